Context: an optimization exercise on an open-source flow, tuned for small area, a short achievable clock period and few clock cycles. The choices shown serve that exercise and are no tape-out recipe. At most, simulation tests tie the RTL to the original design; equivalence was not proved. Runs are listed by start time; runs that overlapped did not see each other's results, and the first one shown may already differ from the original design. Some runs may be left out. An edit can pass the tests and still lose a function that they never use. Only the layout flow was run in runs 4, 8, 10, 16, 19 to 23, 25 to 31, 33, 35, 38 and 40; the RTL was not checked for function there. No activity file was given, so power comes from the tool's default toggle rates.

==> config.mk <==
export PLATFORM = sky130hd
export DESIGN_NAME = finder
export DESIGN_NICKNAME = finder
export VERILOG_FILES = /design/flow/design.v
export SDC_FILE = /design/flow/constraint.sdc
export NUM_CORES = 4
export LEC_CHECK = 0
export CAP_MARGIN = 20
export CORE_MARGIN = 2
export CORE_UTILIZATION = 40
export SLEW_MARGIN = 20
==> constraint.sdc <==
create_clock -name core_clock -period 8.0 [get_ports {clk}]
set_input_delay 1.6000 -clock core_clock [delete_from_list [all_inputs] [get_ports {clk}]]
set_output_delay 1.6000 -clock core_clock [all_outputs]
set_load 0.01 [all_outputs]
==> design.v <==
module finder(clk,rst_n,wr,din,find,dfind,full,is,location);
	input clk;
	input rst_n;
	input wr;
	input [7:0] din;
	input find;
	input [7:0] dfind;
	output reg full;
	output reg is;
	output reg [5:0] location;
	reg [7:0] mem [0:62];
	reg [5:0] pointer;
	always @(posedge clk or negedge rst_n)
		if (!rst_n) begin
			pointer <= 6'd0;
			full <= 1'b0;
		end else if (wr) begin
			if (pointer != 6'd63) begin
				pointer <= pointer + 6'd1;
				full <= 1'b0;
			end else begin
				pointer <= 6'd0;
				full <= 1'b1;
			end
		end
	genvar i;
	generate
		for (i = 0; i < 63; i = i + 1) begin : g_mem
			always @(posedge clk)
				if (wr && pointer == i)
					mem[i] <= din;
		end
	endgenerate
	wire [63:0] m;
	wire [63:0] h;
	generate
		for (i = 0; i < 63; i = i + 1) begin : g_cmp
			assign m[i] = (mem[i] == dfind);
			assign h[i] = m[i] & (location <= i);
		end
	endgenerate
	assign m[63] = 1'b0;
	assign h[63] = 1'b0;
	function [6:0] first64(input [63:0] v);
		reg [5:0] idx;
		integer k;
		begin
			idx = 6'd0;
			for (k = 63; k >= 0; k = k - 1)
				if (v[k]) idx = k;
			first64 = {|v, idx};
		end
	endfunction
	wire [6:0] fh = first64(h);
	wire [6:0] fm = first64(m);
	wire [5:0] loc = fh[6] ? fh[5:0] : fm[5:0];
	always @(posedge clk or negedge rst_n)
		if (!rst_n) begin
			is <= 1'b0;
			location <= 6'd0;
		end else if (find) begin
			is <= fm[6];
			if (fm[6])
				location <= loc;
		end
endmodule
==> run.sh <==
#!/bin/bash
# synth_recipe.tcl (not shown) runs the flow's synth.tcl, then flattens the netlist and writes it again
# the make line also repeats each setting of config.mk as NAME=value (left out here)
make -C /OpenROAD-flow-scripts/flow DESIGN_CONFIG=/design/flow/config.mk WORK_HOME=/design/flow/orfs CLKGATE_MAP_FILE= SYNTH_SCRIPT=/design/flow/synth_recipe.tcl finish
==> flow_summary.yaml, run 1 <==
setup_path:
  crit_fanout: 42
  crit_required_ns: 8.49
  r2r_start: "location[1]$_DFFE_PN0P_"
  endpoint: "location[0]$_DFFE_PN0P_"
  r2r_end: "location[0]$_DFFE_PN0P_"
  crit_path_start: "dfind[5]"
  r2r_setup_slack_ns: 4.07
  criticalPathCategory: "primary input to register"
  r2r_cells: 9
  startpoint_type: "primary input"
  crit_arrival_ns: 5.64
  end_kind: "register"
synthesis:
  yosysWarnings: 2
  syn_area_sq_um: 25300
  synth_compound_area_share_pct: 6.42
  yosysTopAreaCell: "edfxtp_1"
  synth_ff_type: "edfxtp_1"
  synth_top_family_by_area: "XOR/XNOR gates"
  synth.area.mux_share_pct: 0
  synth_common_cells: "504 x edfxtp_1, 258 x xnor2_1, 248 x xor2_1, 144 x nor2_1, 87 x nand2_1"
  synth.distinct_cells: 84
  ys_seq_area_share_pct: 61.2
  synth_top_cell_area_share_pct: 59.8
  synthMostInstantiatedCell: "edfxtp_1"
  synthSimpleGateAreaFrac_pct: 11.1
  synth_area_leaders: "edfxtp_1 60%, xnor2_1 8.9%, xor2_1 8.6%, nor2_1 2.1%, nand4_1 1.9%"
  synthCells: 1879
  synthArstFlopShare_pct: 2.70
  syn_nets: 1903
  synth_edf_count: 504
  synth_xor_area_share_pct: 17.5
  ys_ff_latch: 518
  synth.avg_cell_area_sq_um: 13.5
  synthAdderAreaFrac_pct: 0.198
die:
  fp-row-count: 92
  dieHeight_um: 255
  io_pins: 28
  dieArea_sq_um: 65300
  core_sq_um: 62900
  die_x_um: 255
  start_util_pct: 40.3
timing:
  final-setup-viol-count: 0
  rsz0062_at_grt: "false"
  max_slew.worst_pin.slew_ns: 1.15
  setup-tns-final_ns: 0
  relSlewSlack_pct: 22.7
  slew_viol_final: 0
  period_needed_ns: 5.15
  fmax_mhz: 194
  finalCritPeriodShare_pct: 64.4
  clock-skew-final_ns: 0.0149
  hold_viol: 0
placement:
  place.gp.congestion: 0.981
  dpl.hpwl_mm: 43.7
  port_buffers: 27
  dp_cells: 2693
route:
  wirelength_mm: 70.4
  wire_per_inst_um: 25.2
  drt_iter0_drc: 1345
  antenna_left: 0
  vias: 15452
  wl_met1_mm: 31.0
  drc: 0
  dr.pass1.iters: 6
  wl_met3_mm: 3.93
  met2_length_mm: 33.8
  via_per_inst: 5.54
  route.top_layer_used: "met4"
cells_and_area:
  fin_nets: 1925
  syn_to_final_growth_pct: 9.22
  final-instance-count-excl-fill: 2789
  layout-drive-gt1-share_pct: 8.13
  diodes: 0
clock_tree:
  clkLatencyLatePin_ns: 0.61
  clockBufferDepth: 3
  cts_max_level: 2
  post_cts_resize_count: 0
  root_buffer: "clkbuf_16"
  cts_tree: "yes"
  hold_buffers: 0
  clock-sinks: 518
  cts_buffers: 51
  clkTransAtPathRegs_ns: 0.06
  postCtsSetupBuffers: 0
run_status:
  status: "complete, no violations"
grt:
  grt_use_total_pct: 21.4
  grt_pass1_vias: 15294
  antenna_found_initial: 0
  grt_max_degree: 64
  grt_pass1_wl_mm: 104
  overflow: 0
pwr:
  leakage_nw: 8.84
  power.total_w: 0.00658
  power_density_nw_per_um2: 238
  vdd_drop_max_mv: 0.154
run:
  drv_cap: 0
worst_hold_path:
  hp-class: "register to register"
[registers in the layout, summed over array words and instances, names as in the netlist]
name      count
is            1
pointer       6
full          1
location      6
mem         504
[layout make-up]
cell class                      instances  area [sq um]
Clock buffer                           65          1350
Clock inverter                         30           287
Fill cell                            5690         35200
Multi-Input combinational cell       1258          8920
Timing Repair Buffer                   60           490
Sequential cell                       518         15500
Tap cell                              846          1060
Inverter                               12          45.0
[critical path: stages]
cell and delay [ns]:
buf_4 0.70, buf_4 0.37, xor2_1 0.20, nor4_1 0.13, and2_1 0.19, nor4_1 0.51, nand4_1 0.35, o41ai_4 0.83
a2111oi_0 0.15, and4_1 0.25, a221o_1 0.26
[how the worst min path moves through the flow]
stage,start,end,depth (start not counted)
global placement,full$_DFFE_PN0P_,full$_DFFE_PN0P_,2
floorplan,is$_DFFE_PN0P_,is$_DFFE_PN0P_,2
detailed placement,full$_DFFE_PN0P_,full$_DFFE_PN0P_,2
global route,full$_DFFE_PN0P_,full$_DFFE_PN0P_,2
finish,full$_DFFE_PN0P_,full$_DFFE_PN0P_,2
CTS,full$_DFFE_PN0P_,full$_DFFE_PN0P_,2
[placed cells by master, fill, tap and decap left out, types with 9 or more instances in the layout]
cell,Yosys,layout
xor2_1,248,248
clkdlybuf4s50_1,0,11
buf_4,9,38
dfrtp_1,14,14
clkinv_2,0,9
nor2_1,144,144
clkinv_1,0,11
a21oi_1,31,31
nand4_1,76,76
xnor2_1,258,258
and2_1,29,29
nand2_1,87,87
edfxtp_1,504,504
or2_2,15,15
clkbuf_16,0,51
o21a_1,9,9
clkbuf_1,24,12
a211oi_1,15,15
a31oi_1,10,10
nand3_1,24,24
o21ai_0,38,38
nor3_1,23,23
nor4_1,72,72
inv_1,12,12
o211ai_1,14,14
[stage by stage]
| step | hold slack (ns) | util (%) | cell area, sq um | worst slack [ns] |
|---|---|---|---|---|
| final | 0.547 | 44.0 | 27600 | 2.85 |
| after global routing | 0.582 | 44.0 | 27600 | 2.57 |
| after CTS | 0.551 | 43.9 | 27600 | 2.90 |
| after detailed placement | 0.525 | 41.3 | 26000 | 2.26 |
| after global placement | 0.528 | 41.3 | 26000 | 2.36 |
| after floorplan | 0.549 | - | 25300 | 3.88 |
[cell families (layout without fill, tap and decap cells)]
logic type | after synthesis | count (layout)
simple gates | 531 | 531
flops | 518 | 518
xor+xnor | 506 | 506
compound gates | 217 | 217
buf+inv | 103 | 167
fa+ha+maj | 4 | 4
[metal layers]
layer / vias up / track usage, %
met4: 0 / 5.59
met1: 7863 / 29.7
met2: 494 / 35.4
met5: - / 0
li1: 7010 / -
met3: 85 / 2.90
[report_power, final]
part / leakage [nW] / switching, W / internal [W]
Clock: 0.800 / 0.00102 / 0.00133
Combinational: 3.33 / 0.000756 / 0.000295
Sequential: 4.71 / 0.0000881 / 0.00309
Total: 8.84 / 0.00187 / 0.00471
Testbench counts, summed over its fixed seeds: cycles 2,400.
==> inputs of run 2 (changes only) <==
--- a/config.mk
+++ b/config.mk
@@ -7,5 +7,7 @@
 export LEC_CHECK = 0
+export ABC_CLOCK_PERIOD_IN_PS = 3000
 export CAP_MARGIN = 20
 export CORE_MARGIN = 2
-export CORE_UTILIZATION = 40
+export CORE_UTILIZATION = 60
+export SETUP_SLACK_MARGIN = 4.5
 export SLEW_MARGIN = 20
==> run 2 against run 1 <==
  * Die area fell by 33%
  * Clock power down 2%
  * Critical path depth grew 1
  * Highest routed layer is now met5
  * Routed wire length is 13% higher
  * Sequential share of layout area decreased by 4.3 points
  * Power up 2.8%
  * Area after synthesis is the same
  * Sequential power is essentially flat
  * Synthesized cell count unchanged
  * First-iteration DRC count is 53% higher
  * Clock skew is 0.013 ns higher
  * Register-to-register slack better by 0.35 ns
  * Critical endpoint unchanged
==> flow_summary.yaml, run 2 <==
synthesis:
  synthMostInstantiatedCell: "edfxtp_1"
  synth_ff_type: "edfxtp_1"
  ys_ff_latch: 518
  synth_top_cell_area_share_pct: 59.8
  synth.distinct_cells: 84
  synth_compound_area_share_pct: 6.42
  synthArstFlopShare_pct: 2.70
  synthCells: 1879
  synth_area_leaders: "edfxtp_1 60%, xnor2_1 8.9%, xor2_1 8.6%, nor2_1 2.1%, nand4_1 1.9%"
  syn_nets: 1903
  ys_seq_area_share_pct: 61.2
  synth_common_cells: "504 x edfxtp_1, 258 x xnor2_1, 248 x xor2_1, 144 x nor2_1, 87 x nand2_1"
  synth.avg_cell_area_sq_um: 13.5
  synthSimpleGateAreaFrac_pct: 11.1
  synth_top_family_by_area: "XOR/XNOR gates"
  yosysWarnings: 2
  synth.area.mux_share_pct: 0
  synth_xor_area_share_pct: 17.5
  syn_area_sq_um: 25300
  yosysTopAreaCell: "edfxtp_1"
  synthAdderAreaFrac_pct: 0.198
  synth_edf_count: 504
cells_and_area:
  layout_common_cells: "504 x edfxtp_1, 256 x xnor2_1, 219 x xor2_1"
  diodes: 0
  syn_to_final_growth_pct: 18.3
  reg_top3: "mem: 504 flops, location: 6 flops, pointer: 6 flops"
  layout-drive-gt1-share_pct: 20.0
  finalCoreUtilization_pct: 71.7
  final_common_cell: "edfxtp_1"
  fin_nets: 2014
  fillerInstances: 2782
  largest_register_ffs: 504
  top_register: "mem"
timing:
  rsz0062_at_grt: "true"
  fmax_mhz: 258
  setup-tns-final_ns: 0
  hold_viol: 0
  slew_viol_final: 0
  relSlewSlack_pct: 30.9
  final-setup-viol-count: 0
  clock-skew-final_ns: 0.0284
  max_slew.worst_pin.slew_ns: 1.03
  finalCritPeriodShare_pct: 48.5
  period_needed_ns: 3.88
clock_tree:
  clock-sinks: 518
  cts_buffers: 51
  root_buffer: "clkbuf_16"
  cts_tree: "yes"
  hold_buffers: 0
  cts_max_level: 2
  clkTransAtPathRegs_ns: 0.07
  clockBufferDepth: 3
  clkLatencyLatePin_ns: 0.62
route:
  wire_per_inst_um: 31.0
  drc: 0
  antenna_left: 0
  vias: 16811
  wirelength_mm: 79.8
  via_per_inst: 6.54
  drt_iter0_drc: 2061
  dr.pass1.iters: 6
pwr:
  power_density_nw_per_um2: 226
  switching_share_pct: 29.1
  comb_power_share_pct: 19.1
  internal-power_w: 0.00479
  p_switching_w: 0.00197
  seq_power_share_pct: 46.9
  power.total_w: 0.00676
  clkPwrFrac_pct: 34.0
  vdd_drop_max_mv: 0.277
  leakage_nw: 9.91
grt:
  grt_pass1_vias: 16206
  overflow: 0
  grt_max_degree: 64
  antenna_found_initial: 1
  grt_use_total_pct: 36.8
  grt_pass1_wl_mm: 114
setup_path:
  max_stage_delay_ns: 0.48
  cp_num_buf_inv: 3
  r2r_end: "location[0]$_DFFE_PN0P_"
  crit_required_ns: 8.48
  crit_path_start: "dfind[7]"
  crit_arrival_ns: 4.36
  r2r_start: "location[2]$_DFFE_PN0P_"
  end_kind: "register"
  worst_path_max_delay_cell: "nor4_2"
  r2r_setup_slack_ns: 4.42
  crit_family: "compound AO/OA/AOI/OAI gates"
  crit_fanout: 9
  crit_chain: "buf_16, buf_12, buf_16, xor2_1, nor4_2, nand2_1, a211o_1, a31oi_1, a2111o_1, a211oi_2, a211o_1, a221o_1"
  r2r_cells: 10
  criticalPathCategory: "primary input to register"
  startpoint_type: "primary input"
worst_hold_path:
  min_path_cells: 2
  hp-class: "register to register"
  hp-start: "is$_DFFE_PN0P_"
  min_to: "is$_DFFE_PN0P_"
die:
  start_util_pct: 60.6
  dieArea_sq_um: 43800
  io_pins: 28
  dieHeight_um: 209
  fp-row-count: 75
  die_x_um: 209
  core_sq_um: 41800
run:
  drv_cap: 0
placement:
  port_buffers: 27
  place.gp.congestion: 0.976
  dpl.hpwl_mm: 42.8
run_status:
  status: "complete, no violations"
## run 2: cell counts after synthesis
Identical to the previous run, type by type.
## run 2: worst register-to-register path: stages, from the launching register on
cell,delay [ns]
dfrtp_1,0.34
buf_4,0.33
and2_1,0.56
o21ai_0,0.20
nor3b_2,0.22
or4b_4,0.56
nor4_4,0.19
nand4_1,0.17
or3_4,0.46
and4_1,0.16
a221o_1,0.26
## run 2: per-layer routing
metal  vias to the layer above  track usage, %  share of wire [%]
met3                       189            6.58                 10
met2                       964            58.1                 47
li1                       7179               -                  -
met1                      8477            51.4                 39
met4                         2            14.3                3.9
met5                         -               0              0.023
## run 2: cell type report
type / count / area (sq um) / share of cell area [%]
inverters: 12 / 45.0 / 0.150
repair buffers: 149 / 2110 / 7.05
clock inverters: 29 / 231 / 0.773
flip-flops and latches: 518 / 15500 / 51.7
clock buffers: 64 / 1350 / 4.50
multi-input cells: 1258 / 10000 / 33.5
well taps: 539 / 674 / 2.25
## run 2: power by group through the flow
| stage | Combinational, W | Clock [W] | Sequential [W] |
|---|---|---|---|
| finish | 0.00129 | 0.00230 | 0.00317 |
| global route | 0.00134 | 0.00241 | 0.00318 |
| CTS | 0.00120 | 0.00231 | 0.00317 |
| detailed placement | 0.00102 | 0 | 0.00323 |
| global placement | 0.00102 | 0 | 0.00323 |
| floorplan | 0.000667 | 0 | 0.00319 |
## run 2: worst max path at each step
stage                         endpoint  slack (ns)  cells past startpoint
2_1_floorplan  location[1]$_DFFE_PN0P_        3.91                     11
3_3_place_gp   location[0]$_DFFE_PN0P_        2.21                     11
3_5_place_dp   location[0]$_DFFE_PN0P_        2.18                     11
4_1_cts        location[0]$_DFFE_PN0P_        4.19                     11
5_1_grt        location[0]$_DFFE_PN0P_        4.06                     12
6_report       location[0]$_DFFE_PN0P_        4.12                     12
## run 2: logic make-up (layout without fill, tap and decap cells)
kind of cell             count (synthesis)  in the layout
AND/OR/NAND/NOR                        531            531
flip-flops                             518            518
adder cells (fa/ha/maj)                  4              4
AO/OA/AOI/OAI                          217            217
XOR/XNOR                               506            506
buffers and inverters                  103            254
## run 2: repair_timing
action	4_1_cts	5_1_grt
endpoints found under the setup margin	259	175
resized for setup	201	91
gates cloned	21	1
pin swaps	34	10
buffers inserted	53	20
## run 2: stage by stage
step           hold slack (ns)  area, sq um  instances  setup WS, ns
2_1_floorplan            0.540        25500       1879          3.91
3_5_place_dp             0.571        25600       2381          2.18
5_1_grt                  0.617        29900       2569          4.06
6_report                 0.589        29900       2569          4.12
3_3_place_gp             0.561        25600       2381          2.21
4_1_cts                  0.581        29300       2548          4.19
==> inputs of run 3 (changes only) <==
--- a/config.mk
+++ b/config.mk
@@ -7,6 +7,5 @@
 export LEC_CHECK = 0
-export ABC_CLOCK_PERIOD_IN_PS = 3000
 export CAP_MARGIN = 20
 export CORE_MARGIN = 2
-export CORE_UTILIZATION = 60
+export CORE_UTILIZATION = 40
 export SETUP_SLACK_MARGIN = 4.5
==> run 3 against run 2 <==
  * Still clean
  * Synthesized cell count stayed put
  * Clock skew is 0.011 ns higher
  * Sequential power hardly changed
  * Flip-flop and latch count stayed put
  * Area after synthesis stayed put
  * Critical endpoint unchanged
==> flow_summary.yaml, run 3 <==
timing:
  finalCritPeriodShare_pct: 47.7
  hold_viol: 0
  relSlewSlack_pct: 30.0
  period_needed_ns: 3.81
  setup-tns-final_ns: 0
  fmax_mhz: 262
  rsz0062_at_grt: "true"
  clock-skew-final_ns: 0.0396
  slew_viol_final: 0
  max_slew.worst_pin.slew_ns: 1.05
  final-setup-viol-count: 0
  fin_hold_ws_ns: 0.567
setup_path:
  crit_arrival_ns: 4.33
  crit_fanout: 11
  max_stage_delay_ns: 0.46
  criticalPathCategory: "primary input to register"
  crit_family: "simple AND/OR/NAND/NOR gates"
  startpoint_type: "primary input"
  worst_path_max_delay_cell: "nor4_1"
  end_kind: "register"
  crit_chain: "bufbuf_16, xor2_1, nor4_1, nand2_1, nor3_1, a221oi_1, a211oi_1, a2111oi_0, and4_1, a221o_1"
  r2r_setup_slack_ns: 4.49
  crit_required_ns: 8.52
  cp_num_buf_inv: 1
pwr:
  power.total_w: 0.00701
  vdd_drop_max_mv: 0.137
  power_density_nw_per_um2: 231
  leakage_nw: 9.98
cells_and_area:
  largest_register_ffs: 504
  diodes: 0
  layout-drive-gt1-share_pct: 19.1
  final-instance-count-excl-fill: 2882
  finalCoreUtilization_pct: 48.2
  fillerInstances: 5511
  fin_nets: 2015
  reg_top3: "mem: 504 flops, location: 6 flops, pointer: 6 flops"
  syn_to_final_growth_pct: 19.7
  layout_common_cells: "504 x edfxtp_1, 255 x xnor2_1, 234 x xor2_1"
  final_common_cell: "edfxtp_1"
  top_register: "mem"
synthesis:
  synth_compound_area_share_pct: 6.42
  synthAdderAreaFrac_pct: 0.198
  synth.avg_cell_area_sq_um: 13.5
  synth_top_family_by_area: "XOR/XNOR gates"
  syn_nets: 1903
  synth_common_cells: "504 x edfxtp_1, 258 x xnor2_1, 248 x xor2_1, 144 x nor2_1, 87 x nand2_1"
  yosysWarnings: 2
  synthArstFlopShare_pct: 2.70
  syn_area_sq_um: 25300
  synth_xor_area_share_pct: 17.5
  synth_edf_count: 504
  yosysTopAreaCell: "edfxtp_1"
  synth.area.mux_share_pct: 0
  synth_area_leaders: "edfxtp_1 60%, xnor2_1 8.9%, xor2_1 8.6%, nor2_1 2.1%, nand4_1 1.9%"
  synthSimpleGateAreaFrac_pct: 11.1
  ys_ff_latch: 518
  synth_top_cell_area_share_pct: 59.8
  ys_seq_area_share_pct: 61.2
  synthMostInstantiatedCell: "edfxtp_1"
  synth.distinct_cells: 84
  synthCells: 1879
  synth_ff_type: "edfxtp_1"
placement:
  dp_cells: 2691
  port_buffers: 27
  place.gp.congestion: 0.950
  dpl.hpwl_mm: 45.1
grt:
  grt_pass1_vias: 16237
  grt_use_total_pct: 24.4
  grt_pass1_wl_mm: 115
  grt_max_degree: 64
  antenna_found_initial: 0
  overflow: 0
clock_tree:
  clkTransAtPathRegs_ns: 0.07
  clockBufferDepth: 3
  clkLatencyLatePin_ns: 0.64
  cts_tree: "yes"
  cts_max_level: 2
  clock-sinks: 518
  root_buffer: "clkbuf_16"
  cts_buffers: 53
die:
  die_x_um: 255
  fp-row-count: 92
  io_pins: 28
  start_util_pct: 40.3
  dieArea_sq_um: 65300
  dieHeight_um: 255
  core_sq_um: 62900
run:
  drv_cap: 0
worst_hold_path:
  hp-class: "register to register"
route:
  via_per_inst: 5.68
  wirelength_mm: 80.9
  wire_per_inst_um: 28.1
  vias: 16380
  antenna_left: 0
  drc: 0
  dr.pass1.iters: 6
  drt_iter0_drc: 1947
run_status:
  status: "complete, no violations"
[run 3: layer usage]
metal / up-vias / routed length (um) / global-route usage [%]
met4: 0 / 2260 / 7.02
met3: 126 / 4920 / 3.01
met1: 8375 / 34900 / 33.8
met2: 662 / 38800 / 40.4
li1: 7217 / - / -
met5: - / 0 / 0
[run 3: where the power goes]
| group | total, W | switching [W] | internal [W] | leakage [nW] |
|---|---|---|---|---|
| logic | 0.00129 | 0.000867 | 0.000427 | 4.39 |
| registers | 0.00317 | 0.0000772 | 0.00309 | 4.71 |
| clock network | 0.00255 | 0.00109 | 0.00146 | 0.885 |
| total | 0.00701 | 0.00203 | 0.00497 | 9.98 |
[run 3: per-stage QoR]
step | worst slack (ns) | area, sq um
6_report | 4.19 | 30300
5_1_grt | 4.14 | 30300
4_1_cts | 4.17 | 29800
3_5_place_dp | 2.19 | 26000
3_3_place_gp | 2.24 | 26000
2_1_floorplan | 3.91 | 25500
[run 3: worst paths after layout]
check	from	depth (start not counted)	to
max in group asynchronous	rst_n	1	location[3]$_DFFE_PN0P_
min in group asynchronous	rst_n	1	location[4]$_DFFE_PN0P_
worst min-delay path	full$_DFFE_PN0P_	2	full$_DFFE_PN0P_
worst min register to register	full$_DFFE_PN0P_	2	full$_DFFE_PN0P_
worst max-delay path	dfind[1]	10	location[0]$_DFFE_PN0P_
worst max register to register	location[2]$_DFFE_PN0P_	11	location[3]$_DFFE_PN0P_
[run 3: worst min-delay path: cells and delay by family (launching register included)]
kind            cells  cell delay [ns]
flops               1             0.39
buf+inv             1             0.06
compound gates      1             0.07
[run 3: repair_timing]
action | in CTS | in global routing
resized for setup | 186 | 65
buffers inserted | 53 | 15
hold buffers | 0 | 0
endpoints found under the setup margin | 252 | 177
gates cloned | 21 | 2
pin swaps | 35 | 18
[run 3: logic make-up (layout without fill, tap and decap cells)]
group | count (synthesis) | after routing
AO/OA/AOI/OAI | 217 | 217
XOR/XNOR | 506 | 506
flip-flops | 518 | 518
buffers and inverters | 103 | 260
adder cells (fa/ha/maj) | 4 | 4
AND/OR/NAND/NOR | 531 | 531
[run 3: layout make-up]
type                            count  area [sq um]  area share, %
Sequential cell                   518         15500           51.2
Multi-Input combinational cell   1258          9780           32.3
Timing Repair Buffer              148          2110           6.96
Clock buffer                       58          1350           4.44
Tap cell                          846          1060           3.50
Clock inverter                     42           449           1.48
Inverter                           12          45.0          0.149
==> inputs of run 4 (changes only) <==
--- a/design.v
+++ b/design.v
@@ -62,4 +62,3 @@
 			is <= fm[6];
-			if (fm[6])
-				location <= loc;
+			location <= loc;
 		end
==> run 4 against run 3 <==
  * Still clean
  * First-iteration DRC count down 20%
  * Clock power fell by 7%
  * Sequential power barely moved
==> flow_summary.yaml, run 4 <==
cells_and_area:
  syn_to_final_growth_pct: 17.2
  regArea_sq_um: 15500
  fin_nets: 1981
  top_register: "mem"
  fillerInstances: 5408
  largest_register_ffs: 504
  diodes: 0
  layout_common_cells: "504 x edfxtp_1, 258 x xnor2_1, 238 x xor2_1"
  layout-drive-gt1-share_pct: 15.9
  final-instance-count-excl-fill: 2835
  multi_input_area_sq_um: 9180
  final_common_cell: "edfxtp_1"
  postLayoutCellArea_sq_um: 29200
  reg_top3: "mem: 504 flops, location: 6 flops, pointer: 6 flops"
setup_path:
  end_kind: "register"
  cp_num_buf_inv: 2
  crit_fanout: 8
  max_stage_delay_ns: 0.57
  r2r_setup_slack_ns: 4.47
  startpoint_type: "primary input"
  crit_required_ns: 8.52
  crit_arrival_ns: 4.35
  r2r_start: "location[1]$_DFFE_PN0P_"
  worst_path_max_delay_cell: "or4_4"
  r2r_end: "location[4]$_DFFE_PN0P_"
  cp.depth: 12
  crit_chain: "buf_16, buf_16, xor2_1, nor4_1, nand2_1, o21ai_4, a211o_1, or4_4, nor4_4, nand4_4, or3_1, a31oi_1"
  crit_top_cell: "buf_16"
  criticalPathCategory: "primary input to register"
  crit_family: "simple AND/OR/NAND/NOR gates"
  r2r_cells: 9
placement:
  placed_cell_area_sq_um: 25700
  place.gp.congestion: 0.959
  dp_cells: 2671
  dpl.hpwl_mm: 43.1
  port_buffers: 27
timing:
  finalCritPeriodShare_pct: 47.9
  hold_viol: 0
  final-setup-viol-count: 0
  clock-skew-final_ns: 0.0234
  relSlewSlack_pct: 34.1
  slew_viol_final: 0
  period_needed_ns: 3.83
  rsz0062_at_grt: "true"
  fin_hold_ws_ns: 0.564
  fmax_mhz: 261
  setup-tns-final_ns: 0
  max_slew.worst_pin.slew_ns: 0.989
synthesis:
  ys_seq_area_share_pct: 62.3
  synth_top_family_by_area: "XOR/XNOR gates"
  synth_ff_type: "edfxtp_1"
  synth.distinct_cells: 84
  synth_xor_area_share_pct: 17.8
  synth_edf_count: 504
  synth.area.mux_share_pct: 0
  synth.avg_cell_area_sq_um: 13.4
  synth_area_leaders: "edfxtp_1 61%, xnor2_1 9.1%, xor2_1 8.7%, nor2_1 2.3%, nand4_1 1.8%"
  synthAdderAreaFrac_pct: 0.201
  synthSimpleGateAreaFrac_pct: 10.4
  synth_compound_area_share_pct: 6.16
  syn_area_sq_um: 24900
  yosysTopAreaCell: "edfxtp_1"
  synthArstFlopShare_pct: 2.70
  synth_common_cells: "504 x edfxtp_1, 258 x xnor2_1, 247 x xor2_1, 151 x nor2_1, 103 x nand2_1"
  synthCells: 1860
  ys_ff_latch: 518
  syn_nets: 1884
  synth_top_cell_area_share_pct: 60.8
  yosysWarnings: 2
  synthMostInstantiatedCell: "edfxtp_1"
grt:
  grt_pass1_wl_mm: 110
  grt_use_total_pct: 24.0
  grt_pass1_vias: 15787
  overflow: 0
  antenna_found_initial: 0
  grt_max_degree: 64
clock_tree:
  clock-sinks: 518
  cts_tree: "yes"
  cts_buffers: 53
  clkTransAtPathRegs_ns: 0.06
  root_buffer: "clkbuf_16"
  clkLatencyLatePin_ns: 0.62
  hold_buffers: 0
  cts_max_level: 2
  clockBufferDepth: 3
die:
  io_pins: 28
  dieArea_sq_um: 64200
  die_x_um: 253
  dieHeight_um: 253
  fp-row-count: 91
  start_util_pct: 40.4
  core_sq_um: 61600
pwr:
  power_density_nw_per_um2: 224
  vdd_drop_max_mv: 0.152
  leakage_nw: 9.45
  power.total_w: 0.00652
route:
  antenna_left: 0
  drc: 0
  drt_iter0_drc: 1548
  dr.pass1.iters: 5
  via_per_inst: 5.66
  wirelength_mm: 76.8
  vias: 16058
  wire_per_inst_um: 27.1
worst_hold_path:
  hp-start: "full$_DFFE_PN0P_"
  min_to: "full$_DFFE_PN0P_"
  min_path_cells: 2
  hp-class: "register to register"
run:
  drv_cap: 0
run_status:
  status: "complete, no violations"
-- run 4: cell count changes in the layout (fill, tap and decap cells not counted), moves of 6 or more --
cell / before / now
nor2_1: 102 / 112
clkinv_2: 12 / 6
a21oi_1: 28 / 46
or2_2: 15 / 5
nand2_1: 81 / 98
and2_1: 24 / 12
nor4_4: 18 / 9
buf_4: 75 / 61
clkbuf_1: 5 / 16
nor3_1: 21 / 12
-- run 4: what timing repair did --
item | CTS | global route
pin swaps | 16 | 18
cloned | 14 | 1
setup endpoints to repair | 382 | 195
gates resized for setup | 126 | 73
buffers inserted | 44 | 9
-- run 4: through the flow --
step                setup WS [ns]  util (%)
floorplan                    4.06         -
global placement             2.66      41.8
detailed placement           2.60      41.8
CTS                          4.18      46.7
global route                 4.10      47.3
finish                       4.17      47.3
-- run 4: routing by layer --
| layer | GRT usage, % | wire [um] | up-vias | share of wire, % |
|---|---|---|---|---|
| li1 | - | - | 7028 | - |
| met5 | 0 | 0 | - | 0 |
| met2 | 40.3 | 37500 | 712 | 49 |
| met3 | 3.51 | 5590 | 123 | 7.3 |
| met1 | 31.9 | 31400 | 8195 | 41 |
| met4 | 7.86 | 2380 | 0 | 3.1 |
-- run 4: worst max-delay path by stage --
stage / start / end / slack (ns)
after global placement: dfind[7] / location[0]$_DFFE_PN0P_ / 2.66
after floorplan: dfind[0] / location[0]$_DFFE_PN0P_ / 4.06
final: dfind[4] / location[4]$_DFFE_PN0P_ / 4.17
after global routing: dfind[5] / location[0]$_DFFE_PN0P_ / 4.10
after CTS: dfind[6] / location[4]$_DFFE_PN0P_ / 4.18
after detailed placement: dfind[7] / location[0]$_DFFE_PN0P_ / 2.60
-- run 4: layout make-up --
cell class	count	area share, %
clock inverter	25	0.747
clock buffer	71	4.89
timing repair buffer	124	5.94
multi-input combinational	1245	31.5
sequential	518	53.2
inverter	15	0.206
tap	837	3.59
-- run 4: worst register-to-register path, stage by stage (launching register included) --
cell and delay (ns):
dfrtp_4 0.59, nor2_1 0.25, nor2b_1 0.45, nor2_1 0.19, a221o_1 0.40, or4_4 0.54, nor4_4 0.30, nand4_4 0.19
or3_1 0.35, a31oi_1 0.16
-- run 4: kinds of logic (layout without fill, tap and decap cells) --
logic type | Yosys count | after routing
DFF | 518 | 518
and+or+nand+nor | 508 | 508
xor gates and xnor gates | 506 | 506
AOI/OAI and AO/OA | 227 | 227
buffers and inverters | 97 | 235
adders and majority gates | 4 | 4
-- run 4: report_power, final --
group	internal, W	switching (W)	total [W]
logic	0.000307	0.000644	0.000952
registers	0.00310	0.0000916	0.00319
clock network	0.00135	0.00103	0.00238
==> inputs of run 5 (changes only) <==
--- a/design.v
+++ b/design.v
@@ -9,3 +9,3 @@
 	output reg is;
-	output reg [5:0] location;
+	output [5:0] location;
 	reg [7:0] mem [0:62];
@@ -55,3 +55,4 @@
 	wire [6:0] fm = first64(m);
-	wire [5:0] loc = fh[6] ? fh[5:0] : fm[5:0];
+	reg [5:0] fh_r, fm_r;
+	reg anyh_r;
 	always @(posedge clk or negedge rst_n)
@@ -59,7 +60,12 @@
 			is <= 1'b0;
-			location <= 6'd0;
+			anyh_r <= 1'b0;
+			fh_r <= 6'd0;
+			fm_r <= 6'd0;
 		end else if (find) begin
 			is <= fm[6];
-			location <= loc;
+			anyh_r <= fh[6];
+			fh_r <= fh[5:0];
+			fm_r <= fm[5:0];
 		end
+	assign location = anyh_r ? fh_r : fm_r;
 endmodule
==> run 5 against run 4 <==
  * Cell area increased by 5.1%
  * Flip-flop and latch count up 7
  * Utilization grew 1.5 points
  * Die area rose by 1.3%
  * Critical endpoint is now fh_r[1]$_DFFE_PN0P_
  * Maximum frequency is 8.6% higher
  * Hold slack worse by 0.051 ns
  * Register-to-register slack better by 0.21 ns
  * Power increased by 2.0%
  * Via count rose by 3.6%
==> flow_summary.yaml, run 5 <==
run_status:
  status: "complete, no violations"
setup_path:
  crit_arrival_ns: 4.05
  crit_required_ns: 8.53
  startpoint_type: "primary input"
  r2r_setup_slack_ns: 4.68
  end_kind: "register"
  criticalPathCategory: "primary input to register"
  crit_fanout: 11
  r2r_cells: 12
synthesis:
  ys_seq_area_share_pct: 62.1
  ys_ff_latch: 525
  syn_area_sq_um: 25200
  synth_top_cell_area_share_pct: 60.0
  synthArstFlopShare_pct: 4.00
  yosysWarnings: 2
  synth_common_cells: "504 x edfxtp_1, 304 x xor2_1, 202 x xnor2_1, 144 x nor2_1, 96 x nand2_1"
  synth_area_leaders: "edfxtp_1 60%, xor2_1 11%, xnor2_1 7.0%, nor2_1 2.1%, dfrtp_1 2.1%"
  yosysTopAreaCell: "edfxtp_1"
  synthMostInstantiatedCell: "edfxtp_1"
  synth.distinct_cells: 87
  syn_nets: 1918
  synth.avg_cell_area_sq_um: 13.3
  synth_ff_type: "edfxtp_1"
  synthCells: 1894
  synth_edf_count: 504
placement:
  dp_cells: 2715
  placed_cell_area_sq_um: 26200
  port_buffers: 27
  place.gp.congestion: 0.942
  dpl.hpwl_mm: 45.6
grt:
  grt_pass1_wl_mm: 112
  grt_max_degree: 64
  grt_pass1_vias: 15681
  grt_use_total_pct: 24.0
  overflow: 0
  antenna_found_initial: 2
pwr:
  leakage_nw: 10.3
  vdd_drop_max_mv: 0.207
  power_density_nw_per_um2: 217
cells_and_area:
  layout-drive-gt1-share_pct: 20.6
  regArea_sq_um: 15700
  syn_to_final_growth_pct: 21.6
  fin_nets: 2064
  postLayoutCellArea_sq_um: 30700
  multi_input_area_sq_um: 9770
  final-instance-count-excl-fill: 2934
  fillerInstances: 5406
  final_common_cell: "edfxtp_1"
  top_register: "mem"
  largest_register_ffs: 504
  layout_common_cells: "504 x edfxtp_1, 294 x xor2_1, 200 x xnor2_1"
timing:
  rsz0062_at_grt: "true"
  finalCritPeriodShare_pct: 44.1
  slew_viol_final: 0
  hold_viol: 0
  period_needed_ns: 3.53
  clock-skew-final_ns: 0.0494
  max_slew.worst_pin.slew_ns: 1.02
  relSlewSlack_pct: 31.4
  fin_hold_ws_ns: 0.512
  setup-tns-final_ns: 0
  fmax_mhz: 283
  final-setup-viol-count: 0
route:
  vias: 16630
  via_per_inst: 5.67
  wirelength_mm: 80.1
  wire_per_inst_um: 27.3
  dr.pass1.iters: 6
  antenna_left: 0
  drc: 0
  drt_iter0_drc: 1869
run:
  drv_cap: 0
die:
  die_x_um: 255
  dieArea_sq_um: 65100
  io_pins: 28
  core_sq_um: 62700
  fp-row-count: 92
  dieHeight_um: 255
  start_util_pct: 40.2
clock_tree:
  cts_buffers: 56
  cts_max_level: 2
  clock-sinks: 525
  clkLatencyLatePin_ns: 0.64
  hold_buffers: 0
  clkTransAtPathRegs_ns: 0.06
  clockBufferDepth: 3
  cts_tree: "yes"
  root_buffer: "clkbuf_16"
worst_hold_path:
  hp-class: "register to register"
  min_path_cells: 1
run 5: changes by cell type after synthesis, sizes merged, moves of 7 or more:
cell,before,now
xnor2,258,202
nand4,74,59
nor2,152,144
nor2b,3,11
o2bb2ai,1,8
nand2,105,98
o22ai,5,12
xor2,248,304
nor4,66,83
dfrtp,14,21
a21oi,51,65
run 5: through the flow:
| stage | setup slack (ns) | util [%] | power [W] |
|---|---|---|---|
| after floorplan | 4.37 | - | 0.00368 |
| after global placement | 2.72 | 41.8 | 0.00393 |
| after detailed placement | 2.81 | 41.8 | 0.00394 |
| after CTS | 4.34 | 46.7 | 0.00660 |
| after global routing | 4.36 | 48.8 | 0.00684 |
| final | 4.47 | 48.9 | 0.00665 |
run 5: power by group:
group / total, W / switching, W / internal [W]
Combinational: 0.000887 / 0.000569 / 0.000318
Clock: 0.00258 / 0.00111 / 0.00147
Sequential: 0.00318 / 0.0000702 / 0.00311
run 5: final timing paths:
path	endpoint	from
max	fh_r[1]$_DFFE_PN0P_	dfind[7]
min	full$_DFFE_PN0P_	full$_DFFE_PN0P_
max reg2reg	fh_r[0]$_DFFE_PN0P_	anyh_r$_DFFE_PN0P_
min reg2reg	full$_DFFE_PN0P_	full$_DFFE_PN0P_
max in group asynchronous	anyh_r$_DFFE_PN0P_	rst_n
min in group asynchronous	pointer[4]$_DFFE_PN0P_	rst_n
run 5: cell type report:
type / instances / share of cell area [%]
inverters: 16 / 0.278
multi-input cells: 1267 / 31.9
well taps: 846 / 3.45
repair buffers: 174 / 7.31
diodes: 2 / 0.0163
flip-flops and latches: 525 / 51.1
clock inverters: 32 / 1.02
clock buffers: 72 / 4.94
run 5: what timing repair did:
| item | CTS | global route |
|---|---|---|
| gates cloned | 15 | 4 |
| pin swaps | 9 | 43 |
| endpoints found under the hold margin | 0 | 0 |
| setup buffers | 17 | 76 |
| resized for setup | 150 | 119 |
| setup endpoints to repair | 28 | 64 |
run 5: critical path, cell delays in order:
cell,delay [ns]
buf_16,0.15
buf_16,0.17
buf_8,0.15
xnor2_1,0.17
nand4_1,0.22
a211oi_2,0.34
nand3b_1,0.15
and3b_1,0.19
o311a_1,0.33
nor4b_4,0.28
o31ai_1,0.12
a21oi_1,0.14
run 5: kinds of logic (layout without fill, tap and decap cells):
kind of cell / after synthesis / in the layout / share of synthesized area, %
multiplexers: 4 / 4 / 0.198
buffers and inverters: 102 / 294 / 2.92
AND/OR/NAND/NOR: 493 / 493 / 9.95
AO/OA/AOI/OAI: 260 / 260 / 7.04
XOR/XNOR: 506 / 506 / 17.6
other: 0 / 2 / 0
adder cells (fa/ha/maj): 4 / 4 / 0.198
flip-flops: 525 / 525 / 62.1
run 5: per-layer routing:
layer | global-route usage (%) | share of wire [%] | wire (um)
met4 | 7.90 | 3.0 | 2370
met3 | 3.42 | 7.2 | 5740
met2 | 38.5 | 47 | 37800
met1 | 33.8 | 43 | 34200
met5 | 0 | 0.040 | 32
Testbench counts for the RTL of run 5, summed over its fixed seeds: cycles 2,400.
==> inputs of run 6 (changes only) <==
--- a/config.mk
+++ b/config.mk
@@ -10,3 +10,3 @@
 export CORE_UTILIZATION = 40
-export SETUP_SLACK_MARGIN = 4.5
+export SETUP_SLACK_MARGIN = 5.0
 export SLEW_MARGIN = 20
==> run 6 against run 5 <==
  * Still clean on timing, DRC and antenna
  * Utilization up 2.8 points
  * Sequential power is essentially flat
  * Count of clock-buffer cells in the layout decreased by 8
  * Maximum frequency fell by 3.6%
  * Critical path type unchanged
  * Highest routed layer is now met4
==> flow_summary.yaml, run 6 <==
run_status:
  status: "complete, no violations"
grt:
  antenna_found_initial: 2
  grt_pass1_wl_mm: 119
  grt_max_degree: 64
  grt_pass1_vias: 16602
  grt_use_total_pct: 25.9
  overflow: 0
placement:
  dpl.hpwl_mm: 45.8
  dp_worst_setup_slack_ns: 2.94
  place.gp.congestion: 0.979
  port_buffers: 27
  dp_cells: 2709
synthesis:
  synth.avg_cell_area_sq_um: 13.3
  synth_top_cell_area_share_pct: 60.0
  ys_seq_area_share_pct: 62.1
  syn_nets: 1918
  synthArstFlopShare_pct: 4.00
  syn_area_sq_um: 25200
  yosysTopAreaCell: "edfxtp_1"
  synth.distinct_cells: 87
  synth_ff_type: "edfxtp_1"
  synth_edf_count: 504
  synth_area_leaders: "edfxtp_1 60%, xor2_1 11%, xnor2_1 7.0%, nor2_1 2.1%, dfrtp_1 2.1%"
  synthCells: 1894
  yosysWarnings: 2
  synthMostInstantiatedCell: "edfxtp_1"
  ys_ff_latch: 525
  synth_common_cells: "504 x edfxtp_1, 304 x xor2_1, 202 x xnor2_1, 144 x nor2_1, 96 x nand2_1"
clock_tree:
  clkLatencyLatePin_ns: 0.63
  cts_buffers: 55
  root_buffer: "clkbuf_16"
  cts_max_level: 2
  clock-sinks: 525
  clockBufferDepth: 3
  clkTransAtPathRegs_ns: 0.06
  cts_tree: "yes"
  hold_buffers: 0
die:
  dieArea_sq_um: 65100
  io_pins: 28
  start_util_pct: 40.2
  dieHeight_um: 255
  core_sq_um: 62700
  die_x_um: 255
  fp-row-count: 92
timing:
  setup_ws_ns: 4.34
  setup-tns-final_ns: 0
  rsz0062_at_grt: "true"
  slew_viol_final: 0
  period_needed_ns: 3.66
  fin_hold_ws_ns: 0.607
  final-setup-viol-count: 0
  relSlewSlack_pct: 30.0
  finalCritPeriodShare_pct: 45.8
  max_slew.worst_pin.slew_ns: 1.05
  hold_viol: 0
  clock-skew-final_ns: 0.0355
  fmax_mhz: 273
pwr:
  vdd_drop_max_mv: 0.177
  power.total_w: 0.00667
  power_density_nw_per_um2: 206
  leakage_nw: 11.1
route:
  drc: 0
  vias: 17266
  drt_iter0_drc: 2060
  wire_per_inst_um: 27.9
  dr.pass1.iters: 6
  antenna_left: 0
  via_per_inst: 5.69
  wirelength_mm: 84.8
cells_and_area:
  final_common_cell: "edfxtp_1"
  final-instance-count-excl-fill: 3037
  syn_to_final_growth_pct: 28.5
  layout-drive-gt1-share_pct: 30.0
  top_register: "mem"
  layout_common_cells: "504 x edfxtp_1, 286 x xor2_1, 192 x xnor2_1"
  largest_register_ffs: 504
  fin_nets: 2173
setup_path:
  crit_required_ns: 8.50
  crit_arrival_ns: 4.16
  r2r_cells: 12
  end_kind: "register"
  crit_fanout: 7
  startpoint_type: "primary input"
  criticalPathCategory: "primary input to register"
worst_hold_path:
  min_path_cells: 1
  hp-class: "register to register"
run:
  drv_cap: 0
## run 6: final timing paths
kind	startpoint	to	slack, ns
max reg2reg	anyh_r$_DFFE_PN0P_	fh_r[4]$_DFFE_PN0P_	4.63
max	dfind[5]	fh_r[0]$_DFFE_PN0P_	4.34
min reg2reg	pointer[5]$_DFFE_PN0P_	pointer[5]$_DFFE_PN0P_	0.61
min	pointer[5]$_DFFE_PN0P_	pointer[5]$_DFFE_PN0P_	0.61
min in group asynchronous	rst_n	pointer[5]$_DFFE_PN0P_	0.96
max in group asynchronous	rst_n	fm_r[1]$_DFFE_PN0P_	6.61
## run 6: kinds of logic after synthesis
kind of cell | Yosys count | synth area share, %
adders and majority gates | 4 | 0.198
muxes | 4 | 0.198
AOI/OAI and AO/OA | 260 | 7.04
xor gates and xnor gates | 506 | 17.6
DFF | 525 | 62.1
buffers and inverters | 102 | 2.92
and+or+nand+nor | 493 | 9.95
## run 6: per-stage QoR
stage / utilization (%) / instance area [sq um]
2_1_floorplan: - / 25800
3_3_place_gp: 42.1 / 26400
3_5_place_dp: 42.1 / 26400
4_1_cts: 49.5 / 31000
5_1_grt: 51.7 / 32400
6_report: 51.7 / 32400
## run 6: area by class of cell
class	count	area, sq um
antenna	1	2.50
clock buffer	64	1410
clock inverter	34	270
fill	5222	30300
inverter	16	92.6
multi-input combinational	1267	10600
sequential	525	15700
tap	846	1060
timing repair buffer	283	3340
timing repair inverter	1	11.3
## run 6: what timing repair did
item | in CTS | in global routing
buffers inserted | 121 | 84
pin swaps | 86 | 64
hold endpoints to repair | 0 | 0
cloned | 21 | 3
gates resized for setup | 310 | 113
setup endpoints to repair | 358 | 28
## run 6: power breakdown
part	internal, W	total (W)	switching [W]
clock	0.00135	0.00244	0.00108
combinational	0.000395	0.00105	0.000653
sequential	0.00311	0.00318	0.0000721
total	0.00486	0.00667	0.00181
## run 6: metal layers
metal / global-route usage (%) / up-vias / wire (um)
li1: - / 7491 / -
met3: 3.84 / 167 / 6530
met5: 0 / - / 0
met2: 41.3 / 823 / 39500
met1: 35.9 / 8785 / 35600
met4: 9.54 / 0 / 3170
## run 6: worst max-delay path, stage by stage
cell      delay, ns
buf_16         0.13
buf_12         0.15
buf_16         0.15
xnor2_1        0.16
nand4_1        0.27
nor2_1         0.26
o21a_1         0.33
a2111o_1       0.29
nor3_1         0.10
a211oi_2       0.37
o211ai_2       0.13
a22o_1         0.21
==> inputs of run 7 (changes only) <==
--- a/config.mk
+++ b/config.mk
@@ -10,3 +10,6 @@
 export CORE_UTILIZATION = 40
-export SETUP_SLACK_MARGIN = 5.0
+export CTS_BUF_LIST = sky130_fd_sc_hd__clkbuf_16
+export CTS_CLUSTER_DIAMETER = 100
+export CTS_CLUSTER_SIZE = 30
+export SETUP_SLACK_MARGIN = 4.5
 export SLEW_MARGIN = 20
==> run 7 against run 6 <==
  * Critical endpoint is now fh_r[1]$_DFFE_PN0P_
  * Combinational power down 18%
  * Die area did not move
  * Non-clock buffer count is 164 lower
  * First-iteration DRC count fell by 14%
  * Critical path depth is 1 lower
  * Via count is 7.4% lower
  * Setup slack improved by 0.13 ns
  * Cell count shrank 7.1%
  * Global-route usage shrank 2.2 points
  * Register-to-register slack worse by 0.06 ns
==> flow_summary.yaml, run 7 <==
run_status:
  status: "complete, no violations"
synthesis:
  synthCells: 1894
  yosysWarnings: 2
  synthAdderAreaFrac_pct: 0.198
  syn_nets: 1918
  synth_ff_type: "edfxtp_1"
  synth_compound_area_share_pct: 7.04
  yosysTopAreaCell: "edfxtp_1"
  synth_xor_area_share_pct: 17.6
  synth_edf_count: 504
  synth.avg_cell_area_sq_um: 13.3
  synthArstFlopShare_pct: 4.00
  ys_seq_area_share_pct: 62.1
  synthMostInstantiatedCell: "edfxtp_1"
  synth_common_cells: "504 x edfxtp_1, 304 x xor2_1, 202 x xnor2_1, 144 x nor2_1, 96 x nand2_1"
  ys_ff_latch: 525
  synthSimpleGateAreaFrac_pct: 9.95
  synth_top_cell_area_share_pct: 60.0
  syn_area_sq_um: 25200
  synth.area.mux_share_pct: 0.198
  synth_area_leaders: "edfxtp_1 60%, xor2_1 11%, xnor2_1 7.0%, nor2_1 2.1%, dfrtp_1 2.1%"
  synth.distinct_cells: 87
  synth_top_family_by_area: "XOR/XNOR gates"
setup_path:
  r2r_setup_slack_ns: 4.57
  crit_chain: "buf_16, buf_12, xor2_1, nor4_4, nand2_2, a2bb2o_4, and3b_1, o311a_1, nor4b_2, o31ai_1, a21oi_1"
  criticalPathCategory: "primary input to register"
  max_stage_delay_ns: 0.41
  crit_fanout: 18
  r2r_end: "fh_r[0]$_DFFE_PN0P_"
  crit_required_ns: 8.50
  end_kind: "register"
  r2r_start: "anyh_r$_DFFE_PN0P_"
  worst_path_max_delay_cell: "nor4_4"
  crit_arrival_ns: 4.03
  r2r_cells: 10
  startpoint_type: "primary input"
die:
  io_pins: 28
  dieArea_sq_um: 65100
  core_sq_um: 62700
  die_x_um: 255
  fp-row-count: 92
  dieHeight_um: 255
  start_util_pct: 40.2
worst_hold_path:
  min_path_cells: 1
  min_to: "full$_DFFE_PN0P_"
  hp-class: "register to register"
  hp-start: "full$_DFFE_PN0P_"
cells_and_area:
  finalCoreUtilization_pct: 46.1
  multi_input_area_sq_um: 9560
  fin_nets: 1978
  fillerInstances: 5534
  largest_register_ffs: 504
  layout_common_cells: "504 x edfxtp_1, 302 x xor2_1, 201 x xnor2_1"
  layout-drive-gt1-share_pct: 15.6
  syn_to_final_growth_pct: 14.8
  final_common_cell: "edfxtp_1"
  regArea_sq_um: 15700
  top_register: "mem"
clock_tree:
  cts_max_level: 1
  hold_buffers: 0
  clockBufferDepth: 3
  clkTransAtPathRegs_ns: 0.10
  cts_tree: "yes"
  clock-sinks: 525
  cts_buffers: 25
  clkLatencyLatePin_ns: 0.62
  root_buffer: "clkbuf_16"
placement:
  dp_worst_setup_slack_ns: 2.81
  port_buffers: 27
  dpl.hpwl_mm: 45.6
  place.gp.congestion: 0.942
timing:
  finalCritPeriodShare_pct: 44.1
  clock-skew-final_ns: 0.0562
  slew_viol_final: 0
  setup-tns-final_ns: 0
  hold_viol: 0
  final-setup-viol-count: 0
  relSlewSlack_pct: 30.5
  max_slew.worst_pin.slew_ns: 1.04
  period_needed_ns: 3.53
  rsz0062_at_grt: "true"
  fmax_mhz: 283
  setup_ws_ns: 4.47
route:
  vias: 15981
  wire_per_inst_um: 27.6
  via_per_inst: 5.67
  drt_iter0_drc: 1762
  dr.pass1.iters: 6
  antenna_left: 0
  wirelength_mm: 77.8
  drc: 0
grt:
  grt_pass1_vias: 15232
  grt_use_total_pct: 23.7
  antenna_found_initial: 1
  grt_pass1_wl_mm: 110
  overflow: 0
  grt_max_degree: 64
pwr:
  vdd_drop_max_mv: 0.148
  power_density_nw_per_um2: 193
  leakage_nw: 9.52
  power.total_w: 0.00559
run:
  drv_cap: 0
[run 7: changes by cell type in the layout (fill, tap and decap cells not counted), sizes merged]
| cell | before | now |
|---|---|---|
| buf | 263 | 91 |
| bufinv | 3 | 0 |
| bufbuf | 14 | 16 |
| inv | 17 | 30 |
| clkdlybuf4s50 | 0 | 5 |
| clkbuf | 66 | 28 |
| clkinv | 29 | 5 |
[run 7: cell families (layout without fill, tap and decap cells)]
group | count (synthesis) | count (layout)
AO/OA/AOI/OAI | 260 | 260
AND/OR/NAND/NOR | 493 | 493
buffers and inverters | 102 | 181
XOR/XNOR | 506 | 506
other | 0 | 1
flip-flops | 525 | 525
multiplexers | 4 | 4
adder cells (fa/ha/maj) | 4 | 4
[run 7: worst max path at each step]
stage | endpoint | from | depth (start not counted)
6_report | fh_r[1]$_DFFE_PN0P_ | dfind[2] | 11
5_1_grt | fh_r[1]$_DFFE_PN0P_ | dfind[2] | 11
4_1_cts | location[5] | anyh_r$_DFFE_PN0P_ | 6
3_5_place_dp | fm_r[0]$_DFFE_PN0P_ | dfind[4] | 10
3_3_place_gp | fm_r[0]$_DFFE_PN0P_ | dfind[2] | 10
2_1_floorplan | fh_r[0]$_DFFE_PN0P_ | dfind[4] | 11
[run 7: layout make-up]
cell class / count / area share, %
Antenna cell: 1 / 0.00864
Clock inverter: 21 / 0.705
Sequential cell: 525 / 54.1
Tap cell: 846 / 3.66
Timing Repair Buffer: 119 / 6.05
Inverter: 16 / 0.294
Multi-Input combinational cell: 1267 / 33.0
Clock buffer: 25 / 2.16
[run 7: per-stage QoR]
step,instance area (sq um),cells,hold slack (ns)
final,28900,2820,0.524
after CTS,28500,2804,0.530
after global placement,26200,2715,0.502
after detailed placement,26200,2715,0.500
after global routing,28900,2819,0.546
after floorplan,25500,1894,0.512
[run 7: worst max-delay path: cells and delay by family]
family	cells	cell delay (ns)
simple gates	4	1.05
buf+inv	2	0.36
compound gates	4	0.82
xor+xnor	1	0.17
[run 7: timing repair]
item                                    4_1_cts  5_1_grt
endpoints found under the setup margin       32       65
hold endpoints to repair                      0        0
cloned                                       17        1
pin swaps                                     9       24
setup buffers                                26       14
resized for setup                           155       81
[run 7: power breakdown]
part / leakage (nW) / internal (W) / total (W) / switching, W
combinational: 4.28 / 0.000299 / 0.000857 / 0.000558
clock: 0.438 / 0.000618 / 0.00156 / 0.000938
sequential: 4.81 / 0.00310 / 0.00317 / 0.0000697
[run 7: routing by layer]
metal,track usage [%],routed length [um]
met2,37.9,36200
met3,4.29,5850
met5,0,13
met1,33.1,33200
met4,7.02,2510
==> inputs of run 8 (changes only) <==
--- a/design.v
+++ b/design.v
@@ -43,16 +43,18 @@
 	assign h[63] = 1'b0;
-	function [6:0] first64(input [63:0] v);
-		reg [5:0] idx;
+	function [5:0] first32(input [31:0] v);
+		reg [4:0] idx;
 		integer k;
 		begin
-			idx = 6'd0;
-			for (k = 63; k >= 0; k = k - 1)
+			idx = 5'd0;
+			for (k = 31; k >= 0; k = k - 1)
 				if (v[k]) idx = k;
-			first64 = {|v, idx};
+			first32 = {|v, idx};
 		end
 	endfunction
-	wire [6:0] fh = first64(h);
-	wire [6:0] fm = first64(m);
-	reg [5:0] fh_r, fm_r;
-	reg anyh_r;
+	wire [5:0] c_hl = first32(h[31:0]);
+	wire [5:0] c_hh = first32(h[63:32]);
+	wire [5:0] c_ml = first32(m[31:0]);
+	wire [5:0] c_mh = first32(m[63:32]);
+	reg a_hl, a_hh, a_ml;
+	reg [4:0] i_hl, i_hh, i_ml, i_mh;
 	always @(posedge clk or negedge rst_n)
@@ -60,12 +62,22 @@
 			is <= 1'b0;
-			anyh_r <= 1'b0;
-			fh_r <= 6'd0;
-			fm_r <= 6'd0;
+			a_hl <= 1'b1;
+			a_hh <= 1'b0;
+			a_ml <= 1'b0;
+			i_hl <= 5'd0;
+			i_hh <= 5'd0;
+			i_ml <= 5'd0;
+			i_mh <= 5'd0;
 		end else if (find) begin
-			is <= fm[6];
-			anyh_r <= fh[6];
-			fh_r <= fh[5:0];
-			fm_r <= fm[5:0];
+			is <= c_ml[5] | c_mh[5];
+			a_hl <= c_hl[5];
+			a_hh <= c_hh[5];
+			a_ml <= c_ml[5];
+			i_hl <= c_hl[4:0];
+			i_hh <= c_hh[4:0];
+			i_ml <= c_ml[4:0];
+			i_mh <= c_mh[4:0];
 		end
-	assign location = anyh_r ? fh_r : fm_r;
+	assign location = a_hl ? {1'b0, i_hl} :
+	                  a_hh ? {1'b1, i_hh} :
+	                  a_ml ? {1'b0, i_ml} : {1'b1, i_mh};
 endmodule
--- a/config.mk
+++ b/config.mk
@@ -12,3 +12,3 @@
 export CTS_CLUSTER_DIAMETER = 100
-export CTS_CLUSTER_SIZE = 30
+export CTS_CLUSTER_SIZE = 25
 export SETUP_SLACK_MARGIN = 4.5
==> run 8 against run 7 <==
  * Clock power about the same
  * Flip-flop and latch count up 10
  * Clock skew down 0.030 ns
  * Still clean on timing, DRC and antenna
  * Register-to-register slack better by 0.05 ns
  * Synthesized cell count up 1.8%
  * Critical path type is now register to output port
  * Power up 2.3%
  * Area after synthesis up 2.7%
==> flow_summary.yaml, run 8 <==
run_status:
  status: "complete, no violations"
clock_tree:
  cts_tree: "yes"
  clockBufferDepth: 3
  root_buffer: "clkbuf_16"
  clkLatencyLatePin_ns: 0.62
  hold_buffers: 0
  cts_buffers: 27
  cts_max_level: 1
  clkTransAtPathRegs_ns: 0.09
  clock-sinks: 535
pwr:
  vdd_drop_max_mv: 0.172
  p_switching_w: 0.00161
  clkPwrFrac_pct: 27.3
  seq_power_share_pct: 56.5
  leakage_nw: 9.55
  power_density_nw_per_um2: 197
  comb_power_share_pct: 16.3
  internal-power_w: 0.00411
  switching_share_pct: 28.2
route:
  via_per_inst: 5.68
  dr.pass1.iters: 5
  wirelength_mm: 75.7
  wire_per_inst_um: 26.6
  antenna_left: 0
  vias: 16177
  drt_iter0_drc: 1672
  drc: 0
synthesis:
  synth_area_leaders: "edfxtp_1 58%, xor2_1 11%, xnor2_1 6.4%, dfrtp_1 2.9%, nor4_1 2.1%"
  yosysWarnings: 2
  synth.distinct_cells: 105
  synth.avg_cell_area_sq_um: 13.4
  synthMostInstantiatedCell: "edfxtp_1"
  synth_edf_count: 504
  syn_nets: 1953
  ys_seq_area_share_pct: 61.5
  synth_common_cells: "504 x edfxtp_1, 318 x xor2_1, 188 x xnor2_1, 120 x nor2_1, 100 x nand2_1"
  yosysTopAreaCell: "edfxtp_1"
  synth_ff_type: "edfxtp_1"
  synth_top_cell_area_share_pct: 58.5
  ys_ff_latch: 535
  synthArstFlopShare_pct: 5.79
  synthCells: 1929
  syn_area_sq_um: 25900
grt:
  grt_use_total_pct: 22.1
  grt_max_degree: 64
  grt_pass1_wl_mm: 109
  grt_pass1_vias: 16083
  overflow: 0
  antenna_found_initial: 0
setup_path:
  crit_arrival_ns: 2.25
  crit_fanout: 5
  crit_required_ns: 6.40
  r2r_start: "a_hl$_DFFE_PN1P_"
  r2r_cells: 11
  criticalPathCategory: "register to output port"
  startpoint_type: "register"
  r2r_end: "i_hl[3]$_DFFE_PN0P_"
  end_kind: "output port"
  r2r_setup_slack_ns: 4.62
placement:
  dp_worst_setup_slack_ns: 3.01
  dpl.hpwl_mm: 43.9
  port_buffers: 27
  placed_cell_area_sq_um: 26800
  place.gp.congestion: 0.929
cells_and_area:
  diodes: 0
  fin_nets: 2006
  final_common_cell: "edfxtp_1"
  postLayoutCellArea_sq_um: 29100
  regArea_sq_um: 15900
  layout-drive-gt1-share_pct: 16.0
  multi_input_area_sq_um: 9750
  fillerInstances: 5687
  syn_to_final_growth_pct: 12.2
  largest_register_ffs: 504
  layout_common_cells: "504 x edfxtp_1, 318 x xor2_1, 188 x xnor2_1"
  reg_top3: "mem: 504 flops, pointer: 6 flops"
  top_register: "mem"
die:
  fp-row-count: 93
  core_sq_um: 64200
  dieArea_sq_um: 66800
  io_pins: 28
  die_x_um: 258
  start_util_pct: 40.3
  dieHeight_um: 258
timing:
  rsz0062_at_grt: "true"
  setup-tns-final_ns: 0
  period_needed_ns: 3.85
  clock-skew-final_ns: 0.0266
  setup_ws_ns: 4.15
  max_slew.worst_pin.slew_ns: 1.08
  slew_viol_final: 0
  finalCritPeriodShare_pct: 48.1
  hold_viol: 0
  final-setup-viol-count: 0
  fmax_mhz: 260
  relSlewSlack_pct: 28.0
worst_hold_path:
  hp-start: "i_ml[0]$_DFFE_PN0P_"
  min_to: "i_ml[0]$_DFFE_PN0P_"
  min_path_cells: 1
  hp-class: "register to register"
run:
  drv_cap: 0
[run 8: cell types whose count changed after synthesis, moves of 9 or more]
cell     before  now
a21oi_1      64   38
buf_4        23   35
buf_6        34   20
dfrtp_1      21   30
nor2_1      144  120
o21ai_0      50   36
xnor2_1     202  188
xor2_1      304  318
[run 8: final cells by class]
cell class / instances / share of cell area (%)
Timing Repair Buffer: 111 / 4.75
Multi-Input combinational cell: 1283 / 33.6
Tap cell: 855 / 3.68
Inverter: 24 / 0.487
Sequential cell: 535 / 54.8
Clock inverter: 14 / 0.418
Clock buffer: 27 / 2.33
[run 8: critical path, stage by stage (launching register included)]
cell,delay (ns)
dfstp_4,0.66
buf_6,0.11
and2b_2,0.23
a221oi_4,0.35
buf_12,0.16
inv_12,0.03
buf_6,0.10
[run 8: per-stage QoR]
step | utilization [%] | std cells | hold slack, ns | total power [W]
after floorplan | - | 1929 | 0.451 | 0.00378
after global placement | 41.8 | 2749 | 0.526 | 0.00405
after detailed placement | 41.8 | 2749 | 0.516 | 0.00406
after CTS | 44.5 | 2830 | 0.536 | 0.00569
after global routing | 45.2 | 2849 | 0.561 | 0.00589
final | 45.2 | 2849 | 0.543 | 0.00571
[run 8: kinds of logic after synthesis]
family	share of synthesized area, %
multiplexers	0.329
AND/OR/NAND/NOR	10.5
flip-flops	61.5
buffers and inverters	2.81
XOR/XNOR	17.1
adder cells (fa/ha/maj)	0.232
AO/OA/AOI/OAI	7.51
[run 8: how the worst max path moves through the flow]
stage	endpoint	slack, ns	start	depth (start not counted)
after floorplan	i_ml[0]$_DFFE_PN0P_	4.30	dfind[1]	11
after global placement	i_ml[0]$_DFFE_PN0P_	2.99	dfind[3]	10
after detailed placement	i_ml[0]$_DFFE_PN0P_	3.01	dfind[3]	10
after CTS	location[4]	4.14	a_hl$_DFFE_PN1P_	5
after global routing	location[2]	4.09	a_hl$_DFFE_PN1P_	6
final	location[2]	4.15	a_hl$_DFFE_PN1P_	6
[run 8: power by group through the flow]
| stage | registers, W | logic, W | clock network (W) |
|---|---|---|---|
| after floorplan | 0.00326 | 0.000526 | 0 |
| after global placement | 0.00329 | 0.000764 | 0 |
| after detailed placement | 0.00329 | 0.000768 | 0 |
| after CTS | 0.00322 | 0.000894 | 0.00157 |
| after global routing | 0.00324 | 0.000982 | 0.00167 |
| final | 0.00323 | 0.000930 | 0.00156 |
[run 8: timing repair]
action,4_1_cts,5_1_grt
gates resized for setup,173,70
pin swaps,10,15
setup endpoints to repair,518,235
gates cloned,5,3
setup buffers,35,16
[run 8: per-layer routing]
| metal | track usage [%] | vias to the layer above | wire (um) |
|---|---|---|---|
| met1 | 31.9 | 8281 | 34300 |
| met5 | 0 | - | 0 |
| met3 | 2.05 | 99 | 4200 |
| li1 | - | 7207 | - |
| met2 | 35.9 | 590 | 35400 |
| met4 | 5.60 | 0 | 1760 |
==> inputs of run 9 (changes only) <==
--- a/design.v
+++ b/design.v
@@ -43,18 +43,16 @@
 	assign h[63] = 1'b0;
-	function [5:0] first32(input [31:0] v);
-		reg [4:0] idx;
+	function [6:0] first64(input [63:0] v);
+		reg [5:0] idx;
 		integer k;
 		begin
-			idx = 5'd0;
-			for (k = 31; k >= 0; k = k - 1)
+			idx = 6'd0;
+			for (k = 63; k >= 0; k = k - 1)
 				if (v[k]) idx = k;
-			first32 = {|v, idx};
+			first64 = {|v, idx};
 		end
 	endfunction
-	wire [5:0] c_hl = first32(h[31:0]);
-	wire [5:0] c_hh = first32(h[63:32]);
-	wire [5:0] c_ml = first32(m[31:0]);
-	wire [5:0] c_mh = first32(m[63:32]);
-	reg a_hl, a_hh, a_ml;
-	reg [4:0] i_hl, i_hh, i_ml, i_mh;
+	wire [6:0] fh = first64(h);
+	wire [6:0] fm = first64(m);
+	reg [5:0] fh_r, fm_r;
+	reg anyh_r;
 	always @(posedge clk or negedge rst_n)
@@ -62,22 +60,12 @@
 			is <= 1'b0;
-			a_hl <= 1'b1;
-			a_hh <= 1'b0;
-			a_ml <= 1'b0;
-			i_hl <= 5'd0;
-			i_hh <= 5'd0;
-			i_ml <= 5'd0;
-			i_mh <= 5'd0;
+			anyh_r <= 1'b0;
+			fh_r <= 6'd0;
+			fm_r <= 6'd0;
 		end else if (find) begin
-			is <= c_ml[5] | c_mh[5];
-			a_hl <= c_hl[5];
-			a_hh <= c_hh[5];
-			a_ml <= c_ml[5];
-			i_hl <= c_hl[4:0];
-			i_hh <= c_hh[4:0];
-			i_ml <= c_ml[4:0];
-			i_mh <= c_mh[4:0];
+			is <= fm[6];
+			anyh_r <= fh[6];
+			fh_r <= fh[5:0];
+			fm_r <= fm[5:0];
 		end
-	assign location = a_hl ? {1'b0, i_hl} :
-	                  a_hh ? {1'b1, i_hh} :
-	                  a_ml ? {1'b0, i_ml} : {1'b1, i_mh};
+	assign location = anyh_r ? fh_r : fm_r;
 endmodule
--- a/config.mk
+++ b/config.mk
@@ -10,5 +10,5 @@
 export CORE_UTILIZATION = 40
-export CTS_BUF_LIST = sky130_fd_sc_hd__clkbuf_16
-export CTS_CLUSTER_DIAMETER = 100
-export CTS_CLUSTER_SIZE = 25
+export CTS_BUF_LIST = sky130_fd_sc_hd__clkbuf_8
+export CTS_CLUSTER_DIAMETER = 60
+export CTS_CLUSTER_SIZE = 18
 export SETUP_SLACK_MARGIN = 4.5
==> run 9 against run 8 <==
  * Setup slack better by 0.35 ns
  * Cell count down 0.42%
  * Utilization up 0.71 points
  * First-iteration DRC count up 16%
  * Flip-flop and latch count down 10
  * Clock skew up 0.042 ns
  * Critical path type unchanged
  * Highest routed layer unchanged
==> flow_summary.yaml, run 9 <==
setup_path:
  criticalPathCategory: "register to output port"
  crit_fanout: 18
  crit_path_start: "anyh_r$_DFFE_PN0P_"
  end_kind: "output port"
  r2r_start: "anyh_r$_DFFE_PN0P_"
  startpoint_type: "register"
  crit_arrival_ns: 1.90
  crit_required_ns: 6.40
cells_and_area:
  syn_to_final_growth_pct: 14.3
  fin_nets: 1985
  final_common_cell: "edfxtp_1"
  layout-drive-gt1-share_pct: 15.7
  layout_common_cells: "504 x edfxtp_1, 302 x xor2_1, 201 x xnor2_1"
  top_register: "mem"
  largest_register_ffs: 504
  final-instance-count-excl-fill: 2837
timing:
  rsz0062_at_grt: "true"
  slew_viol_final: 0
  hold_viol: 0
  setup-tns-final_ns: 0
  max_slew.worst_pin.slew_ns: 1.00
  relSlewSlack_pct: 32.7
  clock-skew-final_ns: 0.0688
  fmax_mhz: 286
  period_needed_ns: 3.50
  finalCritPeriodShare_pct: 43.8
  final-setup-viol-count: 0
worst_hold_path:
  hp-start: "full$_DFFE_PN0P_"
  hp-class: "register to register"
placement:
  port_buffers: 27
  place.gp.congestion: 0.942
  dp_cells: 2715
  dpl.hpwl_mm: 45.6
grt:
  grt_pass1_wl_mm: 108
  grt_pass1_vias: 15186
  overflow: 0
  grt_max_degree: 64
  grt_use_total_pct: 23.4
  antenna_found_initial: 0
die:
  dieHeight_um: 255
  die_x_um: 255
  dieArea_sq_um: 65100
  core_sq_um: 62700
  start_util_pct: 40.2
  fp-row-count: 92
  io_pins: 28
clock_tree:
  clock-sinks: 525
  hold_buffers: 0
  root_buffer: "clkbuf_8"
  cts_max_level: 2
  clockBufferDepth: 3
  clkTransAtPathRegs_ns: 0.10
  clkLatencyLatePin_ns: 0.68
  cts_buffers: 43
  cts_tree: "yes"
synthesis:
  ys_ff_latch: 525
  synthArstFlopShare_pct: 4.00
  synth_area_leaders: "edfxtp_1 60%, xor2_1 11%, xnor2_1 7.0%, nor2_1 2.1%, dfrtp_1 2.1%"
  synth_top_cell_area_share_pct: 60.0
  ys_seq_area_share_pct: 62.1
  yosysWarnings: 2
  yosysTopAreaCell: "edfxtp_1"
  syn_nets: 1918
  synth_common_cells: "504 x edfxtp_1, 304 x xor2_1, 202 x xnor2_1, 144 x nor2_1, 96 x nand2_1"
  synth_ff_type: "edfxtp_1"
  syn_area_sq_um: 25200
  synth.distinct_cells: 87
  synthMostInstantiatedCell: "edfxtp_1"
  synthCells: 1894
  synth_edf_count: 504
  synth.avg_cell_area_sq_um: 13.3
run:
  drv_cap: 0
route:
  drt_iter0_drc: 1946
  dr.pass1.iters: 6
  antenna_left: 0
  drc: 0
  wire_per_inst_um: 27.5
  via_per_inst: 5.69
  vias: 16147
  wirelength_mm: 77.9
pwr:
  leakage_nw: 9.47
  vdd_drop_max_mv: 0.149
  power_density_nw_per_um2: 196
  power.total_w: 0.00564
run_status:
  status: "complete, no violations"
run 9: power breakdown:
part | internal [W] | switching, W
registers | 0.00310 | 0.0000712
clock network | 0.000639 | 0.000981
logic | 0.000293 | 0.000554
total | 0.00404 | 0.00161
run 9: metal layers:
layer,up-vias,share of wire [%],GRT usage [%]
li1,7099,-,-
met1,8203,43,33.2
met2,721,46,37.0
met3,124,7.4,3.50
met4,0,3.0,7.82
met5,-,0,0
run 9: per-stage QoR:
step / util (%) / setup slack [ns] / instance area (sq um) / hold WS (ns)
after detailed placement: 41.8 / 2.81 / 26200 / 0.500
after global routing: 45.9 / 4.45 / 28800 / 0.545
after CTS: 44.9 / 4.26 / 28100 / 0.529
after global placement: 41.8 / 2.72 / 26200 / 0.502
final: 46.0 / 4.50 / 28800 / 0.521
after floorplan: - / 4.37 / 25500 / 0.512
run 9: area by class of cell:
| class | count | area (sq um) |
|---|---|---|
| Inverter | 16 | 87.6 |
| Clock inverter | 27 | 274 |
| Multi-Input combinational cell | 1267 | 9500 |
| Antenna cell | 2 | 5.00 |
| Timing Repair Buffer | 108 | 1610 |
| Fill cell | 5563 | 33900 |
| Clock buffer | 46 | 633 |
| Sequential cell | 525 | 15700 |
| Tap cell | 846 | 1060 |
run 9: kinds of logic after synthesis:
group	Yosys count	share of synthesized area (%)
compound gates	260	7.04
xor+xnor	506	17.6
fa+ha+maj	4	0.198
flops	525	62.1
buf+inv	102	2.92
mux	4	0.198
simple gates	493	9.95
run 9: final timing paths:
path / end / slack, ns / depth (start not counted)
worst min-delay path: full$_DFFE_PN0P_ / 0.52 / 1
worst max-delay path: location[5] / 4.50 / 5
worst min register to register: full$_DFFE_PN0P_ / 0.52 / 1
max in group asynchronous: anyh_r$_DFFE_PN0P_ / 6.36 / 2
worst max register to register: fh_r[0]$_DFFE_PN0P_ / 4.64 / 12
min in group asynchronous: pointer[0]$_DFFE_PN0P_ / 1.28 / 2
run 9: timing repair:
item | 4_1_cts | 5_1_grt
setup endpoints to repair | 22 | 55
gates resized for setup | 133 | 82
pin swaps | 6 | 14
cloned | 12 | 6
setup buffers | 13 | 16
run 9: worst max-delay path: stages (launching register included):
cell      delay (ns)
dfrtp_2         0.43
buf_12          0.15
o21a_2          0.24
buf_12          0.15
clkinv_8        0.10
clkbuf_2        0.15
Testbench counts for the RTL of run 9, summed over its fixed seeds: cycles 2,400.
==> inputs of run 10 (changes only) <==
--- a/design.v
+++ b/design.v
@@ -43,16 +43,18 @@
 	assign h[63] = 1'b0;
-	function [6:0] first64(input [63:0] v);
-		reg [5:0] idx;
+	function [5:0] first32(input [31:0] v);
+		reg [4:0] idx;
 		integer k;
 		begin
-			idx = 6'd0;
-			for (k = 63; k >= 0; k = k - 1)
+			idx = 5'd0;
+			for (k = 31; k >= 0; k = k - 1)
 				if (v[k]) idx = k;
-			first64 = {|v, idx};
+			first32 = {|v, idx};
 		end
 	endfunction
-	wire [6:0] fh = first64(h);
-	wire [6:0] fm = first64(m);
-	reg [5:0] fh_r, fm_r;
-	reg anyh_r;
+	wire [5:0] c_hl = first32(h[31:0]);
+	wire [5:0] c_hh = first32(h[63:32]);
+	wire [5:0] c_ml = first32(m[31:0]);
+	wire [5:0] c_mh = first32(m[63:32]);
+	reg s_hh, s_ml, s_mh;
+	reg [4:0] i_hl, i_hh, i_ml, i_mh;
 	always @(posedge clk or negedge rst_n)
@@ -60,12 +62,23 @@
 			is <= 1'b0;
-			anyh_r <= 1'b0;
-			fh_r <= 6'd0;
-			fm_r <= 6'd0;
+			s_hh <= 1'b0;
+			s_ml <= 1'b0;
+			s_mh <= 1'b0;
+			i_hl <= 5'd0;
+			i_hh <= 5'd0;
+			i_ml <= 5'd0;
+			i_mh <= 5'd0;
 		end else if (find) begin
-			is <= fm[6];
-			anyh_r <= fh[6];
-			fh_r <= fh[5:0];
-			fm_r <= fm[5:0];
+			is <= c_ml[5] | c_mh[5];
+			s_hh <= ~c_hl[5] & c_hh[5];
+			s_ml <= ~c_hl[5] & ~c_hh[5] & c_ml[5];
+			s_mh <= ~c_hl[5] & ~c_hh[5] & ~c_ml[5];
+			i_hl <= c_hl[4:0];
+			i_hh <= c_hh[4:0];
+			i_ml <= c_ml[4:0];
+			i_mh <= c_mh[4:0];
 		end
-	assign location = anyh_r ? fh_r : fm_r;
+	wire s_hl = ~(s_hh | s_ml | s_mh);
+	assign location = {s_hh | s_mh,
+	                   ({5{s_hl}} & i_hl) | ({5{s_hh}} & i_hh) |
+	                   ({5{s_ml}} & i_ml) | ({5{s_mh}} & i_mh)};
 endmodule
==> run 10 against run 9 <==
  * Largest power group unchanged
  * Count of clock-buffer cells in the layout shrank 3
  * Still clean on timing, DRC and antenna
  * Area after synthesis is 0.21% higher
  * Hold slack worse by 0.0052 ns
  * Die area grew 0.21%
  * Combinational power about the same
  * Sequential power rose by 1%
==> flow_summary.yaml, run 10 <==
run_status:
  status: "complete, no violations"
setup_path:
  startpoint_type: "register"
  r2r_setup_slack_ns: 4.61
  crit_family: "buffers and inverters"
  max_stage_delay_ns: 0.49
  criticalPathCategory: "register to output port"
  crit_fanout: 7
  r2r_cells: 10
  crit_chain: "buf_6, a222oi_1, buf_4, o31a_4, clkinvlp_4, buf_6"
  crit_required_ns: 6.40
  r2r_start: "s_hh$_DFFE_PN0P_"
  end_kind: "output port"
  crit_arrival_ns: 2.22
  r2r_end: "s_mh$_DFFE_PN0P_"
  crit_top_cell: "buf_6"
  worst_path_max_delay_cell: "dfrtp_2"
  cp_num_buf_inv: 4
die:
  die_x_um: 255
  core_sq_um: 62700
  start_util_pct: 40.3
  fp-row-count: 92
  io_pins: 28
  dieArea_sq_um: 65200
  dieHeight_um: 255
clock_tree:
  cts_tree: "yes"
  clock-sinks: 535
  clkLatencyLatePin_ns: 0.67
  root_buffer: "clkbuf_8"
  clkTransAtPathRegs_ns: 0.09
  clockBufferDepth: 3
  cts_buffers: 43
  cts_max_level: 2
synthesis:
  synthAdderAreaFrac_pct: 0.198
  synthMostInstantiatedCell: "edfxtp_1"
  synthArstFlopShare_pct: 5.79
  syn_nets: 1943
  synth_area_leaders: "edfxtp_1 60%, xor2_1 11%, xnor2_1 7.0%, dfrtp_1 3.1%, nor2_1 2.1%"
  yosysWarnings: 2
  synthSimpleGateAreaFrac_pct: 10.4
  synthCells: 1919
  synth.area.mux_share_pct: 0.0396
  synth_top_family_by_area: "XOR/XNOR gates"
  yosysTopAreaCell: "edfxtp_1"
  synth.distinct_cells: 86
  synth_ff_type: "edfxtp_1"
  synth_common_cells: "504 x edfxtp_1, 305 x xor2_1, 202 x xnor2_1, 144 x nor2_1, 95 x nand2_1"
  ys_ff_latch: 535
  synth_xor_area_share_pct: 17.6
  synth.avg_cell_area_sq_um: 13.2
  synth_edf_count: 504
  ys_seq_area_share_pct: 63.0
  synth_top_cell_area_share_pct: 59.9
  synth_compound_area_share_pct: 6.62
  syn_area_sq_um: 25300
route:
  drc: 0
  wirelength_mm: 74.3
  wire_per_inst_um: 26.0
  dr.pass1.iters: 7
  antenna_left: 0
  via_per_inst: 5.61
  drt_iter0_drc: 1574
  vias: 16037
cells_and_area:
  syn_to_final_growth_pct: 13.9
  largest_register_ffs: 504
  top_register: "mem"
  layout_common_cells: "504 x edfxtp_1, 304 x xor2_1, 202 x xnor2_1"
  fin_nets: 2008
  layout-drive-gt1-share_pct: 16.3
  final_common_cell: "edfxtp_1"
  reg_top3: "mem: 504 flops, pointer: 6 flops"
worst_hold_path:
  hp-class: "register to register"
  hp-start: "i_ml[3]$_DFFE_PN0P_"
  min_path_cells: 1
  min_to: "i_ml[3]$_DFFE_PN0P_"
timing:
  period_needed_ns: 3.82
  hold_viol: 0
  rsz0062_at_grt: "true"
  max_slew.worst_pin.slew_ns: 0.998
  fin_hold_ws_ns: 0.516
  setup-tns-final_ns: 0
  clock-skew-final_ns: 0.0563
  final-setup-viol-count: 0
  slew_viol_final: 0
  relSlewSlack_pct: 33.5
  finalCritPeriodShare_pct: 47.8
  fmax_mhz: 262
grt:
  overflow: 0
  grt_pass1_vias: 15858
  grt_use_total_pct: 21.9
  grt_pass1_wl_mm: 106
  antenna_found_initial: 1
  grt_max_degree: 64
placement:
  port_buffers: 27
  place.gp.congestion: 0.914
  dpl.hpwl_mm: 42.7
pwr:
  vdd_drop_max_mv: 0.142
  leakage_nw: 9.40
  power_density_nw_per_um2: 196
run:
  drv_cap: 0
[run 10: cell types whose count changed after synthesis, moves of 7 or more]
cell	before	now
buf_6	34	5
buf_4	23	3
o21ai_0	50	57
buf_2	9	57
o2bb2ai_1	8	1
dfrtp_1	21	31
and3_1	3	12
and2_1	10	18
a31oi_1	3	12
[run 10: how the worst max path moves through the flow]
stage	startpoint	to	slack, ns	depth (start not counted)
5_1_grt	s_hh$_DFFE_PN0P_	location[4]	4.11	6
3_5_place_dp	dfind[7]	i_hl[1]$_DFFE_PN0P_	3.10	11
4_1_cts	s_hh$_DFFE_PN0P_	location[4]	4.17	6
3_3_place_gp	s_hh$_DFFE_PN0P_	location[4]	3.08	6
6_report	s_hh$_DFFE_PN0P_	location[4]	4.18	6
2_1_floorplan	dfind[2]	s_hh$_DFFE_PN0P_	4.40	12
[run 10: what timing repair did]
item	4_1_cts	5_1_grt
gates resized for setup	152	84
pin swaps	17	16
gates cloned	7	5
endpoints found under the setup margin	334	184
hold buffers	0	0
setup buffers	36	10
[run 10: per-stage QoR]
| step | instance area, sq um | utilization, % | power, W | std cells | setup slack [ns] |
|---|---|---|---|---|---|
| 2_1_floorplan | 25700 | - | 0.00374 | 1919 | 4.40 |
| 3_3_place_gp | 26400 | 42.1 | 0.00397 | 2727 | 3.08 |
| 3_5_place_dp | 26400 | 42.1 | 0.00398 | 2727 | 3.10 |
| 4_1_cts | 28200 | 44.9 | 0.00562 | 2842 | 4.17 |
| 5_1_grt | 28800 | 45.9 | 0.00583 | 2858 | 4.11 |
| 6_report | 28800 | 45.9 | 0.00563 | 2858 | 4.18 |
[run 10: where the power goes]
group	leakage (nW)	switching, W	internal [W]
Sequential	4.94	0.0000607	0.00316
Combinational	4.01	0.000562	0.000283
Clock	0.446	0.000986	0.000576
Total	9.40	0.00161	0.00402
[run 10: routing by layer]
layer / track usage, % / wire length, um / vias to the layer above
met5: 0 / 0 / -
met4: 6.50 / 1960 / 0
met3: 2.92 / 4870 / 115
met2: 35.3 / 34700 / 586
met1: 31.1 / 32700 / 8209
li1: - / - / 7127
[run 10: kinds of logic after synthesis]
group                      Yosys count
muxes                                1
DFF                                535
AOI/OAI and AO/OA                  250
and+or+nand+nor                    509
buffers and inverters              113
adders and majority gates            4
xor gates and xnor gates           507
[run 10: cell type report]
cell class,count,area [sq um]
Inverter,24,130
Multi-Input combinational cell,1271,9410
Timing Repair Buffer,108,1400
Timing Repair inverter,1,5.00
Clock buffer,43,592
Fill cell,5595,34000
Tap cell,846,1060
Sequential cell,535,15900
Clock inverter,29,262
Antenna cell,1,2.50
[run 10: worst register-to-register path, stage by stage, from the launching register on]
cell and delay [ns]:
dfrtp_2 0.49, buf_6 0.16, or4b_4 0.54, a22oi_2 0.58
o21ai_1 0.26, a21o_1 0.30, a21oi_1 0.17, nor4b_4 0.25
and2_1 0.21, nand2b_4 0.08, o32ai_2 0.26
==> inputs of run 11 (changes only) <==
==> design.v (replaced) <==
module finder(clk,rst_n,wr,din,find,dfind,full,is,location);
	input clk;
	input rst_n;
	input wr;
	input [7:0] din;
	input find;
	input [7:0] dfind;
	output reg full;
	output reg is;
	output [5:0] location;
	reg [7:0] mem [0:62];
	reg [5:0] pointer;
	always @(posedge clk or negedge rst_n)
		if (!rst_n) begin
			pointer <= 6'd0;
			full <= 1'b0;
		end else if (wr) begin
			if (pointer != 6'd63) begin
				pointer <= pointer + 6'd1;
				full <= 1'b0;
			end else begin
				pointer <= 6'd0;
				full <= 1'b1;
			end
		end
	genvar i;
	generate
		for (i = 0; i < 63; i = i + 1) begin : g_mem
			always @(posedge clk)
				if (wr && pointer == i)
					mem[i] <= din;
		end
	endgenerate
	wire [63:0] m;
	wire [63:0] h;
	generate
		for (i = 0; i < 63; i = i + 1) begin : g_cmp
			assign m[i] = (mem[i] == dfind);
			assign h[i] = m[i] & (location <= i);
		end
	endgenerate
	assign m[63] = 1'b0;
	assign h[63] = 1'b0;
	function [6:0] first64(input [63:0] v);
		reg [5:0] idx;
		integer k;
		begin
			idx = 6'd0;
			for (k = 63; k >= 0; k = k - 1)
				if (v[k]) idx = k;
			first64 = {|v, idx};
		end
	endfunction
	wire [6:0] fh = first64(h);
	wire [6:0] fm = first64(m);
	reg [5:0] fh_r, fm_r;
	reg anyh_r;
	always @(posedge clk or negedge rst_n)
		if (!rst_n) begin
			is <= 1'b0;
			anyh_r <= 1'b0;
			fh_r <= 6'd0;
			fm_r <= 6'd0;
		end else if (find) begin
			is <= fm[6];
			anyh_r <= fh[6];
			fh_r <= fh[5:0];
			fm_r <= fm[5:0];
		end
	assign location = anyh_r ? fh_r : fm_r;
endmodule
--- a/config.mk
+++ b/config.mk
@@ -9,3 +9,3 @@
 export CORE_MARGIN = 2
-export CORE_UTILIZATION = 40
+export CORE_UTILIZATION = 65
 export CTS_BUF_LIST = sky130_fd_sc_hd__clkbuf_8
==> run 11 against run 10 <==
  * Still clean
  * Maximum frequency increased by 6.4%
  * Flip-flop and latch count decreased by 10
  * Cell count shrank 12%
  * Hold slack better by 0.016 ns
  * Via count rose by 3.5%
==> flow_summary.yaml, run 11 <==
setup_path:
  crit_fanout: 15
  crit_path_start: "dfind[5]"
  crit_required_ns: 8.55
  max_stage_delay_ns: 0.57
  worst_path_max_delay_cell: "a311oi_2"
  crit_chain: "buf_16, buf_6, xnor2_1, nand4_1, a311oi_2, o22ai_1, a22oi_1, o21ai_0, a211oi_2, o211ai_2, a22o_1"
  startpoint_type: "primary input"
  end_kind: "register"
  crit_arrival_ns: 4.14
  r2r_start: "anyh_r$_DFFE_PN0P_"
  criticalPathCategory: "primary input to register"
grt:
  overflow: 0
  grt_pass1_vias: 16159
  grt_pass1_wl_mm: 106
  antenna_found_initial: 0
  grt_use_total_pct: 36.3
  grt_max_degree: 64
route:
  dr.pass1.iters: 9
  wire_per_inst_um: 29.8
  drt_iter0_drc: 2044
  drc: 0
  vias: 16595
  wirelength_mm: 75.1
  via_per_inst: 6.58
  antenna_left: 0
run:
  drv_cap: 0
cells_and_area:
  syn_to_final_growth_pct: 12.3
  final_common_cell: "edfxtp_1"
  final-instance-count-excl-fill: 2522
  largest_register_ffs: 504
  layout_common_cells: "504 x edfxtp_1, 301 x xor2_1, 201 x xnor2_1"
  top_register: "mem"
  diodes: 0
  fin_nets: 2005
  fillerInstances: 2513
  layout-drive-gt1-share_pct: 16.7
clock_tree:
  clkLatencyLatePin_ns: 0.67
  clkTransAtPathRegs_ns: 0.11
  cts_tree: "yes"
  cts_buffers: 39
  clockBufferDepth: 3
  cts_max_level: 2
  clock-sinks: 525
  root_buffer: "clkbuf_8"
synthesis:
  synth.avg_cell_area_sq_um: 13.3
  yosysWarnings: 2
  synthArstFlopShare_pct: 4.00
  syn_area_sq_um: 25200
  ys_ff_latch: 525
  synthMostInstantiatedCell: "edfxtp_1"
  syn_nets: 1918
  synth.distinct_cells: 87
  synth_ff_type: "edfxtp_1"
  synth_edf_count: 504
  ys_seq_area_share_pct: 62.1
  synth_common_cells: "504 x edfxtp_1, 304 x xor2_1, 202 x xnor2_1, 144 x nor2_1, 96 x nand2_1"
  synth_top_cell_area_share_pct: 60.0
  synth_area_leaders: "edfxtp_1 60%, xor2_1 11%, xnor2_1 7.0%, nor2_1 2.1%, dfrtp_1 2.1%"
  yosysTopAreaCell: "edfxtp_1"
  synthCells: 1894
timing:
  max_slew.worst_pin.slew_ns: 1.11
  slew_viol_final: 0
  setup-tns-final_ns: 0
  relSlewSlack_pct: 25.1
  clock-skew-final_ns: 0.0443
  hold_viol: 0
  fmax_mhz: 279
  rsz0062_at_grt: "true"
  period_needed_ns: 3.59
  fin_hold_ws_ns: 0.533
  final-setup-viol-count: 0
  finalCritPeriodShare_pct: 44.9
placement:
  port_buffers: 27
  place.gp.congestion: 1.00
  dp_cells: 2386
  dpl.hpwl_mm: 43.9
die:
  io_pins: 28
  start_util_pct: 65.5
  dieArea_sq_um: 40400
  core_sq_um: 38500
  dieHeight_um: 201
  fp-row-count: 72
  die_x_um: 201
pwr:
  power_density_nw_per_um2: 193
  vdd_drop_max_mv: 0.195
  leakage_nw: 9.46
worst_hold_path:
  hp-start: "full$_DFFE_PN0P_"
  hp-class: "register to register"
run_status:
  status: "complete, no violations"
-- run 11: cell types whose count changed in the layout (fill, tap and decap cells not counted), moves of 10 or more --
cell	before	now
a31oi_1	12	2
and3_1	12	2
buf_4	52	75
dfrtp_1	28	18
o21ai_0	52	40
-- run 11: cell families after synthesis --
family,synth area share (%)
AND/OR/NAND/NOR,9.95
buffers and inverters,2.92
adder cells (fa/ha/maj),0.198
multiplexers,0.198
XOR/XNOR,17.6
flip-flops,62.1
AO/OA/AOI/OAI,7.04
-- run 11: layout make-up --
| cell class | count | area [sq um] | area share [%] |
|---|---|---|---|
| Tap cell | 518 | 648 | 2.29 |
| Inverter | 16 | 71.3 | 0.252 |
| Clock inverter | 22 | 161 | 0.570 |
| Timing Repair Buffer | 132 | 1610 | 5.70 |
| Multi-Input combinational cell | 1267 | 9570 | 33.8 |
| Sequential cell | 525 | 15700 | 55.3 |
| Clock buffer | 42 | 578 | 2.04 |
-- run 11: power breakdown --
group          leakage, nW  switching (W)  internal, W  total (W)
clock network        0.406       0.000904     0.000511    0.00141
registers             4.81      0.0000743      0.00310    0.00318
logic                 4.25       0.000582     0.000289   0.000872
total                 9.46        0.00156      0.00390    0.00547
-- run 11: worst paths after layout --
| kind | endpoint | slack (ns) | cells past startpoint |
|---|---|---|---|
| min in group asynchronous | fm_r[2]$_DFFE_PN0P_ | 1.35 | 2 |
| min reg2reg | full$_DFFE_PN0P_ | 0.53 | 1 |
| min | full$_DFFE_PN0P_ | 0.53 | 1 |
| max | fh_r[0]$_DFFE_PN0P_ | 4.41 | 11 |
| max in group asynchronous | anyh_r$_DFFE_PN0P_ | 6.30 | 2 |
| max reg2reg | fh_r[0]$_DFFE_PN0P_ | 4.56 | 11 |
-- run 11: what timing repair did --
action,CTS,global route
resized for setup,142,73
buffers inserted,17,43
pin swaps,11,19
gates cloned,7,5
hold buffers,0,0
endpoints found under the setup margin,284,97
-- run 11: layer usage --
layer	share of wire (%)	vias to the layer above	global-route usage (%)
li1	-	7108	-
met1	38	8260	48.9
met2	47	1009	58.3
met3	10	218	6.98
met4	5.1	0	15.6
met5	0	-	0
-- run 11: stage by stage --
step           setup slack, ns  area (sq um)  util (%)  total power, W
2_1_floorplan             4.37         25500         -         0.00368
3_3_place_gp              3.04         25800      67.1         0.00394
3_5_place_dp              2.97         25800      67.1         0.00395
4_1_cts                   4.34         27500      71.5         0.00540
5_1_grt                   4.38         28300      73.6         0.00561
6_report                  4.41         28300      73.6         0.00547
-- run 11: critical path: cells and delay by family --
kind                   cells  cell delay, ns
XOR/XNOR                   1            0.13
AND/OR/NAND/NOR            1            0.21
AO/OA/AOI/OAI              7            1.77
buffers and inverters      2            0.39
Testbench counts for the RTL of run 11, summed over its fixed seeds: cycles 2,400.
==> inputs of run 12 (changes only) <==
--- a/config.mk
+++ b/config.mk
@@ -7,5 +7,6 @@
 export LEC_CHECK = 0
+export ABC_CLOCK_PERIOD_IN_PS = 1500
 export CAP_MARGIN = 20
 export CORE_MARGIN = 2
-export CORE_UTILIZATION = 65
+export CORE_UTILIZATION = 40
 export CTS_BUF_LIST = sky130_fd_sc_hd__clkbuf_8
==> run 12 against run 11 <==
  * Via count down 2.7%
  * First-iteration DRC count down 4.8%
  * Hold slack worse by 0.011 ns
  * Area after synthesis unchanged
  * Critical path depth down 6
  * Largest power group unchanged
==> flow_summary.yaml, run 12 <==
pwr:
  internal-power_w: 0.00404
  clkPwrFrac_pct: 28.7
  seq_power_share_pct: 56.3
  power_density_nw_per_um2: 196
  vdd_drop_max_mv: 0.149
  switching_share_pct: 28.5
  leakage_nw: 9.47
  comb_power_share_pct: 15.0
  p_switching_w: 0.00161
clock_tree:
  clkLatencyLatePin_ns: 0.68
  clock-sinks: 525
  clockBufferDepth: 3
  cts_buffers: 43
  cts_tree: "yes"
  root_buffer: "clkbuf_8"
  cts_max_level: 2
  clkTransAtPathRegs_ns: 0.10
grt:
  grt_pass1_vias: 15186
  met3_usage_pct: 3.50
  antenna_found_initial: 0
  overflow: 0
  grt_pass1_wl_mm: 108
  grt_use_total_pct: 23.4
  use_met1_pct: 33.2
  top_usage_layer: "met2"
  met2_usage_pct: 37.0
  grt_max_degree: 64
setup_path:
  crit_fanout: 18
  startpoint_type: "register"
  crit_arrival_ns: 1.90
  criticalPathCategory: "register to output port"
  end_kind: "output port"
  crit_required_ns: 6.40
cells_and_area:
  regArea_sq_um: 15700
  top_register: "mem"
  final_common_cell: "edfxtp_1"
  fillerInstances: 5563
  largest_register_ffs: 504
  finalCoreUtilization_pct: 46.0
  layout-drive-gt1-share_pct: 15.7
  multi_input_area_sq_um: 9500
  syn_to_final_growth_pct: 14.3
  fin_nets: 1985
  layout_common_cells: "504 x edfxtp_1, 302 x xor2_1, 201 x xnor2_1"
synthesis:
  synth.area.mux_share_pct: 0.198
  synth_common_cells: "504 x edfxtp_1, 304 x xor2_1, 202 x xnor2_1, 144 x nor2_1, 96 x nand2_1"
  syn_nets: 1918
  synthAdderAreaFrac_pct: 0.198
  synth_xor_area_share_pct: 17.6
  synthMostInstantiatedCell: "edfxtp_1"
  synth.avg_cell_area_sq_um: 13.3
  synth_area_leaders: "edfxtp_1 60%, xor2_1 11%, xnor2_1 7.0%, nor2_1 2.1%, dfrtp_1 2.1%"
  synthArstFlopShare_pct: 4.00
  synth.distinct_cells: 87
  synth_ff_type: "edfxtp_1"
  ys_seq_area_share_pct: 62.1
  yosysWarnings: 2
  yosysTopAreaCell: "edfxtp_1"
  synthSimpleGateAreaFrac_pct: 9.95
  synth_top_family_by_area: "XOR/XNOR gates"
  syn_area_sq_um: 25200
  synthCells: 1894
  ys_ff_latch: 525
  synth_edf_count: 504
  synth_compound_area_share_pct: 7.04
  synth_top_cell_area_share_pct: 60.0
timing:
  setup-tns-final_ns: 0
  period_needed_ns: 3.50
  max_slew.worst_pin.slew_ns: 1.00
  fmax_mhz: 286
  hold_viol: 0
  finalCritPeriodShare_pct: 43.8
  relSlewSlack_pct: 32.7
  slew_viol_final: 0
  final-setup-viol-count: 0
  rsz0062_at_grt: "true"
  clock-skew-final_ns: 0.0688
route:
  dr.pass1.iters: 6
  drc: 0
  wirelength_mm: 77.9
  via_per_inst: 5.69
  antenna_left: 0
  drt_iter0_drc: 1946
  vias: 16147
  wire_per_inst_um: 27.5
worst_hold_path:
  hp-class: "register to register"
die:
  start_util_pct: 40.2
  core_sq_um: 62700
  io_pins: 28
  fp-row-count: 92
  dieArea_sq_um: 65100
  die_x_um: 255
  dieHeight_um: 255
placement:
  place.gp.congestion: 0.942
  dpl.hpwl_mm: 45.6
  port_buffers: 27
run:
  drv_cap: 0
run_status:
  status: "complete, no violations"
==> run 12: layout make-up <==
cell class	count	area share (%)
sequential	525	54.3
multi-input combinational	1267	32.9
timing repair buffer	108	5.58
tap	846	3.67
clock buffer	46	2.20
clock inverter	27	0.951
inverter	16	0.304
antenna	2	0.0174
==> run 12: per-layer routing <==
metal	wire, um	vias up
met5	0	-
met1	33900	8203
met4	2380	0
li1	-	7099
met3	5790	124
met2	35900	721
==> run 12: critical path, stage by stage, from the launching register on <==
cell      delay [ns]
dfrtp_2         0.43
buf_12          0.15
o21a_2          0.24
buf_12          0.15
clkinv_8        0.10
clkbuf_2        0.15
==> run 12: kinds of logic (layout without fill, tap and decap cells) <==
kind of cell | after synthesis | after routing
and+or+nand+nor | 493 | 493
DFF | 525 | 525
AOI/OAI and AO/OA | 260 | 260
muxes | 4 | 4
other | 0 | 2
buffers and inverters | 102 | 197
adders and majority gates | 4 | 4
xor gates and xnor gates | 506 | 506
==> run 12: timing repair <==
item | in CTS | in global routing
hold buffers | 0 | 0
pin swaps | 6 | 14
setup buffers | 13 | 16
setup endpoints to repair | 22 | 55
endpoints found under the hold margin | 0 | 0
gates resized for setup | 133 | 82
cloned | 12 | 6
==> run 12: path summary, 6_finish.rpt <==
check | start | end | slack [ns] | cells after the start
max | anyh_r$_DFFE_PN0P_ | location[5] | 4.50 | 5
min | full$_DFFE_PN0P_ | full$_DFFE_PN0P_ | 0.52 | 1
max reg2reg | anyh_r$_DFFE_PN0P_ | fh_r[0]$_DFFE_PN0P_ | 4.64 | 12
min reg2reg | full$_DFFE_PN0P_ | full$_DFFE_PN0P_ | 0.52 | 1
max in group asynchronous | rst_n | anyh_r$_DFFE_PN0P_ | 6.36 | 2
min in group asynchronous | rst_n | pointer[0]$_DFFE_PN0P_ | 1.28 | 2
==> run 12: stage by stage <==
step	cell area, sq um	cells	setup slack, ns	hold slack (ns)	power, W
5_1_grt	28800	2835	4.45	0.545	0.00581
4_1_cts	28100	2813	4.26	0.529	0.00561
3_5_place_dp	26200	2715	2.81	0.500	0.00394
3_3_place_gp	26200	2715	2.72	0.502	0.00393
6_report	28800	2837	4.50	0.521	0.00564
2_1_floorplan	25500	1894	4.37	0.512	0.00368
==> run 12: power by group through the flow <==
stage | registers, W | logic [W] | clock network (W)
6_report | 0.00318 | 0.000847 | 0.00162
3_5_place_dp | 0.00323 | 0.000705 | 0
2_1_floorplan | 0.00320 | 0.000487 | 0
3_3_place_gp | 0.00323 | 0.000699 | 0
4_1_cts | 0.00317 | 0.000799 | 0.00164
5_1_grt | 0.00319 | 0.000894 | 0.00173
==> inputs of run 13 (changes only) <==
==> flow/run.sh (new file) <==
#!/bin/bash
# Standard layout (standard synthesis and every standard step), with ORFS's
# power recovery enabled after global-route repair: it downsizes cells on
# paths that have slack to spare.
set -euo pipefail
bash standard.sh RECOVER_POWER=100 finish > flow_make.log 2>&1
==> standard.sh (new file) <==
#!/bin/bash
# synth_recipe.tcl (not shown) runs the flow's synth.tcl, then flattens the netlist and writes it again
# the make line also repeats each setting of config.mk as NAME=value (left out here)
make -C /OpenROAD-flow-scripts/flow DESIGN_CONFIG=/design/flow/config.mk WORK_HOME=/design/flow/orfs CLKGATE_MAP_FILE= SYNTH_SCRIPT=/design/flow/synth_recipe.tcl "${@:-finish}"
--- a/config.mk
+++ b/config.mk
@@ -7,3 +7,2 @@
 export LEC_CHECK = 0
-export ABC_CLOCK_PERIOD_IN_PS = 1500
 export CAP_MARGIN = 20
removed: run.sh
==> run 13 against run 12 <==
  * The layout now fails its checks (capacitance limit, slew limit)
  * Power down 0.36%
  * Critical endpoint is now fm_r[3]$_DFFE_PN0P_
  * Clock power about the same
  * Non-clock buffer count did not move
  * First-iteration DRC count is 1.2% higher
==> flow_summary.yaml, run 13 <==
synthesis:
  yosysTopAreaCell: "edfxtp_1"
  synth_area_leaders: "edfxtp_1 60%, xor2_1 11%, xnor2_1 7.0%, nor2_1 2.1%, dfrtp_1 2.1%"
  synth_top_cell_area_share_pct: 60.0
  syn_area_sq_um: 25200
  synth_ff_type: "edfxtp_1"
  synth.avg_cell_area_sq_um: 13.3
  synth_edf_count: 504
  synthMostInstantiatedCell: "edfxtp_1"
  synth_common_cells: "504 x edfxtp_1, 304 x xor2_1, 202 x xnor2_1, 144 x nor2_1, 96 x nand2_1"
  ys_seq_area_share_pct: 62.1
  synthCells: 1894
  synth.distinct_cells: 87
  synthArstFlopShare_pct: 4.00
  ys_ff_latch: 525
  syn_nets: 1918
  yosysWarnings: 2
setup_path:
  crit_chain: "buf_16, clkbuf_1, xor2_1, nor4_1, nand2_1, o21ai_0, nor4b_1, a21oi_2, o2111ai_1, a2111oi_0, o2bb2ai_1"
  r2r_setup_slack_ns: 4.23
  max_stage_delay_ns: 1.16
  startpoint_type: "primary input"
  crit_fanout: 18
  worst_path_max_delay_cell: "clkbuf_1"
  end_kind: "register"
  r2r_start: "anyh_r$_DFFE_PN0P_"
  criticalPathCategory: "primary input to register"
  crit_path_start: "dfind[5]"
  crit_arrival_ns: 5.66
  r2r_end: "fh_r[0]$_DFFE_PN0P_"
  r2r_cells: 11
  crit_required_ns: 8.55
run_status:
  so_faults: "capacitance limit, slew limit"
  status: "finished with violations"
clock_tree:
  hold_buffers: 0
  clockBufferDepth: 3
  clkTransAtPathRegs_ns: 0.10
  cts_max_level: 2
  clock-sinks: 525
  clkLatencyLatePin_ns: 0.68
  cts_buffers: 43
  cts_tree: "yes"
  root_buffer: "clkbuf_8"
worst_hold_path:
  min_to: "full$_DFFE_PN0P_"
  min_path_cells: 1
  hp-start: "full$_DFFE_PN0P_"
  hp-class: "register to register"
timing:
  rsz0062_at_grt: "true"
  fin_hold_ws_ns: 0.516
  setup-tns-final_ns: 0
  period_needed_ns: 5.11
  hold_viol: 0
  setup_ws_ns: 2.89
  fmax_mhz: 196
  finalCritPeriodShare_pct: 63.9
  relSlewSlack_pct: -172
  final-setup-viol-count: 0
  slew_viol_final: 550
  max_slew.worst_pin.slew_ns: 4.08
  clock-skew-final_ns: 0.0644
route:
  wire_per_inst_um: 27.5
  dr.pass1.iters: 5
  vias: 16146
  drc: 0
  wirelength_mm: 78.1
  antenna_left: 0
  drt_iter0_drc: 1969
  via_per_inst: 5.69
die:
  dieHeight_um: 255
  core_sq_um: 62700
  die_x_um: 255
  dieArea_sq_um: 65100
  start_util_pct: 40.2
  io_pins: 28
  fp-row-count: 92
cells_and_area:
  layout-drive-gt1-share_pct: 14.0
  fin_nets: 1985
  final_common_cell: "edfxtp_1"
  largest_register_ffs: 504
  top_register: "mem"
  layout_common_cells: "504 x edfxtp_1, 302 x xor2_1, 201 x xnor2_1"
  syn_to_final_growth_pct: 13.5
run:
  drv_cap: 10
placement:
  dp_worst_setup_slack_ns: 2.81
  port_buffers: 27
  place.gp.congestion: 0.942
  dpl.hpwl_mm: 45.6
grt:
  antenna_found_initial: 0
  grt_pass1_vias: 15186
  grt_use_total_pct: 23.4
  grt_max_degree: 64
  overflow: 0
  grt_pass1_wl_mm: 108
pwr:
  leakage_nw: 9.38
  vdd_drop_max_mv: 0.147
  power_density_nw_per_um2: 196
-- run 13: cell count changes in the layout (fill, tap and decap cells not counted), sizes merged --
cell	previous run	this run
clkinvlp	3	4
dlygate4sd3	0	4
clkbuf	53	68
clkinv	10	9
clkdlybuf4s50	5	1
diode	2	1
buf	80	65
-- run 13: through the flow --
stage	util, %	total power [W]	area (sq um)	cells
6_report	45.6	0.00562	28600	2836
5_1_grt	45.6	0.00580	28600	2835
4_1_cts	44.9	0.00561	28100	2813
3_5_place_dp	41.8	0.00394	26200	2715
3_3_place_gp	41.8	0.00393	26200	2715
2_1_floorplan	-	0.00368	25500	1894
-- run 13: cell type report --
type                       instances  area, sq um
antenna                            1         2.50
clock buffer                      46          633
clock inverter                    27          274
fill                            5590        34100
inverter                          16         76.3
multi-input combinational       1267         9390
sequential                       525        15700
tap                              846         1060
timing repair buffer             108         1520
-- run 13: routing by layer --
layer | up-vias | routed length (um) | GRT usage, %
met1 | 8197 | 33600 | 33.2
met4 | 0 | 2280 | 7.82
met3 | 119 | 6180 | 3.50
met2 | 733 | 36000 | 37.0
met5 | - | 0 | 0
li1 | 7097 | - | -
-- run 13: kinds of logic after synthesis --
logic type	after synthesis	synth area share (%)
flops	525	62.1
xor+xnor	506	17.6
simple gates	493	9.95
compound gates	260	7.04
buf+inv	102	2.92
mux	4	0.198
fa+ha+maj	4	0.198
-- run 13: timing repair --
item,in CTS,in global routing
pin swaps,6,14
buffers inserted,13,16
resized for setup,133,82
endpoints found under the setup margin,22,55
gates cloned,12,6
-- run 13: power breakdown --
part | internal [W] | switching [W] | total (W)
clock network | 0.000639 | 0.000978 | 0.00162
registers | 0.00311 | 0.0000689 | 0.00318
logic | 0.000279 | 0.000546 | 0.000824
total | 0.00403 | 0.00159 | 0.00562
-- run 13: how the worst max path moves through the flow --
stage                                endpoint  cells after the start
final                     fm_r[3]$_DFFE_PN0P_                     11
after global routing      fm_r[3]$_DFFE_PN0P_                     11
after CTS                         location[5]                      6
after detailed placement  fm_r[0]$_DFFE_PN0P_                     10
after global placement    fm_r[0]$_DFFE_PN0P_                     10
after floorplan           fh_r[0]$_DFFE_PN0P_                     11
-- run 13: critical path: cells and delay by family --
family / cells / cell delay, ns
buf+inv: 2 / 1.33
xor+xnor: 1 / 0.19
simple gates: 3 / 1.37
compound gates: 5 / 1.13
==> inputs of run 14 (changes only) <==
==> run.sh (new file) <==
#!/bin/bash
# synth_recipe.tcl (not shown) runs the flow's synth.tcl, then flattens the netlist and writes it again
# the make line also repeats each setting of config.mk as NAME=value (left out here)
make -C /OpenROAD-flow-scripts/flow DESIGN_CONFIG=/design/flow/config.mk WORK_HOME=/design/flow/orfs CLKGATE_MAP_FILE= SYNTH_SCRIPT=/design/flow/synth_recipe.tcl finish
--- a/config.mk
+++ b/config.mk
@@ -7,2 +7,3 @@
 export LEC_CHECK = 0
+export ABC_CLOCK_PERIOD_IN_PS = 2500
 export CAP_MARGIN = 20
removed: flow/run.sh
removed: standard.sh
==> run 14 against run 13 <==
  * Now clean on timing, DRC and antenna
  * Sequential share of layout area fell by 0.40 points
  * Count of clock-buffer cells in the layout did not move
  * Routed wire length shrank 0.27%
  * Global-route usage unchanged
  * Clock power about the same
  * Hold slack improved by 0.0059 ns
  * Utilization increased by 0.34 points
  * Setup slack gained 1.6 ns
  * Cell area rose by 0.73%
  * Power is 0.36% higher
  * Critical path type is now register to output port
  * Largest power group unchanged
==> flow_summary.yaml, run 14 <==
setup_path:
  crit_chain: "buf_12, o21a_2, buf_12, clkinv_8, clkbuf_2"
  crit_fanout: 18
  worst_path_max_delay_cell: "dfrtp_2"
  startpoint_type: "register"
  crit_top_cell: "buf_12"
  max_stage_delay_ns: 0.43
  crit_arrival_ns: 1.90
  criticalPathCategory: "register to output port"
  crit_required_ns: 6.40
  cp_num_buf_inv: 4
  end_kind: "output port"
  r2r_setup_slack_ns: 4.64
  crit_family: "buffers and inverters"
cells_and_area:
  fin_nets: 1985
  top_register: "mem"
  syn_to_final_growth_pct: 14.3
  layout-drive-gt1-share_pct: 15.7
  largest_register_ffs: 504
  layout_common_cells: "504 x edfxtp_1, 302 x xor2_1, 201 x xnor2_1"
  final_common_cell: "edfxtp_1"
route:
  via_per_inst: 5.69
  wirelength_mm: 77.9
  drt_iter0_drc: 1946
  wire_per_inst_um: 27.5
  antenna_left: 0
  dr.pass1.iters: 6
  vias: 16147
  drc: 0
timing:
  period_needed_ns: 3.50
  relSlewSlack_pct: 32.7
  rsz0062_at_grt: "true"
  final-setup-viol-count: 0
  finalCritPeriodShare_pct: 43.8
  slew_viol_final: 0
  setup-tns-final_ns: 0
  fmax_mhz: 286
  clock-skew-final_ns: 0.0688
  max_slew.worst_pin.slew_ns: 1.00
  hold_viol: 0
placement:
  port_buffers: 27
  dpl.hpwl_mm: 45.6
  place.gp.congestion: 0.942
grt:
  overflow: 0
  grt_pass1_vias: 15186
  antenna_found_initial: 0
  grt_pass1_wl_mm: 108
  grt_max_degree: 64
  grt_use_total_pct: 23.4
worst_hold_path:
  hp-class: "register to register"
synthesis:
  yosysWarnings: 2
  synthCells: 1894
  synth.avg_cell_area_sq_um: 13.3
  ys_ff_latch: 525
  synth_top_cell_area_share_pct: 60.0
  synth.distinct_cells: 87
  yosysTopAreaCell: "edfxtp_1"
  synth_area_leaders: "edfxtp_1 60%, xor2_1 11%, xnor2_1 7.0%, nor2_1 2.1%, dfrtp_1 2.1%"
  synthMostInstantiatedCell: "edfxtp_1"
  syn_area_sq_um: 25200
  synth_edf_count: 504
  synth_common_cells: "504 x edfxtp_1, 304 x xor2_1, 202 x xnor2_1, 144 x nor2_1, 96 x nand2_1"
  synth_ff_type: "edfxtp_1"
  synthArstFlopShare_pct: 4.00
  syn_nets: 1918
  ys_seq_area_share_pct: 62.1
pwr:
  power.total_w: 0.00564
  power_density_nw_per_um2: 196
  vdd_drop_max_mv: 0.149
  leakage_nw: 9.47
run:
  drv_cap: 0
die:
  die_x_um: 255
  dieHeight_um: 255
  io_pins: 28
  start_util_pct: 40.2
  dieArea_sq_um: 65100
  core_sq_um: 62700
  fp-row-count: 92
clock_tree:
  clock-sinks: 525
  cts_max_level: 2
  cts_buffers: 43
  clkLatencyLatePin_ns: 0.68
  cts_tree: "yes"
  hold_buffers: 0
  root_buffer: "clkbuf_8"
  clockBufferDepth: 3
  clkTransAtPathRegs_ns: 0.10
run_status:
  status: "complete, no violations"
## run 14: changes by cell type in the layout (fill, tap and decap cells not counted), sizes merged, moves of 4 or more
cell           change
clkbuf            -15
dlygate4sd3        -4
clkdlybuf4s50      +4
buf               +15
## run 14: cell type report
class                      instances  area (sq um)
fill                            5563         33900
sequential                       525         15700
multi-input combinational       1267          9500
timing repair buffer             108          1610
tap                              846          1060
clock buffer                      46           633
clock inverter                    27           274
inverter                          16          87.6
antenna                            2          5.00
## run 14: stage by stage
step	area, sq um	setup WS [ns]	hold slack, ns	instances	utilization (%)
3_3_place_gp	26200	2.72	0.502	2715	41.8
5_1_grt	28800	4.45	0.545	2835	45.9
3_5_place_dp	26200	2.81	0.500	2715	41.8
2_1_floorplan	25500	4.37	0.512	1894	-
4_1_cts	28100	4.26	0.529	2813	44.9
6_report	28800	4.50	0.521	2837	46.0
## run 14: final timing paths
path,startpoint,to,depth (start not counted)
max,anyh_r$_DFFE_PN0P_,location[5],5
min reg2reg,full$_DFFE_PN0P_,full$_DFFE_PN0P_,1
max in group asynchronous,rst_n,anyh_r$_DFFE_PN0P_,2
min,full$_DFFE_PN0P_,full$_DFFE_PN0P_,1
min in group asynchronous,rst_n,pointer[0]$_DFFE_PN0P_,2
max reg2reg,anyh_r$_DFFE_PN0P_,fh_r[0]$_DFFE_PN0P_,12
## run 14: cell families after synthesis
family	count (synthesis)	share of synthesized area, %
flip-flops	525	62.1
XOR/XNOR	506	17.6
AND/OR/NAND/NOR	493	9.95
AO/OA/AOI/OAI	260	7.04
buffers and inverters	102	2.92
multiplexers	4	0.198
adder cells (fa/ha/maj)	4	0.198
## run 14: layer usage
metal  vias to the layer above  routed length, um  track usage [%]
met2                       721              35900             37.0
met5                         -                  0                0
met1                      8203              33900             33.2
li1                       7099                  -                -
met3                       124               5790             3.50
met4                         0               2380             7.82
## run 14: where the power goes
group,leakage [nW],total (W),internal [W],switching [W]
clock,0.483,0.00162,0.000639,0.000981
sequential,4.81,0.00318,0.00310,0.0000712
combinational,4.18,0.000847,0.000293,0.000554
## run 14: timing repair
action,CTS,global route
resized for setup,133,82
endpoints found under the setup margin,22,55
cloned,12,6
pin swaps,6,14
setup buffers,13,16
==> inputs of run 15 (changes only) <==
--- a/config.mk
+++ b/config.mk
@@ -7,3 +7,3 @@
 export LEC_CHECK = 0
-export ABC_CLOCK_PERIOD_IN_PS = 2500
+export ABC_AREA = 1
 export CAP_MARGIN = 20
==> run 15 against run 14 <==
  * Non-clock buffer count increased by 41
  * Global-route usage increased by 0.40 points
  * Routed wire length increased by 2.5%
  * Clock skew decreased by 0.0041 ns
  * Maximum frequency decreased by 34%
  * Area after synthesis increased by 3.8%
  * Sequential share of layout area decreased by 2.6 points
  * Critical path depth increased by 44
  * Die area increased by 3.8%
  * Count of clock-buffer cells in the layout decreased by 3
  * Critical endpoint is now fm_r[1]$_DFFE_PN0P_
  * Largest power group unchanged
==> flow_summary.yaml, run 15 <==
timing:
  period_needed_ns: 5.32
  clock-skew-final_ns: 0.0648
  slew_viol_final: 0
  relSlewSlack_pct: 32.4
  hold_viol: 0
  rsz0062_at_grt: "true"
  max_slew.worst_pin.slew_ns: 1.01
  fin_hold_ws_ns: 0.493
  fmax_mhz: 188
  setup-tns-final_ns: 0
  finalCritPeriodShare_pct: 66.6
  final-setup-viol-count: 0
die:
  die_x_um: 260
  dieHeight_um: 260
  start_util_pct: 40.5
  core_sq_um: 64600
  io_pins: 28
  fp-row-count: 93
  dieArea_sq_um: 67500
synthesis:
  yosysWarnings: 2
  syn_nets: 2598
  synth_edf_count: 504
  synth_area_leaders: "edfxtp_1 58%, nand2_1 9.2%, or2_2 6.1%, nor2_1 4.1%, xnor2_1 3.0%"
  syn_area_sq_um: 26200
  synthArstFlopShare_pct: 4.00
  synthMostInstantiatedCell: "nand2_1"
  synth_top_cell_area_share_pct: 57.8
  synth.distinct_cells: 48
  yosysTopAreaCell: "edfxtp_1"
  synth_common_cells: "641 x nand2_1, 504 x edfxtp_1, 288 x nor2_1, 257 x or2_2, 166 x inv_1"
  synthCells: 2574
  synth_ff_type: "edfxtp_1"
  synth.avg_cell_area_sq_um: 10.2
  ys_ff_latch: 525
  ys_seq_area_share_pct: 59.8
setup_path:
  crit_arrival_ns: 5.83
  end_kind: "register"
  r2r_start: "anyh_r$_DFFE_PN0P_"
  r2r_cells: 59
  crit_top_cell: "nand2_1"
  max_stage_delay_ns: 0.17
  worst_path_max_delay_cell: "nor2_4"
  startpoint_type: "primary input"
  criticalPathCategory: "primary input to register"
  r2r_end: "fh_r[0]$_DFFE_PN0P_"
  r2r_setup_slack_ns: 3.21
  crit_fanout: 7
  crit_required_ns: 8.50
route:
  via_per_inst: 5.32
  vias: 18960
  wire_per_inst_um: 22.4
  antenna_left: 0
  wirelength_mm: 79.9
  drc: 0
  drt_iter0_drc: 1652
  dr.pass1.iters: 6
clock_tree:
  clockBufferDepth: 3
  clkLatencyLatePin_ns: 0.70
  cts_tree: "yes"
  clkTransAtPathRegs_ns: 0.09
  cts_buffers: 43
  cts_max_level: 2
  root_buffer: "clkbuf_8"
  clock-sinks: 525
cells_and_area:
  top_register: "mem"
  finalCoreUtilization_pct: 46.8
  fillerInstances: 5874
  regArea_sq_um: 15700
  final-instance-count-excl-fill: 3561
  syn_to_final_growth_pct: 15.5
  layout-drive-gt1-share_pct: 23.3
  fin_nets: 2699
  final_common_cell: "nand2_1"
  layout_common_cells: "627 x nand2_1, 504 x edfxtp_1, 266 x nor2_1"
  multi_input_area_sq_um: 10100
  largest_register_ffs: 504
grt:
  grt_max_degree: 64
  grt_use_total_pct: 23.8
  grt_pass1_vias: 18220
  overflow: 0
  grt_pass1_wl_mm: 118
  antenna_found_initial: 3
pwr:
  vdd_drop_max_mv: 0.0979
  leakage_nw: 11.2
  power_density_nw_per_um2: 195
  power.total_w: 0.00589
placement:
  dp_cells: 3397
  place.gp.congestion: 0.996
  dpl.hpwl_mm: 46.6
  port_buffers: 27
worst_hold_path:
  min_to: "fh_r[0]$_DFFE_PN0P_"
  hp-class: "register to register"
  min_path_cells: 2
  hp-start: "fh_r[0]$_DFFE_PN0P_"
run_status:
  status: "complete, no violations"
run:
  drv_cap: 0
-- run 15: changes by cell type after synthesis, sizes merged, moves of 58 or more --
cell	previous run	this run
or2	5	259
xnor2	202	90
nand2	98	653
inv	15	175
nor4	83	25
nor2	144	291
xor2	304	72
-- run 15: layer usage --
metal | up-vias | wire, um | track usage [%]
met5 | - | 0 | 0
met4 | 0 | 2280 | 6.10
met2 | 583 | 36000 | 37.8
met1 | 9399 | 35900 | 34.0
li1 | 8868 | - | -
met3 | 110 | 5760 | 3.93
-- run 15: cells by family after synthesis --
group,Yosys count,synth area share [%]
and+or+nand+nor,1486,27.1
xor gates and xnor gates,162,5.42
adders and majority gates,4,0.191
AOI/OAI and AO/OA,123,3.10
buffers and inverters,274,4.40
DFF,525,59.8
-- run 15: how the worst max path moves through the flow --
stage	start	end	slack (ns)	cells past startpoint
after global routing	dfind[2]	fh_r[0]$_DFFE_PN0P_	2.04	69
final	dfind[0]	fm_r[1]$_DFFE_PN0P_	2.68	49
after detailed placement	dfind[3]	fh_r[0]$_DFFE_PN0P_	1.26	62
after CTS	dfind[0]	fm_r[0]$_DFFE_PN0P_	2.92	68
after global placement	dfind[3]	fh_r[0]$_DFFE_PN0P_	1.15	62
after floorplan	dfind[4]	fh_r[0]$_DFFE_PN0P_	2.97	64
-- run 15: cell type report --
cell class	instances	area share, %
Multi-Input combinational cell	1775	33.3
Sequential cell	525	51.8
Tap cell	855	3.54
Clock buffer	43	1.96
Clock inverter	32	1.11
Timing Repair inverter	5	0.141
Timing Repair Buffer	149	5.63
Antenna cell	1	0.00827
Inverter	176	2.56
-- run 15: where the power goes --
part | internal (W) | leakage, nW | switching [W]
Combinational | 0.000322 | 5.98 | 0.000729
Sequential | 0.00312 | 4.80 | 0.0000521
Clock | 0.000672 | 0.460 | 0.000995
Total | 0.00412 | 11.2 | 0.00178
-- run 15: timing repair --
item	4_1_cts	5_1_grt
resized for setup	244	67
hold buffers	0	0
setup buffers	66	11
pin swaps	59	51
setup endpoints to repair	154	52
cloned	11	0
-- run 15: stage by stage --
step / setup slack, ns / instance area, sq um
after floorplan: 2.97 / 26700
after global placement: 1.15 / 27400
after detailed placement: 1.26 / 27400
after CTS: 2.92 / 29900
after global routing: 2.04 / 30200
final: 2.68 / 30200
-- run 15: worst max-delay path: cells and delay by family --
family | cells | cell delay, ns
AO/OA/AOI/OAI | 3 | 0.36
XOR/XNOR | 1 | 0.11
buffers and inverters | 13 | 1.64
AND/OR/NAND/NOR | 32 | 2.09
==> inputs of run 16 (changes only) <==
--- a/design.v
+++ b/design.v
@@ -37,3 +37,3 @@
 		for (i = 0; i < 63; i = i + 1) begin : g_cmp
-			assign m[i] = (mem[i] == dfind);
+			eq8 u_eq (.a(mem[i]), .b(dfind), .y(m[i]));
 			assign h[i] = m[i] & (location <= i);
@@ -71 +71,7 @@
 endmodule
+module eq8(a, b, y);
+	input [7:0] a;
+	input [7:0] b;
+	output y;
+	assign y = (a == b);
+endmodule
--- a/config.mk
+++ b/config.mk
@@ -7,3 +7,2 @@
 export LEC_CHECK = 0
-export ABC_AREA = 1
 export CAP_MARGIN = 20
@@ -16 +15,2 @@
 export SLEW_MARGIN = 20
+export SYNTH_HIERARCHICAL = 1
==> run 16 against run 15 <==
  * Combinational power decreased by about 20%
  * Non-clock buffer count shrank 12
  * Largest power group unchanged
  * Clock power grew 4%
  * Sequential power hardly changed
  * Area after synthesis shrank 5.5%
  * Via count shrank 14%
  * Routed wire length shrank 5.4%
  * Clock skew is 0.032 ns lower
  * Highest routed layer unchanged
  * First-iteration DRC count up 4.2%
  * Setup slack gained 1.8 ns
  * Global-route usage is 0.79 points lower
  * Die area down 5.4%
==> flow_summary.yaml, run 16 <==
synthesis:
  yosysWarnings: 9
  ys_seq_area_share_pct: 63.3
  synthCells: 1855
  synth_ff_type: "edfxtp_1"
  synth_edf_count: 504
  synthArstFlopShare_pct: 4.00
  synth.distinct_cells: 79
  yosysTopAreaCell: "edfxtp_1"
  synth_common_cells: "506 x xnor2_1, 504 x edfxtp_1, 194 x nor2_1, 130 x nand4_1, 54 x o21ai_0"
  ys_ff_latch: 525
  synth_top_cell_area_share_pct: 61.2
  syn_nets: 1879
  syn_area_sq_um: 24700
  synth.avg_cell_area_sq_um: 13.3
  synthMostInstantiatedCell: "xnor2_1"
  synth_area_leaders: "edfxtp_1 61%, xnor2_1 18%, nand4_1 3.3%, nor2_1 2.9%, dfrtp_1 2.1%"
timing:
  final-setup-viol-count: 0
  clock-skew-final_ns: 0.0323
  hold_viol: 0
  fmax_mhz: 282
  setup-tns-final_ns: 0
  rsz0062_at_grt: "true"
  max_slew.worst_pin.slew_ns: 0.978
  finalCritPeriodShare_pct: 44.4
  setup_ws_ns: 4.45
  relSlewSlack_pct: 34.8
  slew_viol_final: 0
  period_needed_ns: 3.55
grt:
  grt_pass1_wl_mm: 107
  overflow: 0
  antenna_found_initial: 2
  grt_max_degree: 64
  grt_pass1_vias: 15553
  grt_use_total_pct: 23.0
placement:
  port_buffers: 27
  dp_worst_setup_slack_ns: 2.90
  dpl.hpwl_mm: 46.4
  place.gp.congestion: 1.01
setup_path:
  crit_fanout: 16
  crit_arrival_ns: 3.86
  crit_required_ns: 8.31
  startpoint_type: "primary input"
  r2r_cells: 12
  criticalPathCategory: "primary input to register"
  end_kind: "register"
pwr:
  leakage_nw: 8.65
  power_density_nw_per_um2: 201
  vdd_drop_max_mv: 0.140
cells_and_area:
  layout_common_cells: "506 x xnor2_1, 504 x edfxtp_1, 130 x nand4_1"
  top_register: "mem"
  diodes: 0
  largest_register_ffs: 504
  fillerInstances: 5407
  final_common_cell: "xnor2_1"
  syn_to_final_growth_pct: 15.7
  fin_nets: 2028
  finalCoreUtilization_pct: 46.7
  layout-drive-gt1-share_pct: 15.9
route:
  wire_per_inst_um: 26.7
  dr.pass1.iters: 6
  vias: 16280
  wirelength_mm: 75.5
  drt_iter0_drc: 1722
  via_per_inst: 5.76
  drc: 0
  antenna_left: 0
clock_tree:
  cts_buffers: 43
  clock-sinks: 525
  clkTransAtPathRegs_ns: 0.10
  clockBufferDepth: 3
  cts_tree: "yes"
  clkLatencyLatePin_ns: 0.67
  cts_max_level: 2
  root_buffer: "clkbuf_8"
worst_hold_path:
  hp-class: "register to register"
  min_path_cells: 2
die:
  start_util_pct: 40.3
  fp-row-count: 91
  dieHeight_um: 253
  core_sq_um: 61400
  die_x_um: 253
  dieArea_sq_um: 63900
  io_pins: 28
run:
  drv_cap: 0
run_status:
  status: "complete, no violations"
run 16: cell families after synthesis:
family | Yosys count | synth area share (%)
buffers and inverters | 61 | 1.12
muxes | 10 | 0.425
xor gates and xnor gates | 506 | 17.9
and+or+nand+nor | 522 | 10.9
DFF | 525 | 63.3
AOI/OAI and AO/OA | 227 | 6.19
adders and majority gates | 4 | 0.202
run 16: metal layers:
layer	track usage [%]	up-vias	wire length, um
met5	0	-	0
met4	8.62	0	2940
li1	-	7183	-
met2	37.0	651	34700
met1	31.8	8296	33100
met3	3.30	150	4860
run 16: worst paths after layout:
check	slack [ns]	endpoint	from
setup reg to reg	4.81	fh_r[0]$_DFFE_PN0P_	anyh_r$_DFFE_PN0P_
hold reg to reg	0.57	is$_DFFE_PN0P_	is$_DFFE_PN0P_
hold / removal	0.57	is$_DFFE_PN0P_	is$_DFFE_PN0P_
min in group asynchronous	1.32	is$_DFFE_PN0P_	rst_n
setup / recovery	4.45	mem[4][4]$_DFFE_PP_	wr
max in group asynchronous	6.34	fm_r[3]$_DFFE_PN0P_	rst_n
run 16: per-module statistics from Yosys (local to each module, per instance):
module | flip-flops and latches | cells
finder | 525 | 1162
eq8 | 0 | 11
run 16: layout make-up:
type	count	area (sq um)	share of cell area [%]
Clock buffer	45	619	2.16
Multi-Input combinational cell	1269	9240	32.3
Clock inverter	31	377	1.32
Sequential cell	525	15700	54.7
Tap cell	790	988	3.45
Timing Repair Buffer	137	1610	5.62
Inverter	28	125	0.437
run 16: what timing repair did:
item / in CTS / in global routing
gates cloned: 4 / 4
pin swaps: 3 / 13
gates resized for setup: 169 / 81
buffers inserted: 12 / 51
endpoints found under the setup margin: 284 / 107
hold buffers: 0 / 0
run 16: power breakdown:
group          switching (W)  internal [W]
logic               0.000527      0.000313
clock network       0.000976      0.000754
registers          0.0000821       0.00311
run 16: through the flow:
stage / power [W] / cells / hold WS [ns] / area (sq um)
2_1_floorplan: 0.00362 / 1855 / 0.551 / 24700
3_3_place_gp: 0.00395 / 2677 / 0.510 / 26100
3_5_place_dp: 0.00395 / 2678 / 0.552 / 26100
4_1_cts: 0.00573 / 2770 / 0.578 / 27800
5_1_grt: 0.00596 / 2825 / 0.618 / 28600
6_report: 0.00576 / 2825 / 0.571 / 28600
run 16: worst max-delay path, cell delays in order:
cell and delay (ns):
clkdlybuf4s50_1 0.79, or3b_2 0.80, nor2_2 0.65
==> inputs of run 17 (changes only) <==
--- a/design.v
+++ b/design.v
@@ -37,3 +37,3 @@
 		for (i = 0; i < 63; i = i + 1) begin : g_cmp
-			eq8 u_eq (.a(mem[i]), .b(dfind), .y(m[i]));
+			assign m[i] = (mem[i] == dfind);
 			assign h[i] = m[i] & (location <= i);
@@ -71,7 +71 @@
 endmodule
-module eq8(a, b, y);
-	input [7:0] a;
-	input [7:0] b;
-	output y;
-	assign y = (a == b);
-endmodule
--- a/config.mk
+++ b/config.mk
@@ -13,4 +13,3 @@
 export CTS_CLUSTER_SIZE = 18
-export SETUP_SLACK_MARGIN = 4.5
+export SETUP_SLACK_MARGIN = 4.7
 export SLEW_MARGIN = 20
-export SYNTH_HIERARCHICAL = 1
==> run 17 against run 16 <==
  * Register-to-register slack worse by 0.19 ns
  * Combinational power grew 12%
  * Area after synthesis up 1.9%
  * Critical path depth up 3
  * Maximum frequency grew 1.4%
  * Sequential power about the same
  * Synthesized cell count increased by 2.1%
  * Utilization up 1.8 points
  * Cell area up 6.1%
  * Via count up 2.0%
  * Hold slack worse by 0.029 ns
  * First-iteration DRC count is 21% higher
  * Largest power group unchanged
  * Highest routed layer unchanged
==> flow_summary.yaml, run 17 <==
run_status:
  status: "complete, no violations"
timing:
  slew_viol_final: 0
  rsz0062_at_grt: "true"
  clock-skew-final_ns: 0.0515
  max_slew.worst_pin.slew_ns: 0.990
  hold_viol: 0
  fmax_mhz: 286
  fin_hold_ws_ns: 0.542
  setup_ws_ns: 4.50
  relSlewSlack_pct: 34.0
  setup-tns-final_ns: 0
  final-setup-viol-count: 0
  finalCritPeriodShare_pct: 43.7
  period_needed_ns: 3.50
pwr:
  power.total_w: 0.00574
  leakage_nw: 10.1
  clkPwrFrac_pct: 28.2
  power_density_nw_per_um2: 189
  switching_share_pct: 29.0
  internal-power_w: 0.00407
  vdd_drop_max_mv: 0.131
  seq_power_share_pct: 55.3
  p_switching_w: 0.00167
  comb_power_share_pct: 16.5
clock_tree:
  root_buffer: "clkbuf_8"
  clock-sinks: 525
  clockBufferDepth: 3
  clkTransAtPathRegs_ns: 0.09
  clkLatencyLatePin_ns: 0.68
  cts_buffers: 43
  cts_max_level: 2
  cts_tree: "yes"
run:
  drv_cap: 0
setup_path:
  crit_top_cell: "buf_12"
  startpoint_type: "register"
  crit_chain: "buf_12, nand2_1, o21a_4, buf_12, inv_16, buf_4"
  worst_path_max_delay_cell: "dfrtp_2"
  endpoint: "location[5]"
  r2r_cells: 10
  criticalPathCategory: "register to output port"
  end_kind: "output port"
  max_stage_delay_ns: 0.43
  r2r_start: "anyh_r$_DFFE_PN0P_"
  crit_required_ns: 6.40
  crit_arrival_ns: 1.90
  r2r_end: "fh_r[1]$_DFFE_PN0P_"
  r2r_setup_slack_ns: 4.62
  crit_fanout: 18
  crit_path_start: "anyh_r$_DFFE_PN0P_"
synthesis:
  synthArstFlopShare_pct: 4.00
  synth_compound_area_share_pct: 7.04
  ys_seq_area_share_pct: 62.1
  synthAdderAreaFrac_pct: 0.198
  synthCells: 1894
  synthMostInstantiatedCell: "edfxtp_1"
  yosysTopAreaCell: "edfxtp_1"
  yosysWarnings: 2
  synth_top_family_by_area: "XOR/XNOR gates"
  synth.avg_cell_area_sq_um: 13.3
  ys_ff_latch: 525
  syn_area_sq_um: 25200
  synth_xor_area_share_pct: 17.6
  synth_common_cells: "504 x edfxtp_1, 304 x xor2_1, 202 x xnor2_1, 144 x nor2_1, 96 x nand2_1"
  synth_edf_count: 504
  synth.distinct_cells: 87
  syn_nets: 1918
  synth_top_cell_area_share_pct: 60.0
  synth_ff_type: "edfxtp_1"
  synth_area_leaders: "edfxtp_1 60%, xor2_1 11%, xnor2_1 7.0%, nor2_1 2.1%, dfrtp_1 2.1%"
  synthSimpleGateAreaFrac_pct: 9.95
  synth.area.mux_share_pct: 0.198
route:
  dr.pass1.iters: 8
  via_per_inst: 5.69
  antenna_left: 0
  drc: 0
  wire_per_inst_um: 27.4
  drt_iter0_drc: 2083
  vias: 16602
  wirelength_mm: 80.1
die:
  dieArea_sq_um: 65100
  fp-row-count: 92
  die_x_um: 255
  start_util_pct: 40.2
  core_sq_um: 62700
  dieHeight_um: 255
  io_pins: 28
grt:
  grt_pass1_vias: 16093
  grt_max_degree: 64
  grt_use_total_pct: 24.8
  overflow: 0
  antenna_found_initial: 1
  grt_pass1_wl_mm: 115
cells_and_area:
  layout-drive-gt1-share_pct: 24.0
  largest_register_ffs: 504
  fin_nets: 2064
  final_common_cell: "edfxtp_1"
  final-instance-count-excl-fill: 2917
  top_register: "mem"
  layout_common_cells: "504 x edfxtp_1, 292 x xor2_1, 199 x xnor2_1"
  syn_to_final_growth_pct: 20.5
placement:
  dp_cells: 2710
  dp_worst_setup_slack_ns: 2.83
  dpl.hpwl_mm: 46.3
  place.gp.congestion: 0.978
  port_buffers: 27
worst_hold_path:
  hp-class: "register to register"
## run 17: cell types whose count changed after synthesis, sizes merged, moves of 12 or more
cell	before	now
xnor2	506	202
nor2	195	144
nor3	30	18
a31oi	16	3
buf	16	66
nand2	50	98
nor4	24	83
a21oi	40	65
nand4	130	59
inv	27	15
xor2	0	304
## run 17: timing repair
item / in CTS / in global routing
cloned: 20 / 1
hold buffers: 0 / 0
buffers inserted: 91 / 19
resized for setup: 305 / 90
endpoints found under the setup margin: 504 / 269
pin swaps: 60 / 38
endpoints found under the hold margin: 0 / 0
## run 17: worst min-delay path by stage
stage	from	to	slack, ns	cells after the start
floorplan	fh_r[5]$_DFFE_PN0P_	fh_r[5]$_DFFE_PN0P_	0.51	1
global route	is$_DFFE_PN0P_	is$_DFFE_PN0P_	0.58	2
finish	is$_DFFE_PN0P_	is$_DFFE_PN0P_	0.54	2
global placement	is$_DFFE_PN0P_	is$_DFFE_PN0P_	0.52	2
detailed placement	is$_DFFE_PN0P_	is$_DFFE_PN0P_	0.53	2
CTS	is$_DFFE_PN0P_	is$_DFFE_PN0P_	0.55	2
## run 17: critical path, delay by kind of cell, from the launching register on
family	cells	cell delay, ns
buffers and inverters	4	0.56
flip-flops	1	0.43
AO/OA/AOI/OAI	1	0.18
AND/OR/NAND/NOR	1	0.07
## run 17: cell families (layout without fill, tap and decap cells)
kind of cell / after synthesis / after routing
compound gates: 260 / 260
fa+ha+maj: 4 / 4
buf+inv: 102 / 278
other cells: 0 / 1
flops: 525 / 525
mux: 4 / 4
xor+xnor: 506 / 506
simple gates: 493 / 493
## run 17: power by group through the flow
| stage | Clock [W] | Sequential (W) | Combinational (W) |
|---|---|---|---|
| 6_report | 0.00162 | 0.00317 | 0.000945 |
| 5_1_grt | 0.00174 | 0.00319 | 0.000993 |
| 3_3_place_gp | 0 | 0.00323 | 0.000706 |
| 4_1_cts | 0.00165 | 0.00317 | 0.000902 |
| 3_5_place_dp | 0 | 0.00323 | 0.000715 |
| 2_1_floorplan | 0 | 0.00320 | 0.000491 |
## run 17: routing by layer
layer / track usage (%) / vias to the layer above / part of all wire [%]
li1: - / 7245 / -
met3: 3.74 / 129 / 7.2
met4: 7.45 / 0 / 2.9
met2: 39.0 / 710 / 46
met5: 0 / - / 0
met1: 35.5 / 8518 / 44
## run 17: through the flow
step | utilization, % | area (sq um)
global route | 48.4 | 30400
detailed placement | 41.8 | 26200
CTS | 47.4 | 29700
finish | 48.4 | 30400
global placement | 41.7 | 26200
floorplan | - | 25600
## run 17: final cells by class
| type | count | area (sq um) |
|---|---|---|
| clock buffers | 44 | 606 |
| well taps | 846 | 1060 |
| clock inverters | 31 | 298 |
| repair buffers | 187 | 2520 |
| multi-input cells | 1267 | 10100 |
| inverters | 16 | 82.6 |
| diodes | 1 | 2.50 |
| fillers | 5415 | 32400 |
| flip-flops and latches | 525 | 15700 |
Testbench counts for the RTL of run 17, summed over its fixed seeds: cycles 2,400.
==> inputs of run 18 (changes only) <==
--- a/config.mk
+++ b/config.mk
@@ -13,3 +13,4 @@
 export CTS_CLUSTER_SIZE = 18
-export SETUP_SLACK_MARGIN = 4.7
+export PLACE_DENSITY = 0.75
+export SETUP_SLACK_MARGIN = 4.5
 export SLEW_MARGIN = 20
==> run 18 against run 17 <==
  * Non-clock buffer count shrank 44
  * Clock skew increased by 0.0032 ns
  * Die area did not move
  * Global-route usage shrank 2.0 points
  * Area after synthesis is the same
==> flow_summary.yaml, run 18 <==
run_status:
  status: "complete, no violations"
route:
  drt_iter0_drc: 2245
  via_per_inst: 5.87
  wirelength_mm: 77.0
  drc: 0
  antenna_left: 0
  wire_per_inst_um: 27.0
  vias: 16746
  dr.pass1.iters: 8
pwr:
  power_density_nw_per_um2: 187
  switching_share_pct: 28.5
  vdd_drop_max_mv: 0.150
  clkPwrFrac_pct: 25.6
  p_switching_w: 0.00155
  internal-power_w: 0.00389
  leakage_nw: 9.58
  comb_power_share_pct: 16.1
  seq_power_share_pct: 58.3
worst_hold_path:
  min_to: "is$_DFFE_PN0P_"
  hp-class: "register to register"
  min_path_cells: 2
  hp-start: "is$_DFFE_PN0P_"
synthesis:
  syn_nets: 1918
  yosysTopAreaCell: "edfxtp_1"
  synth_edf_count: 504
  synth_top_family_by_area: "XOR/XNOR gates"
  synth.distinct_cells: 87
  synth_common_cells: "504 x edfxtp_1, 304 x xor2_1, 202 x xnor2_1, 144 x nor2_1, 96 x nand2_1"
  synth.avg_cell_area_sq_um: 13.3
  synth.area.mux_share_pct: 0.198
  synth_top_cell_area_share_pct: 60.0
  syn_area_sq_um: 25200
  synthMostInstantiatedCell: "edfxtp_1"
  synth_xor_area_share_pct: 17.6
  yosysWarnings: 2
  synthAdderAreaFrac_pct: 0.198
  synth_area_leaders: "edfxtp_1 60%, xor2_1 11%, xnor2_1 7.0%, nor2_1 2.1%, dfrtp_1 2.1%"
  ys_ff_latch: 525
  synthCells: 1894
  synthSimpleGateAreaFrac_pct: 9.95
  synthArstFlopShare_pct: 4.00
  synth_ff_type: "edfxtp_1"
  ys_seq_area_share_pct: 62.1
  synth_compound_area_share_pct: 7.04
cells_and_area:
  fin_nets: 2016
  fillerInstances: 5371
  diodes: 0
  final_common_cell: "edfxtp_1"
  syn_to_final_growth_pct: 15.3
  layout_common_cells: "504 x edfxtp_1, 302 x xor2_1, 201 x xnor2_1"
  top_register: "mem"
  layout-drive-gt1-share_pct: 18.1
  largest_register_ffs: 504
  postLayoutCellArea_sq_um: 29100
grt:
  grt_pass1_wl_mm: 108
  grt_max_degree: 64
  grt_pass1_vias: 15985
  antenna_found_initial: 0
  overflow: 0
  grt_use_total_pct: 22.8
setup_path:
  crit_arrival_ns: 3.86
  end_kind: "register"
  crit_required_ns: 8.28
  r2r_cells: 11
  criticalPathCategory: "primary input to register"
  startpoint_type: "primary input"
  r2r_end: "fh_r[1]$_DFFE_PN0P_"
  r2r_start: "anyh_r$_DFFE_PN0P_"
  r2r_setup_slack_ns: 4.73
  crit_fanout: 15
timing:
  final-setup-viol-count: 0
  period_needed_ns: 3.57
  rsz0062_at_grt: "true"
  fmax_mhz: 280
  hold_viol: 0
  slew_viol_final: 0
  setup-tns-final_ns: 0
  finalCritPeriodShare_pct: 44.7
  clock-skew-final_ns: 0.0547
  relSlewSlack_pct: 28.0
  max_slew.worst_pin.slew_ns: 1.07
clock_tree:
  clock-sinks: 525
  clkTransAtPathRegs_ns: 0.10
  cts_max_level: 2
  clkLatencyLatePin_ns: 0.67
  clockBufferDepth: 3
  cts_tree: "yes"
  root_buffer: "clkbuf_8"
  cts_buffers: 39
run:
  drv_cap: 0
die:
  dieHeight_um: 255
  fp-row-count: 92
  dieArea_sq_um: 65100
  core_sq_um: 62700
  die_x_um: 255
  io_pins: 28
  start_util_pct: 40.2
placement:
  place.gp.congestion: 0.980
  port_buffers: 27
  placed_cell_area_sq_um: 26200
  dpl.hpwl_mm: 44.7
-- run 18: cell count changes in the layout (fill, tap and decap cells not counted), sizes merged, moves of 2 or more --
cell,previous run,this run
buf,166,119
bufbuf,15,12
bufinv,2,0
clkbuf,45,43
clkdlybuf4s50,3,5
clkinv,11,5
inv,30,23
-- run 18: how the worst max path moves through the flow --
stage,start,to,slack [ns]
after global routing,dfind[2],fh_r[2]$_DFFE_PN0P_,4.36
after detailed placement,dfind[1],fh_r[1]$_DFFE_PN0P_,2.63
final,wr,mem[55][4]$_DFFE_PP_,4.43
after CTS,anyh_r$_DFFE_PN0P_,location[5],4.25
after floorplan,dfind[4],fh_r[0]$_DFFE_PN0P_,4.37
after global placement,dfind[1],fh_r[1]$_DFFE_PN0P_,2.66
-- run 18: power by group through the flow --
stage	Sequential, W	Combinational (W)	Clock [W]
CTS	0.00317	0.000815	0.00139
detailed placement	0.00324	0.000691	0
global route	0.00319	0.000914	0.00149
global placement	0.00323	0.000682	0
floorplan	0.00320	0.000487	0
finish	0.00318	0.000876	0.00139
-- run 18: layout make-up --
type	instances	area (sq um)	area share, %
flip-flops and latches	525	15700	53.9
multi-input cells	1267	9660	33.2
repair buffers	143	1920	6.61
well taps	846	1060	3.64
clock buffers	39	537	1.85
clock inverters	15	141	0.486
inverters	16	92.6	0.318
-- run 18: per-stage QoR --
| stage | total power, W | setup slack, ns | hold slack (ns) | std cells | utilization [%] |
|---|---|---|---|---|---|
| 4_1_cts | 0.00538 | 4.25 | 0.554 | 2823 | 45.3 |
| 5_1_grt | 0.00559 | 4.36 | 0.591 | 2851 | 46.3 |
| 2_1_floorplan | 0.00368 | 4.37 | 0.512 | 1894 | - |
| 3_3_place_gp | 0.00391 | 2.66 | 0.520 | 2709 | 41.8 |
| 3_5_place_dp | 0.00393 | 2.63 | 0.535 | 2709 | 41.8 |
| 6_report | 0.00544 | 4.43 | 0.544 | 2851 | 46.3 |
-- run 18: cell families after synthesis --
logic type,count (synthesis)
AOI/OAI and AO/OA,260
and+or+nand+nor,493
DFF,525
adders and majority gates,4
muxes,4
xor gates and xnor gates,506
buffers and inverters,102
-- run 18: timing repair --
action / CTS / global route
pin swaps: 24 / 28
buffers inserted: 45 / 24
endpoints found under the setup margin: 148 / 178
resized for setup: 169 / 91
hold endpoints to repair: 0 / 0
gates cloned: 15 / 4
hold buffers: 0 / 0
-- run 18: routing by layer --
metal / track usage, % / part of all wire [%]
met3: 4.25 / 11
met2: 35.5 / 46
met5: 0 / 0
met4: 8.97 / 4.0
met1: 31.5 / 39
-- run 18: critical path, cell delays in order --
cell and delay [ns]:
clkdlybuf4s50_1 0.80, nand3_2 0.65, nor2_1 0.80
==> inputs of run 19 (changes only) <==
--- a/design.v
+++ b/design.v
@@ -33,2 +33,3 @@
 	endgenerate
+	wire [5:0] p;
 	wire [63:0] m;
@@ -37,4 +38,4 @@
 		for (i = 0; i < 63; i = i + 1) begin : g_cmp
-			assign m[i] = (mem[i] == dfind);
-			assign h[i] = m[i] & (location <= i);
+			eq8 u_eq (.a(mem[i]), .b(dfind), .y(m[i]));
+			assign h[i] = m[i] & (p <= i);
 		end
@@ -69,3 +70,17 @@
 		end
-	assign location = anyh_r ? fh_r : fm_r;
+	sel6 u_loc (.s(anyh_r), .a(fh_r), .b(fm_r), .y(location));
+	sel6 u_p (.s(anyh_r), .a(fh_r), .b(fm_r), .y(p));
 endmodule
+module eq8(a, b, y);
+	input [7:0] a;
+	input [7:0] b;
+	output y;
+	assign y = (a == b);
+endmodule
+module sel6(s, a, b, y);
+	input s;
+	input [5:0] a;
+	input [5:0] b;
+	output [5:0] y;
+	assign y = s ? a : b;
+endmodule
--- a/config.mk
+++ b/config.mk
@@ -13,4 +13,4 @@
 export CTS_CLUSTER_SIZE = 18
-export PLACE_DENSITY = 0.75
 export SETUP_SLACK_MARGIN = 4.5
 export SLEW_MARGIN = 20
+export SYNTH_HIERARCHICAL = 1
==> run 19 against run 18 <==
  * Clock power up 11%
  * Still clean on timing, DRC and antenna
  * Register-to-register slack got worse by 0.14 ns
  * Highest routed layer unchanged
  * Via count is 4.8% lower
  * Flip-flop and latch count did not move
  * Largest cell class unchanged
  * Power grew 2.0%
  * Sequential power hardly changed
  * Area after synthesis decreased by 1.2%
  * Critical endpoint is now mem[11][4]$_DFFE_PP_
  * Routed wire length fell by 3.1%
  * Setup slack worse by 0.035 ns
  * Global-route usage increased by 0.19 points
==> flow_summary.yaml, run 19 <==
setup_path:
  criticalPathCategory: "primary input to register"
  r2r_setup_slack_ns: 4.59
  r2r_cells: 10
  r2r_start: "anyh_r$_DFFE_PN0P_"
  startpoint_type: "primary input"
  crit_fanout: 16
  crit_family: "simple AND/OR/NAND/NOR gates"
  cp_num_buf_inv: 1
  worst_path_max_delay_cell: "or3b_2"
  crit_arrival_ns: 3.90
  cp.depth: 3
  crit_path_start: "wr"
  end_kind: "register"
  crit_chain: "clkdlybuf4s50_1, or3b_2, nor2_1"
  max_stage_delay_ns: 0.82
  crit_required_ns: 8.30
  r2r_end: "fh_r[1]$_DFFE_PN0P_"
  endpoint: "mem[11][4]$_DFFE_PP_"
synthesis:
  synth.area.mux_share_pct: 0.808
  synth.avg_cell_area_sq_um: 13.3
  ys_ff_latch: 525
  synth_common_cells: "506 x xnor2_1, 504 x edfxtp_1, 186 x nor2_1, 136 x nand4_1, 63 x a21oi_1"
  ys_seq_area_share_pct: 62.8
  synth_ff_type: "edfxtp_1"
  yosysTopAreaCell: "edfxtp_1"
  synth_xor_area_share_pct: 17.8
  synth_top_cell_area_share_pct: 60.7
  yosysWarnings: 9
  synthMostInstantiatedCell: "xnor2_1"
  synth_compound_area_share_pct: 6.68
  synthAdderAreaFrac_pct: 0.241
  synth_area_leaders: "edfxtp_1 61%, xnor2_1 18%, nand4_1 3.4%, nor2_1 2.8%, dfrtp_1 2.1%"
  syn_area_sq_um: 24900
  synth_edf_count: 504
  synth.distinct_cells: 80
  synth_top_family_by_area: "XOR/XNOR gates"
  synthSimpleGateAreaFrac_pct: 10.2
  syn_nets: 1894
  synthCells: 1870
  synthArstFlopShare_pct: 4.00
grt:
  grt_pass1_vias: 15468
  overflow: 0
  antenna_found_initial: 0
  grt_use_total_pct: 23.0
  grt_pass1_wl_mm: 107
  grt_max_degree: 64
route:
  drt_iter0_drc: 1594
  vias: 15940
  dr.pass1.iters: 6
  wire_per_inst_um: 26.3
  drc: 0
  via_per_inst: 5.63
  antenna_left: 0
  wirelength_mm: 74.6
timing:
  relSlewSlack_pct: 34.3
  hold_viol: 0
  setup-tns-final_ns: 0
  period_needed_ns: 3.61
  rsz0062_at_grt: "true"
  setup_ws_ns: 4.39
  clock-skew-final_ns: 0.0399
  slew_viol_final: 0
  final-setup-viol-count: 0
  fmax_mhz: 277
  finalCritPeriodShare_pct: 45.1
  max_slew.worst_pin.slew_ns: 0.986
pwr:
  power_density_nw_per_um2: 196
  leakage_nw: 8.45
  vdd_drop_max_mv: 0.0922
  power.total_w: 0.00555
worst_hold_path:
  hp-class: "register to register"
cells_and_area:
  syn_to_final_growth_pct: 13.4
  diodes: 0
  final_common_cell: "xnor2_1"
  top_register: "mem"
  largest_register_ffs: 504
  layout-drive-gt1-share_pct: 13.4
  layout_common_cells: "505 x xnor2_1, 504 x edfxtp_1, 136 x nand4_1"
  fin_nets: 1997
die:
  dieArea_sq_um: 64300
  core_sq_um: 61600
  dieHeight_um: 254
  fp-row-count: 91
  die_x_um: 254
  io_pins: 28
  start_util_pct: 40.5
clock_tree:
  cts_max_level: 2
  clock-sinks: 525
  cts_tree: "yes"
  clockBufferDepth: 3
  cts_buffers: 41
  hold_buffers: 0
  root_buffer: "clkbuf_8"
  clkTransAtPathRegs_ns: 0.11
  clkLatencyLatePin_ns: 0.65
run_status:
  status: "complete, no violations"
placement:
  port_buffers: 27
  dp_worst_setup_slack_ns: 2.70
  dpl.hpwl_mm: 43.2
  place.gp.congestion: 1.01
run:
  drv_cap: 0
==> run 19: cell types whose count changed after synthesis, moves of 42 or more <==
cell	change
xnor2_1	+304
nand2_1	-44
nor2_1	+42
nor4_1	-69
xor2_1	-304
nand4_1	+77
==> run 19: per-module statistics from Yosys, one instance, submodules excluded <==
module  area, sq um  times used  flops+latches
sel6            101           2              0
eq8            86.3          63              0
finder        19300           1            525
==> run 19: layer usage <==
metal | GRT usage (%) | share of wire, % | up-vias
li1 | - | - | 7090
met1 | 31.1 | 43 | 8074
met2 | 37.4 | 47 | 630
met3 | 3.56 | 6.3 | 146
met4 | 8.55 | 4.1 | 0
met5 | 0 | 0 | -
==> run 19: how the worst min path moves through the flow <==
stage,start,slack [ns],depth (start not counted),to
after detailed placement,fh_r[4]$_DFFE_PN0P_,0.51,1,fh_r[4]$_DFFE_PN0P_
after CTS,fm_r[3]$_DFFE_PN0P_,0.53,1,fm_r[3]$_DFFE_PN0P_
after global routing,fh_r[4]$_DFFE_PN0P_,0.57,1,fh_r[4]$_DFFE_PN0P_
after global placement,fm_r[4]$_DFFE_PN0P_,0.50,1,fm_r[4]$_DFFE_PN0P_
final,fm_r[4]$_DFFE_PN0P_,0.54,1,fm_r[4]$_DFFE_PN0P_
after floorplan,fm_r[3]$_DFFE_PN0P_,0.48,1,fm_r[3]$_DFFE_PN0P_
==> run 19: through the flow <==
stage	hold slack [ns]	area, sq um	cells	utilization, %
2_1_floorplan	0.477	24900	1870	-
3_3_place_gp	0.502	26200	2722	42.5
3_5_place_dp	0.505	26200	2722	42.5
4_1_cts	0.531	27700	2801	45.0
5_1_grt	0.566	28300	2833	45.9
6_report	0.544	28300	2833	45.9
==> run 19: layout make-up <==
cell class / count / area (sq um)
clock buffers: 42 / 578
clock inverters: 24 / 260
fillers: 5452 / 33300
inverters: 34 / 128
multi-input cells: 1273 / 9250
flip-flops and latches: 525 / 15700
well taps: 837 / 1050
repair buffers: 98 / 1340
==> run 19: kinds of logic after synthesis <==
| family | count (synthesis) |
|---|---|
| flops | 525 |
| fa+ha+maj | 5 |
| xor+xnor | 506 |
| simple gates | 496 |
| compound gates | 252 |
| mux | 14 |
| buf+inv | 72 |
==> run 19: power by group <==
group | switching [W] | internal (W) | leakage (nW)
registers | 0.0000671 | 0.00311 | 4.81
clock network | 0.000921 | 0.000614 | 0.426
logic | 0.000553 | 0.000289 | 3.22
==> run 19: timing repair <==
action,CTS,global route
cloned,8,3
pin swaps,0,13
endpoints found under the setup margin,139,101
resized for setup,122,54
endpoints found under the hold margin,0,0
buffers inserted,5,29
==> inputs of run 20 (changes only) <==
--- a/design.v
+++ b/design.v
@@ -44,16 +44,18 @@
 	assign h[63] = 1'b0;
-	function [6:0] first64(input [63:0] v);
-		reg [5:0] idx;
+	function [5:0] first32(input [31:0] v);
+		reg [4:0] idx;
 		integer k;
 		begin
-			idx = 6'd0;
-			for (k = 63; k >= 0; k = k - 1)
+			idx = 5'd0;
+			for (k = 31; k >= 0; k = k - 1)
 				if (v[k]) idx = k;
-			first64 = {|v, idx};
+			first32 = {|v, idx};
 		end
 	endfunction
-	wire [6:0] fh = first64(h);
-	wire [6:0] fm = first64(m);
-	reg [5:0] fh_r, fm_r;
-	reg anyh_r;
+	wire [5:0] c_hl = first32(h[31:0]);
+	wire [5:0] c_hh = first32(h[63:32]);
+	wire [5:0] c_ml = first32(m[31:0]);
+	wire [5:0] c_mh = first32(m[63:32]);
+	reg s_hh, s_ml, s_mh;
+	reg [4:0] i_hl, i_hh, i_ml, i_mh;
 	always @(posedge clk or negedge rst_n)
@@ -61,13 +63,21 @@
 			is <= 1'b0;
-			anyh_r <= 1'b0;
-			fh_r <= 6'd0;
-			fm_r <= 6'd0;
+			s_hh <= 1'b0;
+			s_ml <= 1'b0;
+			s_mh <= 1'b0;
+			i_hl <= 5'd0;
+			i_hh <= 5'd0;
+			i_ml <= 5'd0;
+			i_mh <= 5'd0;
 		end else if (find) begin
-			is <= fm[6];
-			anyh_r <= fh[6];
-			fh_r <= fh[5:0];
-			fm_r <= fm[5:0];
+			is <= c_ml[5] | c_mh[5];
+			s_hh <= ~c_hl[5] & c_hh[5];
+			s_ml <= ~c_hl[5] & ~c_hh[5] & c_ml[5];
+			s_mh <= ~c_hl[5] & ~c_hh[5] & ~c_ml[5];
+			i_hl <= c_hl[4:0];
+			i_hh <= c_hh[4:0];
+			i_ml <= c_ml[4:0];
+			i_mh <= c_mh[4:0];
 		end
-	sel6 u_loc (.s(anyh_r), .a(fh_r), .b(fm_r), .y(location));
-	sel6 u_p (.s(anyh_r), .a(fh_r), .b(fm_r), .y(p));
+	sel4 u_loc (.s({s_mh, s_ml, s_hh}), .a(i_hl), .b(i_hh), .c(i_ml), .d(i_mh), .y(location));
+	sel4 u_p (.s({s_mh, s_ml, s_hh}), .a(i_hl), .b(i_hh), .c(i_ml), .d(i_mh), .y(p));
 endmodule
@@ -79,8 +89,9 @@
 endmodule
-module sel6(s, a, b, y);
-	input s;
-	input [5:0] a;
-	input [5:0] b;
+module sel4(s, a, b, c, d, y);
+	input [2:0] s;
+	input [4:0] a, b, c, d;
 	output [5:0] y;
-	assign y = s ? a : b;
+	wire sa = ~(s[0] | s[1] | s[2]);
+	assign y = {s[0] | s[2],
+	            ({5{sa}} & a) | ({5{s[0]}} & b) | ({5{s[1]}} & c) | ({5{s[2]}} & d)};
 endmodule
==> run 20 against run 19 <==
  * Still clean
  * Setup slack better by 0.00051 ns
  * Via count is 0.97% higher
  * Hold slack worse by 0.013 ns
  * Die area is 1.2% higher
  * Clock power is 16% higher
  * Sequential power is 2% higher
  * Register-to-register slack worse by 0.03 ns
  * Highest routed layer is now met5
==> flow_summary.yaml, run 20 <==
synthesis:
  ys_seq_area_share_pct: 63.1
  synth_common_cells: "506 x xnor2_1, 504 x edfxtp_1, 175 x nor2_1, 137 x nand4_1, 48 x nand2_1"
  synthSimpleGateAreaFrac_pct: 10.6
  synth_compound_area_share_pct: 7.00
  synthCells: 1866
  synth_edf_count: 504
  synthMostInstantiatedCell: "xnor2_1"
  synth_area_leaders: "edfxtp_1 60%, xnor2_1 18%, nand4_1 3.4%, dfrtp_1 3.1%, nor2_1 2.6%"
  synth.avg_cell_area_sq_um: 13.5
  synth_top_family_by_area: "XOR/XNOR gates"
  synth_top_cell_area_share_pct: 60.0
  synth_ff_type: "edfxtp_1"
  syn_nets: 1890
  synth.distinct_cells: 92
  synthArstFlopShare_pct: 5.79
  syn_area_sq_um: 25200
  yosysWarnings: 9
  synthAdderAreaFrac_pct: 0.243
  ys_ff_latch: 535
  synth.area.mux_share_pct: 0.164
  synth_xor_area_share_pct: 17.6
  yosysTopAreaCell: "edfxtp_1"
die:
  dieArea_sq_um: 65100
  fp-row-count: 92
  io_pins: 28
  die_x_um: 255
  core_sq_um: 62700
  dieHeight_um: 255
  start_util_pct: 40.2
cells_and_area:
  regArea_sq_um: 15900
  layout-drive-gt1-share_pct: 13.8
  layout_common_cells: "506 x xnor2_1, 504 x edfxtp_1, 137 x nand4_1"
  top_register: "mem"
  fin_nets: 1993
  reg_top3: "mem: 504 flops, pointer: 6 flops"
  fillerInstances: 5568
  largest_register_ffs: 504
  syn_to_final_growth_pct: 13.8
  postLayoutCellArea_sq_um: 28700
  multi_input_area_sq_um: 9300
  final_common_cell: "xnor2_1"
  finalCoreUtilization_pct: 45.8
worst_hold_path:
  hp-start: "i_mh[3]$_DFFE_PN0P_"
  hp-class: "register to register"
timing:
  fin_hold_ws_ns: 0.531
  clock-skew-final_ns: 0.0351
  relSlewSlack_pct: 32.5
  fmax_mhz: 277
  final-setup-viol-count: 0
  finalCritPeriodShare_pct: 45.1
  period_needed_ns: 3.61
  max_slew.worst_pin.slew_ns: 1.01
  rsz0062_at_grt: "true"
  slew_viol_final: 0
  setup-tns-final_ns: 0
  hold_viol: 0
setup_path:
  crit_path_start: "wr"
  startpoint_type: "primary input"
  r2r_start: "s_hh$_DFFE_PN0P_"
  crit_arrival_ns: 3.91
  criticalPathCategory: "primary input to register"
  crit_fanout: 16
  end_kind: "register"
  crit_required_ns: 8.30
route:
  via_per_inst: 5.65
  dr.pass1.iters: 6
  wirelength_mm: 75.1
  antenna_left: 0
  wl_met1_mm: 33.4
  wire_per_inst_um: 26.4
  met2_length_mm: 35.1
  route.top_layer_used: "met5"
  drc: 0
  wl_met3_mm: 4.62
  drt_iter0_drc: 1683
  vias: 16094
clock_tree:
  cts_buffers: 45
  root_buffer: "clkbuf_8"
  clkTransAtPathRegs_ns: 0.10
  hold_buffers: 0
  clkLatencyLatePin_ns: 0.68
  clock-sinks: 535
  clockBufferDepth: 3
  cts_tree: "yes"
  cts_max_level: 2
grt:
  overflow: 0
  antenna_found_initial: 1
  grt_pass1_wl_mm: 105
  grt_use_total_pct: 22.3
  grt_max_degree: 64
  grt_pass1_vias: 15835
placement:
  place.gp.congestion: 0.927
  dpl.hpwl_mm: 43.3
  port_buffers: 27
  placed_cell_area_sq_um: 26500
pwr:
  comb_power_share_pct: 14.6
  power_density_nw_per_um2: 205
  p_switching_w: 0.00162
  vdd_drop_max_mv: 0.101
  seq_power_share_pct: 54.9
  leakage_nw: 8.65
  switching_share_pct: 27.7
  internal-power_w: 0.00425
  clkPwrFrac_pct: 30.5
  power.total_w: 0.00587
run:
  drv_cap: 0
run_status:
  status: "complete, no violations"
-- run 20: path summary, 6_finish.rpt --
kind / end / slack [ns] / cells after the start
min in group asynchronous: pointer[5]$_DFFE_PN0P_ / 1.10 / 1
worst min-delay path: i_mh[3]$_DFFE_PN0P_ / 0.53 / 1
max in group asynchronous: s_hh$_DFFE_PN0P_ / 6.21 / 1
worst max-delay path: mem[10][5]$_DFFE_PP_ / 4.39 / 3
worst max register to register: i_hl[2]$_DFFE_PN0P_ / 4.56 / 11
worst min register to register: i_mh[3]$_DFFE_PN0P_ / 0.53 / 1
-- run 20: modules after synthesis, one instance, submodules excluded --
module | cell area [sq um] | cells | copies in the design
eq8 | 86.3 | 11 | 63
finder | 19600 | 1149 | 1
sel4 | 116 | 12 | 2
-- run 20: critical path, cell delays in order --
cell	delay, ns
clkdlybuf4s50_1	0.84
or3b_2	0.84
nor2_1	0.62
-- run 20: power groups by stage --
stage / logic (W) / clock network, W / registers [W]
finish: 0.000857 / 0.00179 / 0.00322
global route: 0.000911 / 0.00192 / 0.00323
CTS: 0.000805 / 0.00183 / 0.00322
detailed placement: 0.000745 / 0 / 0.00329
global placement: 0.000742 / 0 / 0.00329
floorplan: 0.000442 / 0 / 0.00326
-- run 20: routing by layer --
layer,track usage (%),vias to the layer above
li1,-,7145
met1,30.9,8257
met2,36.8,590
met3,2.67,100
met4,6.57,2
met5,0,-
-- run 20: cell families (layout without fill, tap and decap cells) --
family | count (synthesis) | count (layout)
multiplexers | 4 | 4
other | 0 | 1
adder cells (fa/ha/maj) | 5 | 5
AO/OA/AOI/OAI | 242 | 242
flip-flops | 535 | 535
XOR/XNOR | 507 | 507
buffers and inverters | 70 | 206
AND/OR/NAND/NOR | 503 | 503
-- run 20: per-stage QoR --
stage	instances	setup WS (ns)
global placement	2730	2.94
global route	2848	4.38
floorplan	1866	4.65
finish	2849	4.39
detailed placement	2730	2.91
CTS	2823	4.13
-- run 20: layout make-up --
cell class                 instances  share of cell area [%]
clock buffer                      45                    2.16
clock inverter                    35                    1.52
timing repair buffer              93                    4.34
inverter                          33                   0.445
multi-input combinational       1261                    32.4
antenna                            1                 0.00872
tap                              846                    3.69
sequential                       535                    55.4
-- run 20: what timing repair did --
item                       CTS  global route
gates resized for setup    114            67
buffers inserted            10            17
pin swaps                    3             7
setup endpoints to repair  227           119
cloned                       3             8
==> inputs of run 21 (changes only) <==
--- a/config.mk
+++ b/config.mk
@@ -13,3 +13,3 @@
 export CTS_CLUSTER_SIZE = 18
-export SETUP_SLACK_MARGIN = 4.5
+export SETUP_SLACK_MARGIN = 4.8
 export SLEW_MARGIN = 20
==> run 21 against run 20 <==
  * Register-to-register slack improved by 0.26 ns
  * Setup slack got worse by 0.032 ns
  * Critical path type is now register to output port
  * Highest routed layer is now met4
  * Non-clock buffer count increased by 74
  * Cell count increased by 2.4%
  * Power increased by 1.1%
  * Sequential power about the same
  * Cell area increased by 5.0%
  * Critical endpoint is now location[3]
  * Count of clock-buffer cells in the layout decreased by 2
  * Maximum frequency decreased by 0.87%
  * Sequential share of layout area decreased by 2.6 points
==> flow_summary.yaml, run 21 <==
setup_path:
  r2r_setup_slack_ns: 4.82
  crit_top_cell: "buf_6"
  crit_chain: "buf_6, buf_6, a22o_1, a221o_1, buf_6"
  end_kind: "output port"
  cp_num_buf_inv: 3
  startpoint_type: "register"
  worst_path_max_delay_cell: "dfrtp_2"
  max_stage_delay_ns: 0.45
  crit_family: "compound AO/OA/AOI/OAI gates"
  crit_arrival_ns: 2.04
  crit_required_ns: 6.40
  criticalPathCategory: "register to output port"
  crit_fanout: 4
placement:
  dp_cells: 2730
  port_buffers: 27
  place.gp.congestion: 0.903
  placed_cell_area_sq_um: 26500
  dpl.hpwl_mm: 41.7
timing:
  final-setup-viol-count: 0
  finalCritPeriodShare_pct: 45.5
  clock-skew-final_ns: 0.0653
  max_slew.worst_pin.slew_ns: 1.03
  setup-tns-final_ns: 0
  rsz0062_at_grt: "true"
  relSlewSlack_pct: 31.0
  fin_hold_ws_ns: 0.528
  hold_viol: 0
  fmax_mhz: 275
  period_needed_ns: 3.64
  slew_viol_final: 0
die:
  dieArea_sq_um: 65100
  fp-row-count: 92
  core_sq_um: 62700
  die_x_um: 255
  io_pins: 28
  start_util_pct: 40.2
  dieHeight_um: 255
cells_and_area:
  fin_nets: 2066
  final_common_cell: "edfxtp_1"
  top_register: "mem"
  final-instance-count-excl-fill: 2916
  layout-drive-gt1-share_pct: 20.2
  syn_to_final_growth_pct: 19.5
  diodes: 0
  largest_register_ffs: 504
  reg_top3: "mem: 504 flops, pointer: 6 flops"
  postLayoutCellArea_sq_um: 30100
  layout_common_cells: "504 x edfxtp_1, 501 x xnor2_1, 137 x nand4_1"
grt:
  antenna_found_initial: 0
  grt_pass1_wl_mm: 108
  overflow: 0
  grt_pass1_vias: 15466
  grt_max_degree: 64
  grt_use_total_pct: 23.2
route:
  vias: 16772
  antenna_left: 0
  drc: 0
  wire_per_inst_um: 26.8
  via_per_inst: 5.75
  wirelength_mm: 78.3
  drt_iter0_drc: 2058
  dr.pass1.iters: 6
clock_tree:
  hold_buffers: 0
  clockBufferDepth: 3
  root_buffer: "clkbuf_8"
  cts_buffers: 43
  clkTransAtPathRegs_ns: 0.10
  cts_max_level: 2
  clock-sinks: 535
  clkLatencyLatePin_ns: 0.69
  cts_tree: "yes"
synthesis:
  ys_seq_area_share_pct: 63.1
  synthArstFlopShare_pct: 5.79
  synth_edf_count: 504
  synth_top_cell_area_share_pct: 60.0
  synthCells: 1866
  synth_ff_type: "edfxtp_1"
  syn_area_sq_um: 25200
  yosysTopAreaCell: "edfxtp_1"
  syn_nets: 1890
  ys_ff_latch: 535
  synth.avg_cell_area_sq_um: 13.5
  synth_common_cells: "506 x xnor2_1, 504 x edfxtp_1, 175 x nor2_1, 137 x nand4_1, 48 x nand2_1"
  synth_area_leaders: "edfxtp_1 60%, xnor2_1 18%, nand4_1 3.4%, dfrtp_1 3.1%, nor2_1 2.6%"
  synthMostInstantiatedCell: "xnor2_1"
  synth.distinct_cells: 92
  yosysWarnings: 9
pwr:
  vdd_drop_max_mv: 0.123
  power_density_nw_per_um2: 197
  leakage_nw: 9.30
worst_hold_path:
  hp-class: "register to register"
run_status:
  status: "complete, no violations"
run:
  drv_cap: 0
[run 21: cells by family after synthesis]
family	synth area share (%)
buf+inv	1.29
xor+xnor	17.6
fa+ha+maj	0.243
flops	63.1
mux	0.164
compound gates	7.00
simple gates	10.6
[run 21: cell type report]
| type | count | area [sq um] |
|---|---|---|
| repair buffers | 167 | 2210 |
| fillers | 5462 | 32600 |
| flip-flops and latches | 535 | 15900 |
| clock buffers | 43 | 592 |
| multi-input cells | 1261 | 9850 |
| well taps | 846 | 1060 |
| repair inverters | 1 | 5.00 |
| clock inverters | 30 | 382 |
| inverters | 33 | 129 |
[run 21: report_power, final]
group          switching [W]  total, W  internal, W
Clock                0.00101   0.00174     0.000737
Sequential         0.0000656   0.00323      0.00316
Combinational       0.000610  0.000965     0.000355
Total                0.00168   0.00594      0.00425
[run 21: per-stage QoR]
step | worst slack (ns) | total power [W] | utilization (%)
2_1_floorplan | 4.75 | 0.00371 | -
3_3_place_gp | 2.99 | 0.00402 | 42.3
3_5_place_dp | 3.00 | 0.00403 | 42.3
4_1_cts | 4.22 | 0.00588 | 46.3
5_1_grt | 4.30 | 0.00611 | 48.0
6_report | 4.36 | 0.00594 | 48.0
[run 21: path summary, 6_finish.rpt]
kind,from,to,cells after the start
min in group asynchronous,rst_n,i_ml[0]$_DFFE_PN0P_,1
max in group asynchronous,rst_n,s_ml$_DFFE_PN0P_,1
hold reg to reg,i_mh[3]$_DFFE_PN0P_,i_mh[3]$_DFFE_PN0P_,1
hold / removal,i_mh[3]$_DFFE_PN0P_,i_mh[3]$_DFFE_PN0P_,1
setup / recovery,s_hh$_DFFE_PN0P_,location[3],5
setup reg to reg,s_ml$_DFFE_PN0P_,i_hh[1]$_DFFE_PN0P_,11
[run 21: modules after synthesis, one instance, submodules excluded]
module  cell area, sq um  cells  times used
finder             19600   1149           1
sel4                 116     12           2
eq8                 86.3     11          63
[run 21: metal layers]
metal / routed length (um) / global-route usage [%] / vias up
met5: 0 / 0 / -
met4: 2670 / 7.44 / 0
met3: 6150 / 3.00 / 150
met2: 35800 / 37.1 / 749
met1: 33600 / 32.9 / 8575
li1: - / - / 7298
[run 21: timing repair]
action                                  in CTS  in global routing
gates resized for setup                    241                111
endpoints found under the hold margin        0                  0
pin swaps                                   23                 47
endpoints found under the setup margin     424                180
cloned                                      16                  9
buffers inserted                            35                 53
==> inputs of run 22 (changes only) <==
==> design.v (replaced) <==
module finder(clk,rst_n,wr,din,find,dfind,full,is,location);
	input clk;
	input rst_n;
	input wr;
	input [7:0] din;
	input find;
	input [7:0] dfind;
	output reg full;
	output reg is;
	output [5:0] location;
	reg [7:0] mem [0:62];
	reg [5:0] pointer;
	always @(posedge clk or negedge rst_n)
		if (!rst_n) begin
			pointer <= 6'd0;
			full <= 1'b0;
		end else if (wr) begin
			if (pointer != 6'd63) begin
				pointer <= pointer + 6'd1;
				full <= 1'b0;
			end else begin
				pointer <= 6'd0;
				full <= 1'b1;
			end
		end
	genvar i;
	generate
		for (i = 0; i < 63; i = i + 1) begin : g_mem
			always @(posedge clk)
				if (wr && pointer == i)
					mem[i] <= din;
		end
	endgenerate
	wire [5:0] p;
	wire [63:0] m;
	wire [63:0] h;
	generate
		for (i = 0; i < 63; i = i + 1) begin : g_cmp
			eq8 u_eq (.a(mem[i]), .b(dfind), .y(m[i]));
			assign h[i] = m[i] & (p <= i);
		end
	endgenerate
	assign m[63] = 1'b0;
	assign h[63] = 1'b0;
	function [6:0] first64(input [63:0] v);
		reg [5:0] idx;
		integer k;
		begin
			idx = 6'd0;
			for (k = 63; k >= 0; k = k - 1)
				if (v[k]) idx = k;
			first64 = {|v, idx};
		end
	endfunction
	wire [6:0] fh = first64(h);
	wire [6:0] fm = first64(m);
	reg [5:0] fh_r, fm_r;
	reg anyh_r;
	always @(posedge clk or negedge rst_n)
		if (!rst_n) begin
			is <= 1'b0;
			anyh_r <= 1'b0;
			fh_r <= 6'd0;
			fm_r <= 6'd0;
		end else if (find) begin
			is <= fm[6];
			anyh_r <= fh[6];
			fh_r <= fh[5:0];
			fm_r <= fm[5:0];
		end
	sel6 u_loc (.s(anyh_r), .a(fh_r), .b(fm_r), .y(location));
	sel6 u_p (.s(anyh_r), .a(fh_r), .b(fm_r), .y(p));
endmodule
module eq8(a, b, y);
	input [7:0] a;
	input [7:0] b;
	output y;
	assign y = (a == b);
endmodule
module sel6(s, a, b, y);
	input s;
	input [5:0] a;
	input [5:0] b;
	output [5:0] y;
	assign y = s ? a : b;
endmodule
==> run 22 against run 21 <==
  * First-iteration DRC count down 18%
  * Utilization up 1.7 points
  * Still clean on timing, DRC and antenna
  * Largest power group unchanged
  * Critical path depth down 1
  * Highest routed layer unchanged
  * Combinational power up 3.0%
  * Clock power down 11%
  * Synthesized cell count up 0.21%
  * Critical endpoint is now location[4]
  * Cell count up 0.65%
  * Cell area up 1.7%
  * Area after synthesis down 1.2%
==> flow_summary.yaml, run 22 <==
worst_hold_path:
  min_to: "fm_r[4]$_DFFE_PN0P_"
  hp-start: "fm_r[4]$_DFFE_PN0P_"
  min_path_cells: 1
  hp-class: "register to register"
synthesis:
  synth_edf_count: 504
  yosysTopAreaCell: "edfxtp_1"
  synth_common_cells: "506 x xnor2_1, 504 x edfxtp_1, 186 x nor2_1, 136 x nand4_1, 63 x a21oi_1"
  synth_top_cell_area_share_pct: 60.7
  synth_area_leaders: "edfxtp_1 61%, xnor2_1 18%, nand4_1 3.4%, nor2_1 2.8%, dfrtp_1 2.1%"
  ys_seq_area_share_pct: 62.8
  synthCells: 1870
  syn_area_sq_um: 24900
  ys_ff_latch: 525
  synth.avg_cell_area_sq_um: 13.3
  synthMostInstantiatedCell: "xnor2_1"
  yosysWarnings: 9
  syn_nets: 1894
  synthArstFlopShare_pct: 4.00
  synth_ff_type: "edfxtp_1"
  synth.distinct_cells: 80
cells_and_area:
  layout-drive-gt1-share_pct: 24.5
  syn_to_final_growth_pct: 22.9
  finalCoreUtilization_pct: 49.7
  diodes: 0
  final_common_cell: "edfxtp_1"
  fillerInstances: 5206
  top_register: "mem"
  fin_nets: 2096
  largest_register_ffs: 504
  layout_common_cells: "504 x edfxtp_1, 474 x xnor2_1, 136 x nand4_1"
setup_path:
  crit_arrival_ns: 1.85
  startpoint_type: "register"
  r2r_start: "anyh_r$_DFFE_PN0P_"
  crit_chain: "buf_6, buf_6, mux2_4, buf_6"
  worst_path_max_delay_cell: "dfrtp_4"
  crit_top_cell: "buf_6"
  max_stage_delay_ns: 0.51
  crit_required_ns: 6.40
  end_kind: "output port"
  r2r_cells: 12
  r2r_setup_slack_ns: 4.65
  criticalPathCategory: "register to output port"
  r2r_end: "fh_r[5]$_DFFE_PN0P_"
  crit_fanout: 4
die:
  start_util_pct: 40.5
  fp-row-count: 91
  io_pins: 28
  dieArea_sq_um: 64300
  core_sq_um: 61600
  dieHeight_um: 254
  die_x_um: 254
timing:
  hold_viol: 0
  final-setup-viol-count: 0
  finalCritPeriodShare_pct: 43.1
  clock-skew-final_ns: 0.0290
  rsz0062_at_grt: "true"
  relSlewSlack_pct: 32.8
  fmax_mhz: 290
  period_needed_ns: 3.45
  fin_hold_ws_ns: 0.533
  setup-tns-final_ns: 0
  max_slew.worst_pin.slew_ns: 1.01
  slew_viol_final: 0
route:
  via_per_inst: 5.71
  wirelength_mm: 80.4
  drc: 0
  vias: 16761
  antenna_left: 0
  wire_per_inst_um: 27.4
  dr.pass1.iters: 6
  drt_iter0_drc: 1685
clock_tree:
  root_buffer: "clkbuf_8"
  clockBufferDepth: 3
  clkTransAtPathRegs_ns: 0.09
  cts_buffers: 41
  cts_tree: "yes"
  clkLatencyLatePin_ns: 0.67
  clock-sinks: 525
  cts_max_level: 2
pwr:
  vdd_drop_max_mv: 0.0955
  power.total_w: 0.00572
  power_density_nw_per_um2: 187
  leakage_nw: 9.54
placement:
  port_buffers: 27
  place.gp.congestion: 0.934
  dpl.hpwl_mm: 43.5
grt:
  grt_use_total_pct: 24.6
  antenna_found_initial: 0
  overflow: 0
  grt_max_degree: 64
  grt_pass1_vias: 15876
  grt_pass1_wl_mm: 113
run:
  drv_cap: 0
run_status:
  status: "complete, no violations"
## run 22: cell types whose count changed after synthesis, sizes merged, moves of 8 or more
| cell | before | now |
|---|---|---|
| a22o | 12 | 2 |
| nor2 | 176 | 190 |
| o21ai | 45 | 56 |
| o21a | 4 | 12 |
| dfrtp | 31 | 21 |
| mux2 | 1 | 13 |
| a22oi | 1 | 9 |
| a221o | 13 | 2 |
| a21oi | 46 | 64 |
## run 22: final cells by class
cell class,count,area [sq um],area share [%]
Tap cell,837,1050,3.42
Clock buffer,41,564,1.84
Clock inverter,28,272,0.886
Multi-Input combinational cell,1276,10300,33.6
Inverter,34,128,0.417
Sequential cell,525,15700,51.1
Timing Repair Buffer,194,2660,8.67
## run 22: how the worst max path moves through the flow
stage | start | end | slack, ns | cells after the start
after floorplan | dfind[6] | fh_r[0]$_DFFE_PN0P_ | 4.74 | 10
after global placement | dfind[7] | fh_r[0]$_DFFE_PN0P_ | 2.58 | 12
after detailed placement | dfind[0] | fh_r[0]$_DFFE_PN0P_ | 2.67 | 12
after CTS | anyh_r$_DFFE_PN0P_ | location[4] | 4.45 | 4
after global routing | anyh_r$_DFFE_PN0P_ | fh_r[5]$_DFFE_PN0P_ | 4.50 | 12
final | anyh_r$_DFFE_PN0P_ | location[4] | 4.55 | 4
## run 22: cells by family after synthesis
| group | Yosys count | synth area share [%] |
|---|---|---|
| flip-flops | 525 | 62.8 |
| buffers and inverters | 72 | 1.48 |
| AO/OA/AOI/OAI | 252 | 6.68 |
| multiplexers | 14 | 0.808 |
| AND/OR/NAND/NOR | 496 | 10.2 |
| adder cells (fa/ha/maj) | 5 | 0.241 |
| XOR/XNOR | 506 | 17.8 |
## run 22: report_power, final
part | switching (W) | internal (W) | leakage, nW
registers | 0.0000676 | 0.00311 | 4.81
logic | 0.000613 | 0.000381 | 4.29
clock network | 0.000945 | 0.000608 | 0.446
## run 22: what timing repair did
item                       CTS  global route
setup endpoints to repair  493           284
pin swaps                   44            59
cloned                      25             7
resized for setup          279           151
buffers inserted            67            48
hold buffers                 0             0
## run 22: per-stage QoR
stage          cells  worst slack, ns  instance area, sq um
2_1_floorplan   1870             4.74                 25000
3_3_place_gp    2718             2.58                 26200
3_5_place_dp    2719             2.67                 26200
4_1_cts         2880             4.45                 29400
5_1_grt         2935             4.50                 30600
6_report        2935             4.55                 30600
## run 22: critical path: cells and delay by family (launching register included)
family / cells / cell delay (ns)
DFF: 1 / 0.51
buffers and inverters: 3 / 0.39
muxes: 1 / 0.30
## run 22: layer usage
| layer | vias to the layer above | track usage [%] | part of all wire, % |
|---|---|---|---|
| met5 | - | 0 | 0 |
| met2 | 732 | 41.0 | 47 |
| met3 | 155 | 3.25 | 7.0 |
| met4 | 0 | 6.93 | 3.7 |
| li1 | 7320 | - | - |
| met1 | 8554 | 33.7 | 42 |
## run 22: modules after synthesis (local to each module, per instance)
module / cell area (sq um) / copies in the design / cells inside / flip-flops and latches
finder: 19300 / 1 / 1163 / 525
eq8: 86.3 / 63 / 11 / 0
sel6: 101 / 2 / 7 / 0
==> inputs of run 23 (changes only) <==
--- a/design.v
+++ b/design.v
@@ -28,4 +28,6 @@
 		for (i = 0; i < 63; i = i + 1) begin : g_mem
+			wire we;
+			and2 u_we (.a(wr), .b(pointer == i), .y(we));
 			always @(posedge clk)
-				if (wr && pointer == i)
+				if (we)
 					mem[i] <= din;
@@ -86 +88,7 @@
 endmodule
+module and2(a, b, y);
+	input a;
+	input b;
+	output y;
+	assign y = a & b;
+endmodule
--- a/config.mk
+++ b/config.mk
@@ -13,3 +13,3 @@
 export CTS_CLUSTER_SIZE = 18
-export SETUP_SLACK_MARGIN = 4.8
+export SETUP_SLACK_MARGIN = 4.5
 export SLEW_MARGIN = 20
==> run 23 against run 22 <==
  * Still clean on timing, DRC and antenna
  * Clock power is essentially flat
  * Non-clock buffer count shrank 93
  * Setup slack lost 0.0039 ns
  * Maximum frequency down 0.11%
  * Power is 2.1% lower
  * Sequential power is essentially flat
  * Critical endpoint is now anyh_r$_DFFE_PN0P_
  * Highest routed layer unchanged
==> flow_summary.yaml, run 23 <==
run_status:
  status: "complete, no violations"
cells_and_area:
  layout-drive-gt1-share_pct: 13.2
  syn_to_final_growth_pct: 14.4
  multi_input_area_sq_um: 9600
  layout_common_cells: "506 x xnor2_1, 504 x edfxtp_1, 142 x nor2_1"
  top_register: "mem"
  fillerInstances: 5568
  final-instance-count-excl-fill: 2899
  final_common_cell: "xnor2_1"
  fin_nets: 2057
  largest_register_ffs: 504
  regArea_sq_um: 15700
setup_path:
  criticalPathCategory: "primary input to register"
  crit_fanout: 19
  startpoint_type: "primary input"
  crit_required_ns: 8.56
  crit_arrival_ns: 4.01
  crit_path_start: "dfind[5]"
  end_kind: "register"
  r2r_start: "anyh_r$_DFFE_PN0P_"
synthesis:
  synth_top_cell_area_share_pct: 60.2
  ys_ff_latch: 525
  synth_edf_count: 504
  synth_area_leaders: "edfxtp_1 60%, xnor2_1 18%, nand4_1 3.3%, nor2_1 3.0%, dfrtp_1 2.1%"
  syn_nets: 1953
  yosysTopAreaCell: "edfxtp_1"
  synthArstFlopShare_pct: 4.00
  yosysWarnings: 9
  synth.avg_cell_area_sq_um: 13.0
  synth.distinct_cells: 74
  ys_seq_area_share_pct: 62.3
  synth_common_cells: "506 x xnor2_1, 504 x edfxtp_1, 201 x nor2_1, 134 x nand4_1, 65 x and2_1"
  syn_area_sq_um: 25100
  synthMostInstantiatedCell: "xnor2_1"
  synth_ff_type: "edfxtp_1"
  synthCells: 1929
placement:
  dpl.hpwl_mm: 43.4
  port_buffers: 27
  place.gp.congestion: 0.963
  dp_worst_setup_slack_ns: 2.82
  dp_cells: 2780
die:
  io_pins: 28
  dieArea_sq_um: 64900
  start_util_pct: 40.6
  core_sq_um: 61900
  fp-row-count: 91
  dieHeight_um: 255
  die_x_um: 255
clock_tree:
  cts_buffers: 41
  cts_tree: "yes"
  cts_max_level: 2
  hold_buffers: 0
  clock-sinks: 525
  clkLatencyLatePin_ns: 0.66
  clkTransAtPathRegs_ns: 0.09
  root_buffer: "clkbuf_8"
  clockBufferDepth: 3
pwr:
  switching_share_pct: 28.6
  internal-power_w: 0.00400
  leakage_nw: 8.69
  p_switching_w: 0.00160
  clkPwrFrac_pct: 27.6
  seq_power_share_pct: 56.2
  power_density_nw_per_um2: 195
  comb_power_share_pct: 16.2
  vdd_drop_max_mv: 0.128
run:
  drv_cap: 0
grt:
  grt_pass1_wl_mm: 110
  overflow: 0
  grt_max_degree: 73
  grt_pass1_vias: 15904
  grt_use_total_pct: 23.3
  antenna_found_initial: 1
route:
  wirelength_mm: 76.4
  vias: 16298
  dr.pass1.iters: 6
  via_per_inst: 5.62
  drt_iter0_drc: 1669
  antenna_left: 0
  wire_per_inst_um: 26.3
  drc: 0
timing:
  finalCritPeriodShare_pct: 43.2
  max_slew.worst_pin.slew_ns: 1.08
  rsz0062_at_grt: "false"
  slew_viol_final: 0
  fmax_mhz: 290
  hold_viol: 0
  period_needed_ns: 3.45
  setup-tns-final_ns: 0
  final-setup-viol-count: 0
  clock-skew-final_ns: 0.0279
  fin_hold_ws_ns: 0.534
  setup_ws_ns: 4.55
  relSlewSlack_pct: 28.1
worst_hold_path:
  hp-class: "register to register"
  hp-start: "fm_r[3]$_DFFE_PN0P_"
## run 23: cell families (layout without fill, tap and decap cells)
group / after synthesis / in the layout / synth area share [%]
compound gates: 250 / 250 / 6.45
xor+xnor: 506 / 506 / 17.6
fa+ha+maj: 5 / 5 / 0.239
buf+inv: 69 / 201 / 1.21
flops: 525 / 525 / 62.3
mux: 14 / 14 / 0.801
other cells: 0 / 1 / 0
simple gates: 560 / 560 / 11.4
## run 23: metrics by stage
| step | util [%] | power, W | cell area, sq um |
|---|---|---|---|
| CTS | 45.4 | 0.00559 | 28100 |
| global placement | 42.7 | 0.00401 | 26400 |
| finish | 46.4 | 0.00560 | 28800 |
| detailed placement | 42.7 | 0.00401 | 26400 |
| global route | 46.4 | 0.00579 | 28800 |
| floorplan | - | 0.00366 | 25100 |
## run 23: repair_timing
action / CTS / global route
setup buffers: 4 / 28
endpoints found under the setup margin: 20 / 15
pin swaps: 4 / 20
gates cloned: 10 / 5
resized for setup: 157 / 63
## run 23: layout make-up
type	count	area share [%]
Antenna cell	1	0.00870
Clock buffer	44	2.11
Clock inverter	27	0.835
Inverter	29	0.405
Multi-Input combinational cell	1335	33.4
Sequential cell	525	54.5
Tap cell	837	3.64
Timing Repair Buffer	101	5.15
## run 23: final timing paths
path / end / slack [ns] / cells after the start
min reg2reg: fm_r[3]$_DFFE_PN0P_ / 0.53 / 1
min in group asynchronous: full$_DFFE_PN0P_ / 1.33 / 2
max: anyh_r$_DFFE_PN0P_ / 4.55 / 12
min: fm_r[3]$_DFFE_PN0P_ / 0.53 / 1
max reg2reg: anyh_r$_DFFE_PN0P_ / 4.63 / 10
max in group asynchronous: anyh_r$_DFFE_PN0P_ / 6.33 / 2
## run 23: worst max-delay path, stage by stage
cell and delay (ns):
buf_16 0.15, buf_16 0.23, xnor2_1 0.14, nand4_1 0.16, nor2_4 0.07, nor2b_1 0.14
a2111oi_2 0.38, o32ai_2 0.14, and3b_1 0.25, nor3b_4 0.20, nand4_1 0.14, o32a_1 0.32
## run 23: per-layer routing
layer / vias to the layer above / global-route usage, % / wire (um)
met5: - / 0 / 0
met4: 0 / 5.83 / 1860
met3: 93 / 2.95 / 4630
met2: 611 / 37.1 / 34900
met1: 8327 / 33.9 / 34900
li1: 7267 / - / -
## run 23: power groups by stage
stage	Sequential, W	Combinational [W]	Clock [W]
floorplan	0.00319	0.000472	0
global placement	0.00321	0.000796	0
detailed placement	0.00322	0.000798	0
CTS	0.00315	0.000866	0.00158
global route	0.00316	0.000956	0.00168
finish	0.00315	0.000905	0.00155
## run 23: modules after synthesis (local to each module, per instance)
module	area, sq um	copies in the design	cells inside	flops+latches
sel6	101	2	7	0
eq8	86.3	63	11	0
and2	6.26	63	1	0
finder	19100	1	1159	525
==> inputs of run 24 (changes only) <==
--- a/design.v
+++ b/design.v
@@ -28,6 +28,4 @@
 		for (i = 0; i < 63; i = i + 1) begin : g_mem
-			wire we;
-			and2 u_we (.a(wr), .b(pointer == i), .y(we));
 			always @(posedge clk)
-				if (we)
+				if (wr && pointer == i)
 					mem[i] <= din;
@@ -35,3 +33,2 @@
 	endgenerate
-	wire [5:0] p;
 	wire [63:0] m;
@@ -40,4 +37,4 @@
 		for (i = 0; i < 63; i = i + 1) begin : g_cmp
-			eq8 u_eq (.a(mem[i]), .b(dfind), .y(m[i]));
-			assign h[i] = m[i] & (p <= i);
+			assign m[i] = (mem[i] == dfind);
+			assign h[i] = m[i] & (location <= i);
 		end
@@ -72,23 +69,3 @@
 		end
-	sel6 u_loc (.s(anyh_r), .a(fh_r), .b(fm_r), .y(location));
-	sel6 u_p (.s(anyh_r), .a(fh_r), .b(fm_r), .y(p));
+	assign location = anyh_r ? fh_r : fm_r;
 endmodule
-module eq8(a, b, y);
-	input [7:0] a;
-	input [7:0] b;
-	output y;
-	assign y = (a == b);
-endmodule
-module sel6(s, a, b, y);
-	input s;
-	input [5:0] a;
-	input [5:0] b;
-	output [5:0] y;
-	assign y = s ? a : b;
-endmodule
-module and2(a, b, y);
-	input a;
-	input b;
-	output y;
-	assign y = a & b;
-endmodule
--- a/config.mk
+++ b/config.mk
@@ -15,2 +15,2 @@
 export SLEW_MARGIN = 20
-export SYNTH_HIERARCHICAL = 1
+export TNS_END_PERCENT = 10
==> run 24 against run 23 <==
  * Still clean on timing, DRC and antenna
  * Via count is essentially flat
  * Non-clock buffer count fell by 8
  * Utilization down 1.1 points
  * Routed wire length increased by 4.3%
  * Combinational power fell by 7.4%
  * Critical path type unchanged
==> flow_summary.yaml, run 24 <==
setup_path:
  r2r_cells: 11
  crit_arrival_ns: 4.22
  startpoint_type: "primary input"
  criticalPathCategory: "primary input to register"
  crit_required_ns: 8.54
  end_kind: "register"
  crit_fanout: 18
synthesis:
  synth.distinct_cells: 87
  ys_seq_area_share_pct: 62.1
  synth_common_cells: "504 x edfxtp_1, 304 x xor2_1, 202 x xnor2_1, 144 x nor2_1, 96 x nand2_1"
  syn_area_sq_um: 25200
  yosysTopAreaCell: "edfxtp_1"
  synth_edf_count: 504
  synth_ff_type: "edfxtp_1"
  yosysWarnings: 2
  synthArstFlopShare_pct: 4.00
  synth_area_leaders: "edfxtp_1 60%, xor2_1 11%, xnor2_1 7.0%, nor2_1 2.1%, dfrtp_1 2.1%"
  syn_nets: 1918
  synth.avg_cell_area_sq_um: 13.3
  synth_top_cell_area_share_pct: 60.0
  ys_ff_latch: 525
  synthCells: 1894
  synthMostInstantiatedCell: "edfxtp_1"
placement:
  dp_cells: 2707
  dp_worst_setup_slack_ns: 2.64
  place.gp.congestion: 0.980
  port_buffers: 27
  dpl.hpwl_mm: 45.7
die:
  io_pins: 28
  dieHeight_um: 255
  core_sq_um: 62700
  dieArea_sq_um: 65100
  start_util_pct: 40.2
  fp-row-count: 92
  die_x_um: 255
route:
  wire_per_inst_um: 28.2
  dr.pass1.iters: 6
  drt_iter0_drc: 1932
  wirelength_mm: 79.7
  antenna_left: 0
  vias: 16309
  drc: 0
  via_per_inst: 5.78
clock_tree:
  cts_buffers: 45
  root_buffer: "clkbuf_8"
  clockBufferDepth: 3
  clkTransAtPathRegs_ns: 0.10
  clock-sinks: 525
  cts_max_level: 2
  cts_tree: "yes"
  clkLatencyLatePin_ns: 0.67
timing:
  hold_viol: 0
  final-setup-viol-count: 0
  rsz0062_at_grt: "true"
  fmax_mhz: 272
  setup-tns-final_ns: 0
  fin_hold_ws_ns: 0.559
  clock-skew-final_ns: 0.0340
  period_needed_ns: 3.68
  relSlewSlack_pct: 30.6
  finalCritPeriodShare_pct: 46.0
  slew_viol_final: 0
  setup_ws_ns: 4.32
  max_slew.worst_pin.slew_ns: 1.04
cells_and_area:
  syn_to_final_growth_pct: 12.9
  layout-drive-gt1-share_pct: 12.9
  finalCoreUtilization_pct: 45.4
  layout_common_cells: "504 x edfxtp_1, 304 x xor2_1, 202 x xnor2_1"
  largest_register_ffs: 504
  final-instance-count-excl-fill: 2823
  top_register: "mem"
  final_common_cell: "edfxtp_1"
  fin_nets: 1972
grt:
  grt_max_degree: 64
  antenna_found_initial: 1
  overflow: 0
  grt_pass1_vias: 15745
  grt_pass1_wl_mm: 114
  grt_use_total_pct: 24.6
worst_hold_path:
  hp-class: "register to register"
  min_path_cells: 1
pwr:
  internal-power_w: 0.00408
  comb_power_share_pct: 14.7
  clkPwrFrac_pct: 29.8
  p_switching_w: 0.00164
  power_density_nw_per_um2: 201
  leakage_nw: 9.36
  switching_share_pct: 28.7
  seq_power_share_pct: 55.5
  vdd_drop_max_mv: 0.143
run:
  drv_cap: 0
run_status:
  status: "complete, no violations"
[run 24: cells by family (layout without fill, tap and decap cells)]
family	count (synthesis)	in the layout	share of synthesized area, %
flops	525	525	62.1
other cells	0	1	0
buf+inv	102	184	2.92
fa+ha+maj	4	4	0.198
mux	4	4	0.198
compound gates	260	260	7.04
simple gates	493	493	9.95
xor+xnor	506	506	17.6
[run 24: repair_timing]
action,4_1_cts,5_1_grt
hold buffers,0,0
setup buffers,21,1
pin swaps,8,1
cloned,17,1
gates resized for setup,139,7
endpoints found under the hold margin,0,0
endpoints found under the setup margin,156,114
[run 24: metal layers]
metal / wire, um / up-vias / track usage (%)
met4: 2070 / 0 / 7.13
met3: 5450 / 108 / 3.31
met5: 0 / - / 0
met2: 37400 / 697 / 39.9
li1: - / 7073 / -
met1: 34700 / 8431 / 34.6
[run 24: path summary, 6_finish.rpt]
path	end	start	slack [ns]
setup / recovery	fm_r[5]$_DFFE_PN0P_	dfind[1]	4.32
hold / removal	full$_DFFE_PN0P_	full$_DFFE_PN0P_	0.56
setup reg to reg	fh_r[1]$_DFFE_PN0P_	anyh_r$_DFFE_PN0P_	4.55
hold reg to reg	full$_DFFE_PN0P_	full$_DFFE_PN0P_	0.56
max in group asynchronous	anyh_r$_DFFE_PN0P_	rst_n	6.36
min in group asynchronous	fm_r[3]$_DFFE_PN0P_	rst_n	1.33
[run 24: critical path: stages]
cell and delay, ns:
buf_16 0.17, bufbuf_16 0.38, xor2_1 0.16, nor4_1 0.07, nand2_1 0.24, nor3b_2 0.30, nand2_1 0.15, or4_1 0.69
o32ai_1 0.42
[run 24: metrics by stage]
step	cell area [sq um]	total power [W]
2_1_floorplan	25300	0.00367
3_3_place_gp	26100	0.00394
3_5_place_dp	26100	0.00395
4_1_cts	28400	0.00573
5_1_grt	28500	0.00589
6_report	28500	0.00572
[run 24: cell type report]
cell class                 count  area [sq um]
antenna                        1          2.50
multi-input combinational   1267          9200
timing repair buffer          93          1480
inverter                      16          78.8
sequential                   525         15700
clock buffer                  46           633
fill                        5609         34300
tap                          846          1060
clock inverter                29           340
[run 24: power groups by stage]
stage               combinational (W)  clock [W]  sequential [W]
finish                       0.000838    0.00170         0.00318
global route                 0.000880    0.00183         0.00319
CTS                          0.000829    0.00172         0.00317
detailed placement           0.000711          0         0.00323
global placement             0.000708          0         0.00323
floorplan                    0.000474          0         0.00320
Testbench counts for the RTL of run 24, summed over its fixed seeds: cycles 2,400.
==> inputs of run 25 (changes only) <==
--- a/design.v
+++ b/design.v
@@ -28,4 +28,6 @@
 		for (i = 0; i < 63; i = i + 1) begin : g_mem
+			wire we;
+			and2 u_we (.a(wr), .b(pointer == i), .y(we));
 			always @(posedge clk)
-				if (wr && pointer == i)
+				if (we)
 					mem[i] <= din;
@@ -33,2 +35,3 @@
 	endgenerate
+	wire [5:0] p;
 	wire [63:0] m;
@@ -37,4 +40,4 @@
 		for (i = 0; i < 63; i = i + 1) begin : g_cmp
-			assign m[i] = (mem[i] == dfind);
-			assign h[i] = m[i] & (location <= i);
+			eq8 u_eq (.a(mem[i]), .b(dfind), .y(m[i]));
+			assign h[i] = m[i] & (p <= i);
 		end
@@ -69,3 +72,23 @@
 		end
-	assign location = anyh_r ? fh_r : fm_r;
+	sel6 u_loc (.s(anyh_r), .a(fh_r), .b(fm_r), .y(location));
+	sel6 u_p (.s(anyh_r), .a(fh_r), .b(fm_r), .y(p));
 endmodule
+module eq8(a, b, y);
+	input [7:0] a;
+	input [7:0] b;
+	output y;
+	assign y = (a == b);
+endmodule
+module sel6(s, a, b, y);
+	input s;
+	input [5:0] a;
+	input [5:0] b;
+	output [5:0] y;
+	assign y = s ? a : b;
+endmodule
+module and2(a, b, y);
+	input a;
+	input b;
+	output y;
+	assign y = a & b;
+endmodule
--- a/config.mk
+++ b/config.mk
@@ -13,4 +13,4 @@
 export CTS_CLUSTER_SIZE = 18
-export SETUP_SLACK_MARGIN = 4.5
+export SETUP_SLACK_MARGIN = 4.6
 export SLEW_MARGIN = 20
-export TNS_END_PERCENT = 10
+export SYNTH_HIERARCHICAL = 1
==> run 25 against run 24 <==
  * Flip-flop and latch count unchanged
  * Critical endpoint is now anyh_r$_DFFE_PN0P_
  * Sequential share of layout area decreased by 3.0 points
  * Largest power group unchanged
  * Still clean
  * Register-to-register slack improved by 0.09 ns
  * First-iteration DRC count decreased by 5.6%
  * Routed wire length decreased by 0.63%
==> flow_summary.yaml, run 25 <==
pwr:
  power_density_nw_per_um2: 190
  p_switching_w: 0.00164
  vdd_drop_max_mv: 0.105
  leakage_nw: 9.33
  seq_power_share_pct: 55.1
  comb_power_share_pct: 17.0
  switching_share_pct: 28.7
  internal-power_w: 0.00408
  clkPwrFrac_pct: 27.8
  power.total_w: 0.00572
synthesis:
  yosysTopAreaCell: "edfxtp_1"
  synthMostInstantiatedCell: "xnor2_1"
  ys_ff_latch: 525
  synthArstFlopShare_pct: 4.00
  ys_seq_area_share_pct: 62.3
  synth.avg_cell_area_sq_um: 13.0
  syn_area_sq_um: 25100
  synth_top_cell_area_share_pct: 60.2
  syn_nets: 1953
  synth_ff_type: "edfxtp_1"
  synth_common_cells: "506 x xnor2_1, 504 x edfxtp_1, 201 x nor2_1, 134 x nand4_1, 65 x and2_1"
  yosysWarnings: 9
  synth_edf_count: 504
  synth_area_leaders: "edfxtp_1 60%, xnor2_1 18%, nand4_1 3.3%, nor2_1 3.0%, dfrtp_1 2.1%"
  synth.distinct_cells: 74
  synthCells: 1929
timing:
  slew_viol_final: 0
  rsz0062_at_grt: "true"
  finalCritPeriodShare_pct: 42.7
  final-setup-viol-count: 0
  max_slew.worst_pin.slew_ns: 1.01
  relSlewSlack_pct: 32.4
  clock-skew-final_ns: 0.0347
  setup-tns-final_ns: 0
  hold_viol: 0
  fmax_mhz: 293
  period_needed_ns: 3.42
placement:
  place.gp.congestion: 0.974
  dpl.hpwl_mm: 43.4
  port_buffers: 27
setup_path:
  crit_family: "simple AND/OR/NAND/NOR gates"
  crit_chain: "buf_16, buf_16, buf_6, xnor2_1, nand4_1, nor2_4, o21a_1, nor2_1, a21oi_2, or2_0, or3_1, o32a_1"
  crit_top_cell: "buf_16"
  worst_path_max_delay_cell: "or3_1"
  crit_arrival_ns: 3.97
  r2r_setup_slack_ns: 4.64
  end_kind: "register"
  criticalPathCategory: "primary input to register"
  startpoint_type: "primary input"
  crit_fanout: 16
  cp_num_buf_inv: 3
  crit_required_ns: 8.56
  max_stage_delay_ns: 0.37
cells_and_area:
  diodes: 0
  fillerInstances: 5456
  final_common_cell: "edfxtp_1"
  largest_register_ffs: 504
  fin_nets: 2127
  syn_to_final_growth_pct: 19.6
  layout-drive-gt1-share_pct: 18.8
  layout_common_cells: "504 x edfxtp_1, 486 x xnor2_1, 141 x nor2_1"
  top_register: "mem"
die:
  core_sq_um: 61900
  die_x_um: 255
  dieArea_sq_um: 64900
  dieHeight_um: 255
  start_util_pct: 40.6
  io_pins: 28
  fp-row-count: 91
grt:
  grt_max_degree: 73
  grt_use_total_pct: 23.4
  grt_pass1_vias: 15898
  overflow: 0
  grt_pass1_wl_mm: 110
  antenna_found_initial: 0
route:
  drt_iter0_drc: 1824
  wire_per_inst_um: 26.7
  antenna_left: 0
  drc: 0
  vias: 16777
  via_per_inst: 5.66
  wirelength_mm: 79.2
  dr.pass1.iters: 5
clock_tree:
  root_buffer: "clkbuf_8"
  clkLatencyLatePin_ns: 0.67
  cts_buffers: 42
  clockBufferDepth: 3
  clock-sinks: 525
  clkTransAtPathRegs_ns: 0.10
  hold_buffers: 0
  cts_max_level: 2
  cts_tree: "yes"
worst_hold_path:
  hp-class: "register to register"
run:
  drv_cap: 0
run_status:
  status: "complete, no violations"
[run 25: worst paths after layout]
| path | from | endpoint | cells after the start |
|---|---|---|---|
| min reg2reg | fm_r[1]$_DFFE_PN0P_ | fm_r[1]$_DFFE_PN0P_ | 2 |
| max | dfind[5] | anyh_r$_DFFE_PN0P_ | 12 |
| max in group asynchronous | rst_n | pointer[3]$_DFFE_PN0P_ | 2 |
| min | fm_r[1]$_DFFE_PN0P_ | fm_r[1]$_DFFE_PN0P_ | 2 |
| min in group asynchronous | rst_n | anyh_r$_DFFE_PN0P_ | 2 |
| max reg2reg | anyh_r$_DFFE_PN0P_ | fh_r[5]$_DFFE_PN0P_ | 11 |
[run 25: logic make-up (layout without fill, tap and decap cells)]
logic type	Yosys count	after routing	share of synthesized area, %
AO/OA/AOI/OAI	250	250	6.45
adder cells (fa/ha/maj)	5	5	0.239
AND/OR/NAND/NOR	560	560	11.4
buffers and inverters	69	268	1.21
XOR/XNOR	506	506	17.6
multiplexers	14	14	0.801
flip-flops	525	525	62.3
[run 25: metrics by stage]
stage | cell area [sq um] | instances | setup WS, ns | hold WS, ns | util (%)
after floorplan | 25100 | 1929 | 4.58 | 0.477 | -
after global placement | 26400 | 2779 | 2.77 | 0.502 | 42.6
after detailed placement | 26400 | 2779 | 2.74 | 0.516 | 42.6
after CTS | 28700 | 2902 | 4.58 | 0.536 | 46.4
after global routing | 30100 | 2965 | 4.50 | 0.557 | 48.6
final | 30100 | 2965 | 4.58 | 0.530 | 48.6
[run 25: layout make-up]
type	count	area, sq um	area share, %
clock buffer	43	592	1.97
clock inverter	26	275	0.915
multi-input combinational	1335	10100	33.4
inverter	29	116	0.387
timing repair buffer	170	2330	7.74
sequential	525	15700	52.1
tap	837	1050	3.48
[run 25: Yosys stat by module, one instance, submodules excluded]
module  cells  times used  flip-flops and latches  area, sq um
finder   1159           1                     525        19100
eq8        11          63                       0         86.3
sel6        7           2                       0          101
and2        1          63                       0         6.26
[run 25: power by group through the flow]
stage	registers, W	logic, W	clock network (W)
2_1_floorplan	0.00319	0.000472	0
3_3_place_gp	0.00321	0.000778	0
3_5_place_dp	0.00322	0.000780	0
4_1_cts	0.00315	0.000892	0.00162
5_1_grt	0.00316	0.00103	0.00172
6_report	0.00315	0.000976	0.00159
[run 25: per-layer routing]
metal	routed length [um]	up-vias	part of all wire (%)	track usage, %
li1	-	7426	-	-
met5	0	-	0	0
met1	34600	8535	44	33.3
met2	37000	695	47	37.9
met4	1850	0	2.3	5.91
met3	5700	121	7.2	3.20
[run 25: worst reg2reg max path, cell delays in order, from the launching register on]
cell       delay (ns)
dfrtp_4          0.55
buf_6            0.15
buf_4            0.13
mux2_4           0.47
nand4_1          0.40
a2111oi_4        0.47
o32ai_2          0.16
and3b_1          0.25
nor3b_2          0.19
nand4_1          0.15
buf_4            0.18
a22o_1           0.16
[run 25: repair_timing]
action | CTS | global route
resized for setup | 188 | 136
buffers inserted | 36 | 53
endpoints found under the setup margin | 20 | 19
cloned | 18 | 10
pin swaps | 15 | 88
==> inputs of run 26 (changes only) <==
--- a/config.mk
+++ b/config.mk
@@ -13,3 +13,3 @@
 export CTS_CLUSTER_SIZE = 18
-export SETUP_SLACK_MARGIN = 4.6
+export SETUP_SLACK_MARGIN = 4.7
 export SLEW_MARGIN = 20
==> run 26 against run 25 <==
  * Flip-flop and latch count stayed put
  * Synthesized cell count unchanged
  * Sequential power is essentially flat
  * Sequential share of layout area decreased by 1.4 points
  * Setup slack better by 0.0091 ns
  * Power rose by 1.7%
  * Highest routed layer unchanged
==> flow_summary.yaml, run 26 <==
placement:
  dpl.hpwl_mm: 43.4
  placed_cell_area_sq_um: 26500
  place.gp.congestion: 0.967
  port_buffers: 27
setup_path:
  startpoint_type: "primary input"
  r2r_end: "fh_r[5]$_DFFE_PN0P_"
  criticalPathCategory: "primary input to register"
  crit_required_ns: 8.57
  crit_fanout: 16
  r2r_cells: 10
  crit_arrival_ns: 3.98
  end_kind: "register"
  r2r_start: "anyh_r$_DFFE_PN0P_"
  r2r_setup_slack_ns: 4.64
route:
  wirelength_mm: 79.9
  dr.pass1.iters: 5
  met2_length_mm: 37.6
  wire_per_inst_um: 26.5
  via_per_inst: 5.64
  drt_iter0_drc: 1726
  route.top_layer_used: "met4"
  wl_met3_mm: 5.57
  vias: 17003
  wl_met1_mm: 34.2
  drc: 0
  antenna_left: 0
grt:
  grt_pass1_wl_mm: 114
  grt_use_total_pct: 24.4
  overflow: 0
  grt_pass1_vias: 16127
  grt_max_degree: 73
  antenna_found_initial: 1
synthesis:
  yosysWarnings: 9
  synthArstFlopShare_pct: 4.00
  synth_ff_type: "edfxtp_1"
  synthMostInstantiatedCell: "xnor2_1"
  synth_common_cells: "506 x xnor2_1, 504 x edfxtp_1, 201 x nor2_1, 134 x nand4_1, 65 x and2_1"
  synth_edf_count: 504
  ys_ff_latch: 525
  synthCells: 1929
  syn_area_sq_um: 25100
  syn_nets: 1953
  synth_top_cell_area_share_pct: 60.2
  yosysTopAreaCell: "edfxtp_1"
  synth.avg_cell_area_sq_um: 13.0
  synth_area_leaders: "edfxtp_1 60%, xnor2_1 18%, nand4_1 3.3%, nor2_1 3.0%, dfrtp_1 2.1%"
  ys_seq_area_share_pct: 62.3
  synth.distinct_cells: 74
pwr:
  p_switching_w: 0.00168
  comb_power_share_pct: 17.3
  vdd_drop_max_mv: 0.0981
  switching_share_pct: 28.8
  leakage_nw: 9.80
  seq_power_share_pct: 54.2
  power.total_w: 0.00582
  power_density_nw_per_um2: 188
  clkPwrFrac_pct: 28.5
  internal-power_w: 0.00414
cells_and_area:
  fillerInstances: 5388
  postLayoutCellArea_sq_um: 30900
  top_register: "mem"
  diodes: 0
  fin_nets: 2174
  finalCoreUtilization_pct: 49.9
  layout-drive-gt1-share_pct: 21.2
  final_common_cell: "edfxtp_1"
  syn_to_final_growth_pct: 22.9
  largest_register_ffs: 504
  layout_common_cells: "504 x edfxtp_1, 484 x xnor2_1, 142 x nor2_1"
die:
  io_pins: 28
  die_x_um: 255
  core_sq_um: 61900
  dieHeight_um: 255
  dieArea_sq_um: 64900
  fp-row-count: 91
  start_util_pct: 40.6
timing:
  fmax_mhz: 293
  finalCritPeriodShare_pct: 42.6
  slew_viol_final: 0
  hold_viol: 0
  max_slew.worst_pin.slew_ns: 0.967
  fin_hold_ws_ns: 0.545
  setup-tns-final_ns: 0
  period_needed_ns: 3.41
  clock-skew-final_ns: 0.0585
  final-setup-viol-count: 0
  relSlewSlack_pct: 35.5
  rsz0062_at_grt: "true"
clock_tree:
  clkLatencyLatePin_ns: 0.68
  cts_buffers: 44
  clock-sinks: 525
  root_buffer: "clkbuf_8"
  clkTransAtPathRegs_ns: 0.09
  cts_tree: "yes"
  cts_max_level: 2
  clockBufferDepth: 3
worst_hold_path:
  hp-class: "register to register"
  min_to: "fm_r[3]$_DFFE_PN0P_"
  min_path_cells: 1
  hp-start: "fm_r[3]$_DFFE_PN0P_"
run:
  drv_cap: 0
run_status:
  status: "complete, no violations"
[run 26: cell types whose count changed in the layout (fill, tap and decap cells not counted), moves of 5 or more]
cell | before | now
xnor2_2 | 17 | 22
bufbuf_16 | 9 | 17
nor4_1 | 8 | 3
buf_4 | 90 | 116
nor2_4 | 42 | 47
nor2_2 | 19 | 13
buf_12 | 7 | 13
clkbuf_16 | 10 | 5
buf_6 | 14 | 21
[run 26: Yosys stat by module (local to each module, per instance)]
module | times used | flops+latches | cells
eq8 | 63 | 0 | 11
and2 | 63 | 0 | 1
sel6 | 2 | 0 | 7
finder | 1 | 525 | 1159
[run 26: cell families after synthesis]
| logic type | share of synthesized area, % |
|---|---|
| xor gates and xnor gates | 17.6 |
| adders and majority gates | 0.239 |
| muxes | 0.801 |
| DFF | 62.3 |
| buffers and inverters | 1.21 |
| AOI/OAI and AO/OA | 6.45 |
| and+or+nand+nor | 11.4 |
[run 26: area by class of cell]
cell class | count | area (sq um) | share of cell area [%]
Clock buffer | 45 | 619 | 2.00
Clock inverter | 30 | 319 | 1.03
Inverter | 29 | 116 | 0.377
Multi-Input combinational cell | 1336 | 10200 | 33.0
Sequential cell | 525 | 15700 | 50.7
Tap cell | 837 | 1050 | 3.39
Timing Repair Buffer | 214 | 2930 | 9.48
[run 26: metal layers]
metal	vias up	global-route usage, %
met5	-	0
li1	7542	-
met3	117	3.19
met4	0	7.40
met2	703	39.6
met1	8641	34.3
[run 26: worst max-delay path, cell delays in order]
cell	delay, ns
bufbuf_16	0.31
xnor2_1	0.17
nand4_1	0.26
nor2_4	0.38
o21bai_1	0.16
a311o_1	0.40
nand2_1	0.07
a211oi_1	0.04
o21ai_1	0.16
nand4_1	0.15
a211oi_2	0.23
[run 26: power by group through the flow]
stage	Clock [W]	Sequential [W]	Combinational [W]
after floorplan	0	0.00319	0.000475
after global placement	0	0.00321	0.000790
after detailed placement	0	0.00322	0.000791
after CTS	0.00169	0.00315	0.000950
after global routing	0.00178	0.00317	0.00106
final	0.00166	0.00316	0.00101
[run 26: metrics by stage]
step | worst slack (ns) | instances
2_1_floorplan | 4.58 | 1929
3_3_place_gp | 2.76 | 2783
3_5_place_dp | 2.78 | 2783
4_1_cts | 4.60 | 2959
5_1_grt | 4.48 | 3016
6_report | 4.59 | 3016
[run 26: what timing repair did]
action                     in CTS  in global routing
cloned                         25                  6
setup endpoints to repair      21                 19
hold buffers                    0                  0
pin swaps                      50                 66
gates resized for setup       249                104
setup buffers                  76                 51
[run 26: worst max-delay path by stage]
stage,to,start,depth (start not counted),slack [ns]
after floorplan,fh_r[0]$_DFFE_PN0P_,dfind[6],11,4.58
after global placement,fm_r[4]$_DFFE_PN0P_,dfind[2],10,2.76
after detailed placement,fh_r[1]$_DFFE_PN0P_,dfind[3],12,2.78
after CTS,location[2],anyh_r$_DFFE_PN0P_,3,4.60
after global routing,fh_r[1]$_DFFE_PN0P_,dfind[4],13,4.48
final,fh_r[1]$_DFFE_PN0P_,dfind[6],11,4.59
==> inputs of run 27 (changes only) <==
--- a/design.v
+++ b/design.v
@@ -46,16 +46,18 @@
 	assign h[63] = 1'b0;
-	function [6:0] first64(input [63:0] v);
-		reg [5:0] idx;
+	function [5:0] first32(input [31:0] v);
+		reg [4:0] idx;
 		integer k;
 		begin
-			idx = 6'd0;
-			for (k = 63; k >= 0; k = k - 1)
+			idx = 5'd0;
+			for (k = 31; k >= 0; k = k - 1)
 				if (v[k]) idx = k;
-			first64 = {|v, idx};
+			first32 = {|v, idx};
 		end
 	endfunction
-	wire [6:0] fh = first64(h);
-	wire [6:0] fm = first64(m);
-	reg [5:0] fh_r, fm_r;
-	reg anyh_r;
+	wire [5:0] c_hl = first32(h[31:0]);
+	wire [5:0] c_hh = first32(h[63:32]);
+	wire [5:0] c_ml = first32(m[31:0]);
+	wire [5:0] c_mh = first32(m[63:32]);
+	reg s_hh, s_ml, s_mh;
+	reg [4:0] i_hl, i_hh, i_ml, i_mh;
 	always @(posedge clk or negedge rst_n)
@@ -63,13 +65,21 @@
 			is <= 1'b0;
-			anyh_r <= 1'b0;
-			fh_r <= 6'd0;
-			fm_r <= 6'd0;
+			s_hh <= 1'b0;
+			s_ml <= 1'b0;
+			s_mh <= 1'b0;
+			i_hl <= 5'd0;
+			i_hh <= 5'd0;
+			i_ml <= 5'd0;
+			i_mh <= 5'd0;
 		end else if (find) begin
-			is <= fm[6];
-			anyh_r <= fh[6];
-			fh_r <= fh[5:0];
-			fm_r <= fm[5:0];
+			is <= c_ml[5] | c_mh[5];
+			s_hh <= ~c_hl[5] & c_hh[5];
+			s_ml <= ~c_hl[5] & ~c_hh[5] & c_ml[5];
+			s_mh <= ~c_hl[5] & ~c_hh[5] & ~c_ml[5];
+			i_hl <= c_hl[4:0];
+			i_hh <= c_hh[4:0];
+			i_ml <= c_ml[4:0];
+			i_mh <= c_mh[4:0];
 		end
-	sel6 u_loc (.s(anyh_r), .a(fh_r), .b(fm_r), .y(location));
-	sel6 u_p (.s(anyh_r), .a(fh_r), .b(fm_r), .y(p));
+	sel4 u_loc (.s({s_mh, s_ml, s_hh}), .a(i_hl), .b(i_hh), .c(i_ml), .d(i_mh), .y(location));
+	sel4 u_p (.s({s_mh, s_ml, s_hh}), .a(i_hl), .b(i_hh), .c(i_ml), .d(i_mh), .y(p));
 endmodule
@@ -81,8 +91,9 @@
 endmodule
-module sel6(s, a, b, y);
-	input s;
-	input [5:0] a;
-	input [5:0] b;
+module sel4(s, a, b, c, d, y);
+	input [2:0] s;
+	input [4:0] a, b, c, d;
 	output [5:0] y;
-	assign y = s ? a : b;
+	wire sa = ~(s[0] | s[1] | s[2]);
+	assign y = {s[0] | s[2],
+	            ({5{sa}} & a) | ({5{s[0]}} & b) | ({5{s[1]}} & c) | ({5{s[2]}} & d)};
 endmodule
--- a/config.mk
+++ b/config.mk
@@ -13,3 +13,3 @@
 export CTS_CLUSTER_SIZE = 18
-export SETUP_SLACK_MARGIN = 4.7
+export SETUP_SLACK_MARGIN = 4.8
 export SLEW_MARGIN = 20
==> run 27 against run 26 <==
  * Combinational power rose by 25%
  * Clock power barely moved
  * Critical path depth fell by 6
  * Cell count rose by 0.53%
  * Flip-flop and latch count rose by 10
  * Synthesized cell count rose by 1.3%
  * Area after synthesis rose by 1.6%
  * Routed wire length rose by 4.7%
==> flow_summary.yaml, run 27 <==
run_status:
  status: "complete, no violations"
setup_path:
  r2r_setup_slack_ns: 4.67
  end_kind: "output port"
  max_stage_delay_ns: 0.43
  crit_chain: "buf_6, nor3_4, buf_4, a221o_1, buf_2"
  r2r_cells: 12
  crit_arrival_ns: 1.94
  criticalPathCategory: "register to output port"
  crit_required_ns: 6.40
  startpoint_type: "register"
  worst_path_max_delay_cell: "dfrtp_2"
  r2r_end: "s_ml$_DFFE_PN0P_"
  crit_fanout: 4
  r2r_start: "s_mh$_DFFE_PN0P_"
timing:
  finalCritPeriodShare_pct: 44.3
  slew_viol_final: 0
  max_slew.worst_pin.slew_ns: 0.979
  relSlewSlack_pct: 34.7
  setup_ws_ns: 4.46
  period_needed_ns: 3.54
  clock-skew-final_ns: 0.0349
  final-setup-viol-count: 0
  setup-tns-final_ns: 0
  rsz0062_at_grt: "true"
  hold_viol: 0
  fmax_mhz: 282
clock_tree:
  clock-sinks: 535
  clockBufferDepth: 3
  cts_buffers: 42
  root_buffer: "clkbuf_8"
  clkTransAtPathRegs_ns: 0.10
  cts_tree: "yes"
  clkLatencyLatePin_ns: 0.67
  cts_max_level: 2
  hold_buffers: 0
die:
  die_x_um: 257
  start_util_pct: 40.5
  fp-row-count: 92
  dieHeight_um: 257
  dieArea_sq_um: 65900
  io_pins: 28
  core_sq_um: 63100
cells_and_area:
  postLayoutCellArea_sq_um: 30900
  fin_nets: 2178
  syn_to_final_growth_pct: 20.9
  reg_top3: "mem: 504 flops, pointer: 6 flops"
  largest_register_ffs: 504
  layout-drive-gt1-share_pct: 19.7
  layout_common_cells: "504 x edfxtp_1, 496 x xnor2_1, 136 x nand4_1"
  top_register: "mem"
  final_common_cell: "edfxtp_1"
worst_hold_path:
  min_to: "i_mh[2]$_DFFE_PN0P_"
  hp-start: "i_mh[2]$_DFFE_PN0P_"
  hp-class: "register to register"
  min_path_cells: 1
synthesis:
  ys_ff_latch: 535
  synth.avg_cell_area_sq_um: 13.1
  synth_common_cells: "507 x xnor2_1, 504 x edfxtp_1, 193 x nor2_1, 136 x nand4_1, 66 x and2_1"
  synthCells: 1955
  ys_seq_area_share_pct: 62.3
  synth_top_cell_area_share_pct: 59.2
  synth_ff_type: "edfxtp_1"
  synthArstFlopShare_pct: 5.79
  synth.distinct_cells: 73
  syn_nets: 1979
  syn_area_sq_um: 25500
  yosysTopAreaCell: "edfxtp_1"
  synthMostInstantiatedCell: "xnor2_1"
  synth_area_leaders: "edfxtp_1 59%, xnor2_1 17%, nand4_1 3.3%, dfrtp_1 3.0%, nor2_1 2.8%"
  synth_edf_count: 504
  yosysWarnings: 9
pwr:
  power_density_nw_per_um2: 200
  comb_power_share_pct: 20.5
  clkPwrFrac_pct: 26.8
  seq_power_share_pct: 52.7
  internal-power_w: 0.00435
  power.total_w: 0.00617
  p_switching_w: 0.00182
  switching_share_pct: 29.5
  leakage_nw: 9.72
  vdd_drop_max_mv: 0.0900
route:
  via_per_inst: 5.73
  antenna_left: 0
  wirelength_mm: 83.7
  vias: 17372
  wire_per_inst_um: 27.6
  drt_iter0_drc: 1882
  drc: 0
  dr.pass1.iters: 7
placement:
  dpl.hpwl_mm: 43.3
  place.gp.congestion: 0.948
  port_buffers: 27
  placed_cell_area_sq_um: 26900
  dp_worst_setup_slack_ns: 2.81
grt:
  antenna_found_initial: 3
  grt_max_degree: 71
  overflow: 0
  grt_pass1_vias: 16727
  grt_use_total_pct: 24.2
  grt_pass1_wl_mm: 116
run:
  drv_cap: 0
-- run 27: cells by family after synthesis --
kind of cell,after synthesis,share of synthesized area [%]
flip-flops,535,62.3
buffers and inverters,72,1.22
XOR/XNOR,508,17.4
AND/OR/NAND/NOR,580,11.9
adder cells (fa/ha/maj),4,0.196
AO/OA/AOI/OAI,256,7.03
-- run 27: modules after synthesis, one instance, submodules excluded --
| module | times used | flip-flops and latches | area (sq um) | cells inside |
|---|---|---|---|---|
| finder | 1 | 535 | 19500 | 1175 |
| sel4 | 2 | 0 | 116 | 12 |
| eq8 | 63 | 0 | 86.3 | 11 |
| and2 | 63 | 0 | 6.26 | 1 |
-- run 27: worst max-delay path: cells and delay by family, from the launching register on --
kind / cells / cell delay (ns)
AO/OA/AOI/OAI: 1 / 0.19
flip-flops: 1 / 0.43
AND/OR/NAND/NOR: 1 / 0.21
buffers and inverters: 3 / 0.45
-- run 27: power by group through the flow --
stage          registers, W  logic (W)  clock network, W
2_1_floorplan       0.00330   0.000523                 0
3_3_place_gp        0.00332   0.000904                 0
3_5_place_dp        0.00333   0.000912                 0
4_1_cts             0.00325    0.00113           0.00169
5_1_grt             0.00327    0.00132           0.00178
6_report            0.00325    0.00126           0.00165
-- run 27: layer usage --
| metal | wire length [um] | up-vias | global-route usage (%) |
|---|---|---|---|
| li1 | - | 7620 | - |
| met1 | 34800 | 8819 | 33.0 |
| met2 | 39200 | 745 | 39.3 |
| met3 | 5630 | 188 | 3.19 |
| met4 | 4140 | 0 | 9.71 |
| met5 | 0 | - | 0 |
-- run 27: worst max-delay path by stage --
stage                      from                   to  slack (ns)  cells past startpoint
6_report       s_hh$_DFFE_PN0P_          location[0]        4.46                      5
3_3_place_gp           dfind[2]  i_mh[0]$_DFFE_PN0P_        2.79                     11
2_1_floorplan          dfind[6]     s_mh$_DFFE_PN0P_        4.76                      8
5_1_grt        s_hh$_DFFE_PN0P_          location[0]        4.42                      5
4_1_cts        s_mh$_DFFE_PN0P_          location[0]        4.47                      4
3_5_place_dp           dfind[4]  i_mh[0]$_DFFE_PN0P_        2.81                     11
-- run 27: repair_timing --
item	CTS	global route
endpoints found under the setup margin	32	26
gates resized for setup	213	145
cloned	22	9
setup buffers	47	62
pin swaps	26	68
-- run 27: layout make-up --
cell class,count,area (sq um)
antenna,1,2.50
clock buffer,46,633
clock inverter,29,302
fill,5474,32200
inverter,32,135
multi-input combinational,1348,10300
sequential,535,15900
tap,846,1060
timing repair buffer,194,2580
timing repair inverter,1,5.00
-- run 27: through the flow --
step	hold WS (ns)	util, %	instances
floorplan	0.478	-	1955
global placement	0.510	42.6	2816
detailed placement	0.518	42.6	2816
CTS	0.542	46.9	2960
global route	0.574	49.0	3032
finish	0.554	49.0	3032
==> inputs of run 28 (changes only) <==
--- a/config.mk
+++ b/config.mk
@@ -13,3 +13,3 @@
 export CTS_CLUSTER_SIZE = 18
-export SETUP_SLACK_MARGIN = 4.8
+export SETUP_SLACK_MARGIN = 4.5
 export SLEW_MARGIN = 20
==> run 28 against run 27 <==
  * Still clean on timing, DRC and antenna
  * Maximum frequency decreased by 0.71%
  * Cell area decreased by 7.4%
  * Combinational power decreased by 23%
  * Clock power about the same
  * Sequential share of layout area increased by 4.1 points
  * Hold slack got worse by 0.013 ns
  * Non-clock buffer count decreased by 111
  * Cell count decreased by 3.7%
  * Power decreased by 5.1%
  * Largest cell class unchanged
==> flow_summary.yaml, run 28 <==
run_status:
  status: "complete, no violations"
timing:
  slew_viol_final: 0
  hold_viol: 0
  setup-tns-final_ns: 0
  rsz0062_at_grt: "true"
  finalCritPeriodShare_pct: 44.6
  fmax_mhz: 280
  max_slew.worst_pin.slew_ns: 0.985
  clock-skew-final_ns: 0.0455
  final-setup-viol-count: 0
  relSlewSlack_pct: 34.3
  period_needed_ns: 3.57
grt:
  grt_pass1_vias: 16039
  grt_pass1_wl_mm: 104
  antenna_found_initial: 1
  overflow: 0
  grt_use_total_pct: 21.0
  grt_max_degree: 71
setup_path:
  startpoint_type: "register"
  r2r_setup_slack_ns: 4.59
  r2r_cells: 10
  crit_arrival_ns: 1.97
  crit_required_ns: 6.40
  criticalPathCategory: "register to output port"
  crit_fanout: 7
  end_kind: "output port"
  r2r_start: "s_hh$_DFFE_PN0P_"
  crit_path_start: "s_hh$_DFFE_PN0P_"
route:
  drt_iter0_drc: 1657
  vias: 16347
  dr.pass1.iters: 7
  antenna_left: 0
  drc: 0
  wirelength_mm: 72.0
  via_per_inst: 5.60
  wire_per_inst_um: 24.7
pwr:
  vdd_drop_max_mv: 0.131
  internal-power_w: 0.00416
  switching_share_pct: 29.0
  power.total_w: 0.00586
  leakage_nw: 8.62
  seq_power_share_pct: 55.5
  comb_power_share_pct: 16.5
  power_density_nw_per_um2: 205
  clkPwrFrac_pct: 28.0
  p_switching_w: 0.00170
die:
  core_sq_um: 63100
  die_x_um: 257
  fp-row-count: 92
  dieHeight_um: 257
  io_pins: 28
  start_util_pct: 40.5
  dieArea_sq_um: 65900
cells_and_area:
  layout_common_cells: "507 x xnor2_1, 504 x edfxtp_1, 158 x nor2_1"
  diodes: 0
  largest_register_ffs: 504
  syn_to_final_growth_pct: 12.0
  finalCoreUtilization_pct: 45.3
  reg_top3: "mem: 504 flops, pointer: 6 flops"
  fillerInstances: 5844
  final-instance-count-excl-fill: 2920
  layout-drive-gt1-share_pct: 10.7
  postLayoutCellArea_sq_um: 28600
  fin_nets: 2068
  top_register: "mem"
  final_common_cell: "xnor2_1"
placement:
  placed_cell_area_sq_um: 26800
  dpl.hpwl_mm: 43.0
  dp_cells: 2819
  place.gp.congestion: 0.959
  port_buffers: 27
run:
  drv_cap: 0
clock_tree:
  cts_tree: "yes"
  cts_max_level: 2
  cts_buffers: 43
  clock-sinks: 535
  clkTransAtPathRegs_ns: 0.11
  clockBufferDepth: 3
  clkLatencyLatePin_ns: 0.68
  root_buffer: "clkbuf_8"
worst_hold_path:
  min_path_cells: 1
  hp-start: "i_mh[2]$_DFFE_PN0P_"
  hp-class: "register to register"
synthesis:
  synthMostInstantiatedCell: "xnor2_1"
  synth.distinct_cells: 73
  synth_area_leaders: "edfxtp_1 59%, xnor2_1 17%, nand4_1 3.3%, dfrtp_1 3.0%, nor2_1 2.8%"
  yosysWarnings: 9
  ys_seq_area_share_pct: 62.3
  syn_area_sq_um: 25500
  synth.avg_cell_area_sq_um: 13.1
  synth_top_cell_area_share_pct: 59.2
  synth_common_cells: "507 x xnor2_1, 504 x edfxtp_1, 193 x nor2_1, 136 x nand4_1, 66 x and2_1"
  syn_nets: 1979
  synthCells: 1955
  synthArstFlopShare_pct: 5.79
  ys_ff_latch: 535
  synth_edf_count: 504
  yosysTopAreaCell: "edfxtp_1"
  synth_ff_type: "edfxtp_1"
-- run 28: logic make-up after synthesis --
family                     count (synthesis)  share of synthesized area, %
AOI/OAI and AO/OA                        256                          7.03
buffers and inverters                     72                          1.22
xor gates and xnor gates                 508                          17.4
adders and majority gates                  4                         0.196
DFF                                      535                          62.3
and+or+nand+nor                          580                          11.9
-- run 28: Yosys stat by module (local to each module, per instance) --
module / cells inside / area [sq um] / copies in the design
finder: 1175 / 19500 / 1
sel4: 12 / 116 / 2
eq8: 11 / 86.3 / 63
and2: 1 / 6.26 / 63
-- run 28: layout make-up --
cell class / count / area [sq um] / share of cell area (%)
Sequential cell: 535 / 15900 / 55.6
Inverter: 32 / 128 / 0.446
Multi-Input combinational cell: 1348 / 9530 / 33.3
Tap cell: 846 / 1060 / 3.70
Clock inverter: 31 / 320 / 1.12
Timing Repair inverter: 1 / 5.00 / 0.0175
Timing Repair Buffer: 83 / 1040 / 3.64
Clock buffer: 44 / 606 / 2.12
-- run 28: worst max-delay path, stage by stage (launching register included) --
cell and delay (ns):
dfrtp_2 0.51, buf_6 0.15, a22o_1 0.19, a221o_1 0.30, buf_2 0.15
-- run 28: per-stage QoR --
step / hold WS [ns] / setup WS (ns)
final: 0.541 / 4.43
after global placement: 0.509 / 2.88
after global routing: 0.560 / 4.38
after floorplan: 0.478 / 4.53
after CTS: 0.537 / 4.39
after detailed placement: 0.515 / 2.94
-- run 28: routing by layer --
metal | routed length, um | share of wire (%) | GRT usage, %
met5 | 0 | 0 | 0
met4 | 1600 | 2.2 | 5.36
met3 | 4470 | 6.2 | 2.81
met2 | 35100 | 49 | 35.5
met1 | 30900 | 43 | 28.6
-- run 28: worst paths after layout --
path,endpoint
min reg2reg,i_mh[2]$_DFFE_PN0P_
min,i_mh[2]$_DFFE_PN0P_
max in group asynchronous,s_hh$_DFFE_PN0P_
min in group asynchronous,pointer[0]$_DFFE_PN0P_
max,location[2]
max reg2reg,s_ml$_DFFE_PN0P_
-- run 28: what timing repair did --
action | CTS | global route
hold buffers | 0 | 0
cloned | 2 | 5
setup endpoints to repair | 30 | 20
pin swaps | 3 | 9
resized for setup | 114 | 50
buffers inserted | 12 | 7
-- run 28: power by group through the flow --
stage	logic, W	clock network [W]	registers, W
after floorplan	0.000520	0	0.00330
after global placement	0.000856	0	0.00332
after detailed placement	0.000864	0	0.00332
after CTS	0.000922	0.00168	0.00325
after global routing	0.00103	0.00177	0.00326
final	0.000966	0.00164	0.00325
==> inputs of run 29 (changes only) <==
--- a/design.v
+++ b/design.v
@@ -60,4 +60,9 @@
 	wire [5:0] c_mh = first32(m[63:32]);
-	reg s_hh, s_ml, s_mh;
+	reg n_hl, s_hh, s_ml, s_mh;
+	reg q_hl, q_hh, q_ml, q_mh;
 	reg [4:0] i_hl, i_hh, i_ml, i_mh;
+	wire e_hl = c_hl[5];
+	wire e_hh = ~c_hl[5] & c_hh[5];
+	wire e_ml = ~c_hl[5] & ~c_hh[5] & c_ml[5];
+	wire e_mh = ~c_hl[5] & ~c_hh[5] & ~c_ml[5];
 	always @(posedge clk or negedge rst_n)
@@ -65,2 +70,3 @@
 			is <= 1'b0;
+			n_hl <= 1'b0;
 			s_hh <= 1'b0;
@@ -68,2 +74,6 @@
 			s_mh <= 1'b0;
+			q_hl <= 1'b1;
+			q_hh <= 1'b1;
+			q_ml <= 1'b1;
+			q_mh <= 1'b1;
 			i_hl <= 5'd0;
@@ -74,5 +84,10 @@
 			is <= c_ml[5] | c_mh[5];
-			s_hh <= ~c_hl[5] & c_hh[5];
-			s_ml <= ~c_hl[5] & ~c_hh[5] & c_ml[5];
-			s_mh <= ~c_hl[5] & ~c_hh[5] & ~c_ml[5];
+			n_hl <= ~e_hl;
+			s_hh <= e_hh;
+			s_ml <= e_ml;
+			s_mh <= e_mh;
+			q_hl <= e_hl;
+			q_hh <= ~e_hh;
+			q_ml <= ~e_ml;
+			q_mh <= ~e_mh;
 			i_hl <= c_hl[4:0];
@@ -82,4 +97,4 @@
 		end
-	sel4 u_loc (.s({s_mh, s_ml, s_hh}), .a(i_hl), .b(i_hh), .c(i_ml), .d(i_mh), .y(location));
-	sel4 u_p (.s({s_mh, s_ml, s_hh}), .a(i_hl), .b(i_hh), .c(i_ml), .d(i_mh), .y(p));
+	sel4 u_loc (.s({s_mh, s_ml, s_hh, n_hl}), .a(i_hl), .b(i_hh), .c(i_ml), .d(i_mh), .y(location));
+	sel4 u_p (.s({~q_mh, ~q_ml, ~q_hh, ~q_hl}), .a(i_hl), .b(i_hh), .c(i_ml), .d(i_mh), .y(p));
 endmodule
@@ -92,8 +107,7 @@
 module sel4(s, a, b, c, d, y);
-	input [2:0] s;
+	input [3:0] s;
 	input [4:0] a, b, c, d;
 	output [5:0] y;
-	wire sa = ~(s[0] | s[1] | s[2]);
-	assign y = {s[0] | s[2],
-	            ({5{sa}} & a) | ({5{s[0]}} & b) | ({5{s[1]}} & c) | ({5{s[2]}} & d)};
+	assign y = {s[1] | s[3],
+	            ({5{~s[0]}} & a) | ({5{s[1]}} & b) | ({5{s[2]}} & c) | ({5{s[3]}} & d)};
 endmodule
==> run 29 against run 28 <==
  * Still clean
  * Sequential power barely moved
  * Non-clock buffer count rose by 55
  * Register-to-register slack improved by 0.07 ns
  * Flip-flop and latch count rose by 5
  * Area after synthesis fell by 0.17%
  * Setup slack improved by 0.081 ns
  * Die area fell by 0.16%
  * Clock skew rose by 0.0078 ns
  * Critical path depth rose by 8
  * Combinational power fell by 11%
  * Cell area rose by 3.4%
  * Sequential share of layout area fell by 1.4 points
==> flow_summary.yaml, run 29 <==
synthesis:
  synth_ff_type: "edfxtp_1"
  ys_ff_latch: 540
  synthArstFlopShare_pct: 6.67
  yosysWarnings: 9
  synthCells: 1950
  synth.avg_cell_area_sq_um: 13.1
  synthMostInstantiatedCell: "xnor2_1"
  synth_common_cells: "506 x xnor2_1, 504 x edfxtp_1, 173 x nor2_1, 143 x nand4_1"
  ys_seq_area_share_pct: 62.9
  synth_area_leaders: "edfxtp_1 59%, xnor2_1 17%, nand4_1 3.5%, dfrtp_1 3.1%, nor2_1 2.5%"
  synth_top_cell_area_share_pct: 59.3
  syn_area_sq_um: 25500
  yosysTopAreaCell: "edfxtp_1"
  syn_nets: 1974
  synth.distinct_cells: 69
  synth_edf_count: 504
route:
  antenna_left: 0
  wirelength_mm: 76.2
  via_per_inst: 5.63
  drt_iter0_drc: 1890
  vias: 16767
  dr.pass1.iters: 6
  drc: 0
  wire_per_inst_um: 25.6
grt:
  grt_pass1_vias: 16018
  grt_pass1_wl_mm: 108
  grt_use_total_pct: 22.1
  antenna_found_initial: 2
  grt_max_degree: 74
  overflow: 0
setup_path:
  crit_fanout: 28
  crit_arrival_ns: 4.08
  criticalPathCategory: "primary input to register"
  crit_required_ns: 8.59
  startpoint_type: "primary input"
  end_kind: "register"
placement:
  placed_cell_area_sq_um: 26800
  port_buffers: 27
  dpl.hpwl_mm: 43.3
  place.gp.congestion: 0.917
clock_tree:
  clock-sinks: 540
  clkTransAtPathRegs_ns: 0.09
  cts_max_level: 2
  cts_tree: "yes"
  cts_buffers: 44
  clkLatencyLatePin_ns: 0.70
  clockBufferDepth: 3
  root_buffer: "clkbuf_8"
timing:
  clock-skew-final_ns: 0.0532
  period_needed_ns: 3.49
  setup-tns-final_ns: 0
  hold_viol: 0
  final-setup-viol-count: 0
  rsz0062_at_grt: "true"
  relSlewSlack_pct: 30.2
  finalCritPeriodShare_pct: 43.6
  slew_viol_final: 0
  fin_hold_ws_ns: 0.548
  fmax_mhz: 287
  max_slew.worst_pin.slew_ns: 1.05
cells_and_area:
  diodes: 0
  largest_register_ffs: 504
  syn_to_final_growth_pct: 16.0
  fillerInstances: 5656
  top_register: "mem"
  layout_common_cells: "504 x edfxtp_1, 503 x xnor2_1, 143 x nand4_1"
  postLayoutCellArea_sq_um: 29600
  layout-drive-gt1-share_pct: 14.4
  finalCoreUtilization_pct: 46.9
  reg_top3: "mem: 504 flops, pointer: 6 flops"
  fin_nets: 2124
  final_common_cell: "edfxtp_1"
die:
  start_util_pct: 40.4
  io_pins: 28
  fp-row-count: 92
  dieArea_sq_um: 65800
  die_x_um: 257
  core_sq_um: 63100
  dieHeight_um: 257
pwr:
  vdd_drop_max_mv: 0.105
  leakage_nw: 9.13
  power_density_nw_per_um2: 197
run_status:
  status: "complete, no violations"
worst_hold_path:
  hp-class: "register to register"
run:
  drv_cap: 0
==> run 29: cell count changes in the layout (fill, tap and decap cells not counted), sizes merged, moves of 10 or more <==
cell	previous run	this run
nand2	57	69
o21ai	53	72
buf	74	116
nor2	193	174
a221o	11	0
inv	43	54
a22o	13	3
==> run 29: final timing paths <==
check                      slack [ns]                  end        startpoint  depth (start not counted)
min in group asynchronous        0.92     full$_DFFE_PN0P_             rst_n                          1
hold reg to reg                  0.55     q_ml$_DFFE_PN1P_  q_ml$_DFFE_PN1P_                          2
setup reg to reg                 4.66  i_hl[2]$_DFFE_PN0P_  q_ml$_DFFE_PN1P_                         10
hold / removal                   0.55     q_ml$_DFFE_PN1P_  q_ml$_DFFE_PN1P_                          2
setup / recovery                 4.51     s_hh$_DFFE_PN0P_          dfind[3]                         12
max in group asynchronous        6.64     s_hh$_DFFE_PN0P_             rst_n                          1
==> run 29: cells by family after synthesis <==
| family | Yosys count | share of synthesized area (%) |
|---|---|---|
| adders and majority gates | 7 | 0.314 |
| DFF | 540 | 62.9 |
| xor gates and xnor gates | 506 | 17.4 |
| and+or+nand+nor | 579 | 11.8 |
| AOI/OAI and AO/OA | 246 | 6.30 |
| buffers and inverters | 71 | 1.25 |
| muxes | 1 | 0.0442 |
==> run 29: final cells by class <==
| type | count | area, sq um | share of cell area [%] |
|---|---|---|---|
| Clock inverter | 32 | 362 | 1.22 |
| Clock buffer | 44 | 606 | 2.05 |
| Tap cell | 846 | 1060 | 3.58 |
| Sequential cell | 540 | 16000 | 54.2 |
| Timing Repair Buffer | 138 | 1760 | 5.95 |
| Multi-Input combinational cell | 1339 | 9610 | 32.5 |
| Inverter | 37 | 143 | 0.482 |
==> run 29: metrics by stage <==
| step | std cells | power, W | setup WS [ns] |
|---|---|---|---|
| final | 2976 | 0.00583 | 4.51 |
| after global routing | 2976 | 0.00604 | 4.44 |
| after CTS | 2906 | 0.00580 | 4.46 |
| after detailed placement | 2820 | 0.00408 | 2.79 |
| after global placement | 2820 | 0.00407 | 2.85 |
| after floorplan | 1950 | 0.00373 | 4.57 |
==> run 29: metal layers <==
| layer | global-route usage (%) | up-vias | share of wire, % |
|---|---|---|---|
| li1 | - | 7446 | - |
| met1 | 31.7 | 8533 | 44 |
| met2 | 35.6 | 677 | 47 |
| met3 | 2.63 | 111 | 6.2 |
| met4 | 5.78 | 0 | 2.5 |
| met5 | 0 | - | 0 |
==> run 29: modules after synthesis, one instance, submodules excluded <==
module,copies in the design,area (sq um),cells inside
finder,1,19400,1152
and2,63,6.26,1
sel4,2,119,21
eq8,63,86.3,11
==> run 29: worst max-delay path, cell delays in order <==
cell	delay, ns
buf_16	0.15
buf_16	0.23
xnor2_1	0.14
nand4_1	0.16
nor2_4	0.08
nor2b_2	0.17
o21ai_0	0.26
o2111ai_2	0.27
a2111oi_4	0.40
nand3_2	0.21
nor2_1	0.18
a21o_1	0.12
==> run 29: timing repair <==
item                                    4_1_cts  5_1_grt
hold buffers                                  0        0
endpoints found under the setup margin       35       23
cloned                                        5        9
resized for setup                           108       97
setup buffers                                 5       61
pin swaps                                     8       30
==> run 29: power breakdown <==
group | internal, W | total [W] | switching [W] | leakage (nW)
combinational | 0.000295 | 0.000863 | 0.000568 | 3.63
clock | 0.000694 | 0.00171 | 0.00102 | 0.504
sequential | 0.00319 | 0.00326 | 0.0000639 | 4.99
==> inputs of run 30 (changes only) <==
--- a/config.mk
+++ b/config.mk
@@ -13,3 +13,3 @@
 export CTS_CLUSTER_SIZE = 18
-export SETUP_SLACK_MARGIN = 4.5
+export SETUP_SLACK_MARGIN = 4.7
 export SLEW_MARGIN = 20
==> run 30 against run 29 <==
  * Still clean on timing, DRC and antenna
  * Utilization is 1.8 points higher
  * Power is 2.2% higher
  * Via count hardly changed
  * Cell count is 1.2% higher
  * Combinational power is 6.3% higher
  * Critical endpoint unchanged
==> flow_summary.yaml, run 30 <==
cells_and_area:
  reg_top3: "mem: 504 flops, pointer: 6 flops"
  fin_nets: 2162
  multi_input_area_sq_um: 10100
  regArea_sq_um: 16000
  syn_to_final_growth_pct: 20.5
  final_common_cell: "edfxtp_1"
  top_register: "mem"
  postLayoutCellArea_sq_um: 30700
  finalCoreUtilization_pct: 48.7
  largest_register_ffs: 504
  fillerInstances: 5567
  layout-drive-gt1-share_pct: 18.9
  layout_common_cells: "504 x edfxtp_1, 480 x xnor2_1, 143 x nand4_1"
  diodes: 0
clock_tree:
  clockBufferDepth: 3
  clkTransAtPathRegs_ns: 0.10
  cts_max_level: 2
  root_buffer: "clkbuf_8"
  cts_tree: "yes"
  clock-sinks: 540
  hold_buffers: 0
  clkLatencyLatePin_ns: 0.66
  cts_buffers: 44
setup_path:
  cp_num_buf_inv: 5
  startpoint_type: "primary input"
  criticalPathCategory: "primary input to register"
  crit_chain: "buf_16, buf_16, buf_12, buf_6, xnor2_2, nand4_1, nor2_4, maj3_2, o21ai_4, a32oi_4, nor4b_4, buf_4, nor2_2, a21o_1"
  crit_family: "buffers and inverters"
  end_kind: "register"
  worst_path_max_delay_cell: "nor4b_4"
  max_stage_delay_ns: 0.35
  crit_arrival_ns: 3.91
  r2r_end: "s_hh$_DFFE_PN0P_"
  crit_fanout: 8
  crit_top_cell: "buf_16"
  crit_required_ns: 8.54
  r2r_setup_slack_ns: 4.79
  r2r_start: "q_hl$_DFFE_PN1P_"
  r2r_cells: 14
synthesis:
  synthCells: 1950
  synth.avg_cell_area_sq_um: 13.1
  yosysWarnings: 9
  synth_edf_count: 504
  syn_nets: 1974
  synth_top_cell_area_share_pct: 59.3
  ys_seq_area_share_pct: 62.9
  synth_common_cells: "506 x xnor2_1, 504 x edfxtp_1, 173 x nor2_1, 143 x nand4_1"
  syn_area_sq_um: 25500
  synth_area_leaders: "edfxtp_1 59%, xnor2_1 17%, nand4_1 3.5%, dfrtp_1 3.1%, nor2_1 2.5%"
  yosysTopAreaCell: "edfxtp_1"
  synthMostInstantiatedCell: "xnor2_1"
  synth.distinct_cells: 69
  ys_ff_latch: 540
  synth_ff_type: "edfxtp_1"
  synthArstFlopShare_pct: 6.67
die:
  core_sq_um: 63100
  dieArea_sq_um: 65800
  die_x_um: 257
  dieHeight_um: 257
  start_util_pct: 40.4
  fp-row-count: 92
  io_pins: 28
placement:
  place.gp.congestion: 0.905
  dpl.hpwl_mm: 40.6
  placed_cell_area_sq_um: 26900
  port_buffers: 27
pwr:
  power_density_nw_per_um2: 194
  vdd_drop_max_mv: 0.0914
  leakage_nw: 9.66
grt:
  grt_max_degree: 74
  grt_pass1_wl_mm: 109
  overflow: 0
  grt_use_total_pct: 22.4
  antenna_found_initial: 0
  grt_pass1_vias: 16077
timing:
  setup-tns-final_ns: 0
  max_slew.worst_pin.slew_ns: 0.994
  final-setup-viol-count: 0
  fmax_mhz: 297
  period_needed_ns: 3.37
  clock-skew-final_ns: 0.0371
  rsz0062_at_grt: "true"
  slew_viol_final: 0
  relSlewSlack_pct: 33.7
  finalCritPeriodShare_pct: 42.1
  hold_viol: 0
route:
  antenna_left: 0
  wirelength_mm: 75.9
  wire_per_inst_um: 25.2
  drt_iter0_drc: 1561
  vias: 16764
  via_per_inst: 5.56
  drc: 0
  dr.pass1.iters: 5
run:
  drv_cap: 0
worst_hold_path:
  min_path_cells: 1
  hp-class: "register to register"
  min_to: "i_hl[4]$_DFFE_PN0P_"
  hp-start: "i_hl[4]$_DFFE_PN0P_"
run_status:
  status: "complete, no violations"
run 30: changes by cell type in the layout (fill, tap and decap cells not counted), sizes merged:
cell / previous run / this run
buf: 116 / 152
bufbuf: 4 / 13
inv: 54 / 45
dlygate4sd2: 5 / 1
bufinv: 4 / 7
clkinv: 7 / 10
clkdlybuf4s15: 0 / 2
clkbuf: 53 / 52
clkdlybuf4s50: 3 / 2
dlymetal6s2s: 1 / 0
run 30: layout make-up:
cell class	instances	share of cell area (%)
sequential	540	52.2
clock buffer	46	2.06
tap	846	3.44
inverter	37	0.476
multi-input combinational	1339	32.9
clock inverter	29	1.30
timing repair buffer	176	7.59
run 30: routing by layer:
layer  part of all wire (%)  vias to the layer above  track usage [%]
met4                    2.5                        0             5.85
met1                     43                     8486             31.1
met5                      0                        -                0
met2                     47                      624             37.3
met3                    6.9                      118             2.63
li1                       -                     7536                -
run 30: worst max path at each step:
stage | startpoint | endpoint | slack, ns | depth (start not counted)
floorplan | dfind[3] | is$_DFFE_PN0P_ | 4.61 | 9
global placement | dfind[4] | is$_DFFE_PN0P_ | 2.82 | 10
detailed placement | dfind[7] | is$_DFFE_PN0P_ | 2.79 | 10
CTS | dfind[5] | is$_DFFE_PN0P_ | 4.56 | 10
global route | dfind[1] | s_hh$_DFFE_PN0P_ | 4.59 | 14
finish | dfind[1] | s_hh$_DFFE_PN0P_ | 4.63 | 14
run 30: what timing repair did:
action / 4_1_cts / 5_1_grt
setup endpoints to repair: 37 / 26
setup buffers: 25 / 72
gates cloned: 21 / 5
resized for setup: 167 / 150
pin swaps: 23 / 62
run 30: kinds of logic after synthesis:
| kind of cell | share of synthesized area, % |
|---|---|
| xor+xnor | 17.4 |
| fa+ha+maj | 0.314 |
| mux | 0.0442 |
| buf+inv | 1.25 |
| simple gates | 11.8 |
| compound gates | 6.30 |
| flops | 62.9 |
run 30: stage by stage:
stage | total power (W) | instances | hold slack [ns] | setup WS, ns
2_1_floorplan | 0.00374 | 1950 | 0.466 | 4.61
3_3_place_gp | 0.00406 | 2815 | 0.513 | 2.82
3_5_place_dp | 0.00407 | 2815 | 0.509 | 2.79
4_1_cts | 0.00593 | 2936 | 0.535 | 4.56
5_1_grt | 0.00616 | 3013 | 0.577 | 4.59
6_report | 0.00596 | 3013 | 0.545 | 4.63
run 30: power breakdown:
group          switching, W  leakage (nW)  internal, W
Sequential        0.0000620          4.99      0.00319
Combinational      0.000588          4.14     0.000329
Clock              0.000990         0.533     0.000795
Total               0.00164          9.66      0.00432
run 30: modules after synthesis, one instance, submodules excluded:
module  copies in the design  cells inside
eq8                       63            11
sel4                       2            21
and2                      63             1
finder                     1          1152
==> inputs of run 31 (changes only) <==
==> design.v (replaced) <==
module finder(clk,rst_n,wr,din,find,dfind,full,is,location);
	input clk;
	input rst_n;
	input wr;
	input [7:0] din;
	input find;
	input [7:0] dfind;
	output reg full;
	output reg is;
	output [5:0] location;
	reg [7:0] mem [0:62];
	reg [5:0] pointer;
	always @(posedge clk or negedge rst_n)
		if (!rst_n) begin
			pointer <= 6'd0;
			full <= 1'b0;
		end else if (wr) begin
			if (pointer != 6'd63) begin
				pointer <= pointer + 6'd1;
				full <= 1'b0;
			end else begin
				pointer <= 6'd0;
				full <= 1'b1;
			end
		end
	genvar i;
	generate
		for (i = 0; i < 63; i = i + 1) begin : g_mem
			wire we;
			and2 u_we (.a(wr), .b(pointer == i), .y(we));
			always @(posedge clk)
				if (we)
					mem[i] <= din;
		end
	endgenerate
	wire [5:0] p;	 
	wire [63:0] m;
	generate
		for (i = 0; i < 63; i = i + 1) begin : g_cmp
			eq8 u_eq (.a(mem[i]), .b(dfind), .y(m[i]));
		end
	endgenerate
	assign m[63] = 1'b0;
	wire [31:0] hs;
	generate
		for (i = 0; i < 32; i = i + 1) begin : g_h
			assign hs[i] = (m[i] & ~p[5] & (p[4:0] <= i)) |
			               (m[32 + i] & p[5] & (p[4:0] <= i));
		end
	endgenerate
	function [5:0] first32(input [31:0] v);
		reg [4:0] idx;
		integer k;
		begin
			idx = 5'd0;
			for (k = 31; k >= 0; k = k - 1)
				if (v[k]) idx = k;
			first32 = {|v, idx};
		end
	endfunction
	wire [5:0] c_h = first32(hs);
	wire [5:0] c_l = first32(m[31:0]);
	wire [5:0] c_u = first32(m[63:32]);
	reg n_h, s_l, s_u, loc5;
	reg [4:0] i_h, i_l, i_u;
	always @(posedge clk or negedge rst_n)
		if (!rst_n) begin
			is <= 1'b0;
			n_h <= 1'b0;
			s_l <= 1'b0;
			s_u <= 1'b0;
			loc5 <= 1'b0;
			i_h <= 5'd0;
			i_l <= 5'd0;
			i_u <= 5'd0;
		end else if (find) begin
			is <= c_l[5] | c_u[5];
			n_h <= ~c_h[5];
			s_l <= ~c_h[5] & (p[5] ? c_l[5] : ~c_u[5]);
			s_u <= ~c_h[5] & (p[5] ? ~c_l[5] : c_u[5]);
			loc5 <= c_h[5] ? p[5] : (p[5] ? ~c_l[5] : c_u[5]);
			i_h <= c_h[4:0];
			i_l <= c_l[4:0];
			i_u <= c_u[4:0];
		end
	sel3 u_loc (.n_h(n_h), .s_l(s_l), .s_u(s_u), .t(loc5), .a(i_h), .b(i_l), .c(i_u), .y(location));
	sel3 u_p (.n_h(n_h), .s_l(s_l), .s_u(s_u), .t(loc5), .a(i_h), .b(i_l), .c(i_u), .y(p));
endmodule
module eq8(a, b, y);
	input [7:0] a;
	input [7:0] b;
	output y;
	assign y = (a == b);
endmodule
module and2(a, b, y);
	input a;
	input b;
	output y;
	assign y = a & b;
endmodule
module sel3(n_h, s_l, s_u, t, a, b, c, y);
	input n_h, s_l, s_u, t;
	input [4:0] a, b, c;
	output [5:0] y;
	assign y = {t, ({5{~n_h}} & a) | ({5{s_l}} & b) | ({5{s_u}} & c)};
endmodule
--- a/config.mk
+++ b/config.mk
@@ -13,3 +13,3 @@
 export CTS_CLUSTER_SIZE = 18
-export SETUP_SLACK_MARGIN = 4.7
+export SETUP_SLACK_MARGIN = 4.5
 export SLEW_MARGIN = 20
==> run 31 against run 30 <==
  * Routed wire length down 7.2%
  * Cell area down 8.5%
  * Critical path type unchanged
  * Utilization down 2.9 points
  * Die area down 3.2%
  * Sequential share of layout area up 4.0 points
  * Register-to-register slack better by 0.15 ns
  * Cell count down 8.6%
  * First-iteration DRC count down 7.0%
  * Still clean on timing, DRC and antenna
  * Global-route usage down 0.32 points
  * Critical path depth down 2
  * Non-clock buffer count down 72
  * Via count down 8.9%
==> flow_summary.yaml, run 31 <==
pwr:
  leakage_nw: 8.64
  power.total_w: 0.00606
  vdd_drop_max_mv: 0.147
  power_density_nw_per_um2: 215
grt:
  antenna_found_initial: 1
  grt_pass1_wl_mm: 103
  grt_pass1_vias: 14748
  grt_max_degree: 74
  overflow: 0
  grt_use_total_pct: 22.0
clock_tree:
  cts_buffers: 42
  root_buffer: "clkbuf_8"
  clkTransAtPathRegs_ns: 0.10
  clkLatencyLatePin_ns: 0.67
  cts_max_level: 2
  hold_buffers: 0
  cts_tree: "yes"
  clock-sinks: 531
  clockBufferDepth: 3
synthesis:
  ys_seq_area_share_pct: 64.1
  syn_nets: 1841
  yosysWarnings: 9
  synth_area_leaders: "edfxtp_1 61%, xnor2_1 18%, nand4_1 3.3%, dfrtp_1 2.7%, nor2_1 2.6%"
  synth.avg_cell_area_sq_um: 13.6
  synth_top_cell_area_share_pct: 61.4
  synth_common_cells: "506 x xnor2_1, 504 x edfxtp_1, 173 x nor2_1, 132 x nand4_1, 64 x and2_1"
  synthCells: 1817
  ys_ff_latch: 531
  yosysTopAreaCell: "edfxtp_1"
  synth.distinct_cells: 69
  synth_edf_count: 504
  syn_area_sq_um: 24700
  synth_ff_type: "edfxtp_1"
  synthArstFlopShare_pct: 5.08
  synthMostInstantiatedCell: "xnor2_1"
cells_and_area:
  reg_top3: "mem: 504 flops, pointer: 6 flops"
  layout-drive-gt1-share_pct: 11.6
  finalCoreUtilization_pct: 45.9
  layout_common_cells: "506 x xnor2_1, 504 x edfxtp_1, 139 x nor2_1"
  fin_nets: 1956
  top_register: "mem"
  postLayoutCellArea_sq_um: 28100
  final_common_cell: "xnor2_1"
  syn_to_final_growth_pct: 14.1
  diodes: 0
  largest_register_ffs: 504
timing:
  fin_hold_ws_ns: 0.571
  rsz0062_at_grt: "true"
  clock-skew-final_ns: 0.0312
  finalCritPeriodShare_pct: 44.3
  slew_viol_final: 0
  setup-tns-final_ns: 0
  max_slew.worst_pin.slew_ns: 1.07
  period_needed_ns: 3.54
  relSlewSlack_pct: 28.5
  final-setup-viol-count: 0
  fmax_mhz: 282
  hold_viol: 0
run_status:
  status: "complete, no violations"
placement:
  dpl.hpwl_mm: 38.6
  port_buffers: 27
  placed_cell_area_sq_um: 25900
  place.gp.congestion: 0.969
setup_path:
  criticalPathCategory: "primary input to register"
  startpoint_type: "primary input"
  r2r_cells: 12
  crit_arrival_ns: 4.10
  crit_fanout: 19
  crit_required_ns: 8.56
  end_kind: "register"
die:
  io_pins: 28
  fp-row-count: 91
  dieArea_sq_um: 63700
  start_util_pct: 40.2
  die_x_um: 252
  core_sq_um: 61400
  dieHeight_um: 252
route:
  antenna_left: 0
  dr.pass1.iters: 5
  drt_iter0_drc: 1451
  drc: 0
  via_per_inst: 5.55
  wirelength_mm: 70.4
  vias: 15278
  wire_per_inst_um: 25.6
run:
  drv_cap: 0
worst_hold_path:
  min_path_cells: 1
  hp-class: "register to register"
run 31: cell types whose count changed after synthesis, moves of 15 or more:
cell and change:
mux2i_1 +27, nand2_1 -18, nand2b_1 -15, nand3_1 -17, o21ai_0 -42
run 31: modules after synthesis, one instance, submodules excluded:
module	area, sq um	copies in the design
and2	6.26	63
sel3	88.8	2
finder	18700	1
eq8	86.3	63
run 31: metrics by stage:
step / instances / setup slack [ns]
5_1_grt: 2754 / 4.43
6_report: 2754 / 4.46
3_5_place_dp: 2628 / 2.81
4_1_cts: 2736 / 4.51
2_1_floorplan: 1817 / 4.58
3_3_place_gp: 2628 / 2.86
run 31: cells by family (layout without fill, tap and decap cells):
kind of cell | after synthesis | after routing | share of synthesized area (%)
DFF | 531 | 531 | 64.1
xor gates and xnor gates | 506 | 506 | 18.0
and+or+nand+nor | 503 | 503 | 10.5
AOI/OAI and AO/OA | 164 | 164 | 4.42
buffers and inverters | 76 | 223 | 1.46
muxes | 33 | 33 | 1.37
adders and majority gates | 4 | 4 | 0.203
run 31: what timing repair did:
action / 4_1_cts / 5_1_grt
pin swaps: 1 / 7
hold endpoints to repair: 0 / 0
setup buffers: 16 / 15
cloned: 16 / 3
gates resized for setup: 92 / 51
endpoints found under the setup margin: 26 / 16
run 31: critical path: stages:
cell and delay [ns]:
buf_16 0.15, buf_16 0.21, xnor2_1 0.13, nand4_1 0.11
nor2_2 0.09, mux2i_1 0.23, a21oi_2 0.09, or4_4 0.56
nand3b_1 0.29, nor4_4 0.33, nand3_1 0.14, o221ai_1 0.11
run 31: worst paths after layout:
| check | startpoint | endpoint | slack (ns) |
|---|---|---|---|
| max in group asynchronous | rst_n | s_l$_DFFE_PN0P_ | 6.29 |
| max reg2reg | s_l$_DFFE_PN0P_ | loc5$_DFFE_PN0P_ | 4.94 |
| max | dfind[4] | loc5$_DFFE_PN0P_ | 4.46 |
| min reg2reg | pointer[4]$_DFFE_PN0P_ | pointer[4]$_DFFE_PN0P_ | 0.57 |
| min | pointer[4]$_DFFE_PN0P_ | pointer[4]$_DFFE_PN0P_ | 0.57 |
| min in group asynchronous | rst_n | pointer[0]$_DFFE_PN0P_ | 1.36 |
run 31: final cells by class:
| cell class | instances | area, sq um |
|---|---|---|
| inverters | 43 | 161 |
| repair buffers | 104 | 1620 |
| clock inverters | 33 | 277 |
| clock buffers | 43 | 592 |
| multi-input cells | 1210 | 8690 |
| well taps | 790 | 988 |
| fillers | 5422 | 33200 |
| flip-flops and latches | 531 | 15800 |
run 31: per-layer routing:
layer	vias up	routed length, um	global-route usage, %
li1	6852	-	-
met1	7807	31600	31.7
met2	507	32400	34.9
met3	112	4440	3.15
met4	0	2040	6.04
met5	-	0	0
run 31: power by group:
group	internal, W	switching (W)
clock network	0.000606	0.000966
logic	0.000480	0.000766
registers	0.00316	0.0000846
==> inputs of run 32 (changes only) <==
--- a/design.v
+++ b/design.v
@@ -28,6 +28,4 @@
 		for (i = 0; i < 63; i = i + 1) begin : g_mem
-			wire we;
-			and2 u_we (.a(wr), .b(pointer == i), .y(we));
 			always @(posedge clk)
-				if (we)
+				if (wr && pointer == i)
 					mem[i] <= din;
@@ -35,3 +33,3 @@
 	endgenerate
-	wire [5:0] p;	 
+	wire [5:0] p = location;	 
 	wire [63:0] m;
@@ -39,3 +37,3 @@
 		for (i = 0; i < 63; i = i + 1) begin : g_cmp
-			eq8 u_eq (.a(mem[i]), .b(dfind), .y(m[i]));
+			assign m[i] = (mem[i] == dfind);
 		end
@@ -85,22 +83,3 @@
 		end
-	sel3 u_loc (.n_h(n_h), .s_l(s_l), .s_u(s_u), .t(loc5), .a(i_h), .b(i_l), .c(i_u), .y(location));
-	sel3 u_p (.n_h(n_h), .s_l(s_l), .s_u(s_u), .t(loc5), .a(i_h), .b(i_l), .c(i_u), .y(p));
+	assign location = {loc5, ({5{~n_h}} & i_h) | ({5{s_l}} & i_l) | ({5{s_u}} & i_u)};
 endmodule
-module eq8(a, b, y);
-	input [7:0] a;
-	input [7:0] b;
-	output y;
-	assign y = (a == b);
-endmodule
-module and2(a, b, y);
-	input a;
-	input b;
-	output y;
-	assign y = a & b;
-endmodule
-module sel3(n_h, s_l, s_u, t, a, b, c, y);
-	input n_h, s_l, s_u, t;
-	input [4:0] a, b, c;
-	output [5:0] y;
-	assign y = {t, ({5{~n_h}} & a) | ({5{s_l}} & b) | ({5{s_u}} & c)};
-endmodule
--- a/config.mk
+++ b/config.mk
@@ -15,2 +15 @@
 export SLEW_MARGIN = 20
-export SYNTH_HIERARCHICAL = 1
==> run 32 against run 31 <==
  * First-iteration DRC count grew 16%
  * Clock power grew 3%
  * Register-to-register slack got worse by 0.06 ns
  * Via count fell by 2.7%
  * Die area is 1.2% higher
  * Power hardly changed
  * Non-clock buffer count decreased by 22
  * Cell count is 2.4% lower
  * Critical path type unchanged
  * Critical endpoint unchanged
  * Largest cell class unchanged
  * Highest routed layer is now met5
==> flow_summary.yaml, run 32 <==
run_status:
  status: "complete, no violations"
pwr:
  comb_power_share_pct: 20.0
  clkPwrFrac_pct: 26.7
  seq_power_share_pct: 53.3
  power_density_nw_per_um2: 219
  vdd_drop_max_mv: 0.134
  leakage_nw: 8.74
  switching_share_pct: 29.9
  p_switching_w: 0.00181
  internal-power_w: 0.00425
die:
  dieArea_sq_um: 64400
  start_util_pct: 40.5
  die_x_um: 254
  core_sq_um: 61700
  dieHeight_um: 254
  io_pins: 28
  fp-row-count: 91
synthesis:
  synth_ff_type: "edfxtp_1"
  synth_area_leaders: "edfxtp_1 61%, xor2_1 9.3%, xnor2_1 8.5%, dfrtp_1 2.7%, nor2_1 1.9%"
  synth.avg_cell_area_sq_um: 14.0
  synth.distinct_cells: 91
  synth_top_family_by_area: "XOR/XNOR gates"
  ys_ff_latch: 531
  synthArstFlopShare_pct: 5.08
  syn_nets: 1803
  yosysTopAreaCell: "edfxtp_1"
  synthAdderAreaFrac_pct: 0.200
  synth_top_cell_area_share_pct: 60.6
  synth_compound_area_share_pct: 4.76
  synthMostInstantiatedCell: "edfxtp_1"
  syn_area_sq_um: 25000
  ys_seq_area_share_pct: 63.3
  synthSimpleGateAreaFrac_pct: 9.94
  synth_xor_area_share_pct: 17.8
  synth_common_cells: "504 x edfxtp_1, 264 x xor2_1, 242 x xnor2_1, 129 x nor2_1, 72 x nand2_1"
  synth_edf_count: 504
  synth.area.mux_share_pct: 0.456
  synthCells: 1779
  yosysWarnings: 2
cells_and_area:
  multi_input_area_sq_um: 8670
  finalCoreUtilization_pct: 44.7
  regArea_sq_um: 15800
  syn_to_final_growth_pct: 10.6
  diodes: 0
  fillerInstances: 5586
  final_common_cell: "edfxtp_1"
  largest_register_ffs: 504
  fin_nets: 1850
  layout-drive-gt1-share_pct: 14.0
  top_register: "mem"
  reg_top3: "mem: 504 flops, pointer: 6 flops"
  layout_common_cells: "504 x edfxtp_1, 264 x xor2_1, 242 x xnor2_1"
  final-instance-count-excl-fill: 2688
timing:
  max_slew.worst_pin.slew_ns: 1.06
  clock-skew-final_ns: 0.0317
  slew_viol_final: 0
  setup_ws_ns: 4.51
  fmax_mhz: 286
  period_needed_ns: 3.49
  final-setup-viol-count: 0
  rsz0062_at_grt: "true"
  fin_hold_ws_ns: 0.507
  relSlewSlack_pct: 28.9
  setup-tns-final_ns: 0
  finalCritPeriodShare_pct: 43.6
  hold_viol: 0
grt:
  grt_pass1_wl_mm: 101
  grt_use_total_pct: 21.5
  grt_max_degree: 64
  grt_pass1_vias: 14658
  overflow: 0
  antenna_found_initial: 1
setup_path:
  max_stage_delay_ns: 0.60
  crit_arrival_ns: 4.04
  criticalPathCategory: "primary input to register"
  crit_family: "simple AND/OR/NAND/NOR gates"
  crit_path_start: "dfind[3]"
  r2r_start: "loc5$_DFFE_PN0P_"
  crit_top_cell: "buf_16"
  crit_fanout: 32
  r2r_setup_slack_ns: 4.88
  startpoint_type: "primary input"
  worst_path_max_delay_cell: "nor4_1"
  crit_required_ns: 8.55
  end_kind: "register"
  cp_num_buf_inv: 2
  crit_chain: "buf_16, buf_16, xor2_1, nor4_1, nand3_1, o21ai_1, a2bb2oi_1, and4_1, nand4_4, mux2i_1"
worst_hold_path:
  hp-start: "i_u[3]$_DFFE_PN0P_"
  hp-class: "register to register"
placement:
  dp_worst_setup_slack_ns: 3.00
  port_buffers: 27
  dp_cells: 2588
  place.gp.congestion: 0.938
  dpl.hpwl_mm: 40.2
route:
  drt_iter0_drc: 1684
  drc: 0
  dr.pass1.iters: 8
  antenna_left: 0
  wire_per_inst_um: 25.9
  vias: 14873
  wirelength_mm: 69.7
  via_per_inst: 5.53
clock_tree:
  cts_tree: "yes"
  hold_buffers: 0
  cts_max_level: 2
  clockBufferDepth: 3
  clkTransAtPathRegs_ns: 0.11
  cts_buffers: 42
  clkLatencyLatePin_ns: 0.67
  root_buffer: "clkbuf_8"
  clock-sinks: 531
run:
  drv_cap: 0
-- run 32: changes by cell type after synthesis, sizes merged, moves of 23 or more --
cell	delta
xor2	+264
xnor2	-264
inv	-29
nand4	-59
buf	+43
nor2	-42
and2	-58
mux2i	-25
nor4	+55
nand2	+23
-- run 32: cell families (layout without fill, tap and decap cells) --
kind of cell               Yosys count  count (layout)
xor gates and xnor gates           506             506
AOI/OAI and AO/OA                  168             168
DFF                                531             531
buffers and inverters               95             167
muxes                               10              10
and+or+nand+nor                    465             465
adders and majority gates            4               4
-- run 32: metrics by stage --
step,total power (W),instance area [sq um]
floorplan,0.00396,25000
global placement,0.00430,25600
detailed placement,0.00431,25600
CTS,0.00603,27300
global route,0.00626,27600
finish,0.00606,27600
-- run 32: timing repair --
action,4_1_cts,5_1_grt
resized for setup,119,53
hold endpoints to repair,0,0
endpoints found under the setup margin,34,44
cloned,5,3
setup buffers,16,7
pin swaps,10,6
-- run 32: final timing paths --
| check | end | cells past startpoint |
|---|---|---|
| max in group asynchronous | s_l$_DFFE_PN0P_ | 2 |
| setup reg to reg | loc5$_DFFE_PN0P_ | 7 |
| setup / recovery | loc5$_DFFE_PN0P_ | 10 |
| hold / removal | i_u[3]$_DFFE_PN0P_ | 2 |
| min in group asynchronous | i_l[2]$_DFFE_PN0P_ | 2 |
| hold reg to reg | i_u[3]$_DFFE_PN0P_ | 2 |
-- run 32: final cells by class --
class,count,area share (%)
well taps,837,3.79
inverters,16,0.317
repair buffers,82,3.97
flip-flops and latches,531,57.3
multi-input cells,1153,31.4
clock buffers,43,2.14
clock inverters,26,1.08
-- run 32: power by group through the flow --
stage,Combinational (W),Sequential [W],Clock [W]
after global routing,0.00128,0.00324,0.00174
after floorplan,0.000711,0.00325,0
after detailed placement,0.00103,0.00329,0
after CTS,0.00116,0.00323,0.00164
after global placement,0.00102,0.00328,0
final,0.00121,0.00323,0.00162
-- run 32: per-layer routing --
metal	wire [um]	global-route usage, %
met5	12	0
met1	30300	29.8
met3	4130	3.31
met4	1720	5.45
met2	33500	35.6
-- run 32: tightest hold or removal path, delay by kind of cell (launching register included) --
kind	cells	cell delay, ns
compound gates	1	0.06
flops	1	0.37
simple gates	1	0.05
Testbench counts for the RTL of run 32, summed over its fixed seeds: cycles 2,400.
==> inputs of run 33 (changes only) <==
--- a/design.v
+++ b/design.v
@@ -28,4 +28,6 @@
 		for (i = 0; i < 63; i = i + 1) begin : g_mem
+			wire we;
+			and2 u_we (.a(wr), .b(pointer == i), .y(we));
 			always @(posedge clk)
-				if (wr && pointer == i)
+				if (we)
 					mem[i] <= din;
@@ -85 +87,7 @@
 endmodule
+module and2(a, b, y);
+	input a;
+	input b;
+	output y;
+	assign y = a & b;
+endmodule
--- a/config.mk
+++ b/config.mk
@@ -15 +15,2 @@
 export SLEW_MARGIN = 20
+export SYNTH_HIERARCHICAL = 1
==> run 33 against run 32 <==
  * Area after synthesis decreased by 0.24%
  * Die area fell by 0.24%
  * Utilization is 2.3 points higher
  * Global-route usage is 1.7 points higher
  * Cell count is 5.2% higher
  * Combinational power up 26%
  * Cell area up 4.9%
  * Largest power group unchanged
  * Clock skew up 0.0069 ns
  * Critical endpoint is now location[5]
  * Hold slack better by 0.027 ns
==> flow_summary.yaml, run 33 <==
pwr:
  seq_power_share_pct: 49.8
  vdd_drop_max_mv: 0.121
  clkPwrFrac_pct: 26.7
  power_density_nw_per_um2: 224
  internal-power_w: 0.00445
  p_switching_w: 0.00203
  comb_power_share_pct: 23.5
  switching_share_pct: 31.3
  leakage_nw: 9.75
synthesis:
  synth_edf_count: 504
  synth_top_cell_area_share_pct: 60.8
  synth_common_cells: "504 x edfxtp_1, 320 x xor2_1, 186 x xnor2_1, 127 x nor2_1, 101 x nand2_1"
  synthCells: 1845
  synth_area_leaders: "edfxtp_1 61%, xor2_1 11%, xnor2_1 6.5%, dfrtp_1 2.7%, nor4_1 2.1%"
  synth.area.mux_share_pct: 0.196
  synth_top_family_by_area: "XOR/XNOR gates"
  synthSimpleGateAreaFrac_pct: 11.0
  synth.avg_cell_area_sq_um: 13.5
  synth_xor_area_share_pct: 17.8
  synthAdderAreaFrac_pct: 0.201
  yosysTopAreaCell: "edfxtp_1"
  synthMostInstantiatedCell: "edfxtp_1"
  syn_area_sq_um: 24900
  ys_ff_latch: 531
  synth_compound_area_share_pct: 4.62
  syn_nets: 1869
  yosysWarnings: 8
  synthArstFlopShare_pct: 5.08
  synth.distinct_cells: 85
  synth_ff_type: "edfxtp_1"
  ys_seq_area_share_pct: 63.5
route:
  wirelength_mm: 74.3
  dr.pass1.iters: 6
  drt_iter0_drc: 1593
  drc: 0
  vias: 15552
  wire_per_inst_um: 26.3
  antenna_left: 0
  via_per_inst: 5.50
grt:
  grt_pass1_wl_mm: 107
  grt_pass1_vias: 15107
  overflow: 0
  grt_max_degree: 74
  antenna_found_initial: 2
  grt_use_total_pct: 23.2
timing:
  finalCritPeriodShare_pct: 43.6
  slew_viol_final: 0
  period_needed_ns: 3.49
  relSlewSlack_pct: 28.9
  rsz0062_at_grt: "true"
  final-setup-viol-count: 0
  setup-tns-final_ns: 0
  fin_hold_ws_ns: 0.534
  fmax_mhz: 287
  hold_viol: 0
  setup_ws_ns: 4.51
  max_slew.worst_pin.slew_ns: 1.06
  clock-skew-final_ns: 0.0386
die:
  dieArea_sq_um: 64300
  core_sq_um: 61600
  start_util_pct: 40.4
  dieHeight_um: 254
  die_x_um: 254
  io_pins: 28
  fp-row-count: 91
cells_and_area:
  layout-drive-gt1-share_pct: 17.2
  reg_top3: "mem: 504 flops, pointer: 6 flops"
  final_common_cell: "edfxtp_1"
  layout_common_cells: "504 x edfxtp_1, 313 x xor2_1, 186 x xnor2_1"
  top_register: "mem"
  largest_register_ffs: 504
  syn_to_final_growth_pct: 16.2
  finalCoreUtilization_pct: 47.0
  fin_nets: 1982
setup_path:
  r2r_setup_slack_ns: 4.99
  crit_arrival_ns: 1.89
  end_kind: "output port"
  r2r_start: "s_u$_DFFE_PN0P_"
  max_stage_delay_ns: 0.58
  endpoint: "location[5]"
  crit_chain: "buf_12, clkdlybuf4s50_1"
  crit_path_start: "loc5$_DFFE_PN0P_"
  crit_required_ns: 6.40
  r2r_cells: 9
  r2r_end: "i_h[2]$_DFFE_PN0P_"
  crit_fanout: 24
  criticalPathCategory: "register to output port"
  startpoint_type: "register"
  worst_path_max_delay_cell: "clkdlybuf4s50_1"
worst_hold_path:
  hp-class: "register to register"
  hp-start: "i_u[0]$_DFFE_PN0P_"
placement:
  place.gp.congestion: 0.928
  dp_worst_setup_slack_ns: 2.89
  port_buffers: 27
  dpl.hpwl_mm: 39.5
clock_tree:
  root_buffer: "clkbuf_8"
  cts_max_level: 2
  clockBufferDepth: 3
  clkLatencyLatePin_ns: 0.68
  cts_buffers: 43
  cts_tree: "yes"
  clkTransAtPathRegs_ns: 0.11
  hold_buffers: 0
  clock-sinks: 531
run:
  drv_cap: 0
run_status:
  status: "complete, no violations"
[run 33: how the worst min path moves through the flow]
| stage | to | slack, ns | depth (start not counted) |
|---|---|---|---|
| 2_1_floorplan | i_u[0]$_DFFE_PN0P_ | 0.47 | 2 |
| 3_3_place_gp | i_u[0]$_DFFE_PN0P_ | 0.50 | 2 |
| 3_5_place_dp | i_u[0]$_DFFE_PN0P_ | 0.50 | 2 |
| 4_1_cts | i_u[0]$_DFFE_PN0P_ | 0.53 | 2 |
| 5_1_grt | full$_DFFE_PN0P_ | 0.57 | 1 |
| 6_report | i_u[0]$_DFFE_PN0P_ | 0.53 | 2 |
[run 33: per-layer routing]
layer	wire length, um	global-route usage, %
met5	0	0
met4	2060	6.81
met3	5400	3.52
met2	35600	38.5
met1	31200	31.5
[run 33: what timing repair did]
item	CTS	global route
gates cloned	13	1
pin swaps	15	36
buffers inserted	58	23
gates resized for setup	125	85
endpoints found under the setup margin	26	18
[run 33: area by class of cell]
type,count,area (sq um)
sequential,531,15800
inverter,27,120
timing repair buffer,149,1940
clock buffer,44,606
fill,5333,32700
multi-input combinational,1206,9030
clock inverter,33,387
antenna,1,2.50
tap,837,1050
[run 33: logic make-up after synthesis]
logic type	count (synthesis)
AND/OR/NAND/NOR	523
flip-flops	531
buffers and inverters	108
XOR/XNOR	506
multiplexers	4
AO/OA/AOI/OAI	169
adder cells (fa/ha/maj)	4
[run 33: Yosys stat by module (local to each module, per instance)]
module	cell area [sq um]	times used	cells	flip-flops and latches
and2	6.26	63	1	0
finder	24500	1	1782	531
[run 33: worst max-delay path: cells and delay by family (launching register included)]
family / cells / cell delay (ns)
flops: 1 / 0.43
buf+inv: 2 / 0.79
[run 33: power groups by stage]
stage	Sequential [W]	Combinational [W]	Clock, W
finish	0.00323	0.00152	0.00173
global route	0.00324	0.00160	0.00186
CTS	0.00322	0.00144	0.00175
detailed placement	0.00328	0.00126	0
global placement	0.00328	0.00126	0
floorplan	0.00326	0.000867	0
[run 33: stage by stage]
step / std cells / cell area (sq um) / power [W]
after detailed placement: 2655 / 25900 / 0.00454
after CTS: 2803 / 28400 / 0.00642
after global placement: 2655 / 25900 / 0.00453
after global routing: 2828 / 28900 / 0.00669
final: 2828 / 28900 / 0.00648
after floorplan: 1845 / 25200 / 0.00412
==> inputs of run 34 (changes only) <==
--- a/design.v
+++ b/design.v
@@ -28,6 +28,4 @@
 		for (i = 0; i < 63; i = i + 1) begin : g_mem
-			wire we;
-			and2 u_we (.a(wr), .b(pointer == i), .y(we));
 			always @(posedge clk)
-				if (we)
+				if (wr && pointer == i)
 					mem[i] <= din;
@@ -87,7 +85 @@
 endmodule
-module and2(a, b, y);
-	input a;
-	input b;
-	output y;
-	assign y = a & b;
-endmodule
--- a/config.mk
+++ b/config.mk
@@ -13,4 +13,3 @@
 export CTS_CLUSTER_SIZE = 18
-export SETUP_SLACK_MARGIN = 4.5
+export SETUP_SLACK_MARGIN = 4.6
 export SLEW_MARGIN = 20
-export SYNTH_HIERARCHICAL = 1
==> run 34 against run 33 <==
  * Sequential share of layout area increased by 1.7 points
  * Die area increased by 0.24%
  * Cell area decreased by 3.0%
  * Critical path type unchanged
  * Critical endpoint is now location[0]
==> flow_summary.yaml, run 34 <==
timing:
  final-setup-viol-count: 0
  slew_viol_final: 0
  fmax_mhz: 287
  relSlewSlack_pct: 34.3
  period_needed_ns: 3.48
  fin_hold_ws_ns: 0.511
  max_slew.worst_pin.slew_ns: 0.985
  setup-tns-final_ns: 0
  rsz0062_at_grt: "true"
  finalCritPeriodShare_pct: 43.5
  clock-skew-final_ns: 0.0333
  hold_viol: 0
pwr:
  vdd_drop_max_mv: 0.138
  leakage_nw: 8.92
  power_density_nw_per_um2: 216
synthesis:
  synthArstFlopShare_pct: 5.08
  synth_top_cell_area_share_pct: 60.6
  syn_area_sq_um: 25000
  ys_ff_latch: 531
  synthMostInstantiatedCell: "edfxtp_1"
  synth.avg_cell_area_sq_um: 14.0
  synth_common_cells: "504 x edfxtp_1, 264 x xor2_1, 242 x xnor2_1, 129 x nor2_1, 72 x nand2_1"
  yosysTopAreaCell: "edfxtp_1"
  ys_seq_area_share_pct: 63.3
  synth_ff_type: "edfxtp_1"
  synth.distinct_cells: 91
  yosysWarnings: 2
  synth_area_leaders: "edfxtp_1 61%, xor2_1 9.3%, xnor2_1 8.5%, dfrtp_1 2.7%, nor2_1 1.9%"
  syn_nets: 1803
  synthCells: 1779
  synth_edf_count: 504
clock_tree:
  cts_max_level: 2
  clock-sinks: 531
  cts_buffers: 40
  clkTransAtPathRegs_ns: 0.12
  clockBufferDepth: 3
  clkLatencyLatePin_ns: 0.65
  root_buffer: "clkbuf_8"
  cts_tree: "yes"
  hold_buffers: 0
die:
  core_sq_um: 61700
  start_util_pct: 40.5
  io_pins: 28
  die_x_um: 254
  dieHeight_um: 254
  fp-row-count: 91
  dieArea_sq_um: 64400
route:
  vias: 14981
  via_per_inst: 5.54
  drt_iter0_drc: 1475
  wire_per_inst_um: 25.9
  drc: 0
  wirelength_mm: 69.9
  antenna_left: 0
  dr.pass1.iters: 5
grt:
  overflow: 0
  grt_pass1_wl_mm: 97.5
  grt_pass1_vias: 14629
  grt_max_degree: 64
  grt_use_total_pct: 20.9
  antenna_found_initial: 1
cells_and_area:
  layout-drive-gt1-share_pct: 16.7
  layout_common_cells: "504 x edfxtp_1, 263 x xor2_1, 242 x xnor2_1"
  largest_register_ffs: 504
  multi_input_area_sq_um: 8880
  fillerInstances: 5479
  fin_nets: 1869
  top_register: "mem"
  regArea_sq_um: 15800
  syn_to_final_growth_pct: 12.4
  reg_top3: "mem: 504 flops, pointer: 6 flops"
  final_common_cell: "edfxtp_1"
  diodes: 0
setup_path:
  crit_required_ns: 6.40
  startpoint_type: "register"
  criticalPathCategory: "register to output port"
  crit_arrival_ns: 1.88
  crit_fanout: 3
  end_kind: "output port"
run:
  drv_cap: 0
placement:
  dpl.hpwl_mm: 40.1
  port_buffers: 27
  place.gp.congestion: 0.981
run_status:
  status: "complete, no violations"
worst_hold_path:
  hp-class: "register to register"
run 34: cell count changes after synthesis, moves of 11 or more:
cell and delta:
xnor2_1 +56, nor4_1 -14, and2_1 -68, buf_8 +14, buf_4 -29, buf_6 +18, xor2_1 -56, nand4_1 +19
inv_1 -11, nand2_1 -29
run 34: worst max-delay path, stage by stage, from the launching register on:
cell and delay (ns):
dfrtp_2 0.44, buf_6 0.13, buf_6 0.11, a22o_4 0.25, nor2_4 0.12, inv_4 0.07, buf_6 0.12
run 34: repair_timing:
item | 4_1_cts | 5_1_grt
setup buffers | 21 | 19
pin swaps | 9 | 19
gates resized for setup | 152 | 93
cloned | 1 | 9
endpoints found under the setup margin | 242 | 198
hold endpoints to repair | 0 | 0
run 34: area by class of cell:
| class | instances | area share, % |
|---|---|---|
| inverter | 16 | 0.294 |
| sequential | 531 | 56.3 |
| multi-input combinational | 1153 | 31.7 |
| clock inverter | 24 | 0.994 |
| timing repair buffer | 103 | 4.97 |
| tap | 837 | 3.73 |
| clock buffer | 41 | 2.01 |
run 34: metal layers:
layer	vias up	global-route usage (%)	share of wire (%)	wire, um
met3	93	3.85	6.3	4440
met5	-	0	0	0
met2	515	34.2	48	33400
met4	0	5.68	2.2	1510
li1	6619	-	-	-
met1	7754	28.6	44	30600
run 34: path summary, 6_finish.rpt:
check,slack (ns),endpoint,cells after the start,startpoint
setup / recovery,4.52,location[0],6,s_l$_DFFE_PN0P_
hold / removal,0.51,i_h[3]$_DFFE_PN0P_,1,i_h[3]$_DFFE_PN0P_
setup reg to reg,5.11,i_h[1]$_DFFE_PN0P_,12,s_u$_DFFE_PN0P_
hold reg to reg,0.51,i_h[3]$_DFFE_PN0P_,1,i_h[3]$_DFFE_PN0P_
max in group asynchronous,6.27,loc5$_DFFE_PN0P_,2,rst_n
min in group asynchronous,1.36,i_u[1]$_DFFE_PN0P_,2,rst_n
run 34: per-stage QoR:
stage	utilization [%]	worst slack (ns)	cells	power (W)	area, sq um
6_report	45.5	4.52	2705	0.00606	28100
5_1_grt	45.5	4.45	2705	0.00626	28100
4_1_cts	44.1	4.20	2677	0.00597	27200
3_5_place_dp	41.5	3.09	2590	0.00431	25600
3_3_place_gp	41.5	3.08	2590	0.00430	25600
2_1_floorplan	-	4.44	1779	0.00397	25100
run 34: cells by family after synthesis:
group,Yosys count,share of synthesized area (%)
compound gates,168,4.76
flops,531,63.3
fa+ha+maj,4,0.200
buf+inv,95,3.57
xor+xnor,506,17.8
simple gates,465,9.94
mux,10,0.456
run 34: report_power, final:
group | switching [W] | internal, W | total [W] | leakage (nW)
sequential | 0.0000750 | 0.00315 | 0.00323 | 4.88
combinational | 0.000796 | 0.000464 | 0.00126 | 3.59
clock | 0.000916 | 0.000659 | 0.00158 | 0.447
Testbench counts for the RTL of run 34, summed over its fixed seeds: cycles 2,400.
==> inputs of run 35 (changes only) <==
--- a/design.v
+++ b/design.v
@@ -37,3 +37,3 @@
 		for (i = 0; i < 63; i = i + 1) begin : g_cmp
-			assign m[i] = (mem[i] == dfind);
+			eq8 u_eq (.a(mem[i]), .b(dfind), .y(m[i]));
 		end
@@ -85 +85,7 @@
 endmodule
+module eq8(a, b, y);
+	input [7:0] a;
+	input [7:0] b;
+	output y;
+	assign y = (a == b);
+endmodule
--- a/config.mk
+++ b/config.mk
@@ -13,3 +13,4 @@
 export CTS_CLUSTER_SIZE = 18
-export SETUP_SLACK_MARGIN = 4.6
+export SETUP_SLACK_MARGIN = 4.5
 export SLEW_MARGIN = 20
+export SYNTH_HIERARCHICAL = 1
==> run 35 against run 34 <==
  * Still clean
  * Maximum frequency down 4.0%
  * Cell area down 0.28%
  * Clock power about the same
  * Via count down 1.7%
  * Count of clock-buffer cells in the layout is 3 higher
  * First-iteration DRC count shrank 9.1%
  * Critical path type unchanged
  * Highest routed layer unchanged
==> flow_summary.yaml, run 35 <==
clock_tree:
  clockBufferDepth: 3
  cts_tree: "yes"
  clkTransAtPathRegs_ns: 0.09
  clkLatencyLatePin_ns: 0.68
  clock-sinks: 531
  cts_max_level: 2
  root_buffer: "clkbuf_8"
  cts_buffers: 43
run:
  drv_cap: 0
cells_and_area:
  final_common_cell: "edfxtp_1"
  reg_top3: "mem: 504 flops, pointer: 6 flops"
  fin_nets: 1893
  fillerInstances: 5349
  largest_register_ffs: 504
  top_register: "mem"
  postLayoutCellArea_sq_um: 28000
  layout_common_cells: "504 x edfxtp_1, 503 x xnor2_1, 131 x nand4_1"
  layout-drive-gt1-share_pct: 16.6
  final-instance-count-excl-fill: 2684
  syn_to_final_growth_pct: 15.7
pwr:
  power_density_nw_per_um2: 213
  leakage_nw: 8.54
  vdd_drop_max_mv: 0.109
route:
  drc: 0
  antenna_left: 0
  wirelength_mm: 67.8
  via_per_inst: 5.49
  dr.pass1.iters: 5
  vias: 14732
  drt_iter0_drc: 1341
  wire_per_inst_um: 25.3
grt:
  grt_max_degree: 64
  grt_pass1_wl_mm: 96.7
  antenna_found_initial: 2
  grt_pass1_vias: 14574
  overflow: 0
  grt_use_total_pct: 21.1
placement:
  port_buffers: 27
  placed_cell_area_sq_um: 25400
  place.gp.congestion: 0.911
  dpl.hpwl_mm: 37.2
  dp_cells: 2528
timing:
  setup-tns-final_ns: 0
  period_needed_ns: 3.63
  max_slew.worst_pin.slew_ns: 0.956
  fin_hold_ws_ns: 0.510
  fmax_mhz: 276
  rsz0062_at_grt: "true"
  clock-skew-final_ns: 0.0394
  relSlewSlack_pct: 36.3
  final-setup-viol-count: 0
  slew_viol_final: 0
  finalCritPeriodShare_pct: 45.3
  hold_viol: 0
synthesis:
  syn_nets: 1744
  synth_edf_count: 504
  synth.avg_cell_area_sq_um: 14.1
  synth_area_leaders: "edfxtp_1 63%, xnor2_1 18%, nand4_1 3.4%, dfrtp_1 2.8%, nor2_1 2.7%"
  ys_ff_latch: 531
  synth.distinct_cells: 75
  synthArstFlopShare_pct: 5.08
  synth_top_cell_area_share_pct: 62.5
  synth_common_cells: "506 x xnor2_1, 504 x edfxtp_1, 174 x nor2_1, 131 x nand4_1, 43 x nand2_1"
  yosysWarnings: 9
  synthMostInstantiatedCell: "xnor2_1"
  synth_ff_type: "edfxtp_1"
  synthCells: 1720
  yosysTopAreaCell: "edfxtp_1"
  syn_area_sq_um: 24200
  ys_seq_area_share_pct: 65.3
die:
  core_sq_um: 60100
  start_util_pct: 40.2
  fp-row-count: 90
  dieHeight_um: 250
  die_x_um: 250
  dieArea_sq_um: 62500
  io_pins: 28
run_status:
  status: "complete, no violations"
setup_path:
  crit_arrival_ns: 2.03
  startpoint_type: "register"
  r2r_setup_slack_ns: 5.09
  crit_required_ns: 6.40
  criticalPathCategory: "register to output port"
  end_kind: "output port"
  crit_fanout: 4
worst_hold_path:
  hp-class: "register to register"
[run 35: cell type report]
class                      count  area [sq um]  area share [%]
multi-input combinational   1137          8540            30.5
timing repair buffer         128          1610            5.76
antenna                        1          2.50         0.00894
tap                          782           978            3.50
sequential                   531         15800            56.5
clock inverter                33           303            1.08
inverter                      28           135           0.483
clock buffer                  44           606            2.16
[run 35: per-stage QoR]
stage | utilization, % | setup slack (ns) | total power, W
finish | 46.5 | 4.37 | 0.00596
global route | 46.5 | 4.34 | 0.00617
CTS | 45.4 | 4.33 | 0.00594
detailed placement | 42.3 | 2.78 | 0.00419
global placement | 42.3 | 2.72 | 0.00419
floorplan | - | 4.58 | 0.00384
[run 35: path summary, 6_finish.rpt]
kind                                          from                 end  depth (start not counted)
worst max-delay path               s_l$_DFFE_PN0P_         location[3]                          6
worst min-delay path            i_l[2]$_DFFE_PN0P_  i_l[2]$_DFFE_PN0P_                          1
worst max register to register     s_l$_DFFE_PN0P_    loc5$_DFFE_PN0P_                         11
worst min register to register  i_l[2]$_DFFE_PN0P_  i_l[2]$_DFFE_PN0P_                          1
max in group asynchronous                    rst_n     s_l$_DFFE_PN0P_                          2
min in group asynchronous                    rst_n    full$_DFFE_PN0P_                          2
[run 35: power by group]
group | total, W | leakage (nW) | switching (W) | internal [W]
clock | 0.00161 | 0.481 | 0.000986 | 0.000619
combinational | 0.00114 | 3.19 | 0.000692 | 0.000448
sequential | 0.00321 | 4.87 | 0.0000717 | 0.00314
total | 0.00596 | 8.54 | 0.00175 | 0.00421
[run 35: routing by layer]
layer	vias to the layer above	wire [um]	GRT usage, %
met4	0	1700	6.14
met3	91	4710	2.88
li1	6628	-	-
met1	7515	29500	29.8
met2	498	31900	34.3
met5	-	0	0
[run 35: cells by family after synthesis]
logic type               count (synthesis)  share of synthesized area, %
adder cells (fa/ha/maj)                  4                         0.207
multiplexers                            31                          1.30
flip-flops                             531                          65.3
AND/OR/NAND/NOR                        441                          9.21
XOR/XNOR                               506                          18.3
buffers and inverters                   52                          1.03
AO/OA/AOI/OAI                          155                          4.61
[run 35: timing repair]
action,CTS,global route
endpoints found under the hold margin,0,0
hold buffers,0,0
cloned,6,6
pin swaps,10,25
gates resized for setup,173,59
endpoints found under the setup margin,353,81
buffers inserted,32,34
[run 35: modules after synthesis, one instance, submodules excluded]
module,flip-flops and latches,area [sq um]
finder,531,18800
eq8,0,86.3
[run 35: critical path, stage by stage (launching register included)]
cell	delay [ns]
dfrtp_2	0.47
buf_6	0.14
buf_6	0.10
a22oi_2	0.26
and2_4	0.23
inv_8	0.04
buf_6	0.11
==> inputs of run 36 (changes only) <==
--- a/design.v
+++ b/design.v
@@ -37,3 +37,3 @@
 		for (i = 0; i < 63; i = i + 1) begin : g_cmp
-			eq8 u_eq (.a(mem[i]), .b(dfind), .y(m[i]));
+			assign m[i] = (mem[i] == dfind);
 		end
@@ -85,7 +85 @@
 endmodule
-module eq8(a, b, y);
-	input [7:0] a;
-	input [7:0] b;
-	output y;
-	assign y = (a == b);
-endmodule
--- a/config.mk
+++ b/config.mk
@@ -13,4 +13,3 @@
 export CTS_CLUSTER_SIZE = 18
-export SETUP_SLACK_MARGIN = 4.5
+export SETUP_SLACK_MARGIN = 4.7
 export SLEW_MARGIN = 20
-export SYNTH_HIERARCHICAL = 1
==> run 36 against run 35 <==
  * First-iteration DRC count increased by 6.6%
  * Die area increased by 3.1%
  * Global-route usage increased by 1.0 points
  * Synthesized cell count increased by 3.4%
  * Flip-flop and latch count unchanged
  * Power increased by 5.7%
  * Hold slack got worse by 0.0097 ns
  * Clock skew decreased by 0.0062 ns
  * Routed wire length increased by 7.9%
  * Maximum frequency increased by 2.5%
==> flow_summary.yaml, run 36 <==
grt:
  grt_pass1_wl_mm: 101
  overflow: 0
  grt_pass1_vias: 14540
  grt_use_total_pct: 22.1
  grt_max_degree: 64
  antenna_found_initial: 1
placement:
  place.gp.congestion: 0.895
  dpl.hpwl_mm: 39.3
  port_buffers: 27
  placed_cell_area_sq_um: 25700
synthesis:
  syn_nets: 1803
  yosysTopAreaCell: "edfxtp_1"
  synthArstFlopShare_pct: 5.08
  synth_common_cells: "504 x edfxtp_1, 264 x xor2_1, 242 x xnor2_1, 129 x nor2_1, 72 x nand2_1"
  ys_seq_area_share_pct: 63.3
  ys_ff_latch: 531
  yosysWarnings: 2
  synth.avg_cell_area_sq_um: 14.0
  synth.distinct_cells: 91
  synthMostInstantiatedCell: "edfxtp_1"
  synth_ff_type: "edfxtp_1"
  synth_top_cell_area_share_pct: 60.6
  synth_edf_count: 504
  syn_area_sq_um: 25000
  synth_area_leaders: "edfxtp_1 61%, xor2_1 9.3%, xnor2_1 8.5%, dfrtp_1 2.7%, nor2_1 1.9%"
  synthCells: 1779
setup_path:
  r2r_end: "loc5$_DFFE_PN0P_"
  r2r_setup_slack_ns: 5.06
  r2r_start: "n_h$_DFFE_PN0P_"
  startpoint_type: "register"
  end_kind: "output port"
  r2r_cells: 11
  criticalPathCategory: "register to output port"
  crit_required_ns: 6.40
  crit_arrival_ns: 1.94
  crit_fanout: 5
route:
  via_per_inst: 5.53
  antenna_left: 0
  dr.pass1.iters: 5
  drt_iter0_drc: 1430
  wirelength_mm: 73.2
  wire_per_inst_um: 26.6
  drc: 0
  vias: 15180
timing:
  clock-skew-final_ns: 0.0331
  max_slew.worst_pin.slew_ns: 0.998
  rsz0062_at_grt: "true"
  slew_viol_final: 0
  relSlewSlack_pct: 33.5
  hold_viol: 0
  fmax_mhz: 282
  period_needed_ns: 3.54
  final-setup-viol-count: 0
  setup-tns-final_ns: 0
  finalCritPeriodShare_pct: 44.3
run_status:
  status: "complete, no violations"
cells_and_area:
  fin_nets: 1903
  reg_top3: "mem: 504 flops, pointer: 6 flops"
  diodes: 0
  top_register: "mem"
  largest_register_ffs: 504
  layout_common_cells: "504 x edfxtp_1, 264 x xor2_1, 234 x xnor2_1"
  syn_to_final_growth_pct: 15.6
  layout-drive-gt1-share_pct: 20.1
  regArea_sq_um: 15800
  postLayoutCellArea_sq_um: 28900
  multi_input_area_sq_um: 9020
  final_common_cell: "edfxtp_1"
  fillerInstances: 5447
worst_hold_path:
  hp-class: "register to register"
  hp-start: "i_h[3]$_DFFE_PN0P_"
  min_path_cells: 1
  min_to: "i_h[3]$_DFFE_PN0P_"
die:
  die_x_um: 254
  io_pins: 28
  dieArea_sq_um: 64400
  core_sq_um: 61700
  dieHeight_um: 254
  fp-row-count: 91
  start_util_pct: 40.5
clock_tree:
  root_buffer: "clkbuf_8"
  clkTransAtPathRegs_ns: 0.10
  clkLatencyLatePin_ns: 0.67
  cts_tree: "yes"
  clock-sinks: 531
  cts_buffers: 44
  cts_max_level: 2
  clockBufferDepth: 3
run:
  drv_cap: 0
pwr:
  vdd_drop_max_mv: 0.170
  power_density_nw_per_um2: 218
  leakage_nw: 9.34
## run 36: cell count changes after synthesis, moves of 8 or more
| cell | change |
|---|---|
| xnor2_1 | -264 |
| nor2_1 | -45 |
| mux2i_1 | -25 |
| nand2_1 | +29 |
| buf_6 | +30 |
| o21bai_1 | -8 |
| xor2_1 | +264 |
| buf_8 | +13 |
| inv_1 | -12 |
| nor4_1 | +53 |
| nand4_1 | -61 |
| or2_2 | +10 |
| o21ai_0 | +9 |
| nand3_1 | +16 |
## run 36: per-stage QoR
| step | utilization, % | cells | hold WS, ns | setup WS (ns) | power (W) |
|---|---|---|---|---|---|
| 2_1_floorplan | - | 1779 | 0.444 | 4.45 | 0.00398 |
| 3_3_place_gp | 41.6 | 2586 | 0.470 | 3.01 | 0.00430 |
| 3_5_place_dp | 41.6 | 2587 | 0.475 | 2.94 | 0.00431 |
| 4_1_cts | 45.4 | 2702 | 0.499 | 4.22 | 0.00618 |
| 5_1_grt | 46.8 | 2746 | 0.531 | 4.40 | 0.00649 |
| 6_report | 46.8 | 2746 | 0.500 | 4.46 | 0.00630 |
## run 36: routing by layer
layer	wire length [um]	share of wire [%]	vias to the layer above	global-route usage (%)
li1	-	-	6706	-
met1	31900	44	7778	31.2
met2	33800	46	579	34.6
met3	5240	7.2	115	4.40
met4	2200	3.0	2	6.72
met5	13	0.018	-	0
## run 36: area by class of cell
class | instances | area share, %
sequential | 531 | 54.8
inverter | 16 | 0.303
multi-input combinational | 1153 | 31.2
clock buffer | 46 | 2.19
clock inverter | 30 | 1.21
tap | 837 | 3.63
timing repair buffer | 133 | 6.64
## run 36: critical path: stages (launching register included)
cell and delay, ns:
dfrtp_2 0.46, buf_6 0.13, buf_6 0.11, a221oi_4 0.27
buf_6 0.16, clkinv_8 0.05, buf_6 0.11
## run 36: where the power goes
| part | switching (W) | internal, W |
|---|---|---|
| clock | 0.000996 | 0.000707 |
| sequential | 0.0000716 | 0.00315 |
| combinational | 0.000848 | 0.000527 |
| total | 0.00192 | 0.00438 |
## run 36: cells by family after synthesis
group,share of synthesized area [%]
flip-flops,63.3
XOR/XNOR,17.8
AND/OR/NAND/NOR,9.94
AO/OA/AOI/OAI,4.76
buffers and inverters,3.57
multiplexers,0.456
adder cells (fa/ha/maj),0.200
## run 36: timing repair
action | 4_1_cts | 5_1_grt
pin swaps | 11 | 29
setup buffers | 24 | 35
resized for setup | 164 | 98
hold buffers | 0 | 0
setup endpoints to repair | 514 | 142
cloned | 15 | 9
## run 36: how the worst max path moves through the flow
stage / slack (ns) / endpoint / start / cells past startpoint
floorplan: 4.45 / loc5$_DFFE_PN0P_ / dfind[7] / 10
global placement: 3.01 / loc5$_DFFE_PN0P_ / dfind[7] / 10
detailed placement: 2.94 / i_h[2]$_DFFE_PN0P_ / dfind[4] / 10
CTS: 4.22 / location[4] / n_h$_DFFE_PN0P_ / 4
global route: 4.40 / location[3] / s_u$_DFFE_PN0P_ / 6
finish: 4.46 / location[3] / s_u$_DFFE_PN0P_ / 6
Testbench counts for the RTL of run 36, summed over its fixed seeds: cycles 2,400.
==> inputs of run 37 (changes only) <==
--- a/config.mk
+++ b/config.mk
@@ -13,3 +13,3 @@
 export CTS_CLUSTER_SIZE = 18
-export SETUP_SLACK_MARGIN = 4.7
+export SETUP_SLACK_MARGIN = 4.8
 export SLEW_MARGIN = 20
==> run 37 against run 36 <==
  * Power rose by 0.52%
  * Combinational power rose by 7%
  * Global-route usage rose by 1.1 points
  * Sequential power barely moved
  * Count of clock-buffer cells in the layout fell by 4
  * Critical path type unchanged
  * Critical endpoint is now location[1]
==> flow_summary.yaml, run 37 <==
clock_tree:
  cts_tree: "yes"
  cts_max_level: 2
  clockBufferDepth: 3
  cts_buffers: 42
  clkLatencyLatePin_ns: 0.68
  root_buffer: "clkbuf_8"
  clock-sinks: 531
  clkTransAtPathRegs_ns: 0.11
cells_and_area:
  top_register: "mem"
  layout-drive-gt1-share_pct: 25.8
  final_common_cell: "edfxtp_1"
  fin_nets: 1966
  largest_register_ffs: 504
  syn_to_final_growth_pct: 18.9
  diodes: 0
  reg_top3: "mem: 504 flops, pointer: 6 flops"
  final-instance-count-excl-fill: 2807
  layout_common_cells: "504 x edfxtp_1, 258 x xor2_1, 231 x xnor2_1"
route:
  dr.pass1.iters: 8
  drc: 0
  wirelength_mm: 76.4
  via_per_inst: 5.60
  vias: 15722
  antenna_left: 0
  wire_per_inst_um: 27.2
  drt_iter0_drc: 1540
synthesis:
  synthArstFlopShare_pct: 5.08
  synth_ff_type: "edfxtp_1"
  synth_common_cells: "504 x edfxtp_1, 264 x xor2_1, 242 x xnor2_1, 129 x nor2_1, 72 x nand2_1"
  syn_area_sq_um: 25000
  synth_area_leaders: "edfxtp_1 61%, xor2_1 9.3%, xnor2_1 8.5%, dfrtp_1 2.7%, nor2_1 1.9%"
  synth.distinct_cells: 91
  yosysTopAreaCell: "edfxtp_1"
  yosysWarnings: 2
  ys_ff_latch: 531
  synthCells: 1779
  synth_edf_count: 504
  synth.avg_cell_area_sq_um: 14.0
  ys_seq_area_share_pct: 63.3
  synth_top_cell_area_share_pct: 60.6
  syn_nets: 1803
  synthMostInstantiatedCell: "edfxtp_1"
worst_hold_path:
  hp-start: "i_h[3]$_DFFE_PN0P_"
  min_to: "i_h[3]$_DFFE_PN0P_"
  hp-class: "register to register"
  min_path_cells: 1
setup_path:
  end_kind: "output port"
  r2r_end: "i_h[1]$_DFFE_PN0P_"
  crit_arrival_ns: 1.92
  criticalPathCategory: "register to output port"
  startpoint_type: "register"
  crit_fanout: 4
  r2r_cells: 12
  r2r_setup_slack_ns: 5.04
  r2r_start: "s_l$_DFFE_PN0P_"
  crit_required_ns: 6.40
die:
  fp-row-count: 91
  dieArea_sq_um: 64400
  io_pins: 28
  start_util_pct: 40.5
  die_x_um: 254
  core_sq_um: 61700
  dieHeight_um: 254
timing:
  hold_viol: 0
  finalCritPeriodShare_pct: 44.0
  final-setup-viol-count: 0
  relSlewSlack_pct: 34.4
  max_slew.worst_pin.slew_ns: 0.985
  slew_viol_final: 0
  clock-skew-final_ns: 0.0347
  period_needed_ns: 3.52
  fmax_mhz: 284
  setup-tns-final_ns: 0
  rsz0062_at_grt: "true"
pwr:
  power_density_nw_per_um2: 213
  leakage_nw: 9.67
  vdd_drop_max_mv: 0.161
grt:
  grt_pass1_vias: 15295
  grt_max_degree: 64
  overflow: 0
  grt_pass1_wl_mm: 107
  grt_use_total_pct: 23.2
  antenna_found_initial: 0
placement:
  dp_cells: 2587
  dpl.hpwl_mm: 39.4
  place.gp.congestion: 0.919
  port_buffers: 27
run:
  drv_cap: 0
run_status:
  status: "complete, no violations"
## run 37: repair_timing
item / in CTS / in global routing
cloned: 18 / 4
setup endpoints to repair: 453 / 220
pin swaps: 31 / 70
buffers inserted: 37 / 89
hold buffers: 0 / 0
resized for setup: 237 / 130
endpoints found under the hold margin: 0 / 0
## run 37: logic make-up after synthesis
logic type | synth area share (%)
flip-flops | 63.3
XOR/XNOR | 17.8
AND/OR/NAND/NOR | 9.94
AO/OA/AOI/OAI | 4.76
buffers and inverters | 3.57
multiplexers | 0.456
adder cells (fa/ha/maj) | 0.200
## run 37: critical path: stages, from the launching register on
cell and delay [ns]:
dfrtp_2 0.45, buf_4 0.14, buf_6 0.11, a22o_4 0.25, nor2_4 0.12, inv_4 0.06
buf_6 0.12
## run 37: power breakdown
| group | switching, W | internal, W |
|---|---|---|
| clock network | 0.000990 | 0.000654 |
| registers | 0.0000757 | 0.00315 |
| logic | 0.000896 | 0.000565 |
| total | 0.00196 | 0.00437 |
## run 37: cell type report
type	count	area [sq um]
fillers	5349	32000
flip-flops and latches	531	15800
multi-input cells	1153	9380
repair buffers	198	2440
well taps	837	1050
clock buffers	42	578
clock inverters	30	319
inverters	16	97.6
## run 37: layer usage
metal	vias to the layer above	GRT usage (%)	routed length [um]
met4	0	6.32	1960
li1	6824	-	-
met1	8037	32.5	32500
met5	-	0	0
met2	714	37.0	35700
met3	147	4.34	6270
## run 37: through the flow
step                area (sq um)  power, W  util, %  hold slack, ns  setup WS (ns)
floorplan                  25200   0.00398        -           0.444           4.45
global placement           25700   0.00432     41.6           0.500           2.98
detailed placement         25700   0.00433     41.6           0.493           2.97
CTS                        28300   0.00614     45.8           0.523           4.37
global route               29700   0.00652     48.1           0.543           4.41
finish                     29700   0.00633     48.1           0.534           4.48
## run 37: worst max path at each step
stage | from | end | slack, ns | cells past startpoint
finish | s_l$_DFFE_PN0P_ | location[1] | 4.48 | 6
global route | s_l$_DFFE_PN0P_ | location[1] | 4.41 | 6
CTS | s_l$_DFFE_PN0P_ | location[3] | 4.37 | 6
detailed placement | dfind[1] | i_l[1]$_DFFE_PN0P_ | 2.97 | 10
global placement | dfind[1] | i_l[1]$_DFFE_PN0P_ | 2.98 | 10
floorplan | dfind[1] | loc5$_DFFE_PN0P_ | 4.45 | 10
==> inputs of run 38 (changes only) <==
--- a/design.v
+++ b/design.v
@@ -28,4 +28,6 @@
 		for (i = 0; i < 63; i = i + 1) begin : g_mem
+			wire we;
+			and2 u_we (.a(wr), .b(pointer == i), .y(we));
 			always @(posedge clk)
-				if (wr && pointer == i)
+				if (we)
 					mem[i] <= din;
@@ -85 +87,7 @@
 endmodule
+module and2(a, b, y);
+	input a;
+	input b;
+	output y;
+	assign y = a & b;
+endmodule
--- a/config.mk
+++ b/config.mk
@@ -13,3 +13,4 @@
 export CTS_CLUSTER_SIZE = 18
-export SETUP_SLACK_MARGIN = 4.8
+export SETUP_SLACK_MARGIN = 4.6
 export SLEW_MARGIN = 20
+export SYNTH_HIERARCHICAL = 1
==> run 38 against run 37 <==
  * Cell area down 0.35%
  * Setup slack worse by 0.0068 ns
  * Clock skew up 0.016 ns
  * Sequential power about the same
  * Critical path type is now primary input to register
  * Largest cell class unchanged
==> flow_summary.yaml, run 38 <==
run_status:
  status: "complete, no violations"
setup_path:
  cp_num_buf_inv: 2
  criticalPathCategory: "primary input to register"
  crit_fanout: 10
  crit_family: "compound AO/OA/AOI/OAI gates"
  end_kind: "register"
  startpoint_type: "primary input"
  crit_arrival_ns: 4.06
  max_stage_delay_ns: 0.44
  crit_required_ns: 8.53
  crit_chain: "buf_16, bufbuf_16, xor2_1, nor4_1, nand2_1, a221oi_4, o21ai_0, a21oi_1, nor3_1, o211ai_1, a31oi_1"
  worst_path_max_delay_cell: "a221oi_4"
timing:
  final-setup-viol-count: 0
  slew_viol_final: 0
  max_slew.worst_pin.slew_ns: 1.11
  clock-skew-final_ns: 0.0511
  setup-tns-final_ns: 0
  fmax_mhz: 283
  finalCritPeriodShare_pct: 44.1
  period_needed_ns: 3.53
  hold_viol: 0
  rsz0062_at_grt: "true"
  relSlewSlack_pct: 26.1
clock_tree:
  clkLatencyLatePin_ns: 0.68
  cts_max_level: 2
  clockBufferDepth: 3
  clock-sinks: 531
  root_buffer: "clkbuf_8"
  clkTransAtPathRegs_ns: 0.11
  cts_tree: "yes"
  cts_buffers: 42
  hold_buffers: 0
cells_and_area:
  largest_register_ffs: 504
  syn_to_final_growth_pct: 18.8
  finalCoreUtilization_pct: 48.0
  reg_top3: "mem: 504 flops, pointer: 6 flops"
  layout_common_cells: "504 x edfxtp_1, 311 x xor2_1, 184 x xnor2_1"
  fin_nets: 2015
  top_register: "mem"
  layout-drive-gt1-share_pct: 19.0
  final_common_cell: "edfxtp_1"
route:
  antenna_left: 0
  drc: 0
  wirelength_mm: 76.6
  vias: 15787
  wire_per_inst_um: 26.8
  dr.pass1.iters: 8
  via_per_inst: 5.52
  drt_iter0_drc: 1685
grt:
  antenna_found_initial: 1
  grt_max_degree: 74
  overflow: 0
  grt_pass1_wl_mm: 109
  grt_pass1_vias: 15539
  grt_use_total_pct: 23.7
synthesis:
  yosysTopAreaCell: "edfxtp_1"
  syn_nets: 1869
  syn_area_sq_um: 24900
  synth.distinct_cells: 85
  synthArstFlopShare_pct: 5.08
  synth_top_cell_area_share_pct: 60.8
  ys_ff_latch: 531
  synth_ff_type: "edfxtp_1"
  synth.avg_cell_area_sq_um: 13.5
  ys_seq_area_share_pct: 63.5
  synthMostInstantiatedCell: "edfxtp_1"
  synth_common_cells: "504 x edfxtp_1, 320 x xor2_1, 186 x xnor2_1, 127 x nor2_1, 101 x nand2_1"
  synth_area_leaders: "edfxtp_1 61%, xor2_1 11%, xnor2_1 6.5%, dfrtp_1 2.7%, nor4_1 2.1%"
  yosysWarnings: 8
  synthCells: 1845
  synth_edf_count: 504
pwr:
  leakage_nw: 10.1
  comb_power_share_pct: 25.0
  p_switching_w: 0.00205
  clkPwrFrac_pct: 25.5
  vdd_drop_max_mv: 0.124
  switching_share_pct: 31.4
  power.total_w: 0.00651
  seq_power_share_pct: 49.5
  power_density_nw_per_um2: 220
  internal-power_w: 0.00447
worst_hold_path:
  hp-class: "register to register"
die:
  dieHeight_um: 254
  core_sq_um: 61600
  dieArea_sq_um: 64300
  fp-row-count: 91
  die_x_um: 254
  start_util_pct: 40.4
  io_pins: 28
placement:
  dpl.hpwl_mm: 39.9
  place.gp.congestion: 0.934
  port_buffers: 27
run:
  drv_cap: 0
run 38: kinds of logic after synthesis:
logic type | synth area share (%)
muxes | 0.196
buffers and inverters | 2.70
adders and majority gates | 0.201
and+or+nand+nor | 11.0
xor gates and xnor gates | 17.8
DFF | 63.5
AOI/OAI and AO/OA | 4.62
run 38: path summary, 6_finish.rpt:
path / startpoint / to / slack, ns / cells past startpoint
setup / recovery: dfind[2] / i_h[0]$_DFFE_PN0P_ / 4.47 / 11
hold / removal: i_u[0]$_DFFE_PN0P_ / i_u[0]$_DFFE_PN0P_ / 0.53 / 2
setup reg to reg: loc5$_DFFE_PN0P_ / loc5$_DFFE_PN0P_ / 4.78 / 7
hold reg to reg: i_u[0]$_DFFE_PN0P_ / i_u[0]$_DFFE_PN0P_ / 0.53 / 2
max in group asynchronous: rst_n / pointer[4]$_DFFE_PN0P_ / 6.28 / 2
min in group asynchronous: rst_n / full$_DFFE_PN0P_ / 1.36 / 2
run 38: metrics by stage:
step | instance area (sq um) | std cells | hold WS [ns] | setup slack, ns
final | 29600 | 2858 | 0.534 | 4.47
after global routing | 29600 | 2858 | 0.565 | 4.38
after CTS | 28900 | 2824 | 0.537 | 4.47
after detailed placement | 25900 | 2653 | 0.515 | 2.89
after global placement | 25900 | 2653 | 0.493 | 2.83
after floorplan | 25200 | 1845 | 0.470 | 4.18
run 38: layout make-up:
type	instances	area, sq um
fill	5366	32000
sequential	531	15800
multi-input combinational	1206	9200
timing repair buffer	183	2450
tap	837	1050
clock buffer	44	606
clock inverter	29	329
inverter	27	134
antenna	1	2.50
run 38: layer usage:
metal	track usage (%)	up-vias	wire [um]
li1	-	6929	-
met1	31.0	8079	31300
met2	40.6	636	37600
met3	3.12	143	4900
met4	8.08	0	2850
met5	0	-	0
run 38: repair_timing:
item | CTS | global route
gates cloned | 18 | 2
setup buffers | 80 | 31
endpoints found under the setup margin | 25 | 20
pin swaps | 23 | 42
gates resized for setup | 174 | 76
run 38: tightest hold or removal path: cells and delay by family (launching register included):
family | cells | cell delay, ns
DFF | 1 | 0.36
and+or+nand+nor | 2 | 0.14
run 38: power groups by stage:
stage	Combinational [W]	Sequential, W	Clock [W]
final	0.00163	0.00323	0.00166
after floorplan	0.000867	0.00326	0
after detailed placement	0.00126	0.00329	0
after CTS	0.00151	0.00322	0.00169
after global routing	0.00172	0.00324	0.00180
after global placement	0.00126	0.00328	0
run 38: per-module statistics from Yosys (local to each module, per instance):
module | cells | flops+latches | area, sq um
and2 | 1 | 0 | 6.26
finder | 1782 | 531 | 24500
==> inputs of run 39 (changes only) <==
--- a/design.v
+++ b/design.v
@@ -28,6 +28,4 @@
 		for (i = 0; i < 63; i = i + 1) begin : g_mem
-			wire we;
-			and2 u_we (.a(wr), .b(pointer == i), .y(we));
 			always @(posedge clk)
-				if (we)
+				if (wr && pointer == i)
 					mem[i] <= din;
@@ -87,7 +85 @@
 endmodule
-module and2(a, b, y);
-	input a;
-	input b;
-	output y;
-	assign y = a & b;
-endmodule
--- a/config.mk
+++ b/config.mk
@@ -13,4 +13,3 @@
 export CTS_CLUSTER_SIZE = 18
-export SETUP_SLACK_MARGIN = 4.6
+export SETUP_SLACK_MARGIN = 4.65
 export SLEW_MARGIN = 20
-export SYNTH_HIERARCHICAL = 1
==> run 39 against run 38 <==
  * Still clean
  * Combinational power shrank about 20%
  * Clock power shrank 5%
  * Setup slack gained 0.077 ns
  * Sequential power about the same
  * Clock skew shrank 0.014 ns
  * First-iteration DRC count increased by 2.9%
  * Hold slack got worse by 0.016 ns
  * Non-clock buffer count decreased by 77
  * Register-to-register slack better by 0.25 ns
  * Cell count decreased by 5.0%
  * Flip-flop and latch count unchanged
  * Cell area fell by 4.8%
  * Largest cell class unchanged
  * Highest routed layer unchanged
==> flow_summary.yaml, run 39 <==
run_status:
  status: "complete, no violations"
route:
  via_per_inst: 5.59
  antenna_left: 0
  wire_per_inst_um: 27.0
  drc: 0
  wirelength_mm: 73.4
  drt_iter0_drc: 1734
  vias: 15173
  dr.pass1.iters: 6
timing:
  fmax_mhz: 290
  relSlewSlack_pct: 32.8
  setup_ws_ns: 4.55
  slew_viol_final: 0
  max_slew.worst_pin.slew_ns: 1.01
  rsz0062_at_grt: "true"
  finalCritPeriodShare_pct: 43.2
  fin_hold_ws_ns: 0.518
  clock-skew-final_ns: 0.0368
  period_needed_ns: 3.45
  hold_viol: 0
  final-setup-viol-count: 0
  setup-tns-final_ns: 0
die:
  dieArea_sq_um: 64400
  dieHeight_um: 254
  fp-row-count: 91
  die_x_um: 254
  start_util_pct: 40.5
  io_pins: 28
  core_sq_um: 61700
setup_path:
  startpoint_type: "register"
  criticalPathCategory: "register to output port"
  crit_top_cell: "buf_6"
  r2r_end: "loc5$_DFFE_PN0P_"
  max_stage_delay_ns: 0.47
  r2r_cells: 12
  crit_arrival_ns: 1.85
  crit_family: "flip-flops"
  crit_chain: "buf_6, a22o_4, nor2_4, inv_4, buf_6"
  r2r_start: "n_h$_DFFE_PN0P_"
  end_kind: "output port"
  worst_path_max_delay_cell: "dfrtp_2"
  crit_required_ns: 6.40
  endpoint: "location[2]"
  r2r_setup_slack_ns: 5.03
  crit_fanout: 4
  cp.depth: 5
  crit_path_start: "s_l$_DFFE_PN0P_"
  cp_num_buf_inv: 3
grt:
  antenna_found_initial: 0
  grt_use_total_pct: 21.6
  grt_pass1_wl_mm: 101
  grt_pass1_vias: 14987
  overflow: 0
  grt_max_degree: 64
synthesis:
  ys_seq_area_share_pct: 63.3
  synth.avg_cell_area_sq_um: 14.0
  synth_common_cells: "504 x edfxtp_1, 264 x xor2_1, 242 x xnor2_1, 129 x nor2_1, 72 x nand2_1"
  synth.distinct_cells: 91
  ys_ff_latch: 531
  synth_xor_area_share_pct: 17.8
  synthCells: 1779
  syn_nets: 1803
  synth_area_leaders: "edfxtp_1 61%, xor2_1 9.3%, xnor2_1 8.5%, dfrtp_1 2.7%, nor2_1 1.9%"
  synth_compound_area_share_pct: 4.76
  yosysTopAreaCell: "edfxtp_1"
  syn_area_sq_um: 25000
  synth_top_family_by_area: "XOR/XNOR gates"
  synth_ff_type: "edfxtp_1"
  yosysWarnings: 2
  synthAdderAreaFrac_pct: 0.200
  synthArstFlopShare_pct: 5.08
  synth.area.mux_share_pct: 0.456
  synth_edf_count: 504
  synthSimpleGateAreaFrac_pct: 9.94
  synth_top_cell_area_share_pct: 60.6
  synthMostInstantiatedCell: "edfxtp_1"
clock_tree:
  cts_tree: "yes"
  clkLatencyLatePin_ns: 0.66
  root_buffer: "clkbuf_8"
  hold_buffers: 0
  cts_max_level: 2
  clock-sinks: 531
  clockBufferDepth: 3
  clkTransAtPathRegs_ns: 0.10
  cts_buffers: 41
cells_and_area:
  fin_nets: 1873
  finalCoreUtilization_pct: 45.7
  layout_common_cells: "504 x edfxtp_1, 263 x xor2_1, 242 x xnor2_1"
  layout-drive-gt1-share_pct: 16.1
  reg_top3: "mem: 504 flops, pointer: 6 flops"
  top_register: "mem"
  syn_to_final_growth_pct: 12.8
  largest_register_ffs: 504
  final_common_cell: "edfxtp_1"
  diodes: 0
  fillerInstances: 5459
pwr:
  power_density_nw_per_um2: 217
  leakage_nw: 9.01
  vdd_drop_max_mv: 0.169
placement:
  port_buffers: 27
  dpl.hpwl_mm: 39.8
  place.gp.congestion: 0.925
  dp_worst_setup_slack_ns: 2.84
run:
  drv_cap: 0
worst_hold_path:
  min_path_cells: 1
  hp-class: "register to register"
## run 39: cell types whose count changed after synthesis, moves of 11 or more
cell,before,now
and2_1,75,7
xnor2_1,186,242
xor2_1,320,264
buf_4,33,4
nand2_1,101,72
nand4_1,51,70
buf_6,15,33
buf_8,0,14
nor4_1,83,69
inv_1,22,11
## run 39: cells by family (layout without fill, tap and decap cells)
logic type,after synthesis,after routing
xor+xnor,506,506
buf+inv,95,193
simple gates,465,465
fa+ha+maj,4,4
mux,10,10
flops,531,531
compound gates,168,168
## run 39: stage by stage
stage               instance area (sq um)  total power, W  cells
floorplan                           25100         0.00397   1779
global placement                    25600         0.00430   2587
detailed placement                  25600         0.00431   2587
CTS                                 27400         0.00601   2680
global route                        28200         0.00630   2714
finish                              28200         0.00611   2714
## run 39: worst min-delay path by stage
stage,slack (ns),endpoint,from
CTS,0.51,i_h[3]$_DFFE_PN0P_,i_h[3]$_DFFE_PN0P_
floorplan,0.44,i_l[2]$_DFFE_PN0P_,i_l[2]$_DFFE_PN0P_
finish,0.52,i_h[3]$_DFFE_PN0P_,i_h[3]$_DFFE_PN0P_
global placement,0.48,i_u[2]$_DFFE_PN0P_,i_u[2]$_DFFE_PN0P_
detailed placement,0.48,i_h[3]$_DFFE_PN0P_,i_h[3]$_DFFE_PN0P_
global route,0.54,i_h[4]$_DFFE_PN0P_,i_h[4]$_DFFE_PN0P_
## run 39: layout make-up
type,instances,area (sq um),area share (%)
Clock buffer,44,606,2.15
Clock inverter,27,255,0.906
Inverter,16,86.3,0.306
Multi-Input combinational cell,1153,8830,31.4
Sequential cell,531,15800,56.1
Tap cell,837,1050,3.72
Timing Repair Buffer,106,1530,5.43
## run 39: where the power goes
group | total [W] | switching, W | internal [W] | leakage, nW
registers | 0.00323 | 0.0000785 | 0.00315 | 4.88
logic | 0.00130 | 0.000820 | 0.000484 | 3.67
clock network | 0.00158 | 0.000949 | 0.000633 | 0.455
total | 0.00611 | 0.00185 | 0.00427 | 9.01
## run 39: repair_timing
item	in CTS	in global routing
pin swaps	10	19
gates resized for setup	163	58
cloned	4	13
setup buffers	18	21
setup endpoints to repair	130	78
## run 39: metal layers
layer | track usage, % | wire, um
met1 | 29.4 | 30800
met2 | 36.3 | 35300
met3 | 3.40 | 5280
met4 | 5.58 | 2020
met5 | 0 | 0
Testbench counts for the RTL of run 39, summed over its fixed seeds: cycles 2,400.
==> inputs of run 40 (changes only) <==
--- a/design.v
+++ b/design.v
@@ -61,3 +61,3 @@
 	wire [5:0] c_u = first32(m[63:32]);
-	reg n_h, s_l, s_u, loc5;
+	reg s_h, s_l, s_u, loc5;
 	reg [4:0] i_h, i_l, i_u;
@@ -66,3 +66,3 @@
 			is <= 1'b0;
-			n_h <= 1'b0;
+			s_h <= 1'b0;
 			s_l <= 1'b0;
@@ -70,8 +70,5 @@
 			loc5 <= 1'b0;
-			i_h <= 5'd0;
-			i_l <= 5'd0;
-			i_u <= 5'd0;
 		end else if (find) begin
 			is <= c_l[5] | c_u[5];
-			n_h <= ~c_h[5];
+			s_h <= c_h[5];
 			s_l <= ~c_h[5] & (p[5] ? c_l[5] : ~c_u[5]);
@@ -79,2 +76,5 @@
 			loc5 <= c_h[5] ? p[5] : (p[5] ? ~c_l[5] : c_u[5]);
+		end
+	always @(posedge clk)
+		if (find) begin
 			i_h <= c_h[4:0];
@@ -83,3 +83,3 @@
 		end
-	assign location = {loc5, ({5{~n_h}} & i_h) | ({5{s_l}} & i_l) | ({5{s_u}} & i_u)};
+	assign location = {loc5, ({5{s_h}} & i_h) | ({5{s_l}} & i_l) | ({5{s_u}} & i_u)};
 endmodule
==> run 40 against run 39 <==
  * First-iteration DRC count is 3.3% lower
  * Sequential share of layout area decreased by 1.4 points
  * Die area fell by 1.8%
  * Count of clock-buffer cells in the layout did not move
  * Critical endpoint is now location[4]
  * Largest power group unchanged
==> flow_summary.yaml, run 40 <==
route:
  wire_per_inst_um: 26.7
  drt_iter0_drc: 1676
  vias: 15297
  antenna_left: 0
  via_per_inst: 5.58
  wirelength_mm: 73.1
  dr.pass1.iters: 5
  drc: 0
cells_and_area:
  reg_top3: "mem: 504 flops, pointer: 6 flops"
  final_common_cell: "edfxtp_1"
  layout-drive-gt1-share_pct: 21.2
  syn_to_final_growth_pct: 18.5
  top_register: "mem"
  fin_nets: 1950
  layout_common_cells: "519 x edfxtp_1, 432 x xnor2_1, 119 x buf_4"
  finalCoreUtilization_pct: 48.0
  largest_register_ffs: 504
run:
  drv_cap: 0
run_status:
  status: "complete, no violations"
timing:
  relSlewSlack_pct: 33.0
  fmax_mhz: 272
  slew_viol_final: 0
  max_slew.worst_pin.slew_ns: 1.00
  rsz0062_at_grt: "true"
  setup-tns-final_ns: 0
  hold_viol: 0
  period_needed_ns: 3.67
  clock-skew-final_ns: 0.0392
  fin_hold_ws_ns: 0.560
  finalCritPeriodShare_pct: 45.9
  final-setup-viol-count: 0
pwr:
  clkPwrFrac_pct: 25.7
  vdd_drop_max_mv: 0.139
  switching_share_pct: 30.8
  seq_power_share_pct: 50.6
  p_switching_w: 0.00197
  comb_power_share_pct: 23.8
  power_density_nw_per_um2: 220
  leakage_nw: 9.09
  internal-power_w: 0.00443
clock_tree:
  hold_buffers: 0
  cts_max_level: 2
  clkTransAtPathRegs_ns: 0.11
  cts_tree: "yes"
  clkLatencyLatePin_ns: 0.67
  root_buffer: "clkbuf_8"
  clock-sinks: 531
  clockBufferDepth: 3
  cts_buffers: 42
setup_path:
  crit_fanout: 5
  crit_arrival_ns: 2.07
  r2r_cells: 13
  r2r_start: "s_h$_DFFE_PN0P_"
  worst_path_max_delay_cell: "dfrtp_2"
  crit_family: "buffers and inverters"
  cp_num_buf_inv: 4
  crit_required_ns: 6.40
  end_kind: "output port"
  crit_path_start: "s_h$_DFFE_PN0P_"
  endpoint: "location[4]"
  cp.depth: 5
  criticalPathCategory: "register to output port"
  startpoint_type: "register"
  r2r_end: "loc5$_DFFE_PN0P_"
  max_stage_delay_ns: 0.45
  crit_chain: "buf_6, a222oi_1, buf_4, clkinvlp_4, buf_6"
  r2r_setup_slack_ns: 4.81
  crit_top_cell: "buf_6"
synthesis:
  synth_edf_count: 519
  syn_nets: 1785
  synth_ff_type: "edfxtp_1"
  synth_common_cells: "519 x edfxtp_1, 434 x xnor2_1, 157 x nor2_1, 113 x nand4_1, 72 x xor2_1"
  synthCells: 1761
  yosysTopAreaCell: "edfxtp_1"
  synth.distinct_cells: 70
  synth_area_leaders: "edfxtp_1 64%, xnor2_1 16%, nand4_1 2.9%, xor2_1 2.6%, nor2_1 2.4%"
  synth_top_cell_area_share_pct: 63.6
  yosysWarnings: 2
  synth.avg_cell_area_sq_um: 13.9
  synthMostInstantiatedCell: "edfxtp_1"
  ys_seq_area_share_pct: 64.8
  syn_area_sq_um: 24500
  synthArstFlopShare_pct: 2.26
  ys_ff_latch: 531
placement:
  dpl.hpwl_mm: 38.5
  place.gp.congestion: 0.940
  port_buffers: 27
grt:
  grt_pass1_vias: 14474
  antenna_found_initial: 2
  grt_max_degree: 64
  grt_pass1_wl_mm: 101
  grt_use_total_pct: 22.2
  overflow: 0
die:
  die_x_um: 252
  start_util_pct: 40.5
  fp-row-count: 90
  io_pins: 28
  core_sq_um: 60500
  dieArea_sq_um: 63300
  dieHeight_um: 252
worst_hold_path:
  hp-class: "register to register"
run 40: cell types whose count changed after synthesis, moves of 28 or more:
cell     before  now
xor2_1      264   72
buf_4         4   40
nor2_1      129  157
nand4_1      70  113
xnor2_1     242  434
nor4_1       69   26
run 40: final cells by class:
cell class / count / area [sq um]
fillers: 5183 / 31400
inverters: 18 / 85.1
repair buffers: 200 / 2560
multi-input cells: 1133 / 8630
flip-flops and latches: 531 / 15900
clock buffers: 44 / 606
well taps: 782 / 978
clock inverters: 29 / 293
diodes: 2 / 5.00
run 40: what timing repair did:
action                                  in CTS  in global routing
pin swaps                                   12                 67
cloned                                      15                 11
endpoints found under the setup margin     402                148
setup buffers                               26                 94
resized for setup                          172                 90
run 40: power by group through the flow:
stage	sequential, W	clock, W	combinational, W
3_5_place_dp	0.00330	0	0.00115
3_3_place_gp	0.00329	0	0.00115
4_1_cts	0.00323	0.00167	0.00135
2_1_floorplan	0.00326	0	0.000794
6_report	0.00323	0.00164	0.00152
5_1_grt	0.00324	0.00175	0.00160
run 40: logic make-up (layout without fill, tap and decap cells):
| group | Yosys count | count (layout) | synth area share (%) |
|---|---|---|---|
| AOI/OAI and AO/OA | 167 | 167 | 4.66 |
| xor gates and xnor gates | 506 | 506 | 18.1 |
| adders and majority gates | 4 | 4 | 0.204 |
| buffers and inverters | 97 | 291 | 2.75 |
| DFF | 531 | 531 | 64.8 |
| muxes | 3 | 3 | 0.133 |
| other | 0 | 2 | 0 |
| and+or+nand+nor | 453 | 453 | 9.37 |
run 40: per-stage QoR:
| stage | instance area (sq um) | power (W) | setup WS (ns) | std cells |
|---|---|---|---|---|
| floorplan | 24900 | 0.00406 | 4.36 | 1761 |
| global placement | 25400 | 0.00444 | 3.00 | 2518 |
| detailed placement | 25400 | 0.00445 | 2.91 | 2518 |
| CTS | 27600 | 0.00625 | 4.32 | 2632 |
| global route | 29000 | 0.00660 | 4.26 | 2739 |
| finish | 29000 | 0.00640 | 4.33 | 2739 |
run 40: how the worst min path moves through the flow:
stage | from | to | depth (start not counted)
finish | full$_DFFE_PN0P_ | full$_DFFE_PN0P_ | 1
global route | full$_DFFE_PN0P_ | full$_DFFE_PN0P_ | 1
CTS | full$_DFFE_PN0P_ | full$_DFFE_PN0P_ | 1
detailed placement | full$_DFFE_PN0P_ | full$_DFFE_PN0P_ | 1
global placement | pointer[5]$_DFFE_PN0P_ | pointer[5]$_DFFE_PN0P_ | 1
floorplan | pointer[5]$_DFFE_PN0P_ | pointer[5]$_DFFE_PN0P_ | 1
run 40: per-layer routing:
layer | wire length (um) | GRT usage, %
met1 | 31500 | 31.2
met2 | 33600 | 34.9
met3 | 5490 | 3.53
met4 | 2510 | 7.62
met5 | 0 | 0
==> inputs of run 41 (changes only) <==
--- a/design.v
+++ b/design.v
@@ -61,3 +61,3 @@
 	wire [5:0] c_u = first32(m[63:32]);
-	reg s_h, s_l, s_u, loc5;
+	reg n_h, s_l, s_u, loc5;
 	reg [4:0] i_h, i_l, i_u;
@@ -66,3 +66,3 @@
 			is <= 1'b0;
-			s_h <= 1'b0;
+			n_h <= 1'b0;
 			s_l <= 1'b0;
@@ -70,5 +70,8 @@
 			loc5 <= 1'b0;
+			i_h <= 5'd0;
+			i_l <= 5'd0;
+			i_u <= 5'd0;
 		end else if (find) begin
 			is <= c_l[5] | c_u[5];
-			s_h <= c_h[5];
+			n_h <= ~c_h[5];
 			s_l <= ~c_h[5] & (p[5] ? c_l[5] : ~c_u[5]);
@@ -76,5 +79,2 @@
 			loc5 <= c_h[5] ? p[5] : (p[5] ? ~c_l[5] : c_u[5]);
-		end
-	always @(posedge clk)
-		if (find) begin
 			i_h <= c_h[4:0];
@@ -83,3 +83,3 @@
 		end
-	assign location = {loc5, ({5{s_h}} & i_h) | ({5{s_l}} & i_l) | ({5{s_u}} & i_u)};
+	assign location = {loc5, ({5{~n_h}} & i_h) | ({5{s_l}} & i_l) | ({5{s_u}} & i_u)};
 endmodule
--- a/config.mk
+++ b/config.mk
@@ -9,3 +9,3 @@
 export CORE_MARGIN = 2
-export CORE_UTILIZATION = 40
+export CORE_UTILIZATION = 30
 export CTS_BUF_LIST = sky130_fd_sc_hd__clkbuf_8
==> run 41 against run 40 <==
  * Clock power shrank 2%
  * Die area grew 35%
  * Non-clock buffer count shrank 111
  * Combinational power shrank 19%
  * Global-route usage shrank 6.0 points
  * Synthesized cell count grew 1.0%
  * Sequential share of layout area grew 1.2 points
  * Clock skew grew 0.0084 ns
  * Cell count grew 7.0%
  * Hold slack lost 0.046 ns
  * Largest power group unchanged
  * Setup slack gained 0.26 ns
==> flow_summary.yaml, run 41 <==
route:
  antenna_left: 0
  drt_iter0_drc: 1575
  dr.pass1.iters: 6
  vias: 14930
  wire_per_inst_um: 24.5
  wirelength_mm: 71.8
  via_per_inst: 5.10
  drc: 0
pwr:
  leakage_nw: 8.93
  power_density_nw_per_um2: 214
  clkPwrFrac_pct: 26.4
  comb_power_share_pct: 20.4
  p_switching_w: 0.00177
  internal-power_w: 0.00429
  seq_power_share_pct: 53.3
  vdd_drop_max_mv: 0.115
  switching_share_pct: 29.2
cells_and_area:
  layout-drive-gt1-share_pct: 15.5
  finalCoreUtilization_pct: 34.4
  multi_input_area_sq_um: 8790
  postLayoutCellArea_sq_um: 28300
  regArea_sq_um: 15800
  final_common_cell: "edfxtp_1"
  layout_common_cells: "504 x edfxtp_1, 264 x xor2_1, 242 x xnor2_1"
  fin_nets: 1855
  fillerInstances: 7890
  syn_to_final_growth_pct: 13.4
  largest_register_ffs: 504
  top_register: "mem"
  final-instance-count-excl-fill: 2930
  reg_top3: "mem: 504 flops, pointer: 6 flops"
clock_tree:
  cts_max_level: 2
  cts_buffers: 40
  clockBufferDepth: 3
  clock-sinks: 531
  clkTransAtPathRegs_ns: 0.10
  clkLatencyLatePin_ns: 0.66
  root_buffer: "clkbuf_8"
  cts_tree: "yes"
placement:
  dp_cells: 2820
  place.gp.congestion: 0.926
  port_buffers: 27
  placed_cell_area_sq_um: 25900
  dpl.hpwl_mm: 39.7
synthesis:
  synth_ff_type: "edfxtp_1"
  synth_top_cell_area_share_pct: 60.6
  synth_area_leaders: "edfxtp_1 61%, xor2_1 9.3%, xnor2_1 8.5%, dfrtp_1 2.7%, nor2_1 1.9%"
  synthArstFlopShare_pct: 5.08
  syn_nets: 1803
  synthCells: 1779
  ys_ff_latch: 531
  yosysWarnings: 2
  synth_edf_count: 504
  synthMostInstantiatedCell: "edfxtp_1"
  ys_seq_area_share_pct: 63.3
  synth.avg_cell_area_sq_um: 14.0
  yosysTopAreaCell: "edfxtp_1"
  syn_area_sq_um: 25000
  synth_common_cells: "504 x edfxtp_1, 264 x xor2_1, 242 x xnor2_1, 129 x nor2_1, 72 x nand2_1"
  synth.distinct_cells: 91
die:
  io_pins: 28
  core_sq_um: 82200
  die_x_um: 292
  dieHeight_um: 292
  fp-row-count: 105
  start_util_pct: 30.4
  dieArea_sq_um: 85500
timing:
  clock-skew-final_ns: 0.0476
  max_slew.worst_pin.slew_ns: 0.965
  setup-tns-final_ns: 0
  finalCritPeriodShare_pct: 42.6
  hold_viol: 0
  relSlewSlack_pct: 35.7
  final-setup-viol-count: 0
  rsz0062_at_grt: "true"
  period_needed_ns: 3.41
  slew_viol_final: 0
  fmax_mhz: 293
setup_path:
  crit_fanout: 4
  r2r_setup_slack_ns: 5.21
  crit_arrival_ns: 1.81
  startpoint_type: "register"
  criticalPathCategory: "register to output port"
  end_kind: "output port"
  r2r_start: "s_l$_DFFE_PN0P_"
  crit_required_ns: 6.40
  crit_path_start: "s_l$_DFFE_PN0P_"
grt:
  grt_pass1_wl_mm: 102
  met3_usage_pct: 3.26
  antenna_found_initial: 2
  grt_use_total_pct: 16.2
  use_met1_pct: 21.4
  top_usage_layer: "met2"
  met2_usage_pct: 26.7
  grt_max_degree: 64
  grt_pass1_vias: 14861
  overflow: 0
run:
  drv_cap: 0
run_status:
  status: "complete, no violations"
worst_hold_path:
  hp-start: "i_h[4]$_DFFE_PN0P_"
  hp-class: "register to register"
run 41: cell count changes after synthesis, moves of 28 or more:
| cell | before | now |
|---|---|---|
| xnor2_1 | 434 | 242 |
| xor2_1 | 72 | 264 |
| nand4_1 | 113 | 70 |
| nor4_1 | 26 | 69 |
| buf_4 | 40 | 4 |
| nor2_1 | 157 | 129 |
run 41: stage by stage:
stage,worst slack [ns],total power (W),hold WS [ns]
final,4.59,0.00605,0.514
after floorplan,4.44,0.00397,0.444
after detailed placement,2.88,0.00430,0.492
after CTS,4.17,0.00602,0.514
after global routing,4.54,0.00627,0.536
after global placement,2.98,0.00429,0.490
run 41: worst paths after layout:
path                                       to  cells past startpoint
max                               location[1]                      5
min                        i_h[4]$_DFFE_PN0P_                      1
max reg2reg                i_h[1]$_DFFE_PN0P_                     11
min reg2reg                i_h[4]$_DFFE_PN0P_                      1
max in group asynchronous     s_u$_DFFE_PN0P_                      2
min in group asynchronous  i_l[2]$_DFFE_PN0P_                      2
run 41: timing repair:
item,CTS,global route
endpoints found under the setup margin,401,149
hold buffers,0,0
pin swaps,11,10
gates cloned,9,9
gates resized for setup,171,41
hold endpoints to repair,0,0
setup buffers,16,5
run 41: worst max-delay path, stage by stage (launching register included):
cell     delay [ns]
dfrtp_2        0.45
buf_6          0.13
a22o_4         0.25
nor2_4         0.14
inv_4          0.08
buf_6          0.12
run 41: power by group through the flow:
stage | sequential [W] | combinational (W) | clock [W]
after floorplan | 0.00325 | 0.000715 | 0
after global placement | 0.00328 | 0.00101 | 0
after detailed placement | 0.00329 | 0.00102 | 0
after CTS | 0.00322 | 0.00117 | 0.00163
after global routing | 0.00324 | 0.00131 | 0.00172
final | 0.00322 | 0.00123 | 0.00160
run 41: layer usage:
metal,part of all wire [%],vias up
met2,48,564
met3,6.9,113
met1,42,7658
met4,3.4,2
li1,-,6593
met5,0.018,-
run 41: cell type report:
type / instances / area share, %
Timing Repair Buffer: 89 / 4.91
Inverter: 16 / 0.292
Sequential cell: 531 / 55.9
Antenna cell: 1 / 0.00884
Clock buffer: 43 / 2.09
Tap cell: 1070 / 4.73
Clock inverter: 27 / 1.04
Multi-Input combinational cell: 1153 / 31.1
run 41: logic make-up after synthesis:
logic type / count (synthesis) / share of synthesized area [%]
AND/OR/NAND/NOR: 465 / 9.94
adder cells (fa/ha/maj): 4 / 0.200
buffers and inverters: 95 / 3.57
multiplexers: 10 / 0.456
flip-flops: 531 / 63.3
XOR/XNOR: 506 / 17.8
AO/OA/AOI/OAI: 168 / 4.76
Testbench counts for the RTL of run 41, summed over its fixed seeds: cycles 2,400.
==> inputs of run 42 (changes only) <==
--- a/config.mk
+++ b/config.mk
@@ -9,3 +9,3 @@
 export CORE_MARGIN = 2
-export CORE_UTILIZATION = 30
+export CORE_UTILIZATION = 50
 export CTS_BUF_LIST = sky130_fd_sc_hd__clkbuf_8
==> run 42 against run 41 <==
  * Global-route usage grew 12 points
  * Via count rose by 3.8%
  * Setup slack worse by 0.14 ns
  * Clock power is essentially flat
  * Routed wire length rose by 4.2%
  * Maximum frequency shrank 3.9%
  * Cell area grew 2.2%
  * Synthesized cell count unchanged
  * Largest cell class unchanged
  * Highest routed layer is now met4
==> flow_summary.yaml, run 42 <==
cells_and_area:
  syn_to_final_growth_pct: 15.9
  final_common_cell: "edfxtp_1"
  diodes: 0
  largest_register_ffs: 504
  final-instance-count-excl-fill: 2621
  fin_nets: 1948
  top_register: "mem"
  fillerInstances: 3877
  layout-drive-gt1-share_pct: 21.5
  layout_common_cells: "504 x edfxtp_1, 261 x xor2_1, 242 x xnor2_1"
  reg_top3: "mem: 504 flops, pointer: 6 flops"
route:
  drt_iter0_drc: 1919
  wire_per_inst_um: 28.5
  dr.pass1.iters: 6
  drc: 0
  vias: 15495
  via_per_inst: 5.91
  antenna_left: 0
  wirelength_mm: 74.8
run:
  drv_cap: 0
worst_hold_path:
  hp-class: "register to register"
die:
  core_sq_um: 49200
  start_util_pct: 50.8
  fp-row-count: 81
  dieArea_sq_um: 51700
  die_x_um: 227
  io_pins: 28
  dieHeight_um: 227
clock_tree:
  clkLatencyLatePin_ns: 0.67
  clkTransAtPathRegs_ns: 0.11
  root_buffer: "clkbuf_8"
  cts_tree: "yes"
  cts_buffers: 43
  hold_buffers: 0
  cts_max_level: 2
  clockBufferDepth: 3
  clock-sinks: 531
grt:
  grt_pass1_vias: 14626
  overflow: 0
  grt_use_total_pct: 28.1
  grt_max_degree: 64
  grt_pass1_wl_mm: 102
  antenna_found_initial: 0
setup_path:
  startpoint_type: "register"
  end_kind: "output port"
  r2r_setup_slack_ns: 4.96
  criticalPathCategory: "register to output port"
  crit_arrival_ns: 1.95
  crit_family: "buffers and inverters"
  crit_chain: "buf_4, nand2_1, and3_4, inv_8, dlygate4sd2_1"
  crit_required_ns: 6.40
  max_stage_delay_ns: 0.46
  cp_num_buf_inv: 3
  crit_fanout: 10
  worst_path_max_delay_cell: "dfrtp_2"
timing:
  slew_viol_final: 0
  relSlewSlack_pct: 34.1
  setup-tns-final_ns: 0
  fmax_mhz: 282
  rsz0062_at_grt: "true"
  hold_viol: 0
  clock-skew-final_ns: 0.0369
  final-setup-viol-count: 0
  finalCritPeriodShare_pct: 44.4
  max_slew.worst_pin.slew_ns: 0.986
  period_needed_ns: 3.55
run_status:
  status: "complete, no violations"
synthesis:
  yosysTopAreaCell: "edfxtp_1"
  synth_common_cells: "504 x edfxtp_1, 264 x xor2_1, 242 x xnor2_1, 129 x nor2_1, 72 x nand2_1"
  synth_ff_type: "edfxtp_1"
  ys_ff_latch: 531
  synthMostInstantiatedCell: "edfxtp_1"
  synth.distinct_cells: 91
  synth.avg_cell_area_sq_um: 14.0
  syn_nets: 1803
  synth_edf_count: 504
  synth_area_leaders: "edfxtp_1 61%, xor2_1 9.3%, xnor2_1 8.5%, dfrtp_1 2.7%, nor2_1 1.9%"
  synthCells: 1779
  yosysWarnings: 2
  synthArstFlopShare_pct: 5.08
  syn_area_sq_um: 25000
  ys_seq_area_share_pct: 63.3
  synth_top_cell_area_share_pct: 60.6
placement:
  place.gp.congestion: 0.965
  dp_cells: 2414
  port_buffers: 27
  dpl.hpwl_mm: 39.4
pwr:
  vdd_drop_max_mv: 0.176
  power.total_w: 0.00623
  leakage_nw: 9.48
  power_density_nw_per_um2: 215
run 42: cell counts after synthesis:
No cell type changed its count.
run 42: logic make-up after synthesis:
family,after synthesis,synth area share [%]
XOR/XNOR,506,17.8
AO/OA/AOI/OAI,168,4.76
multiplexers,10,0.456
AND/OR/NAND/NOR,465,9.94
adder cells (fa/ha/maj),4,0.200
buffers and inverters,95,3.57
flip-flops,531,63.3
run 42: worst paths after layout:
| check | from | end | cells past startpoint |
|---|---|---|---|
| max in group asynchronous | rst_n | n_h$_DFFE_PN0P_ | 2 |
| worst max register to register | s_l$_DFFE_PN0P_ | i_h[1]$_DFFE_PN0P_ | 13 |
| min in group asynchronous | rst_n | i_l[0]$_DFFE_PN0P_ | 2 |
| worst max-delay path | s_u$_DFFE_PN0P_ | location[4] | 5 |
| worst min register to register | i_h[3]$_DFFE_PN0P_ | i_h[3]$_DFFE_PN0P_ | 1 |
| worst min-delay path | i_h[3]$_DFFE_PN0P_ | i_h[3]$_DFFE_PN0P_ | 1 |
run 42: worst reg2reg max path: cells and delay by family (launching register included):
kind,cells,cell delay [ns]
simple gates,4,0.86
flops,1,0.46
compound gates,4,1.02
buf+inv,5,0.59
run 42: per-layer routing:
layer	up-vias	global-route usage, %	wire (um)
met4	0	9.45	2390
li1	6787	-	-
met2	608	44.3	34800
met5	-	0	0
met1	7962	39.3	32200
met3	138	5.55	5310
run 42: final cells by class:
type / count / area [sq um] / share of cell area [%]
Sequential cell: 531 / 15800 / 54.7
Multi-Input combinational cell: 1153 / 9060 / 31.3
Timing Repair Buffer: 179 / 2240 / 7.75
Tap cell: 664 / 831 / 2.87
Clock buffer: 44 / 606 / 2.09
Clock inverter: 34 / 289 / 0.999
Inverter: 16 / 85.1 / 0.294
run 42: power breakdown:
group	internal (W)	total, W	switching [W]
registers	0.00315	0.00322	0.0000736
logic	0.000543	0.00140	0.000862
clock network	0.000621	0.00161	0.000984
total	0.00431	0.00623	0.00192
run 42: timing repair:
| action | in CTS | in global routing |
|---|---|---|
| pin swaps | 12 | 44 |
| setup endpoints to repair | 394 | 259 |
| setup buffers | 22 | 85 |
| cloned | 12 | 10 |
| resized for setup | 164 | 120 |
run 42: metrics by stage:
step                      instance area, sq um  worst slack [ns]  hold slack (ns)  util, %
after global routing                     28900              4.40            0.546     58.9
after global placement                   25400              2.78            0.467     51.7
after detailed placement                 25400              2.80            0.475     51.7
after floorplan                          25100              4.44            0.444        -
after CTS                                27500              4.35            0.503     55.9
final                                    28900              4.45            0.505     58.9
==> inputs of run 43 (changes only) <==
--- a/config.mk
+++ b/config.mk
@@ -9,3 +9,3 @@
 export CORE_MARGIN = 2
-export CORE_UTILIZATION = 50
+export CORE_UTILIZATION = 25
 export CTS_BUF_LIST = sky130_fd_sc_hd__clkbuf_8
==> run 43 against run 42 <==
  * Setup slack better by 0.075 ns
  * Critical path depth did not move
  * Clock power is 7% lower
  * Register-to-register slack improved by 0.18 ns
  * Combinational power is 6% lower
  * Area after synthesis is the same
  * Maximum frequency rose by 2.2%
  * Via count down 2.0%
  * Non-clock buffer count is 68 lower
  * Power fell by 3.1%
  * Global-route usage down 15 points
  * Routed wire length down 1.5%
==> flow_summary.yaml, run 43 <==
clock_tree:
  clockBufferDepth: 3
  cts_buffers: 40
  clock-sinks: 531
  cts_tree: "yes"
  cts_max_level: 2
  root_buffer: "clkbuf_8"
  clkLatencyLatePin_ns: 0.67
  clkTransAtPathRegs_ns: 0.12
synthesis:
  syn_area_sq_um: 25000
  synth_common_cells: "504 x edfxtp_1, 264 x xor2_1, 242 x xnor2_1, 129 x nor2_1, 72 x nand2_1"
  syn_nets: 1803
  yosysWarnings: 2
  yosysTopAreaCell: "edfxtp_1"
  ys_ff_latch: 531
  synthCells: 1779
  synth.distinct_cells: 91
  synth_edf_count: 504
  synth.avg_cell_area_sq_um: 14.0
  synth_ff_type: "edfxtp_1"
  synthArstFlopShare_pct: 5.08
  synthMostInstantiatedCell: "edfxtp_1"
  synth_top_cell_area_share_pct: 60.6
  ys_seq_area_share_pct: 63.3
  synth_area_leaders: "edfxtp_1 61%, xor2_1 9.3%, xnor2_1 8.5%, dfrtp_1 2.7%, nor2_1 1.9%"
timing:
  clock-skew-final_ns: 0.0361
  max_slew.worst_pin.slew_ns: 1.05
  rsz0062_at_grt: "true"
  final-setup-viol-count: 0
  relSlewSlack_pct: 29.7
  slew_viol_final: 0
  finalCritPeriodShare_pct: 43.4
  fmax_mhz: 288
  period_needed_ns: 3.47
  setup-tns-final_ns: 0
  fin_hold_ws_ns: 0.526
  hold_viol: 0
die:
  start_util_pct: 25.3
  die_x_um: 320
  dieArea_sq_um: 102000
  fp-row-count: 115
  io_pins: 28
  dieHeight_um: 320
  core_sq_um: 98700
setup_path:
  crit_fanout: 6
  criticalPathCategory: "register to output port"
  end_kind: "output port"
  crit_arrival_ns: 1.87
  startpoint_type: "register"
  crit_required_ns: 6.40
grt:
  grt_pass1_vias: 14942
  grt_use_total_pct: 13.5
  grt_max_degree: 64
  overflow: 0
  grt_pass1_wl_mm: 103
  antenna_found_initial: 3
route:
  via_per_inst: 4.79
  wire_per_inst_um: 23.2
  drt_iter0_drc: 1702
  dr.pass1.iters: 5
  drc: 0
  antenna_left: 0
  vias: 15187
  wirelength_mm: 73.6
cells_and_area:
  regArea_sq_um: 15800
  largest_register_ffs: 504
  layout_common_cells: "504 x edfxtp_1, 263 x xor2_1, 242 x xnor2_1"
  final_common_cell: "edfxtp_1"
  syn_to_final_growth_pct: 14.9
  fillerInstances: 9840
  fin_nets: 1877
  reg_top3: "mem: 504 flops, pointer: 6 flops"
  layout-drive-gt1-share_pct: 17.0
  top_register: "mem"
  multi_input_area_sq_um: 8800
pwr:
  vdd_drop_max_mv: 0.0978
  power_density_nw_per_um2: 210
  leakage_nw: 8.98
placement:
  dpl.hpwl_mm: 41.6
  place.gp.congestion: 0.937
  port_buffers: 27
run:
  drv_cap: 0
worst_hold_path:
  hp-class: "register to register"
run_status:
  status: "complete, no violations"
-- run 43: cell types whose count changed in the layout (fill, tap and decap cells not counted), moves of 4 or more --
| cell | delta |
|---|---|
| clkinv_1 | -4 |
| nor2_1 | +6 |
| inv_8 | -4 |
| nor2_2 | -8 |
| buf_4 | -57 |
| buf_16 | -6 |
| buf_6 | -5 |
| clkinv_2 | -4 |
| nor4_4 | -5 |
| inv_1 | +5 |
| nor4_1 | +7 |
-- run 43: final cells by class --
class / count / share of cell area (%)
Multi-Input combinational cell: 1153 / 30.7
Clock buffer: 43 / 2.06
Inverter: 16 / 0.314
Timing Repair Buffer: 111 / 5.50
Clock inverter: 25 / 0.693
Tap cell: 1287 / 5.61
Sequential cell: 531 / 55.1
Antenna cell: 2 / 0.0174
-- run 43: power by group --
group          internal (W)  switching [W]
logic              0.000481       0.000833
registers           0.00315      0.0000819
clock network      0.000555       0.000937
-- run 43: cell families after synthesis --
kind of cell | share of synthesized area [%]
simple gates | 9.94
mux | 0.456
compound gates | 4.76
xor+xnor | 17.8
fa+ha+maj | 0.200
flops | 63.3
buf+inv | 3.57
-- run 43: final timing paths --
| check | startpoint | endpoint | slack, ns | cells past startpoint |
|---|---|---|---|---|
| worst min register to register | i_h[3]$_DFFE_PN0P_ | i_h[3]$_DFFE_PN0P_ | 0.53 | 1 |
| worst min-delay path | i_h[3]$_DFFE_PN0P_ | i_h[3]$_DFFE_PN0P_ | 0.53 | 1 |
| worst max register to register | loc5$_DFFE_PN0P_ | i_h[4]$_DFFE_PN0P_ | 5.14 | 9 |
| worst max-delay path | s_l$_DFFE_PN0P_ | location[3] | 4.53 | 5 |
| max in group asynchronous | rst_n | i_l[1]$_DFFE_PN0P_ | 6.39 | 1 |
| min in group asynchronous | rst_n | i_u[2]$_DFFE_PN0P_ | 1.01 | 1 |
-- run 43: worst max-delay path, stage by stage, from the launching register on --
cell and delay, ns:
dfrtp_2 0.48, buf_6 0.13, a221oi_2 0.25, buf_6 0.18, inv_8 0.04, buf_6 0.12
-- run 43: metal layers --
layer	up-vias	wire (um)	GRT usage [%]
met4	6	1390	2.90
li1	6643	-	-
met2	601	34600	21.8
met5	-	44	0
met3	91	5660	2.82
met1	7846	31900	18.6
-- run 43: timing repair --
action,CTS,global route
gates cloned,5,9
endpoints found under the hold margin,0,0
gates resized for setup,162,85
hold buffers,0,0
endpoints found under the setup margin,301,291
pin swaps,10,21
setup buffers,19,25
-- run 43: per-stage QoR --
step | util [%] | instances | power [W] | area, sq um | worst slack [ns]
6_report | 29.1 | 3168 | 0.00604 | 28700 | 4.53
5_1_grt | 29.1 | 3166 | 0.00624 | 28700 | 4.50
4_1_cts | 28.2 | 3132 | 0.00595 | 27900 | 4.48
3_5_place_dp | 26.5 | 3040 | 0.00434 | 26200 | 2.91
3_3_place_gp | 26.5 | 3039 | 0.00433 | 26200 | 2.96
2_1_floorplan | - | 1779 | 0.00397 | 25100 | 4.44
==> inputs of run 44 (changes only) <==
--- a/config.mk
+++ b/config.mk
@@ -9,3 +9,3 @@
 export CORE_MARGIN = 2
-export CORE_UTILIZATION = 25
+export CORE_UTILIZATION = 35
 export CTS_BUF_LIST = sky130_fd_sc_hd__clkbuf_8
==> run 44 against run 43 <==
  * Clock skew fell by 0.0089 ns
  * First-iteration DRC count fell by 12%
  * Combinational power grew 5%
  * Via count rose by 2.4%
  * Setup slack better by 0.028 ns
  * Register-to-register slack worse by 0.04 ns
  * Cell area increased by 2.2%
  * Utilization up 13 points
  * Critical path type unchanged
  * Critical endpoint is now location[1]
==> flow_summary.yaml, run 44 <==
run_status:
  status: "complete, no violations"
grt:
  grt_pass1_vias: 14843
  grt_pass1_wl_mm: 104
  antenna_found_initial: 0
  grt_use_total_pct: 19.3
  grt_max_degree: 64
  overflow: 0
timing:
  rsz0062_at_grt: "true"
  final-setup-viol-count: 0
  clock-skew-final_ns: 0.0272
  finalCritPeriodShare_pct: 43.1
  hold_viol: 0
  slew_viol_final: 0
  fmax_mhz: 290
  period_needed_ns: 3.45
  max_slew.worst_pin.slew_ns: 1.01
  relSlewSlack_pct: 32.7
  setup-tns-final_ns: 0
clock_tree:
  cts_buffers: 42
  clkTransAtPathRegs_ns: 0.11
  clockBufferDepth: 3
  hold_buffers: 0
  root_buffer: "clkbuf_8"
  clock-sinks: 531
  clkLatencyLatePin_ns: 0.67
  cts_tree: "yes"
  cts_max_level: 2
placement:
  place.gp.congestion: 0.951
  port_buffers: 27
  placed_cell_area_sq_um: 25700
  dpl.hpwl_mm: 40.7
  dp_cells: 2691
cells_and_area:
  top_register: "mem"
  syn_to_final_growth_pct: 17.5
  largest_register_ffs: 504
  reg_top3: "mem: 504 flops, pointer: 6 flops"
  layout_common_cells: "504 x edfxtp_1, 256 x xor2_1, 240 x xnor2_1"
  final-instance-count-excl-fill: 2882
  regArea_sq_um: 15800
  layout-drive-gt1-share_pct: 21.9
  finalCoreUtilization_pct: 41.7
  multi_input_area_sq_um: 9160
  postLayoutCellArea_sq_um: 29300
  fillerInstances: 6372
  final_common_cell: "edfxtp_1"
  diodes: 0
  fin_nets: 1943
synthesis:
  synth_area_leaders: "edfxtp_1 61%, xor2_1 9.3%, xnor2_1 8.5%, dfrtp_1 2.7%, nor2_1 1.9%"
  ys_seq_area_share_pct: 63.3
  synth_top_cell_area_share_pct: 60.6
  synth_common_cells: "504 x edfxtp_1, 264 x xor2_1, 242 x xnor2_1, 129 x nor2_1, 72 x nand2_1"
  yosysWarnings: 2
  synthMostInstantiatedCell: "edfxtp_1"
  synthCells: 1779
  ys_ff_latch: 531
  yosysTopAreaCell: "edfxtp_1"
  synth_edf_count: 504
  synth.avg_cell_area_sq_um: 14.0
  synth.distinct_cells: 91
  syn_area_sq_um: 25000
  synthArstFlopShare_pct: 5.08
  synth_ff_type: "edfxtp_1"
  syn_nets: 1803
pwr:
  leakage_nw: 9.46
  power_density_nw_per_um2: 210
  p_switching_w: 0.00190
  switching_share_pct: 30.8
  vdd_drop_max_mv: 0.183
  clkPwrFrac_pct: 25.4
  comb_power_share_pct: 22.3
  internal-power_w: 0.00426
  seq_power_share_pct: 52.3
setup_path:
  max_stage_delay_ns: 0.46
  crit_family: "flip-flops"
  crit_required_ns: 6.40
  criticalPathCategory: "register to output port"
  crit_arrival_ns: 1.85
  crit_fanout: 4
  crit_chain: "buf_6, a22o_4, nor2_4, inv_4, buf_6"
  startpoint_type: "register"
  end_kind: "output port"
  r2r_setup_slack_ns: 5.10
  r2r_start: "loc5$_DFFE_PN0P_"
  worst_path_max_delay_cell: "dfrtp_2"
  crit_path_start: "s_l$_DFFE_PN0P_"
  crit_top_cell: "buf_6"
  r2r_end: "loc5$_DFFE_PN0P_"
  r2r_cells: 9
  cp_num_buf_inv: 3
route:
  vias: 15559
  wirelength_mm: 76.6
  via_per_inst: 5.40
  drt_iter0_drc: 1494
  drc: 0
  wire_per_inst_um: 26.6
  dr.pass1.iters: 7
  antenna_left: 0
die:
  io_pins: 28
  core_sq_um: 70300
  dieArea_sq_um: 73500
  dieHeight_um: 271
  start_util_pct: 35.5
  fp-row-count: 97
  die_x_um: 271
run:
  drv_cap: 0
worst_hold_path:
  hp-class: "register to register"
  hp-start: "i_h[3]$_DFFE_PN0P_"
  min_path_cells: 1
  min_to: "i_h[3]$_DFFE_PN0P_"
## run 44: changes by cell type in the layout (fill, tap and decap cells not counted), sizes merged
cell	previous run	this run
buf	92	152
bufbuf	5	6
bufinv	1	2
clkbuf	52	54
clkdlybuf4s50	3	4
clkinv	9	13
clkinvlp	2	3
diode	2	0
inv	29	22
## run 44: layout make-up
class / instances / area share (%)
multi-input combinational: 1153 / 31.2
inverter: 16 / 0.290
timing repair buffer: 175 / 7.68
clock inverter: 24 / 0.845
tap: 940 / 4.01
sequential: 531 / 53.9
clock buffer: 43 / 2.02
## run 44: kinds of logic after synthesis
logic type                 synth area share [%]
adders and majority gates                 0.200
DFF                                        63.3
buffers and inverters                      3.57
AOI/OAI and AO/OA                          4.76
and+or+nand+nor                            9.94
muxes                                     0.456
xor gates and xnor gates                   17.8
## run 44: how the worst max path moves through the flow
| stage | endpoint | cells after the start |
|---|---|---|
| finish | location[1] | 5 |
| global route | location[3] | 6 |
| CTS | location[4] | 4 |
| detailed placement | i_l[1]$_DFFE_PN0P_ | 10 |
| global placement | loc5$_DFFE_PN0P_ | 10 |
| floorplan | loc5$_DFFE_PN0P_ | 10 |
## run 44: power groups by stage
| stage | clock network, W | logic, W | registers, W |
|---|---|---|---|
| floorplan | 0 | 0.000715 | 0.00325 |
| global placement | 0 | 0.00102 | 0.00328 |
| detailed placement | 0 | 0.00103 | 0.00329 |
| CTS | 0.00158 | 0.00119 | 0.00322 |
| global route | 0.00166 | 0.00143 | 0.00323 |
| finish | 0.00156 | 0.00137 | 0.00322 |
## run 44: stage by stage
step / hold WS [ns] / setup slack (ns) / power, W
finish: 0.505 / 4.55 / 0.00616
detailed placement: 0.466 / 2.98 / 0.00432
floorplan: 0.444 / 4.44 / 0.00397
global route: 0.504 / 4.53 / 0.00632
CTS: 0.495 / 4.45 / 0.00600
global placement: 0.475 / 3.01 / 0.00430
## run 44: timing repair
item / CTS / global route
gates resized for setup: 183 / 126
setup buffers: 17 / 86
gates cloned: 11 / 10
pin swaps: 10 / 59
endpoints found under the setup margin: 274 / 236
## run 44: routing by layer
metal | wire [um] | GRT usage [%] | vias to the layer above | share of wire, %
met5 | 0 | 0 | - | 0
met1 | 32200 | 25.9 | 7994 | 42
met2 | 36900 | 32.6 | 659 | 48
met4 | 2530 | 5.64 | 0 | 3.3
li1 | - | - | 6765 | -
met3 | 5000 | 2.69 | 141 | 6.5

port drivers added, routing unchanged:
In the flow no input, the clock included, has a driving cell. The finished layouts below were timed again as built, in two steps.
Step 1 assumes that a clkbuf_16 drives the clock port and a buf_2 every other input.
Step 2 moves the port delays by t, midway between the first and last clock arrival at a register: inputs arrive t later, outputs are due t later. That takes back most of the time a late clock gives input paths.
Slacks: ideal ports / drivers / drivers and shift; pairs: ideal ports / drivers.
run | t, ns | setup slack, ns | worst slew at a driven data input, ns | pins driven straight from the clock port
run 1 | 0.664 | 2.851 / 2.886 / 2.222 | 0.03 | 1
run 2 | 0.662 | 4.122 / 3.959 / 3.297 | 0.29 | 1
run 3 | 0.680 | 4.186 / 3.975 / 3.295 | 0.35 | 1
run 4 | 0.662 | 4.169 / 4.042 / 3.380 | 0.22 | 1
run 5 | 0.678 | 4.472 / 4.354 / 3.675 | 0.27 | 1
run 6 | 0.680 | 4.340 / 4.205 / 3.525 | 0.33 | 1
run 7 | 0.649 | 4.469 / 4.332 / 3.683 | 0.28 | 1
run 8 | 0.661 | 4.151 / 4.094 / 3.728 | 0.24 | 1
run 9 | 0.707 | 4.498 / 4.392 / 3.685 | 0.28 | 1
run 10 | 0.700 | 4.179 / 4.121 / 3.715 | 0.22 | 1
run 11 | 0.701 | 4.410 / 4.259 / 3.559 | 0.27 | 1
run 12 | 0.707 | 4.498 / 4.392 / 3.685 | 0.28 | 1
run 13 | 0.704 | 2.885 / 2.745 / 2.041 | 0.28 | 1
run 14 | 0.707 | 4.498 / 4.392 / 3.685 | 0.28 | 1
run 15 | 0.719 | 2.675 / 2.674 / 1.955 | 0.09 | 1
run 16 | 0.709 | 4.451 / 4.352 / 3.643 | 0.29 | 1
run 17 | 0.713 | 4.502 / 4.392 / 3.680 | 0.22 | 1
run 18 | 0.699 | 4.427 / 4.260 / 3.561 | 0.27 | 1
run 19 | 0.689 | 4.392 / 4.335 / 3.646 | 0.24 | 1
run 20 | 0.719 | 4.392 / 4.378 / 3.659 | 0.25 | 1
run 21 | 0.716 | 4.360 / 4.302 / 3.866 | 0.28 | 1
run 22 | 0.715 | 4.550 / 4.493 / 3.782 | 0.32 | 1
run 23 | 0.715 | 4.547 / 4.336 / 3.621 | 0.35 | 1
run 24 | 0.716 | 4.319 / 4.188 / 3.472 | 0.27 | 1
run 25 | 0.708 | 4.583 / 4.446 / 3.738 | 0.25 | 1
run 26 | 0.715 | 4.592 / 4.329 / 3.614 | 0.39 | 1
run 27 | 0.712 | 4.458 / 4.404 / 3.765 | 0.31 | 1
run 28 | 0.709 | 4.432 / 4.379 / 3.695 | 0.30 | 1
run 29 | 0.722 | 4.513 / 4.363 / 3.640 | 0.28 | 1
run 30 | 0.701 | 4.631 / 4.476 / 3.775 | 0.33 | 1
run 31 | 0.706 | 4.458 / 4.347 / 3.641 | 0.22 | 1
run 32 | 0.708 | 4.509 / 4.457 / 3.749 | 0.20 | 1
run 33 | 0.714 | 4.514 / 4.424 / 3.710 | 0.21 | 1
run 34 | 0.684 | 4.516 / 4.460 / 3.776 | 0.25 | 1
run 35 | 0.719 | 4.372 / 4.317 / 3.624 | 0.28 | 1
run 36 | 0.716 | 4.460 / 4.402 / 3.841 | 0.27 | 1
run 37 | 0.714 | 4.478 / 4.426 / 3.900 | 0.29 | 1
run 38 | 0.709 | 4.471 / 4.354 / 3.646 | 0.24 | 1
run 39 | 0.702 | 4.548 / 4.489 / 3.788 | 0.25 | 1
run 40 | 0.709 | 4.327 / 4.270 / 3.771 | 0.29 | 1
run 41 | 0.697 | 4.591 / 4.444 / 3.747 | 0.33 | 1
run 42 | 0.702 | 4.451 / 4.399 / 3.741 | 0.33 | 1
run 43 | 0.704 | 4.526 / 4.472 / 3.832 | 0.25 | 1
run 44 | 0.709 | 4.554 / 4.487 / 3.778 | 0.28 | 1
The setup slack of run 26, which loses most, moves by -0.263 ns with the drivers and by -0.978 ns with both steps.
